Source: an optimization exercise on an open RTL-to-GDS flow (aim: small area, a short achievable clock period and few clock cycles per item). Production flows keep margins and buffers that such runs may drop.
RTL that was checked went through simulation tests only; none was proved equivalent to the original.
Order is by start time. A run may have started before the one above it ended, and the first run may already hold edits.
Some runs may be left out. An edit can pass the tests and still lose a function that they never use.
Function not checked in runs 2, 8 to 14 and 16: the RTL went through the layout flow alone.
Power figures rest on the tool's default switching activity, not on a simulated workload.

$ cat config.mk
export PLATFORM = sky130hd
export DESIGN_NAME = EQ
export DESIGN_NICKNAME = EQ
export VERILOG_FILES = /design/flow/design.v
export SDC_FILE = /design/flow/constraint.sdc
export NUM_CORES = 4
export LEC_CHECK = 0
export CAP_MARGIN = 20
export CORE_MARGIN = 2
export CORE_UTILIZATION = 40
export SLEW_MARGIN = 20
$ cat constraint.sdc
create_clock -name core_clock -period 5.5 [get_ports {clk}]
set_input_delay 1.1000 -clock core_clock [delete_from_list [all_inputs] [get_ports {clk}]]
set_output_delay 1.1000 -clock core_clock [all_outputs]
set_load 0.01 [all_outputs]
$ cat design.v
module EQ(
    clk,
    rst_n,
    in_valid,
    in_row,
    in_col,
    out_valid,
    out
);
input clk, rst_n, in_valid;
input [2:0] in_row, in_col;
output logic out_valid;
output logic [2:0] out;
logic diaP [13:1];
logic diaM [13:1];
logic col [7:0];
logic [3:0] CS, NS;
logic [3:0] i;
logic [2:0] Irow [1:0];
logic [2:0] Icol [1:0];
logic [3:0] IdiaP [1:0];
logic [3:0] IdiaM [1:0];
logic [3:0] IdiaP_temp;
logic [3:0] IdiaM_temp;
logic [2:0] outTemp [7:0];
logic UPorDOWN;
logic [3:0] counter;
parameter IDLE = 0;
parameter GET0 = 1;
parameter GET1 = 12;
parameter CAL0 = 2;
parameter CAL1 = 3;
parameter CAL2 = 4;
parameter CAL3 = 5;
parameter CAL4 = 6;
parameter CAL5 = 7;
parameter CAL6 = 8;
parameter CAL7 = 9;
parameter OUT_0 = 10;
parameter OUT = 11;
parameter UP = 0;
parameter DOWN = 1;
always_ff @ ( posedge clk or negedge rst_n ) begin
	if( !rst_n ) begin
		out_valid <= 0;
		out <= 0;
		CS <= IDLE;
		counter <= 0;
	end
	else begin
		case( NS )
			IDLE: begin
				for( i = 0 ; i < 8 ; i = i + 1 ) begin
					col[i] <= 0;
				end
				for( i = 1 ; i < 14 ; i = i + 1 ) begin
					diaP[i] <= 0;
					diaM[i] <= 0;
				end
			end
			GET0: begin
				Irow[0] <= in_row;
				Icol[0] <= in_col;
				IdiaP[0] <= IdiaP_temp;
				IdiaM[0] <= IdiaM_temp;
				col[in_col] <= 1;
				diaP[ IdiaP_temp ] <= 1;
				diaM[ IdiaM_temp ] <= 1;
				outTemp[in_row] <= in_col;
				CS <= GET1;
			end
			GET1: begin
				Irow[1] <= in_row;
				Icol[1] <= in_col;
				IdiaP[1] <= IdiaP_temp;
				IdiaM[1] <= IdiaM_temp;
				col[in_col] <= 1;
				diaP[ IdiaP_temp ] <= 1;
				diaM[ IdiaM_temp ] <= 1;
				outTemp[in_row] <= in_col;
				CS <= CAL0;
				UPorDOWN <= DOWN;
				outTemp[0] <= 0;
			end
			CAL0: begin
				if( Irow[0] != 0 && Irow[1] != 0 ) begin
					case( outTemp[0] )
						0: begin
							if( UPorDOWN == UP ) begin
								col[0] <= 0;
								diaM[7] <= 0;
							end
						end
						1: begin
							col[1] <= 0;
							diaM[6] <= 0;
							diaP[1] <= 0;
						end
						2: begin
							col[2] <= 0;
							diaM[5] <= 0;
							diaP[2] <= 0;
						end
						3: begin
							col[3] <= 0;
							diaM[4] <= 0;
							diaP[3] <= 0;
						end
						4: begin
							col[4] <= 0;
							diaM[3] <= 0;
							diaP[4] <= 0;
						end
						5: begin
							col[5] <= 0;
							diaM[2] <= 0;
							diaP[5] <= 0;
						end
						6: begin
							col[6] <= 0;
							diaM[1] <= 0;
							diaP[6] <= 0;
						end
					endcase
					if( !col[0] && !diaM[7] && UPorDOWN == DOWN ) begin
						outTemp[0] <= 0;
						col[0] <= 1;
						diaM[7] <= 1;
					end
					else if( !col[1] && !diaM[6] && !diaP[1] && outTemp[0] == 0 ) begin
						outTemp[0] <= 1;
						col[1] <= 1;
						diaM[6] <= 1;
						diaP[1] <= 1;
					end
					else if( !col[2] && !diaM[5] && !diaP[2] && outTemp[0] <= 1 ) begin
						outTemp[0] <= 2;
						col[2] <= 1;
						diaM[5] <= 1;
						diaP[2] <= 1;
					end
					else if( !col[3] && !diaM[4] && !diaP[3] && outTemp[0] <= 2 ) begin
						outTemp[0] <= 3;
						col[3] <= 1;
						diaM[4] <= 1;
						diaP[3] <= 1;
					end
					else if( !col[4] && !diaM[3] && !diaP[4] && outTemp[0] <= 3 ) begin
						outTemp[0] <= 4;
						col[4] <= 1;
						diaM[3] <= 1;
						diaP[4] <= 1;
					end
					else if( !col[5] && !diaM[2] && !diaP[5] && outTemp[0] <= 4 ) begin
						outTemp[0] <= 5;
						col[5] <= 1;
						diaM[2] <= 1;
						diaP[5] <= 1;
					end
					else if( !col[6] && !diaM[1] && !diaP[6] && outTemp[0] <= 5 ) begin
						outTemp[0] <= 6;
						col[6] <= 1;
						diaM[1] <= 1;
						diaP[6] <= 1;
					end
					else if( !col[7] && !diaP[7] && outTemp[0] <= 6 ) begin
						outTemp[0] <= 7;
						col[7] <= 1;
						diaP[7] <= 1;
					end
					CS <= CAL1;
					UPorDOWN <= DOWN;
					outTemp[1] <= 0;
				end
				else begin
					CS <= CAL1;
					outTemp[1] <= 0;
				end
			end
			CAL1: begin
				if( Irow[0] != 1 && Irow[1] != 1 ) begin
					case( outTemp[1] )
						0: begin
							if( UPorDOWN == UP ) begin
								col[0] <= 0;
								diaM[8] <= 0;
								diaP[1] <= 0;
							end
						end
						1: begin
							col[1] <= 0;
							diaM[7] <= 0;
							diaP[2] <= 0;
						end
						2: begin
							col[2] <= 0;
							diaM[6] <= 0;
							diaP[3] <= 0;
						end
						3: begin
							col[3] <= 0;
							diaM[5] <= 0;
							diaP[4] <= 0;
						end
						4: begin
							col[4] <= 0;
							diaM[4] <= 0;
							diaP[5] <= 0;
						end
						5: begin
							col[5] <= 0;
							diaM[3] <= 0;
							diaP[6] <= 0;
						end
						6: begin
							col[6] <= 0;
							diaM[2] <= 0;
							diaP[7] <= 0;
						end
						7: begin
							col[7] <= 0;
							diaM[1] <= 0;
							diaP[8] <= 0;
						end
					endcase
					if( !col[0] && !diaM[8] && !diaP[1] && UPorDOWN == DOWN ) begin
						outTemp[1] <= 0;
						col[0] <= 1;
						diaM[8] <= 1;
						diaP[1] <= 1;
						CS <= CAL2;
						outTemp[2] <= 0;
						UPorDOWN <= DOWN;
					end
					else if( !col[1] && !diaM[7] && !diaP[2] && outTemp[1] == 0 ) begin						
						outTemp[1] <= 1;
						col[1] <= 1;
						diaM[7] <= 1;
						diaP[2] <= 1;
						CS <= CAL2;
						outTemp[2] <= 0;
						UPorDOWN <= DOWN;
					end
					else if( !col[2] && !diaM[6] && !diaP[3] && outTemp[1] <= 1 ) begin
						outTemp[1] <= 2;
						col[2] <= 1;
						diaM[6] <= 1;
						diaP[3] <= 1;
						CS <= CAL2;
						outTemp[2] <= 0;
						UPorDOWN <= DOWN;
					end
					else if( !col[3] && !diaM[5] && !diaP[4] && outTemp[1] <= 2 ) begin
						outTemp[1] <= 3;
						col[3] <= 1;
						diaM[5] <= 1;
						diaP[4] <= 1;
						CS <= CAL2;
						outTemp[2] <= 0;
						UPorDOWN <= DOWN;
					end
					else if( !col[4] && !diaM[4] && !diaP[5] && outTemp[1] <= 3 ) begin
						outTemp[1] <= 4;
						col[4] <= 1;
						diaM[4] <= 1;
						diaP[5] <= 1;
						CS <= CAL2;
						outTemp[2] <= 0;
						UPorDOWN <= DOWN;
					end
					else if( !col[5] && !diaM[3] && !diaP[6] && outTemp[1] <= 4 ) begin
						outTemp[1] <= 5;
						col[5] <= 1;
						diaM[3] <= 1;
						diaP[6] <= 1;
						CS <= CAL2;
						outTemp[2] <= 0;
						UPorDOWN <= DOWN;
					end
					else if( !col[6] && !diaM[2] && !diaP[7] && outTemp[1] <= 5 ) begin
						outTemp[1] <= 6;
						col[6] <= 1;
						diaM[2] <= 1;
						diaP[7] <= 1;
						CS <= CAL2;
						outTemp[2] <= 0;
						UPorDOWN <= DOWN;
					end
					else if( !col[7] && !diaM[1] && !diaP[8] && outTemp[1] <= 6 ) begin
						outTemp[1] <= 7;
						col[7] <= 1;
						diaM[1] <= 1;
						diaP[8] <= 1;
						CS <= CAL2;
						outTemp[2] <= 0;
						UPorDOWN <= DOWN;
					end
					else begin
						CS <= CAL0;
						UPorDOWN <= UP;
					end
				end
				else if( UPorDOWN == DOWN ) begin
					CS <= CAL2;
					outTemp[2] <= 0;
				end
				else begin
					CS <= CAL0;
				end
			end
			CAL2: begin
				if( Irow[0] != 2 && Irow[1] != 2 ) begin
					case( outTemp[2] )
						0: begin
							if( UPorDOWN == UP ) begin
								col[0] <= 0;
								diaM[9] <= 0;
								diaP[2] <= 0;
							end
						end
						1: begin
							col[1] <= 0;
							diaM[8] <= 0;
							diaP[3] <= 0;
						end
						2: begin
							col[2] <= 0;
							diaM[7] <= 0;
							diaP[4] <= 0;
						end
						3: begin
							col[3] <= 0;
							diaM[6] <= 0;
							diaP[5] <= 0;
						end
						4: begin
							col[4] <= 0;
							diaM[5] <= 0;
							diaP[6] <= 0;
						end
						5: begin
							col[5] <= 0;
							diaM[4] <= 0;
							diaP[7] <= 0;
						end
						6: begin
							col[6] <= 0;
							diaM[3] <= 0;
							diaP[8] <= 0;
						end
						7: begin
							col[7] <= 0;
							diaM[2] <= 0;
							diaP[9] <= 0;
						end
					endcase
					if( !col[0] && !diaM[9] && !diaP[2] && UPorDOWN == DOWN ) begin
						outTemp[2] <= 0;
						col[0] <= 1;
						diaM[9] <= 1;
						diaP[2] <= 1;
						CS <= CAL3;
						outTemp[3] <= 0;
						UPorDOWN <= DOWN;
					end
					else if( !col[1] && !diaM[8] && !diaP[3] && outTemp[2] == 0 ) begin
						outTemp[2] <= 1;
						col[1] <= 1;
						diaM[8] <= 1;
						diaP[3] <= 1;
						CS <= CAL3;
						outTemp[3] <= 0;
						UPorDOWN <= DOWN;
					end
					else if( !col[2] && !diaM[7] && !diaP[4] && outTemp[2] <= 1 ) begin
						outTemp[2] <= 2;
						col[2] <= 1;
						diaM[7] <= 1;
						diaP[4] <= 1;
						CS <= CAL3;
						outTemp[3] <= 0;
						UPorDOWN <= DOWN;
					end
					else if( !col[3] && !diaM[6] && !diaP[5] && outTemp[2] <= 2 ) begin
						outTemp[2] <= 3;
						col[3] <= 1;
						diaM[6] <= 1;
						diaP[5] <= 1;
						CS <= CAL3;
						outTemp[3] <= 0;
						UPorDOWN <= DOWN;
					end
					else if( !col[4] && !diaM[5] && !diaP[6] && outTemp[2] <= 3 ) begin
						outTemp[2] <= 4;
						col[4] <= 1;
						diaM[5] <= 1;
						diaP[6] <= 1;
						CS <= CAL3;
						outTemp[3] <= 0;
						UPorDOWN <= DOWN;
					end
					else if( !col[5] && !diaM[4] && !diaP[7] && outTemp[2] <= 4 ) begin
						outTemp[2] <= 5;
						col[5] <= 1;
						diaM[4] <= 1;
						diaP[7] <= 1;
						CS <= CAL3;
						outTemp[3] <= 0;
						UPorDOWN <= DOWN;
					end
					else if( !col[6] && !diaM[3] && !diaP[8] && outTemp[2] <= 5 ) begin
						outTemp[2] <= 6;
						col[6] <= 1;
						diaM[3] <= 1;
						diaP[8] <= 1;
						CS <= CAL3;
						outTemp[3] <= 0;
						UPorDOWN <= DOWN;
					end
					else if( !col[7] && !diaM[2] && !diaP[9] && outTemp[2] <= 6 ) begin
						outTemp[2] <= 7;
						col[7] <= 1;
						diaM[2] <= 1;
						diaP[9] <= 1;
						CS <= CAL3;
						outTemp[3] <= 0;
						UPorDOWN <= DOWN;
					end
					else begin
						CS <= CAL1;
						UPorDOWN <= UP;
					end
				end
				else if( UPorDOWN == DOWN ) begin
					CS <= CAL3;
					outTemp[3] <= 0;
				end
				else begin
					CS <= CAL1;
				end
			end
			CAL3: begin
				if( Irow[0] != 3 && Irow[1] != 3 ) begin
					case( outTemp[3] )
						0: begin
							if( UPorDOWN == UP ) begin
								col[0] <= 0;
								diaM[10] <= 0;
								diaP[3] <= 0;
							end
						end
						1: begin
							col[1] <= 0;
							diaM[9] <= 0;
							diaP[4] <= 0;
						end
						2: begin
							col[2] <= 0;
							diaM[8] <= 0;
							diaP[5] <= 0;
						end
						3: begin
							col[3] <= 0;
							diaM[7] <= 0;
							diaP[6] <= 0;
						end
						4: begin
							col[4] <= 0;
							diaM[6] <= 0;
							diaP[7] <= 0;
						end
						5: begin
							col[5] <= 0;
							diaM[5] <= 0;
							diaP[8] <= 0;
						end
						6: begin
							col[6] <= 0;
							diaM[4] <= 0;
							diaP[9] <= 0;
						end
						7: begin
							col[7] <= 0;
							diaM[3] <= 0;
							diaP[10] <= 0;
						end
					endcase
					if( !col[0] && !diaM[10] && !diaP[3] && UPorDOWN == DOWN ) begin
						outTemp[3] <= 0;
						col[0] <= 1;
						diaM[10] <= 1;
						diaP[3] <= 1;
						CS <= CAL4;
						outTemp[4] <= 0;
						UPorDOWN <= DOWN;
					end
					else if( !col[1] && !diaM[9] && !diaP[4] && outTemp[3] == 0 ) begin
						outTemp[3] <= 1;
						col[1] <= 1;
						diaM[9] <= 1;
						diaP[4] <= 1;
						CS <= CAL4;
						outTemp[4] <= 0;
						UPorDOWN <= DOWN;
					end
					else if( !col[2] && !diaM[8] && !diaP[5] && outTemp[3] <= 1 ) begin
						outTemp[3] <= 2;
						col[2] <= 1;
						diaM[8] <= 1;
						diaP[5] <= 1;
						CS <= CAL4;
						outTemp[4] <= 0;
						UPorDOWN <= DOWN;
					end
					else if( !col[3] && !diaM[7] && !diaP[6] && outTemp[3] <= 2 ) begin
						outTemp[3] <= 3;
						col[3] <= 1;
						diaM[7] <= 1;
						diaP[6] <= 1;
						CS <= CAL4;
						outTemp[4] <= 0;
						UPorDOWN <= DOWN;
					end
					else if( !col[4] && !diaM[6] && !diaP[7] && outTemp[3] <= 3 ) begin
						outTemp[3] <= 4;
						col[4] <= 1;
						diaM[6] <= 1;
						diaP[7] <= 1;
						CS <= CAL4;
						outTemp[4] <= 0;
						UPorDOWN <= DOWN;
					end
					else if( !col[5] && !diaM[5] && !diaP[8] && outTemp[3] <= 4 ) begin
						outTemp[3] <= 5;
						col[5] <= 1;
						diaM[5] <= 1;
						diaP[8] <= 1;
						CS <= CAL4;
						outTemp[4] <= 0;
						UPorDOWN <= DOWN;
					end
					else if( !col[6] && !diaM[4] && !diaP[9] && outTemp[3] <= 5 ) begin
						outTemp[3] <= 6;
						col[6] <= 1;
						diaM[4] <= 1;
						diaP[9] <= 1;
						CS <= CAL4;
						outTemp[4] <= 0;
						UPorDOWN <= DOWN;
					end
					else if( !col[7] && !diaM[3] && !diaP[10] && outTemp[3] <= 6 ) begin
						outTemp[3] <= 7;
						col[7] <= 1;
						diaM[3] <= 1;
						diaP[10] <= 1;
						CS <= CAL4;
						outTemp[4] <= 0;
						UPorDOWN <= DOWN;
					end
					else begin
						CS <= CAL2;
						UPorDOWN <= UP;
					end
				end
				else if( UPorDOWN == DOWN ) begin
					CS <= CAL4;
					outTemp[4] <= 0;
				end
				else begin
					CS <= CAL2;
				end
			end
			CAL4: begin
				if( Irow[0] != 4 && Irow[1] != 4 ) begin
					case( outTemp[4] )
						0: begin
							if( UPorDOWN == UP ) begin
								col[0] <= 0;
								diaM[11] <= 0;
								diaP[4] <= 0;
							end
						end
						1: begin
							col[1] <= 0;
							diaM[10] <= 0;
							diaP[5] <= 0;
						end
						2: begin
							col[2] <= 0;
							diaM[9] <= 0;
							diaP[6] <= 0;
						end
						3: begin
							col[3] <= 0;
							diaM[8] <= 0;
							diaP[7] <= 0;
						end
						4: begin
							col[4] <= 0;
							diaM[7] <= 0;
							diaP[8] <= 0;
						end
						5: begin
							col[5] <= 0;
							diaM[6] <= 0;
							diaP[9] <= 0;
						end
						6: begin
							col[6] <= 0;
							diaM[5] <= 0;
							diaP[10] <= 0;
						end
						7: begin
							col[7] <= 0;
							diaM[4] <= 0;
							diaP[11] <= 0;
						end
					endcase
					if( !col[0] && !diaM[11] && !diaP[4] && UPorDOWN == DOWN ) begin
						outTemp[4] <= 0;
						col[0] <= 1;
						diaM[11] <= 1;
						diaP[4] <= 1;
						CS <= CAL5;
						outTemp[5] <= 0;
						UPorDOWN <= DOWN;
					end
					else if( !col[1] && !diaM[10] && !diaP[5] && outTemp[4] == 0 ) begin
						outTemp[4] <= 1;
						col[1] <= 1;
						diaM[10] <= 1;
						diaP[5] <= 1;
						CS <= CAL5;
						outTemp[5] <= 0;
						UPorDOWN <= DOWN;
					end
					else if( !col[2] && !diaM[9] && !diaP[6] && outTemp[4] <= 1 ) begin
						outTemp[4] <= 2;
						col[2] <= 1;
						diaM[9] <= 1;
						diaP[6] <= 1;
						CS <= CAL5;
						outTemp[5] <= 0;
						UPorDOWN <= DOWN;
					end
					else if( !col[3] && !diaM[8] && !diaP[7] && outTemp[4] <= 2 ) begin
						outTemp[4] <= 3;
						col[3] <= 1;
						diaM[8] <= 1;
						diaP[7] <= 1;
						CS <= CAL5;
						outTemp[5] <= 0;
						UPorDOWN <= DOWN;
					end
					else if( !col[4] && !diaM[7] && !diaP[8] && outTemp[4] <= 3 ) begin
						outTemp[4] <= 4;
						col[4] <= 1;
						diaM[7] <= 1;
						diaP[8] <= 1;
						CS <= CAL5;
						outTemp[5] <= 0;
						UPorDOWN <= DOWN;
					end
					else if( !col[5] && !diaM[6] && !diaP[9] && outTemp[4] <= 4 ) begin
						outTemp[4] <= 5;
						col[5] <= 1;
						diaM[6] <= 1;
						diaP[9] <= 1;
						CS <= CAL5;
						outTemp[5] <= 0;
						UPorDOWN <= DOWN;
					end
					else if( !col[6] && !diaM[5] && !diaP[10] && outTemp[4] <= 5 ) begin
						outTemp[4] <= 6;
						col[6] <= 1;
						diaM[5] <= 1;
						diaP[10] <= 1;
						CS <= CAL5;
						outTemp[5] <= 0;
						UPorDOWN <= DOWN;
					end
					else if( !col[7] && !diaM[4] && !diaP[11] && outTemp[4] <= 6 ) begin
						outTemp[4] <= 7;
						col[7] <= 1;
						diaM[4] <= 1;
						diaP[11] <= 1;
						CS <= CAL5;
						outTemp[5] <= 0;
						UPorDOWN <= DOWN;
					end
					else begin
						CS <= CAL3;
						UPorDOWN <= UP;
					end
				end
				else if( UPorDOWN == DOWN ) begin
					CS <= CAL5;
					outTemp[5] <= 0;
				end
				else begin
					CS <= CAL3;
				end
			end
			CAL5: begin
				if( Irow[0] != 5 && Irow[1] != 5 ) begin
					case( outTemp[5] )
						0: begin
							if( UPorDOWN == UP ) begin
								col[0] <= 0;
								diaM[12] <= 0;
								diaP[5] <= 0;
							end
						end
						1: begin
							col[1] <= 0;
							diaM[11] <= 0;
							diaP[6] <= 0;
						end
						2: begin
							col[2] <= 0;
							diaM[10] <= 0;
							diaP[7] <= 0;
						end
						3: begin
							col[3] <= 0;
							diaM[9] <= 0;
							diaP[8] <= 0;
						end
						4: begin
							col[4] <= 0;
							diaM[8] <= 0;
							diaP[9] <= 0;
						end
						5: begin
							col[5] <= 0;
							diaM[7] <= 0;
							diaP[10] <= 0;
						end
						6: begin
							col[6] <= 0;
							diaM[6] <= 0;
							diaP[11] <= 0;
						end
						7: begin
							col[7] <= 0;
							diaM[5] <= 0;
							diaP[12] <= 0;
						end
					endcase						
					if( !col[0] && !diaM[12] && !diaP[5] && UPorDOWN == DOWN ) begin
						outTemp[5] <= 0;
						col[0] <= 1;
						diaM[12] <= 1;
						diaP[5] <= 1;
						CS <= CAL6;
						outTemp[6] <= 0;
						UPorDOWN <= DOWN;
					end
					else if( !col[1] && !diaM[11] && !diaP[6] && outTemp[5] == 0 ) begin
						outTemp[5] <= 1;
						col[1] <= 1;
						diaM[11] <= 1;
						diaP[6] <= 1;
						CS <= CAL6;
						outTemp[6] <= 0;
						UPorDOWN <= DOWN;
					end
					else if( !col[2] && !diaM[10] && !diaP[7] && outTemp[5] <= 1 ) begin
						outTemp[5] <= 2;
						col[2] <= 1;
						diaM[10] <= 1;
						diaP[7] <= 1;
						CS <= CAL6;
						outTemp[6] <= 0;
						UPorDOWN <= DOWN;
					end
					else if( !col[3] && !diaM[9] && !diaP[8] && outTemp[5] <= 2 ) begin
						outTemp[5] <= 3;
						col[3] <= 1;
						diaM[9] <= 1;
						diaP[8] <= 1;
						CS <= CAL6;
						outTemp[6] <= 0;
						UPorDOWN <= DOWN;
					end
					else if( !col[4] && !diaM[8] && !diaP[9] && outTemp[5] <= 3 ) begin
						outTemp[5] <= 4;
						col[4] <= 1;
						diaM[8] <= 1;
						diaP[9] <= 1;
						CS <= CAL6;
						outTemp[6] <= 0;
						UPorDOWN <= DOWN;
					end
					else if( !col[5] && !diaM[7] && !diaP[10] && outTemp[5] <= 4 ) begin
						outTemp[5] <= 5;
						col[5] <= 1;
						diaM[7] <= 1;
						diaP[10] <= 1;
						CS <= CAL6;
						outTemp[6] <= 0;
						UPorDOWN <= DOWN;
					end
					else if( !col[6] && !diaM[6] && !diaP[11] && outTemp[5] <= 5 ) begin
						outTemp[5] <= 6;
						col[6] <= 1;
						diaM[6] <= 1;
						diaP[11] <= 1;
						CS <= CAL6;
						outTemp[6] <= 0;
						UPorDOWN <= DOWN;
					end
					else if( !col[7] && !diaM[5] && !diaP[12] && outTemp[5] <= 6 ) begin
						outTemp[5] <= 7;
						col[7] <= 1;
						diaM[5] <= 1;
						diaP[12] <= 1;
						CS <= CAL6;
						outTemp[6] <= 0;
						UPorDOWN <= DOWN;
					end
					else begin
						CS <= CAL4;
						UPorDOWN <= UP;
					end
				end
				else if( UPorDOWN == DOWN ) begin
					CS <= CAL6;
					outTemp[6] <= 0;
				end
				else begin
					CS <= CAL4;
				end
			end
			CAL6: begin
				if( Irow[0] != 6 && Irow[1] != 6 ) begin
					case( outTemp[6] )
						0: begin
							if( UPorDOWN == UP ) begin
								col[0] <= 0;
								diaM[13] <= 0;
								diaP[6] <= 0;
							end
						end
						1: begin
							col[1] <= 0;
							diaM[12] <= 0;
							diaP[7] <= 0;
						end
						2: begin
							col[2] <= 0;
							diaM[11] <= 0;
							diaP[8] <= 0;
						end
						3: begin
							col[3] <= 0;
							diaM[10] <= 0;
							diaP[9] <= 0;
						end
						4: begin
							col[4] <= 0;
							diaM[9] <= 0;
							diaP[10] <= 0;
						end
						5: begin
							col[5] <= 0;
							diaM[8] <= 0;
							diaP[11] <= 0;
						end
						6: begin
							col[6] <= 0;
							diaM[7] <= 0;
							diaP[12] <= 0;
						end
						7: begin
							col[7] <= 0;
							diaM[6] <= 0;
							diaP[13] <= 0;
						end
					endcase
					if( !col[0] && !diaM[13] && !diaP[6] && UPorDOWN == DOWN ) begin
						outTemp[6] <= 0;
						col[0] <= 1;
						diaM[13] <= 1;
						diaP[6] <= 1;
						CS <= CAL7;
						outTemp[7] <= 0;
						UPorDOWN <= DOWN;
					end
					else if( !col[1] && !diaM[12] && !diaP[7] && outTemp[6] == 0 ) begin
						outTemp[6] <= 1;
						col[1] <= 1;
						diaM[12] <= 1;
						diaP[7] <= 1;
						CS <= CAL7;
						outTemp[7] <= 0;
						UPorDOWN <= DOWN;
					end
					else if( !col[2] && !diaM[11] && !diaP[8] && outTemp[6] <= 1 ) begin
						outTemp[6] <= 2;
						col[2] <= 1;
						diaM[11] <= 1;
						diaP[8] <= 1;
						CS <= CAL7;
						outTemp[7] <= 0;
						UPorDOWN <= DOWN;
					end
					else if( !col[3] && !diaM[10] && !diaP[9] && outTemp[6] <= 2 ) begin
						outTemp[6] <= 3;
						col[3] <= 1;
						diaM[10] <= 1;
						diaP[9] <= 1;
						CS <= CAL7;
						outTemp[7] <= 0;
						UPorDOWN <= DOWN;
					end
					else if( !col[4] && !diaM[9] && !diaP[10] && outTemp[6] <= 3 ) begin
						outTemp[6] <= 4;
						col[4] <= 1;
						diaM[9] <= 1;
						diaP[10] <= 1;
						CS <= CAL7;
						outTemp[7] <= 0;
						UPorDOWN <= DOWN;
					end
					else if( !col[5] && !diaM[8] && !diaP[11] && outTemp[6] <= 4 ) begin
						outTemp[6] <= 5;
						col[5] <= 1;
						diaM[8] <= 1;
						diaP[11] <= 1;
						CS <= CAL7;
						outTemp[7] <= 0;
						UPorDOWN <= DOWN;
					end
					else if( !col[6] && !diaM[7] && !diaP[12] && outTemp[6] <= 5 ) begin
						outTemp[6] <= 6;
						col[6] <= 1;
						diaM[7] <= 1;
						diaP[12] <= 1;
						CS <= CAL7;
						outTemp[7] <= 0;
						UPorDOWN <= DOWN;
					end
					else if( !col[7] && !diaM[6] && !diaP[13] && outTemp[6] <= 6 ) begin
						outTemp[6] <= 7;
						col[7] <= 1;
						diaM[6] <= 1;
						diaP[13] <= 1;
						CS <= CAL7;
						outTemp[7] <= 0;
						UPorDOWN <= DOWN;
					end
					else begin
						CS <= CAL5;
						UPorDOWN <= UP;
					end
				end
				else if( UPorDOWN == DOWN ) begin
					CS <= CAL7;
					outTemp[7] <= 0;
				end
				else begin
					CS <= CAL5;
				end
			end	
			CAL7: begin				
				if( Irow[0] != 7 && Irow[1] != 7 ) begin
					if( !col[0] && !diaP[7] ) begin
						outTemp[7] <= 0;
						CS <= OUT_0;
					end
					else if( !col[1] && !diaM[13] && !diaP[8]) begin
						outTemp[7] <= 1;
						CS <= OUT_0;
					end
					else if( !col[2] && !diaM[12] && !diaP[9] ) begin
						outTemp[7] <= 2;
						CS <= OUT_0;
					end
					else if( !col[3] && !diaM[11] && !diaP[10] ) begin
						outTemp[7] <= 3;
						CS <= OUT_0;
					end
					else if( !col[4] && !diaM[10] && !diaP[11] ) begin
						outTemp[7] <= 4;
						CS <= OUT_0;
					end
					else if( !col[5] && !diaM[9] && !diaP[12] ) begin
						outTemp[7] <= 5;
						CS <= OUT_0;
					end
					else if( !col[6] && !diaM[8] && !diaP[13] ) begin
						outTemp[7] <= 6;
						CS <= OUT_0;
					end
					else if( !col[7] && !diaM[7] ) begin
						outTemp[7] <= 7;
						CS <= OUT_0;
					end
					else begin
						CS <= CAL6;
						UPorDOWN <= UP;
					end
				end
				else begin
					CS <= OUT_0;
				end
			end	
			OUT_0: begin
				outTemp[ Irow[0] ] <= Icol[0];
				outTemp[ Irow[1] ] <= Icol[1];
				CS <= OUT;
			end
			OUT: begin
				out_valid <= 1;
				out <= outTemp[counter];
				counter <= counter + 1;
				if( counter > 7 ) begin
					CS <= IDLE;
					out_valid <= 0;
					out <= 0;
					counter <= 0;
				end
			end
		endcase
	end
end
always_comb begin
	NS = CS;
	IdiaP_temp = 0;
	IdiaM_temp = 0;
	case( CS )
		IDLE: begin
			if( in_valid ) begin
				IdiaP_temp = in_col + in_row;
				IdiaM_temp = 7 + in_row - in_col;
				NS = GET0;
			end
		end
		GET1: begin
			IdiaP_temp = in_col + in_row;
			IdiaM_temp = 7 + in_row - in_col;
		end
	endcase
end
endmodule
$ cat run.sh
#!/bin/bash
# synth_recipe.tcl (not shown) runs the flow's synth.tcl, then flattens the netlist and writes it again
# the make line also repeats each setting of config.mk as NAME=value (left out here)
make -C /OpenROAD-flow-scripts/flow DESIGN_CONFIG=/design/flow/config.mk WORK_HOME=/design/flow/orfs CLKGATE_MAP_FILE= SYNTH_SCRIPT=/design/flow/synth_recipe.tcl finish
==> summary.md, run 1 <==
| Metric | Value |
|---|---|
| Fin crit share | `0.671` |
| DIE HEIGHT | `160 µm` |
| Clock skew | `11.6 ps` |
| Post-CTS Resized | `0` |
| DR iter-0 viols | `2157` |
| Largest net degree at the start of global routing | `38` |
| Worst min-delay path class | `reg -> reg` |
| Synth Register Bits | `83` |
| Final count of hold timing violations | `0` |
| Combinational Power Share | `0.612` |
| Clock tree buffer depth | `2` |
| Post-Layout Cell Count | `1630` |
| Syn avg cell area | `7.16 µm²` |
| CP Data Required Time | `5550 ps` |
| Endpoints failing setup | `0` |
| Root Buffer | `clkbuf_16` |
| Hold_buf cts | `0` |
| Final slew viol count | `0` |
| Max-cap viol count | `0` |
| Htree depth | `3` |
| Clock-pin slew on the worst setup and hold paths | `80 ps` |
| Initial antenna violation count | `1` |
| Boundary Pins | `13` |
| Worst Hold Depth | `2` |
| Post-CTS setup buffer count | `0` |
| Top cell by count, worst path | `nor3_1` |
| Async set-reset flop share out of synthesis | `0.145` |
| Top-count cell post-synth | `nand2_1` |
| DIE AREA | `25600 µm²` |
| Worst Setup Slack, final | `1810 ps` |
| R2R Setup Slk | `1890 ps` |
| Register area share after synthesis | `0.250` |
| Worst path cell trace | `clkdlybuf4s50_1 -> buf_4 -> inv_1 -> ha_1 -> fa_1 -> nor3_1 -> a21oi_1 -> nor3_1 -> a41oi_1 -> nor3_1` |
| TritonRoute pass-1 iters | `7` |
| Avg WL per Cell | `31.0 µm` |
| Cells after Synth | `1361` |
| GRT Util Overall | `0.384` |
| P_leak | `3.75 nW` |
| Antenna Violating Nets Remaining | `0` |
| Slew @ Worst Pin | `1150 ps` |
| Slew HR | `0.229` |
| PD cells | `637 nW/µm²` |
| Post-synth EDFFs | `71` |
| Buf+Inv Stages, Crit Path | `3` |
| Vias/cell | `7.28` |
| Synth warn | `9` |
| Seq pwr share | `0.292` |
| CTS tree | `yes` |
| Part of the power in the clock network | `0.096` |
| P_int | `2.71 mW` |
| Initial Utilization | `0.404` |
| FP Rows | `57` |
| Layout net count | `1324` |
| Setup crit start kind | `primary input` |
| Ys flop type | `edfxtp_1` |
| First-pass GRT wire length | `73000 µm` |
| Switching Share | `0.589` |
| Minimum clock period | `3690 ps` |
| Crit-path max FO | `16` |
| TritonCTS Buffers | `9` |
| Outcome | `no timing/DRC/antenna violations` |
| VDD IR-drop max | `0.396 mV` |
| Most area-hungry cell type in the Yosys netlist | `edfxtp_1` |
| Core area | `24100 µm²` |
| Arrival time at the worst endpoint | `3740 ps` |
| Routability Congestion | `1.06` |
| Synth cell types | `83` |
| Pre-CTS setup slack | `1520 ps` |
| Area Overhead vs Synth | `6.36%` |
| Synthesized area | `9740 µm²` |
| Worst-Skew Late Latency | `360 ps` |
| CP max stage delay | `450 ps` |
| PortBufs | `12` |
| Die width | `160 µm` |
| Fmax achieved | `271 MHz` |
| Synth Net Count | `1384` |
| RSZ-0062 raised after global routing | `false` |
| Slowest cell on crit path | `clkdlybuf4s50_1` |
| Setup TNS | `0 ps` |
| Total congestion overflow | `0` |
| Top Family by Delay on Critical Path | `buffers and inverters` |
| WL final | `50500 µm` |
| Share of the synthesized area in the top cell type | `0.219` |
| CP Capture Type | `flip-flop` |
| Critical path type | `in -> reg` |
| WP depth | `10` |
| HPWL after DPL | `37800 µm` |
| TritonCTS Sinks | `83` |
| Psw | `3.89 mW` |
| Synth cell count leaders | `nand2_1 (207), a21oi_1 (174), clkbuf_1 (93), nor2_1 (93), edfxtp_1 (71)` |
| Placed Instances | `1614` |
| R2R cell count | `6` |
| Drt drc | `0` |
| Vias after detailed routing | `11900` |
| Synth area leaders | `edfxtp_1 (22%), a21oi_1 (8.9%), nand2_1 (8.0%)` |
| Layout cells sized above 1 | `0.0727` |
| Antenna Cells | `0` |
| Number of global-route vias before repair | `10800` |
| WHS | `487 ps` |
## area by class of cell
cell class | instances | area, µm²
inverter | 24 | 90.1
sequential | 83 | 2430
timing repair buffer | 45 | 368
clock buffer | 9 | 225
multi-input combinational | 1138 | 6780
clock inverter | 7 | 58.8
tap | 324 | 405
fill | 2565 | 13700
## through the flow
stage	cell area, µm²	utilization	power [mW]
3_5_place_dp	10100	0.418	5.68
3_3_place_gp	10100	0.418	5.70
5_1_grt	10400	0.430	6.81
4_1_cts	10400	0.430	6.31
2_1_floorplan	9740	-	4.07
6_report	10400	0.430	6.60
## worst register-to-register path: stages, from the launching register on
cell and delay (ps):
edfxtp_1 970, nor4b_1 630, buf_4 240, a21oi_2 50
and3_1 310, a41o_1 320, a211oi_1 720
## placed cells by master, fill, tap and decap left out, types with 12 or more instances in the layout
master             n
a21o_1            23
a21oi_1          174
a31oi_1           16
and2_1            12
buf_4             33
clkdlybuf4s50_1   12
dfrtp_1           12
edfxtp_1          71
ha_1              12
inv_1             24
mux2i_1           18
nand2_1          207
nand3_1           57
nand3b_1          22
nand4_1           22
nor2_1            93
nor3_1            65
nor3b_1           14
nor4_1            31
o2111ai_1         15
o211ai_1          17
o21a_1            13
o21ai_0           61
o221ai_1          13
or3_1             17
or3b_2            13
or4_1             13
## logic make-up (layout without fill, tap and decap cells)
family / after synthesis / count (layout) / synth area share
AOI/OAI and AO/OA: 459 / 459 / 0.305
xor gates and xnor gates: 3 / 3 / 0.00270
adders and majority gates: 14 / 14 / 0.0195
buffers and inverters: 140 / 85 / 0.0574
DFF: 83 / 83 / 0.250
muxes: 24 / 24 / 0.0254
and+or+nand+nor: 638 / 638 / 0.340
## power by group through the flow
stage | clock, mW | sequential, mW | combinational, mW
detailed placement | 0 | 1.87 | 3.81
finish | 0.631 | 1.93 | 4.04
global route | 0.653 | 1.92 | 4.24
floorplan | 0 | 1.22 | 2.85
CTS | 0.629 | 1.86 | 3.83
global placement | 0 | 1.88 | 3.81
## metal layers
| metal | wire length, µm | global-route usage | vias to the layer above |
|---|---|---|---|
| met3 | 7050 | 0.0992 | 209 |
| met4 | 3640 | 0.231 | 0 |
| met2 | 20900 | 0.556 | 1046 |
| met5 | 0 | 0 | - |
| met1 | 19000 | 0.512 | 5523 |
| li1 | - | - | 5094 |
## registers in the layout, indices dropped and copies added, names as in the netlist, 3 cells and up
register,count
diaP,13
CS,4
Icol,6
diaM,13
out,3
counter,4
col,8
Irow,6
outTemp,24
## path summary, 6_finish.rpt
check / start / end
worst max-delay path: in_col[0] / diaM[7]$_DFFE_PP_
worst min-delay path: out[2]$_DFFE_PN0P_ / out[2]$_DFFE_PN0P_
worst max register to register: UPorDOWN$_DFFE_PP_ / outTemp[7][0]$_DFFE_PP_
worst min register to register: out[2]$_DFFE_PN0P_ / out[2]$_DFFE_PN0P_
max in group asynchronous: rst_n / CS[3]$_DFFE_PN0P_
min in group asynchronous: rst_n / out[2]$_DFFE_PN0P_
Testbench counts, summed over its fixed seeds: cycles 20,746, puzzles 384.
==> run 2, diff against run 1 <==
==> design.v (replaced) <==
module EQ(
    clk,
    rst_n,
    in_valid,
    in_row,
    in_col,
    out_valid,
    out
);
input clk, rst_n, in_valid;
input [2:0] in_row, in_col;
output logic out_valid;
output logic [2:0] out;
logic       got_a;       
logic       calc;        
logic [2:0] k;           
logic [2:0] ra, ca;      
logic [2:0] rb, cb;      
logic [6:0] s;           
logic [63:0] da, db;     
logic [91:0] m;          
logic [6:0] s_next;
always_comb begin rb = in_row; cb = in_col; end
always_ff @(posedge clk) begin
    if (in_valid && !got_a) begin ra <= in_row; ca <= in_col; end
    if (in_valid && got_a) s <= s_next;
end
always_ff @(posedge clk or negedge rst_n) begin
    if (!rst_n) begin
        got_a <= 1'b0; out_valid <= 1'b0; k <= 3'd0;
    end else begin
        got_a <= in_valid && !got_a;
        if (in_valid && got_a) begin out_valid <= 1'b1; k <= 3'd0; end
        else if (out_valid) begin k <= k + 3'd1; if (k == 3'd7) out_valid <= 1'b0; end
    end
end
assign calc = 1'b0;
always_comb begin
    da = 64'd0; da[{ra, ca}] = 1'b1;
    db = 64'd0; db[{rb, cb}] = 1'b1;
    m[0] = |(da & 64'h0802400420801001) && |(db & 64'h0802400420801001);
    m[1] = |(da & 64'h1002084004802001) && |(db & 64'h1002084004802001);
    m[2] = |(da & 64'h0410028020084001) && |(db & 64'h0410028020084001);
    m[3] = |(da & 64'h0420080280104001) && |(db & 64'h0420080280104001);
    m[4] = |(da & 64'h1040010480200802) && |(db & 64'h1040010480200802);
    m[5] = |(da & 64'h0820800401401002) && |(db & 64'h0820800401401002);
    m[6] = |(da & 64'h0420800108401002) && |(db & 64'h0420800108401002);
    m[7] = |(da & 64'h1004800840012002) && |(db & 64'h1004800840012002);
    m[8] = |(da & 64'h1040080104802002) && |(db & 64'h1040080104802002);
    m[9] = |(da & 64'h0801108020044002) && |(db & 64'h0801108020044002);
    m[10] = |(da & 64'h0420080180104002) && |(db & 64'h0420080180104002);
    m[11] = |(da & 64'h0840100401208002) && |(db & 64'h0840100401208002);
    m[12] = |(da & 64'h2008028010400104) && |(db & 64'h2008028010400104);
    m[13] = |(da & 64'h2008400180021004) && |(db & 64'h2008400180021004);
    m[14] = |(da & 64'h0140082080021004) && |(db & 64'h0140082080021004);
    m[15] = |(da & 64'h2080020801401004) && |(db & 64'h2080020801401004);
    m[16] = |(da & 64'h2002400108801004) && |(db & 64'h2002400108801004);
    m[17] = |(da & 64'h0840018010022004) && |(db & 64'h0840018010022004);
    m[18] = |(da & 64'h1080080140022004) && |(db & 64'h1080080140022004);
    m[19] = |(da & 64'h0880011040022004) && |(db & 64'h0880011040022004);
    m[20] = |(da & 64'h0240108001082004) && |(db & 64'h0240108001082004);
    m[21] = |(da & 64'h0140108002082004) && |(db & 64'h0140108002082004);
    m[22] = |(da & 64'h0210400801802004) && |(db & 64'h0210400801802004);
    m[23] = |(da & 64'h0802401001802004) && |(db & 64'h0802401001802004);
    m[24] = |(da & 64'h1040010802802004) && |(db & 64'h1040010802802004);
    m[25] = |(da & 64'h2008011080024004) && |(db & 64'h2008011080024004);
    m[26] = |(da & 64'h1001082080024004) && |(db & 64'h1001082080024004);
    m[27] = |(da & 64'h1002200140088004) && |(db & 64'h1002200140088004);
    m[28] = |(da & 64'h2004400280100108) && |(db & 64'h2004400280100108);
    m[29] = |(da & 64'h0240042080100108) && |(db & 64'h0240042080100108);
    m[30] = |(da & 64'h4004012080100208) && |(db & 64'h4004012080100208);
    m[31] = |(da & 64'h1001802004400208) && |(db & 64'h1001802004400208);
    m[32] = |(da & 64'h0110802004400208) && |(db & 64'h0110802004400208);
    m[33] = |(da & 64'h0420800110400208) && |(db & 64'h0420800110400208);
    m[34] = |(da & 64'h2004014010800208) && |(db & 64'h2004014010800208);
    m[35] = |(da & 64'h4010040120800208) && |(db & 64'h4010040120800208);
    m[36] = |(da & 64'h4004800210012008) && |(db & 64'h4004800210012008);
    m[37] = |(da & 64'h1004014002802008) && |(db & 64'h1004014002802008);
    m[38] = |(da & 64'h0210400104802008) && |(db & 64'h0210400104802008);
    m[39] = |(da & 64'h0420021080014008) && |(db & 64'h0420021080014008);
    m[40] = |(da & 64'h2001100280044008) && |(db & 64'h2001100280044008);
    m[41] = |(da & 64'h8004012002104008) && |(db & 64'h8004012002104008);
    m[42] = |(da & 64'h0280200104104008) && |(db & 64'h0280200104104008);
    m[43] = |(da & 64'h1040022004018008) && |(db & 64'h1040022004018008);
    m[44] = |(da & 64'h0420024010018008) && |(db & 64'h0420024010018008);
    m[45] = |(da & 64'h2002400104108008) && |(db & 64'h2002400104108008);
    m[46] = |(da & 64'h0440028020080110) && |(db & 64'h0440028020080110);
    m[47] = |(da & 64'h2004400208800110) && |(db & 64'h2004400208800110);
    m[48] = |(da & 64'h0802400420800110) && |(db & 64'h0802400420800110);
    m[49] = |(da & 64'h4001048020080210) && |(db & 64'h4001048020080210);
    m[50] = |(da & 64'h0120800440080210) && |(db & 64'h0120800440080210);
    m[51] = |(da & 64'h0480084001200210) && |(db & 64'h0480084001200210);
    m[52] = |(da & 64'h2004400801800210) && |(db & 64'h2004400801800210);
    m[53] = |(da & 64'h4008028020010410) && |(db & 64'h4008028020010410);
    m[54] = |(da & 64'h0820800240010410) && |(db & 64'h0820800240010410);
    m[55] = |(da & 64'h0220014008800410) && |(db & 64'h0220014008800410);
    m[56] = |(da & 64'h0208208004014010) && |(db & 64'h0208208004014010);
    m[57] = |(da & 64'h0420800208014010) && |(db & 64'h0420800208014010);
    m[58] = |(da & 64'h2004018008024010) && |(db & 64'h2004018008024010);
    m[59] = |(da & 64'h8008010420024010) && |(db & 64'h8008010420024010);
    m[60] = |(da & 64'h0880010420024010) && |(db & 64'h0880010420024010);
    m[61] = |(da & 64'h0220800401084010) && |(db & 64'h0220800401084010);
    m[62] = |(da & 64'h4002200401088010) && |(db & 64'h4002200401088010);
    m[63] = |(da & 64'h0420024001088010) && |(db & 64'h0420024001088010);
    m[64] = |(da & 64'h0840048002100120) && |(db & 64'h0840048002100120);
    m[65] = |(da & 64'h0880100401400220) && |(db & 64'h0880100401400220);
    m[66] = |(da & 64'h0410800801400220) && |(db & 64'h0410800801400220);
    m[67] = |(da & 64'h0802801040010420) && |(db & 64'h0802801040010420);
    m[68] = |(da & 64'h1040020880010420) && |(db & 64'h1040020880010420);
    m[69] = |(da & 64'h4008021080010420) && |(db & 64'h4008021080010420);
    m[70] = |(da & 64'h8002080140100420) && |(db & 64'h8002080140100420);
    m[71] = |(da & 64'h4002080180100420) && |(db & 64'h4002080180100420);
    m[72] = |(da & 64'h1001800802400420) && |(db & 64'h1001800802400420);
    m[73] = |(da & 64'h0801108002400420) && |(db & 64'h0801108002400420);
    m[74] = |(da & 64'h1002800108400420) && |(db & 64'h1002800108400420);
    m[75] = |(da & 64'h0440028010010820) && |(db & 64'h0440028010010820);
    m[76] = |(da & 64'h0401401080020820) && |(db & 64'h0401401080020820);
    m[77] = |(da & 64'h8002100401400820) && |(db & 64'h8002100401400820);
    m[78] = |(da & 64'h0410028001400820) && |(db & 64'h0410028001400820);
    m[79] = |(da & 64'h0410400108028020) && |(db & 64'h0410400108028020);
    m[80] = |(da & 64'h1002082080040140) && |(db & 64'h1002082080040140);
    m[81] = |(da & 64'h2004108001080240) && |(db & 64'h2004108001080240);
    m[82] = |(da & 64'h1080080104200240) && |(db & 64'h1080080104200240);
    m[83] = |(da & 64'h0802108020010440) && |(db & 64'h0802108020010440);
    m[84] = |(da & 64'h0820011002800440) && |(db & 64'h0820011002800440);
    m[85] = |(da & 64'h2004018010020840) && |(db & 64'h2004018010020840);
    m[86] = |(da & 64'h1004012080020840) && |(db & 64'h1004012080020840);
    m[87] = |(da & 64'h0802802001041040) && |(db & 64'h0802802001041040);
    m[88] = |(da & 64'h2004104001080280) && |(db & 64'h2004104001080280);
    m[89] = |(da & 64'h2008400104100280) && |(db & 64'h2008400104100280);
    m[90] = |(da & 64'h0840100220010480) && |(db & 64'h0840100220010480);
    m[91] = |(da & 64'h1040022004010880) && |(db & 64'h1040022004010880);
    s_next = 7'd0;
    for (int i = 91; i >= 0; i--) if (m[i]) s_next = 7'(i);
end
always_comb begin
    case ({s, k})
        10'd0: out = 3'd0;
        10'd1: out = 3'd4;
        10'd2: out = 3'd7;
        10'd3: out = 3'd5;
        10'd4: out = 3'd2;
        10'd5: out = 3'd6;
        10'd6: out = 3'd1;
        10'd7: out = 3'd3;
        10'd8: out = 3'd0;
        10'd9: out = 3'd5;
        10'd10: out = 3'd7;
        10'd11: out = 3'd2;
        10'd12: out = 3'd6;
        10'd13: out = 3'd3;
        10'd14: out = 3'd1;
        10'd15: out = 3'd4;
        10'd16: out = 3'd0;
        10'd17: out = 3'd6;
        10'd18: out = 3'd3;
        10'd19: out = 3'd5;
        10'd20: out = 3'd7;
        10'd21: out = 3'd1;
        10'd22: out = 3'd4;
        10'd23: out = 3'd2;
        10'd24: out = 3'd0;
        10'd25: out = 3'd6;
        10'd26: out = 3'd4;
        10'd27: out = 3'd7;
        10'd28: out = 3'd1;
        10'd29: out = 3'd3;
        10'd30: out = 3'd5;
        10'd31: out = 3'd2;
        10'd32: out = 3'd1;
        10'd33: out = 3'd3;
        10'd34: out = 3'd5;
        10'd35: out = 3'd7;
        10'd36: out = 3'd2;
        10'd37: out = 3'd0;
        10'd38: out = 3'd6;
        10'd39: out = 3'd4;
        10'd40: out = 3'd1;
        10'd41: out = 3'd4;
        10'd42: out = 3'd6;
        10'd43: out = 3'd0;
        10'd44: out = 3'd2;
        10'd45: out = 3'd7;
        10'd46: out = 3'd5;
        10'd47: out = 3'd3;
        10'd48: out = 3'd1;
        10'd49: out = 3'd4;
        10'd50: out = 3'd6;
        10'd51: out = 3'd3;
        10'd52: out = 3'd0;
        10'd53: out = 3'd7;
        10'd54: out = 3'd5;
        10'd55: out = 3'd2;
        10'd56: out = 3'd1;
        10'd57: out = 3'd5;
        10'd58: out = 3'd0;
        10'd59: out = 3'd6;
        10'd60: out = 3'd3;
        10'd61: out = 3'd7;
        10'd62: out = 3'd2;
        10'd63: out = 3'd4;
        10'd64: out = 3'd1;
        10'd65: out = 3'd5;
        10'd66: out = 3'd7;
        10'd67: out = 3'd2;
        10'd68: out = 3'd0;
        10'd69: out = 3'd3;
        10'd70: out = 3'd6;
        10'd71: out = 3'd4;
        10'd72: out = 3'd1;
        10'd73: out = 3'd6;
        10'd74: out = 3'd2;
        10'd75: out = 3'd5;
        10'd76: out = 3'd7;
        10'd77: out = 3'd4;
        10'd78: out = 3'd0;
        10'd79: out = 3'd3;
        10'd80: out = 3'd1;
        10'd81: out = 3'd6;
        10'd82: out = 3'd4;
        10'd83: out = 3'd7;
        10'd84: out = 3'd0;
        10'd85: out = 3'd3;
        10'd86: out = 3'd5;
        10'd87: out = 3'd2;
        10'd88: out = 3'd1;
        10'd89: out = 3'd7;
        10'd90: out = 3'd5;
        10'd91: out = 3'd0;
        10'd92: out = 3'd2;
        10'd93: out = 3'd4;
        10'd94: out = 3'd6;
        10'd95: out = 3'd3;
        10'd96: out = 3'd2;
        10'd97: out = 3'd0;
        10'd98: out = 3'd6;
        10'd99: out = 3'd4;
        10'd100: out = 3'd7;
        10'd101: out = 3'd1;
        10'd102: out = 3'd3;
        10'd103: out = 3'd5;
        10'd104: out = 3'd2;
        10'd105: out = 3'd4;
        10'd106: out = 3'd1;
        10'd107: out = 3'd7;
        10'd108: out = 3'd0;
        10'd109: out = 3'd6;
        10'd110: out = 3'd3;
        10'd111: out = 3'd5;
        10'd112: out = 3'd2;
        10'd113: out = 3'd4;
        10'd114: out = 3'd1;
        10'd115: out = 3'd7;
        10'd116: out = 3'd5;
        10'd117: out = 3'd3;
        10'd118: out = 3'd6;
        10'd119: out = 3'd0;
        10'd120: out = 3'd2;
        10'd121: out = 3'd4;
        10'd122: out = 3'd6;
        10'd123: out = 3'd0;
        10'd124: out = 3'd3;
        10'd125: out = 3'd1;
        10'd126: out = 3'd7;
        10'd127: out = 3'd5;
        10'd128: out = 3'd2;
        10'd129: out = 3'd4;
        10'd130: out = 3'd7;
        10'd131: out = 3'd3;
        10'd132: out = 3'd0;
        10'd133: out = 3'd6;
        10'd134: out = 3'd1;
        10'd135: out = 3'd5;
        10'd136: out = 3'd2;
        10'd137: out = 3'd5;
        10'd138: out = 3'd1;
        10'd139: out = 3'd4;
        10'd140: out = 3'd7;
        10'd141: out = 3'd0;
        10'd142: out = 3'd6;
        10'd143: out = 3'd3;
        10'd144: out = 3'd2;
        10'd145: out = 3'd5;
        10'd146: out = 3'd1;
        10'd147: out = 3'd6;
        10'd148: out = 3'd0;
        10'd149: out = 3'd3;
        10'd150: out = 3'd7;
        10'd151: out = 3'd4;
        10'd152: out = 3'd2;
        10'd153: out = 3'd5;
        10'd154: out = 3'd1;
        10'd155: out = 3'd6;
        10'd156: out = 3'd4;
        10'd157: out = 3'd0;
        10'd158: out = 3'd7;
        10'd159: out = 3'd3;
        10'd160: out = 3'd2;
        10'd161: out = 3'd5;
        10'd162: out = 3'd3;
        10'd163: out = 3'd0;
        10'd164: out = 3'd7;
        10'd165: out = 3'd4;
        10'd166: out = 3'd6;
        10'd167: out = 3'd1;
        10'd168: out = 3'd2;
        10'd169: out = 3'd5;
        10'd170: out = 3'd3;
        10'd171: out = 3'd1;
        10'd172: out = 3'd7;
        10'd173: out = 3'd4;
        10'd174: out = 3'd6;
        10'd175: out = 3'd0;
        10'd176: out = 3'd2;
        10'd177: out = 3'd5;
        10'd178: out = 3'd7;
        10'd179: out = 3'd0;
        10'd180: out = 3'd3;
        10'd181: out = 3'd6;
        10'd182: out = 3'd4;
        10'd183: out = 3'd1;
        10'd184: out = 3'd2;
        10'd185: out = 3'd5;
        10'd186: out = 3'd7;
        10'd187: out = 3'd0;
        10'd188: out = 3'd4;
        10'd189: out = 3'd6;
        10'd190: out = 3'd1;
        10'd191: out = 3'd3;
        10'd192: out = 3'd2;
        10'd193: out = 3'd5;
        10'd194: out = 3'd7;
        10'd195: out = 3'd1;
        10'd196: out = 3'd3;
        10'd197: out = 3'd0;
        10'd198: out = 3'd6;
        10'd199: out = 3'd4;
        10'd200: out = 3'd2;
        10'd201: out = 3'd6;
        10'd202: out = 3'd1;
        10'd203: out = 3'd7;
        10'd204: out = 3'd4;
        10'd205: out = 3'd0;
        10'd206: out = 3'd3;
        10'd207: out = 3'd5;
        10'd208: out = 3'd2;
        10'd209: out = 3'd6;
        10'd210: out = 3'd1;
        10'd211: out = 3'd7;
        10'd212: out = 3'd5;
        10'd213: out = 3'd3;
        10'd214: out = 3'd0;
        10'd215: out = 3'd4;
        10'd216: out = 3'd2;
        10'd217: out = 3'd7;
        10'd218: out = 3'd3;
        10'd219: out = 3'd6;
        10'd220: out = 3'd0;
        10'd221: out = 3'd5;
        10'd222: out = 3'd1;
        10'd223: out = 3'd4;
        10'd224: out = 3'd3;
        10'd225: out = 3'd0;
        10'd226: out = 3'd4;
        10'd227: out = 3'd7;
        10'd228: out = 3'd1;
        10'd229: out = 3'd6;
        10'd230: out = 3'd2;
        10'd231: out = 3'd5;
        10'd232: out = 3'd3;
        10'd233: out = 3'd0;
        10'd234: out = 3'd4;
        10'd235: out = 3'd7;
        10'd236: out = 3'd5;
        10'd237: out = 3'd2;
        10'd238: out = 3'd6;
        10'd239: out = 3'd1;
        10'd240: out = 3'd3;
        10'd241: out = 3'd1;
        10'd242: out = 3'd4;
        10'd243: out = 3'd7;
        10'd244: out = 3'd5;
        10'd245: out = 3'd0;
        10'd246: out = 3'd2;
        10'd247: out = 3'd6;
        10'd248: out = 3'd3;
        10'd249: out = 3'd1;
        10'd250: out = 3'd6;
        10'd251: out = 3'd2;
        10'd252: out = 3'd5;
        10'd253: out = 3'd7;
        10'd254: out = 3'd0;
        10'd255: out = 3'd4;
        10'd256: out = 3'd3;
        10'd257: out = 3'd1;
        10'd258: out = 3'd6;
        10'd259: out = 3'd2;
        10'd260: out = 3'd5;
        10'd261: out = 3'd7;
        10'd262: out = 3'd4;
        10'd263: out = 3'd0;
        10'd264: out = 3'd3;
        10'd265: out = 3'd1;
        10'd266: out = 3'd6;
        10'd267: out = 3'd4;
        10'd268: out = 3'd0;
        10'd269: out = 3'd7;
        10'd270: out = 3'd5;
        10'd271: out = 3'd2;
        10'd272: out = 3'd3;
        10'd273: out = 3'd1;
        10'd274: out = 3'd7;
        10'd275: out = 3'd4;
        10'd276: out = 3'd6;
        10'd277: out = 3'd0;
        10'd278: out = 3'd2;
        10'd279: out = 3'd5;
        10'd280: out = 3'd3;
        10'd281: out = 3'd1;
        10'd282: out = 3'd7;
        10'd283: out = 3'd5;
        10'd284: out = 3'd0;
        10'd285: out = 3'd2;
        10'd286: out = 3'd4;
        10'd287: out = 3'd6;
        10'd288: out = 3'd3;
        10'd289: out = 3'd5;
        10'd290: out = 3'd0;
        10'd291: out = 3'd4;
        10'd292: out = 3'd1;
        10'd293: out = 3'd7;
        10'd294: out = 3'd2;
        10'd295: out = 3'd6;
        10'd296: out = 3'd3;
        10'd297: out = 3'd5;
        10'd298: out = 3'd7;
        10'd299: out = 3'd1;
        10'd300: out = 3'd6;
        10'd301: out = 3'd0;
        10'd302: out = 3'd2;
        10'd303: out = 3'd4;
        10'd304: out = 3'd3;
        10'd305: out = 3'd5;
        10'd306: out = 3'd7;
        10'd307: out = 3'd2;
        10'd308: out = 3'd0;
        10'd309: out = 3'd6;
        10'd310: out = 3'd4;
        10'd311: out = 3'd1;
        10'd312: out = 3'd3;
        10'd313: out = 3'd6;
        10'd314: out = 3'd0;
        10'd315: out = 3'd7;
        10'd316: out = 3'd4;
        10'd317: out = 3'd1;
        10'd318: out = 3'd5;
        10'd319: out = 3'd2;
        10'd320: out = 3'd3;
        10'd321: out = 3'd6;
        10'd322: out = 3'd2;
        10'd323: out = 3'd7;
        10'd324: out = 3'd1;
        10'd325: out = 3'd4;
        10'd326: out = 3'd0;
        10'd327: out = 3'd5;
        10'd328: out = 3'd3;
        10'd329: out = 3'd6;
        10'd330: out = 3'd4;
        10'd331: out = 3'd1;
        10'd332: out = 3'd5;
        10'd333: out = 3'd0;
        10'd334: out = 3'd2;
        10'd335: out = 3'd7;
        10'd336: out = 3'd3;
        10'd337: out = 3'd6;
        10'd338: out = 3'd4;
        10'd339: out = 3'd2;
        10'd340: out = 3'd0;
        10'd341: out = 3'd5;
        10'd342: out = 3'd7;
        10'd343: out = 3'd1;
        10'd344: out = 3'd3;
        10'd345: out = 3'd7;
        10'd346: out = 3'd0;
        10'd347: out = 3'd2;
        10'd348: out = 3'd5;
        10'd349: out = 3'd1;
        10'd350: out = 3'd6;
        10'd351: out = 3'd4;
        10'd352: out = 3'd3;
        10'd353: out = 3'd7;
        10'd354: out = 3'd0;
        10'd355: out = 3'd4;
        10'd356: out = 3'd6;
        10'd357: out = 3'd1;
        10'd358: out = 3'd5;
        10'd359: out = 3'd2;
        10'd360: out = 3'd3;
        10'd361: out = 3'd7;
        10'd362: out = 3'd4;
        10'd363: out = 3'd2;
        10'd364: out = 3'd0;
        10'd365: out = 3'd6;
        10'd366: out = 3'd1;
        10'd367: out = 3'd5;
        10'd368: out = 3'd4;
        10'd369: out = 3'd0;
        10'd370: out = 3'd3;
        10'd371: out = 3'd5;
        10'd372: out = 3'd7;
        10'd373: out = 3'd1;
        10'd374: out = 3'd6;
        10'd375: out = 3'd2;
        10'd376: out = 3'd4;
        10'd377: out = 3'd0;
        10'd378: out = 3'd7;
        10'd379: out = 3'd3;
        10'd380: out = 3'd1;
        10'd381: out = 3'd6;
        10'd382: out = 3'd2;
        10'd383: out = 3'd5;
        10'd384: out = 3'd4;
        10'd385: out = 3'd0;
        10'd386: out = 3'd7;
        10'd387: out = 3'd5;
        10'd388: out = 3'd2;
        10'd389: out = 3'd6;
        10'd390: out = 3'd1;
        10'd391: out = 3'd3;
        10'd392: out = 3'd4;
        10'd393: out = 3'd1;
        10'd394: out = 3'd3;
        10'd395: out = 3'd5;
        10'd396: out = 3'd7;
        10'd397: out = 3'd2;
        10'd398: out = 3'd0;
        10'd399: out = 3'd6;
        10'd400: out = 3'd4;
        10'd401: out = 3'd1;
        10'd402: out = 3'd3;
        10'd403: out = 3'd6;
        10'd404: out = 3'd2;
        10'd405: out = 3'd7;
        10'd406: out = 3'd5;
        10'd407: out = 3'd0;
        10'd408: out = 3'd4;
        10'd409: out = 3'd1;
        10'd410: out = 3'd5;
        10'd411: out = 3'd0;
        10'd412: out = 3'd6;
        10'd413: out = 3'd3;
        10'd414: out = 3'd7;
        10'd415: out = 3'd2;
        10'd416: out = 3'd4;
        10'd417: out = 3'd1;
        10'd418: out = 3'd7;
        10'd419: out = 3'd0;
        10'd420: out = 3'd3;
        10'd421: out = 3'd6;
        10'd422: out = 3'd2;
        10'd423: out = 3'd5;
        10'd424: out = 3'd4;
        10'd425: out = 3'd2;
        10'd426: out = 3'd0;
        10'd427: out = 3'd5;
        10'd428: out = 3'd7;
        10'd429: out = 3'd1;
        10'd430: out = 3'd3;
        10'd431: out = 3'd6;
        10'd432: out = 3'd4;
        10'd433: out = 3'd2;
        10'd434: out = 3'd0;
        10'd435: out = 3'd6;
        10'd436: out = 3'd1;
        10'd437: out = 3'd7;
        10'd438: out = 3'd5;
        10'd439: out = 3'd3;
        10'd440: out = 3'd4;
        10'd441: out = 3'd2;
        10'd442: out = 3'd7;
        10'd443: out = 3'd3;
        10'd444: out = 3'd6;
        10'd445: out = 3'd0;
        10'd446: out = 3'd5;
        10'd447: out = 3'd1;
        10'd448: out = 3'd4;
        10'd449: out = 3'd6;
        10'd450: out = 3'd0;
        10'd451: out = 3'd2;
        10'd452: out = 3'd7;
        10'd453: out = 3'd5;
        10'd454: out = 3'd3;
        10'd455: out = 3'd1;
        10'd456: out = 3'd4;
        10'd457: out = 3'd6;
        10'd458: out = 3'd0;
        10'd459: out = 3'd3;
        10'd460: out = 3'd1;
        10'd461: out = 3'd7;
        10'd462: out = 3'd5;
        10'd463: out = 3'd2;
        10'd464: out = 3'd4;
        10'd465: out = 3'd6;
        10'd466: out = 3'd1;
        10'd467: out = 3'd3;
        10'd468: out = 3'd7;
        10'd469: out = 3'd0;
        10'd470: out = 3'd2;
        10'd471: out = 3'd5;
        10'd472: out = 3'd4;
        10'd473: out = 3'd6;
        10'd474: out = 3'd1;
        10'd475: out = 3'd5;
        10'd476: out = 3'd2;
        10'd477: out = 3'd0;
        10'd478: out = 3'd3;
        10'd479: out = 3'd7;
        10'd480: out = 3'd4;
        10'd481: out = 3'd6;
        10'd482: out = 3'd1;
        10'd483: out = 3'd5;
        10'd484: out = 3'd2;
        10'd485: out = 3'd0;
        10'd486: out = 3'd7;
        10'd487: out = 3'd3;
        10'd488: out = 3'd4;
        10'd489: out = 3'd6;
        10'd490: out = 3'd3;
        10'd491: out = 3'd0;
        10'd492: out = 3'd2;
        10'd493: out = 3'd7;
        10'd494: out = 3'd5;
        10'd495: out = 3'd1;
        10'd496: out = 3'd4;
        10'd497: out = 3'd7;
        10'd498: out = 3'd3;
        10'd499: out = 3'd0;
        10'd500: out = 3'd2;
        10'd501: out = 3'd5;
        10'd502: out = 3'd1;
        10'd503: out = 3'd6;
        10'd504: out = 3'd4;
        10'd505: out = 3'd7;
        10'd506: out = 3'd3;
        10'd507: out = 3'd0;
        10'd508: out = 3'd6;
        10'd509: out = 3'd1;
        10'd510: out = 3'd5;
        10'd511: out = 3'd2;
        10'd512: out = 3'd5;
        10'd513: out = 3'd0;
        10'd514: out = 3'd4;
        10'd515: out = 3'd1;
        10'd516: out = 3'd7;
        10'd517: out = 3'd2;
        10'd518: out = 3'd6;
        10'd519: out = 3'd3;
        10'd520: out = 3'd5;
        10'd521: out = 3'd1;
        10'd522: out = 3'd6;
        10'd523: out = 3'd0;
        10'd524: out = 3'd2;
        10'd525: out = 3'd4;
        10'd526: out = 3'd7;
        10'd527: out = 3'd3;
        10'd528: out = 3'd5;
        10'd529: out = 3'd1;
        10'd530: out = 3'd6;
        10'd531: out = 3'd0;
        10'd532: out = 3'd3;
        10'd533: out = 3'd7;
        10'd534: out = 3'd4;
        10'd535: out = 3'd2;
        10'd536: out = 3'd5;
        10'd537: out = 3'd2;
        10'd538: out = 3'd0;
        10'd539: out = 3'd6;
        10'd540: out = 3'd4;
        10'd541: out = 3'd7;
        10'd542: out = 3'd1;
        10'd543: out = 3'd3;
        10'd544: out = 3'd5;
        10'd545: out = 3'd2;
        10'd546: out = 3'd0;
        10'd547: out = 3'd7;
        10'd548: out = 3'd3;
        10'd549: out = 3'd1;
        10'd550: out = 3'd6;
        10'd551: out = 3'd4;
        10'd552: out = 3'd5;
        10'd553: out = 3'd2;
        10'd554: out = 3'd0;
        10'd555: out = 3'd7;
        10'd556: out = 3'd4;
        10'd557: out = 3'd1;
        10'd558: out = 3'd3;
        10'd559: out = 3'd6;
        10'd560: out = 3'd5;
        10'd561: out = 3'd2;
        10'd562: out = 3'd4;
        10'd563: out = 3'd6;
        10'd564: out = 3'd0;
        10'd565: out = 3'd3;
        10'd566: out = 3'd1;
        10'd567: out = 3'd7;
        10'd568: out = 3'd5;
        10'd569: out = 3'd2;
        10'd570: out = 3'd4;
        10'd571: out = 3'd7;
        10'd572: out = 3'd0;
        10'd573: out = 3'd3;
        10'd574: out = 3'd1;
        10'd575: out = 3'd6;
        10'd576: out = 3'd5;
        10'd577: out = 3'd2;
        10'd578: out = 3'd6;
        10'd579: out = 3'd1;
        10'd580: out = 3'd3;
        10'd581: out = 3'd7;
        10'd582: out = 3'd0;
        10'd583: out = 3'd4;
        10'd584: out = 3'd5;
        10'd585: out = 3'd2;
        10'd586: out = 3'd6;
        10'd587: out = 3'd1;
        10'd588: out = 3'd7;
        10'd589: out = 3'd4;
        10'd590: out = 3'd0;
        10'd591: out = 3'd3;
        10'd592: out = 3'd5;
        10'd593: out = 3'd2;
        10'd594: out = 3'd6;
        10'd595: out = 3'd3;
        10'd596: out = 3'd0;
        10'd597: out = 3'd7;
        10'd598: out = 3'd1;
        10'd599: out = 3'd4;
        10'd600: out = 3'd5;
        10'd601: out = 3'd3;
        10'd602: out = 3'd0;
        10'd603: out = 3'd4;
        10'd604: out = 3'd7;
        10'd605: out = 3'd1;
        10'd606: out = 3'd6;
        10'd607: out = 3'd2;
        10'd608: out = 3'd5;
        10'd609: out = 3'd3;
        10'd610: out = 3'd1;
        10'd611: out = 3'd7;
        10'd612: out = 3'd4;
        10'd613: out = 3'd6;
        10'd614: out = 3'd0;
        10'd615: out = 3'd2;
        10'd616: out = 3'd5;
        10'd617: out = 3'd3;
        10'd618: out = 3'd6;
        10'd619: out = 3'd0;
        10'd620: out = 3'd2;
        10'd621: out = 3'd4;
        10'd622: out = 3'd1;
        10'd623: out = 3'd7;
        10'd624: out = 3'd5;
        10'd625: out = 3'd3;
        10'd626: out = 3'd6;
        10'd627: out = 3'd0;
        10'd628: out = 3'd7;
        10'd629: out = 3'd1;
        10'd630: out = 3'd4;
        10'd631: out = 3'd2;
        10'd632: out = 3'd5;
        10'd633: out = 3'd7;
        10'd634: out = 3'd1;
        10'd635: out = 3'd3;
        10'd636: out = 3'd0;
        10'd637: out = 3'd6;
        10'd638: out = 3'd4;
        10'd639: out = 3'd2;
        10'd640: out = 3'd6;
        10'd641: out = 3'd0;
        10'd642: out = 3'd2;
        10'd643: out = 3'd7;
        10'd644: out = 3'd5;
        10'd645: out = 3'd3;
        10'd646: out = 3'd1;
        10'd647: out = 3'd4;
        10'd648: out = 3'd6;
        10'd649: out = 3'd1;
        10'd650: out = 3'd3;
        10'd651: out = 3'd0;
        10'd652: out = 3'd7;
        10'd653: out = 3'd4;
        10'd654: out = 3'd2;
        10'd655: out = 3'd5;
        10'd656: out = 3'd6;
        10'd657: out = 3'd1;
        10'd658: out = 3'd5;
        10'd659: out = 3'd2;
        10'd660: out = 3'd0;
        10'd661: out = 3'd3;
        10'd662: out = 3'd7;
        10'd663: out = 3'd4;
        10'd664: out = 3'd6;
        10'd665: out = 3'd2;
        10'd666: out = 3'd0;
        10'd667: out = 3'd5;
        10'd668: out = 3'd7;
        10'd669: out = 3'd4;
        10'd670: out = 3'd1;
        10'd671: out = 3'd3;
        10'd672: out = 3'd6;
        10'd673: out = 3'd2;
        10'd674: out = 3'd7;
        10'd675: out = 3'd1;
        10'd676: out = 3'd4;
        10'd677: out = 3'd0;
        10'd678: out = 3'd5;
        10'd679: out = 3'd3;
        10'd680: out = 3'd6;
        10'd681: out = 3'd3;
        10'd682: out = 3'd1;
        10'd683: out = 3'd4;
        10'd684: out = 3'd7;
        10'd685: out = 3'd0;
        10'd686: out = 3'd2;
        10'd687: out = 3'd5;
        10'd688: out = 3'd6;
        10'd689: out = 3'd3;
        10'd690: out = 3'd1;
        10'd691: out = 3'd7;
        10'd692: out = 3'd5;
        10'd693: out = 3'd0;
        10'd694: out = 3'd2;
        10'd695: out = 3'd4;
        10'd696: out = 3'd6;
        10'd697: out = 3'd4;
        10'd698: out = 3'd2;
        10'd699: out = 3'd0;
        10'd700: out = 3'd5;
        10'd701: out = 3'd7;
        10'd702: out = 3'd1;
        10'd703: out = 3'd3;
        10'd704: out = 3'd7;
        10'd705: out = 3'd1;
        10'd706: out = 3'd3;
        10'd707: out = 3'd0;
        10'd708: out = 3'd6;
        10'd709: out = 3'd4;
        10'd710: out = 3'd2;
        10'd711: out = 3'd5;
        10'd712: out = 3'd7;
        10'd713: out = 3'd1;
        10'd714: out = 3'd4;
        10'd715: out = 3'd2;
        10'd716: out = 3'd0;
        10'd717: out = 3'd6;
        10'd718: out = 3'd3;
        10'd719: out = 3'd5;
        10'd720: out = 3'd7;
        10'd721: out = 3'd2;
        10'd722: out = 3'd0;
        10'd723: out = 3'd5;
        10'd724: out = 3'd1;
        10'd725: out = 3'd4;
        10'd726: out = 3'd6;
        10'd727: out = 3'd3;
        10'd728: out = 3'd7;
        10'd729: out = 3'd3;
        10'd730: out = 3'd0;
        10'd731: out = 3'd2;
        10'd732: out = 3'd5;
        10'd733: out = 3'd1;
        10'd734: out = 3'd6;
        10'd735: out = 3'd4;
        default: out = 3'd0;
    endcase
end
endmodule
==> run 2 against run 1 <==
Effect of this change:
- routed wire length rose by 36%
- critical path depth rose by 1
- first-iteration DRC count rose by 66%
- synthesized cell count rose by 29%
- die area rose by 17%
- critical endpoint is now out[2]
- synthesized area rose by 17%
- register-to-register slack got worse by 1400 ps
- still clean on timing, DRC and antenna
- non-clock buffer count rose by 216
- clock-buffer cell count fell by 5
- via count rose by 41%
- final cell count rose by 38%
- final area rose by 28%
==> summary.md, run 2 <==
| Metric | Value |
|---|---|
| Outcome | `no timing/DRC/antenna violations` |
| Endpoints failing setup | `0` |
| Most area-hungry cell type in the Yosys netlist | `a21oi_1` |
| Share of the synthesized area in the top cell type | `0.0846` |
| GRT Util Overall | `0.435` |
| Ys flop type | `edfxtp_1` |
| Reg area | `517 µm²` |
| DR iter-0 viols | `3589` |
| Vias/cell | `7.45` |
| Async set-reset flop share out of synthesis | `0.278` |
| Psw | `1.97 mW` |
| Switching Share | `0.605` |
| WL final | `68900 µm` |
| Vias after detailed routing | `16700` |
| Setup crit start kind | `flip-flop` |
| Post-synth EDFFs | `13` |
| Synthesized area | `11400 µm²` |
| Post-CTS setup buffer count | `0` |
| CTS tree | `yes` |
| Layout cells sized above 1 | `0.209` |
| Syn avg cell area | `6.49 µm²` |
| Multi-input gate area | `10000 µm²` |
| Synth cell count leaders | `a21oi_1 (193), nor2_1 (190), nand2_1 (162)` |
| Arrival time at the worst endpoint | `4260 ps` |
| Die width | `173 µm` |
| PD cells | `246 nW/µm²` |
| VDD IR-drop max | `0.162 mV` |
| Top-count cell post-synth | `a21oi_1` |
| Final slew viol count | `0` |
| TritonCTS Buffers | `3` |
| Worst path cell trace | `inv_1 -> ha_1 -> buf_4 -> nor2_1 -> o311ai_0 -> o21ai_0 -> a21oi_1 -> mux4_2 -> and2_1 -> o32ai_1 -> clkdlybuf4s50_1` |
| Clock-pin slew on the worst setup and hold paths | `60 ps` |
| Area Overhead vs Synth | `16.0%` |
| Slew HR | `0.283` |
| P_leak | `5.25 nW` |
| Drt drc | `0` |
| Clock skew | `14.3 ps` |
| Total congestion overflow | `0` |
| HPWL after DPL | `55600 µm` |
| Initial antenna violation count | `3` |
| P_int | `1.29 mW` |
| R2R Setup Slk | `500 ps` |
| DIE AREA | `29900 µm²` |
| Post-Layout Cell Count | `2247` |
| Fmax achieved | `187 MHz` |
| Initial Utilization | `0.409` |
| FP Rows | `61` |
| Final count of hold timing violations | `0` |
| Fill cell count | `2939` |
| Worst-Skew Late Latency | `280 ps` |
| TritonRoute pass-1 iters | `11` |
| Combinational Power Share | `0.871` |
| Utilization after layout | `0.474` |
| Pre-CTS setup slack | `-245 ps` |
| Fin crit share | `0.975` |
| Avg WL per Cell | `30.6 µm` |
| Slew @ Worst Pin | `1080 ps` |
| Core area | `27900 µm²` |
| First-pass GRT wire length | `99600 µm` |
| Max-cap viol count | `0` |
| PortBufs | `12` |
| Boundary Pins | `13` |
| Slowest cell on crit path | `clkdlybuf4s50_1` |
| Synth warn | `1` |
| Critical path type | `reg -> out` |
| DIE HEIGHT | `173 µm` |
| Synth cell types | `132` |
| Worst min-delay path class | `reg -> reg` |
| Synth area leaders | `a21oi_1 (8.5%), o21ai_0 (6.6%), nor2_1 (6.2%)` |
| Crit-path max FO | `9` |
| Worst Setup Slack, final | `140 ps` |
| CP max stage delay | `630 ps` |
| Part of the power in the clock network | `0.057` |
| TritonCTS Sinks | `18` |
| Largest net degree at the start of global routing | `96` |
| Htree depth | `1` |
| Number of global-route vias before repair | `15000` |
| Clock tree buffer depth | `2` |
| Top reg by flops | `s` |
| Most frequent cells in the layout | `buf_4 (242), a21oi_1 (192), nor2_1 (190)` |
| Synth Register Bits | `18` |
| Cells after Synth | `1760` |
| Commonest non-fill, non-tap cell in the layout | `buf_4` |
| CP Data Required Time | `4400 ps` |
| Routability Congestion | `1.19` |
| Synth Net Count | `1784` |
| Largest register FFs | `7` |
| CP Capture Type | `primary output` |
| Layout net count | `1892` |
| RSZ-0062 raised after global routing | `false` |
| Antenna Violating Nets Remaining | `0` |
| Placed Instances | `2241` |
| Seq pwr share | `0.072` |
| Root Buffer | `clkbuf_16` |
| Register area share after synthesis | `0.0451` |
| Minimum clock period | `5360 ps` |
-- run 2: metal layers --
metal | global-route usage | vias to the layer above | wire length, µm
met5 | 0.0160 | - | 51
met4 | 0.194 | 4 | 4410
met3 | 0.157 | 356 | 10900
met1 | 0.570 | 7730 | 26000
li1 | - | 7072 | -
met2 | 0.635 | 1579 | 27400
-- run 2: stage by stage --
stage	TNS (ps)	power, mW	area, µm²	hold WS (ps)
finish	0	3.26	13200	630
global placement	-236	2.89	13100	596
detailed placement	-375	2.90	13100	622
CTS	0	3.10	13200	635
floorplan	0	2.04	11400	486
global route	0	3.41	13200	652
-- run 2: final timing paths --
path / start / endpoint / cells past startpoint
min: out_valid$_DFF_PN0_ / out_valid$_DFF_PN0_ / 1
max reg2reg: ca[1]$_DFFE_PP_ / s[1]$_SDFFCE_PP0P_ / 16
min in group asynchronous: rst_n / out_valid$_DFF_PN0_ / 1
max in group asynchronous: rst_n / k[2]$_DFFE_PN0P_ / 1
max: k[0]$_DFFE_PN0P_ / out[2] / 11
min reg2reg: out_valid$_DFF_PN0_ / out_valid$_DFF_PN0_ / 1
-- run 2: cell type report --
cell class                      count  share of cell area
Multi-Input combinational cell   1560               0.755
Timing Repair Buffer              261               0.157
Sequential cell                    18              0.0390
Tap cell                          378              0.0357
Inverter                           24             0.00680
Clock buffer                        4             0.00671
Antenna cell                        2            0.000378
-- run 2: power groups by stage --
| stage | registers [mW] | clock network (mW) | logic (mW) |
|---|---|---|---|
| 3_3_place_gp | 0.236 | 0 | 2.65 |
| 6_report | 0.235 | 0.186 | 2.84 |
| 4_1_cts | 0.233 | 0.185 | 2.68 |
| 3_5_place_dp | 0.235 | 0 | 2.67 |
| 2_1_floorplan | 0.197 | 0 | 1.84 |
| 5_1_grt | 0.239 | 0.191 | 2.98 |
-- run 2: worst max-delay path: cells and delay by family, from the launching register on --
kind	cells	cell delay, ps
buffers and inverters	3	1150
AO/OA/AOI/OAI	4	910
AND/OR/NAND/NOR	2	640
multiplexers	1	480
adder cells (fa/ha/maj)	1	440
flip-flops	1	370
-- run 2: what timing repair did --
| action | in CTS | in global routing |
|---|---|---|
| resized for setup | 0 | 7 |
| setup endpoints to repair | 0 | 7 |
| hold buffers | 0 | 0 |
-- run 2: cells by family (layout without fill, tap and decap cells) --
group,after synthesis,after routing,share of synthesized area
other,0,2,0
XOR/XNOR,24,24,0.0200
buffers and inverters,182,289,0.0836
flip-flops,18,18,0.0451
adder cells (fa/ha/maj),15,15,0.0164
multiplexers,18,18,0.0226
AO/OA/AOI/OAI,783,783,0.474
AND/OR/NAND/NOR,720,720,0.338
## Run 3: large edit since run 2, in outline
design.v: 877 -> 2468 lines; modules unchanged: 0
  EQ: edited, 877 -> 49 lines
  EQ_match: new, 1706 lines, shown in part
  EQ_rom: new, 713 lines, not shown
==> module EQ as of run 3 <==
module EQ(
    clk,
    rst_n,
    in_valid,
    in_row,
    in_col,
    out_valid,
    out
);
input clk, rst_n, in_valid;
input [2:0] in_row, in_col;
output logic out_valid;
output logic [2:0] out;
logic       got_a;       
logic       calc;        
logic       ph;          
logic [2:0] k;           
logic [2:0] ra, ca;      
logic [2:0] rb, cb;      
logic [5:0] idx;         
logic       h;
logic       hit;         
logic [5:0] idx_next;
logic [2:0] col0;        
logic [2:0] col;         
EQ_match u_match (.ra(ra), .ca(ca), .rb(rb), .cb(cb), .ph(ph), .hit(hit), .idx(idx_next), .col0(col0));
EQ_rom u_rom (.idx(idx), .k(k), .h(h), .col(col));
always_ff @(posedge clk) begin
    if (in_valid && !got_a) begin ra <= in_row; ca <= in_col; end
    else if (calc && !hit) ca <= ~ca;
    if (in_valid && got_a) begin rb <= in_row; cb <= in_col; end
    else if (calc && !hit) cb <= ~cb;
    if (calc) begin idx <= idx_next; h <= ph; end
    if (calc) out <= col0;
    else if (out_valid) out <= col;
end
always_ff @(posedge clk or negedge rst_n) begin
    if (!rst_n) begin
        got_a <= 1'b0; calc <= 1'b0; ph <= 1'b0; out_valid <= 1'b0; k <= 3'd0;
    end else begin
        got_a <= in_valid && !got_a;
        if (in_valid && got_a) begin calc <= 1'b1; ph <= 1'b0; end
        else if (calc && (hit || ph)) begin calc <= 1'b0; ph <= 1'b0; end
        else if (calc) ph <= 1'b1;
        if (calc && (hit || ph)) begin out_valid <= 1'b1; k <= 3'd0; end
        else if (out_valid) begin k <= k + 3'd1; if (k == 3'd7) out_valid <= 1'b0; end
    end
end
endmodule
==> module EQ_match as of run 3, first 115 of 1706 lines <==
module EQ_match(ra, ca, rb, cb, ph, hit, idx, col0);
  input [2:0] ra;
  wire [2:0] ra;
  input [2:0] ca;
  wire [2:0] ca;
  input [2:0] rb;
  wire [2:0] rb;
  input [2:0] cb;
  wire [2:0] cb;
  input ph;
  wire ph;
  output hit;
  wire hit;
  output [5:0] idx;
  wire [5:0] idx;
  output [2:0] col0;
  wire [2:0] col0;
  wire _0000_;
  wire _0001_;
  wire _0002_;
  wire _0003_;
  wire _0004_;
  wire _0005_;
  wire _0006_;
  wire _0007_;
  wire _0008_;
  wire _0009_;
  wire _0010_;
  wire _0011_;
  wire _0012_;
  wire _0013_;
  wire _0014_;
  wire _0015_;
  wire _0016_;
  wire _0017_;
  wire _0018_;
  wire _0019_;
  wire _0020_;
  wire _0021_;
  wire _0022_;
  wire _0023_;
  wire _0024_;
  wire _0025_;
  wire _0026_;
  wire _0027_;
  wire _0028_;
  wire _0029_;
  wire _0030_;
  wire _0031_;
  wire _0032_;
  wire _0033_;
  wire _0034_;
  wire _0035_;
  wire _0036_;
  wire _0037_;
  wire _0038_;
  wire _0039_;
  wire _0040_;
  wire _0041_;
  wire _0042_;
  wire _0043_;
  wire _0044_;
  wire _0045_;
  wire _0046_;
  wire _0047_;
  wire _0048_;
  wire _0049_;
  wire _0050_;
  wire _0051_;
  wire _0052_;
  wire _0053_;
  wire _0054_;
  wire _0055_;
  wire _0056_;
  wire _0057_;
  wire _0058_;
  wire _0059_;
  wire _0060_;
  wire _0061_;
  wire _0062_;
  wire _0063_;
  wire _0064_;
  wire _0065_;
  wire _0066_;
  wire _0067_;
  wire _0068_;
  wire _0069_;
  wire _0070_;
  wire _0071_;
  wire _0072_;
  wire _0073_;
  wire _0074_;
  wire _0075_;
  wire _0076_;
  wire _0077_;
  wire _0078_;
  wire _0079_;
  wire _0080_;
  wire _0081_;
  wire _0082_;
  wire _0083_;
  wire _0084_;
  wire _0085_;
  wire _0086_;
  wire _0087_;
  wire _0088_;
  wire _0089_;
  wire _0090_;
  wire _0091_;
  wire _0092_;
  wire _0093_;
  wire _0094_;
  wire _0095_;
  wire _0096_;
  wire _0097_;
--- a/config.mk
+++ b/config.mk
@@ -6,6 +6,7 @@
 export NUM_CORES = 4
 export LEC_CHECK = 0
+export ABC_AREA = 1
 export CAP_MARGIN = 20
 export CORE_MARGIN = 2
-export CORE_UTILIZATION = 40
+export CORE_UTILIZATION = 25
 export SLEW_MARGIN = 20
==> run 3 against run 2 <==
Effect of this change:
- worst hold slack lost 87 ps
- die area decreased by 10%
- register-to-register slack improved by 890 ps
- core utilization shrank 20 points
- clock skew fell by 7.5 ps
- critical path depth is 4 higher
- synthesized cell count shrank 36%
- sequential power rose to 2.6 times the previous value
- largest power group unchanged
- highest routed layer is now met4
==> summary.md, run 3 <==
| Metric | Value |
|---|---|
| Outcome | `no timing/DRC/antenna violations` |
| Worst path cell trace | `inv_1 -> ha_1 -> inv_2 -> ha_1 -> inv_1 -> nand2_1 -> nand2_1 -> o21ai_1 -> nand2_1 -> nor2_2 -> nand2_2 -> nor2_8 -> nand4_1 -> or2_1 -> o21ai_1` |
| Synth Area in Compound Gates | `0.158` |
| Hold_buf cts | `0` |
| Minimum clock period | `4110 ps` |
| Synth warn | `1` |
| Final Total Pwr | `4.80 mW` |
| Post-synthesis simple-gate area fraction | `0.504` |
| Synth area leaders | `nand2_1 (21%), nand3_1 (12%), edfxtp_1 (10%)` |
| CP Data Required Time | `5430 ps` |
| Pre-CTS setup slack | `1540 ps` |
| Critical path type | `reg -> reg` |
| TritonCTS Buffers | `5` |
| First-pass GRT wire length | `40800 µm` |
| Root Buffer | `clkbuf_16` |
| Multiplexer area fraction after synthesis | `0` |
| Antenna Cells | `0` |
| Die width | `164 µm` |
| HPWL after DPL | `21000 µm` |
| PortBufs | `12` |
| Metal3 WL | `1990 µm` |
| XOR/XNOR share of the synthesized area | `0.00275` |
| Worst-Skew Late Latency | `290 ps` |
| Post-Synth Adder-Cell Area | `0.0922` |
| Synthesized area | `6380 µm²` |
| Reg area | `836 µm²` |
| Wl on met1 | `11000 µm` |
| CTS tree | `yes` |
| Area Overhead vs Synth | `8.00%` |
| Fin crit share | `0.748` |
| DIE HEIGHT | `164 µm` |
| Slowest cell on crit path | `edfxtp_1` |
| Synth Net Count | `1175` |
| Antenna Violating Nets Remaining | `0` |
| Max-cap viol count | `0` |
| VDD IR-drop max | `0.220 mV` |
| Ys flop type | `edfxtp_1` |
| Slew HR | `0.390` |
| Worst min-delay path class | `reg -> reg` |
| Layout cells sized above 1 | `0.0821` |
| P_int | `1.74 mW` |
| Boundary Pins | `13` |
| Setup TNS | `0 ps` |
| Avg WL per Cell | `18.2 µm` |
| Clock skew | `6.81 ps` |
| TritonCTS Sinks | `29` |
| Cells after Synth | `1119` |
| Endpoints failing setup | `0` |
| Combinational Power Share | `0.816` |
| Fmax achieved | `243 MHz` |
| Number of global-route vias before repair | `7150` |
| Setup crit start kind | `flip-flop` |
| WL final | `26200 µm` |
| Core area | `25100 µm²` |
| Top-count cell post-synth | `nand2_1` |
| Worst Setup Slack, final | `1390 ps` |
| Part of the power in the clock network | `0.056` |
| Largest register FFs | `6` |
| Drt drc | `0` |
| Seq pwr share | `0.127` |
| Post-CTS setup buffer count | `0` |
| FP Rows | `58` |
| Register area share after synthesis | `0.131` |
| Final count of hold timing violations | `0` |
| Most area-hungry cell type in the Yosys netlist | `nand2_1` |
| Slew @ Worst Pin | `915 ps` |
| Multi-input gate area | `4830 µm²` |
| DIE AREA | `26800 µm²` |
| TritonRoute pass-1 iters | `7` |
| Largest net degree at the start of global routing | `25` |
| Routability Congestion | `1.06` |
| Buf+Inv Stages, Crit Path | `3` |
| Syn avg cell area | `5.70 µm²` |
| DR iter-0 viols | `1155` |
| RSZ-0062 raised after global routing | `false` |
| PD cells | `697 nW/µm²` |
| GRT Util Overall | `0.194` |
| Top cell by count, worst path | `nand2_1` |
| Async set-reset flop share out of synthesis | `0.241` |
| Fill cell count | `2915` |
| Htree depth | `2` |
| Initial Utilization | `0.254` |
| Post-CTS Resized | `0` |
| CP Capture Type | `flip-flop` |
| Psw | `3.06 mW` |
| Clock-pin slew on the worst setup and hold paths | `60 ps` |
| Vias/cell | `5.47` |
| Layout net count | `1163` |
| Arrival time at the worst endpoint | `4040 ps` |
| Synth Register Bits | `29` |
| Synth cell count leaders | `nand2_1 (356), nand3_1 (151), inv_1 (114)` |
| Top reg by flops | `idx` |
| Met2 wire length | `12000 µm` |
| Switching Share | `0.638` |
| Final slew viol count | `0` |
| Vias after detailed routing | `7867` |
| Commonest non-fill, non-tap cell in the layout | `nand2_1` |
| Total congestion overflow | `0` |
| CP max stage delay | `730 ps` |
| Synth cell types | `53` |
| Post-synth EDFFs | `22` |
| DR top layer | `met4` |
| Most frequent cells in the layout | `nand2_1 (356), nand3_1 (151), inv_1 (114)` |
| Initial antenna violation count | `0` |
| Largest family of logic cells by synthesized area | `simple AND/OR/NAND/NOR gates` |
| Crit-path max FO | `14` |
| Clock tree buffer depth | `2` |
| P_leak | `3.51 nW` |
| Share of the synthesized area in the top cell type | `0.209` |
| Top Family by Delay on Critical Path | `simple AND/OR/NAND/NOR gates` |
## run 3: cell count changes after synthesis, sizes merged, moves of 42 or more
| cell | before | now |
|---|---|---|
| nand2 | 162 | 382 |
| nor3 | 54 | 10 |
| buf | 85 | 22 |
| nor2 | 201 | 102 |
| clkbuf | 73 | 13 |
| inv | 21 | 134 |
| nand3 | 43 | 158 |
| a21oi | 206 | 39 |
| o21ai | 182 | 69 |
| nor4 | 42 | 0 |
## run 3: final cells by class
class / instances / area share
clock buffers: 5 / 0.0182
clock inverters: 3 / 0.00254
inverters: 136 / 0.0750
multi-input cells: 919 / 0.701
flip-flops and latches: 29 / 0.121
well taps: 330 / 0.0599
repair buffers: 16 / 0.0218
## run 3: power groups by stage
stage          registers (mW)  logic, mW  clock network [mW]
2_1_floorplan           0.491       2.88                   0
4_1_cts                 0.607       3.83               0.271
3_3_place_gp            0.610       3.88                   0
5_1_grt                 0.630       4.31               0.281
6_report                0.612       3.92               0.269
3_5_place_dp            0.611       3.81                   0
## run 3: logic make-up (layout without fill, tap and decap cells)
group | Yosys count | in the layout
buffers and inverters | 171 | 160
flip-flops | 29 | 29
AO/OA/AOI/OAI | 164 | 164
adder cells (fa/ha/maj) | 47 | 47
XOR/XNOR | 2 | 2
AND/OR/NAND/NOR | 706 | 706
## run 3: worst paths after layout
check | from | end | slack, ps | cells past startpoint
setup reg to reg | rb[1]$_DFFE_PP_ | ca[0]$_DFFE_PP_ | 1390 | 15
min in group asynchronous | rst_n | k[0]$_DFFE_PN0P_ | 1090 | 1
hold / removal | out_valid$_DFF_PN0_ | k[1]$_DFFE_PN0P_ | 540 | 1
hold reg to reg | out_valid$_DFF_PN0_ | k[1]$_DFFE_PN0P_ | 540 | 1
setup / recovery | rb[1]$_DFFE_PP_ | ca[0]$_DFFE_PP_ | 1390 | 15
max in group asynchronous | rst_n | calc$_DFFE_PN0N_ | 4160 | 1
## run 3: through the flow
step | hold WS, ps | instances | util | instance area (µm²)
6_report | 543 | 1438 | 0.274 | 6890
2_1_floorplan | 441 | 1119 | - | 6380
4_1_cts | 549 | 1438 | 0.274 | 6890
3_3_place_gp | 534 | 1430 | 0.269 | 6750
3_5_place_dp | 542 | 1430 | 0.269 | 6750
5_1_grt | 597 | 1438 | 0.274 | 6890
## run 3: metal layers
metal	global-route usage	vias up
met1	0.253	3637
met3	0.0258	79
met2	0.324	437
li1	-	3714
met4	0.0758	0
met5	0	-
Testbench counts for the RTL of run 3, summed over its fixed seeds: cycles 4,707, puzzles 384.
==> run 4, diff against run 3 <==
--- a/config.mk
+++ b/config.mk
@@ -9,4 +9,4 @@
 export CAP_MARGIN = 20
 export CORE_MARGIN = 2
-export CORE_UTILIZATION = 25
+export CORE_UTILIZATION = 40
 export SLEW_MARGIN = 20
==> run 4 against run 3 <==
Effect of this change:
- highest routed layer unchanged
- sequential share of layout area is 0.29 points higher
- flip-flop and latch count did not move
- critical path type unchanged
- core utilization rose by 15 points
- synthesized cell count is the same
- sequential power increased by 11%
- maximum frequency grew 5.5%
- non-clock buffer count decreased by 3
- critical endpoint is now ca[2]$_DFFE_PP_
- first-iteration DRC count grew 4.2%
==> summary.md, run 4 <==
| Metric | Value |
|---|---|
| Outcome | `no timing/DRC/antenna violations` |
| Register area share after synthesis | `0.131` |
| Multi-input gate area | `4830 µm²` |
| Drt drc | `0` |
| Clock skew | `5.57 ps` |
| Synth cell count leaders | `nand2_1 (356), nand3_1 (151), inv_1 (114)` |
| Setup crit start kind | `flip-flop` |
| Part of the power in the clock network | `0.058` |
| RSZ-0062 raised after global routing | `false` |
| Ys flop type | `edfxtp_1` |
| Largest register FFs | `6` |
| Total congestion overflow | `0` |
| DIE AREA | `17000 µm²` |
| CTS tree | `yes` |
| First-pass GRT wire length | `39500 µm` |
| Worst Setup Slack, final | `1600 ps` |
| Cells after Synth | `1119` |
| FP Rows | `46` |
| Seq pwr share | `0.143` |
| Max-cap viol count | `0` |
| Synth area leaders | `nand2_1 (21%), nand3_1 (12%), edfxtp_1 (10%)` |
| Avg WL per Cell | `19.2 µm` |
| Synth Register Bits | `29` |
| Routability Congestion | `0.999` |
| Post-CTS setup buffer count | `0` |
| Top reg by flops | `idx` |
| Fin crit share | `0.709` |
| CP Capture Type | `flip-flop` |
| Reg area | `836 µm²` |
| Initial Utilization | `0.406` |
| Initial antenna violation count | `0` |
| Psw | `3.02 mW` |
| Root Buffer | `clkbuf_16` |
| R2R Setup Slk | `1600 ps` |
| Worst-Skew Late Latency | `280 ps` |
| Worst Hold Depth | `1` |
| Commonest non-fill, non-tap cell in the layout | `nand2_1` |
| Worst R2R End | `ca[2]$_DFFE_PP_` |
| Syn avg cell area | `5.70 µm²` |
| Layout cells sized above 1 | `0.0778` |
| Global routing usage on met1 | `0.393` |
| Setup TNS | `0 ps` |
| Antenna Cells | `0` |
| FF-to-FF Start | `ca[0]$_DFFE_PP_` |
| Worst min-delay path class | `reg -> reg` |
| Synth Net Count | `1175` |
| R2R cell count | `16` |
| Final slew viol count | `0` |
| Largest net degree at the start of global routing | `25` |
| Slew HR | `0.413` |
| Vias after detailed routing | `7920` |
| Start point of the worst min-delay path | `out_valid$_DFF_PN0_` |
| Htree depth | `2` |
| GRT Util Overall | `0.301` |
| Combinational Power Share | `0.799` |
| PD cells | `708 nW/µm²` |
| Layout net count | `1160` |
| Fmax achieved | `257 MHz` |
| P_int | `1.74 mW` |
| Post-CTS Resized | `0` |
| Async set-reset flop share out of synthesis | `0.241` |
| DR iter-0 viols | `1203` |
| Endpoints failing setup | `0` |
| Fill cell count | `1709` |
| Hold Path End | `k[1]$_DFFE_PN0P_` |
| Number of global-route vias before repair | `7110` |
| Hold_buf cts | `0` |
| Top-count cell post-synth | `nand2_1` |
| Arrival time at the worst endpoint | `3850 ps` |
| HPWL after DPL | `20500 µm` |
| Die width | `130 µm` |
| TritonCTS Sinks | `29` |
| Critical path type | `reg -> reg` |
| Boundary Pins | `13` |
| Synth warn | `1` |
| Core area | `15700 µm²` |
| Pre-CTS setup slack | `1690 ps` |
| Synth cell types | `53` |
| TritonCTS Buffers | `5` |
| Share of the synthesized area in the top cell type | `0.209` |
| Clock-pin slew on the worst setup and hold paths | `50 ps` |
| VDD IR-drop max | `0.269 mV` |
| Gr busiest metal | `met2` |
| DIE HEIGHT | `130 µm` |
| Post-synth EDFFs | `22` |
| Area Overhead vs Synth | `5.47%` |
| Final count of hold timing violations | `0` |
| Most area-hungry cell type in the Yosys netlist | `nand2_1` |
| WL final | `25400 µm` |
| Clock tree buffer depth | `2` |
| TritonRoute pass-1 iters | `7` |
| CP Data Required Time | `5450 ps` |
| Slew @ Worst Pin | `880 ps` |
| P_leak | `3.49 nW` |
| Antenna Violating Nets Remaining | `0` |
| Met2 usage | `0.497` |
| Met3 Resource Use GR | `0.0426` |
| Crit-path max FO | `17` |
| PortBufs | `12` |
| Synthesized area | `6380 µm²` |
| Minimum clock period | `3900 ps` |
| Switching Share | `0.635` |
| Most frequent cells in the layout | `nand2_1 (356), nand3_1 (151), inv_1 (114)` |
| Vias/cell | `6.00` |
==> run 4: cell counts after synthesis <==
No cell type changed its count.
==> run 4: per-stage QoR <==
stage                     hold WS, ps  cells  utilization  power [mW]  instance area [µm²]
final                             550   1321        0.428        4.76                 6730
after global routing              604   1321        0.428        5.17                 6730
after CTS                         556   1321        0.428        4.65                 6730
after detailed placement          549   1313        0.419        4.37                 6580
after global placement            544   1313        0.419        4.46                 6580
after floorplan                   441   1119            -        3.37                 6380
==> run 4: worst max-delay path: stages (launching register included) <==
cell,delay [ps]
edfxtp_1,850
inv_2,250
ha_1,510
inv_2,180
nand2_1,80
nand3_1,180
nor2_1,80
nor2_1,100
nand2_1,50
nand2_1,80
nand2_1,80
nor2_2,220
nand2_2,120
nor2_8,150
nand4_1,110
or2_1,300
o21ai_1,200
==> run 4: layer usage <==
layer	up-vias	part of all wire
met5	-	0
met4	0	0.047
met3	84	0.084
met2	498	0.46
met1	3616	0.41
li1	3722	-
==> run 4: worst max-delay path by stage <==
| stage | from | cells after the start | end |
|---|---|---|---|
| 6_report | ca[0]$_DFFE_PP_ | 16 | ca[2]$_DFFE_PP_ |
| 4_1_cts | ca[0]$_DFFE_PP_ | 16 | ca[2]$_DFFE_PP_ |
| 3_5_place_dp | ca[0]$_DFFE_PP_ | 16 | ca[0]$_DFFE_PP_ |
| 2_1_floorplan | rb[1]$_DFFE_PP_ | 16 | ca[0]$_DFFE_PP_ |
| 5_1_grt | rb[1]$_DFFE_PP_ | 15 | ca[1]$_DFFE_PP_ |
| 3_3_place_gp | cb[0]$_DFFE_PP_ | 15 | ca[0]$_DFFE_PP_ |
==> run 4: cell families (layout without fill, tap and decap cells) <==
kind of cell / count (synthesis) / count (layout) / synth area share
AND/OR/NAND/NOR: 706 / 706 / 0.504
buffers and inverters: 171 / 157 / 0.112
AO/OA/AOI/OAI: 164 / 164 / 0.158
adder cells (fa/ha/maj): 47 / 47 / 0.0922
flip-flops: 29 / 29 / 0.131
XOR/XNOR: 2 / 2 / 0.00275
==> run 4: power groups by stage <==
stage               registers, mW  logic (mW)  clock network, mW
finish                      0.682        3.81              0.275
global route                0.699        4.19              0.288
CTS                         0.673        3.70              0.277
detailed placement          0.677        3.69                  0
global placement            0.686        3.77                  0
floorplan                   0.491        2.88                  0
==> run 4: layout make-up <==
class,instances,share of cell area
clock buffers,8,0.0218
repair buffers,13,0.0190
flip-flops and latches,29,0.124
multi-input cells,919,0.718
well taps,216,0.0402
inverters,136,0.0768
--- run 5: outline of the changes from run 4 ---
design.v: 2468 -> 2475 lines; modules unchanged: 1
  EQ: edited, 49 -> 54 lines
  EQ_match: edited, 1706 -> 1708 lines, shown in part
==> module EQ, changes in run 5 <==
@@ -16,6 +16,7 @@
 logic       ph;          
 logic [2:0] k;           
-logic [2:0] ra, ca;      
-logic [2:0] rb, cb;      
+logic [7:0] ra, ca;      
+logic [7:0] rb, cb;      
+logic [7:0] in_r, in_c;  
 logic [5:0] idx;         
 logic       h;
@@ -26,9 +27,13 @@
 EQ_match u_match (.ra(ra), .ca(ca), .rb(rb), .cb(cb), .ph(ph), .hit(hit), .idx(idx_next), .col0(col0));
 EQ_rom u_rom (.idx(idx), .k(k), .h(h), .col(col));
+always_comb begin
+    in_r = 8'd0; in_r[in_row] = 1'b1;
+    in_c = 8'd0; in_c[in_col] = 1'b1;
+end
 always_ff @(posedge clk) begin
-    if (in_valid && !got_a) begin ra <= in_row; ca <= in_col; end
-    else if (calc && !hit) ca <= ~ca;
-    if (in_valid && got_a) begin rb <= in_row; cb <= in_col; end
-    else if (calc && !hit) cb <= ~cb;
+    if (!got_a && !calc) begin ra <= in_r; ca <= in_c; end
+    else if (calc && !ph) ca <= {ca[0], ca[1], ca[2], ca[3], ca[4], ca[5], ca[6], ca[7]};
+    if (!calc) begin rb <= in_r; cb <= in_c; end
+    else if (!ph) cb <= {cb[0], cb[1], cb[2], cb[3], cb[4], cb[5], cb[6], cb[7]};
     if (calc) begin idx <= idx_next; h <= ph; end
     if (calc) out <= col0;
==> module EQ_match, changes in run 5, first 56 of 1714 lines <==
@@ -1,11 +1,11 @@
 module EQ_match(ra, ca, rb, cb, ph, hit, idx, col0);
-  input [2:0] ra;
-  wire [2:0] ra;
-  input [2:0] ca;
-  wire [2:0] ca;
-  input [2:0] rb;
-  wire [2:0] rb;
-  input [2:0] cb;
-  wire [2:0] cb;
+  input [7:0] ra;
+  wire [7:0] ra;
+  input [7:0] ca;
+  wire [7:0] ca;
+  input [7:0] rb;
+  wire [7:0] rb;
+  input [7:0] cb;
+  wire [7:0] cb;
   input ph;
   wire ph;
@@ -849,4 +849,5 @@
   wire _0831_;
   wire _0832_;
+  wire _0833_;
   wire a44;
   wire [31:0] c;
@@ -855,846 +856,847 @@
   wire [31:0] r;
   wire r44;
-  assign _0130_ = 4'h1 >> { ca[1], ra[0] };
-  assign _0141_ = 4'h4 >> { _0130_, ca[0] };
-  assign _0152_ = 4'h8 >> { ca[2], ra[1] };
-  assign _0163_ = 4'h1 >> { _0152_, ra[2] };
-  assign _0174_ = 4'h1 >> { ca[2], ra[1] };
-  assign _0185_ = 4'h2 >> { _0174_, ra[2] };
-  assign _0196_ = 4'h1 >> { _0185_, _0163_ };
-  assign _0207_ = 4'h2 >> { ca[2], ra[1] };
-  assign _0218_ = 4'h4 >> { ca[2], ra[1] };
-  assign _0229_ = 4'h1 >> { _0218_, _0207_ };
-  assign _0240_ = 4'h4 >> { _0229_, _0196_ };
-  assign _0251_ = 4'h8 >> { _0240_, _0141_ };
-  assign _0262_ = 4'h4 >> { _0207_, ra[2] };
-  assign _0273_ = 4'h8 >> { _0218_, ra[2] };
-  assign _0284_ = 4'h1 >> { _0273_, _0262_ };
-  assign _0295_ = 4'h4 >> { ca[1], ra[0] };
-  assign _0306_ = 4'h8 >> { _0295_, ca[0] };
-  assign _0317_ = 4'h4 >> { _0306_, _0284_ };
-  assign _0328_ = 4'h1 >> { _0317_, _0251_ };
-  assign _0339_ = 4'h4 >> { _0284_, _0229_ };
-  assign _0350_ = 4'h8 >> { ca[1], ra[0] };
-  assign _0361_ = 4'h4 >> { _0350_, ca[0] };
-  assign _0372_ = 4'h8 >> { _0361_, _0339_ };
-  assign _0383_ = 4'h8 >> { _0196_, ca[0] };
-  assign _0394_ = 4'h2 >> { ca[1], ra[0] };
-  assign _0405_ = 4'h8 >> { _0394_, _0383_ };
-  assign _0416_ = 4'h1 >> { _0405_, _0372_ };
--- a/config.mk
+++ b/config.mk
@@ -9,4 +9,5 @@
 export CAP_MARGIN = 20
 export CORE_MARGIN = 2
-export CORE_UTILIZATION = 40
+export CORE_UTILIZATION = 50
+export SETUP_SLACK_MARGIN = 2.0
 export SLEW_MARGIN = 20
==> run 5 against run 4 <==
Effect of this change:
- core utilization grew 9.8 points
- global-route usage grew 6.7 points
- largest cell class unchanged
- die area shrank 9.9%
- register-to-register slack gained 850 ps
- still clean on timing, DRC and antenna
- maximum frequency grew 28%
- clock skew grew 4.2 ps
==> summary.md, run 5 <==
| Metric | Value |
|---|---|
| Endpoints failing setup | `0` |
| PD cells | `396 nW/µm²` |
| Part of the power in the clock network | `0.115` |
| Placed Instances | `1419` |
| Minimum clock period | `3050 ps` |
| Core area | `13900 µm²` |
| Htree depth | `2` |
| Async set-reset flop share out of synthesis | `0.143` |
| Hold_buf cts | `0` |
| VDD IR-drop max | `0.217 mV` |
| Top Family by Delay on Critical Path | `simple AND/OR/NAND/NOR gates` |
| Clock-pin slew on the worst setup and hold paths | `80 ps` |
| Commonest non-fill, non-tap cell in the layout | `nand2_1` |
| Clock skew | `9.82 ps` |
| Slew HR | `0.313` |
| First-pass GRT wire length | `42400 µm` |
| Synth warn | `1` |
| Top-count cell post-synth | `nand2_1` |
| Total congestion overflow | `0` |
| RSZ-0062 raised after global routing | `false` |
| Synth Net Count | `1302` |
| Ys flop type | `edfxtp_1` |
| Worst min-delay path class | `reg -> reg` |
| Synth Area in Compound Gates | `0.111` |
| Most area-hungry cell type in the Yosys netlist | `nand2_1` |
| TritonCTS Buffers | `5` |
| Share of the synthesized area in the top cell type | `0.272` |
| CTS tree | `yes` |
| Fmax achieved | `328 MHz` |
| TritonCTS Sinks | `49` |
| Met2 usage | `0.561` |
| Routability Congestion | `1.06` |
| Slew @ Worst Pin | `1030 ps` |
| WHS | `482 ps` |
| DIE HEIGHT | `124 µm` |
| Slowest cell on crit path | `edfxtp_1` |
| Initial Utilization | `0.514` |
| Arrival time at the worst endpoint | `3020 ps` |
| Antenna Violating Nets Remaining | `0` |
| Combinational Power Share | `0.663` |
| Post-Synth Adder-Cell Area | `0.0367` |
| Buf+Inv Stages, Crit Path | `2` |
| Multiplexer area fraction after synthesis | `0` |
| Critical path type | `reg -> reg` |
| Area Overhead vs Synth | `2.36%` |
| GRT Util Overall | `0.368` |
| Worst-Skew Late Latency | `310 ps` |
| CP Data Required Time | `5470 ps` |
| Register area share after synthesis | `0.201` |
| Post-CTS setup buffer count | `0` |
| Number of global-route vias before repair | `7705` |
| Post-Layout Cell Count | `1427` |
| PortBufs | `12` |
| FP Rows | `43` |
| Largest family of logic cells by synthesized area | `simple AND/OR/NAND/NOR gates` |
| Post-DP Area | `7170 µm²` |
| WL final | `26700 µm` |
| TritonRoute pass-1 iters | `8` |
| Synth area leaders | `nand2_1 (27%), edfxtp_1 (18%), nor2_1 (9.0%)` |
| Final count of hold timing violations | `0` |
| CP max stage delay | `590 ps` |
| HPWL after DPL | `21300 µm` |
| Outcome | `no timing/DRC/antenna violations` |
| Fin crit share | `0.555` |
| Global routing usage on met1 | `0.481` |
| Synth cell types | `44` |
| Cells after Synth | `1272` |
| Vias after detailed routing | `8409` |
| DR iter-0 viols | `1387` |
| Vias/cell | `5.89` |
| Layout net count | `1276` |
| Worst path cell trace | `nand2_4 -> nand2_1 -> nor2_1 -> nand2_1 -> nand2_1 -> nand2_1 -> nor2_2 -> nand3_1 -> nand2_1 -> inv_1 -> nand2_1 -> nand2_1 -> nand3_1 -> nand2_1 -> inv_1 -> nand3_1` |
| Synthesized area | `7160 µm²` |
| P_leak | `4.45 nW` |
| Post-CTS Resized | `0` |
| Top cell by count, worst path | `nand2_1` |
| Boundary Pins | `13` |
| Root Buffer | `clkbuf_16` |
| Max-cap viol count | `0` |
| P_int | `1.26 mW` |
| Seq pwr share | `0.223` |
| DIE AREA | `15300 µm²` |
| Gr busiest metal | `met2` |
| Psw | `1.63 mW` |
| Switching Share | `0.564` |
| Post-synthesis simple-gate area fraction | `0.542` |
| Synth cell count leaders | `nand2_1 (519), nor2_1 (171), inv_1 (103)` |
| Synth Register Bits | `49` |
| Setup crit start kind | `flip-flop` |
| Most frequent cells in the layout | `nand2_1 (519), nor2_1 (171), inv_1 (103)` |
| XOR/XNOR share of the synthesized area | `0.00245` |
| Drt drc | `0` |
| Layout cells sized above 1 | `0.0850` |
| Post-synth EDFFs | `42` |
| Worst Setup Slack, final | `2450 ps` |
| Pre-CTS setup slack | `2480 ps` |
| Design Area, Final | `7330 µm²` |
| Crit-path max FO | `9` |
| Antenna Cells | `0` |
| Met3 Resource Use GR | `0.0879` |
| Avg WL per Cell | `18.7 µm` |
| Final slew viol count | `0` |
| Initial antenna violation count | `0` |
| CP Capture Type | `flip-flop` |
| Syn avg cell area | `5.63 µm²` |
| Die width | `124 µm` |
| Setup TNS | `0 ps` |
| Clock tree buffer depth | `2` |
| Largest net degree at the start of global routing | `33` |
==> run 5: worst register-to-register path: stages, from the launching register on <==
cell      delay [ps]
edfxtp_1         590
nand2_4          210
nand2_1           70
nor2_1           340
nand2_1           90
nand2_1          210
nand2_1          130
nor2_2           180
nand3_1          110
nand2_1          210
inv_1             60
nand2_1           70
nand2_1           40
nand3_1           70
nand2_1           50
inv_1             40
nand3_1          220
==> run 5: cell families (layout without fill, tap and decap cells) <==
family / count (synthesis) / count (layout)
adder cells (fa/ha/maj): 21 / 21
AO/OA/AOI/OAI: 144 / 144
flip-flops: 49 / 49
AND/OR/NAND/NOR: 897 / 897
buffers and inverters: 159 / 134
XOR/XNOR: 2 / 2
==> run 5: routing by layer <==
metal | wire (µm) | share of wire | up-vias
met5 | 0 | 0 | -
met1 | 10700 | 0.40 | 3677
met3 | 2800 | 0.11 | 144
met2 | 11500 | 0.43 | 574
li1 | - | - | 4014
met4 | 1680 | 0.063 | 0
==> run 5: cell type report <==
class	instances	area, µm²
clock buffer	5	125
multi-input combinational	1064	4960
tap	180	225
sequential	49	1440
timing repair buffer	14	135
inverter	112	420
fill	1487	6610
clock inverter	3	28.8
==> run 5: metrics by stage <==
step / power [mW] / utilization
final: 2.90 / 0.526
after global routing: 3.15 / 0.526
after CTS: 2.82 / 0.526
after detailed placement: 2.48 / 0.515
after global placement: 2.51 / 0.515
after floorplan: 1.98 / -
==> run 5: power groups by stage <==
stage               logic, mW  registers [mW]  clock network (mW)
floorplan                1.44           0.541                   0
global placement         1.86           0.651                   0
detailed placement       1.84           0.647                   0
CTS                      1.84           0.639               0.335
global route             2.14           0.657               0.352
finish                   1.92           0.645               0.333
==> run 5: final timing paths <==
check	from	to	slack, ps	cells after the start
worst min register to register	got_a$_DFF_PN0_	got_a$_DFF_PN0_	480	1
worst max-delay path	cb[3]$_DFFE_PP_	idx[0]$_SDFFCE_PN1P_	2450	16
min in group asynchronous	rst_n	k[1]$_DFFE_PN0P_	1040	1
worst min-delay path	got_a$_DFF_PN0_	got_a$_DFF_PN0_	480	1
max in group asynchronous	rst_n	calc$_DFFE_PN0N_	4230	1
worst max register to register	cb[3]$_DFFE_PP_	idx[0]$_SDFFCE_PN1P_	2450	16
Testbench counts for the RTL of run 5, summed over its fixed seeds: cycles 4,707, puzzles 384.
==> run 6, diff against run 5 <==
--- a/config.mk
+++ b/config.mk
@@ -10,4 +10,4 @@
 export CORE_MARGIN = 2
 export CORE_UTILIZATION = 50
-export SETUP_SLACK_MARGIN = 2.0
+export SETUP_SLACK_MARGIN = 3.0
 export SLEW_MARGIN = 20
==> run 6 against run 5 <==
Effect of this change:
- still clean on timing, DRC and antenna
- synthesized area is the same
- global-route usage rose by 1.9 points
- flip-flop and latch count unchanged
- final area is 26% higher
- routed wire length increased by 11%
- clock-buffer cell count unchanged
- clock skew up 1.1 ps
- core utilization rose by 14 points
- synthesized cell count unchanged
- total power up 26%
- final cell count rose by 8.0%
- clock power rose by 1%
- critical endpoint unchanged
- largest cell class unchanged
==> summary.md, run 6 <==
| Metric | Value |
|---|---|
| Top Family by Delay on Critical Path | `simple AND/OR/NAND/NOR gates` |
| Root Buffer | `clkbuf_16` |
| HPWL after DPL | `21300 µm` |
| Worst Setup Slack, final | `2730 ps` |
| Top-count cell post-synth | `nand2_1` |
| Largest family of logic cells by synthesized area | `simple AND/OR/NAND/NOR gates` |
| Placed Instances | `1419` |
| Drt drc | `0` |
| Endpoints failing setup | `0` |
| Worst-Skew Late Latency | `310 ps` |
| Cells after Synth | `1272` |
| Antenna Violating Nets Remaining | `0` |
| Outcome | `no timing/DRC/antenna violations` |
| PortBufs | `12` |
| Worst min-delay path class | `reg -> reg` |
| Number of global-route vias before repair | `8365` |
| Fmax achieved | `361 MHz` |
| Vias after detailed routing | `9221` |
| Slew @ Worst Pin | `721 ps` |
| Multiplexer area fraction after synthesis | `0` |
| Post-DP Area | `7170 µm²` |
| CTS tree | `yes` |
| TritonRoute pass-1 iters | `8` |
| Buf+Inv Stages, Crit Path | `1` |
| VDD IR-drop max | `0.220 mV` |
| Top cell by count, worst path | `nand2_1` |
| CP Data Required Time | `5540 ps` |
| Total congestion overflow | `0` |
| PD cells | `396 nW/µm²` |
| Initial antenna violation count | `0` |
| DR iter-0 viols | `1499` |
| Slowest cell on crit path | `edfxtp_1` |
| Final slew viol count | `0` |
| Synth Net Count | `1302` |
| Final count of hold timing violations | `0` |
| CP max stage delay | `550 ps` |
| Synth Register Bits | `49` |
| Vias/cell | `5.98` |
| Crit-path max FO | `6` |
| Core area | `13900 µm²` |
| Most area-hungry cell type in the Yosys netlist | `nand2_1` |
| Htree depth | `2` |
| Most frequent cells in the layout | `nand2_1 (408), nand2_2 (130), nor2_1 (128)` |
| Post-synthesis simple-gate area fraction | `0.542` |
| Initial Utilization | `0.514` |
| RSZ-0062 raised after global routing | `true` |
| Arrival time at the worst endpoint | `2810 ps` |
| Setup crit start kind | `flip-flop` |
| Commonest non-fill, non-tap cell in the layout | `nand2_1` |
| Layout cells sized above 1 | `0.320` |
| GRT Util Overall | `0.387` |
| Final Total Pwr | `3.65 mW` |
| Synth cell types | `44` |
| DIE AREA | `15300 µm²` |
| TritonCTS Sinks | `49` |
| Critical path type | `reg -> reg` |
| TritonCTS Buffers | `5` |
| Area Overhead vs Synth | `29.1%` |
| Layout net count | `1390` |
| CP Capture Type | `flip-flop` |
| First-pass GRT wire length | `44900 µm` |
| Synthesized area | `7160 µm²` |
| Synth Area in Compound Gates | `0.111` |
| Clock tree buffer depth | `2` |
| Clock skew | `10.9 ps` |
| Setup TNS | `0 ps` |
| Pre-CTS setup slack | `2480 ps` |
| Die width | `124 µm` |
| Share of the synthesized area in the top cell type | `0.272` |
| Slew HR | `0.516` |
| WL final | `29700 µm` |
| Boundary Pins | `13` |
| FP Rows | `43` |
| Synth area leaders | `nand2_1 (27%), edfxtp_1 (18%), nor2_1 (9.0%)` |
| Utilization after layout | `0.663` |
| Worst path cell trace | `buf_6 -> nand2_4 -> nand2_1 -> nor2_1 -> nand2_1 -> nand2_1 -> nand2_2 -> nor2_4 -> nand2_2 -> nor2_4 -> nand3_2 -> nand2_2 -> nand2_4 -> nand2_4 -> nor2_1 -> nand2_1 -> nand3_4` |
| Synth warn | `1` |
| Avg WL per Cell | `19.3 µm` |
| Routability Congestion | `1.06` |
| WHS | `522 ps` |
| Register area share after synthesis | `0.201` |
| XOR/XNOR share of the synthesized area | `0.00245` |
| P_leak | `5.32 nW` |
| Clock-pin slew on the worst setup and hold paths | `80 ps` |
| Largest net degree at the start of global routing | `33` |
| Max-cap viol count | `0` |
| Synth cell count leaders | `nand2_1 (519), nor2_1 (171), inv_1 (103)` |
| Antenna Cells | `0` |
| Post-Layout Cell Count | `1541` |
| DIE HEIGHT | `124 µm` |
| Post-synth EDFFs | `42` |
| Async set-reset flop share out of synthesis | `0.143` |
| Post-Synth Adder-Cell Area | `0.0367` |
| Ys flop type | `edfxtp_1` |
| Syn avg cell area | `5.63 µm²` |
| Minimum clock period | `2770 ps` |
| Design Area, Final | `9240 µm²` |
| Fin crit share | `0.504` |
[run 6: what timing repair did]
item,4_1_cts,5_1_grt
gates resized for setup,111,204
cloned,0,1
pin swaps,48,81
setup buffers,84,29
setup endpoints to repair,33,37
hold buffers,0,0
[run 6: worst register-to-register path, delay by kind of cell (launching register included)]
family	cells	cell delay (ps)
buffers and inverters	1	210
and+or+nand+nor	16	1750
DFF	1	550
[run 6: final cells by class]
class                      count  area, µm²
timing repair buffer         127       1080
timing repair inverter         1       5.00
tap                          180        225
sequential                    49       1440
clock buffer                   5        125
fill                        1226       4690
clock inverter                 3       28.8
inverter                     112        440
multi-input combinational   1064       5890
[run 6: cell families after synthesis]
family          Yosys count
xor+xnor                  2
flops                    49
fa+ha+maj                21
buf+inv                 159
simple gates            897
compound gates          144
[run 6: final timing paths]
| kind | start | end | slack [ps] | cells past startpoint |
|---|---|---|---|---|
| max in group asynchronous | rst_n | calc$_DFFE_PN0N_ | 4230 | 1 |
| worst max-delay path | cb[7]$_DFFE_PP_ | idx[0]$_SDFFCE_PN1P_ | 2730 | 17 |
| worst min register to register | got_a$_DFF_PN0_ | got_a$_DFF_PN0_ | 520 | 1 |
| worst min-delay path | got_a$_DFF_PN0_ | got_a$_DFF_PN0_ | 520 | 1 |
| worst max register to register | cb[7]$_DFFE_PP_ | idx[0]$_SDFFCE_PN1P_ | 2730 | 17 |
| min in group asynchronous | rst_n | out_valid$_DFF_PN0_ | 1030 | 1 |
[run 6: where the power goes]
part / internal (mW) / switching (mW) / total [mW] / leakage [nW]
logic: 1.02 / 1.74 / 2.76 / 4.72
clock network: 0.175 / 0.162 / 0.337 / 0.0763
registers: 0.486 / 0.0702 / 0.556 / 0.530
total: 1.68 / 1.97 / 3.65 / 5.32
[run 6: layer usage]
layer | global-route usage | share of wire
met1 | 0.495 | 0.38
met2 | 0.607 | 0.44
met3 | 0.0939 | 0.11
met4 | 0.199 | 0.071
met5 | 0 | 0
==> run 7, diff against run 6 <==
--- a/config.mk
+++ b/config.mk
@@ -10,4 +10,3 @@
 export CORE_MARGIN = 2
 export CORE_UTILIZATION = 50
-export SETUP_SLACK_MARGIN = 3.0
 export SLEW_MARGIN = 20
==> run 7 against run 6 <==
Effect of this change:
- worst hold slack worse by 40 ps
- die area unchanged
- final cell count down 7.4%
==> summary.md, run 7 <==
| Metric | Value |
|---|---|
| Layout net count | `1276` |
| Fmax achieved | `328 MHz` |
| Psw | `1.63 mW` |
| Clock-pin slew on the worst setup and hold paths | `80 ps` |
| Clock tree buffer depth | `2` |
| Htree depth | `2` |
| First-pass GRT wire length | `42400 µm` |
| RSZ-0062 raised after global routing | `false` |
| Clock skew | `9.82 ps` |
| Post-DP Area | `7170 µm²` |
| Synth Net Count | `1302` |
| GRT Util Overall | `0.368` |
| CP startpoint | `cb[3]$_DFFE_PP_` |
| HPWL after DPL | `21300 µm` |
| Post-CTS setup buffer count | `0` |
| Drt drc | `0` |
| Max-cap viol count | `0` |
| Synth warn | `1` |
| Setup TNS | `0 ps` |
| Share of the synthesized area in the top cell type | `0.272` |
| Boundary Pins | `13` |
| Vias after detailed routing | `8409` |
| Fill cell count | `1487` |
| Initial Utilization | `0.514` |
| Minimum clock period | `3050 ps` |
| Synth cell count leaders | `nand2_1 (519), nor2_1 (171), inv_1 (103)` |
| Vias/cell | `5.89` |
| TritonCTS Buffers | `5` |
| VDD IR-drop max | `0.217 mV` |
| Post-synth EDFFs | `42` |
| Most frequent cells in the layout | `nand2_1 (519), nor2_1 (171), inv_1 (103)` |
| Crit-path max FO | `9` |
| Switching Share | `0.564` |
| Total congestion overflow | `0` |
| Syn avg cell area | `5.63 µm²` |
| Seq pwr share | `0.223` |
| Setup crit start kind | `flip-flop` |
| Root Buffer | `clkbuf_16` |
| Routability Congestion | `1.06` |
| Initial antenna violation count | `0` |
| Area Overhead vs Synth | `2.36%` |
| R2R cell count | `16` |
| FF-to-FF Start | `cb[3]$_DFFE_PP_` |
| R2R Setup Slk | `2450 ps` |
| Critical path type | `reg -> reg` |
| P_leak | `4.45 nW` |
| Top-count cell post-synth | `nand2_1` |
| Number of global-route vias before repair | `7705` |
| Layout cells sized above 1 | `0.0850` |
| Start point of the worst min-delay path | `got_a$_DFF_PN0_` |
| Arrival time at the worst endpoint | `3020 ps` |
| Outcome | `no timing/DRC/antenna violations` |
| Most area-hungry cell type in the Yosys netlist | `nand2_1` |
| CP Capture Type | `flip-flop` |
| CP Data Required Time | `5470 ps` |
| Worst R2R End | `idx[0]$_SDFFCE_PN1P_` |
| Final count of hold timing violations | `0` |
| Slew HR | `0.313` |
| Design Area, Final | `7330 µm²` |
| Hold_buf cts | `0` |
| Part of the power in the clock network | `0.115` |
| P_int | `1.26 mW` |
| Commonest non-fill, non-tap cell in the layout | `nand2_1` |
| Synth area leaders | `nand2_1 (27%), edfxtp_1 (18%), nor2_1 (9.0%)` |
| Final slew viol count | `0` |
| Combinational Power Share | `0.663` |
| Slew @ Worst Pin | `1030 ps` |
| Utilization after layout | `0.526` |
| PD cells | `396 nW/µm²` |
| Async set-reset flop share out of synthesis | `0.143` |
| Synth cell types | `44` |
| Endpoints failing setup | `0` |
| Antenna Cells | `0` |
| CTS tree | `yes` |
| DIE HEIGHT | `124 µm` |
| Largest net degree at the start of global routing | `33` |
| Register area share after synthesis | `0.201` |
| Worst-Skew Late Latency | `310 ps` |
| Cells after Synth | `1272` |
| WL final | `26700 µm` |
| DR iter-0 viols | `1387` |
| Worst min-delay path class | `reg -> reg` |
| Core area | `13900 µm²` |
| Placed Instances | `1419` |
| Post-Layout Cell Count | `1427` |
| TritonCTS Sinks | `49` |
| DIE AREA | `15300 µm²` |
| Fin crit share | `0.555` |
| Synth Register Bits | `49` |
| Antenna Violating Nets Remaining | `0` |
| Avg WL per Cell | `18.7 µm` |
| Hold Path End | `got_a$_DFF_PN0_` |
| Die width | `124 µm` |
| PortBufs | `12` |
| Ys flop type | `edfxtp_1` |
| Worst Hold Depth | `1` |
| FP Rows | `43` |
| TritonRoute pass-1 iters | `8` |
| Synthesized area | `7160 µm²` |
| Post-CTS Resized | `0` |
==> run 7: power groups by stage <==
stage                     sequential [mW]  clock (mW)  combinational (mW)
after global routing                0.657       0.352                2.14
after CTS                           0.639       0.335                1.84
after detailed placement            0.647           0                1.84
final                               0.645       0.333                1.92
after global placement              0.651           0                1.86
after floorplan                     0.541           0                1.44
==> run 7: worst max path at each step <==
| stage | endpoint | slack, ps | cells after the start |
|---|---|---|---|
| 2_1_floorplan | out[0]$_DFFE_PP_ | 3130 | 16 |
| 3_5_place_dp | ca[0]$_DFFE_PP_ | 2480 | 3 |
| 6_report | idx[0]$_SDFFCE_PN1P_ | 2450 | 16 |
| 4_1_cts | ca[3]$_DFFE_PP_ | 2480 | 3 |
| 3_3_place_gp | out[2]$_DFFE_PP_ | 2540 | 14 |
| 5_1_grt | out[0]$_DFFE_PP_ | 2060 | 11 |
==> run 7: logic make-up after synthesis <==
logic type                 share of synthesized area
AOI/OAI and AO/OA                              0.111
xor gates and xnor gates                     0.00245
adders and majority gates                     0.0367
buffers and inverters                          0.107
DFF                                            0.201
and+or+nand+nor                                0.542
==> run 7: routing by layer <==
metal,wire length [µm],global-route usage
met5,0,0
met4,1680,0.195
met3,2800,0.0879
met2,11500,0.561
met1,10700,0.481
==> run 7: layout make-up <==
cell class                      instances  area, µm²  area share
Inverter                              112        420      0.0574
Sequential cell                        49       1440       0.196
Multi-Input combinational cell       1064       4960       0.676
Clock inverter                          3       28.8     0.00393
Tap cell                              180        225      0.0307
Clock buffer                            5        125      0.0171
Timing Repair Buffer                   14        135      0.0184
==> run 7: through the flow <==
| stage | setup slack (ps) | hold WS, ps | power [mW] |
|---|---|---|---|
| 3_3_place_gp | 2540 | 478 | 2.51 |
| 6_report | 2450 | 482 | 2.90 |
| 4_1_cts | 2480 | 479 | 2.82 |
| 5_1_grt | 2060 | 512 | 3.15 |
| 3_5_place_dp | 2480 | 467 | 2.48 |
| 2_1_floorplan | 3130 | 421 | 1.98 |
==> run 7: critical path: stages, from the launching register on <==
cell and delay, ps:
edfxtp_1 590, nand2_4 210, nand2_1 60, nor2_1 340
nand2_1 90, nand2_1 210, nand2_1 130, nor2_2 180
nand3_1 110, nand2_1 210, inv_1 60, nand2_1 70
nand2_1 40, nand3_1 70, nand2_1 50, inv_1 40
nand3_1 220
## Run 8: large edit since run 7, in outline
design.v: 2475 -> 2473 lines; modules unchanged: 1
  EQ: edited, 54 -> 56 lines
  EQ_match: edited, 1708 -> 1704 lines, shown in part
==> module EQ as of run 8 <==
module EQ(
    clk,
    rst_n,
    in_valid,
    in_row,
    in_col,
    out_valid,
    out
);
input clk, rst_n, in_valid;
input [2:0] in_row, in_col;
output logic out_valid;
output logic [2:0] out;
logic       got_a;       
logic       calc;        
logic       ph;          
logic [2:0] k;           
logic [2:0] ra, ca;      
logic [2:0] rb, cb;      
logic [7:0] ra_h, ca_h, rb_h, cb_h;  
logic [5:0] idx;         
logic       h;
logic       hit;         
logic [5:0] idx_next;
logic [2:0] col0;        
logic [2:0] col;         
EQ_match u_match (.ra(ra_h), .ca(ca_h), .rb(rb_h), .cb(cb_h), .ph(ph), .hit(hit), .idx(idx_next), .col0(col0));
EQ_rom u_rom (.idx(idx), .k(k), .h(h), .col(col));
always_comb begin
    ra_h = 8'd0; ra_h[ra] = 1'b1;
    ca_h = 8'd0; ca_h[ca] = 1'b1;
    rb_h = 8'd0; rb_h[rb] = 1'b1;
    cb_h = 8'd0; cb_h[cb] = 1'b1;
end
always_ff @(posedge clk) begin
    if (!got_a && !calc) begin ra <= in_row; ca <= in_col; end
    else if (calc && !ph) ca <= ~ca;
    if (!calc) begin rb <= in_row; cb <= in_col; end
    else if (!ph) cb <= ~cb;
    if (calc) begin idx <= idx_next; h <= ph; end
    if (calc) out <= col0;
    else if (out_valid) out <= col;
end
always_ff @(posedge clk or negedge rst_n) begin
    if (!rst_n) begin
        got_a <= 1'b0; calc <= 1'b0; ph <= 1'b0; out_valid <= 1'b0; k <= 3'd0;
    end else begin
        got_a <= in_valid && !got_a;
        if (in_valid && got_a) begin calc <= 1'b1; ph <= 1'b0; end
        else if (calc && (hit || ph)) begin calc <= 1'b0; ph <= 1'b0; end
        else if (calc) ph <= 1'b1;
        if (calc && (hit || ph)) begin out_valid <= 1'b1; k <= 3'd0; end
        else if (out_valid) begin k <= k + 3'd1; if (k == 3'd7) out_valid <= 1'b0; end
    end
end
endmodule
==> module EQ_match, changes in run 8, first 45 of 1632 lines <==
@@ -848,6 +848,4 @@
   wire _0830_;
   wire _0831_;
-  wire _0832_;
-  wire _0833_;
   wire a44;
   wire [31:0] c;
@@ -856,847 +854,845 @@
   wire [31:0] r;
   wire r44;
-  assign _0330_ = 4'h8 >> { ca[2], ra[7] };
-  assign _0341_ = 4'h8 >> { ra[6], ca[5] };
+  assign _0330_ = 4'h8 >> { ca[7], ra[3] };
+  assign _0341_ = 4'h8 >> { ca[4], ra[2] };
   assign _0352_ = 4'h1 >> { _0341_, _0330_ };
-  assign _0363_ = 4'h8 >> { ca[7], ra[3] };
-  assign _0374_ = 4'h8 >> { ca[4], ra[2] };
+  assign _0363_ = 4'h8 >> { ca[2], ra[7] };
+  assign _0374_ = 4'h8 >> { ra[6], ca[5] };
   assign _0385_ = 4'h1 >> { _0374_, _0363_ };
   assign _0396_ = 4'h8 >> { ca[6], ra[1] };
   assign _0407_ = 4'h2 >> { _0396_, _0385_ };
   assign _0418_ = 4'h8 >> { _0407_, _0352_ };
-  assign _0429_ = 4'h8 >> { ra[4], ca[1] };
-  assign _0440_ = 4'h8 >> { ca[0], ra[0] };
-  assign _0451_ = 4'h8 >> { ra[5], ca[3] };
-  assign _0462_ = 4'h1 >> { _0451_, _0440_ };
-  assign _0473_ = 4'h4 >> { _0462_, _0429_ };
+  assign _0429_ = 4'h8 >> { ca[0], ra[0] };
+  assign _0440_ = 4'h8 >> { ra[5], ca[3] };
+  assign _0451_ = 4'h1 >> { _0440_, _0429_ };
+  assign _0462_ = 4'h8 >> { ra[4], ca[1] };
+  assign _0473_ = 4'h2 >> { _0462_, _0451_ };
   assign _0484_ = 4'h8 >> { _0473_, _0418_ };
   assign _0495_ = 4'h8 >> { cb[2], rb[7] };
   assign _0506_ = 4'h8 >> { rb[6], cb[5] };
   assign _0517_ = 4'h1 >> { _0506_, _0495_ };
-  assign _0528_ = 4'h8 >> { cb[6], rb[1] };
-  assign _0539_ = 4'h8 >> { cb[7], rb[3] };
+  assign _0528_ = 4'h8 >> { cb[7], rb[3] };
+  assign _0539_ = 4'h8 >> { cb[6], rb[1] };
   assign _0550_ = 4'h1 >> { _0539_, _0528_ };
   assign _0561_ = 4'h8 >> { _0550_, _0517_ };
   assign _0572_ = 4'h8 >> { cb[4], rb[2] };
   assign _0583_ = 4'h2 >> { _0572_, _0561_ };
==> run 8 against run 7 <==
Effect of this change:
- first-iteration DRC count grew 29%
- still clean
- core utilization grew 1.4 points
- sequential share of layout area shrank 7.8 points
- critical path type unchanged
- clock power shrank 16%
- setup slack lost 480 ps
- final area shrank 3.3%
- combinational power grew 89%
- sequential power shrank 7.8%
- total power grew 55%
- via count grew 5.7%
==> summary.md, run 8 <==
| Metric | Value |
|---|---|
| Total congestion overflow | `0` |
| Clock tree buffer depth | `2` |
| Psw | `2.84 mW` |
| CP max stage delay | `470 ps` |
| Clock-pin slew on the worst setup and hold paths | `60 ps` |
| DIE AREA | `14300 µm²` |
| Critical path type | `reg -> reg` |
| Synth cell count leaders | `nand2_1 (441), nor2_1 (231), inv_1 (106)` |
| Largest register FFs | `6` |
| TritonRoute pass-1 iters | `8` |
| Drt drc | `0` |
| Core area | `13100 µm²` |
| Setup TNS | `0 ps` |
| Arrival time at the worst endpoint | `3570 ps` |
| Start point of the worst min-delay path | `got_a$_DFF_PN0_` |
| First-pass GRT wire length | `42600 µm` |
| Synth cell types | `46` |
| DR iter-0 viols | `1786` |
| Antenna Cells | `0` |
| HPWL after DPL | `21400 µm` |
| Seq pwr share | `0.132` |
| PortBufs | `12` |
| Slew @ Worst Pin | `830 ps` |
| Minimum clock period | `3530 ps` |
| Most frequent cells in the layout | `nand2_1 (441), nor2_1 (231), inv_1 (106)` |
| GRT Util Overall | `0.379` |
| DIE HEIGHT | `119 µm` |
| Htree depth | `2` |
| Area Overhead vs Synth | `6.35%` |
| CP startpoint | `ca[0]$_DFFE_PP_` |
| Post-synth EDFFs | `22` |
| Initial Utilization | `0.507` |
| Initial antenna violation count | `0` |
| PD cells | `635 nW/µm²` |
| Combinational Power Share | `0.806` |
| Slowest cell on crit path | `nor2_1` |
| Top Family by Delay on Critical Path | `simple AND/OR/NAND/NOR gates` |
| Top-count cell post-synth | `nand2_1` |
| Outcome | `no timing/DRC/antenna violations` |
| Top cell by count, worst path | `nand2_1` |
| Synthesized area | `6660 µm²` |
| Avg WL per Cell | `18.6 µm` |
| Antenna Violating Nets Remaining | `0` |
| Post-Synth Adder-Cell Area | `0.0507` |
| WHS | `492 ps` |
| Worst path cell trace | `inv_1 -> ha_1 -> nor2_1 -> inv_1 -> nor2_1 -> nand2_1 -> nand2_1 -> nor2_1 -> nand3b_1 -> nand2_1 -> nand2_1 -> nor2_1 -> nand2_2 -> nand2_1 -> nand2_1 -> nand3_1 -> nand2_1 -> nor2_1 -> nor2_1 -> nand3_1` |
| CP Capture Type | `flip-flop` |
| Register area share after synthesis | `0.125` |
| Most area-hungry cell type in the Yosys netlist | `nand2_1` |
| Boundary Pins | `13` |
| Part of the power in the clock network | `0.062` |
| Crit-path max FO | `6` |
| Hold_buf cts | `0` |
| Layout net count | `1303` |
| XOR/XNOR share of the synthesized area | `0` |
| Switching Share | `0.632` |
| Fin crit share | `0.642` |
| Cells after Synth | `1265` |
| Worst-Skew Late Latency | `290 ps` |
| Synth Area in Compound Gates | `0.145` |
| TritonCTS Sinks | `29` |
| Layout cells sized above 1 | `0.0962` |
| VDD IR-drop max | `0.371 mV` |
| Top reg by flops | `idx` |
| Post-synthesis simple-gate area fraction | `0.600` |
| Die width | `119 µm` |
| Endpoints failing setup | `0` |
| Utilization after layout | `0.539` |
| Multiplexer area fraction after synthesis | `0` |
| P_leak | `4.21 nW` |
| Commonest non-fill, non-tap cell in the layout | `nand2_1` |
| P_int | `1.65 mW` |
| CTS tree | `yes` |
| Synth warn | `1` |
| Synth area leaders | `nand2_1 (25%), nor2_1 (13%), edfxtp_1 (9.9%)` |
| Setup crit start kind | `flip-flop` |
| Slew HR | `0.445` |
| Post-CTS setup buffer count | `0` |
| Share of the synthesized area in the top cell type | `0.248` |
| Syn avg cell area | `5.27 µm²` |
| Clock skew | `4.34 ps` |
| Buf+Inv Stages, Crit Path | `2` |
| Largest family of logic cells by synthesized area | `simple AND/OR/NAND/NOR gates` |
| Vias after detailed routing | `8886` |
| Max-cap viol count | `0` |
| FF-to-FF Start | `ca[0]$_DFFE_PP_` |
| Post-CTS Resized | `0` |
| Fill cell count | `1421` |
| Final Total Pwr | `4.50 mW` |
| WL final | `26800 µm` |
| Fmax achieved | `283 MHz` |
| Ys flop type | `edfxtp_1` |
| Routability Congestion | `1.13` |
| Async set-reset flop share out of synthesis | `0.241` |
| TritonCTS Buffers | `5` |
| CP Data Required Time | `5540 ps` |
| Synth Register Bits | `29` |
| Number of global-route vias before repair | `8083` |
| Final count of hold timing violations | `0` |
| Vias/cell | `6.15` |
| Final slew viol count | `0` |
| Synth Net Count | `1301` |
| Largest net degree at the start of global routing | `33` |
| Root Buffer | `clkbuf_16` |
| Worst min-delay path class | `reg -> reg` |
| RSZ-0062 raised after global routing | `false` |
| FP Rows | `42` |
## run 8: cell types whose count changed after synthesis, moves of 7 or more
cell      delta
nor2_1      +60
nand2_1     -78
buf_4        -9
nor3_1      +11
o211ai_1     +7
o21ai_0     -15
edfxtp_1    -20
buf_6       -17
nand2_2     -11
nor2_2      +15
o21ai_1      +9
## run 8: logic make-up (layout without fill, tap and decap cells)
family	Yosys count	after routing
fa+ha+maj	27	27
buf+inv	141	144
simple gates	904	904
compound gates	164	164
flops	29	29
## run 8: path summary, 6_finish.rpt
check	to	slack (ps)	cells past startpoint
max in group asynchronous	ph$_DFFE_PN0P_	4100	1
worst min register to register	got_a$_DFF_PN0_	490	1
worst min-delay path	got_a$_DFF_PN0_	490	1
min in group asynchronous	k[0]$_DFFE_PN0P_	1110	1
worst max-delay path	idx[0]$_SDFFCE_PN1P_	1970	20
worst max register to register	idx[0]$_SDFFCE_PN1P_	1970	20
## run 8: layout make-up
| class | count | area [µm²] | area share |
|---|---|---|---|
| Sequential cell | 29 | 836 | 0.118 |
| Inverter | 122 | 458 | 0.0646 |
| Timing Repair Buffer | 14 | 135 | 0.0191 |
| Multi-Input combinational cell | 1095 | 5300 | 0.748 |
| Clock buffer | 6 | 129 | 0.0182 |
| Clock inverter | 2 | 10.0 | 0.00141 |
| Tap cell | 176 | 220 | 0.0311 |
## run 8: power groups by stage
stage | logic (mW) | registers (mW) | clock network [mW]
6_report | 3.62 | 0.595 | 0.279
3_5_place_dp | 3.47 | 0.589 | 0
3_3_place_gp | 3.49 | 0.588 | 0
4_1_cts | 3.49 | 0.584 | 0.281
2_1_floorplan | 2.66 | 0.493 | 0
5_1_grt | 3.98 | 0.606 | 0.290
## run 8: routing by layer
metal  share of wire  up-vias  global-route usage  wire length [µm]
met4           0.048        0               0.154              1290
met2            0.41      716               0.561             11000
met5               0        -                   0                 0
met3            0.13      155              0.0948              3590
li1                -     4102                   -                 -
met1            0.41     3913               0.525             10900
## run 8: per-stage QoR
stage               std cells  area, µm²  worst slack [ps]
floorplan                1265       6660              2760
detailed placement       1436       6950              2090
global placement         1436       6950              2080
CTS                      1444       7090              2080
global route             1444       7090              1720
finish                   1444       7090              1970
==> run 9, diff against run 8 <==
==> design.v (replaced) <==
module EQ(
    clk,
    rst_n,
    in_valid,
    in_row,
    in_col,
    out_valid,
    out
);
input clk, rst_n, in_valid;
input [2:0] in_row, in_col;
output logic out_valid;
output logic [2:0] out;
logic       got_a;       
logic       c1;          
logic       c2;          
logic       c3;          
logic [2:0] k;           
logic [7:0] ra, ca;      
logic [7:0] rb, cb;      
logic [7:0] in_r, in_c;  
logic [5:0] s1_any;      
logic [17:0] s1_loc;     
logic [5:0] idx;         
logic       h;
logic       hit;         
logic       done;        
logic [5:0] idx_next;
logic [2:0] col0;        
logic [2:0] col;         
logic [5:0] any_next;
logic [17:0] loc_next;
EQ_stage1 u_stage1 (.ra(ra), .ca(ca), .rb(rb), .cb(cb), .dir(c2), .any(any_next), .loc(loc_next));
EQ_stage2 u_stage2 (.any(s1_any), .loc(s1_loc), .dir(c3), .hit(hit), .idx(idx_next), .col0(col0));
EQ_rom u_rom (.idx(idx), .k(k), .h(h), .col(col));
assign done = (c2 && hit) || c3;
always_comb begin
    in_r = 8'd0; in_r[in_row] = 1'b1;
    in_c = 8'd0; in_c[in_col] = 1'b1;
end
always_ff @(posedge clk) begin
    if (!got_a && !c1 && !c2) begin ra <= in_r; ca <= in_c; end
    else if (c1) ca <= {ca[0], ca[1], ca[2], ca[3], ca[4], ca[5], ca[6], ca[7]};
    if (!c1 && !c2) begin rb <= in_r; cb <= in_c; end
    else if (c1) cb <= {cb[0], cb[1], cb[2], cb[3], cb[4], cb[5], cb[6], cb[7]};
    s1_any <= any_next;
    s1_loc <= loc_next;
    if (done) begin idx <= idx_next; h <= c3; end
    if (done) out <= col0;
    else if (out_valid) out <= col;
end
always_ff @(posedge clk or negedge rst_n) begin
    if (!rst_n) begin
        got_a <= 1'b0; c1 <= 1'b0; c2 <= 1'b0; c3 <= 1'b0; out_valid <= 1'b0; k <= 3'd0;
    end else begin
        got_a <= in_valid && !got_a;
        c1 <= in_valid && got_a;
        c2 <= c1;
        c3 <= c2 && !hit;
        if (done) begin out_valid <= 1'b1; k <= 3'd0; end
        else if (out_valid) begin k <= k + 3'd1; if (k == 3'd7) out_valid <= 1'b0; end
    end
end
endmodule
module EQ_stage1(ra, ca, rb, cb, dir, any, loc);
  input [7:0] ra;
  wire [7:0] ra;
  input [7:0] ca;
  wire [7:0] ca;
  input [7:0] rb;
  wire [7:0] rb;
  input [7:0] cb;
  wire [7:0] cb;
  input dir;
  wire dir;
  output [5:0] any;
  wire [5:0] any;
  output [17:0] loc;
  wire [17:0] loc;
  wire _0000_;
  wire _0001_;
  wire _0002_;
  wire _0003_;
  wire _0004_;
  wire _0005_;
  wire _0006_;
  wire _0007_;
  wire _0008_;
  wire _0009_;
  wire _0010_;
  wire _0011_;
  wire _0012_;
  wire _0013_;
  wire _0014_;
  wire _0015_;
  wire _0016_;
  wire _0017_;
  wire _0018_;
  wire _0019_;
  wire _0020_;
  wire _0021_;
  wire _0022_;
  wire _0023_;
  wire _0024_;
  wire _0025_;
  wire _0026_;
  wire _0027_;
  wire _0028_;
  wire _0029_;
  wire _0030_;
  wire _0031_;
  wire _0032_;
  wire _0033_;
  wire _0034_;
  wire _0035_;
  wire _0036_;
  wire _0037_;
  wire _0038_;
  wire _0039_;
  wire _0040_;
  wire _0041_;
  wire _0042_;
  wire _0043_;
  wire _0044_;
  wire _0045_;
  wire _0046_;
  wire _0047_;
  wire _0048_;
  wire _0049_;
  wire _0050_;
  wire _0051_;
  wire _0052_;
  wire _0053_;
  wire _0054_;
  wire _0055_;
  wire _0056_;
  wire _0057_;
  wire _0058_;
  wire _0059_;
  wire _0060_;
  wire _0061_;
  wire _0062_;
  wire _0063_;
  wire _0064_;
  wire _0065_;
  wire _0066_;
  wire _0067_;
  wire _0068_;
  wire _0069_;
  wire _0070_;
  wire _0071_;
  wire _0072_;
  wire _0073_;
  wire _0074_;
  wire _0075_;
  wire _0076_;
  wire _0077_;
  wire _0078_;
  wire _0079_;
  wire _0080_;
  wire _0081_;
  wire _0082_;
  wire _0083_;
  wire _0084_;
  wire _0085_;
  wire _0086_;
  wire _0087_;
  wire _0088_;
  wire _0089_;
  wire _0090_;
  wire _0091_;
  wire _0092_;
  wire _0093_;
  wire _0094_;
  wire _0095_;
  wire _0096_;
  wire _0097_;
  wire _0098_;
  wire _0099_;
  wire _0100_;
  wire _0101_;
  wire _0102_;
  wire _0103_;
  wire _0104_;
  wire _0105_;
  wire _0106_;
  wire _0107_;
  wire _0108_;
  wire _0109_;
  wire _0110_;
  wire _0111_;
  wire _0112_;
  wire _0113_;
  wire _0114_;
  wire _0115_;
  wire _0116_;
  wire _0117_;
  wire _0118_;
  wire _0119_;
  wire _0120_;
  wire _0121_;
  wire _0122_;
  wire _0123_;
  wire _0124_;
  wire _0125_;
  wire _0126_;
  wire _0127_;
  wire _0128_;
  wire _0129_;
  wire _0130_;
  wire _0131_;
  wire _0132_;
  wire _0133_;
  wire _0134_;
  wire _0135_;
  wire _0136_;
  wire _0137_;
  wire _0138_;
  wire _0139_;
  wire _0140_;
  wire _0141_;
  wire _0142_;
  wire _0143_;
  wire _0144_;
  wire _0145_;
  wire _0146_;
  wire _0147_;
  wire _0148_;
  wire _0149_;
  wire _0150_;
  wire _0151_;
  wire _0152_;
  wire _0153_;
  wire _0154_;
  wire _0155_;
  wire _0156_;
  wire _0157_;
  wire _0158_;
  wire _0159_;
  wire _0160_;
  wire _0161_;
  wire _0162_;
  wire _0163_;
  wire _0164_;
  wire _0165_;
  wire _0166_;
  wire _0167_;
  wire _0168_;
  wire _0169_;
  wire _0170_;
  wire _0171_;
  wire _0172_;
  wire _0173_;
  wire _0174_;
  wire _0175_;
  wire _0176_;
  wire _0177_;
  wire _0178_;
  wire _0179_;
  wire _0180_;
  wire _0181_;
  wire _0182_;
  wire _0183_;
  wire _0184_;
  wire _0185_;
  wire _0186_;
  wire _0187_;
  wire _0188_;
  wire _0189_;
  wire _0190_;
  wire _0191_;
  wire _0192_;
  wire _0193_;
  wire _0194_;
  wire _0195_;
  wire _0196_;
  wire _0197_;
  wire _0198_;
  wire _0199_;
  wire _0200_;
  wire _0201_;
  wire _0202_;
  wire _0203_;
  wire _0204_;
  wire _0205_;
  wire _0206_;
  wire _0207_;
  wire _0208_;
  wire _0209_;
  wire _0210_;
  wire _0211_;
  wire _0212_;
  wire _0213_;
  wire _0214_;
  wire _0215_;
  wire _0216_;
  wire _0217_;
  wire _0218_;
  wire _0219_;
  wire _0220_;
  wire _0221_;
  wire _0222_;
  wire _0223_;
  wire _0224_;
  wire _0225_;
  wire _0226_;
  wire _0227_;
  wire _0228_;
  wire _0229_;
  wire _0230_;
  wire _0231_;
  wire _0232_;
  wire _0233_;
  wire _0234_;
  wire _0235_;
  wire _0236_;
  wire _0237_;
  wire _0238_;
  wire _0239_;
  wire _0240_;
  wire _0241_;
  wire _0242_;
  wire _0243_;
  wire _0244_;
  wire _0245_;
  wire _0246_;
  wire _0247_;
  wire _0248_;
  wire _0249_;
  wire _0250_;
  wire _0251_;
  wire _0252_;
  wire _0253_;
  wire _0254_;
  wire _0255_;
  wire _0256_;
  wire _0257_;
  wire _0258_;
  wire _0259_;
  wire _0260_;
  wire _0261_;
  wire _0262_;
  wire _0263_;
  wire _0264_;
  wire _0265_;
  wire _0266_;
  wire _0267_;
  wire _0268_;
  wire _0269_;
  wire _0270_;
  wire _0271_;
  wire _0272_;
  wire _0273_;
  wire _0274_;
  wire _0275_;
  wire _0276_;
  wire _0277_;
  wire _0278_;
  wire _0279_;
  wire _0280_;
  wire _0281_;
  wire _0282_;
  wire _0283_;
  wire _0284_;
  wire _0285_;
  wire _0286_;
  wire _0287_;
  wire _0288_;
  wire _0289_;
  wire _0290_;
  wire _0291_;
  wire _0292_;
  wire _0293_;
  wire _0294_;
  wire _0295_;
  wire _0296_;
  wire _0297_;
  wire _0298_;
  wire _0299_;
  wire _0300_;
  wire _0301_;
  wire _0302_;
  wire _0303_;
  wire _0304_;
  wire _0305_;
  wire _0306_;
  wire _0307_;
  wire _0308_;
  wire _0309_;
  wire _0310_;
  wire _0311_;
  wire _0312_;
  wire _0313_;
  wire _0314_;
  wire _0315_;
  wire _0316_;
  wire _0317_;
  wire _0318_;
  wire _0319_;
  wire _0320_;
  wire _0321_;
  wire _0322_;
  wire _0323_;
  wire _0324_;
  wire _0325_;
  wire _0326_;
  wire _0327_;
  wire _0328_;
  wire _0329_;
  wire _0330_;
  wire _0331_;
  wire _0332_;
  wire _0333_;
  wire _0334_;
  wire _0335_;
  wire _0336_;
  wire _0337_;
  wire _0338_;
  wire _0339_;
  wire _0340_;
  wire _0341_;
  wire _0342_;
  wire _0343_;
  wire _0344_;
  wire _0345_;
  wire _0346_;
  wire _0347_;
  wire _0348_;
  wire _0349_;
  wire _0350_;
  wire _0351_;
  wire _0352_;
  wire _0353_;
  wire _0354_;
  wire _0355_;
  wire _0356_;
  wire _0357_;
  wire _0358_;
  wire _0359_;
  wire _0360_;
  wire _0361_;
  wire _0362_;
  wire _0363_;
  wire _0364_;
  wire _0365_;
  wire _0366_;
  wire _0367_;
  wire _0368_;
  wire _0369_;
  wire _0370_;
  wire _0371_;
  wire _0372_;
  wire _0373_;
  wire _0374_;
  wire _0375_;
  wire _0376_;
  wire _0377_;
  wire _0378_;
  wire _0379_;
  wire _0380_;
  wire _0381_;
  wire _0382_;
  wire _0383_;
  wire _0384_;
  wire _0385_;
  wire _0386_;
  wire _0387_;
  wire _0388_;
  wire _0389_;
  wire _0390_;
  wire _0391_;
  wire _0392_;
  wire _0393_;
  wire _0394_;
  wire _0395_;
  wire _0396_;
  wire _0397_;
  wire _0398_;
  wire _0399_;
  wire _0400_;
  wire _0401_;
  wire _0402_;
  wire _0403_;
  wire _0404_;
  wire _0405_;
  wire _0406_;
  wire _0407_;
  wire _0408_;
  wire _0409_;
  wire _0410_;
  wire _0411_;
  wire _0412_;
  wire _0413_;
  wire _0414_;
  wire _0415_;
  wire _0416_;
  wire _0417_;
  wire _0418_;
  wire _0419_;
  wire _0420_;
  wire _0421_;
  wire _0422_;
  wire _0423_;
  wire _0424_;
  wire _0425_;
  wire _0426_;
  wire _0427_;
  wire _0428_;
  wire _0429_;
  wire _0430_;
  wire _0431_;
  wire _0432_;
  wire _0433_;
  wire _0434_;
  wire _0435_;
  wire _0436_;
  wire _0437_;
  wire _0438_;
  wire _0439_;
  wire _0440_;
  wire _0441_;
  wire _0442_;
  wire _0443_;
  wire _0444_;
  wire _0445_;
  wire _0446_;
  wire _0447_;
  wire _0448_;
  wire _0449_;
  wire _0450_;
  wire _0451_;
  wire _0452_;
  wire _0453_;
  wire _0454_;
  wire _0455_;
  wire _0456_;
  wire _0457_;
  wire _0458_;
  wire _0459_;
  wire _0460_;
  wire _0461_;
  wire _0462_;
  wire _0463_;
  wire _0464_;
  wire _0465_;
  wire _0466_;
  wire _0467_;
  wire _0468_;
  wire _0469_;
  wire _0470_;
  wire _0471_;
  wire _0472_;
  wire _0473_;
  wire _0474_;
  wire _0475_;
  wire _0476_;
  wire _0477_;
  wire _0478_;
  wire _0479_;
  wire _0480_;
  wire _0481_;
  wire _0482_;
  wire _0483_;
  wire _0484_;
  wire _0485_;
  wire _0486_;
  wire _0487_;
  wire _0488_;
  wire _0489_;
  wire _0490_;
  wire _0491_;
  wire _0492_;
  wire _0493_;
  wire _0494_;
  wire _0495_;
  wire _0496_;
  wire _0497_;
  wire _0498_;
  wire _0499_;
  wire _0500_;
  wire _0501_;
  wire _0502_;
  wire _0503_;
  wire _0504_;
  wire _0505_;
  wire _0506_;
  wire _0507_;
  wire _0508_;
  wire _0509_;
  wire _0510_;
  wire _0511_;
  wire _0512_;
  wire _0513_;
  wire _0514_;
  wire _0515_;
  wire _0516_;
  wire _0517_;
  wire _0518_;
  wire _0519_;
  wire _0520_;
  wire _0521_;
  wire _0522_;
  wire _0523_;
  wire _0524_;
  wire _0525_;
  wire _0526_;
  wire _0527_;
  wire _0528_;
  wire _0529_;
  wire _0530_;
  wire _0531_;
  wire _0532_;
  wire _0533_;
  wire _0534_;
  wire _0535_;
  wire _0536_;
  wire _0537_;
  wire _0538_;
  wire _0539_;
  wire _0540_;
  wire _0541_;
  wire _0542_;
  wire _0543_;
  wire _0544_;
  wire _0545_;
  wire _0546_;
  wire _0547_;
  wire _0548_;
  wire _0549_;
  wire _0550_;
  wire _0551_;
  wire _0552_;
  wire _0553_;
  wire _0554_;
  wire _0555_;
  wire _0556_;
  wire _0557_;
  wire _0558_;
  wire _0559_;
  wire _0560_;
  wire _0561_;
  wire _0562_;
  wire _0563_;
  wire _0564_;
  wire _0565_;
  wire _0566_;
  wire _0567_;
  wire _0568_;
  wire _0569_;
  wire _0570_;
  wire _0571_;
  wire _0572_;
  wire _0573_;
  wire _0574_;
  wire _0575_;
  wire _0576_;
  wire _0577_;
  wire _0578_;
  wire _0579_;
  wire _0580_;
  wire _0581_;
  wire _0582_;
  wire _0583_;
  wire _0584_;
  wire _0585_;
  wire _0586_;
  wire _0587_;
  wire _0588_;
  wire _0589_;
  wire _0590_;
  wire _0591_;
  wire _0592_;
  wire _0593_;
  wire _0594_;
  wire _0595_;
  wire _0596_;
  wire _0597_;
  wire _0598_;
  wire _0599_;
  wire _0600_;
  wire _0601_;
  wire _0602_;
  wire _0603_;
  wire _0604_;
  wire _0605_;
  wire _0606_;
  wire _0607_;
  wire _0608_;
  wire _0609_;
  wire _0610_;
  wire _0611_;
  wire _0612_;
  wire _0613_;
  wire _0614_;
  wire _0615_;
  wire _0616_;
  wire _0617_;
  wire _0618_;
  wire _0619_;
  wire _0620_;
  wire _0621_;
  wire _0622_;
  wire _0623_;
  wire _0624_;
  wire _0625_;
  wire _0626_;
  wire _0627_;
  wire _0628_;
  wire _0629_;
  wire _0630_;
  wire _0631_;
  wire _0632_;
  wire _0633_;
  wire _0634_;
  wire _0635_;
  wire _0636_;
  wire _0637_;
  wire _0638_;
  wire _0639_;
  wire _0640_;
  wire _0641_;
  wire _0642_;
  wire _0643_;
  wire _0644_;
  wire _0645_;
  wire _0646_;
  wire _0647_;
  wire _0648_;
  wire _0649_;
  wire _0650_;
  wire _0651_;
  wire _0652_;
  wire _0653_;
  wire _0654_;
  wire _0655_;
  wire _0656_;
  wire _0657_;
  wire _0658_;
  wire _0659_;
  wire _0660_;
  wire _0661_;
  wire _0662_;
  wire _0663_;
  wire _0664_;
  wire _0665_;
  wire _0666_;
  wire _0667_;
  wire _0668_;
  wire _0669_;
  wire _0670_;
  wire _0671_;
  wire _0672_;
  wire _0673_;
  wire _0674_;
  wire _0675_;
  wire _0676_;
  wire _0677_;
  wire _0678_;
  wire _0679_;
  wire _0680_;
  wire _0681_;
  wire _0682_;
  wire _0683_;
  wire _0684_;
  wire _0685_;
  wire _0686_;
  wire _0687_;
  wire _0688_;
  wire _0689_;
  wire _0690_;
  wire _0691_;
  wire _0692_;
  wire _0693_;
  wire _0694_;
  wire _0695_;
  wire _0696_;
  wire _0697_;
  wire _0698_;
  wire _0699_;
  wire _0700_;
  wire _0701_;
  wire _0702_;
  wire _0703_;
  wire _0704_;
  wire _0705_;
  wire _0706_;
  wire _0707_;
  wire _0708_;
  wire _0709_;
  wire _0710_;
  wire _0711_;
  wire _0712_;
  wire _0713_;
  wire _0714_;
  wire _0715_;
  wire _0716_;
  wire _0717_;
  wire _0718_;
  wire _0719_;
  wire _0720_;
  wire _0721_;
  wire _0722_;
  wire _0723_;
  wire _0724_;
  wire _0725_;
  wire _0726_;
  wire _0727_;
  wire _0728_;
  wire _0729_;
  wire _0730_;
  wire _0731_;
  wire _0732_;
  wire _0733_;
  wire _0734_;
  wire _0735_;
  wire _0736_;
  wire _0737_;
  wire _0738_;
  wire _0739_;
  wire _0740_;
  wire _0741_;
  wire _0742_;
  wire _0743_;
  wire _0744_;
  wire [31:0] c;
  wire [63:0] da;
  wire [63:0] db;
  wire [2:0] l0;
  wire [2:0] l1;
  wire [2:0] l2;
  wire [2:0] l3;
  wire [2:0] l4;
  wire [2:0] l5;
  wire [31:0] r;
  assign _0474_ = 4'h8 >> { cb[2], rb[2] };
  assign _0485_ = 4'h8 >> { rb[5], cb[4] };
  assign _0496_ = 4'h8 >> { rb[6], cb[0] };
  assign _0505_ = 4'h1 >> { _0496_, _0485_ };
  assign _0516_ = 4'h4 >> { _0505_, _0474_ };
  assign _0526_ = 4'h8 >> { cb[1], rb[0] };
  assign _0537_ = 4'h8 >> { cb[6], rb[1] };
  assign _0548_ = 4'h1 >> { _0537_, _0526_ };
  assign _0559_ = 4'h8 >> { rb[7], cb[3] };
  assign _0570_ = 4'h8 >> { cb[5], rb[3] };
  assign _0581_ = 4'h8 >> { rb[4], cb[7] };
  assign _0591_ = 4'h1 >> { _0581_, _0570_ };
  assign _0600_ = 4'h4 >> { _0591_, _0559_ };
  assign _0609_ = 4'h8 >> { _0600_, _0548_ };
  assign _0620_ = 4'h8 >> { _0609_, _0516_ };
  assign _0631_ = 4'h8 >> { ca[4], ra[5] };
  assign _0642_ = 4'h8 >> { ra[4], ca[7] };
  assign _0653_ = 4'h1 >> { _0642_, _0631_ };
  assign _0664_ = 4'h8 >> { ra[7], ca[3] };
  assign _0675_ = 4'h8 >> { ca[5], ra[3] };
  assign _0686_ = 4'h1 >> { _0675_, _0664_ };
  assign _0697_ = 4'h8 >> { _0686_, _0653_ };
  assign _0707_ = 4'h8 >> { ra[6], ca[0] };
  assign _0718_ = 4'h8 >> { ca[2], ra[2] };
  assign _0723_ = 4'h1 >> { _0718_, _0707_ };
  assign _0728_ = 4'h8 >> { ca[6], ra[1] };
  assign _0729_ = 4'h8 >> { ca[1], ra[0] };
  assign _0730_ = 4'h1 >> { _0729_, _0728_ };
  assign _0731_ = 4'h8 >> { _0730_, _0723_ };
  assign _0732_ = 4'h8 >> { _0731_, _0697_ };
  assign _0733_ = 4'h1 >> { _0732_, _0620_ };
  assign _0734_ = 4'h8 >> { ra[7], ca[4] };
  assign _0735_ = 4'h8 >> { ra[4], ca[0] };
  assign _0736_ = 4'h8 >> { ca[3], ra[5] };
  assign _0737_ = 4'h1 >> { _0736_, _0735_ };
  assign _0738_ = 4'h4 >> { _0737_, _0734_ };
  assign _0739_ = 4'h8 >> { ra[2], ca[7] };
  assign _0740_ = 4'h8 >> { ca[2], ra[3] };
  assign _0741_ = 4'h1 >> { _0740_, _0739_ };
  assign _0742_ = 4'h8 >> { ca[5], ra[1] };
  assign _0743_ = 4'h1 >> { _0742_, _0729_ };
  assign _0744_ = 4'h8 >> { ca[6], ra[6] };
  assign _0000_ = 4'h2 >> { _0744_, _0743_ };
  assign _0001_ = 4'h8 >> { _0000_, _0741_ };
  assign _0002_ = 4'h8 >> { _0001_, _0738_ };
  assign _0003_ = 4'h8 >> { cb[5], rb[1] };
  assign _0004_ = 4'h1 >> { _0003_, _0526_ };
  assign _0005_ = 4'h8 >> { cb[3], rb[5] };
  assign _0006_ = 4'h8 >> { cb[0], rb[4] };
  assign _0007_ = 4'h1 >> { _0006_, _0005_ };
  assign _0008_ = 4'h8 >> { _0007_, _0004_ };
  assign _0009_ = 4'h8 >> { rb[7], cb[4] };
  assign _0010_ = 4'h8 >> { rb[6], cb[6] };
  assign _0011_ = 4'h1 >> { _0010_, _0009_ };
  assign _0012_ = 4'h8 >> { cb[2], rb[3] };
  assign _0013_ = 4'h8 >> { rb[2], cb[7] };
  assign _0014_ = 4'h1 >> { _0013_, _0012_ };
  assign _0015_ = 4'h8 >> { _0014_, _0011_ };
  assign _0016_ = 4'h8 >> { _0015_, _0008_ };
  assign _0017_ = 4'h1 >> { _0016_, _0002_ };
  assign _0018_ = 4'h1 >> { _0017_, _0733_ };
  assign _0019_ = 4'h8 >> { ra[3], ca[7] };
  assign _0020_ = 4'h8 >> { ca[4], ra[2] };
  assign _0021_ = 4'h1 >> { _0020_, _0019_ };
  assign _0022_ = 4'h8 >> { ra[6], ca[5] };
  assign _0023_ = 4'h8 >> { ra[7], ca[2] };
  assign _0024_ = 4'h1 >> { _0023_, _0022_ };
  assign _0025_ = 4'h8 >> { _0024_, _0021_ };
  assign _0026_ = 4'h8 >> { _0737_, _0730_ };
  assign _0027_ = 4'h8 >> { _0026_, _0025_ };
  assign _0028_ = 4'h8 >> { cb[7], rb[3] };
  assign _0029_ = 4'h8 >> { cb[4], rb[2] };
  assign _0030_ = 4'h1 >> { _0029_, _0028_ };
  assign _0031_ = 4'h8 >> { cb[5], rb[6] };
  assign _0032_ = 4'h8 >> { rb[7], cb[2] };
  assign _0033_ = 4'h1 >> { _0032_, _0031_ };
  assign _0034_ = 4'h8 >> { _0033_, _0030_ };
  assign _0035_ = 4'h8 >> { _0007_, _0548_ };
  assign _0036_ = 4'h8 >> { _0035_, _0034_ };
  assign _0037_ = 4'h1 >> { _0036_, _0027_ };
  assign _0038_ = 4'h8 >> { ca[5], ra[2] };
  assign _0039_ = 4'h8 >> { ca[2], ra[4] };
  assign _0040_ = 4'h1 >> { _0039_, _0729_ };
  assign _0041_ = 4'h4 >> { _0040_, _0038_ };
  assign _0042_ = 4'h1 >> { _0744_, _0664_ };
  assign _0043_ = 4'h8 >> { ca[0], ra[3] };
  assign _0044_ = 4'h8 >> { ca[7], ra[1] };
  assign _0045_ = 4'h1 >> { _0044_, _0631_ };
  assign _0046_ = 4'h4 >> { _0045_, _0043_ };
  assign _0047_ = 4'h8 >> { _0046_, _0042_ };
  assign _0048_ = 4'h8 >> { _0047_, _0041_ };
  assign _0049_ = 4'h8 >> { cb[2], rb[4] };
  assign _0050_ = 4'h8 >> { cb[5], rb[2] };
  assign _0051_ = 4'h1 >> { _0050_, _0526_ };
  assign _0052_ = 4'h4 >> { _0051_, _0049_ };
  assign _0053_ = 4'h1 >> { _0010_, _0559_ };
  assign _0054_ = 4'h8 >> { cb[7], rb[1] };
  assign _0055_ = 4'h8 >> { cb[0], rb[3] };
  assign _0056_ = 4'h1 >> { _0055_, _0485_ };
  assign _0057_ = 4'h4 >> { _0056_, _0054_ };
  assign _0058_ = 4'h8 >> { _0057_, _0053_ };
  assign _0059_ = 4'h8 >> { _0058_, _0052_ };
  assign _0060_ = 4'h1 >> { _0059_, _0048_ };
  assign _0061_ = 4'h1 >> { _0060_, _0037_ };
  assign _0062_ = 4'h8 >> { cb[2], rb[0] };
  assign _0063_ = 4'h8 >> { cb[4], rb[1] };
  assign _0064_ = 4'h1 >> { _0063_, _0062_ };
  assign _0065_ = 4'h8 >> { rb[2], cb[1] };
  assign _0066_ = 4'h1 >> { _0065_, _0028_ };
  assign _0067_ = 4'h8 >> { _0066_, _0064_ };
  assign _0068_ = 4'h8 >> { rb[5], cb[6] };
  assign _0069_ = 4'h1 >> { _0068_, _0006_ };
  assign _0070_ = 4'h8 >> { rb[7], cb[5] };
  assign _0071_ = 4'h8 >> { rb[6], cb[3] };
  assign _0072_ = 4'h1 >> { _0071_, _0070_ };
  assign _0073_ = 4'h8 >> { _0072_, _0069_ };
  assign _0074_ = 4'h8 >> { _0073_, _0067_ };
  assign _0075_ = 4'h8 >> { ra[0], ca[2] };
  assign _0076_ = 4'h8 >> { ca[4], ra[1] };
  assign _0077_ = 4'h1 >> { _0076_, _0075_ };
  assign _0078_ = 4'h8 >> { ca[1], ra[2] };
  assign _0079_ = 4'h1 >> { _0078_, _0019_ };
  assign _0080_ = 4'h8 >> { _0079_, _0077_ };
  assign _0081_ = 4'h8 >> { ca[6], ra[5] };
  assign _0082_ = 4'h1 >> { _0081_, _0735_ };
  assign _0083_ = 4'h8 >> { ra[7], ca[5] };
  assign _0084_ = 4'h8 >> { ca[3], ra[6] };
  assign _0085_ = 4'h1 >> { _0084_, _0083_ };
  assign _0086_ = 4'h8 >> { _0085_, _0082_ };
  assign _0087_ = 4'h8 >> { _0086_, _0080_ };
  assign _0088_ = 4'h1 >> { _0087_, _0074_ };
  assign _0089_ = 4'h4 >> { _0085_, _0075_ };
  assign _0090_ = 4'h8 >> { ca[1], ra[5] };
  assign _0091_ = 4'h1 >> { _0090_, _0642_ };
  assign _0092_ = 4'h8 >> { ca[0], ra[1] };
  assign _0093_ = 4'h8 >> { ca[6], ra[2] };
  assign _0094_ = 4'h8 >> { ca[4], ra[3] };
  assign _0095_ = 4'h1 >> { _0094_, _0093_ };
  assign _0096_ = 4'h4 >> { _0095_, _0092_ };
  assign _0097_ = 4'h8 >> { _0096_, _0091_ };
  assign _0098_ = 4'h8 >> { _0097_, _0089_ };
  assign _0099_ = 4'h4 >> { _0072_, _0062_ };
  assign _0100_ = 4'h8 >> { cb[4], rb[3] };
  assign _0101_ = 4'h1 >> { _0100_, _0581_ };
  assign _0102_ = 4'h8 >> { rb[5], cb[1] };
  assign _0103_ = 4'h8 >> { rb[2], cb[6] };
  assign _0104_ = 4'h1 >> { _0103_, _0102_ };
  assign _0105_ = 4'h8 >> { cb[0], rb[1] };
  assign _0106_ = 4'h2 >> { _0105_, _0104_ };
  assign _0107_ = 4'h8 >> { _0106_, _0101_ };
  assign _0108_ = 4'h8 >> { _0107_, _0099_ };
  assign _0109_ = 4'h1 >> { _0108_, _0098_ };
  assign _0110_ = 4'h1 >> { _0109_, _0088_ };
  assign _0111_ = 4'h2 >> { _0110_, _0061_ };
  assign _0112_ = 4'h2 >> { _0111_, _0018_ };
  assign _0113_ = 4'h1 >> { _0112_, dir };
  assign _0114_ = 4'h8 >> { ra[7], ca[0] };
  assign _0115_ = 4'h1 >> { _0114_, _0744_ };
  assign _0116_ = 4'h8 >> { ra[4], ca[5] };
  assign _0117_ = 4'h1 >> { _0116_, _0736_ };
  assign _0118_ = 4'h8 >> { _0117_, _0115_ };
  assign _0119_ = 4'h8 >> { _0118_, _0080_ };
  assign _0120_ = 4'h8 >> { cb[5], rb[4] };
  assign _0121_ = 4'h1 >> { _0120_, _0005_ };
  assign _0122_ = 4'h8 >> { rb[7], cb[0] };
  assign _0123_ = 4'h1 >> { _0122_, _0010_ };
  assign _0124_ = 4'h8 >> { _0123_, _0121_ };
  assign _0125_ = 4'h8 >> { _0124_, _0067_ };
  assign _0126_ = 4'h1 >> { _0125_, _0119_ };
  assign _0127_ = 4'h1 >> { _0090_, _0083_ };
  assign _0128_ = 4'h8 >> { ra[6], ca[7] };
  assign _0129_ = 4'h8 >> { ca[3], ra[4] };
  assign _0130_ = 4'h1 >> { _0129_, _0128_ };
  assign _0131_ = 4'h8 >> { _0130_, _0127_ };
  assign _0132_ = 4'h1 >> { _0093_, _0043_ };
  assign _0133_ = 4'h8 >> { _0132_, _0077_ };
  assign _0134_ = 4'h8 >> { _0133_, _0131_ };
  assign _0135_ = 4'h1 >> { _0070_, _0055_ };
  assign _0136_ = 4'h8 >> { rb[4], cb[3] };
  assign _0137_ = 4'h8 >> { rb[6], cb[7] };
  assign _0138_ = 4'h1 >> { _0137_, _0136_ };
  assign _0139_ = 4'h8 >> { _0138_, _0135_ };
  assign _0140_ = 4'h8 >> { _0104_, _0064_ };
  assign _0141_ = 4'h8 >> { _0140_, _0139_ };
  assign _0142_ = 4'h1 >> { _0141_, _0134_ };
  assign _0143_ = 4'h1 >> { _0142_, _0126_ };
  assign _0144_ = 4'h2 >> { _0110_, dir };
  assign _0145_ = 4'h1 >> { _0144_, _0061_ };
  assign _0146_ = 4'h2 >> { _0145_, _0143_ };
  assign loc[4] = 4'h1 >> { _0146_, _0113_ };
  assign _0147_ = 4'h4 >> { _0142_, _0126_ };
  assign _0148_ = 4'h1 >> { _0147_, _0088_ };
  assign _0149_ = 4'h1 >> { _0148_, _0109_ };
  assign _0150_ = 4'h1 >> { _0149_, _0060_ };
  assign _0151_ = 4'h1 >> { _0150_, _0037_ };
  assign _0152_ = 4'h1 >> { _0151_, _0733_ };
  assign _0153_ = 4'h1 >> { _0152_, _0017_ };
  assign _0154_ = 4'h1 >> { _0153_, dir };
  assign _0155_ = 4'h2 >> { _0037_, _0733_ };
  assign _0156_ = 4'h1 >> { _0155_, _0060_ };
  assign _0157_ = 4'h1 >> { _0156_, _0109_ };
  assign _0158_ = 4'h1 >> { _0157_, _0088_ };
  assign _0159_ = 4'h1 >> { _0158_, _0126_ };
  assign _0160_ = 4'h2 >> { _0142_, dir };
  assign _0161_ = 4'h4 >> { _0160_, _0159_ };
  assign loc[3] = 4'h1 >> { _0161_, _0154_ };
  assign _0162_ = 4'h1 >> { _0075_, _0742_ };
  assign _0163_ = 4'h4 >> { _0162_, _0078_ };
  assign _0164_ = 4'h8 >> { ra[5], ca[0] };
  assign _0165_ = 4'h1 >> { _0094_, _0642_ };
  assign _0166_ = 4'h4 >> { _0165_, _0164_ };
  assign _0167_ = 4'h8 >> { _0166_, _0042_ };
  assign _0168_ = 4'h8 >> { _0167_, _0163_ };
  assign _0169_ = 4'h1 >> { _0062_, _0003_ };
  assign _0170_ = 4'h4 >> { _0169_, _0065_ };
  assign _0171_ = 4'h8 >> { cb[0], rb[5] };
  assign _0172_ = 4'h2 >> { _0171_, _0170_ };
  assign _0173_ = 4'h8 >> { _0101_, _0053_ };
  assign _0174_ = 4'h8 >> { _0173_, _0172_ };
  assign _0175_ = 4'h1 >> { _0174_, _0168_ };
  assign _0176_ = 4'h8 >> { ca[1], ra[6] };
  assign _0177_ = 4'h1 >> { _0176_, _0083_ };
  assign _0178_ = 4'h8 >> { _0177_, _0082_ };
  assign _0179_ = 4'h8 >> { ca[3], ra[3] };
  assign _0180_ = 4'h1 >> { _0179_, _0739_ };
  assign _0181_ = 4'h8 >> { _0180_, _0077_ };
  assign _0182_ = 4'h8 >> { _0181_, _0178_ };
  assign _0183_ = 4'h8 >> { rb[6], cb[1] };
  assign _0184_ = 4'h1 >> { _0183_, _0070_ };
  assign _0185_ = 4'h8 >> { _0184_, _0069_ };
  assign _0186_ = 4'h8 >> { cb[3], rb[3] };
  assign _0187_ = 4'h1 >> { _0186_, _0013_ };
  assign _0188_ = 4'h8 >> { _0187_, _0064_ };
  assign _0189_ = 4'h8 >> { _0188_, _0185_ };
  assign _0190_ = 4'h1 >> { _0189_, _0182_ };
  assign _0191_ = 4'h1 >> { _0190_, _0175_ };
  assign _0192_ = 4'h8 >> { cb[3], rb[2] };
  assign _0193_ = 4'h1 >> { _0581_, _0485_ };
  assign _0194_ = 4'h4 >> { _0193_, _0192_ };
  assign _0195_ = 4'h8 >> { _0194_, _0169_ };
  assign _0196_ = 4'h8 >> { rb[7], cb[1] };
  assign _0197_ = 4'h1 >> { _0196_, _0010_ };
  assign _0198_ = 4'h4 >> { _0197_, _0055_ };
  assign _0199_ = 4'h8 >> { _0198_, _0195_ };
  assign _0200_ = 4'h8 >> { ca[3], ra[2] };
  assign _0201_ = 4'h2 >> { _0200_, _0653_ };
  assign _0202_ = 4'h4 >> { _0162_, _0043_ };
  assign _0203_ = 4'h8 >> { ca[1], ra[7] };
  assign _0204_ = 4'h1 >> { _0203_, _0744_ };
  assign _0205_ = 4'h8 >> { _0204_, _0202_ };
  assign _0206_ = 4'h8 >> { _0205_, _0201_ };
  assign _0207_ = 4'h1 >> { _0206_, _0199_ };
  assign _0208_ = 4'h8 >> { ca[1], ra[3] };
  assign _0209_ = 4'h2 >> { _0208_, _0115_ };
  assign _0210_ = 4'h8 >> { _0209_, _0162_ };
  assign _0211_ = 4'h8 >> { _0210_, _0201_ };
  assign _0212_ = 4'h8 >> { rb[3], cb[1] };
  assign _0213_ = 4'h2 >> { _0212_, _0123_ };
  assign _0214_ = 4'h8 >> { _0213_, _0195_ };
  assign _0215_ = 4'h1 >> { _0214_, _0211_ };
  assign _0216_ = 4'h1 >> { _0215_, _0207_ };
  assign _0217_ = 4'h8 >> { rb[4], cb[4] };
  assign _0218_ = 4'h1 >> { _0217_, _0559_ };
  assign _0219_ = 4'h8 >> { rb[3], cb[6] };
  assign _0220_ = 4'h1 >> { _0219_, _0137_ };
  assign _0221_ = 4'h8 >> { _0220_, _0218_ };
  assign _0222_ = 4'h8 >> { _0221_, _0172_ };
  assign _0223_ = 4'h8 >> { ca[6], ra[3] };
  assign _0224_ = 4'h1 >> { _0223_, _0128_ };
  assign _0225_ = 4'h8 >> { _0224_, _0163_ };
  assign _0226_ = 4'h8 >> { ca[4], ra[4] };
  assign _0227_ = 4'h1 >> { _0226_, _0164_ };
  assign _0228_ = 4'h4 >> { _0227_, _0664_ };
  assign _0229_ = 4'h8 >> { _0228_, _0225_ };
  assign _0230_ = 4'h1 >> { _0229_, _0222_ };
  assign _0231_ = 4'h8 >> { _0225_, _0738_ };
  assign _0232_ = 4'h1 >> { _0219_, _0009_ };
  assign _0233_ = 4'h2 >> { _0137_, _0007_ };
  assign _0234_ = 4'h8 >> { _0233_, _0232_ };
  assign _0235_ = 4'h8 >> { _0234_, _0170_ };
  assign _0236_ = 4'h1 >> { _0235_, _0231_ };
  assign _0237_ = 4'h1 >> { _0236_, _0230_ };
  assign _0238_ = 4'h4 >> { _0237_, _0216_ };
  assign _0239_ = 4'h2 >> { _0238_, _0191_ };
  assign _0240_ = 4'h1 >> { _0239_, dir };
  assign _0241_ = 4'h1 >> { _0068_, _0013_ };
  assign _0242_ = 4'h4 >> { _0241_, _0055_ };
  assign _0243_ = 4'h4 >> { _0169_, _0136_ };
  assign _0244_ = 4'h8 >> { rb[6], cb[4] };
  assign _0245_ = 4'h1 >> { _0244_, _0196_ };
  assign _0246_ = 4'h8 >> { _0245_, _0243_ };
  assign _0247_ = 4'h8 >> { _0246_, _0242_ };
  assign _0248_ = 4'h8 >> { ra[6], ca[4] };
  assign _0249_ = 4'h1 >> { _0248_, _0203_ };
  assign _0250_ = 4'h1 >> { _0081_, _0739_ };
  assign _0251_ = 4'h4 >> { _0250_, _0129_ };
  assign _0252_ = 4'h8 >> { _0251_, _0249_ };
  assign _0253_ = 4'h8 >> { _0252_, _0202_ };
  assign _0254_ = 4'h1 >> { _0253_, _0247_ };
  assign _0255_ = 4'h1 >> { _0176_, _0664_ };
  assign _0256_ = 4'h8 >> { _0255_, _0250_ };
  assign _0257_ = 4'h2 >> { _0226_, _0202_ };
  assign _0258_ = 4'h8 >> { _0257_, _0256_ };
  assign _0259_ = 4'h2 >> { _0183_, _0169_ };
  assign _0260_ = 4'h8 >> { _0259_, _0218_ };
  assign _0261_ = 4'h8 >> { _0260_, _0242_ };
  assign _0262_ = 4'h1 >> { _0261_, _0258_ };
  assign _0263_ = 4'h1 >> { _0262_, _0254_ };
  assign _0264_ = 4'h2 >> { _0216_, dir };
  assign _0265_ = 4'h1 >> { _0264_, _0237_ };
  assign _0266_ = 4'h2 >> { _0265_, _0263_ };
  assign loc[7] = 4'h1 >> { _0266_, _0240_ };
  assign _0267_ = 4'h4 >> { _0262_, _0254_ };
  assign _0268_ = 4'h1 >> { _0267_, _0215_ };
  assign _0269_ = 4'h1 >> { _0268_, _0207_ };
  assign _0270_ = 4'h1 >> { _0269_, _0230_ };
  assign _0271_ = 4'h1 >> { _0270_, _0236_ };
  assign _0272_ = 4'h1 >> { _0271_, _0175_ };
  assign _0273_ = 4'h1 >> { _0272_, _0190_ };
  assign _0274_ = 4'h1 >> { _0273_, dir };
  assign _0275_ = 4'h2 >> { _0236_, _0175_ };
  assign _0276_ = 4'h1 >> { _0275_, _0230_ };
  assign _0277_ = 4'h1 >> { _0276_, _0207_ };
  assign _0278_ = 4'h1 >> { _0277_, _0215_ };
  assign _0279_ = 4'h1 >> { _0278_, _0254_ };
  assign _0280_ = 4'h2 >> { _0262_, dir };
  assign _0281_ = 4'h4 >> { _0280_, _0279_ };
  assign loc[6] = 4'h1 >> { _0281_, _0274_ };
  assign _0282_ = 4'h4 >> { _0066_, _0537_ };
  assign _0283_ = 4'h1 >> { _0217_, _0171_ };
  assign _0284_ = 4'h8 >> { _0283_, _0099_ };
  assign _0285_ = 4'h8 >> { _0284_, _0282_ };
  assign _0286_ = 4'h4 >> { _0079_, _0728_ };
  assign _0287_ = 4'h8 >> { _0227_, _0089_ };
  assign _0288_ = 4'h8 >> { _0287_, _0286_ };
  assign _0289_ = 4'h1 >> { _0288_, _0285_ };
  assign _0290_ = 4'h1 >> { _0744_, _0734_ };
  assign _0291_ = 4'h4 >> { _0290_, _0164_ };
  assign _0292_ = 4'h1 >> { _0208_, _0739_ };
  assign _0293_ = 4'h4 >> { _0162_, _0129_ };
  assign _0294_ = 4'h8 >> { _0293_, _0292_ };
  assign _0295_ = 4'h8 >> { _0294_, _0291_ };
  assign _0296_ = 4'h2 >> { _0171_, _0011_ };
  assign _0297_ = 4'h1 >> { _0212_, _0013_ };
  assign _0298_ = 4'h8 >> { _0297_, _0243_ };
  assign _0299_ = 4'h8 >> { _0298_, _0296_ };
  assign _0300_ = 4'h1 >> { _0299_, _0295_ };
  assign _0301_ = 4'h1 >> { _0300_, _0289_ };
  assign _0302_ = 4'h1 >> { _0734_, _0707_ };
  assign _0303_ = 4'h4 >> { _0117_, _0075_ };
  assign _0304_ = 4'h8 >> { _0303_, _0302_ };
  assign _0305_ = 4'h8 >> { _0304_, _0286_ };
  assign _0306_ = 4'h1 >> { _0009_, _0496_ };
  assign _0307_ = 4'h4 >> { _0121_, _0062_ };
  assign _0308_ = 4'h8 >> { _0307_, _0306_ };
  assign _0309_ = 4'h8 >> { _0308_, _0282_ };
  assign _0310_ = 4'h1 >> { _0309_, _0305_ };
  assign _0311_ = 4'h1 >> { _0075_, _0044_ };
  assign _0312_ = 4'h1 >> { _0223_, _0200_ };
  assign _0313_ = 4'h8 >> { _0312_, _0311_ };
  assign _0314_ = 4'h8 >> { ra[5], ca[5] };
  assign _0315_ = 4'h1 >> { _0314_, _0735_ };
  assign _0316_ = 4'h1 >> { _0176_, _0734_ };
  assign _0317_ = 4'h8 >> { _0316_, _0315_ };
  assign _0318_ = 4'h8 >> { _0317_, _0313_ };
  assign _0319_ = 4'h1 >> { _0062_, _0054_ };
  assign _0320_ = 4'h1 >> { _0192_, _0183_ };
  assign _0321_ = 4'h8 >> { _0320_, _0319_ };
  assign _0322_ = 4'h8 >> { cb[5], rb[5] };
  assign _0323_ = 4'h1 >> { _0322_, _0006_ };
  assign _0324_ = 4'h8 >> { _0323_, _0232_ };
  assign _0325_ = 4'h8 >> { _0324_, _0321_ };
  assign _0326_ = 4'h1 >> { _0325_, _0318_ };
  assign _0327_ = 4'h1 >> { _0326_, _0310_ };
  assign _0328_ = 4'h8 >> { ra[0], ca[3] };
  assign _0329_ = 4'h1 >> { _0328_, _0092_ };
  assign _0330_ = 4'h8 >> { _0329_, _0021_ };
  assign _0331_ = 4'h8 >> { ra[5], ca[2] };
  assign _0332_ = 4'h1 >> { _0331_, _0116_ };
  assign _0333_ = 4'h8 >> { _0332_, _0204_ };
  assign _0334_ = 4'h8 >> { _0333_, _0330_ };
  assign _0335_ = 4'h8 >> { cb[3], rb[0] };
  assign _0336_ = 4'h1 >> { _0335_, _0105_ };
  assign _0337_ = 4'h8 >> { _0336_, _0030_ };
  assign _0338_ = 4'h8 >> { cb[2], rb[5] };
  assign _0339_ = 4'h1 >> { _0338_, _0120_ };
  assign _0340_ = 4'h8 >> { _0339_, _0197_ };
  assign _0341_ = 4'h8 >> { _0340_, _0337_ };
  assign _0342_ = 4'h1 >> { _0341_, _0334_ };
  assign _0343_ = 4'h8 >> { ra[6], ca[2] };
  assign _0344_ = 4'h1 >> { _0343_, _0083_ };
  assign _0345_ = 4'h8 >> { ca[1], ra[4] };
  assign _0346_ = 4'h1 >> { _0345_, _0081_ };
  assign _0347_ = 4'h8 >> { _0346_, _0344_ };
  assign _0348_ = 4'h8 >> { _0347_, _0330_ };
  assign _0349_ = 4'h8 >> { rb[4], cb[1] };
  assign _0350_ = 4'h1 >> { _0349_, _0070_ };
  assign _0351_ = 4'h8 >> { cb[2], rb[6] };
  assign _0352_ = 4'h1 >> { _0351_, _0068_ };
  assign _0353_ = 4'h8 >> { _0352_, _0350_ };
  assign _0354_ = 4'h8 >> { _0353_, _0337_ };
  assign _0355_ = 4'h1 >> { _0354_, _0348_ };
  assign _0356_ = 4'h1 >> { _0355_, _0342_ };
  assign _0357_ = 4'h2 >> { _0356_, _0327_ };
  assign _0358_ = 4'h2 >> { _0357_, _0301_ };
  assign _0359_ = 4'h1 >> { _0358_, dir };
  assign _0360_ = 4'h1 >> { _0116_, _0740_ };
  assign _0361_ = 4'h8 >> { ca[1], ra[1] };
  assign _0362_ = 4'h1 >> { _0361_, _0328_ };
  assign _0363_ = 4'h8 >> { ra[5], ca[7] };
  assign _0364_ = 4'h1 >> { _0363_, _0093_ };
  assign _0365_ = 4'h8 >> { _0364_, _0362_ };
  assign _0366_ = 4'h8 >> { _0365_, _0360_ };
  assign _0367_ = 4'h8 >> { _0366_, _0302_ };
  assign _0368_ = 4'h8 >> { rb[1], cb[1] };
  assign _0369_ = 4'h1 >> { _0368_, _0335_ };
  assign _0370_ = 4'h8 >> { rb[5], cb[7] };
  assign _0371_ = 4'h1 >> { _0370_, _0103_ };
  assign _0372_ = 4'h8 >> { _0371_, _0369_ };
  assign _0373_ = 4'h1 >> { _0120_, _0012_ };
  assign _0374_ = 4'h8 >> { _0373_, _0372_ };
  assign _0375_ = 4'h8 >> { _0374_, _0306_ };
  assign _0376_ = 4'h1 >> { _0375_, _0367_ };
  assign _0377_ = 4'h8 >> { _0362_, _0021_ };
  assign _0378_ = 4'h1 >> { _0164_, _0116_ };
  assign _0379_ = 4'h8 >> { ra[7], ca[6] };
  assign _0380_ = 4'h1 >> { _0379_, _0343_ };
  assign _0381_ = 4'h8 >> { _0380_, _0378_ };
  assign _0382_ = 4'h8 >> { _0381_, _0377_ };
  assign _0383_ = 4'h8 >> { _0369_, _0030_ };
  assign _0384_ = 4'h1 >> { _0171_, _0120_ };
  assign _0385_ = 4'h8 >> { rb[7], cb[6] };
  assign _0386_ = 4'h1 >> { _0385_, _0351_ };
  assign _0387_ = 4'h8 >> { _0386_, _0384_ };
  assign _0388_ = 4'h8 >> { _0387_, _0383_ };
  assign _0389_ = 4'h1 >> { _0388_, _0382_ };
  assign _0390_ = 4'h1 >> { _0389_, _0376_ };
  assign _0391_ = 4'h2 >> { _0356_, dir };
  assign _0392_ = 4'h1 >> { _0391_, _0327_ };
  assign _0393_ = 4'h2 >> { _0392_, _0390_ };
  assign loc[10] = 4'h1 >> { _0393_, _0359_ };
  assign _0394_ = 4'h2 >> { _0389_, _0376_ };
  assign _0395_ = 4'h1 >> { _0394_, _0342_ };
  assign _0396_ = 4'h1 >> { _0395_, _0355_ };
  assign _0397_ = 4'h1 >> { _0396_, _0326_ };
  assign _0398_ = 4'h1 >> { _0397_, _0310_ };
  assign _0399_ = 4'h1 >> { _0398_, _0289_ };
  assign _0400_ = 4'h1 >> { _0399_, _0300_ };
  assign _0401_ = 4'h1 >> { _0400_, dir };
  assign _0402_ = 4'h2 >> { _0310_, _0289_ };
  assign _0403_ = 4'h1 >> { _0402_, _0326_ };
  assign _0404_ = 4'h1 >> { _0403_, _0355_ };
  assign _0405_ = 4'h1 >> { _0404_, _0342_ };
  assign _0406_ = 4'h1 >> { _0405_, _0389_ };
  assign _0407_ = 4'h2 >> { _0376_, dir };
  assign _0408_ = 4'h4 >> { _0407_, _0406_ };
  assign loc[9] = 4'h1 >> { _0408_, _0401_ };
  assign _0409_ = 4'h1 >> { _0335_, _0537_ };
  assign _0410_ = 4'h4 >> { _0409_, _0028_ };
  assign _0411_ = 4'h8 >> { cb[0], rb[2] };
  assign _0412_ = 4'h1 >> { _0411_, _0102_ };
  assign _0413_ = 4'h2 >> { _0217_, _0033_ };
  assign _0414_ = 4'h8 >> { _0413_, _0412_ };
  assign _0415_ = 4'h8 >> { _0414_, _0410_ };
  assign _0416_ = 4'h1 >> { _0226_, _0019_ };
  assign _0417_ = 4'h8 >> { _0416_, _0024_ };
  assign _0418_ = 4'h8 >> { ra[2], ca[0] };
  assign _0419_ = 4'h1 >> { _0418_, _0090_ };
  assign _0420_ = 4'h1 >> { _0328_, _0728_ };
  assign _0421_ = 4'h8 >> { _0420_, _0419_ };
  assign _0422_ = 4'h8 >> { _0421_, _0417_ };
  assign _0423_ = 4'h1 >> { _0422_, _0415_ };
  assign _0424_ = 4'h8 >> { _0082_, _0741_ };
  assign _0425_ = 4'h1 >> { _0328_, _0742_ };
  assign _0426_ = 4'h8 >> { _0425_, _0249_ };
  assign _0427_ = 4'h8 >> { _0426_, _0424_ };
  assign _0428_ = 4'h8 >> { _0069_, _0014_ };
  assign _0429_ = 4'h1 >> { _0335_, _0003_ };
  assign _0430_ = 4'h8 >> { _0429_, _0245_ };
  assign _0431_ = 4'h8 >> { _0430_, _0428_ };
  assign _0432_ = 4'h1 >> { _0431_, _0427_ };
  assign _0433_ = 4'h1 >> { _0432_, _0423_ };
  assign _0434_ = 4'h1 >> { _0345_, _0094_ };
  assign _0435_ = 4'h8 >> { _0434_, _0380_ };
  assign _0436_ = 4'h1 >> { _0418_, _0363_ };
  assign _0437_ = 4'h8 >> { _0436_, _0425_ };
  assign _0438_ = 4'h8 >> { _0437_, _0435_ };
  assign _0439_ = 4'h1 >> { _0349_, _0100_ };
  assign _0440_ = 4'h8 >> { _0439_, _0386_ };
  assign _0441_ = 4'h1 >> { _0411_, _0370_ };
  assign _0442_ = 4'h8 >> { _0441_, _0429_ };
  assign _0443_ = 4'h8 >> { _0442_, _0440_ };
  assign _0444_ = 4'h1 >> { _0443_, _0438_ };
  assign _0445_ = 4'h8 >> { _0425_, _0292_ };
  assign _0446_ = 4'h8 >> { ca[6], ra[4] };
  assign _0447_ = 4'h1 >> { _0446_, _0164_ };
  assign _0448_ = 4'h1 >> { _0343_, _0734_ };
  assign _0449_ = 4'h8 >> { _0448_, _0447_ };
  assign _0450_ = 4'h8 >> { _0449_, _0445_ };
  assign _0451_ = 4'h8 >> { rb[4], cb[6] };
  assign _0452_ = 4'h1 >> { _0351_, _0171_ };
  assign _0453_ = 4'h4 >> { _0452_, _0451_ };
  assign _0454_ = 4'h4 >> { _0297_, _0009_ };
  assign _0455_ = 4'h8 >> { _0454_, _0429_ };
  assign _0456_ = 4'h8 >> { _0455_, _0453_ };
  assign _0457_ = 4'h1 >> { _0456_, _0450_ };
  assign _0458_ = 4'h1 >> { _0457_, _0444_ };
  assign _0459_ = 4'h1 >> { _0458_, dir };
  assign _0460_ = 4'h1 >> { _0459_, _0433_ };
  assign _0461_ = 4'h4 >> { _0369_, _0013_ };
  assign _0462_ = 4'h1 >> { _0006_, _0570_ };
  assign _0463_ = 4'h1 >> { _0338_, _0244_ };
  assign _0464_ = 4'h4 >> { _0463_, _0385_ };
  assign _0465_ = 4'h8 >> { _0464_, _0462_ };
  assign _0466_ = 4'h8 >> { _0465_, _0461_ };
  assign _0467_ = 4'h4 >> { _0362_, _0739_ };
  assign _0468_ = 4'h1 >> { _0735_, _0675_ };
  assign _0469_ = 4'h1 >> { _0331_, _0248_ };
  assign _0470_ = 4'h4 >> { _0469_, _0379_ };
  assign _0471_ = 4'h8 >> { _0470_, _0468_ };
  assign _0472_ = 4'h8 >> { _0471_, _0467_ };
  assign _0473_ = 4'h1 >> { _0472_, _0466_ };
  assign _0475_ = 4'h4 >> { _0344_, _0094_ };
  assign _0476_ = 4'h8 >> { _0475_, _0447_ };
  assign _0477_ = 4'h8 >> { _0476_, _0467_ };
  assign _0478_ = 4'h1 >> { _0100_, _0070_ };
  assign _0479_ = 4'h8 >> { _0478_, _0453_ };
  assign _0480_ = 4'h8 >> { _0479_, _0461_ };
  assign _0481_ = 4'h1 >> { _0480_, _0477_ };
  assign _0482_ = 4'h1 >> { _0481_, _0473_ };
  assign _0483_ = 4'h8 >> { _0458_, _0433_ };
  assign _0484_ = 4'h1 >> { _0244_, _0122_ };
  assign _0486_ = 4'h8 >> { _0484_, _0374_ };
  assign _0487_ = 4'h1 >> { _0248_, _0114_ };
  assign _0488_ = 4'h8 >> { _0487_, _0366_ };
  assign _0489_ = 4'h1 >> { _0488_, _0486_ };
  assign _0490_ = 4'h2 >> { _0100_, _0033_ };
  assign _0491_ = 4'h4 >> { _0372_, _0006_ };
  assign _0492_ = 4'h8 >> { _0491_, _0490_ };
  assign _0493_ = 4'h4 >> { _0024_, _0735_ };
  assign _0494_ = 4'h4 >> { _0365_, _0094_ };
  assign _0495_ = 4'h8 >> { _0494_, _0493_ };
  assign _0497_ = 4'h1 >> { _0495_, _0492_ };
  assign _0498_ = 4'h1 >> { _0497_, _0489_ };
  assign _0499_ = 4'h8 >> { _0498_, _0482_ };
  assign _0500_ = 4'h1 >> { _0499_, dir };
  assign loc[14] = 4'h1 >> { _0500_, _0483_ };
  assign _0501_ = 4'h1 >> { loc[14], _0482_ };
  assign _0502_ = 4'h1 >> { _0501_, _0460_ };
  assign _0503_ = 4'h1 >> { _0498_, dir };
  assign loc[13] = 4'h1 >> { _0503_, _0502_ };
  assign _0504_ = 4'h2 >> { _0432_, _0423_ };
  assign _0506_ = 4'h1 >> { _0504_, _0457_ };
  assign _0507_ = 4'h1 >> { _0506_, _0444_ };
  assign _0508_ = 4'h1 >> { _0507_, _0473_ };
  assign _0509_ = 4'h1 >> { _0508_, _0481_ };
  assign _0510_ = 4'h1 >> { _0509_, _0497_ };
  assign _0511_ = 4'h1 >> { _0510_, _0489_ };
  assign _0512_ = 4'h1 >> { _0511_, dir };
  assign _0513_ = 4'h4 >> { _0497_, _0481_ };
  assign _0514_ = 4'h1 >> { _0513_, _0473_ };
  assign _0515_ = 4'h1 >> { _0514_, _0444_ };
  assign _0517_ = 4'h1 >> { _0515_, _0457_ };
  assign _0518_ = 4'h1 >> { _0517_, _0432_ };
  assign _0519_ = 4'h2 >> { _0423_, dir };
  assign _0520_ = 4'h4 >> { _0519_, _0518_ };
  assign loc[12] = 4'h1 >> { _0520_, _0512_ };
  assign _0521_ = 4'h1 >> { _0212_, _0029_ };
  assign _0522_ = 4'h8 >> { rb[7], cb[7] };
  assign _0523_ = 4'h1 >> { _0522_, _0351_ };
  assign _0524_ = 4'h8 >> { _0523_, _0521_ };
  assign _0525_ = 4'h8 >> { _0409_, _0384_ };
  assign _0527_ = 4'h8 >> { _0525_, _0524_ };
  assign _0528_ = 4'h1 >> { _0208_, _0020_ };
  assign _0529_ = 4'h8 >> { ra[7], ca[7] };
  assign _0530_ = 4'h1 >> { _0529_, _0343_ };
  assign _0531_ = 4'h8 >> { _0530_, _0528_ };
  assign _0532_ = 4'h8 >> { _0420_, _0378_ };
  assign _0533_ = 4'h8 >> { _0532_, _0531_ };
  assign _0534_ = 4'h1 >> { _0533_, _0527_ };
  assign _0535_ = 4'h1 >> { _0019_, _0631_ };
  assign _0536_ = 4'h1 >> { _0328_, _0083_ };
  assign _0538_ = 4'h8 >> { _0536_, _0535_ };
  assign _0539_ = 4'h1 >> { _0345_, _0728_ };
  assign _0540_ = 4'h8 >> { _0539_, _0723_ };
  assign _0541_ = 4'h8 >> { _0540_, _0538_ };
  assign _0542_ = 4'h8 >> { _0350_, _0516_ };
  assign _0543_ = 4'h8 >> { _0542_, _0410_ };
  assign _0544_ = 4'h1 >> { _0543_, _0541_ };
  assign _0545_ = 4'h1 >> { _0544_, _0534_ };
  assign _0546_ = 4'h1 >> { _0545_, dir };
  assign _0547_ = 4'h1 >> { _0335_, _0054_ };
  assign _0549_ = 4'h8 >> { _0547_, _0412_ };
  assign _0550_ = 4'h8 >> { _0373_, _0011_ };
  assign _0551_ = 4'h8 >> { _0550_, _0549_ };
  assign _0552_ = 4'h1 >> { _0328_, _0044_ };
  assign _0553_ = 4'h8 >> { _0552_, _0419_ };
  assign _0554_ = 4'h8 >> { _0360_, _0290_ };
  assign _0555_ = 4'h8 >> { _0554_, _0553_ };
  assign _0556_ = 4'h1 >> { _0555_, _0551_ };
  assign _0557_ = 4'h1 >> { _0203_, _0128_ };
  assign _0558_ = 4'h8 >> { _0557_, _0315_ };
  assign _0560_ = 4'h1 >> { _0020_, _0740_ };
  assign _0561_ = 4'h8 >> { _0560_, _0420_ };
  assign _0562_ = 4'h8 >> { _0561_, _0558_ };
  assign _0563_ = 4'h1 >> { _0196_, _0137_ };
  assign _0564_ = 4'h8 >> { _0563_, _0323_ };
  assign _0565_ = 4'h1 >> { _0029_, _0012_ };
  assign _0566_ = 4'h8 >> { _0565_, _0409_ };
  assign _0567_ = 4'h8 >> { _0566_, _0564_ };
  assign _0568_ = 4'h1 >> { _0567_, _0562_ };
  assign _0569_ = 4'h1 >> { _0568_, _0556_ };
  assign _0571_ = 4'h4 >> { _0490_, _0451_ };
  assign _0572_ = 4'h8 >> { _0571_, _0549_ };
  assign _0573_ = 4'h1 >> { _0446_, _0094_ };
  assign _0574_ = 4'h8 >> { _0573_, _0024_ };
  assign _0575_ = 4'h8 >> { _0574_, _0553_ };
  assign _0576_ = 4'h1 >> { _0575_, _0572_ };
  assign _0577_ = 4'h8 >> { _0560_, _0552_ };
  assign _0578_ = 4'h8 >> { _0577_, _0178_ };
  assign _0579_ = 4'h8 >> { _0565_, _0547_ };
  assign _0580_ = 4'h8 >> { _0579_, _0185_ };
  assign _0582_ = 4'h1 >> { _0580_, _0578_ };
  assign _0583_ = 4'h1 >> { _0582_, _0576_ };
  assign _0584_ = 4'h2 >> { _0583_, dir };
  assign _0585_ = 4'h1 >> { _0584_, _0569_ };
  assign loc[16] = 4'h4 >> { _0585_, _0546_ };
  assign _0586_ = 4'h8 >> { _0568_, dir };
  assign _0587_ = 4'h2 >> { _0586_, _0534_ };
  assign _0588_ = 4'h1 >> { _0587_, _0556_ };
  assign _0589_ = 4'h8 >> { _0569_, _0545_ };
  assign _0590_ = 4'h1 >> { _0589_, dir };
  assign loc[17] = 4'h1 >> { _0590_, _0583_ };
  assign _0592_ = 4'h1 >> { loc[17], _0588_ };
  assign _0593_ = 4'h1 >> { _0592_, _0582_ };
  assign _0594_ = 4'h4 >> { _0576_, _0556_ };
  assign _0595_ = 4'h1 >> { _0594_, _0568_ };
  assign _0596_ = 4'h1 >> { _0595_, _0534_ };
  assign _0597_ = 4'h1 >> { _0596_, _0544_ };
  assign _0598_ = 4'h1 >> { _0597_, dir };
  assign loc[15] = 4'h1 >> { _0598_, _0593_ };
  assign _0599_ = 4'h8 >> { _0263_, _0216_ };
  assign _0601_ = 4'h8 >> { _0237_, _0191_ };
  assign _0602_ = 4'h1 >> { _0601_, dir };
  assign loc[8] = 4'h1 >> { _0602_, _0599_ };
  assign _0603_ = 4'h8 >> { _0143_, _0110_ };
  assign _0604_ = 4'h8 >> { _0061_, _0018_ };
  assign _0605_ = 4'h1 >> { _0604_, dir };
  assign loc[5] = 4'h1 >> { _0605_, _0603_ };
  assign _0606_ = 4'h1 >> { _0063_, _0570_ };
  assign _0607_ = 4'h8 >> { _0606_, _0241_ };
  assign _0608_ = 4'h8 >> { cb[0], rb[0] };
  assign _0610_ = 4'h1 >> { _0608_, _0183_ };
  assign _0611_ = 4'h1 >> { _0049_, _0559_ };
  assign _0612_ = 4'h8 >> { _0611_, _0610_ };
  assign _0613_ = 4'h8 >> { _0612_, _0607_ };
  assign _0614_ = 4'h8 >> { ra[0], ca[0] };
  assign _0615_ = 4'h1 >> { _0614_, _0675_ };
  assign _0616_ = 4'h1 >> { _0076_, _0039_ };
  assign _0617_ = 4'h8 >> { _0616_, _0615_ };
  assign _0618_ = 4'h8 >> { _0617_, _0256_ };
  assign _0619_ = 4'h1 >> { _0618_, _0613_ };
  assign _0621_ = 4'h1 >> { _0446_, _0742_ };
  assign _0622_ = 4'h8 >> { _0621_, _0741_ };
  assign _0623_ = 4'h1 >> { _0614_, _0736_ };
  assign _0624_ = 4'h8 >> { _0623_, _0316_ };
  assign _0625_ = 4'h8 >> { _0624_, _0622_ };
  assign _0626_ = 4'h1 >> { _0005_, _0003_ };
  assign _0627_ = 4'h1 >> { _0451_, _0009_ };
  assign _0628_ = 4'h8 >> { _0627_, _0626_ };
  assign _0629_ = 4'h8 >> { _0610_, _0014_ };
  assign _0630_ = 4'h8 >> { _0629_, _0628_ };
  assign _0632_ = 4'h1 >> { _0630_, _0625_ };
  assign _0633_ = 4'h1 >> { _0632_, _0619_ };
  assign _0634_ = 4'h8 >> { cb[3], rb[1] };
  assign _0635_ = 4'h1 >> { _0634_, _0028_ };
  assign _0636_ = 4'h8 >> { _0635_, _0052_ };
  assign _0637_ = 4'h8 >> { _0636_, _0296_ };
  assign _0638_ = 4'h8 >> { ca[3], ra[1] };
  assign _0639_ = 4'h1 >> { _0638_, _0019_ };
  assign _0640_ = 4'h8 >> { _0639_, _0041_ };
  assign _0641_ = 4'h8 >> { _0640_, _0291_ };
  assign _0643_ = 4'h1 >> { _0641_, _0637_ };
  assign _0644_ = 4'h1 >> { _0076_, _0729_ };
  assign _0645_ = 4'h4 >> { _0644_, _0363_ };
  assign _0646_ = 4'h1 >> { _0022_, _0664_ };
  assign _0647_ = 4'h4 >> { _0646_, _0039_ };
  assign _0648_ = 4'h8 >> { _0647_, _0132_ };
  assign _0649_ = 4'h8 >> { _0648_, _0645_ };
  assign _0650_ = 4'h1 >> { _0063_, _0526_ };
  assign _0651_ = 4'h8 >> { _0650_, _0371_ };
  assign _0652_ = 4'h1 >> { _0055_, _0031_ };
  assign _0654_ = 4'h8 >> { _0652_, _0611_ };
  assign _0655_ = 4'h8 >> { _0654_, _0651_ };
  assign _0656_ = 4'h1 >> { _0655_, _0649_ };
  assign _0657_ = 4'h1 >> { _0656_, _0643_ };
  assign _0658_ = 4'h1 >> { _0023_, _0728_ };
  assign _0659_ = 4'h1 >> { _0248_, _0200_ };
  assign _0660_ = 4'h8 >> { _0659_, _0658_ };
  assign _0661_ = 4'h8 >> { _0615_, _0091_ };
  assign _0662_ = 4'h8 >> { _0661_, _0660_ };
  assign _0663_ = 4'h1 >> { _0102_, _0032_ };
  assign _0665_ = 4'h1 >> { _0244_, _0192_ };
  assign _0666_ = 4'h8 >> { _0665_, _0663_ };
  assign _0667_ = 4'h1 >> { _0608_, _0537_ };
  assign _0668_ = 4'h8 >> { _0667_, _0591_ };
  assign _0669_ = 4'h8 >> { _0668_, _0666_ };
  assign _0670_ = 4'h1 >> { _0669_, _0662_ };
  assign _0671_ = 4'h8 >> { _0623_, _0539_ };
  assign _0672_ = 4'h8 >> { _0671_, _0025_ };
  assign _0673_ = 4'h1 >> { _0349_, _0005_ };
  assign _0674_ = 4'h8 >> { _0673_, _0667_ };
  assign _0676_ = 4'h8 >> { _0674_, _0034_ };
  assign _0677_ = 4'h1 >> { _0676_, _0672_ };
  assign _0678_ = 4'h1 >> { _0677_, _0670_ };
  assign _0679_ = 4'h4 >> { _0678_, _0657_ };
  assign _0680_ = 4'h2 >> { _0679_, _0633_ };
  assign _0681_ = 4'h1 >> { _0680_, dir };
  assign _0682_ = 4'h1 >> { _0179_, _0093_ };
  assign _0683_ = 4'h8 >> { _0682_, _0493_ };
  assign _0684_ = 4'h8 >> { _0683_, _0645_ };
  assign _0685_ = 4'h1 >> { _0186_, _0006_ };
  assign _0687_ = 4'h8 >> { _0685_, _0033_ };
  assign _0688_ = 4'h8 >> { _0687_, _0651_ };
  assign _0689_ = 4'h1 >> { _0688_, _0684_ };
  assign _0690_ = 4'h1 >> { _0351_, _0136_ };
  assign _0691_ = 4'h8 >> { _0690_, _0004_ };
  assign _0692_ = 4'h8 >> { _0441_, _0232_ };
  assign _0693_ = 4'h8 >> { _0692_, _0691_ };
  assign _0694_ = 4'h1 >> { _0223_, _0129_ };
  assign _0695_ = 4'h8 >> { _0694_, _0743_ };
  assign _0696_ = 4'h8 >> { _0448_, _0436_ };
  assign _0698_ = 4'h8 >> { _0696_, _0695_ };
  assign _0699_ = 4'h1 >> { _0698_, _0693_ };
  assign _0700_ = 4'h1 >> { _0699_, _0689_ };
  assign _0701_ = 4'h2 >> { _0657_, dir };
  assign _0702_ = 4'h1 >> { _0701_, _0678_ };
  assign _0703_ = 4'h2 >> { _0702_, _0700_ };
  assign loc[1] = 4'h1 >> { _0703_, _0681_ };
  assign _0704_ = 4'h4 >> { _0699_, _0689_ };
  assign _0705_ = 4'h1 >> { _0704_, _0656_ };
  assign _0706_ = 4'h1 >> { _0705_, _0643_ };
  assign _0708_ = 4'h1 >> { _0706_, _0677_ };
  assign _0709_ = 4'h1 >> { _0708_, _0670_ };
  assign _0710_ = 4'h1 >> { _0709_, _0632_ };
  assign _0711_ = 4'h1 >> { _0710_, _0619_ };
  assign _0712_ = 4'h1 >> { _0711_, dir };
  assign _0713_ = 4'h2 >> { _0670_, _0632_ };
  assign _0714_ = 4'h1 >> { _0713_, _0677_ };
  assign _0715_ = 4'h1 >> { _0714_, _0643_ };
  assign _0716_ = 4'h1 >> { _0715_, _0656_ };
  assign _0717_ = 4'h1 >> { _0716_, _0689_ };
  assign _0719_ = 4'h2 >> { _0699_, dir };
  assign _0720_ = 4'h4 >> { _0719_, _0717_ };
  assign loc[0] = 4'h1 >> { _0720_, _0712_ };
  assign any[5] = 4'h7 >> { _0589_, _0583_ };
  assign any[4] = 4'h7 >> { _0499_, _0483_ };
  assign _0721_ = 4'h8 >> { _0327_, _0301_ };
  assign _0722_ = 4'h8 >> { _0390_, _0356_ };
  assign any[3] = 4'h7 >> { _0722_, _0721_ };
  assign any[2] = 4'h7 >> { _0601_, _0599_ };
  assign any[1] = 4'h7 >> { _0604_, _0603_ };
  assign _0724_ = 4'h8 >> { _0700_, _0657_ };
  assign _0725_ = 4'h8 >> { _0678_, _0633_ };
  assign any[0] = 4'h7 >> { _0725_, _0724_ };
  assign _0726_ = 4'h1 >> { _0725_, dir };
  assign loc[2] = 4'h1 >> { _0726_, _0724_ };
  assign _0727_ = 4'h1 >> { _0721_, dir };
  assign loc[11] = 4'h1 >> { _0727_, _0722_ };
  assign l5 = loc[17:15];
  assign l4 = loc[14:12];
  assign l3 = loc[11:9];
  assign l2 = loc[8:6];
  assign l1 = loc[5:3];
  assign l0 = loc[2:0];
  assign c = 32'd8;
  assign r = 32'd8;
  assign { db[10], db[7:4] } = 5'hxx;
  assign { da[10], da[7:4] } = 5'hxx;
endmodule
module EQ_stage2(any, loc, dir, hit, idx, col0);
  input [5:0] any;
  wire [5:0] any;
  input [17:0] loc;
  wire [17:0] loc;
  input dir;
  wire dir;
  output hit;
  wire hit;
  output [5:0] idx;
  wire [5:0] idx;
  output [2:0] col0;
  wire [2:0] col0;
  wire _000_;
  wire _001_;
  wire _002_;
  wire _003_;
  wire _004_;
  wire _005_;
  wire _006_;
  wire _007_;
  wire _008_;
  wire _009_;
  wire _010_;
  wire _011_;
  wire _012_;
  wire _013_;
  wire _014_;
  wire _015_;
  wire _016_;
  wire _017_;
  wire _018_;
  wire _019_;
  wire _020_;
  wire _021_;
  wire _022_;
  wire _023_;
  wire _024_;
  wire _025_;
  wire _026_;
  wire _027_;
  wire _028_;
  wire _029_;
  wire _030_;
  wire _031_;
  wire _032_;
  wire _033_;
  wire _034_;
  wire _035_;
  wire _036_;
  wire _037_;
  wire _038_;
  wire _039_;
  wire _040_;
  wire _041_;
  wire _042_;
  wire _043_;
  wire _044_;
  wire _045_;
  wire _046_;
  wire _047_;
  wire _048_;
  wire _049_;
  wire _050_;
  wire _051_;
  wire _052_;
  wire _053_;
  wire _054_;
  wire _055_;
  wire _056_;
  wire _057_;
  wire _058_;
  wire _059_;
  wire _060_;
  wire _061_;
  wire _062_;
  wire _063_;
  wire _064_;
  wire [2:0] gs;
  assign _006_ = 4'h1 >> any[1:0];
  assign _007_ = 4'h1 >> { _006_, dir };
  assign _008_ = 4'h1 >> { any[2], any[3] };
  assign _009_ = 4'h1 >> { _008_, _007_ };
  assign _010_ = 4'h1 >> any[5:4];
  assign _011_ = 4'h8 >> { _008_, _006_ };
  assign _012_ = 4'h1 >> { _011_, dir };
  assign idx[5] = 4'h1 >> { _012_, _010_ };
  assign idx[4] = 4'h2 >> { idx[5], _009_ };
  assign _013_ = 4'h4 >> { any[2], any[3] };
  assign _014_ = 4'h1 >> { _013_, any[4] };
  assign _015_ = 4'h2 >> { _014_, dir };
  assign _016_ = 4'h1 >> { any[1], any[3] };
  assign _017_ = 4'h1 >> { _016_, _015_ };
  assign _018_ = 4'h1 >> { _017_, any[5] };
  assign _019_ = 4'h2 >> { any[3], any[4] };
  assign _020_ = 4'h1 >> { _019_, any[2] };
  assign _021_ = 4'h1 >> { _020_, any[1] };
  assign _022_ = 4'h1 >> { _021_, any[0] };
  assign _023_ = 4'h1 >> { _022_, dir };
  assign idx[3] = 4'h1 >> { _023_, _018_ };
  assign _024_ = 4'h1 >> { idx[5], _009_ };
  assign _025_ = 4'h4 >> { _024_, idx[3] };
  assign _026_ = 4'h4 >> { _025_, loc[2] };
  assign _027_ = 4'h2 >> { idx[3], idx[4] };
  assign _028_ = 4'h4 >> { _009_, loc[11] };
  assign _029_ = 4'h1 >> { _028_, _027_ };
  assign _030_ = 4'h4 >> { _029_, _026_ };
  assign _031_ = 4'h8 >> { _024_, idx[3] };
  assign _032_ = 4'h1 >> { _031_, idx[5] };
  assign _033_ = 4'h8 >> { _032_, _030_ };
  assign _034_ = 4'h8 >> { _027_, loc[8] };
  assign _035_ = 4'h8 >> { _031_, loc[5] };
  assign _036_ = 4'h1 >> { _035_, _034_ };
  assign _037_ = 4'h2 >> { idx[3], idx[5] };
  assign _038_ = 4'h8 >> { _037_, loc[14] };
  assign _039_ = 4'h8 >> { idx[3], idx[5] };
  assign _040_ = 4'h8 >> { _039_, loc[17] };
  assign _041_ = 4'h1 >> { _040_, _038_ };
  assign _042_ = 4'h8 >> { _041_, _036_ };
  assign idx[2] = 4'hb >> { _042_, _033_ };
  assign _043_ = 4'h8 >> { _037_, loc[13] };
  assign _044_ = 4'h8 >> { idx[3], idx[4] };
  assign _045_ = 4'h8 >> { _044_, loc[10] };
  assign _046_ = 4'h1 >> { _045_, _043_ };
  assign _047_ = 4'h8 >> { _025_, loc[1] };
  assign _048_ = 4'h8 >> { _031_, loc[4] };
  assign _049_ = 4'h1 >> { _048_, _047_ };
  assign _050_ = 4'h8 >> { _027_, loc[7] };
  assign _051_ = 4'h8 >> { _039_, loc[16] };
  assign _052_ = 4'h1 >> { _051_, _050_ };
  assign _053_ = 4'h8 >> { _052_, _049_ };
  assign idx[1] = 4'h7 >> { _053_, _046_ };
  assign _054_ = 4'h4 >> { _044_, loc[9] };
  assign _055_ = 4'h4 >> { _039_, loc[15] };
  assign _056_ = 4'h1 >> { _055_, _054_ };
  assign _057_ = 4'h4 >> { _025_, loc[0] };
  assign _058_ = 4'h4 >> { _027_, loc[6] };
  assign _059_ = 4'h1 >> { _058_, _057_ };
  assign _060_ = 4'h4 >> { _031_, loc[3] };
  assign _061_ = 4'h4 >> { _037_, loc[12] };
  assign _062_ = 4'h1 >> { _061_, _060_ };
  assign _063_ = 4'h8 >> { _062_, _059_ };
  assign idx[0] = 4'h8 >> { _063_, _056_ };
  assign _064_ = 4'h2 >> { _035_, _030_ };
  assign _000_ = 4'h8 >> { _010_, dir };
  assign _001_ = 4'h1 >> { _000_, _064_ };
  assign _002_ = 4'h8 >> { _064_, dir };
  assign col0[0] = 4'h1 >> { _002_, _001_ };
  assign _003_ = 4'h2 >> { _035_, _024_ };
  assign _004_ = 4'h8 >> { _003_, dir };
  assign _005_ = 4'h1 >> { _003_, dir };
  assign col0[1] = 4'he >> { _005_, _004_ };
  assign hit = 4'h7 >> { _011_, _010_ };
  assign gs = idx[5:3];
  assign col0[2] = dir;
endmodule
module EQ_rom(idx, k, h, col);
  input [5:0] idx;
  wire [5:0] idx;
  input [2:0] k;
  wire [2:0] k;
  input h;
  wire h;
  output [2:0] col;
  wire [2:0] col;
  wire _000_;
  wire _001_;
  wire _002_;
  wire _003_;
  wire _004_;
  wire _005_;
  wire _006_;
  wire _007_;
  wire _008_;
  wire _009_;
  wire _010_;
  wire _011_;
  wire _012_;
  wire _013_;
  wire _014_;
  wire _015_;
  wire _016_;
  wire _017_;
  wire _018_;
  wire _019_;
  wire _020_;
  wire _021_;
  wire _022_;
  wire _023_;
  wire _024_;
  wire _025_;
  wire _026_;
  wire _027_;
  wire _028_;
  wire _029_;
  wire _030_;
  wire _031_;
  wire _032_;
  wire _033_;
  wire _034_;
  wire _035_;
  wire _036_;
  wire _037_;
  wire _038_;
  wire _039_;
  wire _040_;
  wire _041_;
  wire _042_;
  wire _043_;
  wire _044_;
  wire _045_;
  wire _046_;
  wire _047_;
  wire _048_;
  wire _049_;
  wire _050_;
  wire _051_;
  wire _052_;
  wire _053_;
  wire _054_;
  wire _055_;
  wire _056_;
  wire _057_;
  wire _058_;
  wire _059_;
  wire _060_;
  wire _061_;
  wire _062_;
  wire _063_;
  wire _064_;
  wire _065_;
  wire _066_;
  wire _067_;
  wire _068_;
  wire _069_;
  wire _070_;
  wire _071_;
  wire _072_;
  wire _073_;
  wire _074_;
  wire _075_;
  wire _076_;
  wire _077_;
  wire _078_;
  wire _079_;
  wire _080_;
  wire _081_;
  wire _082_;
  wire _083_;
  wire _084_;
  wire _085_;
  wire _086_;
  wire _087_;
  wire _088_;
  wire _089_;
  wire _090_;
  wire _091_;
  wire _092_;
  wire _093_;
  wire _094_;
  wire _095_;
  wire _096_;
  wire _097_;
  wire _098_;
  wire _099_;
  wire _100_;
  wire _101_;
  wire _102_;
  wire _103_;
  wire _104_;
  wire _105_;
  wire _106_;
  wire _107_;
  wire _108_;
  wire _109_;
  wire _110_;
  wire _111_;
  wire _112_;
  wire _113_;
  wire _114_;
  wire _115_;
  wire _116_;
  wire _117_;
  wire _118_;
  wire _119_;
  wire _120_;
  wire _121_;
  wire _122_;
  wire _123_;
  wire _124_;
  wire _125_;
  wire _126_;
  wire _127_;
  wire _128_;
  wire _129_;
  wire _130_;
  wire _131_;
  wire _132_;
  wire _133_;
  wire _134_;
  wire _135_;
  wire _136_;
  wire _137_;
  wire _138_;
  wire _139_;
  wire _140_;
  wire _141_;
  wire _142_;
  wire _143_;
  wire _144_;
  wire _145_;
  wire _146_;
  wire _147_;
  wire _148_;
  wire _149_;
  wire _150_;
  wire _151_;
  wire _152_;
  wire _153_;
  wire _154_;
  wire _155_;
  wire _156_;
  wire _157_;
  wire _158_;
  wire _159_;
  wire _160_;
  wire _161_;
  wire _162_;
  wire _163_;
  wire _164_;
  wire _165_;
  wire _166_;
  wire _167_;
  wire _168_;
  wire _169_;
  wire _170_;
  wire _171_;
  wire _172_;
  wire _173_;
  wire _174_;
  wire _175_;
  wire _176_;
  wire _177_;
  wire _178_;
  wire _179_;
  wire _180_;
  wire _181_;
  wire _182_;
  wire _183_;
  wire _184_;
  wire _185_;
  wire _186_;
  wire _187_;
  wire _188_;
  wire _189_;
  wire _190_;
  wire _191_;
  wire _192_;
  wire _193_;
  wire _194_;
  wire _195_;
  wire _196_;
  wire _197_;
  wire _198_;
  wire _199_;
  wire _200_;
  wire _201_;
  wire _202_;
  wire _203_;
  wire _204_;
  wire _205_;
  wire _206_;
  wire _207_;
  wire _208_;
  wire _209_;
  wire _210_;
  wire _211_;
  wire _212_;
  wire _213_;
  wire _214_;
  wire _215_;
  wire _216_;
  wire _217_;
  wire _218_;
  wire _219_;
  wire _220_;
  wire _221_;
  wire _222_;
  wire _223_;
  wire _224_;
  wire _225_;
  wire _226_;
  wire _227_;
  wire _228_;
  wire _229_;
  wire _230_;
  wire _231_;
  wire _232_;
  wire _233_;
  wire _234_;
  wire _235_;
  wire _236_;
  wire _237_;
  wire _238_;
  wire _239_;
  wire _240_;
  wire _241_;
  wire _242_;
  wire _243_;
  wire _244_;
  wire _245_;
  wire _246_;
  wire _247_;
  wire _248_;
  wire _249_;
  wire _250_;
  wire _251_;
  wire _252_;
  wire _253_;
  wire _254_;
  wire _255_;
  wire _256_;
  wire _257_;
  wire _258_;
  wire _259_;
  wire _260_;
  wire _261_;
  wire _262_;
  wire _263_;
  wire _264_;
  wire _265_;
  wire _266_;
  wire _267_;
  wire _268_;
  wire _269_;
  wire _270_;
  wire _271_;
  wire _272_;
  wire _273_;
  wire _274_;
  wire _275_;
  wire _276_;
  wire _277_;
  wire _278_;
  wire _279_;
  wire _280_;
  wire _281_;
  wire _282_;
  wire _283_;
  wire _284_;
  wire _285_;
  wire _286_;
  wire _287_;
  wire _288_;
  wire _289_;
  wire _290_;
  wire _291_;
  wire _292_;
  wire _293_;
  wire _294_;
  wire _295_;
  wire _296_;
  wire _297_;
  wire _298_;
  wire _299_;
  wire _300_;
  assign _040_ = 4'h2 >> { k[1], k[2] };
  assign _051_ = 4'h4 >> { k[1], k[2] };
  assign _061_ = 4'h1 >> { _051_, _040_ };
  assign _072_ = 4'h1 >> { _061_, k[0] };
  assign _083_ = 4'h2 >> { k[2], k[0] };
  assign _094_ = 4'h1 >> { _083_, _072_ };
  assign _105_ = 4'h8 >> { k[1], k[2] };
  assign _116_ = 4'h1 >> { _105_, k[0] };
  assign _127_ = 4'h1 >> { k[2], k[0] };
  assign _138_ = 4'h2 >> k[1:0];
  assign _148_ = 4'h1 >> { _138_, _127_ };
  assign _159_ = 4'h1 >> { _148_, k[2] };
  assign _170_ = 4'h1 >> { _159_, _116_ };
  assign _181_ = 4'h1 >> { _170_, _094_ };
  assign _192_ = 4'h4 >> { _181_, idx[1] };
  assign _203_ = 4'h2 >> { _105_, k[0] };
  assign _214_ = 4'h8 >> { _203_, idx[1] };
  assign _225_ = 4'h1 >> { _214_, _192_ };
  assign _233_ = 4'h1 >> { _225_, idx[0] };
  assign _234_ = 4'h1 >> { _233_, idx[2] };
  assign _235_ = 4'h8 >> { _040_, k[0] };
  assign _236_ = 4'h1 >> { _235_, _127_ };
  assign _237_ = 4'h2 >> { _051_, idx[0] };
  assign _238_ = 4'h8 >> { _237_, _236_ };
  assign _239_ = 4'h2 >> { _238_, _234_ };
  assign _240_ = 4'h8 >> { _094_, idx[0] };
  assign _241_ = 4'h1 >> { _240_, _181_ };
  assign _242_ = 4'h1 >> { _127_, k[1] };
  assign _243_ = 4'h8 >> { _242_, idx[0] };
  assign _244_ = 4'h1 >> { _243_, _241_ };
  assign _245_ = 4'h2 >> { _244_, idx[1] };
  assign _246_ = 4'h8 >> { _203_, idx[0] };
  assign _247_ = 4'h4 >> { k[2], idx[0] };
  assign _248_ = 4'h1 >> { _247_, idx[1] };
  assign _249_ = 4'h4 >> { _248_, _246_ };
  assign _250_ = 4'h1 >> { _249_, _245_ };
  assign _251_ = 4'h2 >> { _250_, idx[2] };
  assign _252_ = 4'h1 >> { _251_, _239_ };
  assign _253_ = 4'h1 >> { _252_, idx[3] };
  assign _254_ = 4'h4 >> { _159_, idx[0] };
  assign _255_ = 4'h1 >> { _254_, idx[1] };
  assign _256_ = 4'h4 >> { _255_, _240_ };
  assign _257_ = 4'h8 >> { _236_, idx[1] };
  assign _258_ = 4'h1 >> { _257_, idx[2] };
  assign _259_ = 4'h4 >> { _258_, _256_ };
  assign _260_ = 4'h1 >> { _072_, _040_ };
  assign _261_ = 4'h1 >> { _260_, idx[0] };
  assign _262_ = 4'h8 >> { _170_, idx[0] };
  assign _263_ = 4'h2 >> { _138_, idx[2] };
  assign _264_ = 4'h4 >> { _263_, _262_ };
  assign _265_ = 4'h4 >> { _264_, _261_ };
  assign _266_ = 4'h2 >> { _265_, idx[3] };
  assign _267_ = 4'h4 >> { _266_, _259_ };
  assign _268_ = 4'h2 >> { _267_, idx[5] };
  assign _269_ = 4'h4 >> { _268_, _253_ };
  assign _270_ = 4'h2 >> { _261_, idx[1] };
  assign _271_ = 4'h4 >> { _270_, _246_ };
  assign _272_ = 4'h2 >> { _260_, idx[0] };
  assign _273_ = 4'h1 >> { _272_, idx[1] };
  assign _274_ = 4'h4 >> { _203_, idx[0] };
  assign _275_ = 4'h2 >> { _274_, _273_ };
  assign _276_ = 4'h2 >> { _275_, idx[2] };
  assign _277_ = 4'h4 >> { _276_, _271_ };
  assign _278_ = 4'h2 >> idx[2:1];
  assign _279_ = 4'h8 >> { _181_, idx[0] };
  assign _280_ = 4'h1 >> { _279_, _274_ };
  assign _281_ = 4'h8 >> { _280_, _278_ };
  assign _282_ = 4'h1 >> { _138_, idx[0] };
  assign _283_ = 4'h8 >> { _282_, _260_ };
  assign _284_ = 4'h1 >> { _283_, idx[2] };
  assign _285_ = 4'h8 >> { _284_, _273_ };
  assign _286_ = 4'h2 >> { _285_, idx[3] };
  assign _287_ = 4'h4 >> { _286_, _281_ };
  assign _288_ = 4'h4 >> { _287_, _277_ };
  assign _289_ = 4'h4 >> idx[1:0];
  assign _290_ = 4'h2 >> { _061_, idx[1] };
  assign _291_ = 4'h1 >> { _290_, _289_ };
  assign _292_ = 4'h1 >> { _235_, _051_ };
  assign _293_ = 4'h2 >> { _292_, idx[0] };
  assign _294_ = 4'h1 >> { _051_, idx[0] };
  assign _295_ = 4'h8 >> { _294_, _236_ };
  assign _296_ = 4'h1 >> { _295_, _293_ };
  assign _297_ = 4'h8 >> { _296_, _241_ };
  assign _298_ = 4'h1 >> { _297_, _291_ };
  assign _299_ = 4'h2 >> { _236_, idx[0] };
  assign _300_ = 4'h1 >> { _299_, idx[1] };
  assign _000_ = 4'h4 >> { _300_, _295_ };
  assign _001_ = 4'h1 >> { _000_, _298_ };
  assign _002_ = 4'h2 >> { _001_, idx[2] };
  assign _003_ = 4'h4 >> { _203_, idx[1] };
  assign _004_ = 4'h1 >> { _003_, _256_ };
  assign _005_ = 4'h1 >> { _004_, _235_ };
  assign _006_ = 4'h1 >> { _005_, _271_ };
  assign _007_ = 4'h1 >> { _006_, idx[2] };
  assign _008_ = 4'h1 >> { _007_, idx[3] };
  assign _009_ = 4'h4 >> { _008_, _002_ };
  assign _010_ = 4'h1 >> { _009_, _288_ };
  assign _011_ = 4'h1 >> { _010_, idx[4] };
  assign _012_ = 4'h1 >> { _262_, idx[1] };
  assign _013_ = 4'h8 >> { _012_, _234_ };
  assign _014_ = 4'h4 >> { _094_, idx[0] };
  assign _015_ = 4'h2 >> { _014_, idx[1] };
  assign _016_ = 4'h2 >> { _293_, _236_ };
  assign _017_ = 4'h8 >> { _016_, _015_ };
  assign _018_ = 4'h2 >> { _003_, idx[2] };
  assign _019_ = 4'h4 >> { _018_, _017_ };
  assign _020_ = 4'h1 >> { _148_, _061_ };
  assign _021_ = 4'h1 >> { _020_, _105_ };
  assign _022_ = 4'h2 >> { _021_, idx[0] };
  assign _023_ = 4'h1 >> { _022_, idx[2] };
  assign _024_ = 4'h8 >> { _023_, _270_ };
  assign _025_ = 4'h1 >> { _024_, idx[3] };
  assign _026_ = 4'h4 >> { _025_, _019_ };
  assign _027_ = 4'h4 >> { _026_, _013_ };
  assign _028_ = 4'h4 >> { _300_, _274_ };
  assign _029_ = 4'h8 >> { _159_, idx[0] };
  assign _030_ = 4'h4 >> { _116_, idx[0] };
  assign _031_ = 4'h2 >> { _030_, idx[1] };
  assign _032_ = 4'h4 >> { _031_, _029_ };
  assign _033_ = 4'h1 >> { _032_, idx[2] };
  assign _034_ = 4'h4 >> { _033_, _028_ };
  assign _035_ = 4'h1 >> { _021_, idx[0] };
  assign _036_ = 4'h2 >> { _035_, idx[1] };
  assign _037_ = 4'h4 >> { _036_, _279_ };
  assign _038_ = 4'h4 >> { _260_, idx[1] };
  assign _039_ = 4'h2 >> { _038_, idx[2] };
  assign _041_ = 4'h4 >> { _039_, _037_ };
  assign _042_ = 4'h1 >> { _041_, _034_ };
  assign _043_ = 4'h2 >> { _042_, idx[3] };
  assign _044_ = 4'h2 >> { _043_, idx[4] };
  assign _045_ = 4'h4 >> { _044_, _027_ };
  assign _046_ = 4'h1 >> { _045_, idx[5] };
  assign _047_ = 4'h4 >> { _046_, _011_ };
  assign _048_ = 4'h1 >> { _047_, _269_ };
  assign _049_ = 4'h8 >> { _048_, h };
  assign _050_ = 4'h1 >> { _048_, h };
  assign col[1] = 4'he >> { _050_, _049_ };
  assign _052_ = 4'h2 >> { _138_, idx[0] };
  assign _053_ = 4'h8 >> { _052_, _021_ };
  assign _054_ = 4'h1 >> { _053_, _247_ };
  assign _055_ = 4'h2 >> { _054_, idx[1] };
  assign _056_ = 4'h2 >> { idx[1], k[1] };
  assign _057_ = 4'h1 >> { _056_, _055_ };
  assign _058_ = 4'h1 >> { _057_, idx[2] };
  assign _059_ = 4'h1 >> { _083_, k[1] };
  assign _060_ = 4'h4 >> { _059_, idx[0] };
  assign _062_ = 4'h1 >> { _060_, _240_ };
  assign _063_ = 4'h2 >> { _062_, idx[2] };
  assign _064_ = 4'h2 >> { _063_, idx[3] };
  assign _065_ = 4'h4 >> { _064_, _058_ };
  assign _066_ = 4'h8 >> idx[2:1];
  assign _067_ = 4'h8 >> { _066_, _260_ };
  assign _068_ = 4'h1 >> idx[2:1];
  assign _069_ = 4'h2 >> { _068_, _159_ };
  assign _070_ = 4'h8 >> { _068_, _059_ };
  assign _071_ = 4'h1 >> { _070_, _066_ };
  assign _073_ = 4'h4 >> { _071_, _069_ };
  assign _074_ = 4'h2 >> { _073_, idx[0] };
  assign _075_ = 4'h4 >> { _074_, _067_ };
  assign _076_ = 4'h8 >> { _021_, _282_ };
  assign _077_ = 4'h1 >> { _076_, _289_ };
  assign _078_ = 4'h1 >> { _077_, _290_ };
  assign _079_ = 4'h1 >> { _078_, idx[3] };
  assign _080_ = 4'h4 >> { _079_, _075_ };
  assign _081_ = 4'h1 >> { _080_, _065_ };
  assign _082_ = 4'h2 >> { _081_, idx[5] };
  assign _084_ = 4'h2 >> { _029_, _015_ };
  assign _085_ = 4'h2 >> { _053_, _255_ };
  assign _086_ = 4'h1 >> { _085_, _084_ };
  assign _087_ = 4'h2 >> { _086_, idx[2] };
  assign _088_ = 4'h8 >> { k[1], idx[0] };
  assign _089_ = 4'h1 >> { _088_, idx[1] };
  assign _090_ = 4'h1 >> { k[1], idx[0] };
  assign _091_ = 4'h8 >> { _090_, _021_ };
  assign _092_ = 4'h2 >> { _091_, _089_ };
  assign _093_ = 4'h1 >> { _291_, _261_ };
  assign _095_ = 4'h1 >> { _093_, idx[2] };
  assign _096_ = 4'h4 >> { _095_, _092_ };
  assign _097_ = 4'h2 >> { _096_, idx[3] };
  assign _098_ = 4'h4 >> { _097_, _087_ };
  assign _099_ = 4'h1 >> { _014_, _291_ };
  assign _100_ = 4'h4 >> { _089_, _076_ };
  assign _101_ = 4'h1 >> { _100_, _099_ };
  assign _102_ = 4'h1 >> { _101_, idx[2] };
  assign _103_ = 4'h2 >> { _053_, _270_ };
  assign _104_ = 4'h8 >> { _248_, k[2] };
  assign _106_ = 4'h2 >> { _104_, _255_ };
  assign _107_ = 4'h2 >> { _106_, idx[2] };
  assign _108_ = 4'h4 >> { _107_, _103_ };
  assign _109_ = 4'h1 >> { _108_, idx[3] };
  assign _110_ = 4'h4 >> { _109_, _102_ };
  assign _111_ = 4'h1 >> { _110_, _098_ };
  assign _112_ = 4'h1 >> { _111_, idx[4] };
  assign _113_ = 4'h2 >> { _295_, idx[1] };
  assign _114_ = 4'h1 >> { _022_, _138_ };
  assign _115_ = 4'h8 >> { _114_, _113_ };
  assign _117_ = 4'h2 >> { _056_, idx[2] };
  assign _118_ = 4'h4 >> { _117_, _115_ };
  assign _119_ = 4'h2 >> { _088_, _015_ };
  assign _120_ = 4'h2 >> { _053_, _248_ };
  assign _121_ = 4'h1 >> { _120_, idx[2] };
  assign _122_ = 4'h4 >> { _121_, _119_ };
  assign _123_ = 4'h2 >> { _122_, idx[3] };
  assign _124_ = 4'h4 >> { _123_, _118_ };
  assign _125_ = 4'h1 >> { _076_, _272_ };
  assign _126_ = 4'h2 >> { _125_, _068_ };
  assign _128_ = 4'h1 >> { _104_, _261_ };
  assign _129_ = 4'h2 >> { _128_, idx[2] };
  assign _130_ = 4'h4 >> { _052_, _061_ };
  assign _131_ = 4'h4 >> { k[1], idx[0] };
  assign _132_ = 4'h4 >> { _131_, idx[2] };
  assign _133_ = 4'h1 >> { _132_, _130_ };
  assign _134_ = 4'h2 >> { _133_, idx[1] };
  assign _135_ = 4'h1 >> { _134_, idx[3] };
  assign _136_ = 4'h4 >> { _135_, _129_ };
  assign _137_ = 4'h4 >> { _136_, _126_ };
  assign _139_ = 4'h2 >> { _137_, idx[4] };
  assign _140_ = 4'h4 >> { _139_, _124_ };
  assign _141_ = 4'h1 >> { _140_, _112_ };
  assign _142_ = 4'h1 >> { _141_, idx[5] };
  assign _143_ = 4'h1 >> { _142_, _082_ };
  assign _144_ = 4'h2 >> { _143_, h };
  assign _145_ = 4'h4 >> { _143_, h };
  assign col[0] = 4'he >> { _145_, _144_ };
  assign _146_ = 4'h4 >> { _052_, _051_ };
  assign _147_ = 4'h1 >> { _146_, idx[1] };
  assign _149_ = 4'h4 >> { _147_, _297_ };
  assign _150_ = 4'h2 >> { _060_, idx[1] };
  assign _151_ = 4'h4 >> { _150_, _299_ };
  assign _152_ = 4'h2 >> { _151_, idx[3] };
  assign _153_ = 4'h4 >> { _152_, _149_ };
  assign _154_ = 4'h2 >> { _131_, idx[1] };
  assign _155_ = 4'h4 >> { _154_, _022_ };
  assign _156_ = 4'h8 >> { _051_, k[0] };
  assign _157_ = 4'h1 >> { _156_, _059_ };
  assign _158_ = 4'h1 >> { _157_, idx[1] };
  assign _160_ = 4'h1 >> { _158_, idx[3] };
  assign _161_ = 4'h4 >> { _160_, _155_ };
  assign _162_ = 4'h2 >> { _161_, idx[2] };
  assign _163_ = 4'h4 >> { _162_, _153_ };
  assign _164_ = 4'h1 >> { _115_, _214_ };
  assign _165_ = 4'h1 >> { _164_, _156_ };
  assign _166_ = 4'h1 >> { _165_, _103_ };
  assign _167_ = 4'h1 >> { _166_, _138_ };
  assign _168_ = 4'h4 >> { _282_, _061_ };
  assign _169_ = 4'h1 >> { _168_, idx[1] };
  assign _171_ = 4'h4 >> { _169_, _243_ };
  assign _172_ = 4'h2 >> { _171_, idx[3] };
  assign _173_ = 4'h4 >> { _172_, _167_ };
  assign _174_ = 4'h1 >> { _091_, _293_ };
  assign _175_ = 4'h8 >> { _174_, _000_ };
  assign _176_ = 4'h1 >> { _175_, _017_ };
  assign _177_ = 4'h1 >> { _176_, idx[3] };
  assign _178_ = 4'h1 >> { _177_, idx[2] };
  assign _179_ = 4'h4 >> { _178_, _173_ };
  assign _180_ = 4'h1 >> { _179_, _163_ };
  assign _182_ = 4'h2 >> { _180_, idx[4] };
  assign _183_ = 4'h4 >> { _237_, _116_ };
  assign _184_ = 4'h2 >> { _183_, _169_ };
  assign _185_ = 4'h1 >> { _184_, _165_ };
  assign _186_ = 4'h1 >> { _185_, idx[2] };
  assign _187_ = 4'h2 >> { _130_, _113_ };
  assign _188_ = 4'h1 >> { _246_, idx[1] };
  assign _189_ = 4'h4 >> { _188_, _060_ };
  assign _190_ = 4'h1 >> { _189_, _187_ };
  assign _191_ = 4'h2 >> { _190_, idx[2] };
  assign _193_ = 4'h2 >> { _191_, idx[3] };
  assign _194_ = 4'h4 >> { _193_, _186_ };
  assign _195_ = 4'h4 >> { _170_, idx[0] };
  assign _196_ = 4'h2 >> { _195_, _273_ };
  assign _197_ = 4'h8 >> { _148_, idx[0] };
  assign _198_ = 4'h2 >> { _197_, _113_ };
  assign _199_ = 4'h1 >> { _198_, idx[2] };
  assign _200_ = 4'h4 >> { _199_, _196_ };
  assign _201_ = 4'h4 >> { _154_, _246_ };
  assign _202_ = 4'h2 >> { _201_, idx[2] };
  assign _204_ = 4'h4 >> { _202_, _100_ };
  assign _205_ = 4'h1 >> { _204_, _200_ };
  assign _206_ = 4'h1 >> { _205_, idx[3] };
  assign _207_ = 4'h1 >> { _206_, idx[4] };
  assign _208_ = 4'h4 >> { _207_, _194_ };
  assign _209_ = 4'h1 >> { _208_, _182_ };
  assign _210_ = 4'h1 >> { _209_, idx[5] };
  assign _211_ = 4'h2 >> { _296_, idx[2] };
  assign _212_ = 4'h4 >> { _154_, _279_ };
  assign _213_ = 4'h1 >> { _275_, idx[2] };
  assign _215_ = 4'h4 >> { _213_, _212_ };
  assign _216_ = 4'h1 >> { _215_, _211_ };
  assign _217_ = 4'h2 >> { _216_, idx[3] };
  assign _218_ = 4'h4 >> { _154_, _238_ };
  assign _219_ = 4'h2 >> { _218_, _276_ };
  assign _220_ = 4'h1 >> { _060_, _053_ };
  assign _221_ = 4'h2 >> { _220_, _278_ };
  assign _222_ = 4'h4 >> { _068_, _242_ };
  assign _223_ = 4'h8 >> { _222_, _280_ };
  assign _224_ = 4'h1 >> { _223_, _221_ };
  assign _226_ = 4'h4 >> { _224_, _219_ };
  assign _227_ = 4'h1 >> { _226_, idx[3] };
  assign _228_ = 4'h2 >> { _227_, idx[5] };
  assign _229_ = 4'h4 >> { _228_, _217_ };
  assign _230_ = 4'h1 >> { _229_, _210_ };
  assign _231_ = 4'h2 >> { _230_, h };
  assign _232_ = 4'h4 >> { _230_, h };
  assign col[2] = 4'h1 >> { _232_, _231_ };
endmodule
==> run 9 against run 8 <==
Effect of this change:
- non-clock buffer count is 1 lower
- synthesized area rose by 6.3%
- clock-buffer cell count grew 8
- flip-flop and latch count up 45
- largest cell class unchanged
- clock power up 140%
==> summary.md, run 9 <==
| Metric | Value |
|---|---|
| PD cells | `435 nW/µm²` |
| Synth Net Count | `1187` |
| Final slew viol count | `0` |
| Vias/cell | `6.19` |
| R2R Setup Slk | `2580 ps` |
| Psw | `1.62 mW` |
| Crit-path max FO | `23` |
| Synthesized area | `7080 µm²` |
| Critical path type | `reg -> reg` |
| Layout net count | `1176` |
| Htree depth | `3` |
| Minimum clock period | `2920 ps` |
| Seq pwr share | `0.280` |
| Initial antenna violation count | `0` |
| Multi-input gate area | `4430 µm²` |
| Max-cap viol count | `0` |
| Post-CTS setup buffer count | `0` |
| PortBufs | `12` |
| Fill cell count | `1408` |
| CTS tree | `yes` |
| Core area | `13900 µm²` |
| Synth cell count leaders | `nand2_1 (426), inv_1 (121), nand3_1 (92)` |
| Commonest non-fill, non-tap cell in the layout | `nand2_1` |
| Post-CTS Resized | `0` |
| Synth warn | `1` |
| Arrival time at the worst endpoint | `2920 ps` |
| Setup TNS | `0 ps` |
| Worst Hold Depth | `0` |
| Largest register FFs | `18` |
| FF-to-FF Start | `c2$_DFF_PN0_` |
| Area Overhead vs Synth | `7.15%` |
| CP Data Required Time | `5500 ps` |
| P_int | `1.68 mW` |
| TritonCTS Buffers | `9` |
| Most frequent cells in the layout | `nand2_1 (426), inv_1 (121), nand3_1 (92)` |
| Outcome | `no timing/DRC/antenna violations` |
| Slew HR | `0.405` |
| Setup crit start kind | `flip-flop` |
| Hold_buf cts | `0` |
| Start point of the worst min-delay path | `c1$_DFF_PN0_` |
| Top-count cell post-synth | `nand2_1` |
| Synth Register Bits | `74` |
| Ys flop type | `edfxtp_1` |
| R2R cell count | `6` |
| Largest net degree at the start of global routing | `24` |
| Final count of hold timing violations | `0` |
| Reg area | `1940 µm²` |
| Clock-pin slew on the worst setup and hold paths | `60 ps` |
| Switching Share | `0.491` |
| Number of global-route vias before repair | `7603` |
| Pre-CTS setup slack | `2440 ps` |
| RSZ-0062 raised after global routing | `false` |
| Share of the synthesized area in the top cell type | `0.226` |
| Synth area leaders | `nand2_1 (23%), edfxtp_1 (18%), dfxtp_1 (6.8%)` |
| Avg WL per Cell | `21.1 µm` |
| WHS | `446 ps` |
| Die width | `123 µm` |
| Synth cell types | `50` |
| Boundary Pins | `13` |
| TritonRoute pass-1 iters | `8` |
| Worst-Skew Late Latency | `340 ps` |
| First-pass GRT wire length | `43200 µm` |
| Top reg by flops | `s1_loc` |
| Part of the power in the clock network | `0.200` |
| Clock skew | `12.9 ps` |
| Routability Congestion | `1.10` |
| Layout cells sized above 1 | `0.0760` |
| Combinational Power Share | `0.520` |
| Post-synth EDFFs | `42` |
| CP startpoint | `c2$_DFF_PN0_` |
| HPWL after DPL | `22000 µm` |
| CP Capture Type | `flip-flop` |
| Fmax achieved | `342 MHz` |
| Cells after Synth | `1164` |
| GRT Util Overall | `0.385` |
| FP Rows | `43` |
| Register area share after synthesis | `0.274` |
| Drt drc | `0` |
| DIE AREA | `15100 µm²` |
| DIE HEIGHT | `123 µm` |
| WL final | `28300 µm` |
| TritonCTS Sinks | `74` |
| Slew @ Worst Pin | `881 ps` |
| DR iter-0 viols | `1155` |
| Initial Utilization | `0.510` |
| Hold Path End | `c2$_DFF_PN0_` |
| Worst min-delay path class | `reg -> reg` |
| P_leak | `3.99 nW` |
| Clock tree buffer depth | `2` |
| Total congestion overflow | `0` |
| Worst R2R End | `ca[3]$_DFFE_PP_` |
| Antenna Violating Nets Remaining | `0` |
| Fin crit share | `0.531` |
| Syn avg cell area | `6.09 µm²` |
| Root Buffer | `clkbuf_16` |
| Endpoints failing setup | `0` |
| Worst Setup Slack, final | `2580 ps` |
| Async set-reset flop share out of synthesis | `0.108` |
| Most area-hungry cell type in the Yosys netlist | `nand2_1` |
| VDD IR-drop max | `0.218 mV` |
| Antenna Cells | `0` |
| Vias after detailed routing | `8279` |
==> run 9: how the worst max path moves through the flow <==
stage,to,slack [ps],cells after the start
2_1_floorplan,cb[0]$_DFFE_PP_,3270,6
3_3_place_gp,cb[0]$_DFFE_PP_,2450,7
3_5_place_dp,cb[0]$_DFFE_PP_,2440,7
4_1_cts,ca[3]$_DFFE_PP_,2560,6
5_1_grt,ca[3]$_DFFE_PP_,2250,6
6_report,ca[3]$_DFFE_PP_,2580,6
==> run 9: kinds of logic after synthesis <==
logic type	Yosys count	share of synthesized area
simple gates	709	0.431
compound gates	193	0.168
buf+inv	172	0.0998
flops	74	0.274
fa+ha+maj	14	0.0247
xor+xnor	2	0.00247
==> run 9: power groups by stage <==
stage / Combinational (mW) / Clock (mW) / Sequential (mW)
floorplan: 1.26 / 0 / 0.811
global placement: 1.63 / 0 / 0.928
detailed placement: 1.63 / 0 / 0.924
CTS: 1.64 / 0.666 / 0.914
global route: 1.89 / 0.690 / 0.935
finish: 1.72 / 0.659 / 0.924
==> run 9: area by class of cell <==
cell class	count	share of cell area
multi-input cells	918	0.584
flip-flops and latches	74	0.256
inverters	137	0.0678
clock buffers	14	0.0434
well taps	180	0.0297
repair buffers	13	0.0168
clock inverters	2	0.00231
==> run 9: stage by stage <==
stage	utilization	total power, mW	instances	cell area (µm²)
2_1_floorplan	-	2.08	1164	7080
3_3_place_gp	0.522	2.56	1322	7240
3_5_place_dp	0.522	2.56	1322	7240
4_1_cts	0.547	3.22	1338	7590
5_1_grt	0.547	3.52	1338	7590
6_report	0.547	3.30	1338	7590
==> run 9: critical path, cell delays in order (launching register included) <==
cell and delay, ps:
dfrtp_1 350, buf_4 220, nor2_2 610, inv_2 210, nor2_2 620, inv_2 200, nand2_1 360
==> run 9: metal layers <==
metal | wire length, µm | track usage
met5 | 0 | 0
met4 | 2070 | 0.254
met3 | 2830 | 0.0996
met2 | 12500 | 0.599
met1 | 10900 | 0.470
==> run 10: too many edits to list; what changed since run 9 <==
design.v: 2385 -> 2472 lines; modules unchanged: 1
  EQ: edited, 64 -> 59 lines
  EQ_stage1: edited, 1550 -> 1644 lines, shown in part
  EQ_stage2: edited, 156 -> 154 lines
==> module EQ, changes in run 10 <==
@@ -17,7 +17,6 @@
 logic       c3;          
 logic [2:0] k;           
-logic [7:0] ra, ca;      
-logic [7:0] rb, cb;      
-logic [7:0] in_r, in_c;  
+logic [2:0] ra, ca;      
+logic [2:0] rb, cb;      
 logic [5:0] s1_any;      
 logic [17:0] s1_loc;     
@@ -35,13 +34,9 @@
 EQ_rom u_rom (.idx(idx), .k(k), .h(h), .col(col));
 assign done = (c2 && hit) || c3;
-always_comb begin
-    in_r = 8'd0; in_r[in_row] = 1'b1;
-    in_c = 8'd0; in_c[in_col] = 1'b1;
-end
 always_ff @(posedge clk) begin
-    if (!got_a && !c1 && !c2) begin ra <= in_r; ca <= in_c; end
-    else if (c1) ca <= {ca[0], ca[1], ca[2], ca[3], ca[4], ca[5], ca[6], ca[7]};
-    if (!c1 && !c2) begin rb <= in_r; cb <= in_c; end
-    else if (c1) cb <= {cb[0], cb[1], cb[2], cb[3], cb[4], cb[5], cb[6], cb[7]};
+    if (!got_a && !c1 && !c2) begin ra <= in_row; ca <= in_col; end
+    else if (c1) ca <= ~ca;
+    if (!c1 && !c2) begin rb <= in_row; cb <= in_col; end
+    else if (c1) cb <= ~cb;
     s1_any <= any_next;
     s1_loc <= loc_next;
==> module EQ_stage1, changes in run 10, first 96 of 1681 lines <==
@@ -1,11 +1,11 @@
 module EQ_stage1(ra, ca, rb, cb, dir, any, loc);
-  input [7:0] ra;
-  wire [7:0] ra;
-  input [7:0] ca;
-  wire [7:0] ca;
-  input [7:0] rb;
-  wire [7:0] rb;
-  input [7:0] cb;
-  wire [7:0] cb;
+  input [2:0] ra;
+  wire [2:0] ra;
+  input [2:0] ca;
+  wire [2:0] ca;
+  input [2:0] rb;
+  wire [2:0] rb;
+  input [2:0] cb;
+  wire [2:0] cb;
   input dir;
   wire dir;
@@ -759,792 +759,886 @@
   wire _0743_;
   wire _0744_;
+  wire _0745_;
+  wire _0746_;
+  wire _0747_;
+  wire _0748_;
+  wire _0749_;
+  wire _0750_;
+  wire _0751_;
+  wire _0752_;
+  wire _0753_;
+  wire _0754_;
+  wire _0755_;
+  wire _0756_;
+  wire _0757_;
+  wire _0758_;
+  wire _0759_;
+  wire _0760_;
+  wire _0761_;
+  wire _0762_;
+  wire _0763_;
+  wire _0764_;
+  wire _0765_;
+  wire _0766_;
+  wire _0767_;
+  wire _0768_;
+  wire _0769_;
+  wire _0770_;
+  wire _0771_;
+  wire _0772_;
+  wire _0773_;
+  wire _0774_;
+  wire _0775_;
+  wire _0776_;
+  wire _0777_;
+  wire _0778_;
+  wire _0779_;
+  wire _0780_;
+  wire _0781_;
+  wire _0782_;
+  wire _0783_;
+  wire _0784_;
+  wire _0785_;
+  wire _0786_;
+  wire _0787_;
+  wire _0788_;
+  wire _0789_;
+  wire _0790_;
   wire [31:0] c;
   wire [63:0] da;
   wire [63:0] db;
-  wire [2:0] l0;
-  wire [2:0] l1;
-  wire [2:0] l2;
-  wire [2:0] l3;
-  wire [2:0] l4;
-  wire [2:0] l5;
+  wire g0_a6;
+  wire g0_r6;
+  wire g1_a6;
+  wire g1_r6;
+  wire g2_a6;
+  wire g2_r6;
+  wire g3_a6;
+  wire g3_r6;
+  wire g4_a6;
+  wire g4_r6;
+  wire g5_a4;
+  wire g5_r4;
   wire [31:0] r;
-  assign _0474_ = 4'h8 >> { cb[2], rb[2] };
-  assign _0485_ = 4'h8 >> { rb[5], cb[4] };
-  assign _0496_ = 4'h8 >> { rb[6], cb[0] };
-  assign _0505_ = 4'h1 >> { _0496_, _0485_ };
-  assign _0516_ = 4'h4 >> { _0505_, _0474_ };
==> module EQ_stage2 as of run 10 <==
module EQ_stage2(any, loc, dir, hit, idx, col0);
  input [5:0] any;
  wire [5:0] any;
  input [17:0] loc;
  wire [17:0] loc;
  input dir;
  wire dir;
  output hit;
  wire hit;
  output [5:0] idx;
  wire [5:0] idx;
  output [2:0] col0;
  wire [2:0] col0;
  wire _000_;
  wire _001_;
  wire _002_;
  wire _003_;
  wire _004_;
  wire _005_;
  wire _006_;
  wire _007_;
  wire _008_;
  wire _009_;
  wire _010_;
  wire _011_;
  wire _012_;
  wire _013_;
  wire _014_;
  wire _015_;
  wire _016_;
  wire _017_;
  wire _018_;
  wire _019_;
  wire _020_;
  wire _021_;
  wire _022_;
  wire _023_;
  wire _024_;
  wire _025_;
  wire _026_;
  wire _027_;
  wire _028_;
  wire _029_;
  wire _030_;
  wire _031_;
  wire _032_;
  wire _033_;
  wire _034_;
  wire _035_;
  wire _036_;
  wire _037_;
  wire _038_;
  wire _039_;
  wire _040_;
  wire _041_;
  wire _042_;
  wire _043_;
  wire _044_;
  wire _045_;
  wire _046_;
  wire _047_;
  wire _048_;
  wire _049_;
  wire _050_;
  wire _051_;
  wire _052_;
  wire _053_;
  wire _054_;
  wire _055_;
  wire _056_;
  wire _057_;
  wire _058_;
  wire _059_;
  wire _060_;
  wire _061_;
  wire _062_;
  wire [2:0] gs;
  wire s_r4;
  assign _004_ = 4'h1 >> { any[2], any[3] };
  assign _005_ = 4'h1 >> { any[0], any[1] };
  assign _006_ = 4'h4 >> { _005_, any[4] };
  assign _007_ = 4'h8 >> { _006_, _004_ };
  assign _008_ = 4'h1 >> { _007_, dir };
  assign _009_ = 4'h2 >> { any[5], dir };
  assign _010_ = 4'h1 >> { _009_, _008_ };
  assign _011_ = 4'h8 >> { any[2], dir };
  assign _012_ = 4'h2 >> { _011_, any[1] };
  assign _013_ = 4'h1 >> { _012_, any[3] };
  assign _014_ = 4'h4 >> any[2:1];
  assign _015_ = 4'h1 >> { _014_, any[0] };
  assign _016_ = 4'h1 >> { _015_, dir };
  assign _017_ = 4'h8 >> { any[4], dir };
  assign _018_ = 4'h1 >> { _017_, _016_ };
  assign _019_ = 4'h4 >> { _018_, _013_ };
  assign idx[3] = 4'he >> { _019_, _010_ };
  assign _020_ = 4'h2 >> { _016_, any[4] };
  assign _021_ = 4'h4 >> { _020_, idx[3] };
  assign s_r4 = 4'he >> { _021_, _010_ };
  assign _022_ = 4'h1 >> { _005_, dir };
  assign _023_ = 4'h1 >> { _022_, _004_ };
  assign idx[4] = 4'h4 >> { _023_, s_r4 };
  assign _024_ = 4'h1 >> { _023_, s_r4 };
  assign _025_ = 4'h8 >> { _024_, _019_ };
  assign _026_ = 4'h8 >> { _025_, loc[5] };
  assign _027_ = 4'h8 >> { idx[4], _019_ };
  assign _028_ = 4'h4 >> { _027_, loc[11] };
  assign _029_ = 4'h4 >> { _024_, _019_ };
  assign _030_ = 4'h4 >> { _029_, loc[2] };
  assign _031_ = 4'h1 >> { _030_, _028_ };
  assign _032_ = 4'h4 >> { idx[4], _019_ };
  assign _033_ = 4'h4 >> { _032_, loc[8] };
  assign _034_ = 4'h4 >> { _010_, loc[17] };
  assign _035_ = 4'h4 >> { _021_, loc[14] };
  assign _036_ = 4'h1 >> { _035_, _034_ };
  assign _037_ = 4'h4 >> { _036_, _025_ };
  assign _038_ = 4'h4 >> { _037_, _033_ };
  assign _039_ = 4'h8 >> { _038_, _031_ };
  assign idx[2] = 4'he >> { _039_, _026_ };
  assign _040_ = 4'h4 >> { _032_, loc[7] };
  assign _041_ = 4'h4 >> { _021_, loc[13] };
  assign _042_ = 4'h4 >> { _010_, loc[16] };
  assign _043_ = 4'h1 >> { _042_, _041_ };
  assign _044_ = 4'h4 >> { _043_, _040_ };
  assign _045_ = 4'h4 >> { _025_, loc[4] };
  assign _046_ = 4'h4 >> { _027_, loc[10] };
  assign _047_ = 4'h4 >> { _029_, loc[1] };
  assign _048_ = 4'h1 >> { _047_, _046_ };
  assign _049_ = 4'h4 >> { _048_, _045_ };
  assign idx[1] = 4'h8 >> { _049_, _044_ };
  assign _050_ = 4'h4 >> { _025_, loc[3] };
  assign _051_ = 4'h4 >> { _021_, loc[12] };
  assign _052_ = 4'h4 >> { _010_, loc[15] };
  assign _053_ = 4'h1 >> { _052_, _051_ };
  assign _054_ = 4'h4 >> { _053_, _050_ };
  assign _055_ = 4'h4 >> { _032_, loc[6] };
  assign _056_ = 4'h4 >> { _027_, loc[9] };
  assign _057_ = 4'h4 >> { _029_, loc[0] };
  assign _058_ = 4'h1 >> { _057_, _056_ };
  assign _059_ = 4'h4 >> { _058_, _055_ };
  assign idx[0] = 4'h8 >> { _059_, _054_ };
  assign _060_ = 4'h1 >> { _032_, _026_ };
  assign _061_ = 4'h8 >> { _060_, _031_ };
  assign _062_ = 4'h2 >> { _061_, dir };
  assign _000_ = 4'h4 >> { _061_, dir };
  assign col0[0] = 4'he >> { _000_, _062_ };
  assign _001_ = 4'h2 >> { _026_, _024_ };
  assign _002_ = 4'h2 >> { _001_, dir };
  assign _003_ = 4'h4 >> { _001_, dir };
  assign col0[1] = 4'h1 >> { _003_, _002_ };
  assign hit = 4'hb >> { _007_, any[5] };
  assign gs = { s_r4, idx[4:3] };
  assign col0[2] = dir;
  assign idx[5] = s_r4;
endmodule
==> run 10 against run 9 <==
Effect of this change:
- sequential share of layout area is 5.8 points lower
- sequential power is 22% lower
- die area is 8.7% lower
- register-to-register slack worse by 430 ps
- via count is 6.5% lower
- clock power is 49% lower
- combinational power is 8% higher
- total power is 12% lower
- final area is 11% lower
- setup slack worse by 430 ps
- final cell count is 7.3% lower
==> summary.md, run 10 <==
| Metric | Value |
|---|---|
| Fin crit share | `0.609` |
| TritonRoute pass-1 iters | `9` |
| Synth warn | `1` |
| Synth cell count leaders | `nand2_1 (324), inv_1 (131), nand3_1 (124)` |
| Post-CTS Resized | `0` |
| Synth cell types | `52` |
| Final slew viol count | `0` |
| Max-cap viol count | `0` |
| Top-count cell post-synth | `nand2_1` |
| Worst min-delay path class | `reg -> reg` |
| DIE AREA | `13800 µm²` |
| Share of the synthesized area in the top cell type | `0.189` |
| CP Capture Type | `flip-flop` |
| Ys flop type | `dfxtp_1` |
| Largest register FFs | `18` |
| Post-synth EDFFs | `22` |
| P_leak | `3.49 nW` |
| Initial antenna violation count | `0` |
| Synthesized area | `6450 µm²` |
| Synth Register Bits | `54` |
| Utilization after layout | `0.538` |
| Fmax achieved | `298 MHz` |
| Crit-path max FO | `15` |
| Htree depth | `2` |
| R2R Setup Slk | `2150 ps` |
| Buf+Inv Stages, Crit Path | `2` |
| Hold_buf cts | `0` |
| Cells after Synth | `1073` |
| TritonCTS Sinks | `54` |
| Top cell by count, worst path | `nand2_1` |
| Number of global-route vias before repair | `7072` |
| DIE HEIGHT | `118 µm` |
| Minimum clock period | `3350 ps` |
| WL final | `24800 µm` |
| Top Registers | `s1_loc x18, idx x6, s1_any x6` |
| Antenna Violating Nets Remaining | `0` |
| Top Family by Delay on Critical Path | `simple AND/OR/NAND/NOR gates` |
| Final Total Pwr | `2.92 mW` |
| Slew HR | `0.459` |
| Endpoints failing setup | `0` |
| VDD IR-drop max | `0.167 mV` |
| Layout cells sized above 1 | `0.0290` |
| Initial Utilization | `0.511` |
| Synth Net Count | `1136` |
| Core area | `12600 µm²` |
| WHS | `406 ps` |
| Synth area leaders | `nand2_1 (19%), ha_1 (10%), edfxtp_1 (10%)` |
| Critical path type | `reg -> reg` |
| Area Overhead vs Synth | `5.32%` |
| Top reg by flops | `s1_loc` |
| GRT Util Overall | `0.352` |
| Total congestion overflow | `0` |
| First-pass GRT wire length | `38300 µm` |
| Worst path cell trace | `inv_1 -> ha_1 -> nand2_1 -> o21ai_2 -> inv_1 -> nor2_2 -> nand3b_1 -> nand3b_1 -> nand2_1 -> nand2_1 -> nor2_1 -> nor2_1 -> nor2_2 -> nor2_1 -> o21ai_0 -> nand2_1` |
| TritonCTS Buffers | `5` |
| Clock tree buffer depth | `2` |
| Clock-pin slew on the worst setup and hold paths | `80 ps` |
| Antenna Cells | `0` |
| Final count of hold timing violations | `0` |
| Vias/cell | `6.25` |
| Syn avg cell area | `6.01 µm²` |
| Post-CTS setup buffer count | `0` |
| Routability Congestion | `1.16` |
| Largest net degree at the start of global routing | `25` |
| Layout net count | `1130` |
| Clock skew | `17.4 ps` |
| Die width | `118 µm` |
| Setup TNS | `0 ps` |
| Avg WL per Cell | `20.0 µm` |
| CTS tree | `yes` |
| Boundary Pins | `13` |
| Async set-reset flop share out of synthesis | `0.148` |
| Slowest cell on crit path | `edfxtp_1` |
| Worst-Skew Late Latency | `320 ps` |
| HPWL after DPL | `19500 µm` |
| Commonest non-fill, non-tap cell in the layout | `nand2_1` |
| Fill cell count | `1327` |
| PortBufs | `12` |
| Outcome | `no timing/DRC/antenna violations` |
| Register area share after synthesis | `0.208` |
| DR iter-0 viols | `1337` |
| Multi-input gate area | `4440 µm²` |
| Most area-hungry cell type in the Yosys netlist | `nand2_1` |
| Vias after detailed routing | `7744` |
| Reg area | `1340 µm²` |
| Most frequent cells in the layout | `nand2_1 (324), inv_1 (131), nand3_1 (124)` |
| CP max stage delay | `710 ps` |
| Slew @ Worst Pin | `803 ps` |
| Arrival time at the worst endpoint | `3620 ps` |
| PD cells | `430 nW/µm²` |
| Setup crit start kind | `flip-flop` |
| Drt drc | `0` |
| Root Buffer | `clkbuf_16` |
| RSZ-0062 raised after global routing | `false` |
| CP Data Required Time | `5770 ps` |
| FP Rows | `41` |
## run 10: cell count changes in the layout (fill, tap and decap cells not counted), sizes merged, moves of 10 or more
cell and delta:
nand2 -121, nand4 -23, nand3 +30, edfxtp -20
a21oi -19, o21ai +10, ha +40, nor3 +10
## run 10: cells by family after synthesis
logic type | share of synthesized area
AO/OA/AOI/OAI | 0.177
XOR/XNOR | 0.00408
adder cells (fa/ha/maj) | 0.105
buffers and inverters | 0.103
flip-flops | 0.208
AND/OR/NAND/NOR | 0.403
## run 10: final timing paths
check | startpoint | cells after the start | endpoint
min reg2reg | c1$_DFF_PN0_ | 0 | c2$_DFF_PN0_
min | c1$_DFF_PN0_ | 0 | c2$_DFF_PN0_
min in group asynchronous | rst_n | 1 | k[0]$_DFFE_PN0P_
max reg2reg | rb[0]$_DFFE_PP_ | 16 | s1_loc[9]$_SDFF_PP1_
max | rb[0]$_DFFE_PP_ | 16 | s1_loc[9]$_SDFF_PP1_
max in group asynchronous | rst_n | 1 | c2$_DFF_PN0_
## run 10: power breakdown
part / switching, mW / leakage (nW) / total [mW] / internal [mW]
Sequential: 0.170 / 0.515 / 0.725 / 0.555
Combinational: 1.28 / 2.90 / 1.86 / 0.581
Clock: 0.164 / 0.0759 / 0.338 / 0.174
## run 10: layer usage
metal | track usage | vias to the layer above | wire length [µm]
met5 | 0 | - | 0
met4 | 0.242 | 0 | 2080
met3 | 0.0673 | 150 | 2430
met1 | 0.421 | 3404 | 9260
li1 | - | 3602 | -
met2 | 0.572 | 588 | 11000
## run 10: layout make-up
type                            instances  share of cell area
Clock inverter                          3             0.00424
Sequential cell                        54               0.198
Tap cell                              172              0.0317
Clock buffer                            5              0.0184
Timing Repair Buffer                   12              0.0177
Inverter                              138              0.0763
Multi-Input combinational cell        856               0.654
## run 10: through the flow
stage	setup WS, ps	cells	instance area [µm²]
final	2150	1240	6790
after global routing	2010	1240	6790
after CTS	2330	1240	6790
after detailed placement	2320	1232	6640
after global placement	2180	1232	6640
after floorplan	3090	1073	6450
## Run 11: large edit since run 10, in outline
design.v: 2472 -> 2427 lines; modules unchanged: 0
  EQ: edited, 59 -> 67 lines
  EQ_stage1: edited, 1644 -> 1580 lines, shown in part
  EQ_stage2: edited, 154 -> 215 lines
  EQ_rom: edited, 615 -> 565 lines, not shown
==> module EQ as of run 11 <==
module EQ(
    clk,
    rst_n,
    in_valid,
    in_row,
    in_col,
    out_valid,
    out
);
input clk, rst_n, in_valid;
input [2:0] in_row, in_col;
output logic out_valid;
output logic [2:0] out;
logic       got_a;       
logic       c1;          
logic       c2;          
logic       c3;          
logic [2:0] k;           
logic [7:0] ra, ca;      
logic [7:0] rb, cb;      
logic [7:0] in_r, in_c;
logic [5:0] s1_any;      
logic [17:0] s1_loc;     
logic       h;           
logic [5:0] idx;         
logic       hit;         
logic       found;       
logic [2:0] col0;        
logic [5:0] any_next;
logic [17:0] loc_next;
logic [5:0] idx_next;    
logic [2:0] col1;        
logic [2:0] col;         
EQ_stage1 u_stage1 (.ra(ra), .ca(ca), .rb(rb), .cb(cb), .dir(c2), .hit(hit), .col0(col0), .any(any_next), .loc(loc_next));
EQ_stage2 u_stage2 (.any(s1_any), .loc(s1_loc), .dir(h), .idx(idx_next), .col1(col1));
EQ_rom u_rom (.idx(idx), .k(k), .h(h), .col(col));
assign found = (c1 && hit) || c2;
always_comb begin
    in_r = 8'd0; in_r[in_row] = 1'b1;
    in_c = 8'd0; in_c[in_col] = 1'b1;
end
always_ff @(posedge clk) begin
    if (!got_a && !c1 && !c2) begin ra <= in_r; ca <= in_c; end
    else if (c1) ca <= {ca[0], ca[1], ca[2], ca[3], ca[4], ca[5], ca[6], ca[7]};
    if (!c1 && !c2) begin rb <= in_r; cb <= in_c; end
    else if (c1) cb <= {cb[0], cb[1], cb[2], cb[3], cb[4], cb[5], cb[6], cb[7]};
    s1_any <= any_next;
    s1_loc <= loc_next;
    if (c1 || c2) h <= c2;
    if (c3) idx <= idx_next;
    if (c1 || c2) out <= col0;
    else if (c3) out <= col1;
    else if (out_valid) out <= col;
end
always_ff @(posedge clk or negedge rst_n) begin
    if (!rst_n) begin
        got_a <= 1'b0; c1 <= 1'b0; c2 <= 1'b0; c3 <= 1'b0; out_valid <= 1'b0; k <= 3'd0;
    end else begin
        got_a <= in_valid && !got_a;
        c1 <= in_valid && got_a;
        c2 <= c1 && !hit;
        c3 <= found;
        if (found) begin out_valid <= 1'b1; k <= 3'd0; end
        else if (out_valid) begin k <= k + 3'd1; if (k == 3'd7) out_valid <= 1'b0; end
    end
end
endmodule
==> module EQ_stage1, changes in run 11, first 82 of 1674 lines <==
@@ -1,13 +1,17 @@
-module EQ_stage1(ra, ca, rb, cb, dir, any, loc);
-  input [2:0] ra;
-  wire [2:0] ra;
-  input [2:0] ca;
-  wire [2:0] ca;
-  input [2:0] rb;
-  wire [2:0] rb;
-  input [2:0] cb;
-  wire [2:0] cb;
+module EQ_stage1(ra, ca, rb, cb, dir, hit, col0, any, loc);
+  input [7:0] ra;
+  wire [7:0] ra;
+  input [7:0] ca;
+  wire [7:0] ca;
+  input [7:0] rb;
+  wire [7:0] rb;
+  input [7:0] cb;
+  wire [7:0] cb;
   input dir;
   wire dir;
+  output hit;
+  wire hit;
+  output [2:0] col0;
+  wire [2:0] col0;
   output [5:0] any;
   wire [5:0] any;
@@ -769,40 +773,4 @@
   wire _0753_;
   wire _0754_;
-  wire _0755_;
-  wire _0756_;
-  wire _0757_;
-  wire _0758_;
-  wire _0759_;
-  wire _0760_;
-  wire _0761_;
-  wire _0762_;
-  wire _0763_;
-  wire _0764_;
-  wire _0765_;
-  wire _0766_;
-  wire _0767_;
-  wire _0768_;
-  wire _0769_;
-  wire _0770_;
-  wire _0771_;
-  wire _0772_;
-  wire _0773_;
-  wire _0774_;
-  wire _0775_;
-  wire _0776_;
-  wire _0777_;
-  wire _0778_;
-  wire _0779_;
-  wire _0780_;
-  wire _0781_;
-  wire _0782_;
-  wire _0783_;
-  wire _0784_;
-  wire _0785_;
-  wire _0786_;
-  wire _0787_;
-  wire _0788_;
-  wire _0789_;
-  wire _0790_;
   wire [31:0] c;
   wire [63:0] da;
@@ -821,819 +789,786 @@
   wire g5_r4;
   wire [31:0] r;
-  assign _0278_ = 4'h2 >> { ca[2], ra[1] };
-  assign _0287_ = 4'h2 >> { ca[1], ra[0] };
-  assign _0296_ = 4'h8 >> { _0287_, _0278_ };
-  assign _0307_ = 4'h1 >> { ca[2], ra[0] };
-  assign _0318_ = 4'h4 >> { _0307_, ra[1] };
-  assign _0329_ = 4'h8 >> { _0318_, ca[1] };
-  assign _0340_ = 4'h1 >> { _0329_, _0296_ };
-  assign _0351_ = 4'h4 >> { ca[0], ra[2] };
-  assign _0362_ = 4'h8 >> { _0351_, ca[1] };
-  assign _0373_ = 4'h8 >> { ca[0], ra[2] };
-  assign _0384_ = 4'h4 >> { _0373_, ca[1] };
==> module EQ_stage2 as of run 11 <==
module EQ_stage2(any, loc, dir, idx, col1);
  input [5:0] any;
  wire [5:0] any;
  input [17:0] loc;
  wire [17:0] loc;
  input dir;
  wire dir;
  output [5:0] idx;
  wire [5:0] idx;
  output [2:0] col1;
  wire [2:0] col1;
  wire _000_;
  wire _001_;
  wire _002_;
  wire _003_;
  wire _004_;
  wire _005_;
  wire _006_;
  wire _007_;
  wire _008_;
  wire _009_;
  wire _010_;
  wire _011_;
  wire _012_;
  wire _013_;
  wire _014_;
  wire _015_;
  wire _016_;
  wire _017_;
  wire _018_;
  wire _019_;
  wire _020_;
  wire _021_;
  wire _022_;
  wire _023_;
  wire _024_;
  wire _025_;
  wire _026_;
  wire _027_;
  wire _028_;
  wire _029_;
  wire _030_;
  wire _031_;
  wire _032_;
  wire _033_;
  wire _034_;
  wire _035_;
  wire _036_;
  wire _037_;
  wire _038_;
  wire _039_;
  wire _040_;
  wire _041_;
  wire _042_;
  wire _043_;
  wire _044_;
  wire _045_;
  wire _046_;
  wire _047_;
  wire _048_;
  wire _049_;
  wire _050_;
  wire _051_;
  wire _052_;
  wire _053_;
  wire _054_;
  wire _055_;
  wire _056_;
  wire _057_;
  wire _058_;
  wire _059_;
  wire _060_;
  wire _061_;
  wire _062_;
  wire _063_;
  wire _064_;
  wire _065_;
  wire _066_;
  wire _067_;
  wire _068_;
  wire _069_;
  wire _070_;
  wire _071_;
  wire _072_;
  wire _073_;
  wire _074_;
  wire _075_;
  wire _076_;
  wire _077_;
  wire _078_;
  wire _079_;
  wire _080_;
  wire _081_;
  wire _082_;
  wire _083_;
  wire _084_;
  wire _085_;
  wire _086_;
  wire _087_;
  wire _088_;
  wire _089_;
  wire _090_;
  wire _091_;
  wire _092_;
  wire _093_;
  wire _094_;
  wire [2:0] gs;
  wire s_r4;
  assign _036_ = 4'h8 >> { any[2], dir };
  assign _037_ = 4'h2 >> { _036_, any[1] };
  assign _038_ = 4'h1 >> { _037_, any[3] };
  assign _039_ = 4'h4 >> any[2:1];
  assign _040_ = 4'h1 >> { _039_, any[0] };
  assign _041_ = 4'h1 >> { _040_, dir };
  assign _042_ = 4'h1 >> { _041_, _038_ };
  assign _043_ = 4'h1 >> any[1:0];
  assign _044_ = 4'h1 >> any[3:2];
  assign _045_ = 4'h8 >> { _044_, _043_ };
  assign _046_ = 4'h1 >> { _045_, dir };
  assign _047_ = 4'h2 >> { any[5], dir };
  assign _048_ = 4'h4 >> { _047_, any[4] };
  assign s_r4 = 4'h1 >> { _048_, _046_ };
  assign _049_ = 4'h2 >> { s_r4, _042_ };
  assign _050_ = 4'h4 >> { any[4], dir };
  assign _051_ = 4'h1 >> { _050_, _047_ };
  assign _052_ = 4'h4 >> { _051_, _046_ };
  assign idx[3] = 4'he >> { _052_, _049_ };
  assign _053_ = 4'h1 >> { _043_, dir };
  assign _054_ = 4'h1 >> { _053_, _044_ };
  assign idx[4] = 4'h4 >> { _054_, s_r4 };
  assign _055_ = 4'h4 >> { _054_, idx[3] };
  assign _056_ = 4'h4 >> { _055_, loc[8] };
  assign _057_ = 4'h2 >> { _054_, _042_ };
  assign _058_ = 4'h4 >> { _057_, loc[5] };
  assign _059_ = 4'h1 >> { _058_, s_r4 };
  assign _060_ = 4'h1 >> { _054_, _042_ };
  assign _061_ = 4'h4 >> { _060_, loc[2] };
  assign _062_ = 4'h8 >> { _054_, _042_ };
  assign _063_ = 4'h4 >> { _062_, loc[11] };
  assign _064_ = 4'h1 >> { _063_, _061_ };
  assign _065_ = 4'h8 >> { _064_, _059_ };
  assign _066_ = 4'h4 >> { _065_, _056_ };
  assign _067_ = 4'h2 >> { _051_, s_r4 };
  assign _068_ = 4'h8 >> { _067_, loc[14] };
  assign _069_ = 4'h8 >> { _052_, loc[17] };
  assign _070_ = 4'h1 >> { _069_, _068_ };
  assign idx[2] = 4'hb >> { _070_, _066_ };
  assign _071_ = 4'h4 >> { _054_, _042_ };
  assign _072_ = 4'h4 >> { _071_, loc[7] };
  assign _073_ = 4'h4 >> { _060_, loc[1] };
  assign _074_ = 4'h1 >> { _073_, s_r4 };
  assign _075_ = 4'h4 >> { _074_, _072_ };
  assign _076_ = 4'h2 >> { _054_, loc[4] };
  assign _077_ = 4'h8 >> { _054_, loc[10] };
  assign _078_ = 4'h2 >> { _077_, _042_ };
  assign _079_ = 4'h4 >> { _078_, _076_ };
  assign _080_ = 4'h2 >> { _079_, _075_ };
  assign _081_ = 4'h8 >> { _067_, loc[13] };
  assign _082_ = 4'h8 >> { _052_, loc[16] };
  assign _083_ = 4'h1 >> { _082_, _081_ };
  assign idx[1] = 4'hb >> { _083_, _080_ };
  assign _084_ = 4'h8 >> { _062_, loc[9] };
  assign _085_ = 4'h1 >> { _084_, s_r4 };
  assign _086_ = 4'h8 >> { _060_, loc[0] };
  assign _087_ = 4'h8 >> { _071_, loc[6] };
  assign _088_ = 4'h8 >> { _057_, loc[3] };
  assign _089_ = 4'h1 >> { _088_, _087_ };
  assign _090_ = 4'h4 >> { _089_, _086_ };
  assign _091_ = 4'h8 >> { _090_, _085_ };
  assign _092_ = 4'h4 >> { _067_, loc[12] };
  assign _093_ = 4'h4 >> { _052_, loc[15] };
  assign _094_ = 4'h1 >> { _093_, _092_ };
  assign idx[0] = 4'h4 >> { _094_, _091_ };
  assign _000_ = 4'h4 >> { _065_, _055_ };
  assign _001_ = 4'h4 >> { _000_, _077_ };
  assign _002_ = 4'h1 >> { _091_, _075_ };
  assign _003_ = 4'h8 >> { _075_, _055_ };
  assign _004_ = 4'h1 >> { _003_, idx[2] };
  assign _005_ = 4'h4 >> { _004_, _002_ };
  assign _006_ = 4'h1 >> { _005_, _001_ };
  assign _007_ = 4'h1 >> { idx[0], idx[1] };
  assign _008_ = 4'h4 >> { _066_, _042_ };
  assign _009_ = 4'h2 >> { _008_, _007_ };
  assign _010_ = 4'h2 >> { _007_, _066_ };
  assign _011_ = 4'h1 >> { _010_, _009_ };
  assign _012_ = 4'h4 >> { _011_, _006_ };
  assign _013_ = 4'h8 >> { idx[0], idx[1] };
  assign _014_ = 4'h8 >> { _013_, _068_ };
  assign _015_ = 4'h1 >> { _014_, _052_ };
  assign _016_ = 4'h4 >> { _015_, _012_ };
  assign _017_ = 4'h2 >> { _016_, dir };
  assign _018_ = 4'h4 >> { _016_, dir };
  assign col1[1] = 4'h1 >> { _018_, _017_ };
  assign _019_ = 4'h2 >> { _066_, _042_ };
  assign _020_ = 4'h1 >> { _019_, _008_ };
  assign _021_ = 4'h1 >> { _013_, _007_ };
  assign _022_ = 4'h1 >> { _021_, _020_ };
  assign _023_ = 4'h1 >> { _022_, _006_ };
  assign _024_ = 4'h4 >> { _052_, loc[17] };
  assign _025_ = 4'h4 >> { _024_, _013_ };
  assign _026_ = 4'h1 >> { _025_, _014_ };
  assign _027_ = 4'h4 >> { _026_, _023_ };
  assign _028_ = 4'h2 >> { _027_, dir };
  assign _029_ = 4'h4 >> { _027_, dir };
  assign col1[0] = 4'he >> { _029_, _028_ };
  assign _030_ = 4'h1 >> { _007_, _054_ };
  assign _031_ = 4'h2 >> { _030_, _000_ };
  assign _032_ = 4'h4 >> { _067_, loc[14] };
  assign _033_ = 4'h1 >> { _032_, _031_ };
  assign _034_ = 4'h2 >> { _033_, dir };
  assign _035_ = 4'h4 >> { _033_, dir };
  assign col1[2] = 4'he >> { _035_, _034_ };
  assign gs = { s_r4, idx[4:3] };
  assign idx[5] = s_r4;
endmodule
==> run 11 against run 10 <==
Effect of this change:
- final area rose by 15%
- flip-flop and latch count up 20
- worst hold slack improved by 63 ps
- combinational power decreased by 13%
- total power rose by 6.4%
- sequential share of layout area up 5.2 points
- setup slack improved by 380 ps
- non-clock buffer count grew 3
==> summary.md, run 11 <==
| Metric | Value |
|---|---|
| Core area | `14500 µm²` |
| Root Buffer | `clkbuf_16` |
| Post-CTS setup buffer count | `0` |
| Final count of hold timing violations | `0` |
| Slew HR | `0.487` |
| Utilization after layout | `0.538` |
| Final Total Pwr | `3.11 mW` |
| Cells after Synth | `1149` |
| Max-cap viol count | `0` |
| DR iter-0 viols | `1553` |
| Endpoints failing setup | `0` |
| Clock-pin slew on the worst setup and hold paths | `60 ps` |
| Minimum clock period | `2980 ps` |
| WL final | `27100 µm` |
| Top cell by count, worst path | `nand2_1` |
| Async set-reset flop share out of synthesis | `0.108` |
| CP Capture Type | `flip-flop` |
| Boundary Pins | `13` |
| Drt drc | `0` |
| Vias after detailed routing | `8331` |
| Synth Register Bits | `74` |
| Number of global-route vias before repair | `7687` |
| Total congestion overflow | `0` |
| Commonest non-fill, non-tap cell in the layout | `nand2_1` |
| Top reg by flops | `s1_loc` |
| Slowest cell on crit path | `edfxtp_1` |
| Area Overhead vs Synth | `5.12%` |
| Share of the synthesized area in the top cell type | `0.189` |
| Layout net count | `1160` |
| Initial antenna violation count | `0` |
| Syn avg cell area | `6.45 µm²` |
| CP max stage delay | `550 ps` |
| Slew @ Worst Pin | `764 ps` |
| Worst path cell trace | `inv_1 -> nand2_1 -> nand2_2 -> inv_1 -> nand3_1 -> nand3_1 -> nor2_1 -> nor2_1 -> inv_1 -> ha_1 -> or2_2 -> nand2_1 -> nand2_1 -> nand2_1 -> nand2_1 -> nand2_1 -> nand2_1 -> nand2_1 -> nand2_1` |
| PD cells | `399 nW/µm²` |
| GRT Util Overall | `0.348` |
| Clock skew | `8.34 ps` |
| Antenna Cells | `0` |
| CTS tree | `yes` |
| Fmax achieved | `336 MHz` |
| Synth warn | `1` |
| Htree depth | `3` |
| Synthesized area | `7410 µm²` |
| Register area share after synthesis | `0.262` |
| Largest net degree at the start of global routing | `23` |
| Synth area leaders | `nand2_1 (19%), edfxtp_1 (17%), nand3_1 (7.8%)` |
| Post-CTS Resized | `0` |
| DIE HEIGHT | `126 µm` |
| Die width | `126 µm` |
| Synth Net Count | `1178` |
| Worst min-delay path class | `reg -> reg` |
| Setup TNS | `0 ps` |
| Arrival time at the worst endpoint | `3070 ps` |
| Routability Congestion | `1.11` |
| Largest register FFs | `18` |
| Synth cell count leaders | `nand2_1 (373), inv_1 (125), nand3_1 (115)` |
| Most area-hungry cell type in the Yosys netlist | `nand2_1` |
| Antenna Violating Nets Remaining | `0` |
| Clock tree buffer depth | `2` |
| Layout cells sized above 1 | `0.102` |
| FP Rows | `44` |
| CP Data Required Time | `5590 ps` |
| Post-Layout Cell Count | `1319` |
| Fin crit share | `0.541` |
| HPWL after DPL | `21200 µm` |
| First-pass GRT wire length | `42800 µm` |
| Synth cell types | `61` |
| TritonRoute pass-1 iters | `9` |
| Hold_buf cts | `0` |
| RSZ-0062 raised after global routing | `false` |
| VDD IR-drop max | `0.161 mV` |
| Setup crit start kind | `flip-flop` |
| Placed Instances | `1304` |
| DIE AREA | `15800 µm²` |
| Post-synth EDFFs | `42` |
| Crit-path max FO | `10` |
| P_leak | `4.22 nW` |
| Most frequent cells in the layout | `nand2_1 (373), inv_1 (125), nand3_1 (115)` |
| Outcome | `no timing/DRC/antenna violations` |
| PortBufs | `12` |
| Critical path type | `reg -> reg` |
| TritonCTS Sinks | `74` |
| Buf+Inv Stages, Crit Path | `3` |
| Ys flop type | `edfxtp_1` |
| TritonCTS Buffers | `9` |
| Vias/cell | `6.32` |
| Worst-Skew Late Latency | `340 ps` |
| Top-count cell post-synth | `nand2_1` |
| Top Family by Delay on Critical Path | `simple AND/OR/NAND/NOR gates` |
| Initial Utilization | `0.512` |
| Final slew viol count | `0` |
| Avg WL per Cell | `20.6 µm` |
-- run 11: metal layers --
metal,track usage,routed length (µm)
met5,0,0
met4,0.189,1890
met3,0.0820,3170
met2,0.535,11600
met1,0.454,10500
-- run 11: power breakdown --
part | switching [mW] | internal, mW
clock network | 0.224 | 0.345
logic | 1.08 | 0.540
registers | 0.180 | 0.742
total | 1.48 | 1.63
-- run 11: metrics by stage --
stage / setup slack, ps / cell area (µm²) / hold WS (ps)
global route: 2260 / 7790 / 483
CTS: 2550 / 7790 / 475
floorplan: 3080 / 7410 / 421
detailed placement: 2390 / 7500 / 468
global placement: 2460 / 7500 / 445
finish: 2520 / 7790 / 469
-- run 11: logic make-up (layout without fill, tap and decap cells) --
logic type | Yosys count | after routing | synth area share
simple gates | 681 | 681 | 0.412
compound gates | 187 | 187 | 0.180
buf+inv | 183 | 169 | 0.108
flops | 74 | 74 | 0.262
fa+ha+maj | 20 | 20 | 0.0338
xor+xnor | 3 | 3 | 0.00355
mux | 1 | 1 | 0.00135
-- run 11: layout make-up --
class                      count  area [µm²]
timing repair buffer          15         143
clock inverter                 6        58.8
tap                          184         230
fill                        1448        6690
inverter                     139         522
multi-input combinational    892        4670
sequential                    74        1940
clock buffer                   9         225
-- run 11: final timing paths --
kind	startpoint	endpoint	slack [ps]	depth (start not counted)
max	h$_DFFE_PN_	out[0]$_DFFE_PP_	2520	19
min	got_a$_DFF_PN0_	got_a$_DFF_PN0_	470	1
max reg2reg	h$_DFFE_PN_	out[0]$_DFFE_PP_	2520	19
min reg2reg	got_a$_DFF_PN0_	got_a$_DFF_PN0_	470	1
max in group asynchronous	rst_n	c1$_DFF_PN0_	4210	1
min in group asynchronous	rst_n	got_a$_DFF_PN0_	1030	1
==> run 12, diff against run 11 <==
--- a/config.mk
+++ b/config.mk
@@ -10,3 +10,4 @@
 export CORE_MARGIN = 2
 export CORE_UTILIZATION = 50
+export SETUP_SLACK_MARGIN = 2.7
 export SLEW_MARGIN = 20
==> run 12 against run 11 <==
Effect of this change:
- synthesized cell count stayed put
- clock-buffer cell count unchanged
- final area up 4.7%
- sequential share of layout area down 1.1 points
- worst hold slack got worse by 1.2 ps
- critical path depth fell by 8
- non-clock buffer count grew 32
- still clean on timing, DRC and antenna
- critical path type unchanged
- via count is 1.6% higher
- final cell count grew 2.5%
- total power increased by 4.0%
==> summary.md, run 12 <==
| Metric | Value |
|---|---|
| Outcome | `no timing/DRC/antenna violations` |
| Drt drc | `0` |
| Clock-pin slew on the worst setup and hold paths | `60 ps` |
| Design Area, Final | `8160 µm²` |
| Synth Register Bits | `74` |
| CP Capture Type | `flip-flop` |
| Post-synth EDFFs | `42` |
| Max-cap viol count | `0` |
| Worst path cell trace | `buf_4 -> nand2_1 -> o21ai_0 -> o31ai_1 -> nand2_1 -> nor2_4 -> nand2_1 -> o21ai_0 -> nand2_1 -> nand2_1 -> nand2_1` |
| Psw | `1.53 mW` |
| Number of global-route vias before repair | `7723` |
| VDD IR-drop max | `0.165 mV` |
| Critical path type | `reg -> reg` |
| Total congestion overflow | `0` |
| DR iter-0 viols | `1651` |
| Antenna Cells | `0` |
| DIE HEIGHT | `126 µm` |
| Fmax achieved | `357 MHz` |
| Fill cell count | `1417` |
| Top reg by flops | `s1_loc` |
| PD cells | `396 nW/µm²` |
| Worst min-delay path class | `reg -> reg` |
| Synth cell count leaders | `nand2_1 (373), inv_1 (125), nand3_1 (115)` |
| Top-count cell post-synth | `nand2_1` |
| Metal3 WL | `3090 µm` |
| Largest register FFs | `18` |
| Top Family by Delay on Critical Path | `simple AND/OR/NAND/NOR gates` |
| Die width | `126 µm` |
| Ys flop type | `edfxtp_1` |
| Syn avg cell area | `6.45 µm²` |
| Slew @ Worst Pin | `620 ps` |
| Combinational Power Share | `0.551` |
| FP Rows | `44` |
| Endpoints failing setup | `0` |
| Crit-path max FO | `6` |
| Area Overhead vs Synth | `10.1%` |
| WL final | `27800 µm` |
| Wl on met1 | `10800 µm` |
| CP Data Required Time | `5600 ps` |
| Final slew viol count | `0` |
| Buf+Inv Stages, Crit Path | `1` |
| CTS tree | `yes` |
| Clock skew | `9.08 ps` |
| Minimum clock period | `2800 ps` |
| Arrival time at the worst endpoint | `2900 ps` |
| Largest net degree at the start of global routing | `23` |
| Synth area leaders | `nand2_1 (19%), edfxtp_1 (17%), nand3_1 (7.8%)` |
| Root Buffer | `clkbuf_16` |
| Synth warn | `1` |
| Commonest non-fill, non-tap cell in the layout | `nand2_1` |
| Initial Utilization | `0.512` |
| Utilization after layout | `0.563` |
| Avg WL per Cell | `20.6 µm` |
| Layout cells sized above 1 | `0.148` |
| P_leak | `4.41 nW` |
| Initial antenna violation count | `0` |
| Clock tree buffer depth | `2` |
| Seq pwr share | `0.272` |
| PortBufs | `12` |
| Synth cell types | `61` |
| Vias after detailed routing | `8466` |
| Hold_buf cts | `0` |
| Routability Congestion | `1.11` |
| TritonCTS Buffers | `9` |
| Most area-hungry cell type in the Yosys netlist | `nand2_1` |
| DR top layer | `met4` |
| CP max stage delay | `550 ps` |
| Layout net count | `1193` |
| Register area share after synthesis | `0.262` |
| GRT Util Overall | `0.349` |
| First-pass GRT wire length | `42900 µm` |
| Post-DP Area | `7500 µm²` |
| TritonCTS Sinks | `74` |
| Core area | `14500 µm²` |
| Boundary Pins | `13` |
| Cells after Synth | `1149` |
| Part of the power in the clock network | `0.176` |
| HPWL after DPL | `21200 µm` |
| Final count of hold timing violations | `0` |
| Htree depth | `3` |
| Setup TNS | `0 ps` |
| Vias/cell | `6.26` |
| P_int | `1.70 mW` |
| Fin crit share | `0.509` |
| Slowest cell on crit path | `o31ai_1` |
| Met2 wire length | `11900 µm` |
| Worst-Skew Late Latency | `340 ps` |
| DIE AREA | `15800 µm²` |
| Top cell by count, worst path | `nand2_1` |
| TritonRoute pass-1 iters | `10` |
| Synth Net Count | `1178` |
| Most frequent cells in the layout | `nand2_1 (368), inv_1 (123), nand3_1 (112)` |
| Switching Share | `0.474` |
| Setup crit start kind | `flip-flop` |
| RSZ-0062 raised after global routing | `true` |
| Async set-reset flop share out of synthesis | `0.108` |
| Synthesized area | `7410 µm²` |
| Antenna Violating Nets Remaining | `0` |
| Slew HR | `0.582` |
| Share of the synthesized area in the top cell type | `0.189` |
[run 12: stage by stage]
stage                     power (mW)  hold slack, ps  setup slack [ps]  instances
after floorplan                 2.06             421              3080       1149
after global placement          2.50             445              2460       1304
after detailed placement        2.48             468              2390       1304
after CTS                       3.06             475              2700       1321
after global routing            3.45             483              2580       1352
final                           3.23             468              2700       1352
[run 12: final timing paths]
check,slack [ps],start,end,cells after the start
max,2700,ca[6]$_DFFE_PP_,out[0]$_DFFE_PP_,11
min,470,got_a$_DFF_PN0_,got_a$_DFF_PN0_,1
max reg2reg,2700,ca[6]$_DFFE_PP_,out[0]$_DFFE_PP_,11
min reg2reg,470,got_a$_DFF_PN0_,got_a$_DFF_PN0_,1
max in group asynchronous,4180,rst_n,k[1]$_DFFE_PN0P_,1
min in group asynchronous,1030,rst_n,got_a$_DFF_PN0_,1
[run 12: per-layer routing]
metal,vias to the layer above,track usage
li1,3873,-
met1,3719,0.455
met2,678,0.537
met3,196,0.0824
met4,0,0.191
met5,-,0
[run 12: layout make-up]
cell class              count  area, µm²  share of cell area
clock buffers               9        225              0.0276
clock inverters             6       58.8             0.00721
inverters                 139        529              0.0649
multi-input cells         892       4760               0.584
flip-flops and latches     74       1940               0.238
well taps                 184        230              0.0282
repair buffers             47        399              0.0489
repair inverters            1       5.00            0.000614
[run 12: logic make-up after synthesis]
family / count (synthesis) / share of synthesized area
fa+ha+maj: 20 / 0.0338
compound gates: 187 / 0.180
simple gates: 681 / 0.412
xor+xnor: 3 / 0.00355
mux: 1 / 0.00135
flops: 74 / 0.262
buf+inv: 183 / 0.108
[run 12: power by group through the flow]
stage	registers [mW]	clock network [mW]	logic, mW
floorplan	0.817	0	1.24
global placement	0.923	0	1.58
detailed placement	0.923	0	1.55
CTS	0.912	0.577	1.57
global route	0.895	0.603	1.95
finish	0.880	0.570	1.78
[run 12: worst register-to-register path, stage by stage (launching register included)]
cell and delay [ps]:
edfxtp_1 500, buf_4 230, nand2_1 210, o21ai_0 170, o31ai_1 560, nand2_1 220
nor2_4 180, nand2_1 80, o21ai_0 160, nand2_1 110, nand2_1 80, nand2_1 60
[run 12: repair_timing]
action,CTS,global route
resized for setup,1,31
endpoints found under the setup margin,2,32
cloned,0,1
endpoints found under the hold margin,0,0
pin swaps,0,1
buffers inserted,2,30
==> run 13, diff against run 12 <==
--- a/design.v
+++ b/design.v
@@ -16,4 +16,6 @@
 logic       c2;          
 logic       c3;          
+logic       ld_a;        
+logic       ld_b;        
 logic [2:0] k;           
 logic [7:0] ra, ca;      
@@ -22,4 +24,5 @@
 logic [5:0] s1_any;      
 logic [17:0] s1_loc;     
+logic       h2;          
 logic       h;           
 logic [5:0] idx;         
@@ -33,5 +36,5 @@
 logic [2:0] col;         
 EQ_stage1 u_stage1 (.ra(ra), .ca(ca), .rb(rb), .cb(cb), .dir(c2), .hit(hit), .col0(col0), .any(any_next), .loc(loc_next));
-EQ_stage2 u_stage2 (.any(s1_any), .loc(s1_loc), .dir(h), .idx(idx_next), .col1(col1));
+EQ_stage2 u_stage2 (.any(s1_any), .loc(s1_loc), .dir(h2), .idx(idx_next), .col1(col1));
 EQ_rom u_rom (.idx(idx), .k(k), .h(h), .col(col));
 assign found = (c1 && hit) || c2;
@@ -41,12 +44,12 @@
 end
 always_ff @(posedge clk) begin
-    if (!got_a && !c1 && !c2) begin ra <= in_r; ca <= in_c; end
+    if (ld_a) begin ra <= in_r; ca <= in_c; end
     else if (c1) ca <= {ca[0], ca[1], ca[2], ca[3], ca[4], ca[5], ca[6], ca[7]};
-    if (!c1 && !c2) begin rb <= in_r; cb <= in_c; end
+    if (ld_b) begin rb <= in_r; cb <= in_c; end
     else if (c1) cb <= {cb[0], cb[1], cb[2], cb[3], cb[4], cb[5], cb[6], cb[7]};
     s1_any <= any_next;
     s1_loc <= loc_next;
-    if (c1 || c2) h <= c2;
-    if (c3) idx <= idx_next;
+    h2 <= c2;
+    if (c3) begin idx <= idx_next; h <= h2; end
     if (c1 || c2) out <= col0;
     else if (c3) out <= col1;
@@ -56,8 +59,11 @@
     if (!rst_n) begin
         got_a <= 1'b0; c1 <= 1'b0; c2 <= 1'b0; c3 <= 1'b0; out_valid <= 1'b0; k <= 3'd0;
+        ld_a <= 1'b1; ld_b <= 1'b1;
     end else begin
         got_a <= in_valid && !got_a;
         c1 <= in_valid && got_a;
         c2 <= c1 && !hit;
+        ld_a <= !in_valid && !(c1 && !hit);
+        ld_b <= !(in_valid && got_a) && !(c1 && !hit);
         c3 <= found;
         if (found) begin out_valid <= 1'b1; k <= 3'd0; end
@@ -1752,110 +1758,146 @@
   wire _093_;
   wire _094_;
+  wire _095_;
+  wire _096_;
+  wire _097_;
+  wire _098_;
+  wire _099_;
+  wire _100_;
+  wire _101_;
+  wire _102_;
+  wire _103_;
+  wire _104_;
+  wire _105_;
+  wire _106_;
+  wire _107_;
+  wire _108_;
+  wire _109_;
   wire [2:0] gs;
   wire s_r4;
-  assign _036_ = 4'h8 >> { any[2], dir };
-  assign _037_ = 4'h2 >> { _036_, any[1] };
-  assign _038_ = 4'h1 >> { _037_, any[3] };
-  assign _039_ = 4'h4 >> any[2:1];
-  assign _040_ = 4'h1 >> { _039_, any[0] };
-  assign _041_ = 4'h1 >> { _040_, dir };
-  assign _042_ = 4'h1 >> { _041_, _038_ };
-  assign _043_ = 4'h1 >> any[1:0];
-  assign _044_ = 4'h1 >> any[3:2];
-  assign _045_ = 4'h8 >> { _044_, _043_ };
-  assign _046_ = 4'h1 >> { _045_, dir };
-  assign _047_ = 4'h2 >> { any[5], dir };
-  assign _048_ = 4'h4 >> { _047_, any[4] };
-  assign s_r4 = 4'h1 >> { _048_, _046_ };
-  assign _049_ = 4'h2 >> { s_r4, _042_ };
-  assign _050_ = 4'h4 >> { any[4], dir };
-  assign _051_ = 4'h1 >> { _050_, _047_ };
-  assign _052_ = 4'h4 >> { _051_, _046_ };
-  assign idx[3] = 4'he >> { _052_, _049_ };
-  assign _053_ = 4'h1 >> { _043_, dir };
-  assign _054_ = 4'h1 >> { _053_, _044_ };
-  assign idx[4] = 4'h4 >> { _054_, s_r4 };
-  assign _055_ = 4'h4 >> { _054_, idx[3] };
-  assign _056_ = 4'h4 >> { _055_, loc[8] };
-  assign _057_ = 4'h2 >> { _054_, _042_ };
-  assign _058_ = 4'h4 >> { _057_, loc[5] };
-  assign _059_ = 4'h1 >> { _058_, s_r4 };
-  assign _060_ = 4'h1 >> { _054_, _042_ };
-  assign _061_ = 4'h4 >> { _060_, loc[2] };
-  assign _062_ = 4'h8 >> { _054_, _042_ };
-  assign _063_ = 4'h4 >> { _062_, loc[11] };
-  assign _064_ = 4'h1 >> { _063_, _061_ };
-  assign _065_ = 4'h8 >> { _064_, _059_ };
-  assign _066_ = 4'h4 >> { _065_, _056_ };
-  assign _067_ = 4'h2 >> { _051_, s_r4 };
-  assign _068_ = 4'h8 >> { _067_, loc[14] };
-  assign _069_ = 4'h8 >> { _052_, loc[17] };
-  assign _070_ = 4'h1 >> { _069_, _068_ };
-  assign idx[2] = 4'hb >> { _070_, _066_ };
-  assign _071_ = 4'h4 >> { _054_, _042_ };
-  assign _072_ = 4'h4 >> { _071_, loc[7] };
-  assign _073_ = 4'h4 >> { _060_, loc[1] };
+  wire [2:0] t2;
+  wire [2:0] t4;
+  wire [2:0] t5;
+  assign _051_ = 4'h1 >> any[1:0];
+  assign _052_ = 4'h1 >> { _051_, dir };
+  assign _053_ = 4'h1 >> any[3:2];
+  assign _054_ = 4'h8 >> { _053_, dir };
+  assign _055_ = 4'h1 >> { _054_, _052_ };
+  assign _056_ = 4'h8 >> { any[5], dir };
+  assign _057_ = 4'h8 >> { any[4], dir };
+  assign _058_ = 4'h1 >> { _057_, _056_ };
+  assign _059_ = 4'h4 >> { _058_, _055_ };
+  assign _060_ = 4'h4 >> { _058_, _053_ };
+  assign s_r4 = 4'h1 >> { _060_, _059_ };
+  assign _061_ = 4'h1 >> { any[4], dir };
+  assign _062_ = 4'h1 >> { _061_, _056_ };
+  assign _063_ = 4'h8 >> { _062_, s_r4 };
+  assign _064_ = 4'h2 >> any[2:1];
+  assign _065_ = 4'h1 >> { _064_, any[3] };
+  assign _066_ = 4'h2 >> { _065_, dir };
+  assign _067_ = 4'h4 >> any[2:1];
+  assign _068_ = 4'h1 >> { dir, any[0] };
+  assign _069_ = 4'h4 >> { _068_, _067_ };
+  assign _070_ = 4'h1 >> { _069_, _066_ };
+  assign _071_ = 4'h8 >> { _070_, _058_ };
+  assign idx[3] = 4'h1 >> { _071_, _063_ };
+  assign idx[4] = 4'h4 >> { _060_, _052_ };
+  assign _072_ = 4'h4 >> { idx[4], _070_ };
+  assign _073_ = 4'h4 >> { _072_, loc[11] };
   assign _074_ = 4'h1 >> { _073_, s_r4 };
-  assign _075_ = 4'h4 >> { _074_, _072_ };
-  assign _076_ = 4'h2 >> { _054_, loc[4] };
-  assign _077_ = 4'h8 >> { _054_, loc[10] };
-  assign _078_ = 4'h2 >> { _077_, _042_ };
-  assign _079_ = 4'h4 >> { _078_, _076_ };
-  assign _080_ = 4'h2 >> { _079_, _075_ };
-  assign _081_ = 4'h8 >> { _067_, loc[13] };
-  assign _082_ = 4'h8 >> { _052_, loc[16] };
-  assign _083_ = 4'h1 >> { _082_, _081_ };
-  assign idx[1] = 4'hb >> { _083_, _080_ };
-  assign _084_ = 4'h8 >> { _062_, loc[9] };
-  assign _085_ = 4'h1 >> { _084_, s_r4 };
-  assign _086_ = 4'h8 >> { _060_, loc[0] };
-  assign _087_ = 4'h8 >> { _071_, loc[6] };
-  assign _088_ = 4'h8 >> { _057_, loc[3] };
-  assign _089_ = 4'h1 >> { _088_, _087_ };
-  assign _090_ = 4'h4 >> { _089_, _086_ };
-  assign _091_ = 4'h8 >> { _090_, _085_ };
-  assign _092_ = 4'h4 >> { _067_, loc[12] };
-  assign _093_ = 4'h4 >> { _052_, loc[15] };
+  assign _075_ = 4'h8 >> { _055_, loc[8] };
+  assign _076_ = 4'h2 >> { _075_, _070_ };
+  assign _077_ = 4'h1 >> { _055_, loc[5] };
+  assign _078_ = 4'h1 >> { _077_, _076_ };
+  assign _079_ = 4'h8 >> { _070_, _059_ };
+  assign _080_ = 4'h8 >> { _079_, loc[2] };
+  assign _081_ = 4'h1 >> { _080_, _078_ };
+  assign _082_ = 4'h2 >> { _081_, _074_ };
+  assign _083_ = 4'h2 >> { _062_, s_r4 };
+  assign _084_ = 4'h8 >> { _083_, loc[17] };
+  assign _085_ = 4'h8 >> { _063_, loc[14] };
+  assign _086_ = 4'h1 >> { _085_, _084_ };
+  assign idx[2] = 4'hb >> { _086_, _082_ };
+  assign _087_ = 4'h2 >> { _070_, _059_ };
+  assign _088_ = 4'h8 >> { _087_, loc[4] };
+  assign _089_ = 4'h8 >> { idx[4], _070_ };
+  assign _090_ = 4'h8 >> { _089_, loc[7] };
+  assign _091_ = 4'h1 >> { _090_, _088_ };
+  assign _092_ = 4'h8 >> { _079_, loc[1] };
+  assign _093_ = 4'h8 >> { _072_, loc[10] };
   assign _094_ = 4'h1 >> { _093_, _092_ };
-  assign idx[0] = 4'h4 >> { _094_, _091_ };
-  assign _000_ = 4'h4 >> { _065_, _055_ };
-  assign _001_ = 4'h4 >> { _000_, _077_ };
-  assign _002_ = 4'h1 >> { _091_, _075_ };
-  assign _003_ = 4'h8 >> { _075_, _055_ };
-  assign _004_ = 4'h1 >> { _003_, idx[2] };
-  assign _005_ = 4'h4 >> { _004_, _002_ };
-  assign _006_ = 4'h1 >> { _005_, _001_ };
-  assign _007_ = 4'h1 >> { idx[0], idx[1] };
-  assign _008_ = 4'h4 >> { _066_, _042_ };
-  assign _009_ = 4'h2 >> { _008_, _007_ };
-  assign _010_ = 4'h2 >> { _007_, _066_ };
-  assign _011_ = 4'h1 >> { _010_, _009_ };
-  assign _012_ = 4'h4 >> { _011_, _006_ };
-  assign _013_ = 4'h8 >> { idx[0], idx[1] };
-  assign _014_ = 4'h8 >> { _013_, _068_ };
-  assign _015_ = 4'h1 >> { _014_, _052_ };
-  assign _016_ = 4'h4 >> { _015_, _012_ };
-  assign _017_ = 4'h2 >> { _016_, dir };
-  assign _018_ = 4'h4 >> { _016_, dir };
-  assign col1[1] = 4'h1 >> { _018_, _017_ };
-  assign _019_ = 4'h2 >> { _066_, _042_ };
-  assign _020_ = 4'h1 >> { _019_, _008_ };
-  assign _021_ = 4'h1 >> { _013_, _007_ };
-  assign _022_ = 4'h1 >> { _021_, _020_ };
-  assign _023_ = 4'h1 >> { _022_, _006_ };
-  assign _024_ = 4'h4 >> { _052_, loc[17] };
-  assign _025_ = 4'h4 >> { _024_, _013_ };
-  assign _026_ = 4'h1 >> { _025_, _014_ };
-  assign _027_ = 4'h4 >> { _026_, _023_ };
-  assign _028_ = 4'h2 >> { _027_, dir };
-  assign _029_ = 4'h4 >> { _027_, dir };
-  assign col1[0] = 4'he >> { _029_, _028_ };
-  assign _030_ = 4'h1 >> { _007_, _054_ };
-  assign _031_ = 4'h2 >> { _030_, _000_ };
-  assign _032_ = 4'h4 >> { _067_, loc[14] };
-  assign _033_ = 4'h1 >> { _032_, _031_ };
-  assign _034_ = 4'h2 >> { _033_, dir };
-  assign _035_ = 4'h4 >> { _033_, dir };
-  assign col1[2] = 4'he >> { _035_, _034_ };
+  assign _095_ = 4'h8 >> { _094_, _091_ };
+  assign _096_ = 4'h8 >> { _063_, loc[13] };
+  assign _097_ = 4'h8 >> { _083_, loc[16] };
+  assign _098_ = 4'h1 >> { _097_, _096_ };
+  assign idx[1] = 4'h7 >> { _098_, _095_ };
+  assign _099_ = 4'h8 >> { _087_, loc[3] };
+  assign _100_ = 4'h8 >> { _072_, loc[9] };
+  assign _101_ = 4'h1 >> { _100_, _099_ };
+  assign _102_ = 4'h8 >> { _079_, loc[0] };
+  assign _103_ = 4'h8 >> { _089_, loc[6] };
+  assign _104_ = 4'h1 >> { _103_, _102_ };
+  assign _105_ = 4'h8 >> { _104_, _101_ };
+  assign _106_ = 4'h8 >> { _083_, loc[15] };
+  assign _107_ = 4'h8 >> { _063_, loc[12] };
+  assign _108_ = 4'h1 >> { _107_, _106_ };
+  assign idx[0] = 4'h7 >> { _108_, _105_ };
+  assign _109_ = 4'h4 >> { _092_, loc[2] };
+  assign _000_ = 4'h8 >> { loc[13], loc[14] };
+  assign _001_ = 4'h8 >> { _000_, loc[12] };
+  assign _002_ = 4'h2 >> { _001_, _063_ };
+  assign _003_ = 4'h1 >> { _002_, _074_ };
+  assign _004_ = 4'h1 >> { loc[3], loc[4] };
+  assign _005_ = 4'h4 >> { _059_, loc[5] };
+  assign _006_ = 4'h4 >> { _005_, _004_ };
+  assign _007_ = 4'h1 >> { _006_, _003_ };
+  assign _008_ = 4'h1 >> { loc[9], loc[11] };
+  assign _009_ = 4'h4 >> { _008_, loc[10] };
+  assign _010_ = 4'h8 >> { _009_, idx[4] };
+  assign _011_ = 4'h1 >> { _010_, _071_ };
+  assign _012_ = 4'h4 >> { _011_, _007_ };
+  assign _013_ = 4'h1 >> { _012_, _109_ };
+  assign _014_ = 4'h4 >> { _080_, loc[1] };
+  assign _015_ = 4'h4 >> { _014_, loc[0] };
+  assign _016_ = 4'h2 >> { _015_, dir };
+  assign _017_ = 4'h4 >> { _015_, dir };
+  assign _018_ = 4'h1 >> { _017_, _016_ };
+  assign _019_ = 4'h8 >> { _018_, _013_ };
+  assign _020_ = 4'h1 >> { _018_, _013_ };
+  assign col1[1] = 4'h1 >> { _020_, _019_ };
+  assign _021_ = 4'h4 >> { loc[15], loc[17] };
+  assign _022_ = 4'h2 >> { _021_, loc[16] };
+  assign _023_ = 4'h1 >> { _097_, _084_ };
+  assign _024_ = 4'h1 >> { _023_, _022_ };
+  assign _025_ = 4'h8 >> { loc[3], loc[4] };
+  assign _026_ = 4'h1 >> { _025_, _004_ };
+  assign _027_ = 4'h2 >> { _026_, _005_ };
+  assign _028_ = 4'h1 >> { _027_, _002_ };
+  assign _029_ = 4'h2 >> { _008_, _093_ };
+  assign _030_ = 4'h4 >> { _055_, loc[7] };
+  assign _031_ = 4'h8 >> { _030_, _076_ };
+  assign _032_ = 4'h1 >> { _031_, _011_ };
+  assign _033_ = 4'h1 >> { _032_, _029_ };
+  assign _034_ = 4'h8 >> { _033_, _028_ };
+  assign _035_ = 4'h4 >> { _034_, _024_ };
+  assign _036_ = 4'h4 >> { _079_, loc[0] };
+  assign _037_ = 4'h1 >> { _036_, _109_ };
+  assign _038_ = 4'h4 >> { _037_, _014_ };
+  assign _039_ = 4'h4 >> { _038_, _035_ };
+  assign _040_ = 4'h1 >> { _039_, _103_ };
+  assign _041_ = 4'h4 >> { _040_, _018_ };
+  assign _042_ = 4'h2 >> { _040_, _018_ };
+  assign col1[0] = 4'he >> { _042_, _041_ };
+  assign _043_ = 4'h4 >> { _063_, loc[14] };
+  assign _044_ = 4'h1 >> { _043_, _074_ };
+  assign _045_ = 4'h8 >> { _004_, loc[5] };
+  assign _046_ = 4'h2 >> { _045_, _059_ };
+  assign _047_ = 4'h1 >> { _046_, _071_ };
+  assign _048_ = 4'h4 >> { _047_, _044_ };
+  assign _049_ = 4'h4 >> { _048_, _018_ };
+  assign _050_ = 4'h2 >> { _048_, _018_ };
+  assign col1[2] = 4'he >> { _050_, _049_ };
+  assign t5[2:1] = 2'h3;
+  assign t4[2] = loc[14];
+  assign t2[2:1] = 2'h2;
   assign gs = { s_r4, idx[4:3] };
   assign idx[5] = s_r4;
--- a/config.mk
+++ b/config.mk
@@ -10,4 +10,3 @@
 export CORE_MARGIN = 2
 export CORE_UTILIZATION = 50
-export SETUP_SLACK_MARGIN = 2.7
 export SLEW_MARGIN = 20
==> run 13 against run 12 <==
Effect of this change:
- critical path depth increased by 8
- final cell count rose by 5.6%
- clock power grew 12%
- still clean on timing, DRC and antenna
==> summary.md, run 13 <==
| Metric | Value |
|---|---|
| Antenna Violating Nets Remaining | `0` |
| Pre-CTS setup slack | `2500 ps` |
| WHS | `416 ps` |
| Number of global-route vias before repair | `7857` |
| Ys flop type | `edfxtp_1` |
| Synth Register Bits | `77` |
| Share of the synthesized area in the top cell type | `0.209` |
| Post-CTS setup buffer count | `0` |
| R2R cell count | `19` |
| Crit-path max FO | `12` |
| Synth Area in Compound Gates | `0.119` |
| Minimum clock period | `2960 ps` |
| Commonest non-fill, non-tap cell in the layout | `nand2_1` |
| HPWL after DPL | `21400 µm` |
| Setup crit start kind | `flip-flop` |
| Synth cell types | `50` |
| Largest net degree at the start of global routing | `24` |
| Largest family of logic cells by synthesized area | `simple AND/OR/NAND/NOR gates` |
| Synth warn | `1` |
| Clock-pin slew on the worst setup and hold paths | `60 ps` |
| Most area-hungry cell type in the Yosys netlist | `nand2_1` |
| Worst min-delay path class | `reg -> reg` |
| Clock tree buffer depth | `2` |
| VDD IR-drop max | `0.232 mV` |
| Initial Utilization | `0.507` |
| Final slew viol count | `0` |
| Post-synth EDFFs | `42` |
| Synthesized area | `7660 µm²` |
| Top cell by count, worst path | `nor2_1` |
| Final Total Pwr | `3.14 mW` |
| TritonRoute pass-1 iters | `7` |
| Worst Hold Depth | `1` |
| Syn avg cell area | `6.09 µm²` |
| Multiplexer area fraction after synthesis | `0` |
| PD cells | `388 nW/µm²` |
| Post-CTS Resized | `0` |
| Setup TNS | `0 ps` |
| Slew @ Worst Pin | `675 ps` |
| Layout net count | `1262` |
| Vias after detailed routing | `8497` |
| Area Overhead vs Synth | `5.47%` |
| Core area | `15100 µm²` |
| Synth cell count leaders | `nand2_1 (427), inv_1 (127), nand3_1 (123)` |
| Total congestion overflow | `0` |
| Fmax achieved | `338 MHz` |
| Initial antenna violation count | `0` |
| Antenna Cells | `0` |
| CTS tree | `yes` |
| Worst-Skew Late Latency | `350 ps` |
| P_leak | `4.44 nW` |
| CP max stage delay | `590 ps` |
| First-pass GRT wire length | `42300 µm` |
| Post-Synth Adder-Cell Area | `0.0294` |
| Root Buffer | `clkbuf_16` |
| Boundary Pins | `13` |
| Fin crit share | `0.538` |
| RSZ-0062 raised after global routing | `false` |
| Routability Congestion | `1.05` |
| Top-count cell post-synth | `nand2_1` |
| Layout cells sized above 1 | `0.106` |
| Async set-reset flop share out of synthesis | `0.130` |
| Slowest cell on crit path | `dfrtp_1` |
| Largest register FFs | `18` |
| Worst path cell trace | `inv_1 -> ha_1 -> nor2_1 -> inv_1 -> ha_1 -> inv_1 -> nor2_1 -> nor2_1 -> nor2_1 -> a21oi_1 -> nand2_1 -> nand2_1 -> nor2_1 -> nor2_1 -> nand2_1 -> nand3_1 -> nand2_1 -> nor2_1 -> nor2_1` |
| Die width | `128 µm` |
| DIE AREA | `16300 µm²` |
| Post-synthesis simple-gate area fraction | `0.479` |
| PortBufs | `12` |
| Worst Setup Slack, final | `2540 ps` |
| DR iter-0 viols | `1410` |
| Outcome | `no timing/DRC/antenna violations` |
| Top reg by flops | `s1_loc` |
| Most frequent cells in the layout | `nand2_1 (427), inv_1 (127), nand3_1 (123)` |
| TritonCTS Sinks | `77` |
| GRT Util Overall | `0.336` |
| WL final | `26600 µm` |
| Hold_buf cts | `0` |
| Slew HR | `0.550` |
| DIE HEIGHT | `128 µm` |
| Critical path type | `reg -> reg` |
| Final count of hold timing violations | `0` |
| Synth area leaders | `nand2_1 (21%), edfxtp_1 (16%), nand3_1 (8.0%)` |
| Cells after Synth | `1258` |
| Register area share after synthesis | `0.263` |
| XOR/XNOR share of the synthesized area | `0.00343` |
| Clock skew | `12.5 ps` |
| Synth Net Count | `1285` |
| Max-cap viol count | `0` |
| Drt drc | `0` |
| Avg WL per Cell | `18.7 µm` |
| TritonCTS Buffers | `9` |
| Endpoints failing setup | `0` |
| Vias/cell | `5.95` |
| CP Capture Type | `flip-flop` |
| Arrival time at the worst endpoint | `3050 ps` |
| CP Data Required Time | `5590 ps` |
| FP Rows | `45` |
| Htree depth | `3` |
[run 13: cell types whose count changed after synthesis, sizes merged, moves of 5 or more]
| cell | delta |
|---|---|
| a21oi | +7 |
| o32ai | -10 |
| nand4 | +19 |
| nand3 | +7 |
| o41ai | -6 |
| a31oi | -5 |
| nor2 | +41 |
| nand2 | +74 |
[run 13: final cells by class]
type | instances | area [µm²]
Clock buffer | 12 | 279
Clock inverter | 4 | 52.6
Fill cell | 1534 | 7010
Inverter | 143 | 538
Multi-Input combinational cell | 991 | 4830
Sequential cell | 77 | 2010
Tap cell | 188 | 235
Timing Repair Buffer | 13 | 128
[run 13: critical path: cells and delay by family (launching register included)]
kind	cells	cell delay, ps
and+or+nand+nor	13	950
adders and majority gates	2	600
DFF	1	590
buffers and inverters	3	400
AOI/OAI and AO/OA	1	170
[run 13: routing by layer]
| layer | vias to the layer above | GRT usage | share of wire |
|---|---|---|---|
| met5 | - | 0 | 0 |
| met4 | 0 | 0.186 | 0.065 |
| met3 | 153 | 0.0476 | 0.091 |
| met2 | 602 | 0.546 | 0.45 |
| met1 | 3685 | 0.431 | 0.39 |
| li1 | 4057 | - | - |
[run 13: per-stage QoR]
stage,instances,cell area [µm²],utilization
finish,1428,8080,0.535
CTS,1428,8080,0.535
global placement,1412,7740,0.513
global route,1428,8080,0.535
detailed placement,1412,7740,0.513
floorplan,1258,7660,-
[run 13: final timing paths]
check | startpoint | to | slack [ps]
min in group asynchronous | rst_n | k[2]$_DFFE_PN0P_ | 1060
worst min-delay path | got_a$_DFF_PN0_ | got_a$_DFF_PN0_ | 420
worst max register to register | k[1]$_DFFE_PN0P_ | out[0]$_DFFE_PP_ | 2540
max in group asynchronous | rst_n | ld_b$_DFF_PN1_ | 4110
worst max-delay path | k[1]$_DFFE_PN0P_ | out[0]$_DFFE_PP_ | 2540
worst min register to register | got_a$_DFF_PN0_ | got_a$_DFF_PN0_ | 420
[run 13: kinds of logic after synthesis]
kind of cell / Yosys count
simple gates: 818
buf+inv: 190
compound gates: 152
flops: 77
fa+ha+maj: 18
xor+xnor: 3
[run 13: report_power, final]
group | switching, mW | internal, mW
Combinational | 1.03 | 0.521
Clock | 0.234 | 0.407
Sequential | 0.187 | 0.754
Total | 1.45 | 1.68
==> run 14, diff against run 13 <==
--- a/design.v
+++ b/design.v
@@ -19,4 +19,5 @@
 logic       ld_b;        
 logic [2:0] k;           
+logic [6:1] kh;          
 logic [7:0] ra, ca;      
 logic [7:0] rb, cb;      
@@ -37,5 +38,5 @@
 EQ_stage1 u_stage1 (.ra(ra), .ca(ca), .rb(rb), .cb(cb), .dir(c2), .hit(hit), .col0(col0), .any(any_next), .loc(loc_next));
 EQ_stage2 u_stage2 (.any(s1_any), .loc(s1_loc), .dir(h2), .idx(idx_next), .col1(col1));
-EQ_rom u_rom (.idx(idx), .k(k), .h(h), .col(col));
+EQ_rom u_rom (.idx(idx), .kh(kh), .h(h), .col(col));
 assign found = (c1 && hit) || c2;
 always_comb begin
@@ -59,5 +60,5 @@
     if (!rst_n) begin
         got_a <= 1'b0; c1 <= 1'b0; c2 <= 1'b0; c3 <= 1'b0; out_valid <= 1'b0; k <= 3'd0;
-        ld_a <= 1'b1; ld_b <= 1'b1;
+        ld_a <= 1'b1; ld_b <= 1'b1; kh <= 6'd0;
     end else begin
         got_a <= in_valid && !got_a;
@@ -69,4 +70,5 @@
         if (found) begin out_valid <= 1'b1; k <= 3'd0; end
         else if (out_valid) begin k <= k + 3'd1; if (k == 3'd7) out_valid <= 1'b0; end
+        kh <= {kh[5:1], c3};
     end
 end
@@ -1903,9 +1905,9 @@
   assign idx[5] = s_r4;
 endmodule
-module EQ_rom(idx, k, h, col);
+module EQ_rom(idx, kh, h, col);
   input [5:0] idx;
   wire [5:0] idx;
-  input [2:0] k;
-  wire [2:0] k;
+  input [6:1] kh;
+  wire [6:1] kh;
   input h;
   wire h;
@@ -2186,284 +2188,280 @@
   wire _272_;
   wire _273_;
-  wire _274_;
-  wire _275_;
-  assign _040_ = 4'h8 >> { k[0], k[1] };
-  assign _050_ = 4'h1 >> { k[0], k[1] };
-  assign _061_ = 4'h2 >> { _050_, k[2] };
-  assign _072_ = 4'h1 >> { _061_, _040_ };
-  assign _083_ = 4'h1 >> { _072_, idx[0] };
-  assign _094_ = 4'h1 >> { _083_, idx[1] };
-  assign _105_ = 4'h2 >> { k[0], k[2] };
-  assign _116_ = 4'h2 >> { k[0], k[1] };
-  assign _127_ = 4'h8 >> { k[1], k[2] };
-  assign _137_ = 4'h1 >> { _127_, _116_ };
-  assign _148_ = 4'h4 >> { _137_, _105_ };
-  assign _159_ = 4'h1 >> { _148_, idx[0] };
-  assign _170_ = 4'h2 >> { _159_, idx[1] };
-  assign _181_ = 4'h1 >> { _170_, _094_ };
-  assign _192_ = 4'h4 >> { k[1], k[2] };
-  assign _203_ = 4'h2 >> { k[1], k[2] };
-  assign _206_ = 4'h1 >> { _203_, _192_ };
-  assign _207_ = 4'h1 >> { _206_, _050_ };
-  assign _208_ = 4'h8 >> { _207_, idx[0] };
-  assign _209_ = 4'h1 >> { _208_, idx[2] };
-  assign _210_ = 4'h4 >> { _209_, _181_ };
-  assign _211_ = 4'h2 >> { _148_, idx[0] };
-  assign _212_ = 4'h1 >> { k[2], idx[0] };
-  assign _213_ = 4'h1 >> { _212_, idx[1] };
-  assign _214_ = 4'h4 >> { _213_, _211_ };
-  assign _215_ = 4'h8 >> { _137_, idx[0] };
-  assign _216_ = 4'h2 >> { _215_, idx[1] };
-  assign _217_ = 4'h4 >> { _216_, _083_ };
-  assign _218_ = 4'h1 >> { _217_, _214_ };
-  assign _219_ = 4'h2 >> { _218_, idx[2] };
-  assign _220_ = 4'h1 >> { _219_, idx[3] };
-  assign _221_ = 4'h4 >> { _220_, _210_ };
-  assign _222_ = 4'h1 >> { k[1], idx[0] };
-  assign _223_ = 4'h1 >> { _040_, k[2] };
-  assign _224_ = 4'h4 >> { _223_, idx[0] };
-  assign _225_ = 4'h1 >> { _224_, _222_ };
-  assign _226_ = 4'h2 >> { _072_, idx[0] };
-  assign _227_ = 4'h2 >> { _226_, _225_ };
-  assign _228_ = 4'h2 >> { _227_, _094_ };
-  assign _229_ = 4'h4 >> { _116_, k[2] };
-  assign _230_ = 4'h1 >> { _229_, _203_ };
-  assign _231_ = 4'h2 >> { _230_, idx[1] };
-  assign _232_ = 4'h4 >> { _231_, _050_ };
-  assign _233_ = 4'h1 >> { _232_, _228_ };
-  assign _234_ = 4'h1 >> { _223_, _061_ };
-  assign _235_ = 4'h1 >> { _234_, idx[2] };
-  assign _236_ = 4'h4 >> { _235_, _233_ };
-  assign _237_ = 4'h8 >> { _206_, idx[0] };
-  assign _238_ = 4'h2 >> { _237_, idx[2] };
-  assign _239_ = 4'h8 >> { _238_, _227_ };
-  assign _240_ = 4'h2 >> { _239_, idx[3] };
-  assign _241_ = 4'h4 >> { _240_, _236_ };
-  assign _242_ = 4'h1 >> { _241_, _221_ };
-  assign _243_ = 4'h2 >> { _242_, idx[5] };
-  assign _244_ = 4'h1 >> { _234_, idx[0] };
-  assign _245_ = 4'h2 >> { k[1], idx[0] };
-  assign _246_ = 4'h1 >> { _245_, _244_ };
-  assign _247_ = 4'h8 >> { _246_, k[2] };
-  assign _248_ = 4'h2 >> { _247_, _233_ };
-  assign _249_ = 4'h1 >> { _248_, idx[2] };
-  assign _250_ = 4'h4 >> { _148_, idx[1] };
-  assign _251_ = 4'h1 >> { _116_, _061_ };
-  assign _252_ = 4'h1 >> { _251_, idx[0] };
-  assign _253_ = 4'h2 >> { _252_, idx[1] };
-  assign _254_ = 4'h4 >> { _253_, _208_ };
-  assign _255_ = 4'h1 >> { _254_, _250_ };
-  assign _256_ = 4'h2 >> { _255_, idx[2] };
-  assign _257_ = 4'h1 >> { _256_, idx[3] };
-  assign _258_ = 4'h4 >> { _257_, _249_ };
-  assign _259_ = 4'h8 >> { _234_, idx[0] };
-  assign _260_ = 4'h1 >> { _259_, _224_ };
-  assign _261_ = 4'h8 >> { _260_, _231_ };
-  assign _262_ = 4'h1 >> { _261_, _230_ };
-  assign _263_ = 4'h8 >> { k[2], idx[0] };
-  assign _264_ = 4'h1 >> { _263_, _224_ };
-  assign _265_ = 4'h8 >> { _264_, idx[1] };
-  assign _266_ = 4'h4 >> { _265_, _234_ };
-  assign _267_ = 4'h2 >> { _266_, idx[2] };
-  assign _268_ = 4'h4 >> { _267_, _262_ };
-  assign _269_ = 4'h8 >> { _230_, idx[0] };
-  assign _270_ = 4'h1 >> { _269_, idx[1] };
-  assign _271_ = 4'h4 >> { _270_, _159_ };
-  assign _272_ = 4'h4 >> { _271_, _105_ };
-  assign _273_ = 4'h4 >> { _244_, _192_ };
-  assign _274_ = 4'h2 >> { _040_, idx[1] };
-  assign _275_ = 4'h4 >> { _274_, _263_ };
-  assign _000_ = 4'h4 >> { _275_, _273_ };
-  assign _001_ = 4'h1 >> { _000_, idx[2] };
-  assign _002_ = 4'h4 >> { _001_, _272_ };
-  assign _003_ = 4'h1 >> { _002_, _268_ };
-  assign _004_ = 4'h2 >> { _003_, idx[3] };
-  assign _005_ = 4'h2 >> { _004_, idx[4] };
-  assign _006_ = 4'h4 >> { _005_, _258_ };
-  assign _007_ = 4'h1 >> { _230_, idx[0] };
-  assign _008_ = 4'h8 >> { _148_, idx[0] };
-  assign _009_ = 4'h1 >> { _008_, _007_ };
-  assign _010_ = 4'h2 >> { _009_, idx[1] };
-  assign _011_ = 4'h2 >> { _271_, idx[2] };
-  assign _012_ = 4'h4 >> { _011_, _010_ };
-  assign _013_ = 4'h4 >> { _270_, idx[2] };
-  assign _014_ = 4'h8 >> { _013_, _225_ };
-  assign _015_ = 4'h1 >> { _226_, idx[2] };
-  assign _016_ = 4'h8 >> { _015_, _170_ };
-  assign _017_ = 4'h2 >> { _016_, idx[3] };
-  assign _018_ = 4'h4 >> { _017_, _014_ };
-  assign _019_ = 4'h4 >> { _018_, _012_ };
-  assign _020_ = 4'h2 >> { _007_, idx[1] };
-  assign _021_ = 4'h1 >> { _007_, _263_ };
-  assign _022_ = 4'h1 >> { _021_, _020_ };
-  assign _023_ = 4'h4 >> { _022_, _050_ };
-  assign _024_ = 4'h1 >> { _023_, _010_ };
-  assign _025_ = 4'h1 >> { _024_, idx[2] };
-  assign _026_ = 4'h1 >> { _207_, idx[0] };
-  assign _027_ = 4'h1 >> { _026_, _208_ };
-  assign _028_ = 4'h8 >> { _027_, _260_ };
-  assign _029_ = 4'h2 >> { _028_, idx[1] };
-  assign _030_ = 4'h4 >> { _027_, idx[1] };
-  assign _031_ = 4'h8 >> { _250_, k[1] };
-  assign _032_ = 4'h2 >> { _031_, idx[2] };
-  assign _033_ = 4'h4 >> { _032_, _030_ };
-  assign _034_ = 4'h4 >> { _033_, _029_ };
-  assign _035_ = 4'h1 >> { _034_, idx[3] };
-  assign _036_ = 4'h4 >> { _035_, _025_ };
-  assign _037_ = 4'h1 >> { _036_, _019_ };
-  assign _038_ = 4'h1 >> { _037_, idx[4] };
-  assign _039_ = 4'h1 >> { _038_, idx[5] };
-  assign _041_ = 4'h4 >> { _039_, _006_ };
-  assign _042_ = 4'h1 >> { _041_, _243_ };
-  assign _043_ = 4'h1 >> { _042_, h };
-  assign _044_ = 4'h8 >> { _042_, h };
-  assign col[1] = 4'h1 >> { _044_, _043_ };
-  assign _045_ = 4'h8 >> { idx[2], k[2] };
-  assign _046_ = 4'h4 >> { _045_, _239_ };
-  assign _047_ = 4'h2 >> { _234_, idx[0] };
-  assign _048_ = 4'h1 >> { _047_, _212_ };
-  assign _049_ = 4'h2 >> { _048_, idx[1] };
-  assign _051_ = 4'h1 >> { idx[1], k[1] };
-  assign _052_ = 4'h1 >> { _051_, idx[2] };
-  assign _053_ = 4'h4 >> { _052_, _049_ };
-  assign _054_ = 4'h2 >> { _053_, idx[3] };
-  assign _055_ = 4'h4 >> { _054_, _046_ };
-  assign _056_ = 4'h1 >> { _203_, idx[1] };
-  assign _057_ = 4'h4 >> { _056_, _234_ };
-  assign _058_ = 4'h2 >> { _057_, idx[2] };
-  assign _059_ = 4'h1 >> { _058_, _045_ };
-  assign _060_ = 4'h1 >> { _059_, _231_ };
-  assign _062_ = 4'h2 >> { _223_, idx[1] };
-  assign _063_ = 4'h1 >> { _062_, _056_ };
-  assign _064_ = 4'h1 >> { _063_, idx[2] };
-  assign _065_ = 4'h2 >> { _064_, idx[0] };
-  assign _066_ = 4'h4 >> { _065_, _060_ };
-  assign _067_ = 4'h8 >> { idx[1], k[2] };
-  assign _068_ = 4'h2 >> { _067_, k[1] };
-  assign _069_ = 4'h8 >> { _203_, idx[1] };
-  assign _070_ = 4'h1 >> { _069_, _068_ };
-  assign _071_ = 4'h1 >> { _070_, _271_ };
-  assign _073_ = 4'h1 >> { _246_, idx[1] };
-  assign _074_ = 4'h1 >> { _073_, idx[0] };
-  assign _075_ = 4'h4 >> { _074_, _071_ };
-  assign _076_ = 4'h1 >> { _075_, idx[3] };
-  assign _077_ = 4'h4 >> { _076_, _066_ };
-  assign _078_ = 4'h1 >> { _077_, _055_ };
-  assign _079_ = 4'h2 >> { _078_, idx[5] };
-  assign _080_ = 4'h1 >> { _048_, idx[1] };
-  assign _081_ = 4'h8 >> { k[1], idx[0] };
-  assign _082_ = 4'h1 >> { _000_, _253_ };
-  assign _084_ = 4'h1 >> { _082_, _081_ };
-  assign _085_ = 4'h1 >> { _084_, _080_ };
-  assign _086_ = 4'h1 >> { _085_, idx[2] };
-  assign _087_ = 4'h2 >> { _261_, idx[2] };
-  assign _088_ = 4'h4 >> { _087_, _070_ };
-  assign _089_ = 4'h2 >> { _088_, idx[3] };
-  assign _090_ = 4'h4 >> { _089_, _086_ };
-  assign _091_ = 4'h1 >> { _234_, _192_ };
-  assign _092_ = 4'h2 >> { _091_, idx[0] };
-  assign _093_ = 4'h8 >> { _015_, k[1] };
-  assign _095_ = 4'h1 >> { _093_, _092_ };
-  assign _096_ = 4'h2 >> { _095_, idx[1] };
-  assign _097_ = 4'h8 >> { _022_, idx[2] };
-  assign _098_ = 4'h4 >> { _013_, _244_ };
-  assign _099_ = 4'h1 >> { _098_, _097_ };
-  assign _100_ = 4'h4 >> { _099_, _096_ };
-  assign _101_ = 4'h1 >> { _100_, idx[3] };
-  assign _102_ = 4'h2 >> { _101_, idx[4] };
-  assign _103_ = 4'h4 >> { _102_, _090_ };
-  assign _104_ = 4'h1 >> { _081_, idx[1] };
-  assign _106_ = 4'h4 >> { _026_, k[1] };
-  assign _107_ = 4'h2 >> { _106_, _104_ };
-  assign _108_ = 4'h4 >> { _020_, _237_ };
-  assign _109_ = 4'h1 >> { _108_, idx[2] };
-  assign _110_ = 4'h4 >> { _109_, _107_ };
-  assign _111_ = 4'h1 >> { _260_, idx[1] };
-  assign _112_ = 4'h2 >> { _111_, _267_ };
-  assign _113_ = 4'h2 >> { _112_, idx[3] };
-  assign _114_ = 4'h4 >> { _113_, _110_ };
-  assign _115_ = 4'h2 >> { _265_, _246_ };
-  assign _117_ = 4'h4 >> { _265_, _246_ };
-  assign _118_ = 4'h1 >> { _117_, idx[2] };
-  assign _119_ = 4'h4 >> { _118_, _115_ };
-  assign _120_ = 4'h4 >> { _020_, _259_ };
-  assign _121_ = 4'h4 >> { _264_, idx[1] };
-  assign _122_ = 4'h2 >> { _121_, idx[2] };
-  assign _123_ = 4'h4 >> { _122_, _120_ };
-  assign _124_ = 4'h1 >> { _123_, idx[3] };
-  assign _125_ = 4'h4 >> { _124_, _119_ };
-  assign _126_ = 4'h1 >> { _125_, idx[4] };
-  assign _128_ = 4'h4 >> { _126_, _114_ };
-  assign _129_ = 4'h1 >> { _128_, idx[5] };
-  assign _130_ = 4'h4 >> { _129_, _103_ };
-  assign _131_ = 4'h1 >> { _130_, _079_ };
-  assign _132_ = 4'h1 >> { _131_, h };
-  assign _133_ = 4'h8 >> { _131_, h };
-  assign col[0] = 4'h1 >> { _133_, _132_ };
-  assign _134_ = 4'h4 >> { _071_, _049_ };
-  assign _135_ = 4'h1 >> { _134_, idx[2] };
-  assign _136_ = 4'h2 >> { _222_, idx[1] };
-  assign _138_ = 4'h4 >> { _136_, _208_ };
-  assign _139_ = 4'h2 >> { _138_, _011_ };
-  assign _140_ = 4'h1 >> { _139_, idx[3] };
-  assign _141_ = 4'h4 >> { _140_, _135_ };
-  assign _142_ = 4'h4 >> { _136_, _226_ };
-  assign _143_ = 4'h1 >> { _142_, idx[2] };
-  assign _144_ = 4'h4 >> { _143_, _271_ };
-  assign _145_ = 4'h8 >> { _027_, idx[2] };
-  assign _146_ = 4'h2 >> { _145_, idx[3] };
-  assign _147_ = 4'h4 >> { _146_, _144_ };
-  assign _149_ = 4'h2 >> { _147_, idx[5] };
-  assign _150_ = 4'h4 >> { _149_, _141_ };
-  assign _151_ = 4'h4 >> { _104_, _273_ };
-  assign _152_ = 4'h1 >> { _151_, idx[2] };
-  assign _153_ = 4'h4 >> { _152_, _094_ };
-  assign _154_ = 4'h1 >> { _153_, _014_ };
-  assign _155_ = 4'h2 >> { _026_, idx[1] };
-  assign _156_ = 4'h1 >> { _259_, _127_ };
-  assign _157_ = 4'h8 >> { _156_, _155_ };
-  assign _158_ = 4'h1 >> { _157_, _154_ };
-  assign _160_ = 4'h1 >> { _222_, _211_ };
-  assign _161_ = 4'h2 >> { _160_, idx[1] };
-  assign _162_ = 4'h2 >> { _073_, idx[2] };
-  assign _163_ = 4'h4 >> { _162_, _161_ };
-  assign _164_ = 4'h1 >> { _163_, idx[3] };
-  assign _165_ = 4'h4 >> { _164_, _158_ };
-  assign _166_ = 4'h1 >> { _246_, _127_ };
-  assign _167_ = 4'h2 >> { _166_, idx[1] };
-  assign _168_ = 4'h1 >> { _273_, idx[1] };
-  assign _169_ = 4'h4 >> { _168_, _092_ };
-  assign _171_ = 4'h1 >> { _169_, _167_ };
-  assign _172_ = 4'h1 >> { _171_, idx[2] };
-  assign _173_ = 4'h1 >> { _008_, _222_ };
-  assign _174_ = 4'h1 >> { _173_, _212_ };
-  assign _175_ = 4'h1 >> { _174_, idx[1] };
-  assign _176_ = 4'h4 >> { _155_, _092_ };
-  assign _177_ = 4'h2 >> { _176_, idx[2] };
-  assign _178_ = 4'h4 >> { _177_, _175_ };
-  assign _179_ = 4'h2 >> { _178_, idx[3] };
-  assign _180_ = 4'h4 >> { _179_, _172_ };
-  assign _182_ = 4'h1 >> { _180_, idx[4] };
-  assign _183_ = 4'h4 >> { _182_, _165_ };
-  assign _184_ = 4'h1 >> { _030_, idx[2] };
-  assign _185_ = 4'h4 >> { _184_, _254_ };
-  assign _186_ = 4'h8 >> { _251_, idx[0] };
-  assign _187_ = 4'h2 >> { _186_, _136_ };
-  assign _188_ = 4'h2 >> { _187_, _058_ };
-  assign _189_ = 4'h1 >> { _188_, idx[3] };
-  assign _190_ = 4'h4 >> { _189_, _185_ };
-  assign _191_ = 4'h4 >> { _030_, _223_ };
-  assign _193_ = 4'h2 >> { _191_, _087_ };
-  assign _194_ = 4'h2 >> { _173_, idx[1] };
-  assign _195_ = 4'h2 >> { _194_, _152_ };
-  assign _196_ = 4'h2 >> { _195_, idx[3] };
-  assign _197_ = 4'h4 >> { _196_, _193_ };
-  assign _198_ = 4'h1 >> { _197_, _190_ };
-  assign _199_ = 4'h2 >> { _198_, idx[4] };
-  assign _200_ = 4'h1 >> { _199_, idx[5] };
-  assign _201_ = 4'h4 >> { _200_, _183_ };
-  assign _202_ = 4'h1 >> { _201_, _150_ };
-  assign _204_ = 4'h4 >> { _202_, h };
-  assign _205_ = 4'h2 >> { _202_, h };
-  assign col[2] = 4'h1 >> { _205_, _204_ };
+  assign _069_ = 4'h8 >> idx[3:2];
+  assign _080_ = 4'h4 >> { _069_, idx[0] };
+  assign _091_ = 4'h8 >> { idx[0], idx[1] };
+  assign _102_ = 4'h1 >> { idx[0], idx[1] };
+  assign _113_ = 4'h1 >> { _102_, _091_ };
+  assign _124_ = 4'h8 >> { _113_, idx[3] };
+  assign _135_ = 4'h1 >> { _102_, idx[2] };
+  assign _145_ = 4'h4 >> { _135_, idx[3] };
+  assign _156_ = 4'h1 >> { _145_, _124_ };
+  assign _167_ = 4'h4 >> { _156_, _080_ };
+  assign _178_ = 4'h2 >> { _167_, idx[4] };
+  assign _189_ = 4'h2 >> { idx[2], idx[0] };
+  assign _200_ = 4'h2 >> { _113_, idx[2] };
+  assign _204_ = 4'h1 >> { _200_, idx[3] };
+  assign _205_ = 4'h4 >> { _204_, _189_ };
+  assign _206_ = 4'h2 >> { _113_, _069_ };
+  assign _207_ = 4'h1 >> idx[2:1];
+  assign _208_ = 4'h1 >> { _207_, idx[4] };
+  assign _209_ = 4'h4 >> { _208_, _206_ };
+  assign _210_ = 4'h4 >> { _209_, _205_ };
+  assign _211_ = 4'h1 >> { _210_, idx[5] };
+  assign _212_ = 4'h4 >> { _211_, _178_ };
+  assign _213_ = 4'h8 >> { _135_, idx[3] };
+  assign _214_ = 4'h1 >> { _213_, _069_ };
+  assign _215_ = 4'h2 >> { _200_, idx[5] };
+  assign _216_ = 4'h8 >> { _215_, _214_ };
+  assign _217_ = 4'h1 >> { _216_, _212_ };
+  assign _218_ = 4'h2 >> { _217_, kh[1] };
+  assign _219_ = 4'h4 >> { _102_, idx[3] };
+  assign _220_ = 4'h8 >> { _219_, idx[2] };
+  assign _221_ = 4'h1 >> { _220_, idx[3] };
+  assign _222_ = 4'h1 >> { idx[2], idx[0] };
+  assign _223_ = 4'h1 >> { _222_, idx[3] };
+  assign _224_ = 4'h8 >> { _223_, _113_ };
+  assign _225_ = 4'h2 >> { _224_, _221_ };
+  assign _226_ = 4'h2 >> { _225_, _214_ };
+  assign _227_ = 4'h2 >> { _226_, idx[4] };
+  assign _228_ = 4'h8 >> { idx[2], idx[0] };
+  assign _229_ = 4'h1 >> { _228_, _222_ };
+  assign _230_ = 4'h1 >> { _229_, idx[3] };
+  assign _231_ = 4'h4 >> { _230_, _091_ };
+  assign _232_ = 4'h1 >> { _200_, _189_ };
+  assign _233_ = 4'h2 >> { _232_, idx[3] };
+  assign _234_ = 4'h1 >> { _233_, _231_ };
+  assign _235_ = 4'h4 >> idx[2:1];
+  assign _236_ = 4'h2 >> idx[2:1];
+  assign _237_ = 4'h1 >> { _236_, _235_ };
+  assign _238_ = 4'h8 >> { _237_, idx[0] };
+  assign _239_ = 4'h1 >> { _219_, idx[4] };
+  assign _240_ = 4'h4 >> { _239_, _238_ };
+  assign _241_ = 4'h8 >> { _240_, _234_ };
+  assign _242_ = 4'h1 >> { _241_, _227_ };
+  assign _243_ = 4'h1 >> { _242_, idx[5] };
+  assign _244_ = 4'h4 >> { _231_, _207_ };
+  assign _245_ = 4'h2 >> { _080_, idx[5] };
+  assign _246_ = 4'h4 >> { _245_, _244_ };
+  assign _247_ = 4'h2 >> { _246_, kh[3] };
+  assign _248_ = 4'h4 >> { _247_, _243_ };
+  assign _249_ = 4'h4 >> idx[3:2];
+  assign _250_ = 4'h4 >> { idx[0], idx[1] };
+  assign _251_ = 4'h2 >> { _250_, _249_ };
+  assign _252_ = 4'h8 >> { _228_, idx[3] };
+  assign _253_ = 4'h2 >> { _252_, idx[5] };
+  assign _254_ = 4'h4 >> { _253_, _251_ };
+  assign _255_ = 4'h4 >> { _254_, _205_ };
+  assign _256_ = 4'h1 >> { _213_, idx[4] };
+  assign _257_ = 4'h2 >> { _238_, _221_ };
+  assign _258_ = 4'h2 >> { _257_, _256_ };
+  assign _259_ = 4'h8 >> { _080_, idx[1] };
+  assign _260_ = 4'h1 >> { _235_, idx[3] };
+  assign _261_ = 4'h8 >> { _260_, idx[0] };
+  assign _262_ = 4'h2 >> { _261_, idx[4] };
+  assign _263_ = 4'h4 >> { _262_, _259_ };
+  assign _264_ = 4'h1 >> { _263_, idx[5] };
+  assign _265_ = 4'h4 >> { _264_, _258_ };
+  assign _266_ = 4'h1 >> { _265_, _255_ };
+  assign _267_ = 4'h2 >> { _266_, kh[6] };
+  assign _268_ = 4'h4 >> { _260_, _135_ };
+  assign _269_ = 4'h1 >> { _252_, _251_ };
+  assign _270_ = 4'h2 >> { _269_, idx[1] };
+  assign _271_ = 4'h2 >> { _270_, idx[4] };
+  assign _272_ = 4'h4 >> { _271_, _268_ };
+  assign _273_ = 4'h1 >> { _124_, idx[4] };
+  assign _000_ = 4'h1 >> { _273_, _256_ };
+  assign _001_ = 4'h1 >> { _000_, _204_ };
+  assign _002_ = 4'h1 >> { _001_, idx[5] };
+  assign _003_ = 4'h4 >> { _002_, _272_ };
+  assign _004_ = 4'h2 >> { _213_, idx[5] };
+  assign _005_ = 4'h1 >> { _237_, idx[3] };
+  assign _006_ = 4'h4 >> { _005_, _189_ };
+  assign _007_ = 4'h2 >> { _006_, _004_ };
+  assign _008_ = 4'h2 >> { _007_, kh[5] };
+  assign _009_ = 4'h4 >> { _008_, _003_ };
+  assign _010_ = 4'h1 >> { _009_, _267_ };
+  assign _011_ = 4'h4 >> { _010_, _248_ };
+  assign _012_ = 4'h4 >> { _011_, _218_ };
+  assign _013_ = 4'h2 >> { idx[0], idx[1] };
+  assign _014_ = 4'h2 >> { _013_, _249_ };
+  assign _015_ = 4'h1 >> { _014_, _259_ };
+  assign _016_ = 4'h4 >> { _235_, idx[3] };
+  assign _017_ = 4'h2 >> { _135_, idx[4] };
+  assign _018_ = 4'h4 >> { _017_, _016_ };
+  assign _019_ = 4'h2 >> { _069_, idx[4] };
+  assign _020_ = 4'h1 >> { _229_, idx[1] };
+  assign _021_ = 4'h8 >> { _020_, idx[3] };
+  assign _022_ = 4'h2 >> { _021_, idx[4] };
+  assign _023_ = 4'h1 >> { _022_, _019_ };
+  assign _024_ = 4'h1 >> { _023_, _223_ };
+  assign _025_ = 4'h1 >> { _024_, _018_ };
+  assign _026_ = 4'h2 >> { _025_, _015_ };
+  assign _027_ = 4'h4 >> { _005_, idx[0] };
+  assign _028_ = 4'h1 >> { _027_, idx[4] };
+  assign _029_ = 4'h4 >> { _028_, _233_ };
+  assign _030_ = 4'h1 >> { _029_, idx[5] };
+  assign _031_ = 4'h4 >> { _030_, _026_ };
+  assign _032_ = 4'h4 >> { _013_, idx[2] };
+  assign _033_ = 4'h1 >> { _228_, idx[3] };
+  assign _034_ = 4'h4 >> { _033_, _032_ };
+  assign _035_ = 4'h2 >> { _034_, _253_ };
+  assign _036_ = 4'h2 >> { _035_, kh[4] };
+  assign _037_ = 4'h4 >> { _036_, _031_ };
+  assign _038_ = 4'h1 >> { _234_, idx[4] };
+  assign _039_ = 4'h1 >> { _226_, idx[2] };
+  assign _040_ = 4'h2 >> { _039_, _019_ };
+  assign _041_ = 4'h1 >> { _040_, _038_ };
+  assign _042_ = 4'h1 >> { _041_, idx[5] };
+  assign _043_ = 4'h2 >> { _268_, _254_ };
+  assign _044_ = 4'h2 >> { _043_, kh[2] };
+  assign _045_ = 4'h4 >> { _044_, _042_ };
+  assign _046_ = 4'h1 >> { _045_, _037_ };
+  assign _047_ = 4'h8 >> { _046_, _012_ };
+  assign _048_ = 4'h2 >> { _047_, h };
+  assign _049_ = 4'h4 >> { _047_, h };
+  assign col[1] = 4'h1 >> { _049_, _048_ };
+  assign _050_ = 4'h8 >> { _207_, idx[3] };
+  assign _051_ = 4'h1 >> { _050_, _252_ };
+  assign _052_ = 4'h4 >> { _051_, _013_ };
+  assign _053_ = 4'h2 >> { _052_, _245_ };
+  assign _054_ = 4'h1 >> { _235_, idx[0] };
+  assign _055_ = 4'h8 >> { _054_, idx[3] };
+  assign _056_ = 4'h1 >> { _055_, idx[4] };
+  assign _057_ = 4'h1 >> { _020_, idx[3] };
+  assign _058_ = 4'h2 >> { _057_, _056_ };
+  assign _059_ = 4'h1 >> { _269_, _113_ };
+  assign _060_ = 4'h1 >> { _059_, _055_ };
+  assign _061_ = 4'h2 >> { _244_, idx[4] };
+  assign _062_ = 4'h8 >> { _061_, _060_ };
+  assign _063_ = 4'h1 >> { _062_, _058_ };
+  assign _064_ = 4'h1 >> { _063_, idx[5] };
+  assign _065_ = 4'h1 >> { _064_, _053_ };
+  assign _066_ = 4'h2 >> { _065_, kh[6] };
+  assign _067_ = 4'h1 >> { _207_, idx[3] };
+  assign _068_ = 4'h4 >> { _067_, _027_ };
+  assign _070_ = 4'h1 >> { _000_, _206_ };
+  assign _071_ = 4'h4 >> { _070_, _068_ };
+  assign _072_ = 4'h1 >> { _019_, idx[5] };
+  assign _073_ = 4'h4 >> { _072_, _071_ };
+  assign _074_ = 4'h4 >> { _067_, _200_ };
+  assign _075_ = 4'h2 >> { _074_, idx[5] };
+  assign _076_ = 4'h2 >> { _075_, kh[1] };
+  assign _077_ = 4'h4 >> { _076_, _073_ };
+  assign _078_ = 4'h1 >> { _057_, _091_ };
+  assign _079_ = 4'h2 >> { _078_, idx[4] };
+  assign _081_ = 4'h1 >> { _238_, idx[3] };
+  assign _082_ = 4'h4 >> { _081_, _250_ };
+  assign _083_ = 4'h2 >> { _082_, _273_ };
+  assign _084_ = 4'h1 >> { _083_, _079_ };
+  assign _085_ = 4'h1 >> { _084_, idx[5] };
+  assign _086_ = 4'h1 >> { _236_, _228_ };
+  assign _087_ = 4'h1 >> { _086_, idx[3] };
+  assign _088_ = 4'h2 >> { _087_, idx[5] };
+  assign _089_ = 4'h1 >> { _088_, _053_ };
+  assign _090_ = 4'h1 >> { _089_, _050_ };
+  assign _092_ = 4'h2 >> { _090_, kh[2] };
+  assign _093_ = 4'h4 >> { _092_, _085_ };
+  assign _094_ = 4'h2 >> { _251_, _239_ };
+  assign _095_ = 4'h4 >> { _094_, _021_ };
+  assign _096_ = 4'h4 >> { _095_, _226_ };
+  assign _097_ = 4'h8 >> { _249_, idx[0] };
+  assign _098_ = 4'h2 >> { _097_, idx[4] };
+  assign _099_ = 4'h4 >> { _098_, _225_ };
+  assign _100_ = 4'h1 >> { _099_, idx[5] };
+  assign _101_ = 4'h4 >> { _100_, _096_ };
+  assign _103_ = 4'h2 >> { _014_, idx[5] };
+  assign _104_ = 4'h4 >> { _103_, _219_ };
+  assign _105_ = 4'h2 >> { _104_, kh[3] };
+  assign _106_ = 4'h4 >> { _105_, _101_ };
+  assign _107_ = 4'h1 >> { _106_, _093_ };
+  assign _108_ = 4'h4 >> { _107_, _077_ };
+  assign _109_ = 4'h8 >> { _075_, _051_ };
+  assign _110_ = 4'h1 >> { _206_, _145_ };
+  assign _111_ = 4'h8 >> { _110_, _056_ };
+  assign _112_ = 4'h4 >> { _111_, _068_ };
+  assign _114_ = 4'h2 >> { _032_, _271_ };
+  assign _115_ = 4'h1 >> { _114_, idx[5] };
+  assign _116_ = 4'h4 >> { _115_, _112_ };
+  assign _117_ = 4'h1 >> { _116_, _109_ };
+  assign _118_ = 4'h2 >> { _117_, kh[4] };
+  assign _119_ = 4'h8 >> { _230_, idx[1] };
+  assign _120_ = 4'h4 >> { _015_, _220_ };
+  assign _121_ = 4'h4 >> { _120_, _119_ };
+  assign _122_ = 4'h1 >> { _121_, idx[4] };
+  assign _123_ = 4'h1 >> { _122_, _099_ };
+  assign _125_ = 4'h1 >> { _123_, idx[5] };
+  assign _126_ = 4'h1 >> { _081_, _014_ };
+  assign _127_ = 4'h2 >> { _126_, idx[5] };
+  assign _128_ = 4'h2 >> { _127_, kh[5] };
+  assign _129_ = 4'h4 >> { _128_, _125_ };
+  assign _130_ = 4'h1 >> { _129_, _118_ };
+  assign _131_ = 4'h8 >> { _130_, _108_ };
+  assign _132_ = 4'h4 >> { _131_, _066_ };
+  assign _133_ = 4'h2 >> { _132_, h };
+  assign _134_ = 4'h4 >> { _132_, h };
+  assign col[0] = 4'h1 >> { _134_, _133_ };
+  assign _136_ = 4'h1 >> { _121_, _113_ };
+  assign _137_ = 4'h1 >> { _136_, _080_ };
+  assign _138_ = 4'h4 >> { _137_, _135_ };
+  assign _139_ = 4'h2 >> { _138_, _004_ };
+  assign _140_ = 4'h8 >> { _017_, _167_ };
+  assign _141_ = 4'h1 >> { _059_, _224_ };
+  assign _142_ = 4'h1 >> { _141_, idx[4] };
+  assign _143_ = 4'h1 >> { _142_, idx[5] };
+  assign _144_ = 4'h4 >> { _143_, _140_ };
+  assign _146_ = 4'h1 >> { _144_, _139_ };
+  assign _147_ = 4'h2 >> { _146_, kh[2] };
+  assign _148_ = 4'h4 >> { _111_, _220_ };
+  assign _149_ = 4'h8 >> { _022_, _156_ };
+  assign _150_ = 4'h1 >> { _149_, _148_ };
+  assign _151_ = 4'h1 >> { _150_, idx[5] };
+  assign _152_ = 4'h8 >> { _229_, idx[3] };
+  assign _153_ = 4'h2 >> { _152_, _088_ };
+  assign _154_ = 4'h1 >> { _153_, _151_ };
+  assign _155_ = 4'h2 >> { _154_, kh[4] };
+  assign _157_ = 4'h1 >> { _152_, _054_ };
+  assign _158_ = 4'h1 >> { _157_, _124_ };
+  assign _159_ = 4'h2 >> { _158_, idx[4] };
+  assign _160_ = 4'h8 >> { _269_, _239_ };
+  assign _161_ = 4'h4 >> { _160_, _068_ };
+  assign _162_ = 4'h1 >> { _161_, idx[5] };
+  assign _163_ = 4'h4 >> { _162_, _159_ };
+  assign _164_ = 4'h2 >> { _230_, idx[5] };
+  assign _165_ = 4'h4 >> { _164_, _152_ };
+  assign _166_ = 4'h2 >> { _165_, kh[3] };
+  assign _168_ = 4'h4 >> { _166_, _163_ };
+  assign _169_ = 4'h1 >> { _168_, _155_ };
+  assign _170_ = 4'h2 >> { _137_, idx[5] };
+  assign _171_ = 4'h2 >> { _236_, _124_ };
+  assign _172_ = 4'h1 >> { _119_, idx[4] };
+  assign _173_ = 4'h4 >> { _172_, _171_ };
+  assign _174_ = 4'h1 >> { _018_, idx[5] };
+  assign _175_ = 4'h4 >> { _174_, _173_ };
+  assign _176_ = 4'h2 >> { _175_, kh[1] };
+  assign _177_ = 4'h4 >> { _176_, _170_ };
+  assign _179_ = 4'h1 >> { _005_, _224_ };
+  assign _180_ = 4'h8 >> { _179_, _022_ };
+  assign _181_ = 4'h2 >> { _074_, _028_ };
+  assign _182_ = 4'h8 >> { _181_, _060_ };
+  assign _183_ = 4'h1 >> { _182_, _180_ };
+  assign _184_ = 4'h1 >> { _183_, idx[5] };
+  assign _185_ = 4'h4 >> { _051_, _006_ };
+  assign _186_ = 4'h2 >> { _185_, idx[5] };
+  assign _187_ = 4'h2 >> { _186_, kh[5] };
+  assign _188_ = 4'h4 >> { _187_, _184_ };
+  assign _190_ = 4'h2 >> { _259_, _258_ };
+  assign _191_ = 4'h1 >> { _024_, idx[5] };
+  assign _192_ = 4'h4 >> { _191_, _190_ };
+  assign _193_ = 4'h1 >> { _005_, _252_ };
+  assign _194_ = 4'h8 >> { _193_, _103_ };
+  assign _195_ = 4'h2 >> { _194_, kh[6] };
+  assign _196_ = 4'h4 >> { _195_, _192_ };
+  assign _197_ = 4'h1 >> { _196_, _188_ };
+  assign _198_ = 4'h4 >> { _197_, _177_ };
+  assign _199_ = 4'h8 >> { _198_, _169_ };
+  assign _201_ = 4'h4 >> { _199_, _147_ };
+  assign _202_ = 4'h2 >> { _201_, h };
+  assign _203_ = 4'h4 >> { _201_, h };
+  assign col[2] = 4'h1 >> { _203_, _202_ };
 endmodule
==> run 14 against run 13 <==
Effect of this change:
- routed wire length increased by 4.7%
- clock-buffer cell count decreased by 3
- register-to-register slack improved by 99 ps
- highest routed layer unchanged
- global-route usage decreased by 1.4 points
- via count increased by 2.8%
- synthesized cell count increased by 4.8%
- final cell count increased by 6.4%
- critical path depth decreased by 3
==> summary.md, run 14 <==
| Metric | Value |
|---|---|
| DR iter-0 viols | `1113` |
| RSZ-0062 raised after global routing | `false` |
| Synth warn | `1` |
| Top cell by count, worst path | `nand2_1` |
| FP Rows | `46` |
| Register area share after synthesis | `0.266` |
| Synth area leaders | `nand2_1 (23%), edfxtp_1 (16%), nor2_1 (6.7%)` |
| Final count of hold timing violations | `0` |
| Final slew viol count | `0` |
| Ys flop type | `edfxtp_1` |
| TritonRoute pass-1 iters | `8` |
| Most frequent cells in the layout | `nand2_1 (506), nor2_1 (145), inv_1 (112)` |
| P_leak | `4.79 nW` |
| Post-synth EDFFs | `42` |
| Number of global-route vias before repair | `8190` |
| Worst path cell trace | `inv_1 -> ha_1 -> inv_1 -> nand2_1 -> nand2_1 -> nand3_1 -> o21ai_0 -> nand2_1 -> nand2_1 -> nand2_1 -> nor2_1 -> nand2_1 -> nand2_1 -> nand3_1 -> nand2_1 -> nand2_1` |
| Initial antenna violation count | `0` |
| Root Buffer | `clkbuf_16` |
| Antenna Violating Nets Remaining | `0` |
| CTS tree | `yes` |
| Top-count cell post-synth | `nand2_1` |
| Crit-path max FO | `11` |
| Post-CTS Resized | `0` |
| Hold Path End | `got_a$_DFF_PN0_` |
| Fill cell count | `1668` |
| Design Area, Final | `8470 µm²` |
| CP startpoint | `idx[0]$_SDFFCE_PN1P_` |
| Top reg by flops | `s1_loc` |
| GRT Util Overall | `0.322` |
| Synth cell count leaders | `nand2_1 (506), nor2_1 (145), inv_1 (112)` |
| Avg WL per Cell | `18.4 µm` |
| R2R cell count | `16` |
| CP Capture Type | `flip-flop` |
| First-pass GRT wire length | `43800 µm` |
| Htree depth | `3` |
| Worst R2R End | `out[2]$_DFFE_PP_` |
| Async set-reset flop share out of synthesis | `0.193` |
| HPWL after DPL | `22200 µm` |
| Slowest cell on crit path | `edfxtp_1` |
| Boundary Pins | `13` |
| Vias after detailed routing | `8737` |
| Clock tree buffer depth | `2` |
| CP max stage delay | `630 ps` |
| Clock skew | `4.51 ps` |
| FF-to-FF Start | `idx[0]$_SDFFCE_PN1P_` |
| Area Overhead vs Synth | `4.09%` |
| Layout cells sized above 1 | `0.109` |
| Synthesized area | `8140 µm²` |
| Most area-hungry cell type in the Yosys netlist | `nand2_1` |
| Setup crit start kind | `flip-flop` |
| Initial Utilization | `0.512` |
| Drt drc | `0` |
| Post-DP Area | `8170 µm²` |
| WL final | `27900 µm` |
| Worst-Skew Late Latency | `350 ps` |
| Fin crit share | `0.520` |
| Fmax achieved | `350 MHz` |
| DIE HEIGHT | `132 µm` |
| Layout net count | `1327` |
| Minimum clock period | `2860 ps` |
| Routability Congestion | `1.04` |
| Synth cell types | `47` |
| Syn avg cell area | `6.17 µm²` |
| R2R Setup Slk | `2640 ps` |
| Vias/cell | `5.75` |
| Max-cap viol count | `0` |
| DIE AREA | `17300 µm²` |
| Setup TNS | `0 ps` |
| Antenna Cells | `0` |
| TritonCTS Buffers | `9` |
| Hold_buf cts | `0` |
| VDD IR-drop max | `0.185 mV` |
| Worst min-delay path class | `reg -> reg` |
| Endpoints failing setup | `0` |
| Die width | `132 µm` |
| Largest register FFs | `18` |
| PortBufs | `12` |
| Arrival time at the worst endpoint | `2940 ps` |
| Clock-pin slew on the worst setup and hold paths | `60 ps` |
| Commonest non-fill, non-tap cell in the layout | `nand2_1` |
| Share of the synthesized area in the top cell type | `0.233` |
| Total congestion overflow | `0` |
| Slew HR | `0.517` |
| Post-CTS setup buffer count | `0` |
| TritonCTS Sinks | `83` |
| Outcome | `no timing/DRC/antenna violations` |
| CP Data Required Time | `5590 ps` |
| PD cells | `327 nW/µm²` |
| Critical path type | `reg -> reg` |
| Cells after Synth | `1318` |
| Largest net degree at the start of global routing | `23` |
| Synth Register Bits | `83` |
| Start point of the worst min-delay path | `got_a$_DFF_PN0_` |
| Slew @ Worst Pin | `725 ps` |
| Synth Net Count | `1347` |
| Worst Hold Depth | `1` |
| Core area | `15900 µm²` |
run 14: cell count changes in the layout (fill, tap and decap cells not counted), sizes merged, moves of 3 or more:
cell	before	now
o211ai	2	5
dfrtp	8	14
nand3b	4	13
nand4	50	30
nor3	14	9
o31ai	6	2
o21ai	86	69
nor2	136	169
inv	138	125
nand2	481	575
nand3	125	105
clkbuf	12	9
run 14: final cells by class:
class                           instances  area, µm²  share of cell area
Timing Repair Buffer                   12        120              0.0142
Tap cell                              216        270              0.0319
Inverter                              129        485              0.0573
Clock buffer                            9        225              0.0266
Clock inverter                          7       75.1             0.00887
Sequential cell                        83       2160               0.256
Multi-Input combinational cell       1063       5130               0.605
run 14: worst max-delay path, delay by kind of cell (launching register included):
kind	cells	cell delay, ps
AND/OR/NAND/NOR	12	990
buffers and inverters	2	360
adder cells (fa/ha/maj)	1	390
AO/OA/AOI/OAI	1	220
flip-flops	1	630
run 14: per-stage QoR:
| step | total power [mW] | setup WS, ps | std cells | utilization | hold WS [ps] |
|---|---|---|---|---|---|
| finish | 2.77 | 2640 | 1519 | 0.533 | 420 |
| detailed placement | 2.13 | 2490 | 1503 | 0.514 | 407 |
| CTS | 2.74 | 2700 | 1519 | 0.533 | 422 |
| global route | 2.96 | 2350 | 1519 | 0.533 | 434 |
| floorplan | 1.81 | 3280 | 1318 | - | 345 |
| global placement | 2.14 | 2550 | 1503 | 0.514 | 391 |
run 14: where the power goes:
part / switching [mW] / internal, mW
combinational: 0.795 / 0.401
clock: 0.259 / 0.354
sequential: 0.162 / 0.795
total: 1.22 / 1.55
run 14: layer usage:
| metal | global-route usage | part of all wire | vias up |
|---|---|---|---|
| li1 | - | - | 4203 |
| met3 | 0.0664 | 0.095 | 136 |
| met5 | 0 | 0 | - |
| met2 | 0.522 | 0.45 | 594 |
| met4 | 0.156 | 0.057 | 0 |
| met1 | 0.408 | 0.40 | 3804 |
run 14: cell families (layout without fill, tap and decap cells):
kind of cell | after synthesis | in the layout | share of synthesized area
buffers and inverters | 172 | 157 | 0.104
XOR/XNOR | 3 | 3 | 0.00323
AO/OA/AOI/OAI | 135 | 135 | 0.0986
flip-flops | 83 | 83 | 0.266
adder cells (fa/ha/maj) | 20 | 20 | 0.0308
AND/OR/NAND/NOR | 905 | 905 | 0.498
run 14: worst max-delay path by stage:
stage / end / slack, ps
finish: out[2]$_DFFE_PP_ / 2640
global route: out[2]$_DFFE_PP_ / 2350
CTS: out[2]$_DFFE_PP_ / 2700
detailed placement: cb[7]$_DFFE_PP_ / 2490
global placement: cb[7]$_DFFE_PP_ / 2550
floorplan: out[2]$_DFFE_PP_ / 3280
==> run 15, diff against run 14 <==
==> design.v: back to that of run 5 <==
--- a/config.mk
+++ b/config.mk
@@ -10,3 +10,4 @@
 export CORE_MARGIN = 2
 export CORE_UTILIZATION = 50
+export SETUP_SLACK_MARGIN = 2.5
 export SLEW_MARGIN = 20
==> run 15 against run 14 <==
Effect of this change:
- still clean on timing, DRC and antenna
- maximum frequency grew 0.86%
- critical path depth rose by 1
- sequential share of layout area shrank 6.8 points
- non-clock buffer count increased by 46
- register-to-register slack gained 20 ps
- total power increased by 9.3%
- routed wire length shrank 1.9%
- synthesized cell count decreased by 3.5%
- clock power shrank 45%
- via count shrank 1.2%
- final cell count shrank 3.2%
- largest power group unchanged
==> summary.md, run 15 <==
| Metric | Value |
|---|---|
| Outcome | `no timing/DRC/antenna violations` |
| Synth cell count leaders | `nand2_1 (519), nor2_1 (171), inv_1 (103)` |
| Antenna Cells | `0` |
| Final slew viol count | `0` |
| Post-DP Area | `7170 µm²` |
| R2R Setup Slk | `2670 ps` |
| Top-count cell post-synth | `nand2_1` |
| Syn avg cell area | `5.63 µm²` |
| Arrival time at the worst endpoint | `2850 ps` |
| Fill cell count | `1468` |
| Final Total Pwr | `3.02 mW` |
| Clock skew | `12.2 ps` |
| Vias after detailed routing | `8628` |
| Hold_buf cts | `0` |
| GRT Util Overall | `0.368` |
| DIE HEIGHT | `124 µm` |
| Die width | `124 µm` |
| Synthesized area | `7160 µm²` |
| Max-cap viol count | `0` |
| PortBufs | `12` |
| HPWL after DPL | `21300 µm` |
| R2R cell count | `17` |
| Area Overhead vs Synth | `7.50%` |
| Post-synth EDFFs | `42` |
| First-pass GRT wire length | `42400 µm` |
| Commonest non-fill, non-tap cell in the layout | `nand2_1` |
| Vias/cell | `5.87` |
| Worst min-delay path class | `reg -> reg` |
| Worst-Skew Late Latency | `310 ps` |
| RSZ-0062 raised after global routing | `false` |
| DIE AREA | `15300 µm²` |
| Clock tree buffer depth | `2` |
| Ys flop type | `edfxtp_1` |
| Hold Path End | `got_a$_DFF_PN0_` |
| VDD IR-drop max | `0.213 mV` |
| Utilization after layout | `0.552` |
| Minimum clock period | `2830 ps` |
| Share of the synthesized area in the top cell type | `0.272` |
| Core area | `13900 µm²` |
| CP Data Required Time | `5520 ps` |
| Most frequent cells in the layout | `nand2_1 (518), nor2_1 (168), inv_1 (102)` |
| Number of global-route vias before repair | `7705` |
| Total congestion overflow | `0` |
| WL final | `27400 µm` |
| Async set-reset flop share out of synthesis | `0.143` |
| Design Area, Final | `7690 µm²` |
| TritonRoute pass-1 iters | `8` |
| Cells after Synth | `1272` |
| Crit-path max FO | `7` |
| TritonCTS Buffers | `5` |
| Reg area | `1440 µm²` |
| Slew HR | `0.306` |
| Drt drc | `0` |
| Synth cell types | `44` |
| Final count of hold timing violations | `0` |
| DR iter-0 viols | `1251` |
| Htree depth | `2` |
| Multi-input gate area | `4990 µm²` |
| TritonCTS Sinks | `49` |
| Routability Congestion | `1.06` |
| Register area share after synthesis | `0.201` |
| Setup TNS | `0 ps` |
| Start point of the worst min-delay path | `got_a$_DFF_PN0_` |
| Initial antenna violation count | `0` |
| CTS tree | `yes` |
| Most area-hungry cell type in the Yosys netlist | `nand2_1` |
| CP Capture Type | `flip-flop` |
| Slew @ Worst Pin | `1040 ps` |
| Fmax achieved | `353 MHz` |
| Fin crit share | `0.515` |
| Root Buffer | `clkbuf_16` |
| Antenna Violating Nets Remaining | `0` |
| FP Rows | `43` |
| Endpoints failing setup | `0` |
| Layout cells sized above 1 | `0.125` |
| Avg WL per Cell | `18.6 µm` |
| Synth area leaders | `nand2_1 (27%), edfxtp_1 (18%), nor2_1 (9.0%)` |
| Synth Net Count | `1302` |
| P_leak | `4.68 nW` |
| Clock-pin slew on the worst setup and hold paths | `80 ps` |
| Initial Utilization | `0.514` |
| Critical path type | `reg -> reg` |
| Largest net degree at the start of global routing | `33` |
| Worst R2R End | `idx[0]$_SDFFCE_PN1P_` |
| PD cells | `393 nW/µm²` |
| Synth Register Bits | `49` |
| WHS | `492 ps` |
| Boundary Pins | `13` |
| Layout net count | `1320` |
| Worst Hold Depth | `1` |
| Setup crit start kind | `flip-flop` |
| Synth warn | `1` |
| FF-to-FF Start | `ca[0]$_DFFE_PP_` |
==> run 15: logic make-up after synthesis <==
family	synth area share
and+or+nand+nor	0.542
xor gates and xnor gates	0.00245
buffers and inverters	0.107
DFF	0.201
AOI/OAI and AO/OA	0.111
adders and majority gates	0.0367
==> run 15: repair_timing <==
item	CTS	global route
pin swaps	0	2
setup endpoints to repair	8	5
buffers inserted	0	44
resized for setup	1	13
==> run 15: per-stage QoR <==
step | std cells | worst slack (ps)
2_1_floorplan | 1272 | 3130
3_3_place_gp | 1419 | 2540
3_5_place_dp | 1419 | 2480
4_1_cts | 1427 | 2550
5_1_grt | 1471 | 2500
6_report | 1471 | 2670
==> run 15: worst max path at each step <==
stage                                 from  slack [ps]                    to  cells after the start
after detailed placement  calc$_DFFE_PN0N_        2480       ca[0]$_DFFE_PP_                      3
after floorplan           k[2]$_DFFE_PN0P_        3130      out[0]$_DFFE_PP_                     16
after CTS                 calc$_DFFE_PN0N_        2550       ca[3]$_DFFE_PP_                      2
final                      ca[0]$_DFFE_PP_        2670  idx[0]$_SDFFCE_PN1P_                     17
after global placement    k[0]$_DFFE_PN0P_        2540      out[2]$_DFFE_PP_                     14
after global routing      k[2]$_DFFE_PN0P_        2500      out[2]$_DFFE_PP_                     13
==> run 15: area by class of cell <==
| type | instances | area share |
|---|---|---|
| Multi-Input combinational cell | 1064 | 0.648 |
| Sequential cell | 49 | 0.187 |
| Timing Repair Buffer | 58 | 0.0605 |
| Inverter | 112 | 0.0551 |
| Tap cell | 180 | 0.0293 |
| Clock buffer | 5 | 0.0163 |
| Clock inverter | 3 | 0.00374 |
==> run 15: report_power, final <==
| group | switching (mW) | leakage (nW) | internal (mW) |
|---|---|---|---|
| Sequential | 0.106 | 0.532 | 0.487 |
| Combinational | 1.41 | 4.07 | 0.684 |
| Clock | 0.163 | 0.0763 | 0.175 |
==> run 15: per-layer routing <==
layer / global-route usage / part of all wire / vias to the layer above
met5: 0 / 0 / -
met4: 0.195 / 0.067 / 0
met3: 0.0879 / 0.11 / 157
met2: 0.561 / 0.43 / 598
met1: 0.481 / 0.40 / 3767
li1: - / - / 4106
==> run 15: worst max-delay path, cell delays in order (launching register included) <==
cell,delay [ps]
edfxtp_1,550
buf_4,210
nand2_4,110
nand2_1,90
inv_1,70
nand4_1,230
nand2_1,170
nand2_1,130
nor2_2,180
nand3_1,110
nor2_1,110
inv_1,70
nand2_4,110
inv_2,60
nand2_1,70
nand2_1,50
inv_1,60
nand3_2,140
Testbench counts for the RTL of run 15, summed over its fixed seeds: cycles 4,707, puzzles 384.
## Run 16: large edit since run 15, in outline
design.v: 2475 -> 2480 lines; modules unchanged: 1
  EQ: edited, 54 -> 61 lines
  EQ_match: edited, 1708 -> 1706 lines, shown in part
==> module EQ, changes in run 16 <==
@@ -15,4 +15,7 @@
 logic       calc;        
 logic       ph;          
+logic       ld_a;        
+logic       ld_b;        
+logic       mir;         
 logic [2:0] k;           
 logic [7:0] ra, ca;      
@@ -32,8 +35,8 @@
 end
 always_ff @(posedge clk) begin
-    if (!got_a && !calc) begin ra <= in_r; ca <= in_c; end
-    else if (calc && !ph) ca <= {ca[0], ca[1], ca[2], ca[3], ca[4], ca[5], ca[6], ca[7]};
-    if (!calc) begin rb <= in_r; cb <= in_c; end
-    else if (!ph) cb <= {cb[0], cb[1], cb[2], cb[3], cb[4], cb[5], cb[6], cb[7]};
+    if (ld_a) begin ra <= in_r; ca <= in_c; end
+    else if (mir) ca <= {ca[0], ca[1], ca[2], ca[3], ca[4], ca[5], ca[6], ca[7]};
+    if (ld_b) begin rb <= in_r; cb <= in_c; end
+    else if (mir) cb <= {cb[0], cb[1], cb[2], cb[3], cb[4], cb[5], cb[6], cb[7]};
     if (calc) begin idx <= idx_next; h <= ph; end
     if (calc) out <= col0;
@@ -43,6 +46,10 @@
     if (!rst_n) begin
         got_a <= 1'b0; calc <= 1'b0; ph <= 1'b0; out_valid <= 1'b0; k <= 3'd0;
+        ld_a <= 1'b1; ld_b <= 1'b1; mir <= 1'b0;
     end else begin
         got_a <= in_valid && !got_a;
+        ld_a <= !in_valid && !(calc && !hit && !ph);
+        ld_b <= !(in_valid && got_a) && !(calc && !hit && !ph);
+        mir <= in_valid && got_a;
         if (in_valid && got_a) begin calc <= 1'b1; ph <= 1'b0; end
         else if (calc && (hit || ph)) begin calc <= 1'b0; ph <= 1'b0; end
==> module EQ_match, changes in run 16, first 45 of 1481 lines <==
@@ -849,5 +849,4 @@
   wire _0831_;
   wire _0832_;
-  wire _0833_;
   wire a44;
   wire [31:0] c;
@@ -856,72 +855,72 @@
   wire [31:0] r;
   wire r44;
-  assign _0330_ = 4'h8 >> { ca[2], ra[7] };
-  assign _0341_ = 4'h8 >> { ra[6], ca[5] };
+  assign _0330_ = 4'h8 >> { cb[2], rb[7] };
+  assign _0341_ = 4'h8 >> { rb[6], cb[5] };
   assign _0352_ = 4'h1 >> { _0341_, _0330_ };
-  assign _0363_ = 4'h8 >> { ca[7], ra[3] };
-  assign _0374_ = 4'h8 >> { ca[4], ra[2] };
+  assign _0363_ = 4'h8 >> { cb[6], rb[1] };
+  assign _0374_ = 4'h8 >> { cb[7], rb[3] };
   assign _0385_ = 4'h1 >> { _0374_, _0363_ };
-  assign _0396_ = 4'h8 >> { ca[6], ra[1] };
-  assign _0407_ = 4'h2 >> { _0396_, _0385_ };
-  assign _0418_ = 4'h8 >> { _0407_, _0352_ };
-  assign _0429_ = 4'h8 >> { ra[4], ca[1] };
-  assign _0440_ = 4'h8 >> { ca[0], ra[0] };
-  assign _0451_ = 4'h8 >> { ra[5], ca[3] };
+  assign _0396_ = 4'h8 >> { _0385_, _0352_ };
+  assign _0407_ = 4'h8 >> { cb[4], rb[2] };
+  assign _0418_ = 4'h2 >> { _0407_, _0396_ };
+  assign _0429_ = 4'h8 >> { rb[4], cb[1] };
+  assign _0440_ = 4'h8 >> { cb[0], rb[0] };
+  assign _0451_ = 4'h8 >> { rb[5], cb[3] };
   assign _0462_ = 4'h1 >> { _0451_, _0440_ };
   assign _0473_ = 4'h4 >> { _0462_, _0429_ };
   assign _0484_ = 4'h8 >> { _0473_, _0418_ };
-  assign _0495_ = 4'h8 >> { cb[2], rb[7] };
-  assign _0506_ = 4'h8 >> { rb[6], cb[5] };
+  assign _0495_ = 4'h8 >> { ca[2], ra[7] };
+  assign _0506_ = 4'h8 >> { ra[6], ca[5] };
   assign _0517_ = 4'h1 >> { _0506_, _0495_ };
-  assign _0528_ = 4'h8 >> { cb[6], rb[1] };
-  assign _0539_ = 4'h8 >> { cb[7], rb[3] };
+  assign _0528_ = 4'h8 >> { ca[7], ra[3] };
+  assign _0539_ = 4'h8 >> { ca[4], ra[2] };
   assign _0550_ = 4'h1 >> { _0539_, _0528_ };
-  assign _0561_ = 4'h8 >> { _0550_, _0517_ };
==> run 16 against run 15 <==
Effect of this change:
- synthesized area rose by 2.8%
- setup slack got worse by 56 ps
- combinational power fell by 11%
- core utilization fell by 2.1 points
- flip-flop and latch count rose by 3
- global-route usage fell by 2.4 points
- synthesized cell count did not move
- non-clock buffer count fell by 24
- critical path type unchanged
- highest routed layer unchanged
==> summary.md, run 16 <==
| Metric | Value |
|---|---|
| Outcome | `no timing/DRC/antenna violations` |
| Antenna Cells | `0` |
| Layout net count | `1296` |
| Root Buffer | `clkbuf_16` |
| CP Capture Type | `flip-flop` |
| Clock tree buffer depth | `2` |
| CP max stage delay | `710 ps` |
| Hold Path End | `got_a$_DFF_PN0_` |
| Antenna Violating Nets Remaining | `0` |
| CTS tree | `yes` |
| RSZ-0062 raised after global routing | `true` |
| Die width | `125 µm` |
| Synth area leaders | `nand2_1 (26%), edfxtp_1 (17%), nor2_1 (8.4%)` |
| Top cell by count, worst path | `o21ai_0` |
| VDD IR-drop max | `0.219 mV` |
| Initial Utilization | `0.508` |
| Largest net degree at the start of global routing | `33` |
| Slew @ Worst Pin | `749 ps` |
| Share of the synthesized area in the top cell type | `0.259` |
| Async set-reset flop share out of synthesis | `0.192` |
| CP Data Required Time | `5560 ps` |
| Top-count cell post-synth | `nand2_1` |
| R2R Setup Slk | `2610 ps` |
| HPWL after DPL | `22000 µm` |
| Fin crit share | `0.525` |
| Area Overhead vs Synth | `4.56%` |
| Cells after Synth | `1272` |
| Setup crit start kind | `flip-flop` |
| DIE HEIGHT | `125 µm` |
| Top Family by Delay on Critical Path | `flip-flops` |
| Number of global-route vias before repair | `7949` |
| First-pass GRT wire length | `42600 µm` |
| Layout cells sized above 1 | `0.115` |
| FF-to-FF Start | `idx[0]$_SDFFCE_PN1P_` |
| Endpoints failing setup | `0` |
| Most area-hungry cell type in the Yosys netlist | `nand2_1` |
| Synth cell types | `48` |
| DR iter-0 viols | `1479` |
| Clock-pin slew on the worst setup and hold paths | `80 ps` |
| Vias/cell | `5.93` |
| Minimum clock period | `2890 ps` |
| Worst min-delay path class | `reg -> reg` |
| Htree depth | `2` |
| Max-cap viol count | `0` |
| Fmax achieved | `346 MHz` |
| Total congestion overflow | `0` |
| Worst-Skew Late Latency | `320 ps` |
| Final slew viol count | `0` |
| Arrival time at the worst endpoint | `2950 ps` |
| Initial antenna violation count | `0` |
| Start point of the worst min-delay path | `got_a$_DFF_PN0_` |
| FP Rows | `44` |
| TritonCTS Sinks | `52` |
| Vias after detailed routing | `8603` |
| DIE AREA | `15700 µm²` |
| PortBufs | `12` |
| Slew HR | `0.500` |
| Ys flop type | `edfxtp_1` |
| Most frequent cells in the layout | `nand2_1 (507), nor2_1 (164), inv_1 (100)` |
| Hold_buf cts | `0` |
| Clock skew | `13.8 ps` |
| Register area share after synthesis | `0.206` |
| Worst R2R End | `out[2]$_DFFE_PP_` |
| R2R cell count | `12` |
| Synth cell count leaders | `nand2_1 (507), nor2_1 (165), inv_1 (101)` |
| Boundary Pins | `13` |
| Avg WL per Cell | `18.9 µm` |
| TritonCTS Buffers | `5` |
| Worst Hold Depth | `1` |
| Core area | `14500 µm²` |
| Synthesized area | `7360 µm²` |
| Drt drc | `0` |
| Commonest non-fill, non-tap cell in the layout | `nand2_1` |
| Synth Net Count | `1302` |
| GRT Util Overall | `0.344` |
| TritonRoute pass-1 iters | `14` |
| Post-synth EDFFs | `42` |
| Setup TNS | `0 ps` |
| WL final | `27500 µm` |
| Utilization after layout | `0.531` |
| Worst Setup Slack, final | `2610 ps` |
| Crit-path max FO | `14` |
| Synth warn | `1` |
| Final count of hold timing violations | `0` |
| Buf+Inv Stages, Crit Path | `1` |
| PD cells | `366 nW/µm²` |
| Slowest cell on crit path | `edfxtp_1` |
| Worst path cell trace | `inv_1 -> ha_1 -> nor2_1 -> o21ai_0 -> a21oi_1 -> o21ai_0 -> nand3_1 -> nand3_1 -> o21ai_0 -> nand2_1 -> nand2_1 -> o21ai_0` |
| Synth Register Bits | `52` |
| Routability Congestion | `1.08` |
| Pre-CTS setup slack | `2460 ps` |
| Critical path type | `reg -> reg` |
| P_leak | `4.47 nW` |
| Syn avg cell area | `5.78 µm²` |
[run 16: logic make-up (layout without fill, tap and decap cells)]
| family | Yosys count | after routing | share of synthesized area |
|---|---|---|---|
| adder cells (fa/ha/maj) | 21 | 21 | 0.0357 |
| buffers and inverters | 158 | 153 | 0.106 |
| AO/OA/AOI/OAI | 150 | 150 | 0.114 |
| XOR/XNOR | 2 | 2 | 0.00238 |
| AND/OR/NAND/NOR | 889 | 889 | 0.536 |
| flip-flops | 52 | 52 | 0.206 |
[run 16: how the worst max path moves through the flow]
stage / end / cells past startpoint / startpoint / slack, ps
after detailed placement: ca[4]$_DFFE_PP_ / 6 / in_col[0] / 2460
after floorplan: out[0]$_DFFE_PP_ / 17 / k[2]$_DFFE_PN0P_ / 3100
after CTS: out[2]$_DFFE_PP_ / 12 / idx[0]$_SDFFCE_PN1P_ / 2560
final: out[2]$_DFFE_PP_ / 12 / idx[0]$_SDFFCE_PN1P_ / 2610
after global placement: out[2]$_DFFE_PP_ / 12 / idx[0]$_SDFFCE_PN1P_ / 2460
after global routing: out[2]$_DFFE_PP_ / 12 / idx[0]$_SDFFCE_PN1P_ / 2400
[run 16: through the flow]
stage / power [mW] / area [µm²] / hold slack [ps] / cells
floorplan: 1.89 / 7360 / 401 / 1272
global placement: 2.39 / 7370 / 413 / 1424
detailed placement: 2.35 / 7370 / 413 / 1424
CTS: 2.69 / 7520 / 432 / 1432
global route: 3.02 / 7690 / 483 / 1451
finish: 2.82 / 7690 / 434 / 1451
[run 16: power by group]
part	leakage (nW)	switching [mW]	internal, mW
combinational	3.84	1.28	0.588
clock	0.0708	0.164	0.173
sequential	0.558	0.111	0.499
[run 16: what timing repair did]
action / CTS / global route
buffers inserted: 0 / 19
setup endpoints to repair: 0 / 4
resized for setup: 0 / 6
[run 16: cell type report]
type / count / area, µm²
inverters: 111 / 423
fillers: 1551 / 6790
multi-input cells: 1062 / 5070
flip-flops and latches: 52 / 1520
well taps: 184 / 230
clock inverters: 3 / 25.0
clock buffers: 5 / 125
repair buffers: 34 / 298
[run 16: worst reg2reg max path, stage by stage, from the launching register on]
cell and delay, ps:
edfxtp_1 710, inv_1 390, ha_1 330, nor2_1 270, o21ai_0 140, a21oi_1 140
o21ai_0 140, nand3_1 140, nand3_1 80, o21ai_0 80, nand2_1 80, nand2_1 70
o21ai_0 70
[run 16: per-layer routing]
layer  vias up  global-route usage  wire length (µm)
li1       4056                   -                 -
met1      3777               0.438             10900
met2       623               0.547             12100
met3       147              0.0591              2600
met4         0               0.207              1930
met5         -                   0                 0
==> run 17, diff against run 16 <==
==> design.v: back to that of run 5 <==
--- a/config.mk
+++ b/config.mk
@@ -10,4 +10,5 @@
 export CORE_MARGIN = 2
 export CORE_UTILIZATION = 50
+export PLACE_DENSITY = 0.8
 export SETUP_SLACK_MARGIN = 2.5
 export SLEW_MARGIN = 20
==> run 17 against run 16 <==
Effect of this change:
- clock power decreased by 1%
- register-to-register slack improved by 100 ps
- final cell count decreased by 0.28%
- still clean on timing, DRC and antenna
- combinational power increased by 7%
- maximum frequency increased by 3.7%
- clock skew increased by 1.9 ps
==> summary.md, run 17 <==
| Metric | Value |
|---|---|
| Seq pwr share | `0.210` |
| Gr busiest metal | `met2` |
| Most area-hungry cell type in the Yosys netlist | `nand2_1` |
| Placed Instances | `1421` |
| FP Rows | `43` |
| P_leak | `4.53 nW` |
| Htree depth | `2` |
| Total congestion overflow | `0` |
| Psw | `1.64 mW` |
| Clock-pin slew on the worst setup and hold paths | `80 ps` |
| Syn avg cell area | `5.63 µm²` |
| TritonCTS Buffers | `5` |
| Avg WL per Cell | `18.5 µm` |
| Root Buffer | `clkbuf_16` |
| DIE HEIGHT | `124 µm` |
| DR iter-0 viols | `1825` |
| TritonCTS Sinks | `49` |
| Antenna Violating Nets Remaining | `0` |
| Critical path type | `reg -> reg` |
| VDD IR-drop max | `0.184 mV` |
| Core area | `13900 µm²` |
| Arrival time at the worst endpoint | `2840 ps` |
| Async set-reset flop share out of synthesis | `0.143` |
| Initial antenna violation count | `0` |
| Post-Layout Cell Count | `1447` |
| Synth warn | `1` |
| DIE AREA | `15300 µm²` |
| Register area share after synthesis | `0.201` |
| Synthesized area | `7160 µm²` |
| RSZ-0062 raised after global routing | `false` |
| Endpoints failing setup | `0` |
| Ys flop type | `edfxtp_1` |
| Slew @ Worst Pin | `985 ps` |
| Layout net count | `1296` |
| Worst Setup Slack, final | `2710 ps` |
| Clock skew | `15.6 ps` |
| Synth cell count leaders | `nand2_1 (519), nor2_1 (171), inv_1 (103)` |
| Fmax achieved | `359 MHz` |
| Pre-CTS setup slack | `2580 ps` |
| Worst min-delay path class | `reg -> reg` |
| Layout cells sized above 1 | `0.105` |
| Clock tree buffer depth | `2` |
| Drt drc | `0` |
| Largest net degree at the start of global routing | `34` |
| Crit-path max FO | `8` |
| PD cells | `395 nW/µm²` |
| Cells after Synth | `1272` |
| P_int | `1.32 mW` |
| Outcome | `no timing/DRC/antenna violations` |
| Setup crit start kind | `flip-flop` |
| Combinational Power Share | `0.678` |
| Vias after detailed routing | `8761` |
| Synth area leaders | `nand2_1 (27%), edfxtp_1 (18%), nor2_1 (9.0%)` |
| Post-synth EDFFs | `42` |
| Minimum clock period | `2790 ps` |
| Synth cell types | `44` |
| Met2 usage | `0.566` |
| Max-cap viol count | `0` |
| Commonest non-fill, non-tap cell in the layout | `nand2_1` |
| CP Data Required Time | `5550 ps` |
| Antenna Cells | `0` |
| Start point of the worst min-delay path | `got_a$_DFF_PN0_` |
| HPWL after DPL | `20700 µm` |
| CTS tree | `yes` |
| CP Capture Type | `flip-flop` |
| Slew HR | `0.341` |
| Final count of hold timing violations | `0` |
| Number of global-route vias before repair | `7867` |
| Met3 Resource Use GR | `0.0838` |
| Initial Utilization | `0.514` |
| PortBufs | `12` |
| FF-to-FF Start | `ca[2]$_DFFE_PP_` |
| Switching Share | `0.554` |
| Synth Net Count | `1302` |
| Fin crit share | `0.507` |
| CP startpoint | `ca[2]$_DFFE_PP_` |
| WL final | `26700 µm` |
| Most frequent cells in the layout | `nand2_1 (518), nor2_1 (171), inv_1 (101)` |
| Part of the power in the clock network | `0.112` |
| Area Overhead vs Synth | `4.68%` |
| Vias/cell | `6.05` |
| Setup TNS | `0 ps` |
| Routability Congestion | `1.10` |
| Synth Register Bits | `49` |
| Top-count cell post-synth | `nand2_1` |
| Die width | `124 µm` |
| Boundary Pins | `13` |
| GRT Util Overall | `0.358` |
| First-pass GRT wire length | `41800 µm` |
| Share of the synthesized area in the top cell type | `0.272` |
| Final slew viol count | `0` |
| TritonRoute pass-1 iters | `10` |
| Global routing usage on met1 | `0.456` |
| Worst-Skew Late Latency | `310 ps` |
[run 17: timing repair]
| item | in CTS | in global routing |
|---|---|---|
| buffers inserted | 0 | 17 |
| endpoints found under the hold margin | 0 | 0 |
| hold buffers | 0 | 0 |
| resized for setup | 0 | 8 |
| setup endpoints to repair | 0 | 4 |
[run 17: area by class of cell]
class | instances | area (µm²)
clock buffers | 5 | 125
clock inverters | 3 | 28.8
fillers | 1440 | 6440
inverters | 112 | 428
multi-input cells | 1064 | 4960
flip-flops and latches | 49 | 1440
well taps | 180 | 225
repair buffers | 33 | 278
repair inverters | 1 | 5.00
[run 17: final timing paths]
path,endpoint,slack [ps],cells after the start
setup / recovery,idx[1]$_SDFFCE_PN0P_,2710,14
hold / removal,got_a$_DFF_PN0_,490,1
max in group asynchronous,k[2]$_DFFE_PN0P_,4210,1
hold reg to reg,got_a$_DFF_PN0_,490,1
setup reg to reg,idx[1]$_SDFFCE_PN0P_,2710,14
min in group asynchronous,out_valid$_DFF_PN0_,1040,1
[run 17: cell families after synthesis]
logic type,Yosys count,synth area share
flops,49,0.201
simple gates,897,0.542
buf+inv,159,0.107
xor+xnor,2,0.00245
compound gates,144,0.111
fa+ha+maj,21,0.0367
[run 17: critical path: stages, from the launching register on]
cell	delay (ps)
edfxtp_1	590
nand2_1	210
nand2_1	120
nor2_1	190
nand4_1	240
nand2_1	160
nand2_1	130
nor2_2	170
nand3_1	120
nand2_1	110
inv_1	80
o21ai_0	200
nand2_1	90
nand2_1	90
nor2_2	40
[run 17: metal layers]
metal | wire, µm | up-vias | part of all wire
li1 | - | 4053 | -
met1 | 10100 | 3757 | 0.38
met2 | 11400 | 744 | 0.43
met3 | 3110 | 207 | 0.12
met4 | 2050 | 0 | 0.077
met5 | 0 | - | 0
[run 17: stage by stage]
step	power (mW)	cell area (µm²)	hold slack (ps)	utilization
floorplan	1.98	7160	421	-
global placement	2.47	7190	447	0.516
detailed placement	2.46	7190	481	0.516
CTS	2.79	7340	501	0.527
global route	3.21	7490	511	0.538
finish	2.96	7490	490	0.538
[run 17: power groups by stage]
stage	Combinational, mW	Clock (mW)	Sequential [mW]
floorplan	1.44	0	0.541
global placement	1.83	0	0.638
detailed placement	1.82	0	0.641
CTS	1.83	0.336	0.633
global route	2.23	0.352	0.624
finish	2.01	0.332	0.620
Testbench counts for the RTL of run 17, summed over its fixed seeds: cycles 4,707, puzzles 384.
==> run 18, diff against run 17 <==
--- a/config.mk
+++ b/config.mk
@@ -10,5 +10,5 @@
 export CORE_MARGIN = 2
 export CORE_UTILIZATION = 50
-export PLACE_DENSITY = 0.8
-export SETUP_SLACK_MARGIN = 2.5
+export PLACE_DENSITY = 0.9
+export SETUP_SLACK_MARGIN = 2.7
 export SLEW_MARGIN = 20
==> run 18 against run 17 <==
Effect of this change:
- sequential share of layout area is 0.74 points lower
- via count is 0.86% higher
- synthesized area stayed put
- die area stayed put
- worst hold slack worse by 36 ps
- register-to-register slack better by 80 ps
- flip-flop and latch count stayed put
- setup slack better by 82 ps
- global-route usage hardly changed
- clock skew is 5.5 ps lower
- non-clock buffer count is 28 higher
- routed wire length is 2.1% higher
- critical path type unchanged
- highest routed layer unchanged
==> summary.md, run 18 <==
| Metric | Value |
|---|---|
| Outcome | `no timing/DRC/antenna violations` |
| VDD IR-drop max | `0.161 mV` |
| Fin crit share | `0.492` |
| FF-to-FF Start | `cb[4]$_DFFE_PP_` |
| Commonest non-fill, non-tap cell in the layout | `nand2_1` |
| Synth warn | `1` |
| Async set-reset flop share out of synthesis | `0.143` |
| Final slew viol count | `0` |
| Endpoints failing setup | `0` |
| Combinational Power Share | `0.705` |
| Core area | `13900 µm²` |
| Synth Register Bits | `49` |
| Routability Congestion | `1.13` |
| Slew @ Worst Pin | `1080 ps` |
| DIE HEIGHT | `124 µm` |
| Minimum clock period | `2710 ps` |
| Vias after detailed routing | `8836` |
| Final Total Pwr | `3.03 mW` |
| R2R cell count | `17` |
| Worst-Skew Late Latency | `300 ps` |
| R2R Setup Slk | `2800 ps` |
| Synth Net Count | `1302` |
| P_int | `1.35 mW` |
| Worst R2R End | `idx[0]$_SDFFCE_PN1P_` |
| Reg area | `1440 µm²` |
| Final count of hold timing violations | `0` |
| Boundary Pins | `13` |
| Number of global-route vias before repair | `7856` |
| Seq pwr share | `0.191` |
| Largest net degree at the start of global routing | `34` |
| TritonCTS Sinks | `49` |
| GRT Util Overall | `0.358` |
| Crit-path max FO | `8` |
| CTS tree | `yes` |
| PortBufs | `12` |
| Switching Share | `0.553` |
| Synth cell count leaders | `nand2_1 (519), nor2_1 (171), inv_1 (103)` |
| TritonCTS Buffers | `5` |
| Fill cell count | `1434` |
| Multi-input gate area | `5060 µm²` |
| HPWL after DPL | `21100 µm` |
| Setup crit end | `idx[0]$_SDFFCE_PN1P_` |
| Layout net count | `1324` |
| Fmax achieved | `370 MHz` |
| Root Buffer | `clkbuf_16` |
| Initial Utilization | `0.514` |
| Max-cap viol count | `0` |
| Syn avg cell area | `5.63 µm²` |
| Setup TNS | `0 ps` |
| Most frequent cells in the layout | `nand2_1 (499), nor2_1 (161), inv_1 (101)` |
| WL final | `27300 µm` |
| Setup crit start kind | `flip-flop` |
| Pre-CTS setup slack | `2530 ps` |
| Initial antenna violation count | `0` |
| Critical path type | `reg -> reg` |
| Vias/cell | `5.99` |
| Htree depth | `2` |
| PD cells | `389 nW/µm²` |
| RSZ-0062 raised after global routing | `true` |
| Total congestion overflow | `0` |
| Top-count cell post-synth | `nand2_1` |
| DR iter-0 viols | `1680` |
| DIE AREA | `15300 µm²` |
| Arrival time at the worst endpoint | `2750 ps` |
| Clock skew | `10.1 ps` |
| CP Capture Type | `flip-flop` |
| Antenna Violating Nets Remaining | `0` |
| Share of the synthesized area in the top cell type | `0.272` |
| CP startpoint | `cb[4]$_DFFE_PP_` |
| Die width | `124 µm` |
| Worst min-delay path class | `reg -> reg` |
| Most area-hungry cell type in the Yosys netlist | `nand2_1` |
| Antenna Cells | `0` |
| TritonRoute pass-1 iters | `9` |
| Synthesized area | `7160 µm²` |
| P_leak | `4.70 nW` |
| Avg WL per Cell | `18.5 µm` |
| Cells after Synth | `1272` |
| CP Data Required Time | `5540 ps` |
| Clock-pin slew on the worst setup and hold paths | `70 ps` |
| Synth area leaders | `nand2_1 (27%), edfxtp_1 (18%), nor2_1 (9.0%)` |
| Post-synth EDFFs | `42` |
| Part of the power in the clock network | `0.104` |
| Register area share after synthesis | `0.201` |
| Worst Setup Slack, final | `2800 ps` |
| Drt drc | `0` |
| Ys flop type | `edfxtp_1` |
| Clock tree buffer depth | `2` |
| Area Overhead vs Synth | `8.90%` |
| Post-DP Area | `7190 µm²` |
| FP Rows | `43` |
| Synth cell types | `44` |
| Psw | `1.68 mW` |
| Layout cells sized above 1 | `0.148` |
| Design Area, Final | `7790 µm²` |
| First-pass GRT wire length | `41600 µm` |
| Slew HR | `0.276` |
## run 18: cell count changes in the layout (fill, tap and decap cells not counted), moves of 2 or more
| cell | before | now |
|---|---|---|
| nand2_1 | 518 | 499 |
| buf_4 | 21 | 49 |
| nor2_2 | 13 | 21 |
| nand2_2 | 51 | 70 |
| nor2_1 | 171 | 161 |
| nor2_4 | 7 | 9 |
## run 18: cell type report
cell class | count | area share
clock buffers | 5 | 0.0161
clock inverters | 3 | 0.00273
inverters | 112 | 0.0549
multi-input cells | 1064 | 0.649
flip-flops and latches | 49 | 0.185
well taps | 180 | 0.0289
repair buffers | 61 | 0.0626
repair inverters | 1 | 0.000642
## run 18: through the flow
step | std cells | util | hold WS [ps]
after floorplan | 1272 | - | 421
after global placement | 1421 | 0.516 | 439
after detailed placement | 1421 | 0.516 | 449
after CTS | 1429 | 0.527 | 461
after global routing | 1475 | 0.559 | 491
final | 1475 | 0.559 | 453
## run 18: worst min-delay path by stage
stage	start	endpoint	slack, ps	cells after the start
after global routing	got_a$_DFF_PN0_	got_a$_DFF_PN0_	490	1
after CTS	got_a$_DFF_PN0_	got_a$_DFF_PN0_	460	1
after detailed placement	got_a$_DFF_PN0_	got_a$_DFF_PN0_	450	1
after floorplan	got_a$_DFF_PN0_	got_a$_DFF_PN0_	420	1
final	got_a$_DFF_PN0_	got_a$_DFF_PN0_	450	1
after global placement	got_a$_DFF_PN0_	got_a$_DFF_PN0_	440	1
## run 18: routing by layer
layer	vias up	GRT usage	wire, µm
met2	685	0.560	11600
met1	3848	0.446	10200
met5	-	0	0
li1	4095	-	-
met4	0	0.212	2390
met3	208	0.0888	3100
## run 18: power groups by stage
stage	logic, mW	clock network [mW]	registers [mW]
after CTS	1.84	0.317	0.635
final	2.14	0.317	0.579
after global placement	1.85	0	0.638
after global routing	2.34	0.333	0.584
after detailed placement	1.84	0	0.640
after floorplan	1.44	0	0.541
## run 18: worst max-delay path, stage by stage, from the launching register on
cell      delay, ps
edfxtp_1        550
buf_4           210
nand2_2         110
nand2_1          60
nor2_1          160
nand2_1         160
nand2_2         130
nand2_2          90
nor2_4          150
nand2_2          80
nor2_4          150
nand3_2         110
nand2_2         100
nand2_4         100
nand2_1         110
nor2_1           50
nand2_1          60
nand3_1          80
## run 18: repair_timing
action                     in CTS  in global routing
resized for setup               3                 40
setup endpoints to repair       2                 21
cloned                          0                  1
pin swaps                       0                  2
hold buffers                    0                  0
setup buffers                   0                 45
## run 18: kinds of logic (layout without fill, tap and decap cells)
family / count (synthesis) / count (layout) / share of synthesized area
adders and majority gates: 21 / 21 / 0.0367
AOI/OAI and AO/OA: 144 / 144 / 0.111
DFF: 49 / 49 / 0.201
buffers and inverters: 159 / 182 / 0.107
and+or+nand+nor: 897 / 897 / 0.542
xor gates and xnor gates: 2 / 2 / 0.00245
==> run 19, diff against run 18 <==
--- a/config.mk
+++ b/config.mk
@@ -11,4 +11,4 @@
 export CORE_UTILIZATION = 50
 export PLACE_DENSITY = 0.9
-export SETUP_SLACK_MARGIN = 2.7
+export SETUP_SLACK_MARGIN = 2.5
 export SLEW_MARGIN = 20
==> run 19 against run 18 <==
Effect of this change:
- worst hold slack is essentially flat
- register-to-register slack worse by 190 ps
- via count shrank 1.5%
- critical path type unchanged
- largest cell class unchanged
- largest power group unchanged
==> summary.md, run 19 <==
| Metric | Value |
|---|---|
| Outcome | `no timing/DRC/antenna violations` |
| Cells after Synth | `1272` |
| Drt drc | `0` |
| Most area-hungry cell type in the Yosys netlist | `nand2_1` |
| PortBufs | `12` |
| Slew @ Worst Pin | `1060 ps` |
| Synth cell types | `44` |
| Most frequent cells in the layout | `nand2_1 (519), nor2_1 (171), inv_1 (101)` |
| Register area share after synthesis | `0.201` |
| Root Buffer | `clkbuf_16` |
| Initial Utilization | `0.514` |
| Critical path type | `reg -> reg` |
| Syn avg cell area | `5.63 µm²` |
| Boundary Pins | `13` |
| Routability Congestion | `1.13` |
| DIE HEIGHT | `124 µm` |
| Synth Register Bits | `49` |
| Post-synth EDFFs | `42` |
| Synth warn | `1` |
| Initial antenna violation count | `0` |
| Setup TNS | `0 ps` |
| FP Rows | `43` |
| First-pass GRT wire length | `41600 µm` |
| RSZ-0062 raised after global routing | `true` |
| Clock skew | `8.95 ps` |
| Seq pwr share | `0.219` |
| Fin crit share | `0.527` |
| P_int | `1.29 mW` |
| CTS tree | `yes` |
| Combinational Power Share | `0.672` |
| Synth Net Count | `1302` |
| DIE AREA | `15300 µm²` |
| Final slew viol count | `0` |
| Largest net degree at the start of global routing | `34` |
| Final Total Pwr | `2.92 mW` |
| Antenna Violating Nets Remaining | `0` |
| Fill cell count | `1457` |
| Arrival time at the worst endpoint | `2940 ps` |
| HPWL after DPL | `21100 µm` |
| Max-cap viol count | `0` |
| Setup crit start kind | `flip-flop` |
| Psw | `1.63 mW` |
| Worst R2R End | `out[0]$_DFFE_PP_` |
| Worst Hold Depth | `1` |
| Avg WL per Cell | `18.6 µm` |
| TritonCTS Buffers | `5` |
| TritonCTS Sinks | `49` |
| Async set-reset flop share out of synthesis | `0.143` |
| WL final | `27000 µm` |
| Fmax achieved | `345 MHz` |
| Commonest non-fill, non-tap cell in the layout | `nand2_1` |
| Clock tree buffer depth | `2` |
| Layout cells sized above 1 | `0.105` |
| Synthesized area | `7160 µm²` |
| DR iter-0 viols | `1628` |
| VDD IR-drop max | `0.161 mV` |
| Die width | `124 µm` |
| Total congestion overflow | `0` |
| Final count of hold timing violations | `0` |
| GRT Util Overall | `0.358` |
| Minimum clock period | `2900 ps` |
| Number of global-route vias before repair | `7859` |
| Share of the synthesized area in the top cell type | `0.272` |
| Hold Path End | `got_a$_DFF_PN0_` |
| Antenna Cells | `0` |
| Part of the power in the clock network | `0.108` |
| Worst min-delay path class | `reg -> reg` |
| Vias/cell | `6.00` |
| Slew HR | `0.292` |
| Worst-Skew Late Latency | `300 ps` |
| Start point of the worst min-delay path | `got_a$_DFF_PN0_` |
| PD cells | `389 nW/µm²` |
| Top-count cell post-synth | `nand2_1` |
| Ys flop type | `edfxtp_1` |
| CP Capture Type | `flip-flop` |
| Clock-pin slew on the worst setup and hold paths | `70 ps` |
| P_leak | `4.55 nW` |
| Synth area leaders | `nand2_1 (27%), edfxtp_1 (18%), nor2_1 (9.0%)` |
| Htree depth | `2` |
| Synth cell count leaders | `nand2_1 (519), nor2_1 (171), inv_1 (103)` |
| R2R cell count | `13` |
| Area Overhead vs Synth | `4.79%` |
| CP Data Required Time | `5550 ps` |
| Vias after detailed routing | `8700` |
| Endpoints failing setup | `0` |
| Core area | `13900 µm²` |
| TritonRoute pass-1 iters | `8` |
| Crit-path max FO | `9` |
| Switching Share | `0.558` |
| Layout net count | `1299` |
| FF-to-FF Start | `k[2]$_DFFE_PN0P_` |
| R2R Setup Slk | `2600 ps` |
## run 19: per-stage QoR
stage / hold slack [ps] / setup WS [ps] / cell area (µm²) / utilization / std cells
floorplan: 421 / 3130 / 7160 / - / 1272
detailed placement: 449 / 2530 / 7190 / 0.516 / 1421
global route: 491 / 2390 / 7500 / 0.538 / 1450
CTS: 461 / 2580 / 7330 / 0.526 / 1429
global placement: 439 / 2590 / 7190 / 0.516 / 1421
finish: 453 / 2600 / 7500 / 0.538 / 1450
## run 19: cell families (layout without fill, tap and decap cells)
logic type	count (synthesis)	in the layout	synth area share
AOI/OAI and AO/OA	144	144	0.111
xor gates and xnor gates	2	2	0.00245
adders and majority gates	21	21	0.0367
buffers and inverters	159	157	0.107
DFF	49	49	0.201
and+or+nand+nor	897	897	0.542
## run 19: how the worst max path moves through the flow
stage,start,endpoint,slack (ps),cells after the start
global route,k[2]$_DFFE_PN0P_,out[0]$_DFFE_PP_,2390,16
global placement,in_col[0],cb[5]$_DFFE_PP_,2590,7
CTS,k[2]$_DFFE_PN0P_,out[0]$_DFFE_PP_,2580,13
floorplan,k[2]$_DFFE_PN0P_,out[0]$_DFFE_PP_,3130,16
detailed placement,in_col[0],cb[5]$_DFFE_PP_,2530,7
finish,k[2]$_DFFE_PN0P_,out[0]$_DFFE_PP_,2600,13
## run 19: area by class of cell
class                      instances  area (µm²)  area share
clock buffer                       5         125      0.0167
tap                              180         225      0.0300
timing repair inverter             1        5.00    0.000667
inverter                         112         428      0.0570
clock inverter                     3        21.3     0.00284
sequential                        49        1440       0.192
timing repair buffer              36         300      0.0400
multi-input combinational       1064        4960       0.661
## run 19: power by group through the flow
stage	registers, mW	logic (mW)	clock network, mW
floorplan	0.541	1.44	0
global placement	0.638	1.85	0
detailed placement	0.640	1.84	0
CTS	0.633	1.84	0.317
global route	0.648	2.17	0.332
finish	0.640	1.96	0.317
## run 19: layer usage
metal / up-vias / track usage / share of wire
met2: 661 / 0.559 / 0.43
met4: 0 / 0.212 / 0.077
met1: 3805 / 0.446 / 0.38
li1: 4053 / - / -
met5: - / 0 / 0
met3: 181 / 0.0888 / 0.11
## run 19: what timing repair did
| item | 4_1_cts | 5_1_grt |
|---|---|---|
| gates resized for setup | 0 | 5 |
| buffers inserted | 0 | 20 |
| hold buffers | 0 | 0 |
| setup endpoints to repair | 0 | 5 |
## run 19: critical path: stages (launching register included)
cell and delay (ps):
dfrtp_2 480, clkinvlp_4 170, ha_1 330, nand2_1 210, nand3_1 300, and2_1 270, o311ai_0 370, nand2_1 100
nor2_1 100, nor2_1 40, nand2_1 80, nand2_1 60, nand2_1 60, nand3_1 70

-- what the ideal ports hide --
No port has a modelled driver above. Below, the same layouts with a new extraction and two added sets of constraints.
Step 1 assumes that a clkbuf_16 drives the clock port and a buf_2 every other input.
Step 2 adds t to the input delays and takes it off the output delays; t is the mean of the earliest and latest rising clock arrival at the registers after step 1. Input paths then give back, and output paths get back, about the clock's delay inside the block.
Slacks: ideal / step 1 / step 2; pairs: ideal / step 1.
run | t (ns) | setup slack, ns | hold slack, ns | worst setup path at the end | pins driven straight from the clock port
run 1 | 0.404 | 1.808 / 1.833 / 1.429 | 0.487 / 0.487 / 0.487 | input to register | 1
run 2 | 0.317 | 0.140 / 0.097 / -0.080 | 0.630 / 0.630 / 0.630 | input to register | 1
run 3 | 0.322 | 1.387 / 1.387 / 1.387 | 0.543 / 0.543 / 0.543 | register to register | 1
run 4 | 0.320 | 1.603 / 1.603 / 1.603 | 0.550 / 0.550 / 0.550 | register to register | 1
run 5 | 0.339 | 2.450 / 2.450 / 2.450 | 0.482 / 0.482 / 0.482 | register to register | 1
run 6 | 0.346 | 2.728 / 2.728 / 2.728 | 0.522 / 0.522 / 0.522 | register to register | 1
run 7 | 0.339 | 2.450 / 2.450 / 2.450 | 0.482 / 0.482 / 0.482 | register to register | 1
run 8 | 0.327 | 1.967 / 1.967 / 1.967 | 0.492 / 0.492 / 0.492 | register to register | 1
run 9 | 0.382 | 2.580 / 2.580 / 2.414 | 0.446 / 0.446 / 0.446 | input to register | 1
run 10 | 0.353 | 2.150 / 2.150 / 2.150 | 0.406 / 0.406 / 0.406 | register to register | 1
run 11 | 0.376 | 2.525 / 2.525 / 2.342 | 0.469 / 0.469 / 0.469 | input to register | 1
run 12 | 0.381 | 2.700 / 2.700 / 2.568 | 0.468 / 0.468 / 0.468 | input to register | 1
run 13 | 0.390 | 2.542 / 2.542 / 2.484 | 0.416 / 0.416 / 0.416 | input to register | 1
run 14 | 0.392 | 2.641 / 2.641 / 2.511 | 0.420 / 0.420 / 0.420 | input to register | 1
run 15 | 0.343 | 2.666 / 2.666 / 2.549 | 0.492 / 0.492 / 0.492 | input to register | 1
run 16 | 0.345 | 2.610 / 2.610 / 2.482 | 0.434 / 0.434 / 0.434 | input to register | 1
run 17 | 0.345 | 2.713 / 2.713 / 2.602 | 0.490 / 0.490 / 0.490 | input to register | 1
run 18 | 0.334 | 2.795 / 2.795 / 2.559 | 0.453 / 0.453 / 0.453 | input to register | 1
run 19 | 0.334 | 2.604 / 2.604 / 2.517 | 0.453 / 0.453 / 0.453 | input to register | 1
Met with ideal ports but missed after step 2: setup timing in run 2. For run 1, which loses most, drivers alone change the setup slack by +0.025 ns; drivers and shift together by -0.379 ns.
